Background: an optimization exercise with open tools, aiming at small area and a short achievable clock period. Do not read the settings as production practice.
Where RTL was checked, it was by simulation tests only, not by an equivalence proof against the original.
Order is by start time. A run may have started before the one above it ended, and the first run may already hold edits.
Not every run is shown, and edits may drop behaviour that the tests do not exercise.
For runs 2 to 7, 10, 12 to 14, 16 to 24, 30 to 32, 35, 39, 40, 42 and 47, only the layout was checked, not whether the RTL still works.
Power and IR drop assume default switching activity.

--- design/flow/run.sh ---
#!/bin/bash
# synth_recipe.tcl (not shown) runs the flow's synth.tcl, then flattens the netlist and writes it again
# the make line also repeats each setting of config.mk as NAME=value (left out here)
make -C /OpenROAD-flow-scripts/flow DESIGN_CONFIG=/design/flow/config.mk WORK_HOME=/design/flow/orfs CLKGATE_MAP_FILE= SYNTH_SCRIPT=/design/flow/synth_recipe.tcl finish
--- design/flow/constraint.sdc ---
create_clock -name core_clock -period 11.0 [get_ports {Clock}]
set_input_delay 2.2000 -clock core_clock [delete_from_list [all_inputs] [get_ports {Clock}]]
set_output_delay 2.2000 -clock core_clock [all_outputs]
set_load 0.01 [all_outputs]
--- design/flow/config.mk ---
export PLATFORM = sky130hd
export DESIGN_NAME = NEURON
export DESIGN_NICKNAME = NEURON
export VERILOG_FILES = /design/flow/design.v
export SDC_FILE = /design/flow/constraint.sdc
export NUM_CORES = 4
export LEC_CHECK = 0
export CAP_MARGIN = 20
export CORE_MARGIN = 2
export CORE_UTILIZATION = 40
export SLEW_MARGIN = 20
--- design/flow/design.v ---
`timescale 1ns / 1ps
module HA (I1, I2, sum, carry);
input I1, I2;
output sum, carry;
xor (sum, I1, I2);
and (carry, I1, I2);
endmodule
module FA (I1, I2, I3, sum, carry);
input I1, I2, I3;
output sum, carry;
xor (xout, I1, I2);
xor (sum, xout, I3);
and (o1, I1, I2);
and (o2, xout, I3);
or (carry, o1, o2);
endmodule
module MYLTIPLY6BIT (SignA, SignB, ExponentA, ExponentB, MantissaA, MantissaB, SignOut, ExponentOut, ExponentC, MantissaOut);
input SignA;
input SignB;
input [4:0] ExponentA;
input [4:0] ExponentB;
input	[5 :0] MantissaA;
input	[5 :0] MantissaB;
output SignOut;
output [5:0] ExponentOut;
output ExponentC;
output [11 :0] MantissaOut;
assign SignOut = SignA ~^ SignB;
FA	inst1	(ExponentA[0], ExponentB[0], 1'b0, ExponentOut[0], rca1);
FA	inst2	(ExponentA[1], ExponentB[1], rca1, ExponentOut[1], rca2);
FA	inst3 (ExponentA[2], ExponentB[2], rca2, ExponentOut[2], rca3);
FA	inst4	(ExponentA[3], ExponentB[3], rca3, ExponentOut[3], rca4);
FA	inst5	(ExponentA[4], ExponentB[4], rca4, ExponentOut[4], ExponentC);
assign ExponentOut[5]=ExponentC;
wire	[35 :1]	pp;
wire	[4 :0]	r1c;
wire	[4 :1]	r1s;
wire	[4 :0]	r2c;
wire	[4 :1]	r2s;
wire	[4 :0]	r3c;
wire	[4 :1]	r3s;
wire	[4 :0]	r4c;
wire	[4 :1]	r4s;
wire	[4 :0]	r5c;
wire	[4 :1]	r5s;
wire	[3 :0]	r6c;
and	(MantissaOut[0], MantissaA[0], MantissaB[0]);
and	(pp[1], MantissaA[0], MantissaB[1]);
and	(pp[2], MantissaA[0], MantissaB[2]);
and	(pp[3], MantissaA[0], MantissaB[3]);
and	(pp[4], MantissaA[0], MantissaB[4]);
and	(pp[5], MantissaA[0], MantissaB[5]);
and	(pp[6], MantissaA[1], MantissaB[0]);
and	(pp[7], MantissaA[1], MantissaB[1]);
and	(pp[8], MantissaA[1], MantissaB[2]);
and	(pp[9], MantissaA[1], MantissaB[3]);
and	(pp[10], MantissaA[1], MantissaB[4]);
and	(pp[11], MantissaA[1], MantissaB[5]);
and	(pp[12], MantissaA[2], MantissaB[0]);
and	(pp[13], MantissaA[2], MantissaB[1]);
and	(pp[14], MantissaA[2], MantissaB[2]);
and	(pp[15], MantissaA[2], MantissaB[3]);
and	(pp[16], MantissaA[2], MantissaB[4]);
and	(pp[17], MantissaA[2], MantissaB[5]);
and	(pp[18], MantissaA[3], MantissaB[0]);
and	(pp[19], MantissaA[3], MantissaB[1]);
and	(pp[20], MantissaA[3], MantissaB[2]);
and	(pp[21], MantissaA[3], MantissaB[3]);
and	(pp[22], MantissaA[3], MantissaB[4]);
and	(pp[23], MantissaA[3], MantissaB[5]);
and	(pp[24], MantissaA[4], MantissaB[0]);
and	(pp[25], MantissaA[4], MantissaB[1]);
and	(pp[26], MantissaA[4], MantissaB[2]);
and	(pp[27], MantissaA[4], MantissaB[3]);
and	(pp[28], MantissaA[4], MantissaB[4]);
and	(pp[29], MantissaA[4], MantissaB[5]);
and	(pp[30], MantissaA[5], MantissaB[0]);
and	(pp[31], MantissaA[5], MantissaB[1]);
and	(pp[32], MantissaA[5], MantissaB[2]);
and	(pp[33], MantissaA[5], MantissaB[3]);
and	(pp[34], MantissaA[5], MantissaB[4]);
and	(pp[35], MantissaA[5], MantissaB[5]);
HA	inst37	(pp[6], pp[1], MantissaOut[1], r1c[0]);
FA	inst38	(pp[7], pp[2], r1c[0], r1s[1], r1c[1]);
FA	inst39	(pp[8], pp[3], r1c[1], r1s[2], r1c[2]);
FA	inst40	(pp[9], pp[4], r1c[2], r1s[3], r1c[3]);
FA	inst41	(pp[10], pp[5], r1c[3], r1s[4], r1c[4]);
HA	inst42	(r1s[1], pp[12], MantissaOut[2], r2c[0]);
FA	inst43	(r1s[2], pp[13], r2c[0], r2s[1], r2c[1]);
FA	inst44	(r1s[3], pp[14], r2c[1], r2s[2], r2c[2]);
FA	inst45	(r1s[4], pp[15], r2c[2], r2s[3], r2c[3]);
FA	inst46	(r1c[4], pp[11], r2c[3], r2s[4], r2c[4]);
HA	inst47	(r2s[1], pp[18], MantissaOut[3], r3c[0]);
FA	inst48	(r2s[2], pp[19], r3c[0], r3s[1], r3c[1]);
FA	inst49	(r2s[3], pp[20], r3c[1], r3s[2], r3c[2]);
FA	inst50	(r2s[4], pp[16], r3c[2], r3s[3], r3c[3]);
FA	inst51	(r2c[4], pp[17], r3c[3], r3s[4], r3c[4]);
HA	inst52	(r3s[1], pp[24], MantissaOut[4], r4c[0]);
FA	inst53	(r3s[2], pp[25], r4c[0], r4s[1], r4c[1]);
FA	inst54	(r3s[3], pp[21], r4c[1], r4s[2], r4c[2]);
FA	inst55	(r3s[4], pp[22], r4c[2], r4s[3], r4c[3]);
FA	inst56	(r3c[4], pp[23], r4c[3], r4s[4], r4c[4]);
HA	inst57	(r4s[1], pp[30], MantissaOut[5], r5c[0]);
FA	inst58	(r4s[2], pp[26], r5c[0], r5s[1], r5c[1]);
FA	inst59	(r4s[3], pp[27], r5c[1], r5s[2], r5c[2]);
FA	inst60	(r4s[4], pp[28], r5c[2], r5s[3], r5c[3]);
FA	inst61	(r4c[4], pp[29], r5c[3], r5s[4], r5c[4]);
HA	inst62	(r5s[1], pp[31], MantissaOut[6], r6c[0]);
FA	inst63	(r5s[2], pp[32], r6c[0], MantissaOut[7], r6c[1]);
FA	inst64	(r5s[3], pp[33], r6c[1], MantissaOut[8], r6c[2]);
FA	inst65	(r5s[4], pp[34], r6c[2], MantissaOut[9], r6c[3]);
FA	inst66	(r5c[4], pp[35], r6c[3], MantissaOut[10], MantissaOut[11]);
endmodule
`timescale 1ns / 1ps
module ADDER (Clock, SignA, SignB, ExponentA, ExponentB, MantissaA, MantissaB, SignOut, ExponentOut, MantissaOut, Cout);
	input Clock;
	input SignA;
	input SignB;
	input [5 :0] ExponentA;
	input [5 :0] ExponentB;
	input	[11 :0] MantissaA;
	input	[11 :0] MantissaB;
	output reg SignOut;
	output reg[5:0] ExponentOut;
	output [11 :0] MantissaOut;
	output Cout;
	reg mode;  
	reg [5 :0] diff;
	reg [11 :0] ma;
	reg [11 :0] mb;
	reg [11 :0] aa;
	reg [11 :0] bb;
	always @ (posedge Clock)
	begin
		if(ExponentA==ExponentB)
		begin
			diff <= ExponentA - ExponentB;
			ma <= MantissaA;
			mb <= MantissaB;
			ExponentOut <= ExponentA;
		end
		else if (ExponentA > ExponentB) 
		begin 
			diff <= ExponentA - ExponentB;
			mb <= MantissaB >> diff;
			ma <= MantissaA;
			ExponentOut <= ExponentA;
		end
		else if (ExponentB > ExponentA) 
		begin
			diff <= ExponentB - ExponentA;
			ma <= MantissaA >> diff;
			mb <= MantissaB;
			ExponentOut <= ExponentB;
		end
		if ((SignA == 1) && (SignB == 1))
		begin 
			SignOut <= 1;
			aa <= ma;
			bb <= mb;
			mode <= 1'b0;
		end
		else if ((SignA == 0) && (SignB == 0))
		begin
			SignOut <= 0;
			aa <= ma;
			bb <= mb;
			mode <= 1'b0;
		end
		else if ((SignA == 0) && (SignB == 1))
		begin 
			if (ma>mb)
			begin
				SignOut <= 0;
				aa <= ma;
				bb <= ~mb;
				mode <= 1'b1;
			end
			else
			begin
				SignOut <= 1;
				aa <= mb;
				bb <= ~ma;
				mode <= 1'b1;
			end
		end
		else if ((SignA == 1) && (SignB == 0))
		begin 
			if (ma>mb)
			begin 
				SignOut <= 1;
				aa <= ma;
				bb <= ~mb;
				mode <= 1'b1;
			end
			else
			begin
				SignOut <= 0;
				aa <= mb;
				bb <= ~ma;
				mode <= 1'b1;
			end
		end
	end
	FA	inst100	(aa[0], bb[0], mode, MantissaOut[0], rca1);
	FA	inst101	(aa[1], bb[1], rca1, MantissaOut[1], rca2);
	FA	inst102	(aa[2], bb[2], rca2, MantissaOut[2], rca3);
	FA	inst103	(aa[3], bb[3], rca3, MantissaOut[3], rca4);
	FA	inst104	(aa[4], bb[4], rca4, MantissaOut[4], rca5);
	FA	inst105	(aa[5], bb[5], rca5, MantissaOut[5], rca6);
	FA	inst106	(aa[6], bb[6], rca6, MantissaOut[6], rca7);
	FA	inst107	(aa[7], bb[7], rca7, MantissaOut[7], rca8);
	FA	inst108	(aa[8], bb[8], rca8, MantissaOut[8], rca9);
	FA	inst109	(aa[9], bb[9], rca9, MantissaOut[9], rca10);
	FA	inst110	(aa[10], bb[10], rca10, MantissaOut[10], rca11);
	FA	inst111	(aa[11], bb[11], rca11, MantissaOut[11], Cout);
endmodule
`timescale 1ns / 1ps
module TANH(Clock, Sign, Exponent, Mantissa, SignOut, ExponentOut, MantissaOut);
	input Clock;
	input Sign;
	input [5:0] Exponent;
	input [11:0] Mantissa;
	output reg SignOut;
	output reg[4:0] ExponentOut;
	output reg[5:0] MantissaOut;
	always @(posedge Clock)
	begin
		if (Sign == 0 && Exponent == 6'b000000 && Mantissa == 12'b000000000000)
		begin
			SignOut <= 0;
			ExponentOut <= 5'b00000;
			MantissaOut <= 6'b000000;
		end
		else if(Sign == 1)
		begin 
			if (((Exponent == 6'b100000) && (Mantissa[11] == 1)) || (Exponent >= 6'b100000))
			begin
				SignOut <= Sign;
				ExponentOut <= 5'b01111;
				MantissaOut <= 6'b000000;
			end 
			else if ((Exponent == 6'b011111) && (Mantissa[11] == 1))
			begin
				SignOut <= Sign;
				ExponentOut <= 5'b01110;
				MantissaOut <= 6'b111000;
			end
			else if (((Exponent == 6'b011111) && (Mantissa[11:6] == 6'b000111)) || (Exponent == 6'b011111))
			begin
				SignOut <= Sign;
				ExponentOut <= 5'b01110;
				MantissaOut <= 6'b101100;
			end
			else if (((Exponent == 6'b011111) && (Mantissa[11:6] == 6'b000000)) || (Exponent == 6'b011110))
			begin
				SignOut <= Sign;
				ExponentOut <= 5'b01110;
				MantissaOut <= 6'b100000;
			end
			else if ((Exponent == 6'b011110) && (Mantissa[11:10] == 2'b01))
			begin
				SignOut <= Sign;
				ExponentOut <= 5'b01110;
				MantissaOut <= 6'b010100;
			end
			else if (Exponent == 6'b011110) 
			begin
				SignOut <= Sign;
				ExponentOut <= 5'b01110;
				MantissaOut <= 6'b000100;
			end
			else if (Exponent == 6'b011101)
			begin
				SignOut <= Sign;
				ExponentOut <= 5'b01101;
				MantissaOut <= 6'b011000;
			end
			else if (Exponent == 6'b011100)
			begin
				SignOut <= Sign;
				ExponentOut <= 5'b01100;
				MantissaOut <= 6'b011110;
			end
			else
			begin
				SignOut <= Sign;
				ExponentOut <= 5'b01011;
				MantissaOut <= 6'b001000;
			end
		end
		else
		begin
			if ( ((Exponent == 6'b100000) && (Mantissa[11] == 1)) || (Exponent >= 6'b100000))
			begin
				SignOut <= Sign;
				ExponentOut <= 5'b01111;
				MantissaOut <= 6'b000000;
			end 
			else if ((Exponent == 6'b011111) && (Mantissa[11] == 1))
			begin
				SignOut <= Sign;
				ExponentOut <= 5'b01110;
				MantissaOut <= 6'b111000;
			end
			else if (((Exponent == 6'b011111) && (Mantissa[11:6] == 6'b000111)) || (Exponent == 6'b011111))
			begin
				SignOut <= Sign;
				ExponentOut <= 5'b01110;
				MantissaOut <= 6'b101100;
			end
			else if (((Exponent == 6'b011111) && (Mantissa[11:6] == 6'b000000)) || (Exponent == 6'b011110))
			begin
				SignOut <= Sign;
				ExponentOut <= 5'b01110;
				MantissaOut <= 6'b100001;
			end
			else if ((Exponent == 6'b011110) && (Mantissa[11:10] == 2'b01))
			begin
				SignOut <= Sign;
				ExponentOut <= 5'b01110;
				MantissaOut <= 6'b010100;
			end
			else if (Exponent == 6'b011110) 
			begin
				SignOut <= Sign;
				ExponentOut <= 5'b01110;
				MantissaOut <= 6'b000100;
			end
			else if (Exponent == 6'b011101)
			begin
				SignOut <= Sign;
				ExponentOut <= 5'b01101;
				MantissaOut <= 6'b011000;
			end
			else if (Exponent == 6'b011100)
			begin
				SignOut <= Sign;
				ExponentOut <= 5'b01100;
				MantissaOut <= 6'b011110;
			end
			else
			begin
				SignOut <= Sign;
				ExponentOut <= 5'b01011;
				MantissaOut <= 6'b001000;
			end
		end
	end
endmodule
`timescale 1ns / 1ps
module SIGMOID(Clock, Sign, Exponent, Mantissa, SignOut, ExponentOut, MantissaOut);
	input Clock;
	input Sign;
	input [5:0] Exponent;
	input [11:0] Mantissa;
	output reg SignOut;
	output reg[4:0] ExponentOut;
	output reg[5:0] MantissaOut;
	always @(posedge Clock )
	begin
		if (Sign == 0 && Exponent == 6'b000000 && Mantissa == 12'b000000000000)
		begin
			SignOut <= 1;
			ExponentOut <= 5'b01110;
			MantissaOut <= 6'b000000;
		end
		else if (Sign == 0)
		begin
			if (Exponent >= 6'b100001)
			begin
				SignOut <= 1;
				ExponentOut <= 5'b00000;
				MantissaOut <= 6'b000000;
			end
			else if (Exponent == 6'b100000)
			begin
				SignOut <= 1;
				ExponentOut <= 5'b01011;
				MantissaOut <= 6'b000000;
			end
			else if ((Exponent == 6'b011111 && ((Mantissa[11:8] == 4'b1111) || Mantissa[11:8] == 4'b0111)))
			begin
				SignOut <= 1;
				ExponentOut <= 5'b01100;
				MantissaOut <= 6'b010000;
			end
			else if ((Exponent == 6'b011110 && Mantissa [11:10] == 2'b11) || (Exponent == 6'b011111))
			begin
				SignOut <= 1;
				ExponentOut <= 5'b01101;
				MantissaOut <= 6'b000001;
			end
			else if (Exponent == 6'b011110)
			begin
				SignOut <= 1;
				ExponentOut <= 5'b01101;
				MantissaOut <= 6'b011000;
			end
			else
			begin
				SignOut <= 1;
				ExponentOut <= 5'b01101;
				MantissaOut <= 6'b110100;
			end
		end
		else
		begin
			if (Exponent >= 6'b100001)
			begin
				SignOut <= 1;
				ExponentOut <= 5'b01111;
				MantissaOut <= 6'b000000;
			end
			else if (Exponent == 6'b100000)
			begin
				SignOut <= 1;
				ExponentOut <= 5'b01110;
				MantissaOut <= 6'b111010;
			end
			else if ((Exponent == 6'b011111 && ((Mantissa[11:8] == 4'b1111) || Mantissa[11:8] == 4'b0111)))
			begin
				SignOut <= 1;
				ExponentOut <= 5'b01110;
				MantissaOut <= 6'b110000;
			end
			else if ((Exponent == 6'b011110 && Mantissa [11:10] == 2'b11) || (Exponent == 6'b011111))
			begin
				SignOut <= 1;
				ExponentOut <= 5'b01110;
				MantissaOut <= 6'b100000;
			end
			else if (Exponent == 6'b011110)
			begin
				SignOut <= 1;
				ExponentOut <= 5'b01110;
				MantissaOut <= 6'b010100;
			end
			else
			begin
				SignOut <= 1;
				ExponentOut <= 5'b01110;
				MantissaOut <= 6'b000110;
			end
		end
	end
endmodule
`timescale 1ns / 1ps
module RELU(Clock, Sign, Exponent, Mantissa, SignOut, ExponentOut, MantissaOut);
	input Clock;
	input Sign;
	input [5:0] Exponent;
	input [11:0] Mantissa;
	output reg SignOut;
	output reg[4:0] ExponentOut;
	output reg[5:0] MantissaOut;
	always @(posedge Clock)
	begin
		if (Sign == 0 && Exponent == 6'b000000 && Mantissa == 12'b000000000000)
		begin 
			SignOut <= 0;
			ExponentOut <= 5'b00000;
			MantissaOut <= 6'b000000;
		end
		else if (Sign == 1)
		begin
			SignOut <= Sign;
			ExponentOut <= Exponent[4:0];
			MantissaOut <= Mantissa[11:6];
		end
		else
		begin
			SignOut <= 0;
			ExponentOut <= 5'b00000;
			MantissaOut <= 6'b000000;
		end
	end
endmodule
`timescale 1ns / 1ps
module NEURON(Clock, SignA, SignB, SignC, SignD, ExponentA, ExponentB, ExponentC, ExponentD, MantissaA, MantissaB, MantissaC, MantissaD, SignOut, ExponentOut, MantissaOut, SignOut1, ExponentOut1, MantissaOut1, SignOut2, ExponentOut2, MantissaOut2);
input Clock;
input SignA;
input SignB;
input SignC;
input SignD;
input [4:0] ExponentA;
input [4:0] ExponentB;
input [4:0] ExponentC;
input [4:0] ExponentD;
input [5:0] MantissaA;
input [5:0] MantissaB;
input [5:0] MantissaC;
input [5:0] MantissaD;
output SignOut, SignOut1, SignOut2;
output [4:0] ExponentOut, ExponentOut1, ExponentOut2;
output [5:0] MantissaOut, MantissaOut1, MantissaOut2;
wire Sign1, Sign2, SignADD, ExponentC3, ExponentC1, ExponentC2;
wire [5:0] Exponent1, Exponent2, ExponentADD;
wire [11:0] Mantissa1, Mantissa2, MantissaADD;
MYLTIPLY6BIT inst1 (SignA, SignB, ExponentA, ExponentB, MantissaA, MantissaB, Sign1, Exponent1, ExponentC1, Mantissa1);
MYLTIPLY6BIT inst2 (SignC, SignD, ExponentC, ExponentD, MantissaC, MantissaD, Sign2, Exponent2, ExponentC2, Mantissa2);
ADDER inst3 (Clock, Sign1, Sign2, Exponent1, Exponent2, Mantissa1, Mantissa2, SignADD, ExponentADD, MantissaADD, ExponentC3);
TANH inst4 (Clock, SignADD, ExponentADD, MantissaADD, SignOut, ExponentOut, MantissaOut);
SIGMOID inst5 (Clock, SignADD, ExponentADD, MantissaADD, SignOut1, ExponentOut1, MantissaOut1);
RELU inst6 (Clock, SignADD, ExponentADD, MantissaADD, SignOut2, ExponentOut2, MantissaOut2);
endmodule
==> impl_metrics.py, run 1 <==
metrics = {
    "status": {
        "status": "complete, no violations",
    },
    "layout": {
        "layout_cells_sized_above_1": 0.0497,
        "final_cell_area_um2": 9230,
        "layout-area-overhead-vs-synth_pct": 15.7,
        "insertedDiodeCount": 0,
        "multi_input_comb_area_um2": 5040,
        "final-seq-area_um2": 2240,
        "final_net_count": 1081,
        "filler_cell_count": 1961,
    },
    "setup_path": {
        "cp_data_arrival_time_ns": 10.27,
        "setup.worst_path.end_class": "flip-flop",
        "worst_ep_required_time_ns": 11.08,
        "timing.setup.critical_path_class": "input pin to flip-flop",
        "path_max_fanout": 7,
        "setup.worst_path.start_class": "input pin",
    },
    "yosys": {
        "flip_flop_and_latch_count_after_synthesis": 94,
        "synth_enable_flop_cells": 36,
        "synth_warnings": 22,
        "synth_top_family_by_area": "adder cells",
        "synth_simple_gate_area_frac": 0.180,
        "synth-async-reset-ratio": 0,
        "synth.avg_cell_area_um2": 9.10,
        "synth_cells": 877,
        "synth_xor_area_frac": 0.00878,
        "cell_area_after_synthesis_um2": 7980,
        "synth-compound-area-share": 0.166,
        "post_synth_num_cell_types": 67,
        "synth_adder_area_share": 0.239,
        "synth_seq_area_share": 0.281,
        "yosys_most_used_dff": "sky130_fd_sc_hd__dfxtp_1",
        "post_synth_mux_area_share": 0.0362,
    },
    "drt": {
        "final_antenna_net_count": 0,
        "drc_errors": 0,
        "post_drt_wl_per_cell_um": 14.3,
        "routed-via-count": 6275,
        "drt-pass1-iter-count": 5,
        "detail_route.iter0.violations": 587,
        "vias_per_cell": 5.27,
        "detailed_route_wl_um": 17100,
    },
    "timing": {
        "grt_setup_unrepaired": "no",
        "final-max-slew-violation-count": 0,
        "max_freq_mhz": 98.1,
        "relative_slew_margins": 0.351,
        "number_of_setup_violations_in_the_final_report": 0,
        "max_slew.worst_pin.slew_ns": 0.973,
        "clock-skew-final_ns": 0.00828,
        "final_min_period_over_clock_period": 0.927,
        "period_minus_slack_ns": 10.19,
        "setup-tns-final_ns": 0,
        "final-hold-violation-count": 0,
    },
    "pwr": {
        "vdd_drop_max_uv": 124,
        "power.density_nw_per_um2": 277,
        "internal-power_mw": 1.39,
        "comb_power_share": 0.601,
        "leakage_nw": 3.90,
        "pwr-share-clk": 0.119,
        "power_frac_seq": 0.280,
        "p_switching_mw": 1.17,
        "power_switching_share": 0.456,
    },
    "clock_network": {
        "tritoncts_buffer_count": 9,
        "clk_pin_slew_ns": 0.07,
        "postCtsSetupBuffers": 0,
        "tritoncts_num_sinks": 94,
        "tritoncts": "done",
        "cts_max_path_buffers": 2,
        "cts_root_buffer": "sky130_fd_sc_hd__clkbuf_16",
        "htreeDepth": 3,
        "worst_skew_pair.late_latency_ns": 0.35,
        "post_cts_resize_count": 0,
        "cts-hold-fix-buffers": 0,
    },
    "die": {
        "die_height_um": 145,
        "row_count": 51,
        "chipWidth_um": 145,
        "initial_core_util": 0.408,
        "ios": 85,
        "core_area_um2": 19500,
        "die_area_um2": 21100,
    },
    "grt": {
        "grt_pass1_vias": 6235,
        "grt_pass1_wl_um": 30000,
        "gr_usage_total": 0.169,
        "globalRouteOverflowTotal": 0,
        "antenna_found_initial": 0,
        "maximum_number_of_pins_on_one_net_before_global_route_repair": 40,
    },
    "min_path": {
        "hold_path.class": "flip-flop to flip-flop",
    },
    "job": {
        "max_cap_violations": 0,
    },
    "place": {
        "placed_cell_area_um2": 8930,
        "buffer_ports.inserted": 81,
        "place_hpwl_um": 13200,
        "finalWeightedCongestion": 0.869,
    },
}
-- per-layer routing --
layer	up-vias	global-route usage	wire (µm)
met2	170	0.281	8050
li1	3093	-	-
met4	0	0.0456	330
met3	20	0.0280	784
met5	-	0	0
met1	2992	0.228	7910
-- per-stage QoR --
stage,instances,worst slack (ns),hold WS [ns],utilization,total power [mW]
final,1191,0.807,0.541,0.473,2.56
after global placement,1175,0.536,0.519,0.457,2.25
after CTS,1191,0.790,0.540,0.473,2.57
after detailed placement,1175,0.420,0.523,0.457,2.26
after global routing,1191,0.405,0.590,0.473,2.81
after floorplan,878,1.36,0.475,-,1.82
-- state kept, by name, indices dropped and copies added (netlist names) --
register	flops
inst3.ma	12
inst4.MantissaOut	6
inst3.mb	12
inst3.mode	1
inst4.ExponentOut	4
inst5.ExponentOut	4
inst6.MantissaOut	6
inst3.ExponentOut	6
inst5.MantissaOut	6
inst3.SignOut	1
inst6.ExponentOut	5
inst4.SignOut	1
inst3.bb	12
inst3.diff	6
inst3.aa	12
-- cell usage after synthesis (4+ instances only) --
library cell                count  area share
sky130_fd_sc_hd__a211oi_1      10      0.0094
sky130_fd_sc_hd__a21o_1         9      0.0085
sky130_fd_sc_hd__a21oi_1       34       0.021
sky130_fd_sc_hd__a221oi_1      14       0.015
sky130_fd_sc_hd__a22o_1         5      0.0055
sky130_fd_sc_hd__a31oi_1        4      0.0031
sky130_fd_sc_hd__and2_1        68       0.053
sky130_fd_sc_hd__buf_1          4      0.0019
sky130_fd_sc_hd__buf_2          7      0.0044
sky130_fd_sc_hd__buf_4          4      0.0038
sky130_fd_sc_hd__clkbuf_1      39       0.018
sky130_fd_sc_hd__dfxtp_1       58        0.15
sky130_fd_sc_hd__edfxtp_1      36        0.14
sky130_fd_sc_hd__fa_1          69        0.17
sky130_fd_sc_hd__ha_1          42       0.066
sky130_fd_sc_hd__inv_1        118       0.056
sky130_fd_sc_hd__mux2i_1       21       0.026
sky130_fd_sc_hd__nand2_1       97       0.046
sky130_fd_sc_hd__nand2b_1       6      0.0047
sky130_fd_sc_hd__nand3_1        6      0.0038
sky130_fd_sc_hd__nand3b_1       5      0.0047
sky130_fd_sc_hd__nand4_1        6      0.0047
sky130_fd_sc_hd__nor2_1        51       0.024
sky130_fd_sc_hd__nor2b_1        4      0.0031
sky130_fd_sc_hd__nor3_1        17       0.011
sky130_fd_sc_hd__nor4_1         6      0.0047
sky130_fd_sc_hd__o2111ai_1     11       0.012
sky130_fd_sc_hd__o21ai_0       18       0.011
sky130_fd_sc_hd__o221ai_1       4      0.0044
sky130_fd_sc_hd__o22ai_1        4      0.0031
sky130_fd_sc_hd__o311ai_0      19       0.021
sky130_fd_sc_hd__o311ai_1       6      0.0066
sky130_fd_sc_hd__o31ai_1        9      0.0085
sky130_fd_sc_hd__or2_2          8      0.0063
sky130_fd_sc_hd__xnor2_1        6      0.0066
-- power by group through the flow --
stage	sequential [mW]	combinational [mW]	clock (mW)
4_1_cts	0.720	1.54	0.314
3_5_place_dp	0.727	1.54	0
2_1_floorplan	0.667	1.16	0
6_report	0.718	1.54	0.305
5_1_grt	0.744	1.74	0.326
3_3_place_gp	0.725	1.52	0
-- path summary, 6_finish.rpt --
check	startpoint	end	slack, ns	cells past startpoint
worst min-delay path	inst3.mb[11]	inst3.bb[11]	0.54	2
worst max register to register	inst3.aa[0]	inst5.MantissaOut[0]	4.85	18
worst min register to register	inst3.mb[11]	inst3.bb[11]	0.54	2
worst max-delay path	MantissaB[0]	inst3.ma[0]	0.81	26
-- cells in the final DEF (no fill, tap or decap), drive strengths merged, types with 25 or more instances in the layout --
| master | instances |
|---|---|
| inv | 123 |
| and2 | 68 |
| ha | 42 |
| clkdlybuf4s50 | 81 |
| edfxtp | 36 |
| dfxtp | 58 |
| o311ai | 25 |
| nand2 | 97 |
| fa | 69 |
| a21oi | 34 |
| nor2 | 51 |
-- cells by family (layout without fill, tap and decap cells) --
kind of cell | after synthesis | in the layout
and+or+nand+nor | 283 | 283
AOI/OAI and AO/OA | 177 | 177
buffers and inverters | 176 | 224
adders and majority gates | 111 | 111
DFF | 94 | 94
muxes | 26 | 26
xor gates and xnor gates | 8 | 8
other | 2 | 3
-- cell type report --
type	instances	share of cell area
Inverter	119	0.0484
Tap cell	265	0.0359
Clock inverter	7	0.00786
Multi-Input combinational cell	608	0.546
Clock buffer	9	0.0244
Timing Repair Buffer	89	0.0944
Sequential cell	94	0.243
-- critical path: stages --
cell	delay [ns]
sky130_fd_sc_hd__clkdlybuf4s50_1	0.50
sky130_fd_sc_hd__and2_1	0.21
sky130_fd_sc_hd__ha_1	0.18
sky130_fd_sc_hd__inv_1	0.06
sky130_fd_sc_hd__fa_1	0.16
sky130_fd_sc_hd__inv_1	0.05
sky130_fd_sc_hd__fa_1	0.37
sky130_fd_sc_hd__fa_1	0.47
sky130_fd_sc_hd__fa_1	0.45
sky130_fd_sc_hd__fa_1	0.49
sky130_fd_sc_hd__fa_1	0.55
sky130_fd_sc_hd__inv_1	0.05
sky130_fd_sc_hd__fa_1	0.40
sky130_fd_sc_hd__inv_1	0.07
sky130_fd_sc_hd__fa_1	0.43
sky130_fd_sc_hd__fa_1	0.45
sky130_fd_sc_hd__fa_1	0.40
sky130_fd_sc_hd__fa_1	0.49
sky130_fd_sc_hd__inv_1	0.05
sky130_fd_sc_hd__fa_1	0.43
sky130_fd_sc_hd__fa_1	0.36
sky130_fd_sc_hd__inv_1	0.07
sky130_fd_sc_hd__fa_1	0.50
sky130_fd_sc_hd__mux4_2	0.54
sky130_fd_sc_hd__a21oi_1	0.22
sky130_fd_sc_hd__o41ai_2	0.09
==> inputs of run 2 (changes only) <==
==> design/flow/design.v (replaced) <==
`timescale 1ns / 1ps
module MUL6_FA (input a, input b, input c, output s, output co);
  assign s = a ^ b ^ c;
  assign co = (a & b) | (a & c) | (b & c);
endmodule
module MUL6_HA (input a, input b, output s, output co);
  assign s = a ^ b;
  assign co = a & b;
endmodule
module MUL6 (input [5:0] a, input [5:0] b, output [11:0] p);
  wire [5:0] pp [0:5];
  genvar i, j;
  generate
    for (i = 0; i < 6; i = i + 1) begin : gi
      for (j = 0; j < 6; j = j + 1) begin : gj
        assign pp[i][j] = a[i] & b[j];
      end
    end
  endgenerate
  wire s1_4, c1_4, s1_5a, c1_5a, s1_5b, c1_5b, s1_6a, c1_6a, s1_6b, c1_6b, s1_7, c1_7;
  MUL6_HA h14 (pp[0][4], pp[1][3], s1_4, c1_4);
  MUL6_FA f15 (pp[0][5], pp[1][4], pp[2][3], s1_5a, c1_5a);
  MUL6_HA h15 (pp[3][2], pp[4][1], s1_5b, c1_5b);
  MUL6_FA f16 (pp[1][5], pp[2][4], pp[3][3], s1_6a, c1_6a);
  MUL6_HA h16 (pp[4][2], pp[5][1], s1_6b, c1_6b);
  MUL6_FA f17 (pp[2][5], pp[3][4], pp[4][3], s1_7, c1_7);
  wire s2_3, c2_3, s2_4, c2_4, s2_5, c2_5, s2_6, c2_6, s2_7, c2_7, s2_8, c2_8;
  MUL6_HA h23 (pp[0][3], pp[1][2], s2_3, c2_3);
  MUL6_FA f24 (pp[2][2], pp[3][1], pp[4][0], s2_4, c2_4);
  MUL6_FA f25 (pp[5][0], c1_4, s1_5a, s2_5, c2_5);
  MUL6_FA f26 (c1_5a, c1_5b, s1_6a, s2_6, c2_6);
  MUL6_FA f27 (pp[5][2], c1_6a, c1_6b, s2_7, c2_7);
  MUL6_FA f28 (pp[3][5], pp[4][4], pp[5][3], s2_8, c2_8);
  wire s3_2, c3_2, s3_3, c3_3, s3_4, c3_4, s3_5, c3_5, s3_6, c3_6, s3_7, c3_7, s3_8, c3_8, s3_9, c3_9;
  MUL6_HA h32 (pp[0][2], pp[1][1], s3_2, c3_2);
  MUL6_FA f33 (pp[2][1], pp[3][0], s2_3, s3_3, c3_3);
  MUL6_FA f34 (s1_4, c2_3, s2_4, s3_4, c3_4);
  MUL6_FA f35 (s1_5b, c2_4, s2_5, s3_5, c3_5);
  MUL6_FA f36 (s1_6b, c2_5, s2_6, s3_6, c3_6);
  MUL6_FA f37 (s1_7, c2_6, s2_7, s3_7, c3_7);
  MUL6_FA f38 (c1_7, c2_7, s2_8, s3_8, c3_8);
  MUL6_FA f39 (pp[4][5], pp[5][4], c2_8, s3_9, c3_9);
  wire [11:0] r0 = {1'b0, pp[5][5], s3_9, s3_8, s3_7, s3_6, s3_5, s3_4, s3_3, s3_2, pp[0][1], pp[0][0]};
  wire [11:0] r1 = {1'b0, c3_9, c3_8, c3_7, c3_6, c3_5, c3_4, c3_3, c3_2, pp[2][0], pp[1][0], 1'b0};
  assign p = r0 + r1;
endmodule
`timescale 1ns / 1ps
module NEURON(Clock, SignA, SignB, SignC, SignD, ExponentA, ExponentB, ExponentC, ExponentD, MantissaA, MantissaB, MantissaC, MantissaD, SignOut, ExponentOut, MantissaOut, SignOut1, ExponentOut1, MantissaOut1, SignOut2, ExponentOut2, MantissaOut2);
input Clock;
input SignA;
input SignB;
input SignC;
input SignD;
input [4:0] ExponentA;
input [4:0] ExponentB;
input [4:0] ExponentC;
input [4:0] ExponentD;
input [5:0] MantissaA;
input [5:0] MantissaB;
input [5:0] MantissaC;
input [5:0] MantissaD;
output reg SignOut, SignOut1, SignOut2;
output reg [4:0] ExponentOut, ExponentOut1, ExponentOut2;
output reg [5:0] MantissaOut, MantissaOut1, MantissaOut2;
reg [5:0] r_ma, r_mb, r_mc, r_md;
reg [5:0] r_e1, r_e2;    
reg r_t1, r_t2;          
always @(posedge Clock) begin
  r_ma <= MantissaA; r_mb <= MantissaB; r_mc <= MantissaC; r_md <= MantissaD;
  r_e1 <= ExponentA + ExponentB;
  r_e2 <= ExponentC + ExponentD;
  r_t1 <= SignA ~^ SignB;
  r_t2 <= SignC ~^ SignD;
end
wire e1_gt = r_e1 > r_e2;
wire e2_gt = r_e2 > r_e1;
wire [5:0] ediff = e1_gt ? r_e1 - r_e2 : r_e2 - r_e1;
wire [3:0] dsat = ediff[3:0] | {4{ediff[5] | ediff[4]}};
wire [11:0] p1, p2;
MUL6 mul1 (r_ma, r_mb, p1);
MUL6 mul2 (r_mc, r_md, p2);
reg [3:0] r_d;           
reg [11:0] r_p1, r_p2;   
reg [3:0] r_sh1, r_sh2;  
always @(posedge Clock) begin
  r_d <= dsat;
  r_p1 <= p1;
  r_p2 <= p2;
  r_sh1 <= e2_gt ? r_d : 4'd0;
  r_sh2 <= e1_gt ? r_d : 4'd0;
end
wire [11:0] ma = r_p1 >> r_sh1;
wire [11:0] mb = r_p2 >> r_sh2;
wire same = r_t1 ~^ r_t2;
wire [11:0] b = same ? mb : ~mb;
wire [12:0] s0 = {1'b0, ma} + {1'b0, b};
wire [11:0] s1 = ma + b + 12'd1;
wire c = s0[12];         
wire [5:0] m = same ? s0[11:6] : (c ? s1[11:6] : ~s0[11:6]);
wire z = same ? (s0[11:0] == 12'd0) : (s0[11:0] == 12'hfff);
wire s = (same | c) ? r_t1 : r_t2;
wire [5:0] E = e1_gt ? r_e1 : r_e2;
wire zero = ~s & (E == 6'd0) & z;
wire ge32 = E[5];
wire ge33 = E[5] & (E[4:0] != 5'd0);
wire eq32 = E == 6'd32;
wire eq31 = E == 6'd31;
wire eq30 = E == 6'd30;
wire eq29 = E == 6'd29;
wire eq28 = E == 6'd28;
reg [4:0] te; reg [5:0] tm;
always @* begin
  if (zero) begin te = 5'b00000; tm = 6'b000000; end
  else if (ge32) begin te = 5'b01111; tm = 6'b000000; end
  else if (eq31 & m[5]) begin te = 5'b01110; tm = 6'b111000; end
  else if (eq31) begin te = 5'b01110; tm = 6'b101100; end
  else if (eq30) begin te = 5'b01110; tm = {5'b10000, ~s}; end
  else if (eq29) begin te = 5'b01101; tm = 6'b011000; end
  else if (eq28) begin te = 5'b01100; tm = 6'b011110; end
  else begin te = 5'b01011; tm = 6'b001000; end
end
reg [4:0] se; reg [5:0] sm;
always @* begin
  if (zero) begin se = 5'b01110; sm = 6'b000000; end
  else if (~s) begin
    if (ge33) begin se = 5'b00000; sm = 6'b000000; end
    else if (eq32) begin se = 5'b01011; sm = 6'b000000; end
    else if (eq31 & (m[4:2] == 3'b111)) begin se = 5'b01100; sm = 6'b010000; end
    else if ((eq30 & (m[5:4] == 2'b11)) | eq31) begin se = 5'b01101; sm = 6'b000001; end
    else if (eq30) begin se = 5'b01101; sm = 6'b011000; end
    else begin se = 5'b01101; sm = 6'b110100; end
  end else begin
    if (ge33) begin se = 5'b01111; sm = 6'b000000; end
    else if (eq32) begin se = 5'b01110; sm = 6'b111010; end
    else if (eq31 & (m[4:2] == 3'b111)) begin se = 5'b01110; sm = 6'b110000; end
    else if ((eq30 & (m[5:4] == 2'b11)) | eq31) begin se = 5'b01110; sm = 6'b100000; end
    else if (eq30) begin se = 5'b01110; sm = 6'b010100; end
    else begin se = 5'b01110; sm = 6'b000110; end
  end
end
always @(posedge Clock) begin
  SignOut <= s;
  ExponentOut <= te;
  MantissaOut <= tm;
  SignOut1 <= 1'b1;
  ExponentOut1 <= se;
  MantissaOut1 <= sm;
  SignOut2 <= s;
  ExponentOut2 <= s ? E[4:0] : 5'd0;
  MantissaOut2 <= s ? m : 6'd0;
end
endmodule
==> run 2 against run 1 <==
  * Cell count fell by 3.9%
  * Register-to-register slack improved by 1.4 ns
  * Synthesized cell count fell by 4.0%
  * Routed wire length fell by 13%
  * Clock power rose by 2%
  * First-iteration DRC count fell by 47%
  * Sequential power fell by 19%
  * Critical path depth fell by 9
  * Flip-flop and latch count rose by 12
  * Die area fell by 5.7%
  * Design area fell by 4.9%
  * Largest power group unchanged
==> impl_metrics.py, run 2 <==
metrics = {
    "yosys": {
        "cell_area_after_synthesis_um2": 7510,
        "synth_enable_flop_cells": 0,
        "synth.largest_area_cell": "sky130_fd_sc_hd__dfxtp_1",
        "synth-async-reset-ratio": 0,
        "synthDominantCellAreaShare": 0.283,
        "yosys_most_used_dff": "sky130_fd_sc_hd__dfxtp_1",
        "yosys.cell_count.top_type": "sky130_fd_sc_hd__dfxtp_1",
        "synth.avg_cell_area_um2": 8.92,
        "netlist_top_cells_area": "sky130_fd_sc_hd__dfxtp_1, sky130_fd_sc_hd__ha_1, sky130_fd_sc_hd__fa_1, sky130_fd_sc_hd__and2_1, sky130_fd_sc_hd__xnor2_1",
        "flip_flop_and_latch_count_after_synthesis": 106,
        "synth_seq_area_share": 0.283,
        "synth_cells": 842,
        "post_synth_num_cell_types": 68,
        "synth.top_cells.by_count": "sky130_fd_sc_hd__dfxtp_1, sky130_fd_sc_hd__inv_1, sky130_fd_sc_hd__ha_1",
        "synth_warnings": 2,
    },
    "setup_path": {
        "timing.setup.critical_path_class": "flip-flop to flip-flop",
        "path_max_fanout": 12,
        "worst_ep_required_time_ns": 11.24,
        "cp_data_arrival_time_ns": 4.99,
        "worst_path_max_delay_cell": "sky130_fd_sc_hd__dfxtp_1",
        "setup.worst_path.start_class": "flip-flop",
        "critical_path.cell_chain": "mux2_2 -> nor2_1 -> a211oi_1 -> a21oi_1 -> o22ai_1 -> xnor2_1 -> ha_1 -> fa_1 -> a21o_1 -> a221oi_4 -> nor4_2 -> nor2_1 -> or4b_2 -> nand4_1 -> or2_1 -> a21o_1 -> a31o_1",
        "max_stage_delay_ns": 0.66,
        "setup.worst_path.end_class": "flip-flop",
        "worst-r2r-cell-count": 17,
    },
    "layout": {
        "insertedDiodeCount": 0,
        "final_core_utilization": 0.472,
        "final_net_count": 1056,
        "most_frequent_standard_cell_in_the_layout_excluding_fill_and_tap_cells": "sky130_fd_sc_hd__dfxtp_1",
        "largestRegisters": "r_p1 (12), r_p2 (12)",
        "final_cell_mix": "sky130_fd_sc_hd__dfxtp_1, sky130_fd_sc_hd__clkdlybuf4s50_1, sky130_fd_sc_hd__inv_1, sky130_fd_sc_hd__ha_1",
        "layout-area-overhead-vs-synth_pct": 16.8,
        "layout_cells_sized_above_1": 0.0505,
    },
    "place": {
        "finalWeightedCongestion": 0.825,
        "dpl_worst_slack_ns": 6.31,
        "place_hpwl_um": 12000,
        "buffer_ports.inserted": 81,
    },
    "grt": {
        "grt_pass1_wl_um": 25900,
        "grt_pass1_vias": 5633,
        "maximum_number_of_pins_on_one_net_before_global_route_repair": 19,
        "gr_usage_total": 0.156,
        "globalRouteOverflowTotal": 0,
        "antenna_found_initial": 0,
    },
    "job": {
        "max_cap_violations": 0,
    },
    "clock_network": {
        "cts_root_buffer": "sky130_fd_sc_hd__clkbuf_16",
        "tritoncts_buffer_count": 9,
        "post_cts_resize_count": 0,
        "tritoncts_num_sinks": 106,
        "tritoncts": "done",
        "cts_max_path_buffers": 2,
        "htreeDepth": 3,
        "cts-hold-fix-buffers": 0,
        "worst_skew_pair.late_latency_ns": 0.35,
        "clk_pin_slew_ns": 0.07,
        "postCtsSetupBuffers": 0,
    },
    "die": {
        "row_count": 50,
        "core_area_um2": 18600,
        "ios": 85,
        "initial_core_util": 0.404,
        "die_height_um": 141,
        "chipWidth_um": 141,
        "die_area_um2": 19900,
    },
    "drt": {
        "drc_errors": 0,
        "drt-pass1-iter-count": 5,
        "vias_per_cell": 5.12,
        "detailed_route_wl_um": 14800,
        "post_drt_wl_per_cell_um": 13.0,
        "final_antenna_net_count": 0,
        "routed-via-count": 5861,
        "detail_route.iter0.violations": 309,
    },
    "timing": {
        "final-max-slew-violation-count": 0,
        "clock-skew-final_ns": 0.00830,
        "relative_slew_margins": 0.541,
        "max_freq_mhz": 211,
        "final-hold-violation-count": 0,
        "final_critical_path_setup_slack_ns": 6.25,
        "setup-tns-final_ns": 0,
        "max_slew.worst_pin.slew_ns": 0.689,
        "final_min_period_over_clock_period": 0.432,
        "period_minus_slack_ns": 4.75,
        "finalHoldWorstSlack_ns": 0.446,
        "grt_setup_unrepaired": "no",
        "number_of_setup_violations_in_the_final_report": 0,
    },
    "pwr": {
        "power.density_nw_per_um2": 295,
        "vdd_drop_max_uv": 199,
        "leakage_nw": 3.90,
        "power.total_mw": 2.59,
    },
    "min_path": {
        "hold_path.class": "flip-flop to flip-flop",
        "whs_path_depth": 1,
    },
    "status": {
        "status": "complete, no violations",
    },
}
[run 2: worst max-delay path, delay by kind of cell, from the launching register on]
family | cells | cell delay, ns
mux | 1 | 0.41
simple gates | 6 | 1.44
flops | 1 | 0.66
compound gates | 7 | 1.29
fa+ha+maj | 2 | 0.66
xor+xnor | 1 | 0.18
[run 2: metal layers]
metal / share of wire / vias up / track usage / routed length (µm)
met5: 0 / - / 0 / 0
met4: 0.015 / 0 / 0.0447 / 225
met3: 0.030 / 13 / 0.0258 / 438
met2: 0.46 / 85 / 0.254 / 6860
met1: 0.49 / 2775 / 0.216 / 7300
li1: - / 2988 / - / -
[run 2: power by group]
group | switching (mW) | internal, mW
Clock | 0.146 | 0.167
Combinational | 0.959 | 0.732
Sequential | 0.0964 | 0.488
Total | 1.20 | 1.39
[run 2: final timing paths]
check / start / endpoint / slack [ns]
worst max-delay path: r_sh2[0] / MantissaOut1[2] / 6.25
worst min-delay path: r_d[2] / r_sh1[2] / 0.45
worst max register to register: r_sh2[0] / MantissaOut1[2] / 6.25
worst min register to register: r_d[2] / r_sh1[2] / 0.45
[run 2: layout make-up]
| type | instances | area, µm² |
|---|---|---|
| Fill cell | 1800 | 9810 |
| Multi-Input combinational cell | 628 | 4940 |
| Sequential cell | 106 | 2120 |
| Timing Repair Buffer | 85 | 841 |
| Tap cell | 234 | 293 |
| Inverter | 75 | 282 |
| Clock buffer | 11 | 253 |
| Clock inverter | 5 | 38.8 |
[run 2: cells by family after synthesis]
logic type	count (synthesis)	synth area share
and+or+nand+nor	265	0.183
AOI/OAI and AO/OA	166	0.144
buffers and inverters	109	0.0593
DFF	106	0.283
adders and majority gates	102	0.207
xor gates and xnor gates	53	0.0618
muxes	39	0.0607
other	2	0.00100
[run 2: stage by stage]
stage,area [µm²],std cells
2_1_floorplan,7510,843
3_3_place_gp,8480,1128
3_5_place_dp,8480,1128
4_1_cts,8770,1144
5_1_grt,8770,1144
6_report,8770,1144
==> inputs of run 3 (changes only) <==
==> design/flow/flow/run.sh (new file) <==
#!/bin/bash
set -euo pipefail
export SETUP_SLACK_MARGIN=7.5
bash standard.sh > standard_flow.log 2>&1
==> design/flow/standard.sh (new file) <==
#!/bin/bash
# synth_recipe.tcl (not shown) runs the flow's synth.tcl, then flattens the netlist and writes it again
# the make line also repeats each setting of config.mk as NAME=value (left out here)
make -C /OpenROAD-flow-scripts/flow DESIGN_CONFIG=/design/flow/config.mk WORK_HOME=/design/flow/orfs CLKGATE_MAP_FILE= SYNTH_SCRIPT=/design/flow/synth_recipe.tcl "${@:-finish}"
removed: design/flow/run.sh
==> run 3 against run 2 <==
  * Still clean on timing, DRC and antenna
  * Worst hold slack better by 0.017 ns
  * Power rose by 24%
  * Flip-flop and latch count stayed put
  * Count of clock-buffer cells in the layout increased by 1
  * Synthesized cell count did not move
  * Combinational power up 37%
==> impl_metrics.py, run 3 <==
metrics = {
    "setup_path": {
        "cp_data_arrival_time_ns": 4.49,
        "setup.worst_path.start_class": "flip-flop",
        "timing.setup.critical_path_class": "flip-flop to flip-flop",
        "worst_ep_required_time_ns": 11.28,
        "setup.worst_path.end_class": "flip-flop",
        "path_max_fanout": 6,
    },
    "clock_network": {
        "tritoncts": "done",
        "worst_skew_pair.late_latency_ns": 0.36,
        "htreeDepth": 3,
        "tritoncts_num_sinks": 106,
        "clk_pin_slew_ns": 0.07,
        "cts_max_path_buffers": 2,
        "tritoncts_buffer_count": 9,
        "cts_root_buffer": "sky130_fd_sc_hd__clkbuf_16",
    },
    "timing": {
        "period_minus_slack_ns": 4.21,
        "relative_slew_margins": 0.579,
        "max_freq_mhz": 237,
        "finalHoldWorstSlack_ns": 0.463,
        "grt_setup_unrepaired": "yes",
        "number_of_setup_violations_in_the_final_report": 0,
        "clock-skew-final_ns": 0.0124,
        "final-hold-violation-count": 0,
        "final_min_period_over_clock_period": 0.383,
        "final-max-slew-violation-count": 0,
        "max_slew.worst_pin.slew_ns": 0.632,
        "final_critical_path_setup_slack_ns": 6.79,
        "setup-tns-final_ns": 0,
    },
    "layout": {
        "final_cell_area_um2": 9500,
        "most_frequent_standard_cell_in_the_layout_excluding_fill_and_tap_cells": "sky130_fd_sc_hd__dfxtp_1",
        "insertedDiodeCount": 0,
        "final_net_count": 1084,
        "largestRegisters": "r_p1 (12), r_p2 (12)",
        "final_core_utilization": 0.511,
        "final_cell_mix": "sky130_fd_sc_hd__dfxtp_1, sky130_fd_sc_hd__clkdlybuf4s50_1, sky130_fd_sc_hd__inv_1, sky130_fd_sc_hd__and2_1, sky130_fd_sc_hd__nor2_1",
        "layout-area-overhead-vs-synth_pct": 26.6,
        "instances_no_fill": 1171,
        "filler_cell_count": 1744,
        "layout_cells_sized_above_1": 0.160,
    },
    "place": {
        "placed_cell_area_um2": 8520,
        "finalWeightedCongestion": 0.874,
        "dpl.cell_count": 1127,
        "buffer_ports.inserted": 81,
        "place_hpwl_um": 12000,
        "dpl_worst_slack_ns": 5.84,
    },
    "yosys": {
        "synthDominantCellAreaShare": 0.283,
        "synth_enable_flop_cells": 0,
        "synth_cells": 842,
        "synth_seq_area_share": 0.283,
        "post_synth_num_cell_types": 68,
        "synth_warnings": 2,
        "netlist_top_cells_area": "sky130_fd_sc_hd__dfxtp_1, sky130_fd_sc_hd__ha_1, sky130_fd_sc_hd__fa_1, sky130_fd_sc_hd__and2_1, sky130_fd_sc_hd__xnor2_1",
        "yosys_most_used_dff": "sky130_fd_sc_hd__dfxtp_1",
        "synth-async-reset-ratio": 0,
        "synth.top_cells.by_count": "sky130_fd_sc_hd__dfxtp_1, sky130_fd_sc_hd__inv_1, sky130_fd_sc_hd__ha_1",
        "synth.largest_area_cell": "sky130_fd_sc_hd__dfxtp_1",
        "yosys.cell_count.top_type": "sky130_fd_sc_hd__dfxtp_1",
        "synth.avg_cell_area_um2": 8.92,
        "flip_flop_and_latch_count_after_synthesis": 106,
        "cell_area_after_synthesis_um2": 7510,
    },
    "status": {
        "status": "complete, no violations",
    },
    "pwr": {
        "power.total_mw": 3.22,
        "vdd_drop_max_uv": 201,
        "power.density_nw_per_um2": 339,
        "leakage_nw": 4.13,
    },
    "drt": {
        "vias_per_cell": 5.16,
        "drt-pass1-iter-count": 5,
        "post_drt_wl_per_cell_um": 13.9,
        "detailed_route_wl_um": 16300,
        "final_antenna_net_count": 0,
        "detail_route.iter0.violations": 345,
        "routed-via-count": 6047,
        "drc_errors": 0,
    },
    "die": {
        "core_area_um2": 18600,
        "ios": 85,
        "initial_core_util": 0.404,
        "row_count": 50,
        "chipWidth_um": 141,
        "die_height_um": 141,
        "die_area_um2": 19900,
    },
    "grt": {
        "antenna_found_initial": 0,
        "grt_pass1_wl_um": 27400,
        "grt_pass1_vias": 5727,
        "maximum_number_of_pins_on_one_net_before_global_route_repair": 20,
        "gr_usage_total": 0.167,
        "globalRouteOverflowTotal": 0,
    },
    "min_path": {
        "hold_path.class": "flip-flop to flip-flop",
    },
    "job": {
        "max_cap_violations": 0,
    },
}
run 3: cell counts after synthesis:
Identical to the previous run, type by type.
run 3: path summary, 6_finish.rpt:
check	startpoint	end	slack (ns)	cells past startpoint
max reg2reg	r_sh2[0]	MantissaOut1[4]	6.79	21
max	r_sh2[0]	MantissaOut1[4]	6.79	21
min reg2reg	r_d[3]	r_sh1[3]	0.46	1
min	r_d[3]	r_sh1[3]	0.46	1
run 3: critical path, cell delays in order (launching register included):
cell and delay, ns:
sky130_fd_sc_hd__dfxtp_4 0.40, sky130_fd_sc_hd__buf_8 0.14, sky130_fd_sc_hd__buf_6 0.10, sky130_fd_sc_hd__mux2i_1 0.20, sky130_fd_sc_hd__a211oi_2 0.09, sky130_fd_sc_hd__a21oi_1 0.16, sky130_fd_sc_hd__o22ai_2 0.11, sky130_fd_sc_hd__xnor2_2 0.18
sky130_fd_sc_hd__ha_2 0.21, sky130_fd_sc_hd__fa_2 0.35, sky130_fd_sc_hd__a21o_1 0.20, sky130_fd_sc_hd__a221oi_4 0.28, sky130_fd_sc_hd__buf_6 0.16, sky130_fd_sc_hd__buf_6 0.10, sky130_fd_sc_hd__o21ai_4 0.07, sky130_fd_sc_hd__and3_4 0.20
sky130_fd_sc_hd__a311oi_2 0.24, sky130_fd_sc_hd__nand4_1 0.18, sky130_fd_sc_hd__buf_4 0.18, sky130_fd_sc_hd__nor4_4 0.31, sky130_fd_sc_hd__a221oi_2 0.10, sky130_fd_sc_hd__o22ai_1 0.17
run 3: power breakdown:
group	internal, mW	switching [mW]	total (mW)
combinational	1.09	1.22	2.31
clock	0.166	0.147	0.313
sequential	0.490	0.103	0.593
total	1.75	1.47	3.22
run 3: cell families after synthesis:
group | share of synthesized area
buf+inv | 0.0593
compound gates | 0.144
simple gates | 0.183
xor+xnor | 0.0618
other cells | 0.00100
fa+ha+maj | 0.207
flops | 0.283
mux | 0.0607
run 3: area by class of cell:
class	instances	area, µm²	share of cell area
clock buffers	12	256	0.0270
clock inverters	3	23.8	0.00250
inverters	75	287	0.0302
multi-input cells	628	5430	0.571
flip-flops and latches	106	2130	0.224
well taps	234	293	0.0308
repair buffers	113	1080	0.114
run 3: per-layer routing:
metal / vias up / global-route usage / routed length, µm
li1: 3044 / - / -
met1: 2864 / 0.236 / 7830
met2: 111 / 0.263 / 7670
met3: 28 / 0.0296 / 507
met4: 0 / 0.0489 / 317
met5: - / 0 / 0
run 3: timing repair:
item	in CTS	in global routing
setup endpoints to repair	33	40
setup buffers	19	10
resized for setup	47	62
hold buffers	0	0
pin swaps	24	18
==> inputs of run 4 (changes only) <==
==> design/flow/design.v (replaced) <==
`timescale 1ns / 1ps
module MUL6_FA (input a, input b, input c, output s, output co);
  assign s = a ^ b ^ c;
  assign co = (a & b) | (a & c) | (b & c);
endmodule
module MUL6_HA (input a, input b, output s, output co);
  assign s = a ^ b;
  assign co = a & b;
endmodule
module MUL6 (input [5:0] a, input [5:0] b, output [11:0] p);
  wire [5:0] pp [0:5];
  genvar i, j;
  generate
    for (i = 0; i < 6; i = i + 1) begin : gi
      for (j = 0; j < 6; j = j + 1) begin : gj
        assign pp[i][j] = a[i] & b[j];
      end
    end
  endgenerate
  wire s1_4, c1_4, s1_5a, c1_5a, s1_5b, c1_5b, s1_6a, c1_6a, s1_6b, c1_6b, s1_7, c1_7;
  MUL6_HA h14 (pp[0][4], pp[1][3], s1_4, c1_4);
  MUL6_FA f15 (pp[0][5], pp[1][4], pp[2][3], s1_5a, c1_5a);
  MUL6_HA h15 (pp[3][2], pp[4][1], s1_5b, c1_5b);
  MUL6_FA f16 (pp[1][5], pp[2][4], pp[3][3], s1_6a, c1_6a);
  MUL6_HA h16 (pp[4][2], pp[5][1], s1_6b, c1_6b);
  MUL6_FA f17 (pp[2][5], pp[3][4], pp[4][3], s1_7, c1_7);
  wire s2_3, c2_3, s2_4, c2_4, s2_5, c2_5, s2_6, c2_6, s2_7, c2_7, s2_8, c2_8;
  MUL6_HA h23 (pp[0][3], pp[1][2], s2_3, c2_3);
  MUL6_FA f24 (pp[2][2], pp[3][1], pp[4][0], s2_4, c2_4);
  MUL6_FA f25 (pp[5][0], c1_4, s1_5a, s2_5, c2_5);
  MUL6_FA f26 (c1_5a, c1_5b, s1_6a, s2_6, c2_6);
  MUL6_FA f27 (pp[5][2], c1_6a, c1_6b, s2_7, c2_7);
  MUL6_FA f28 (pp[3][5], pp[4][4], pp[5][3], s2_8, c2_8);
  wire s3_2, c3_2, s3_3, c3_3, s3_4, c3_4, s3_5, c3_5, s3_6, c3_6, s3_7, c3_7, s3_8, c3_8, s3_9, c3_9;
  MUL6_HA h32 (pp[0][2], pp[1][1], s3_2, c3_2);
  MUL6_FA f33 (pp[2][1], pp[3][0], s2_3, s3_3, c3_3);
  MUL6_FA f34 (s1_4, c2_3, s2_4, s3_4, c3_4);
  MUL6_FA f35 (s1_5b, c2_4, s2_5, s3_5, c3_5);
  MUL6_FA f36 (s1_6b, c2_5, s2_6, s3_6, c3_6);
  MUL6_FA f37 (s1_7, c2_6, s2_7, s3_7, c3_7);
  MUL6_FA f38 (c1_7, c2_7, s2_8, s3_8, c3_8);
  MUL6_FA f39 (pp[4][5], pp[5][4], c2_8, s3_9, c3_9);
  wire [11:0] r0 = {1'b0, pp[5][5], s3_9, s3_8, s3_7, s3_6, s3_5, s3_4, s3_3, s3_2, pp[0][1], pp[0][0]};
  wire [11:0] r1 = {1'b0, c3_9, c3_8, c3_7, c3_6, c3_5, c3_4, c3_3, c3_2, pp[2][0], pp[1][0], 1'b0};
  assign p[0] = r0[0];
  assign p[11:1] = r0[11:1] + r1[11:1];
endmodule
`timescale 1ns / 1ps
module NEURON(Clock, SignA, SignB, SignC, SignD, ExponentA, ExponentB, ExponentC, ExponentD, MantissaA, MantissaB, MantissaC, MantissaD, SignOut, ExponentOut, MantissaOut, SignOut1, ExponentOut1, MantissaOut1, SignOut2, ExponentOut2, MantissaOut2);
input Clock;
input SignA;
input SignB;
input SignC;
input SignD;
input [4:0] ExponentA;
input [4:0] ExponentB;
input [4:0] ExponentC;
input [4:0] ExponentD;
input [5:0] MantissaA;
input [5:0] MantissaB;
input [5:0] MantissaC;
input [5:0] MantissaD;
output SignOut, SignOut1, SignOut2;
output [4:0] ExponentOut, ExponentOut1, ExponentOut2;
output [5:0] MantissaOut, MantissaOut1, MantissaOut2;
reg [5:0] r_ma, r_mb, r_mc, r_md;
reg [5:0] r_e1, r_e2;    
reg r_t1, r_t2;          
always @(posedge Clock) begin
  r_ma <= MantissaA; r_mb <= MantissaB; r_mc <= MantissaC; r_md <= MantissaD;
  r_e1 <= ExponentA + ExponentB;
  r_e2 <= ExponentC + ExponentD;
  r_t1 <= SignA ~^ SignB;
  r_t2 <= SignC ~^ SignD;
end
wire [6:0] xd = {1'b0, r_e1} + {1'b0, ~r_e2};
wire [6:0] yd = {1'b0, r_e2} + {1'b0, ~r_e1};
wire e1_gt = xd[6];
wire e2_gt = yd[6];
wire [5:0] ediff = e1_gt ? ~yd[5:0] : ~xd[5:0];
wire [3:0] dsat = ediff[3:0] | {4{ediff[5] | ediff[4]}};
wire [11:0] p1, p2;
MUL6 mul1 (r_ma, r_mb, p1);
MUL6 mul2 (r_mc, r_md, p2);
reg [3:0] r_d;           
reg [11:0] r_p1, r_p2;   
reg [3:0] r_sh1, r_sh2;  
always @(posedge Clock) begin
  r_d <= dsat;
  r_p1 <= p1;
  r_p2 <= p2;
  r_sh1 <= r_d & {4{e2_gt}};
  r_sh2 <= r_d & {4{e1_gt}};
end
wire [11:0] ma = r_p1 >> r_sh1;
wire [11:0] mb = r_p2 >> r_sh2;
wire same = r_t1 ~^ r_t2;
wire inv = ~same;
wire [11:0] bb = mb ^ {12{inv}};
wire [6:0] lo = {1'b0, ma[5:0]} + {1'b0, bb[5:0]};
wire gl = lo[6];                           
wire pl = &(ma[5:0] ^ bb[5:0]);            
wire [6:0] u0 = {1'b0, ma[11:6]} + {1'b0, bb[11:6]};
wire [5:0] u1 = ma[11:6] + bb[11:6] + 6'd1;
wire gu = u0[6];
wire pu = &(ma[11:6] ^ bb[11:6]);
wire c_g1 = gu | pu;                       
wire c_g0 = gu;                            
wire [5:0] m_g1 = same ? u1 : (c_g1 ? u1 : ~u1);
wire [5:0] m_g0 = same ? u0[5:0] : (c_g0 ? (pl ? u1 : u0[5:0]) : ~u0[5:0]);
wire [5:0] m = gl ? m_g1 : m_g0;
wire c = gl ? c_g1 : c_g0;                 
wire [11:0] pr = ma ^ bb;
wire [11:0] kk = ma | bb;
wire z = (pr[0] == inv) & (pr[11:1] == kk[10:0]);
wire s = (same | c) ? r_t1 : r_t2;
wire [5:0] E = e1_gt ? r_e1 : r_e2;
wire ge33 = (r_e1[5] & |r_e1[4:0]) | (r_e2[5] & |r_e2[4:0]);
wire ge32 = r_e1[5] | r_e2[5];
wire ge31 = ge32 | (&r_e1[4:0]) | (&r_e2[4:0]);
wire ge30 = ge32 | (&r_e1[4:1]) | (&r_e2[4:1]);
wire ge29 = ge32 | (&r_e1[4:2] & (r_e1[1] | r_e1[0])) | (&r_e2[4:2] & (r_e2[1] | r_e2[0]));
wire ge28 = ge32 | (&r_e1[4:2]) | (&r_e2[4:2]);
wire e0 = ~|{r_e1, r_e2};
reg q_s, q_zero, q_ge33, q_ge32, q_eq31, q_eq30, q_eq29, q_eq28;
reg [5:0] q_m;
reg [4:0] q_e;
always @(posedge Clock) begin
  q_s <= s;
  q_m <= m;
  q_e <= E[4:0];
  q_zero <= ~s & e0 & z;
  q_ge33 <= ge33;
  q_ge32 <= ge32;
  q_eq31 <= ge31 & ~ge32;
  q_eq30 <= ge30 & ~ge31;
  q_eq29 <= ge29 & ~ge30;
  q_eq28 <= ge28 & ~ge29;
end
wire ss = q_s;
wire zero = q_zero;
wire eq32 = q_ge32 & ~q_ge33;
reg [4:0] te; reg [5:0] tm;
always @* begin
  if (zero) begin te = 5'b00000; tm = 6'b000000; end
  else if (q_ge32) begin te = 5'b01111; tm = 6'b000000; end
  else if (q_eq31 & q_m[5]) begin te = 5'b01110; tm = 6'b111000; end
  else if (q_eq31) begin te = 5'b01110; tm = 6'b101100; end
  else if (q_eq30) begin te = 5'b01110; tm = {5'b10000, ~ss}; end
  else if (q_eq29) begin te = 5'b01101; tm = 6'b011000; end
  else if (q_eq28) begin te = 5'b01100; tm = 6'b011110; end
  else begin te = 5'b01011; tm = 6'b001000; end
end
reg [4:0] se; reg [5:0] sm;
always @* begin
  if (zero) begin se = 5'b01110; sm = 6'b000000; end
  else if (~ss) begin
    if (q_ge33) begin se = 5'b00000; sm = 6'b000000; end
    else if (eq32) begin se = 5'b01011; sm = 6'b000000; end
    else if (q_eq31 & (q_m[4:2] == 3'b111)) begin se = 5'b01100; sm = 6'b010000; end
    else if ((q_eq30 & (q_m[5:4] == 2'b11)) | q_eq31) begin se = 5'b01101; sm = 6'b000001; end
    else if (q_eq30) begin se = 5'b01101; sm = 6'b011000; end
    else begin se = 5'b01101; sm = 6'b110100; end
  end else begin
    if (q_ge33) begin se = 5'b01111; sm = 6'b000000; end
    else if (eq32) begin se = 5'b01110; sm = 6'b111010; end
    else if (q_eq31 & (q_m[4:2] == 3'b111)) begin se = 5'b01110; sm = 6'b110000; end
    else if ((q_eq30 & (q_m[5:4] == 2'b11)) | q_eq31) begin se = 5'b01110; sm = 6'b100000; end
    else if (q_eq30) begin se = 5'b01110; sm = 6'b010100; end
    else begin se = 5'b01110; sm = 6'b000110; end
  end
end
assign SignOut = ss;
assign ExponentOut = te;
assign MantissaOut = tm;
assign SignOut1 = 1'b1;
assign ExponentOut1 = se;
assign MantissaOut1 = sm;
assign SignOut2 = ss;
assign ExponentOut2 = ss ? q_e : 5'd0;
assign MantissaOut2 = ss ? q_m : 6'd0;
endmodule
==> design/flow/run.sh (new file) <==
#!/bin/bash
# synth_recipe.tcl (not shown) runs the flow's synth.tcl, then flattens the netlist and writes it again
# the make line also repeats each setting of config.mk as NAME=value (left out here)
make -C /OpenROAD-flow-scripts/flow DESIGN_CONFIG=/design/flow/config.mk WORK_HOME=/design/flow/orfs CLKGATE_MAP_FILE= SYNTH_SCRIPT=/design/flow/synth_recipe.tcl finish
removed: design/flow/flow/run.sh
removed: design/flow/standard.sh
==> run 4 against run 3 <==
  * Critical endpoint is now MantissaOut1[5]
  * Clock skew fell by 0.0044 ns
  * Critical path type is now flip-flop to output port
  * Area after synthesis rose by 0.73%
  * Count of clock-buffer cells in the layout fell by 3
  * Worst hold slack got worse by 0.014 ns
  * Clock power fell by 3%
==> impl_metrics.py, run 4 <==
metrics = {
    "setup_path": {
        "cp_data_arrival_time_ns": 2.12,
        "timing.setup.critical_path_class": "flip-flop to output port",
        "setup.reg_to_reg.worst_slack_ns": 7.04,
        "worst_ep_required_time_ns": 8.80,
        "setup.worst_path.end_class": "output port",
        "regToRegEndpoint": "q_m[5]",
        "path_max_fanout": 27,
        "worst_r2r_startpoint": "r_sh2[1]",
        "worst-r2r-cell-count": 13,
        "critPathCapture": "MantissaOut1[5]",
        "setup.worst_path.start_class": "flip-flop",
        "critical_path.startpoint": "q_s",
    },
    "place": {
        "finalWeightedCongestion": 0.900,
        "dpl_worst_slack_ns": 7.06,
        "dpl.cell_count": 1147,
        "buffer_ports.inserted": 81,
        "place_hpwl_um": 12100,
    },
    "timing": {
        "grt_setup_unrepaired": "no",
        "max_slew.worst_pin.slew_ns": 0.982,
        "period_minus_slack_ns": 4.32,
        "setup-tns-final_ns": 0,
        "number_of_setup_violations_in_the_final_report": 0,
        "clock-skew-final_ns": 0.00799,
        "final-hold-violation-count": 0,
        "final_min_period_over_clock_period": 0.393,
        "max_freq_mhz": 232,
        "final-max-slew-violation-count": 0,
        "relative_slew_margins": 0.345,
        "final_critical_path_setup_slack_ns": 6.68,
    },
    "yosys": {
        "synth_xor_area_frac": 0.0793,
        "synth_enable_flop_cells": 0,
        "synth_seq_area_share": 0.246,
        "yosys_most_used_dff": "sky130_fd_sc_hd__dfxtp_1",
        "yosys.cell_count.top_type": "sky130_fd_sc_hd__dfxtp_1",
        "synth.largest_area_cell": "sky130_fd_sc_hd__dfxtp_1",
        "synth.top_cells.by_count": "sky130_fd_sc_hd__dfxtp_1, sky130_fd_sc_hd__inv_1, sky130_fd_sc_hd__and2_1",
        "synth.avg_cell_area_um2": 8.81,
        "cell_area_after_synthesis_um2": 7560,
        "netlist_top_cells_area": "sky130_fd_sc_hd__dfxtp_1, sky130_fd_sc_hd__ha_1, sky130_fd_sc_hd__fa_1, sky130_fd_sc_hd__and2_1, sky130_fd_sc_hd__xnor2_1",
        "synth_simple_gate_area_frac": 0.189,
        "post_synth_mux_area_share": 0.0668,
        "synth_top_family_by_area": "adder cells",
        "post_synth_num_cell_types": 66,
        "flip_flop_and_latch_count_after_synthesis": 93,
        "synth_cells": 858,
        "synth_warnings": 2,
        "synth_adder_area_share": 0.226,
        "synth-async-reset-ratio": 0,
        "synth-compound-area-share": 0.132,
        "synthDominantCellAreaShare": 0.246,
    },
    "grt": {
        "grt_pass1_wl_um": 26100,
        "maximum_number_of_pins_on_one_net_before_global_route_repair": 28,
        "gr_usage_total": 0.157,
        "antenna_found_initial": 0,
        "grt_pass1_vias": 5546,
        "globalRouteOverflowTotal": 0,
    },
    "clock_network": {
        "clk_pin_slew_ns": 0.07,
        "tritoncts": "done",
        "htreeDepth": 3,
        "post_cts_resize_count": 0,
        "tritoncts_buffer_count": 9,
        "tritoncts_num_sinks": 93,
        "cts_root_buffer": "sky130_fd_sc_hd__clkbuf_16",
        "worst_skew_pair.late_latency_ns": 0.35,
        "cts-hold-fix-buffers": 0,
        "cts_max_path_buffers": 2,
        "postCtsSetupBuffers": 0,
    },
    "die": {
        "die_height_um": 141,
        "row_count": 50,
        "core_area_um2": 18600,
        "die_area_um2": 20000,
        "initial_core_util": 0.406,
        "ios": 85,
        "chipWidth_um": 141,
    },
    "status": {
        "status": "complete, no violations",
    },
    "drt": {
        "detail_route.iter0.violations": 267,
        "routed-via-count": 5770,
        "drt-pass1-iter-count": 5,
        "final_antenna_net_count": 0,
        "drc_errors": 0,
        "post_drt_wl_per_cell_um": 12.8,
        "vias_per_cell": 4.96,
        "detailed_route_wl_um": 14900,
    },
    "layout": {
        "layout-area-overhead-vs-synth_pct": 16.9,
        "final_cell_mix": "sky130_fd_sc_hd__dfxtp_1, sky130_fd_sc_hd__inv_1, sky130_fd_sc_hd__clkdlybuf4s50_1, sky130_fd_sc_hd__and2_1, sky130_fd_sc_hd__ha_1",
        "most_frequent_standard_cell_in_the_layout_excluding_fill_and_tap_cells": "sky130_fd_sc_hd__dfxtp_1",
        "filler_cell_count": 1816,
        "layout_cells_sized_above_1": 0.0527,
        "largestRegisters": "r_p1 (12), r_p2 (12)",
        "instances_no_fill": 1163,
        "final_net_count": 1087,
        "insertedDiodeCount": 0,
    },
    "min_path": {
        "hold_path.class": "flip-flop to flip-flop",
        "whs_path_depth": 1,
    },
    "pwr": {
        "vdd_drop_max_uv": 122,
        "power.density_nw_per_um2": 270,
        "leakage_nw": 3.91,
    },
    "job": {
        "max_cap_violations": 0,
    },
}
run 4: changes by cell type after synthesis, sizes merged, moves of 6 or more:
cell / change
o21ai: +8
inv: +10
dfxtp: -13
nor2: -14
a21oi: -10
nand4: -6
o21bai: -8
xnor2: +9
nor2b: +10
and2: +15
ha: +11
clkbuf: -6
run 4: cell families after synthesis:
kind of cell / after synthesis
compound gates: 155
buf+inv: 112
xor+xnor: 66
mux: 44
other cells: 2
simple gates: 272
fa+ha+maj: 114
flops: 93
run 4: power by group:
part	total [mW]	internal, mW	switching (mW)	leakage, nW
clock network	0.303	0.159	0.144	0.145
logic	1.54	0.742	0.802	2.99
registers	0.541	0.432	0.109	0.781
run 4: critical path, cell delays in order, from the launching register on:
cell	delay [ns]
sky130_fd_sc_hd__dfxtp_1	0.81
sky130_fd_sc_hd__o21ai_0	0.20
sky130_fd_sc_hd__a31oi_1	0.19
sky130_fd_sc_hd__clkdlybuf4s50_1	0.57
run 4: layer usage:
| layer | vias up | share of wire | GRT usage |
|---|---|---|---|
| li1 | 3020 | - | - |
| met1 | 2660 | 0.51 | 0.222 |
| met2 | 75 | 0.45 | 0.250 |
| met3 | 15 | 0.025 | 0.0243 |
| met4 | 0 | 0.011 | 0.0426 |
| met5 | - | 0 | 0 |
run 4: cell type report:
| cell class | instances | area, µm² | area share |
|---|---|---|---|
| clock buffer | 9 | 225 | 0.0255 |
| clock inverter | 7 | 67.6 | 0.00764 |
| inverter | 84 | 315 | 0.0357 |
| multi-input combinational | 654 | 5260 | 0.595 |
| sequential | 93 | 1860 | 0.211 |
| tap | 234 | 293 | 0.0331 |
| timing repair buffer | 82 | 818 | 0.0926 |
run 4: worst min-delay path by stage:
stage,start,to,slack [ns]
4_1_cts,r_d[2],r_sh2[2],0.45
3_3_place_gp,r_d[2],r_sh2[2],0.43
2_1_floorplan,r_d[0],r_sh2[0],0.42
3_5_place_dp,r_d[2],r_sh2[2],0.43
5_1_grt,r_d[3],r_sh2[3],0.46
6_report,r_d[3],r_sh2[3],0.45
run 4: stage by stage:
stage	util	hold WS [ns]	total power, mW	instance area, µm²
after floorplan	-	0.421	1.74	7570
after global placement	0.458	0.430	2.09	8550
after detailed placement	0.458	0.435	2.09	8550
after CTS	0.474	0.452	2.41	8840
after global routing	0.474	0.464	2.61	8840
final	0.474	0.448	2.39	8840
==> inputs of run 5 (changes only) <==
--- a/design/flow/design.v
+++ b/design/flow/design.v
@@ -97,22 +97,39 @@
 wire same = r_t1 ~^ r_t2;
 wire inv = ~same;
 wire [11:0] bb = mb ^ {12{inv}};
-wire [6:0] lo = {1'b0, ma[5:0]} + {1'b0, bb[5:0]};
-wire gl = lo[6];                           
-wire pl = &(ma[5:0] ^ bb[5:0]);            
-wire [6:0] u0 = {1'b0, ma[11:6]} + {1'b0, bb[11:6]};
-wire [5:0] u1 = ma[11:6] + bb[11:6] + 6'd1;
-wire gu = u0[6];
-wire pu = &(ma[11:6] ^ bb[11:6]);
-wire c_g1 = gu | pu;                       
-wire c_g0 = gu;                            
-wire [5:0] m_g1 = same ? u1 : (c_g1 ? u1 : ~u1);
-wire [5:0] m_g0 = same ? u0[5:0] : (c_g0 ? (pl ? u1 : u0[5:0]) : ~u0[5:0]);
-wire [5:0] m = gl ? m_g1 : m_g0;
-wire c = gl ? c_g1 : c_g0;                 
-wire [11:0] pr = ma ^ bb;
-wire [11:0] kk = ma | bb;
-wire z = (pr[0] == inv) & (pr[11:1] == kk[10:0]);
+wire [11:0] p = ma ^ bb;
+wire [11:0] g = ma & bb;
+wire g10 = g[1] | p[1] & g[0],    p10 = p[1] & p[0];
+wire g32 = g[3] | p[3] & g[2],    p32 = p[3] & p[2];
+wire g54 = g[5] | p[5] & g[4],    p54 = p[5] & p[4];
+wire g76 = g[7] | p[7] & g[6],    p76 = p[7] & p[6];
+wire g98 = g[9] | p[9] & g[8],    p98 = p[9] & p[8];
+wire gba = g[11] | p[11] & g[10], pba = p[11] & p[10];
+wire g30 = g32 | p32 & g10,       p30 = p32 & p10;
+wire g74 = g76 | p76 & g54,       p74 = p76 & p54;
+wire gb8 = gba | pba & g98,       pb8 = pba & p98;
+wire g50 = g54 | p54 & g30,       p50 = p54 & p30;
+wire g70 = g74 | p74 & g30,       p70 = p74 & p30;
+wire gb0 = gb8 | pb8 & g70;        
+wire g60 = g[6] | p[6] & g50,     p60 = p[6] & p50;
+wire g80 = g[8] | p[8] & g70,     p80 = p[8] & p70;
+wire g90 = g98 | p98 & g70,       p90 = p98 & p70;
+wire ga0 = g[10] | p[10] & g90,   pa0 = p[10] & p90;
+wire ci = inv & gb0;
+wire [11:6] cc;
+assign cc[6]  = g50 | p50 & ci;
+assign cc[7]  = g60 | p60 & ci;
+assign cc[8]  = g70 | p70 & ci;
+assign cc[9]  = g80 | p80 & ci;
+assign cc[10] = g90 | p90 & ci;
+assign cc[11] = ga0 | pa0 & ci;
+wire flip = inv & ~gb0;
+wire [5:0] su = p[11:6] ^ cc[11:6];
+wire [5:0] m = su ^ {6{flip}};
+wire c = gb0;
+wire [5:0] kl = ma[5:0] | mb[5:0];
+wire lowz = ~p[0] & (p[5:1] == kl[4:0]);
+wire z = inv ? (p50 & p[6] & p[7] & pb8) : (lowz & ~|su);
 wire s = (same | c) ? r_t1 : r_t2;
 wire [5:0] E = e1_gt ? r_e1 : r_e2;
 wire ge33 = (r_e1[5] & |r_e1[4:0]) | (r_e2[5] & |r_e2[4:0]);
==> run 5 against run 4 <==
  * First-iteration DRC count fell by 48%
  * Sequential power rose by 2%
  * Worst hold slack improved by 0.015 ns
  * Critical path type unchanged
  * Non-clock buffer count did not move
  * Die area fell by 8.7%
  * Highest routed layer unchanged
  * Still clean
  * Routed wire length fell by 2.6%
  * Combinational power fell by 26%
  * Area after synthesis fell by 9.0%
==> impl_metrics.py, run 5 <==
metrics = {
    "place": {
        "place_hpwl_um": 11800,
        "placed_cell_area_um2": 7820,
        "buffer_ports.inserted": 81,
        "finalWeightedCongestion": 0.860,
    },
    "yosys": {
        "netlist_top_cells_area": "sky130_fd_sc_hd__dfxtp_1, sky130_fd_sc_hd__ha_1, sky130_fd_sc_hd__fa_1, sky130_fd_sc_hd__and2_1, sky130_fd_sc_hd__xnor2_1",
        "synth_xor_area_frac": 0.0725,
        "post_synth_num_cell_types": 62,
        "yosys_most_used_dff": "sky130_fd_sc_hd__dfxtp_1",
        "synth_seq_area_share": 0.270,
        "synth-async-reset-ratio": 0,
        "synth_top_family_by_area": "adder cells",
        "synth_warnings": 2,
        "synth_simple_gate_area_frac": 0.176,
        "synth.top_cells.by_count": "sky130_fd_sc_hd__dfxtp_1, sky130_fd_sc_hd__and2_1, sky130_fd_sc_hd__inv_1",
        "synth-compound-area-share": 0.119,
        "cell_area_after_synthesis_um2": 6880,
        "synth_enable_flop_cells": 0,
        "synth_adder_area_share": 0.223,
        "synthDominantCellAreaShare": 0.270,
        "flip_flop_and_latch_count_after_synthesis": 93,
        "yosys.cell_count.top_type": "sky130_fd_sc_hd__dfxtp_1",
        "synth.avg_cell_area_um2": 9.24,
        "synth_cells": 745,
        "synth.largest_area_cell": "sky130_fd_sc_hd__dfxtp_1",
        "post_synth_mux_area_share": 0.0771,
    },
    "clock_network": {
        "post_cts_resize_count": 0,
        "htreeDepth": 3,
        "tritoncts_buffer_count": 9,
        "tritoncts_num_sinks": 93,
        "clk_pin_slew_ns": 0.07,
        "cts_max_path_buffers": 2,
        "cts-hold-fix-buffers": 0,
        "worst_skew_pair.late_latency_ns": 0.35,
        "tritoncts": "done",
        "postCtsSetupBuffers": 0,
        "cts_root_buffer": "sky130_fd_sc_hd__clkbuf_16",
    },
    "grt": {
        "grt_pass1_vias": 5300,
        "maximum_number_of_pins_on_one_net_before_global_route_repair": 26,
        "globalRouteOverflowTotal": 0,
        "gr_usage_total": 0.168,
        "antenna_found_initial": 0,
        "grt_pass1_wl_um": 24500,
    },
    "pwr": {
        "power_frac_seq": 0.270,
        "p_switching_uw": 840,
        "pwr-share-clk": 0.171,
        "internal-power_mw": 1.20,
        "vdd_drop_max_uv": 115,
        "power.density_nw_per_um2": 251,
        "leakage_nw": 3.57,
        "comb_power_share": 0.559,
        "power_switching_share": 0.411,
    },
    "setup_path": {
        "worst_ep_required_time_ns": 8.80,
        "setup.worst_path.start_class": "flip-flop",
        "setup.worst_path.end_class": "output port",
        "worst_path_max_delay_cell": "sky130_fd_sc_hd__dfxtp_1",
        "worst-path-buf-inv": 1,
        "max_stage_delay_ns": 0.77,
        "crit_family": "flip-flops",
        "cp_data_arrival_time_ns": 2.30,
        "critical_path.cell_chain": "nand2_1 -> a2111oi_0 -> clkdlybuf4s50_1",
        "worst_r2r_startpoint": "r_sh2[0]",
        "timing.setup.critical_path_class": "flip-flop to output port",
        "path_max_fanout": 25,
        "critical_path.startpoint": "q_s",
    },
    "layout": {
        "layout_cells_sized_above_1": 0.0502,
        "largestRegisters": "r_p1 (12), r_p2 (12)",
        "final_cell_mix": "sky130_fd_sc_hd__dfxtp_1, sky130_fd_sc_hd__clkdlybuf4s50_1, sky130_fd_sc_hd__and2_1, sky130_fd_sc_hd__inv_1, sky130_fd_sc_hd__ha_1",
        "multi_input_comb_area_um2": 4600,
        "final-seq-area_um2": 1860,
        "most_frequent_standard_cell_in_the_layout_excluding_fill_and_tap_cells": "sky130_fd_sc_hd__dfxtp_1",
        "final_net_count": 961,
        "filler_cell_count": 1593,
        "layout-area-overhead-vs-synth_pct": 18.6,
        "final_cell_area_um2": 8160,
        "insertedDiodeCount": 0,
    },
    "die": {
        "die_height_um": 135,
        "chipWidth_um": 135,
        "core_area_um2": 16700,
        "ios": 85,
        "row_count": 47,
        "die_area_um2": 18300,
        "initial_core_util": 0.412,
    },
    "timing": {
        "period_minus_slack_ns": 4.50,
        "max_freq_mhz": 222,
        "number_of_setup_violations_in_the_final_report": 0,
        "clock-skew-final_ns": 0.00918,
        "grt_setup_unrepaired": "no",
        "setup-tns-final_ns": 0,
        "final-hold-violation-count": 0,
        "max_slew.worst_pin.slew_ns": 0.697,
        "final_min_period_over_clock_period": 0.409,
        "final-max-slew-violation-count": 0,
        "relative_slew_margins": 0.534,
    },
    "drt": {
        "routed-via-count": 5200,
        "drt-pass1-iter-count": 4,
        "detail_route.iter0.violations": 139,
        "met3WireLength_um": 452,
        "wl_met1_um": 6160,
        "post_drt_wl_per_cell_um": 14.0,
        "detailed_route_wl_um": 14500,
        "drc_errors": 0,
        "final_antenna_net_count": 0,
        "vias_per_cell": 5.02,
        "highest_layer": "met4",
        "met2_length_um": 7560,
    },
    "status": {
        "status": "complete, no violations",
    },
    "min_path": {
        "worstHoldStart": "r_d[0]",
        "hold_path.class": "flip-flop to flip-flop",
    },
    "job": {
        "max_cap_violations": 0,
    },
}
[run 5: metrics by stage]
step,setup slack (ns),power (mW),hold WS (ns),util,cells
6_report,6.50,2.04,0.463,0.489,1036
5_1_grt,6.31,2.21,0.483,0.489,1036
4_1_cts,6.47,2.06,0.468,0.489,1036
3_5_place_dp,6.69,1.70,0.458,0.468,1020
3_3_place_gp,6.85,1.67,0.461,0.468,1020
2_1_floorplan,7.22,1.42,0.430,-,746
[run 5: cell type report]
type                       count  area share
inverter                      70      0.0322
clock inverter                 6      0.0123
sequential                    93       0.228
tap                          220      0.0337
clock buffer                  10      0.0293
multi-input combinational    555       0.564
timing repair buffer          82       0.100
[run 5: worst register-to-register path: stages (launching register included)]
cell and delay [ns]:
sky130_fd_sc_hd__dfxtp_1 0.74, sky130_fd_sc_hd__mux4_2 0.58, sky130_fd_sc_hd__mux2i_1 0.15, sky130_fd_sc_hd__o22ai_1 0.14
sky130_fd_sc_hd__xnor2_1 0.16, sky130_fd_sc_hd__ha_1 0.32, sky130_fd_sc_hd__a21oi_1 0.18, sky130_fd_sc_hd__o22ai_1 0.13
sky130_fd_sc_hd__a311oi_1 0.36, sky130_fd_sc_hd__o21bai_1 0.15, sky130_fd_sc_hd__a21o_1 0.21, sky130_fd_sc_hd__xor2_1 0.17
sky130_fd_sc_hd__or4_1 0.55, sky130_fd_sc_hd__nor4_1 0.27, sky130_fd_sc_hd__o21a_1 0.15
[run 5: power groups by stage]
| stage | Combinational, mW | Sequential [mW] | Clock, mW |
|---|---|---|---|
| 3_3_place_gp | 1.11 | 0.554 | 0 |
| 5_1_grt | 1.27 | 0.569 | 0.372 |
| 2_1_floorplan | 0.942 | 0.478 | 0 |
| 6_report | 1.14 | 0.552 | 0.350 |
| 4_1_cts | 1.15 | 0.552 | 0.360 |
| 3_5_place_dp | 1.14 | 0.560 | 0 |
[run 5: final timing paths]
path | to | cells past startpoint | slack (ns)
worst max-delay path | MantissaOut1[2] | 3 | 6.50
worst max register to register | q_zero | 14 | 6.69
worst min register to register | r_sh2[0] | 1 | 0.46
worst min-delay path | r_sh2[0] | 1 | 0.46
[run 5: per-layer routing]
metal,up-vias,GRT usage
met3,20,0.0307
met5,-,0
met1,2459,0.196
met2,81,0.303
met4,0,0.0660
li1,2640,-
==> inputs of run 6 (changes only) <==
--- a/design/flow/design.v
+++ b/design/flow/design.v
@@ -139,13 +139,18 @@
 wire ge29 = ge32 | (&r_e1[4:2] & (r_e1[1] | r_e1[0])) | (&r_e2[4:2] & (r_e2[1] | r_e2[0]));
 wire ge28 = ge32 | (&r_e1[4:2]) | (&r_e2[4:2]);
 wire e0 = ~|{r_e1, r_e2};
-reg q_s, q_zero, q_ge33, q_ge32, q_eq31, q_eq30, q_eq29, q_eq28;
-reg [5:0] q_m;
-reg [4:0] q_e;
+reg q_s, q_sn, q_zero, q_ge33, q_ge32, q_eq31, q_eq30, q_eq29, q_eq28;
+reg q_m5, q_m432, q_m54;
+reg [5:0] q_rm;
+reg [4:0] q_re;
 always @(posedge Clock) begin
   q_s <= s;
-  q_m <= m;
-  q_e <= E[4:0];
+  q_sn <= ~s;
+  q_rm <= s ? m : 6'd0;
+  q_re <= s ? E[4:0] : 5'd0;
+  q_m5 <= m[5];
+  q_m432 <= &m[4:2];
+  q_m54 <= &m[5:4];
   q_zero <= ~s & e0 & z;
   q_ge33 <= ge33;
   q_ge32 <= ge32;
@@ -154,16 +159,15 @@
   q_eq29 <= ge29 & ~ge30;
   q_eq28 <= ge28 & ~ge29;
 end
-wire ss = q_s;
 wire zero = q_zero;
 wire eq32 = q_ge32 & ~q_ge33;
 reg [4:0] te; reg [5:0] tm;
 always @* begin
   if (zero) begin te = 5'b00000; tm = 6'b000000; end
   else if (q_ge32) begin te = 5'b01111; tm = 6'b000000; end
-  else if (q_eq31 & q_m[5]) begin te = 5'b01110; tm = 6'b111000; end
+  else if (q_eq31 & q_m5) begin te = 5'b01110; tm = 6'b111000; end
   else if (q_eq31) begin te = 5'b01110; tm = 6'b101100; end
-  else if (q_eq30) begin te = 5'b01110; tm = {5'b10000, ~ss}; end
+  else if (q_eq30) begin te = 5'b01110; tm = {5'b10000, ~q_s}; end
   else if (q_eq29) begin te = 5'b01101; tm = 6'b011000; end
   else if (q_eq28) begin te = 5'b01100; tm = 6'b011110; end
   else begin te = 5'b01011; tm = 6'b001000; end
@@ -171,29 +175,29 @@
 reg [4:0] se; reg [5:0] sm;
 always @* begin
   if (zero) begin se = 5'b01110; sm = 6'b000000; end
-  else if (~ss) begin
+  else if (q_sn) begin
     if (q_ge33) begin se = 5'b00000; sm = 6'b000000; end
     else if (eq32) begin se = 5'b01011; sm = 6'b000000; end
-    else if (q_eq31 & (q_m[4:2] == 3'b111)) begin se = 5'b01100; sm = 6'b010000; end
-    else if ((q_eq30 & (q_m[5:4] == 2'b11)) | q_eq31) begin se = 5'b01101; sm = 6'b000001; end
+    else if (q_eq31 & q_m432) begin se = 5'b01100; sm = 6'b010000; end
+    else if ((q_eq30 & q_m54) | q_eq31) begin se = 5'b01101; sm = 6'b000001; end
     else if (q_eq30) begin se = 5'b01101; sm = 6'b011000; end
     else begin se = 5'b01101; sm = 6'b110100; end
   end else begin
     if (q_ge33) begin se = 5'b01111; sm = 6'b000000; end
     else if (eq32) begin se = 5'b01110; sm = 6'b111010; end
-    else if (q_eq31 & (q_m[4:2] == 3'b111)) begin se = 5'b01110; sm = 6'b110000; end
-    else if ((q_eq30 & (q_m[5:4] == 2'b11)) | q_eq31) begin se = 5'b01110; sm = 6'b100000; end
+    else if (q_eq31 & q_m432) begin se = 5'b01110; sm = 6'b110000; end
+    else if ((q_eq30 & q_m54) | q_eq31) begin se = 5'b01110; sm = 6'b100000; end
     else if (q_eq30) begin se = 5'b01110; sm = 6'b010100; end
     else begin se = 5'b01110; sm = 6'b000110; end
   end
 end
-assign SignOut = ss;
+assign SignOut = q_s;
 assign ExponentOut = te;
 assign MantissaOut = tm;
 assign SignOut1 = 1'b1;
 assign ExponentOut1 = se;
 assign MantissaOut1 = sm;
-assign SignOut2 = ss;
-assign ExponentOut2 = ss ? q_e : 5'd0;
-assign MantissaOut2 = ss ? q_m : 6'd0;
-endmodule
+assign SignOut2 = q_s;
+assign ExponentOut2 = q_re;
+assign MantissaOut2 = q_rm;
+endmodule
==> run 6 against run 5 <==
  * Routed wire length fell by 0.98%
  * Non-clock buffer count is the same
  * Die area is 3.5% higher
  * Setup slack worse by 0.23 ns
  * Flip-flop and latch count up 4
  * Register-to-register slack lost 0.42 ns
  * Critical endpoint is now q_zero
  * Still clean
  * Critical path type is now flip-flop to flip-flop
  * Via count up 6.0%
==> impl_metrics.py, run 6 <==
metrics = {
    "status": {
        "status": "complete, no violations",
    },
    "yosys": {
        "synth.largest_area_cell": "sky130_fd_sc_hd__dfxtp_1",
        "flip_flop_and_latch_count_after_synthesis": 97,
        "yosys.cell_count.top_type": "sky130_fd_sc_hd__dfxtp_1",
        "synth_seq_area_share": 0.272,
        "synth_simple_gate_area_frac": 0.197,
        "synth-async-reset-ratio": 0,
        "synth.top_cells.by_count": "sky130_fd_sc_hd__dfxtp_1, sky130_fd_sc_hd__and2_1, sky130_fd_sc_hd__inv_1",
        "cell_area_after_synthesis_um2": 7130,
        "synthDominantCellAreaShare": 0.272,
        "synth_top_family_by_area": "adder cells",
        "synth.avg_cell_area_um2": 9.06,
        "synth_xor_area_frac": 0.0663,
        "synth_warnings": 2,
        "netlist_top_cells_area": "sky130_fd_sc_hd__dfxtp_1, sky130_fd_sc_hd__ha_1, sky130_fd_sc_hd__fa_1, sky130_fd_sc_hd__and2_1, sky130_fd_sc_hd__xnor2_1",
        "post_synth_num_cell_types": 61,
        "synth_adder_area_share": 0.215,
        "synth_enable_flop_cells": 0,
        "yosys_most_used_dff": "sky130_fd_sc_hd__dfxtp_1",
        "synth_cells": 787,
        "synth-compound-area-share": 0.118,
        "post_synth_mux_area_share": 0.0779,
    },
    "clock_network": {
        "tritoncts_buffer_count": 9,
        "cts-hold-fix-buffers": 0,
        "postCtsSetupBuffers": 0,
        "tritoncts": "done",
        "worst_skew_pair.late_latency_ns": 0.35,
        "cts_max_path_buffers": 2,
        "post_cts_resize_count": 0,
        "clk_pin_slew_ns": 0.07,
        "htreeDepth": 3,
        "tritoncts_num_sinks": 97,
        "cts_root_buffer": "sky130_fd_sc_hd__clkbuf_16",
    },
    "die": {
        "chipWidth_um": 138,
        "die_area_um2": 18900,
        "initial_core_util": 0.411,
        "core_area_um2": 17400,
        "die_height_um": 138,
        "ios": 85,
        "row_count": 48,
    },
    "timing": {
        "relative_slew_margins": 0.322,
        "final_critical_path_setup_slack_ns": 6.27,
        "final-hold-violation-count": 0,
        "max_slew.worst_pin.slew_ns": 1.01,
        "final-max-slew-violation-count": 0,
        "max_freq_mhz": 212,
        "final_min_period_over_clock_period": 0.430,
        "period_minus_slack_ns": 4.73,
        "clock-skew-final_ns": 0.00785,
        "number_of_setup_violations_in_the_final_report": 0,
        "grt_setup_unrepaired": "no",
        "setup-tns-final_ns": 0,
    },
    "layout": {
        "layout_cells_sized_above_1": 0.0547,
        "final_core_utilization": 0.485,
        "final_cell_area_um2": 8420,
        "largestRegisters": "r_p1 (12), r_p2 (12)",
        "final_net_count": 1005,
        "final_cell_mix": "sky130_fd_sc_hd__dfxtp_1, sky130_fd_sc_hd__clkdlybuf4s50_1, sky130_fd_sc_hd__inv_1, sky130_fd_sc_hd__and2_1, sky130_fd_sc_hd__ha_1",
        "insertedDiodeCount": 0,
    },
    "grt": {
        "globalRouteOverflowTotal": 0,
        "grt_pass1_vias": 5311,
        "grt_pass1_wl_um": 24700,
        "gr_usage_total": 0.162,
        "maximum_number_of_pins_on_one_net_before_global_route_repair": 21,
        "antenna_found_initial": 0,
    },
    "pwr": {
        "pwr-share-clk": 0.144,
        "internal-power_mw": 1.26,
        "vdd_drop_max_uv": 134,
        "power.density_nw_per_um2": 263,
        "leakage_nw": 3.68,
        "power_switching_share": 0.431,
        "power_frac_seq": 0.252,
        "comb_power_share": 0.604,
        "p_switching_uw": 955,
        "power.total_mw": 2.21,
    },
    "setup_path": {
        "setup.worst_path.end_class": "flip-flop",
        "critical_path.cell_chain": "mux4_2 -> and2_1 -> a211o_1 -> xnor2_1 -> ha_1 -> nand4_1 -> nor4_1 -> nand2_1 -> nor4b_1 -> nor3_1 -> xor2_1 -> or4_1 -> a2111oi_2",
        "cp_data_arrival_time_ns": 4.98,
        "timing.setup.critical_path_class": "flip-flop to flip-flop",
        "crit_family": "simple AND/OR/NAND/NOR gates",
        "setup.reg_to_reg.worst_slack_ns": 6.27,
        "path_max_fanout": 13,
        "worst_ep_required_time_ns": 11.25,
        "setup.worst_path.start_class": "flip-flop",
        "worst_path_max_delay_cell": "sky130_fd_sc_hd__dfxtp_1",
        "worst-path-buf-inv": 0,
        "max_stage_delay_ns": 0.73,
    },
    "drt": {
        "vias_per_cell": 5.08,
        "post_drt_wl_per_cell_um": 13.2,
        "final_antenna_net_count": 0,
        "detailed_route_wl_um": 14300,
        "detail_route.iter0.violations": 331,
        "drc_errors": 0,
        "drt-pass1-iter-count": 4,
        "routed-via-count": 5510,
    },
    "place": {
        "finalWeightedCongestion": 0.847,
        "place_hpwl_um": 11700,
        "placed_cell_area_um2": 8120,
        "dpl_worst_slack_ns": 6.26,
        "buffer_ports.inserted": 81,
    },
    "job": {
        "max_cap_violations": 0,
    },
    "min_path": {
        "hold_path.class": "flip-flop to flip-flop",
    },
}
run 6: changes by cell type in the layout (fill, tap and decap cells not counted), sizes merged, moves of 5 or more:
cell | before | now
o21bai | 12 | 7
nand2 | 51 | 57
and2 | 73 | 68
a21o | 8 | 13
o211ai | 0 | 5
nor2 | 35 | 63
o21ai | 34 | 19
a21oi | 41 | 51
run 6: layout make-up:
type                            count  area (µm²)
Tap cell                          225         282
Sequential cell                    97        1940
Inverter                           67         251
Clock inverter                      5        63.8
Clock buffer                       10         239
Timing Repair Buffer               82         818
Fill cell                        1666        8940
Multi-Input combinational cell    598        4820
run 6: final timing paths:
kind / cells after the start / endpoint / startpoint
max: 13 / q_zero / r_sh2[0]
min: 1 / r_sh2[3] / r_d[3]
max reg2reg: 13 / q_zero / r_sh2[0]
min reg2reg: 1 / r_sh2[3] / r_d[3]
run 6: per-stage QoR:
stage | std cells | hold slack (ns)
detailed placement | 1069 | 0.434
finish | 1084 | 0.446
CTS | 1084 | 0.449
global route | 1084 | 0.481
floorplan | 788 | 0.421
global placement | 1069 | 0.428
run 6: logic make-up (layout without fill, tap and decap cells):
family	count (synthesis)	after routing
compound gates	131	131
xor+xnor	54	54
fa+ha+maj	101	101
buf+inv	93	164
flops	97	97
mux	37	37
other cells	2	3
simple gates	272	272
run 6: worst register-to-register path, cell delays in order, from the launching register on:
cell                        delay [ns]
sky130_fd_sc_hd__dfxtp_1          0.73
sky130_fd_sc_hd__mux4_2           0.59
sky130_fd_sc_hd__and2_1           0.17
sky130_fd_sc_hd__a211o_1          0.30
sky130_fd_sc_hd__xnor2_1          0.14
sky130_fd_sc_hd__ha_1             0.36
sky130_fd_sc_hd__nand4_1          0.21
sky130_fd_sc_hd__nor4_1           0.52
sky130_fd_sc_hd__nand2_1          0.20
sky130_fd_sc_hd__nor4b_1          0.18
sky130_fd_sc_hd__nor3_1           0.23
sky130_fd_sc_hd__xor2_1           0.17
sky130_fd_sc_hd__or4_1            0.55
sky130_fd_sc_hd__a2111oi_2        0.29
run 6: power by group through the flow:
stage	logic [mW]	registers, mW	clock network, mW
3_5_place_dp	1.33	0.568	0
6_report	1.34	0.558	0.318
4_1_cts	1.34	0.559	0.329
5_1_grt	1.49	0.577	0.344
2_1_floorplan	1.09	0.507	0
3_3_place_gp	1.33	0.568	0
run 6: per-layer routing:
| layer | global-route usage | vias up | wire, µm |
|---|---|---|---|
| li1 | - | 2805 | - |
| met1 | 0.219 | 2620 | 6790 |
| met2 | 0.267 | 72 | 6900 |
| met3 | 0.0309 | 13 | 459 |
| met4 | 0.0435 | 0 | 189 |
| met5 | 0 | - | 0 |
==> inputs of run 7 (changes only) <==
==> design/flow/flow/run.sh (new file) <==
#!/bin/bash
# The standard layout; the port buffers are plain buf_2 cells instead of
# the resizer's default pick.
set -euo pipefail
export BUFFER_PORTS_ARGS="-buffer_cell sky130_fd_sc_hd__buf_2"
bash standard.sh > standard_flow.log 2>&1
==> design/flow/standard.sh (new file) <==
#!/bin/bash
# synth_recipe.tcl (not shown) runs the flow's synth.tcl, then flattens the netlist and writes it again
# the make line also repeats each setting of config.mk as NAME=value (left out here)
make -C /OpenROAD-flow-scripts/flow DESIGN_CONFIG=/design/flow/config.mk WORK_HOME=/design/flow/orfs CLKGATE_MAP_FILE= SYNTH_SCRIPT=/design/flow/synth_recipe.tcl "${@:-finish}"
removed: design/flow/run.sh
==> run 7 against run 6 <==
  * Still clean on timing, DRC and antenna
  * Combinational power is 3% lower
  * Maximum frequency increased by 0.78%
  * Die area unchanged
  * Critical path type unchanged
  * Critical endpoint unchanged
  * Largest cell class unchanged
  * Highest routed layer unchanged
==> impl_metrics.py, run 7 <==
metrics = {
    "yosys": {
        "flip_flop_and_latch_count_after_synthesis": 97,
        "yosys_most_used_dff": "sky130_fd_sc_hd__dfxtp_1",
        "synth_cells": 787,
        "netlist_top_cells_area": "sky130_fd_sc_hd__dfxtp_1, sky130_fd_sc_hd__ha_1, sky130_fd_sc_hd__fa_1, sky130_fd_sc_hd__and2_1, sky130_fd_sc_hd__xnor2_1",
        "synth.top_cells.by_count": "sky130_fd_sc_hd__dfxtp_1, sky130_fd_sc_hd__and2_1, sky130_fd_sc_hd__inv_1",
        "cell_area_after_synthesis_um2": 7130,
        "post_synth_num_cell_types": 61,
        "synth.avg_cell_area_um2": 9.06,
        "synth_enable_flop_cells": 0,
        "yosys.cell_count.top_type": "sky130_fd_sc_hd__dfxtp_1",
        "synth-async-reset-ratio": 0,
        "synthDominantCellAreaShare": 0.272,
        "synth_seq_area_share": 0.272,
        "synth.largest_area_cell": "sky130_fd_sc_hd__dfxtp_1",
        "synth_warnings": 2,
    },
    "layout": {
        "most_frequent_standard_cell_in_the_layout_excluding_fill_and_tap_cells": "sky130_fd_sc_hd__dfxtp_1",
        "final-seq-area_um2": 1940,
        "final_net_count": 1005,
        "multi_input_comb_area_um2": 4820,
        "largestRegisters": "r_p1 (12), r_p2 (12)",
        "final_cell_mix": "sky130_fd_sc_hd__dfxtp_1, sky130_fd_sc_hd__buf_2, sky130_fd_sc_hd__inv_1, sky130_fd_sc_hd__and2_1, sky130_fd_sc_hd__ha_1",
        "layout-area-overhead-vs-synth_pct": 12.2,
        "final_core_utilization": 0.461,
        "insertedDiodeCount": 0,
        "layout_cells_sized_above_1": 0.150,
        "filler_cell_count": 1708,
    },
    "setup_path": {
        "worst-r2r-cell-count": 12,
        "setup.worst_path.end_class": "flip-flop",
        "cp_data_arrival_time_ns": 4.94,
        "critical_path.cell_chain": "mux4_2 -> and2_1 -> a211o_1 -> xnor2_1 -> ha_1 -> nand4_1 -> nor3_1 -> nor4_1 -> nor2_1 -> mux2i_1 -> inv_1 -> a2111oi_2",
        "path_max_fanout": 13,
        "worst_path_max_delay_cell": "sky130_fd_sc_hd__mux2i_1",
        "timing.setup.critical_path_class": "flip-flop to flip-flop",
        "setup.reg_to_reg.worst_slack_ns": 6.31,
        "worst_ep_required_time_ns": 11.25,
        "setup.worst_path.start_class": "flip-flop",
        "regToRegEndpoint": "q_zero",
        "worst_r2r_startpoint": "r_sh2[0]",
        "max_stage_delay_ns": 0.76,
    },
    "grt": {
        "grt_pass1_vias": 5121,
        "globalRouteOverflowTotal": 0,
        "antenna_found_initial": 0,
        "gr_usage_total": 0.160,
        "maximum_number_of_pins_on_one_net_before_global_route_repair": 21,
        "grt_pass1_wl_um": 24000,
    },
    "place": {
        "buffer_ports.inserted": 81,
        "place_hpwl_um": 11500,
        "finalWeightedCongestion": 0.847,
    },
    "pwr": {
        "power.density_nw_per_um2": 270,
        "power.total_mw": 2.16,
        "power_frac_seq": 0.259,
        "vdd_drop_max_uv": 119,
        "pwr-share-clk": 0.139,
        "power_switching_share": 0.446,
        "p_switching_uw": 963,
        "comb_power_share": 0.602,
        "leakage_nw": 3.70,
        "internal-power_mw": 1.20,
    },
    "min_path": {
        "whs_path_depth": 1,
        "worst_min_delay_path_endpoint": "r_sh2[1]",
        "hold_path.class": "flip-flop to flip-flop",
        "worstHoldStart": "r_d[1]",
    },
    "job": {
        "max_cap_violations": 0,
    },
    "die": {
        "initial_core_util": 0.411,
        "die_height_um": 138,
        "core_area_um2": 17400,
        "chipWidth_um": 138,
        "die_area_um2": 18900,
        "row_count": 48,
        "ios": 85,
    },
    "drt": {
        "detail_route.iter0.violations": 243,
        "final_antenna_net_count": 0,
        "drt-pass1-iter-count": 5,
        "detailed_route_wl_um": 14300,
        "routed-via-count": 5477,
        "drc_errors": 0,
        "vias_per_cell": 5.05,
        "post_drt_wl_per_cell_um": 13.1,
    },
    "clock_network": {
        "tritoncts_buffer_count": 9,
        "cts_max_path_buffers": 2,
        "htreeDepth": 3,
        "postCtsSetupBuffers": 0,
        "cts-hold-fix-buffers": 0,
        "tritoncts": "done",
        "worst_skew_pair.late_latency_ns": 0.36,
        "post_cts_resize_count": 0,
        "tritoncts_num_sinks": 97,
        "cts_root_buffer": "sky130_fd_sc_hd__clkbuf_16",
        "clk_pin_slew_ns": 0.07,
    },
    "status": {
        "status": "complete, no violations",
    },
    "timing": {
        "max_freq_mhz": 213,
        "grt_setup_unrepaired": "no",
        "setup-tns-final_ns": 0,
        "number_of_setup_violations_in_the_final_report": 0,
        "max_slew.worst_pin.slew_ns": 1.07,
        "clock-skew-final_ns": 0.00692,
        "final_min_period_over_clock_period": 0.426,
        "final-hold-violation-count": 0,
        "final-max-slew-violation-count": 0,
        "relative_slew_margins": 0.285,
        "period_minus_slack_ns": 4.69,
    },
}
run 7: worst max-delay path by stage:
stage | startpoint | cells past startpoint | endpoint
2_1_floorplan | r_sh2[0] | 13 | q_zero
3_3_place_gp | r_sh2[0] | 13 | q_zero
3_5_place_dp | r_sh2[0] | 13 | q_zero
4_1_cts | r_sh2[0] | 13 | q_zero
5_1_grt | r_sh2[0] | 12 | q_zero
6_report | r_sh2[0] | 12 | q_zero
run 7: power groups by stage:
stage,registers [mW],logic [mW],clock network [mW]
finish,0.559,1.30,0.300
CTS,0.560,1.30,0.312
floorplan,0.507,1.09,0
detailed placement,0.568,1.30,0
global route,0.577,1.47,0.326
global placement,0.567,1.29,0
run 7: stage by stage:
stage	std cells	area (µm²)	hold slack, ns	setup WS, ns
2_1_floorplan	788	7130	0.421	6.90
3_3_place_gp	1069	7710	0.426	6.42
3_5_place_dp	1069	7710	0.437	6.36
4_1_cts	1085	8000	0.454	6.34
5_1_grt	1085	8000	0.480	5.84
6_report	1085	8000	0.448	6.31
run 7: critical path, delay by kind of cell, from the launching register on:
kind | cells | cell delay, ns
AOI/OAI and AO/OA | 2 | 0.66
xor gates and xnor gates | 1 | 0.14
adders and majority gates | 1 | 0.35
buffers and inverters | 1 | 0.19
DFF | 1 | 0.73
muxes | 2 | 1.33
and+or+nand+nor | 5 | 1.20
run 7: cell families after synthesis:
kind of cell / Yosys count / synth area share
AO/OA/AOI/OAI: 131 / 0.118
XOR/XNOR: 54 / 0.0663
adder cells (fa/ha/maj): 101 / 0.215
buffers and inverters: 93 / 0.0525
flip-flops: 97 / 0.272
multiplexers: 37 / 0.0779
other: 2 / 0.00105
AND/OR/NAND/NOR: 272 / 0.197
run 7: final cells by class:
type,count,area share
Inverter,67,0.0314
Multi-Input combinational cell,598,0.603
Clock buffer,9,0.0282
Timing Repair Buffer,82,0.0516
Sequential cell,97,0.243
Tap cell,225,0.0352
Clock inverter,7,0.00751
run 7: metal layers:
metal	vias up	GRT usage	routed length, µm
li1	2815	-	-
met1	2558	0.211	6740
met2	81	0.260	6840
met3	23	0.0287	402
met4	0	0.0624	280
met5	-	0	0
==> inputs of run 8 (changes only) <==
--- a/design/flow/design.v
+++ b/design/flow/design.v
@@ -127,9 +127,8 @@
 wire [5:0] su = p[11:6] ^ cc[11:6];
 wire [5:0] m = su ^ {6{flip}};
 wire c = gb0;
-wire [5:0] kl = ma[5:0] | mb[5:0];
-wire lowz = ~p[0] & (p[5:1] == kl[4:0]);
-wire z = inv ? (p50 & p[6] & p[7] & pb8) : (lowz & ~|su);
+wire [11:0] kl = ma | mb;
+wire z = inv ? (p50 & p[6] & p[7] & pb8) : (~p[0] & (p[11:1] == kl[10:0]));
 wire s = (same | c) ? r_t1 : r_t2;
 wire [5:0] E = e1_gt ? r_e1 : r_e2;
 wire ge33 = (r_e1[5] & |r_e1[4:0]) | (r_e2[5] & |r_e2[4:0]);
==> design/flow/flow/run.sh (replaced) <==
#!/bin/bash
# The standard layout, with plain buf_2 cells as port buffers and timing
# repair aiming below the clock period (paths with less than SETUP_SLACK_MARGIN
# ns of slack are repaired).
set -euo pipefail
export BUFFER_PORTS_ARGS="-buffer_cell sky130_fd_sc_hd__buf_2"
export SETUP_SLACK_MARGIN=7.5
bash standard.sh > standard_flow.log 2>&1
==> run 8 against run 7 <==
  * Via count rose by 6.4%
  * Non-clock buffer count rose by 42
  * First-iteration DRC count rose by 51%
  * Sequential power barely moved
  * Critical path depth fell by 7
  * Die area rose by 1.3%
  * Register-to-register slack improved by 1.2 ns
  * Synthesized cell count rose by 2.3%
  * Largest power group unchanged
  * Clock power rose by 17%
  * Routed wire length rose by 9.6%
  * Largest cell class unchanged
  * Maximum frequency rose by 29%
  * Clock skew fell by 0.0024 ns
==> impl_metrics.py, run 8 <==
metrics = {
    "grt": {
        "maximum_number_of_pins_on_one_net_before_global_route_repair": 18,
        "grt_pass1_wl_um": 26100,
        "grt_pass1_vias": 5495,
        "globalRouteOverflowTotal": 0,
        "gr_usage_total": 0.163,
        "antenna_found_initial": 0,
    },
    "yosys": {
        "synth_warnings": 2,
        "synth_cells": 805,
        "synth.largest_area_cell": "sky130_fd_sc_hd__dfxtp_1",
        "synthDominantCellAreaShare": 0.269,
        "flip_flop_and_latch_count_after_synthesis": 97,
        "synth.avg_cell_area_um2": 8.97,
        "yosys_most_used_dff": "sky130_fd_sc_hd__dfxtp_1",
        "yosys.cell_count.top_type": "sky130_fd_sc_hd__dfxtp_1",
        "synth.top_cells.by_count": "sky130_fd_sc_hd__dfxtp_1, sky130_fd_sc_hd__inv_1, sky130_fd_sc_hd__nand2_1",
        "netlist_top_cells_area": "sky130_fd_sc_hd__dfxtp_1, sky130_fd_sc_hd__ha_1, sky130_fd_sc_hd__fa_1, sky130_fd_sc_hd__xnor2_1, sky130_fd_sc_hd__and2_1",
        "synth_enable_flop_cells": 0,
        "cell_area_after_synthesis_um2": 7220,
        "synth-async-reset-ratio": 0,
        "synth_seq_area_share": 0.269,
        "post_synth_num_cell_types": 64,
    },
    "timing": {
        "grt_setup_unrepaired": "yes",
        "max_freq_mhz": 275,
        "relative_slew_margins": 0.523,
        "final_min_period_over_clock_period": 0.331,
        "period_minus_slack_ns": 3.64,
        "clock-skew-final_ns": 0.00453,
        "final-hold-violation-count": 0,
        "number_of_setup_violations_in_the_final_report": 0,
        "max_slew.worst_pin.slew_ns": 0.713,
        "setup-tns-final_ns": 0,
        "finalHoldWorstSlack_ns": 0.453,
        "final-max-slew-violation-count": 0,
    },
    "die": {
        "core_area_um2": 17800,
        "row_count": 49,
        "ios": 85,
        "die_height_um": 138,
        "initial_core_util": 0.405,
        "die_area_um2": 19100,
        "chipWidth_um": 138,
    },
    "setup_path": {
        "path_max_fanout": 9,
        "worst_ep_required_time_ns": 8.80,
        "setup.worst_path.end_class": "output port",
        "cp_data_arrival_time_ns": 1.44,
        "timing.setup.critical_path_class": "flip-flop to output port",
        "setup.worst_path.start_class": "flip-flop",
    },
    "drt": {
        "drt-pass1-iter-count": 5,
        "detail_route.iter0.violations": 366,
        "routed-via-count": 5830,
        "detailed_route_wl_um": 15600,
        "vias_per_cell": 5.08,
        "drc_errors": 0,
        "post_drt_wl_per_cell_um": 13.6,
        "final_antenna_net_count": 0,
    },
    "pwr": {
        "vdd_drop_max_uv": 137,
        "leakage_nw": 4.05,
        "power.density_nw_per_um2": 291,
        "power.total_mw": 2.57,
    },
    "place": {
        "place_hpwl_um": 11500,
        "finalWeightedCongestion": 0.860,
        "buffer_ports.inserted": 81,
    },
    "layout": {
        "insertedDiodeCount": 0,
        "layout-area-overhead-vs-synth_pct": 22.3,
        "most_frequent_standard_cell_in_the_layout_excluding_fill_and_tap_cells": "sky130_fd_sc_hd__buf_2",
        "final_cell_mix": "sky130_fd_sc_hd__buf_2, sky130_fd_sc_hd__dfxtp_1, sky130_fd_sc_hd__inv_1, sky130_fd_sc_hd__nand2_1, sky130_fd_sc_hd__ha_1",
        "final-seq-area_um2": 1990,
        "filler_cell_count": 1665,
        "largestRegisters": "r_p1 (12), r_p2 (12)",
        "multi_input_comb_area_um2": 5130,
        "layout_cells_sized_above_1": 0.242,
        "final_net_count": 1063,
    },
    "clock_network": {
        "cts_max_path_buffers": 2,
        "tritoncts_num_sinks": 97,
        "tritoncts": "done",
        "clk_pin_slew_ns": 0.07,
        "cts_root_buffer": "sky130_fd_sc_hd__clkbuf_16",
        "worst_skew_pair.late_latency_ns": 0.35,
        "cts-hold-fix-buffers": 0,
        "htreeDepth": 3,
        "tritoncts_buffer_count": 9,
    },
    "min_path": {
        "hold_path.class": "flip-flop to flip-flop",
    },
    "status": {
        "status": "complete, no violations",
    },
    "job": {
        "max_cap_violations": 0,
    },
}
==> run 8: logic make-up (layout without fill, tap and decap cells) <==
group	after synthesis	count (layout)	synth area share
mux	41	41	0.0793
other cells	2	3	0.00104
simple gates	253	253	0.175
compound gates	149	149	0.132
flops	97	97	0.269
buf+inv	100	212	0.0558
xor+xnor	62	62	0.0752
fa+ha+maj	101	101	0.212
==> run 8: cell type report <==
cell class	count	area share
timing repair buffer	124	0.0924
tap	229	0.0324
inverter	72	0.0309
clock inverter	6	0.0110
multi-input combinational	609	0.581
clock buffer	10	0.0271
sequential	97	0.225
==> run 8: report_power, final <==
part           switching [mW]  internal (mW)
clock network           0.143          0.209
registers               0.109          0.451
logic                   0.831          0.824
total                    1.08           1.48
==> run 8: final timing paths <==
path / from / to / slack, ns / cells after the start
max: q_eq31 / MantissaOut1[4] / 7.36 / 5
min: r_d[3] / r_sh1[3] / 0.45 / 1
max reg2reg: r_sh2[0] / q_zero / 7.48 / 15
min reg2reg: r_d[3] / r_sh1[3] / 0.45 / 1
==> run 8: what timing repair did <==
action | in CTS | in global routing
endpoints found under the setup margin | 35 | 39
pin swaps | 12 | 29
buffers inserted | 26 | 15
resized for setup | 41 | 58
cloned | 0 | 1
==> run 8: metal layers <==
| metal | vias up | global-route usage | wire [µm] |
|---|---|---|---|
| met5 | - | 0 | 0 |
| met4 | 0 | 0.0532 | 275 |
| met3 | 20 | 0.0326 | 565 |
| met2 | 105 | 0.262 | 7390 |
| met1 | 2750 | 0.221 | 7390 |
| li1 | 2955 | - | - |
==> run 8: worst max-delay path: stages, from the launching register on <==
cell                       delay [ns]
sky130_fd_sc_hd__dfxtp_4         0.39
sky130_fd_sc_hd__nand2b_4        0.17
sky130_fd_sc_hd__o211ai_1        0.16
sky130_fd_sc_hd__a21oi_1         0.09
sky130_fd_sc_hd__nor3_1          0.12
sky130_fd_sc_hd__buf_2           0.15
==> run 8: per-stage QoR <==
stage / instances / setup WS (ns) / area, µm² / util
2_1_floorplan: 806 / 7.51 / 7250 / -
3_3_place_gp: 1089 / 6.51 / 7810 / 0.438
3_5_place_dp: 1089 / 6.48 / 7810 / 0.438
4_1_cts: 1131 / 7.35 / 8490 / 0.476
5_1_grt: 1147 / 7.28 / 8830 / 0.495
6_report: 1147 / 7.36 / 8830 / 0.495
==> inputs of run 9 (changes only) <==
--- a/design/flow/flow/run.sh
+++ b/design/flow/flow/run.sh
@@ -4,5 +4,5 @@
 # ns of slack are repaired).
 set -euo pipefail
 export BUFFER_PORTS_ARGS="-buffer_cell sky130_fd_sc_hd__buf_2"
-export SETUP_SLACK_MARGIN=7.5
+export SETUP_SLACK_MARGIN=7.0
 bash standard.sh > standard_flow.log 2>&1
==> run 9 against run 8 <==
  * Combinational power is 19% lower
  * Clock power shrank 12%
  * Sequential share of layout area grew 1.3 points
  * Critical path depth fell by 1
  * Area after synthesis stayed put
  * Worst hold slack worse by 0.0065 ns
  * Still clean on timing, DRC and antenna
  * Maximum frequency decreased by 4.3%
  * Core utilization down 3.4 points
  * Power shrank 14%
  * Largest power group unchanged
  * Non-clock buffer count decreased by 32
==> impl_metrics.py, run 9 <==
metrics = {
    "layout": {
        "final_net_count": 1031,
        "layout-area-overhead-vs-synth_pct": 13.8,
        "insertedDiodeCount": 0,
        "filler_cell_count": 1731,
        "final-seq-area_um2": 1960,
        "layout_cells_sized_above_1": 0.155,
        "final_cell_area_um2": 8220,
        "most_frequent_standard_cell_in_the_layout_excluding_fill_and_tap_cells": "sky130_fd_sc_hd__dfxtp_1",
        "largestRegisters": "r_p1 (12), r_p2 (12)",
        "final_cell_mix": "sky130_fd_sc_hd__dfxtp_1, sky130_fd_sc_hd__buf_2, sky130_fd_sc_hd__inv_1, sky130_fd_sc_hd__nand2_1, sky130_fd_sc_hd__ha_1",
        "multi_input_comb_area_um2": 4920,
    },
    "yosys": {
        "yosys_most_used_dff": "sky130_fd_sc_hd__dfxtp_1",
        "flip_flop_and_latch_count_after_synthesis": 97,
        "synth_enable_flop_cells": 0,
        "post_synth_num_cell_types": 64,
        "synth.top_cells.by_count": "sky130_fd_sc_hd__dfxtp_1, sky130_fd_sc_hd__inv_1, sky130_fd_sc_hd__nand2_1",
        "synthDominantCellAreaShare": 0.269,
        "yosys.cell_count.top_type": "sky130_fd_sc_hd__dfxtp_1",
        "synth-async-reset-ratio": 0,
        "synth_warnings": 2,
        "synth.avg_cell_area_um2": 8.97,
        "synth_cells": 805,
        "cell_area_after_synthesis_um2": 7220,
        "synth.largest_area_cell": "sky130_fd_sc_hd__dfxtp_1",
        "netlist_top_cells_area": "sky130_fd_sc_hd__dfxtp_1, sky130_fd_sc_hd__ha_1, sky130_fd_sc_hd__fa_1, sky130_fd_sc_hd__xnor2_1, sky130_fd_sc_hd__and2_1",
        "synth_seq_area_share": 0.269,
    },
    "drt": {
        "drc_errors": 0,
        "vias_per_cell": 5.03,
        "routed-via-count": 5605,
        "drt-pass1-iter-count": 4,
        "final_antenna_net_count": 0,
        "detail_route.iter0.violations": 354,
        "post_drt_wl_per_cell_um": 12.8,
        "detailed_route_wl_um": 14200,
    },
    "place": {
        "finalWeightedCongestion": 0.847,
        "place_hpwl_um": 11200,
        "buffer_ports.inserted": 81,
        "placed_cell_area_um2": 7790,
    },
    "die": {
        "ios": 85,
        "initial_core_util": 0.405,
        "die_height_um": 138,
        "chipWidth_um": 138,
        "die_area_um2": 19100,
        "core_area_um2": 17800,
        "row_count": 49,
    },
    "clock_network": {
        "tritoncts_num_sinks": 97,
        "htreeDepth": 3,
        "cts_root_buffer": "sky130_fd_sc_hd__clkbuf_16",
        "tritoncts_buffer_count": 9,
        "cts-hold-fix-buffers": 0,
        "cts_max_path_buffers": 2,
        "clk_pin_slew_ns": 0.07,
        "worst_skew_pair.late_latency_ns": 0.36,
        "tritoncts": "done",
    },
    "setup_path": {
        "worst_ep_required_time_ns": 8.80,
        "timing.setup.critical_path_class": "flip-flop to output port",
        "worst-r2r-cell-count": 13,
        "setup.reg_to_reg.worst_slack_ns": 7.23,
        "setup.worst_path.start_class": "flip-flop",
        "regToRegEndpoint": "q_m5",
        "setup.worst_path.end_class": "output port",
        "critical_path.startpoint": "q_ge32",
        "cp_data_arrival_time_ns": 1.60,
        "path_max_fanout": 12,
        "critPathCapture": "MantissaOut1[5]",
        "worst_r2r_startpoint": "r_sh2[0]",
    },
    "timing": {
        "period_minus_slack_ns": 3.80,
        "final-max-slew-violation-count": 0,
        "max_freq_mhz": 263,
        "final_min_period_over_clock_period": 0.346,
        "setup-tns-final_ns": 0,
        "grt_setup_unrepaired": "no",
        "relative_slew_margins": 0.338,
        "clock-skew-final_ns": 0.0150,
        "final-hold-violation-count": 0,
        "number_of_setup_violations_in_the_final_report": 0,
        "max_slew.worst_pin.slew_ns": 0.989,
    },
    "grt": {
        "gr_usage_total": 0.152,
        "globalRouteOverflowTotal": 0,
        "maximum_number_of_pins_on_one_net_before_global_route_repair": 20,
        "grt_pass1_wl_um": 24500,
        "grt_pass1_vias": 5268,
        "antenna_found_initial": 0,
    },
    "pwr": {
        "vdd_drop_max_uv": 104,
        "power.density_nw_per_um2": 270,
        "leakage_nw": 3.79,
    },
    "job": {
        "max_cap_violations": 0,
    },
    "min_path": {
        "hold_path.class": "flip-flop to flip-flop",
        "worstHoldStart": "r_d[2]",
    },
    "status": {
        "status": "complete, no violations",
    },
}
[run 9: worst min-delay path by stage]
stage	endpoint	slack, ns	cells after the start
3_3_place_gp	r_sh1[3]	0.44	1
4_1_cts	r_sh1[2]	0.46	1
5_1_grt	r_sh2[2]	0.47	1
6_report	r_sh2[2]	0.45	1
3_5_place_dp	r_sh1[3]	0.45	1
2_1_floorplan	r_sh1[0]	0.43	1
[run 9: metal layers]
metal	vias to the layer above	track usage	wire length, µm
li1	2894	-	-
met1	2612	0.218	7260
met2	80	0.234	6370
met3	19	0.0201	348
met4	0	0.0569	254
met5	-	0	0
[run 9: final cells by class]
cell class                      count  share of cell area
Inverter                           72              0.0329
Clock buffer                       10              0.0279
Timing Repair Buffer               92              0.0609
Multi-Input combinational cell    609               0.599
Clock inverter                      5             0.00685
Tap cell                          229              0.0349
Sequential cell                    97               0.238
[run 9: metrics by stage]
step | utilization | cells | power (mW) | setup WS [ns] | hold slack (ns)
2_1_floorplan | - | 806 | 1.59 | 7.26 | 0.430
6_report | 0.461 | 1114 | 2.22 | 7.20 | 0.447
4_1_cts | 0.454 | 1104 | 2.17 | 7.01 | 0.459
3_5_place_dp | 0.437 | 1089 | 1.85 | 6.34 | 0.447
3_3_place_gp | 0.437 | 1089 | 1.85 | 6.40 | 0.442
5_1_grt | 0.461 | 1114 | 2.42 | 7.02 | 0.472
[run 9: logic make-up (layout without fill, tap and decap cells)]
group | count (synthesis) | in the layout | share of synthesized area
AND/OR/NAND/NOR | 253 | 253 | 0.175
AO/OA/AOI/OAI | 149 | 149 | 0.132
adder cells (fa/ha/maj) | 101 | 101 | 0.212
buffers and inverters | 100 | 179 | 0.0558
flip-flops | 97 | 97 | 0.269
XOR/XNOR | 62 | 62 | 0.0752
multiplexers | 41 | 41 | 0.0793
other | 2 | 3 | 0.00104
[run 9: where the power goes]
group / internal [mW] / switching, mW
combinational: 0.636 / 0.709
clock: 0.175 / 0.134
sequential: 0.449 / 0.113
total: 1.26 / 0.956
[run 9: timing repair]
| action | CTS | global route |
|---|---|---|
| gates resized for setup | 6 | 8 |
| setup endpoints to repair | 16 | 16 |
| pin swaps | 0 | 1 |
| buffers inserted | 0 | 10 |
[run 9: worst max-delay path, stage by stage (launching register included)]
cell and delay (ns):
sky130_fd_sc_hd__dfxtp_1 0.42, sky130_fd_sc_hd__nor3_1 0.42, sky130_fd_sc_hd__a21oi_1 0.13, sky130_fd_sc_hd__nor3_1 0.13, sky130_fd_sc_hd__buf_2 0.15
==> inputs of run 10 (changes only) <==
--- a/design/flow/design.v
+++ b/design/flow/design.v
@@ -139,17 +139,13 @@
 wire ge28 = ge32 | (&r_e1[4:2]) | (&r_e2[4:2]);
 wire e0 = ~|{r_e1, r_e2};
 reg q_s, q_sn, q_zero, q_ge33, q_ge32, q_eq31, q_eq30, q_eq29, q_eq28;
-reg q_m5, q_m432, q_m54;
-reg [5:0] q_rm;
-reg [4:0] q_re;
+reg [5:0] q_m;
+reg [4:0] q_e;
 always @(posedge Clock) begin
   q_s <= s;
   q_sn <= ~s;
-  q_rm <= s ? m : 6'd0;
-  q_re <= s ? E[4:0] : 5'd0;
-  q_m5 <= m[5];
-  q_m432 <= &m[4:2];
-  q_m54 <= &m[5:4];
+  q_m <= m;
+  q_e <= E[4:0];
   q_zero <= ~s & e0 & z;
   q_ge33 <= ge33;
   q_ge32 <= ge32;
@@ -158,6 +154,9 @@
   q_eq29 <= ge29 & ~ge30;
   q_eq28 <= ge28 & ~ge29;
 end
+wire q_m5 = q_m[5];
+wire q_m432 = &q_m[4:2];
+wire q_m54 = &q_m[5:4];
 wire zero = q_zero;
 wire eq32 = q_ge32 & ~q_ge33;
 reg [4:0] te; reg [5:0] tm;
@@ -197,6 +196,6 @@
 assign ExponentOut1 = se;
 assign MantissaOut1 = sm;
 assign SignOut2 = q_s;
-assign ExponentOut2 = q_re;
-assign MantissaOut2 = q_rm;
-endmodule
+assign ExponentOut2 = q_s ? q_e : 5'd0;
+assign MantissaOut2 = q_s ? q_m : 6'd0;
+endmodule
==> run 10 against run 9 <==
  * Largest cell class unchanged
  * Design area shrank 4.3%
  * Synthesized cell count down 6.5%
  * Routed wire length decreased by 4.3%
  * Worst hold slack lost 0.0050 ns
  * Register-to-register slack gained 0.17 ns
  * Sequential share of layout area increased by 0.24 points
  * Sequential power down 1%
==> impl_metrics.py, run 10 <==
metrics = {
    "pwr": {
        "vdd_drop_max_uv": 113,
        "power.density_nw_per_um2": 257,
        "leakage_nw": 3.69,
    },
    "layout": {
        "layout-area-overhead-vs-synth_pct": 12.6,
        "filler_cell_count": 1742,
        "largestRegisters": "r_p1 (12), r_p2 (12)",
        "most_frequent_standard_cell_in_the_layout_excluding_fill_and_tap_cells": "sky130_fd_sc_hd__dfxtp_1",
        "final-seq-area_um2": 1890,
        "layout_cells_sized_above_1": 0.169,
        "instances_no_fill": 1051,
        "final_cell_mix": "sky130_fd_sc_hd__dfxtp_1, sky130_fd_sc_hd__buf_2, sky130_fd_sc_hd__inv_1, sky130_fd_sc_hd__and2_1, sky130_fd_sc_hd__ha_1",
        "multi_input_comb_area_um2": 4740,
        "insertedDiodeCount": 0,
        "final_net_count": 972,
    },
    "clock_network": {
        "tritoncts": "done",
        "cts_max_path_buffers": 2,
        "worst_skew_pair.late_latency_ns": 0.35,
        "htreeDepth": 3,
        "clk_pin_slew_ns": 0.06,
        "tritoncts_buffer_count": 9,
        "tritoncts_num_sinks": 94,
        "cts_root_buffer": "sky130_fd_sc_hd__clkbuf_16",
    },
    "timing": {
        "max_freq_mhz": 257,
        "setup-tns-final_ns": 0,
        "number_of_setup_violations_in_the_final_report": 0,
        "final-hold-violation-count": 0,
        "grt_setup_unrepaired": "no",
        "final_min_period_over_clock_period": 0.353,
        "relative_slew_margins": 0.453,
        "max_slew.worst_pin.slew_ns": 0.821,
        "final_critical_path_setup_slack_ns": 7.11,
        "clock-skew-final_ns": 0.00608,
        "period_minus_slack_ns": 3.89,
        "final-max-slew-violation-count": 0,
        "finalHoldWorstSlack_ns": 0.442,
    },
    "yosys": {
        "synth-compound-area-share": 0.116,
        "synth.avg_cell_area_um2": 9.28,
        "yosys_most_used_dff": "sky130_fd_sc_hd__dfxtp_1",
        "synth_top_family_by_area": "adder cells",
        "synth_xor_area_frac": 0.0777,
        "cell_area_after_synthesis_um2": 6980,
        "synth_enable_flop_cells": 0,
        "synth.largest_area_cell": "sky130_fd_sc_hd__dfxtp_1",
        "synth.top_cells.by_count": "sky130_fd_sc_hd__dfxtp_1, sky130_fd_sc_hd__and2_1, sky130_fd_sc_hd__ha_1, sky130_fd_sc_hd__inv_1, sky130_fd_sc_hd__nand2_1",
        "synth_seq_area_share": 0.269,
        "post_synth_mux_area_share": 0.0863,
        "post_synth_num_cell_types": 62,
        "flip_flop_and_latch_count_after_synthesis": 94,
        "synth_adder_area_share": 0.220,
        "synth_warnings": 2,
        "synth_simple_gate_area_frac": 0.175,
        "synth_cells": 753,
        "synthDominantCellAreaShare": 0.269,
        "yosys.cell_count.top_type": "sky130_fd_sc_hd__dfxtp_1",
        "netlist_top_cells_area": "sky130_fd_sc_hd__dfxtp_1, sky130_fd_sc_hd__ha_1, sky130_fd_sc_hd__fa_1, sky130_fd_sc_hd__xnor2_1, sky130_fd_sc_hd__and2_1",
        "synth-async-reset-ratio": 0,
    },
    "drt": {
        "post_drt_wl_per_cell_um": 13.0,
        "drt-pass1-iter-count": 4,
        "routed-via-count": 5231,
        "drc_errors": 0,
        "vias_per_cell": 4.98,
        "detail_route.iter0.violations": 253,
        "final_antenna_net_count": 0,
        "detailed_route_wl_um": 13600,
    },
    "setup_path": {
        "setup.worst_path.end_class": "output port",
        "worst-r2r-cell-count": 13,
        "path_max_fanout": 8,
        "worst_ep_required_time_ns": 8.80,
        "timing.setup.critical_path_class": "flip-flop to output port",
        "setup.worst_path.start_class": "flip-flop",
        "regToRegEndpoint": "q_m[5]",
        "critical_path.cell_chain": "and4_2 -> o21ai_0 -> a2111oi_1 -> buf_2",
        "worst_r2r_startpoint": "r_sh2[0]",
        "critPathCapture": "MantissaOut1[4]",
        "setup.reg_to_reg.worst_slack_ns": 7.40,
        "critical_path.startpoint": "q_eq31",
        "max_stage_delay_ns": 0.41,
        "worst_path_max_delay_cell": "sky130_fd_sc_hd__dfxtp_2",
        "cp_data_arrival_time_ns": 1.69,
    },
    "place": {
        "buffer_ports.inserted": 81,
        "dpl.cell_count": 1036,
        "dpl_worst_slack_ns": 6.81,
        "finalWeightedCongestion": 0.851,
        "place_hpwl_um": 11100,
    },
    "die": {
        "core_area_um2": 17200,
        "chipWidth_um": 136,
        "row_count": 48,
        "die_height_um": 136,
        "die_area_um2": 18500,
        "initial_core_util": 0.407,
        "ios": 85,
    },
    "min_path": {
        "hold_path.class": "flip-flop to flip-flop",
    },
    "grt": {
        "antenna_found_initial": 0,
        "maximum_number_of_pins_on_one_net_before_global_route_repair": 17,
        "grt_pass1_wl_um": 23400,
        "gr_usage_total": 0.156,
        "grt_pass1_vias": 5160,
        "globalRouteOverflowTotal": 0,
    },
    "job": {
        "max_cap_violations": 0,
    },
    "status": {
        "status": "complete, no violations",
    },
}
run 10: worst min-delay path by stage:
| stage | to | start | slack (ns) | cells after the start |
|---|---|---|---|---|
| floorplan | r_sh2[0] | r_d[0] | 0.42 | 1 |
| global placement | r_sh2[1] | r_d[1] | 0.43 | 1 |
| detailed placement | r_sh2[3] | r_d[3] | 0.43 | 1 |
| CTS | r_sh2[3] | r_d[3] | 0.45 | 1 |
| global route | r_sh2[3] | r_d[3] | 0.46 | 1 |
| finish | r_sh2[3] | r_d[3] | 0.44 | 1 |
run 10: stage by stage:
step	total power, mW	util	area [µm²]
5_1_grt	2.22	0.458	7870
4_1_cts	2.04	0.457	7850
2_1_floorplan	1.49	-	6990
3_3_place_gp	1.71	0.439	7540
3_5_place_dp	1.72	0.439	7540
6_report	2.03	0.458	7870
run 10: per-layer routing:
metal  global-route usage  vias up  wire [µm]
met3               0.0291       15        435
met4               0.0451        0        182
met1                0.202     2474       6400
met5                    0        -          0
li1                     -     2670          -
met2                0.265       72       6600
run 10: cells by family after synthesis:
family | Yosys count
AOI/OAI and AO/OA | 126
xor gates and xnor gates | 62
adders and majority gates | 101
buffers and inverters | 91
DFF | 94
muxes | 42
other | 2
and+or+nand+nor | 235
run 10: cell type report:
class	count	share of cell area
Inverter	67	0.0320
Clock inverter	5	0.00732
Tap cell	225	0.0358
Sequential cell	94	0.240
Clock buffer	10	0.0304
Timing Repair Buffer	81	0.0515
Multi-Input combinational cell	569	0.603
run 10: what timing repair did:
| action | 4_1_cts | 5_1_grt |
|---|---|---|
| endpoints found under the setup margin | 7 | 8 |
| hold buffers | 0 | 0 |
| buffers inserted | 0 | 0 |
| resized for setup | 5 | 7 |
| cloned | 0 | 0 |
run 10: where the power goes:
part | switching, mW | total, mW | internal, mW
Combinational | 0.598 | 1.16 | 0.560
Sequential | 0.118 | 0.555 | 0.437
Clock | 0.130 | 0.311 | 0.181
Total | 0.846 | 2.03 | 1.18
run 10: worst max-delay path, delay by kind of cell (launching register included):
family / cells / cell delay [ns]
simple gates: 1 / 0.27
compound gates: 2 / 0.47
buf+inv: 1 / 0.19
flops: 1 / 0.41
==> inputs of run 11 (changes only) <==
--- a/design/flow/design.v
+++ b/design/flow/design.v
@@ -83,17 +83,18 @@
 MUL6 mul1 (r_ma, r_mb, p1);
 MUL6 mul2 (r_mc, r_md, p2);
 reg [3:0] r_d;           
-reg [11:0] r_p1, r_p2;   
-reg [3:0] r_sh1, r_sh2;  
+reg [11:0] r_x, r_y;
+reg [3:0] r_amt;
+reg r_swp;
 always @(posedge Clock) begin
   r_d <= dsat;
-  r_p1 <= p1;
-  r_p2 <= p2;
-  r_sh1 <= r_d & {4{e2_gt}};
-  r_sh2 <= r_d & {4{e1_gt}};
-end
-wire [11:0] ma = r_p1 >> r_sh1;
-wire [11:0] mb = r_p2 >> r_sh2;
+  r_x <= e2_gt ? p1 : p2;
+  r_y <= e2_gt ? p2 : p1;
+  r_amt <= r_d & {4{e1_gt | e2_gt}};
+  r_swp <= e2_gt;
+end
+wire [11:0] ma = r_y;
+wire [11:0] mb = r_x >> r_amt;
 wire same = r_t1 ~^ r_t2;
 wire inv = ~same;
 wire [11:0] bb = mb ^ {12{inv}};
@@ -128,8 +129,11 @@
 wire [5:0] m = su ^ {6{flip}};
 wire c = gb0;
 wire [11:0] kl = ma | mb;
-wire z = inv ? (p50 & p[6] & p[7] & pb8) : (~p[0] & (p[11:1] == kl[10:0]));
-wire s = (same | c) ? r_t1 : r_t2;
+wire zsub = p50 & p[6] & p[7] & pb8;    
+wire z = inv ? zsub : (~p[0] & (p[11:1] == kl[10:0]));
+wire ta = r_swp ? r_t2 : r_t1;   
+wire tb = r_swp ? r_t1 : r_t2;   
+wire s = same ? r_t1 : ((c | (r_swp & zsub)) ? ta : tb);
 wire [5:0] E = e1_gt ? r_e1 : r_e2;
 wire ge33 = (r_e1[5] & |r_e1[4:0]) | (r_e2[5] & |r_e2[4:0]);
 wire ge32 = r_e1[5] | r_e2[5];
==> run 11 against run 10 <==
  * Still clean on timing, DRC and antenna
  * Power is 3.8% lower
  * Area after synthesis is 0.47% higher
  * Die area rose by 0.45%
  * Count of clock-buffer cells in the layout unchanged
  * Routed wire length rose by 4.3%
  * Flip-flop and latch count fell by 3
  * Maximum frequency about the same
  * Non-clock buffer count is 1 higher
  * Cell count increased by 0.95%
  * First-iteration DRC count rose by 22%
  * Sequential power fell by 3%
  * Sequential share of layout area shrank 0.96 points
  * Largest power group unchanged
==> impl_metrics.py, run 11 <==
metrics = {
    "clock_network": {
        "htreeDepth": 3,
        "clk_pin_slew_ns": 0.07,
        "worst_skew_pair.late_latency_ns": 0.35,
        "tritoncts_buffer_count": 9,
        "tritoncts": "done",
        "postCtsSetupBuffers": 0,
        "tritoncts_num_sinks": 91,
        "cts_root_buffer": "sky130_fd_sc_hd__clkbuf_16",
        "cts_max_path_buffers": 2,
    },
    "setup_path": {
        "timing.setup.critical_path_class": "flip-flop to output port",
        "cp_data_arrival_time_ns": 1.69,
        "worst-r2r-cell-count": 13,
        "worst-path-buf-inv": 1,
        "setup.worst_path.end_class": "output port",
        "critical_path.cell_chain": "nor2_2 -> nand2_1 -> a221oi_1 -> buf_2",
        "regToRegEndpoint": "r_y[10]",
        "worst_r2r_startpoint": "r_mc[0]",
        "setup.worst_path.start_class": "flip-flop",
        "crit_family": "flip-flops",
        "worst_path_max_delay_cell": "sky130_fd_sc_hd__dfxtp_1",
        "max_stage_delay_ns": 0.43,
        "setup.reg_to_reg.worst_slack_ns": 7.27,
        "path_max_fanout": 9,
        "worst_ep_required_time_ns": 8.80,
    },
    "min_path": {
        "whs_path_depth": 1,
        "worst_min_delay_path_endpoint": "r_amt[2]",
        "worstHoldStart": "r_d[2]",
        "hold_path.class": "flip-flop to flip-flop",
    },
    "place": {
        "dpl.cell_count": 1045,
        "finalWeightedCongestion": 0.895,
        "buffer_ports.inserted": 81,
        "place_hpwl_um": 11600,
    },
    "yosys": {
        "synthDominantCellAreaShare": 0.260,
        "netlist_top_cells_area": "sky130_fd_sc_hd__dfxtp_1, sky130_fd_sc_hd__ha_1, sky130_fd_sc_hd__fa_1, sky130_fd_sc_hd__and2_1, sky130_fd_sc_hd__xnor2_1",
        "post_synth_num_cell_types": 70,
        "synth_enable_flop_cells": 0,
        "synth.avg_cell_area_um2": 9.23,
        "synth_warnings": 2,
        "yosys_most_used_dff": "sky130_fd_sc_hd__dfxtp_1",
        "synth-async-reset-ratio": 0,
        "flip_flop_and_latch_count_after_synthesis": 91,
        "synth_seq_area_share": 0.260,
        "synth.top_cells.by_count": "sky130_fd_sc_hd__dfxtp_1, sky130_fd_sc_hd__and2_1, sky130_fd_sc_hd__ha_1",
        "synth.largest_area_cell": "sky130_fd_sc_hd__dfxtp_1",
        "yosys.cell_count.top_type": "sky130_fd_sc_hd__dfxtp_1",
        "synth_cells": 760,
        "cell_area_after_synthesis_um2": 7020,
    },
    "timing": {
        "final-max-slew-violation-count": 0,
        "clock-skew-final_ns": 0.0102,
        "max_slew.worst_pin.slew_ns": 0.882,
        "final_min_period_over_clock_period": 0.353,
        "setup-tns-final_ns": 0,
        "number_of_setup_violations_in_the_final_report": 0,
        "max_freq_mhz": 257,
        "final-hold-violation-count": 0,
        "period_minus_slack_ns": 3.89,
        "relative_slew_margins": 0.410,
        "grt_setup_unrepaired": "yes",
    },
    "die": {
        "row_count": 48,
        "ios": 85,
        "die_height_um": 136,
        "initial_core_util": 0.407,
        "chipWidth_um": 136,
        "die_area_um2": 18600,
        "core_area_um2": 17200,
    },
    "drt": {
        "detailed_route_wl_um": 14200,
        "final_antenna_net_count": 0,
        "vias_per_cell": 5.08,
        "drt-pass1-iter-count": 4,
        "drc_errors": 0,
        "detail_route.iter0.violations": 308,
        "routed-via-count": 5393,
        "post_drt_wl_per_cell_um": 13.4,
    },
    "grt": {
        "grt_pass1_wl_um": 24500,
        "globalRouteOverflowTotal": 0,
        "grt_pass1_vias": 5260,
        "antenna_found_initial": 0,
        "gr_usage_total": 0.164,
        "maximum_number_of_pins_on_one_net_before_global_route_repair": 24,
    },
    "layout": {
        "final_cell_mix": "sky130_fd_sc_hd__dfxtp_1, sky130_fd_sc_hd__buf_2, sky130_fd_sc_hd__and2_1, sky130_fd_sc_hd__ha_1, sky130_fd_sc_hd__inv_1",
        "most_frequent_standard_cell_in_the_layout_excluding_fill_and_tap_cells": "sky130_fd_sc_hd__dfxtp_1",
        "layout-area-overhead-vs-synth_pct": 12.6,
        "instances_no_fill": 1061,
        "largestRegisters": "r_x (12), r_y (12)",
        "insertedDiodeCount": 0,
        "layout_cells_sized_above_1": 0.166,
        "final_net_count": 981,
    },
    "pwr": {
        "leakage_nw": 3.67,
        "power.density_nw_per_um2": 247,
        "vdd_drop_max_uv": 100,
    },
    "job": {
        "max_cap_violations": 0,
    },
    "status": {
        "status": "complete, no violations",
    },
}
## run 11: worst max path at each step
stage	from	end	cells after the start
final	q_eq31	MantissaOut1[5]	4
after global routing	q_eq31	MantissaOut1[5]	4
after CTS	q_eq31	MantissaOut1[5]	4
after detailed placement	r_ma[0]	r_y[10]	13
after global placement	r_ma[0]	r_x[10]	11
after floorplan	r_mc[0]	r_x[10]	13
## run 11: layer usage
metal,global-route usage,wire length (µm)
met1,0.233,7300
met2,0.259,6490
met3,0.0268,286
met4,0.0417,124
met5,0,0
## run 11: layout make-up
type | instances | area [µm²]
clock inverter | 6 | 52.6
multi-input combinational | 584 | 4860
sequential | 91 | 1820
timing repair buffer | 82 | 413
clock buffer | 10 | 239
tap | 225 | 282
fill | 1676 | 9340
inverter | 63 | 236
## run 11: kinds of logic (layout without fill, tap and decap cells)
logic type | after synthesis | after routing | share of synthesized area
and+or+nand+nor | 242 | 242 | 0.187
AOI/OAI and AO/OA | 143 | 143 | 0.132
xor gates and xnor gates | 50 | 50 | 0.0635
buffers and inverters | 86 | 161 | 0.0524
DFF | 91 | 91 | 0.260
other | 2 | 3 | 0.00107
adders and majority gates | 101 | 101 | 0.219
muxes | 45 | 45 | 0.0851
## run 11: where the power goes
| group | internal, mW | total, mW | switching (mW) | leakage, nW |
|---|---|---|---|---|
| Combinational | 0.527 | 1.11 | 0.583 | 2.76 |
| Clock | 0.164 | 0.302 | 0.138 | 0.145 |
| Sequential | 0.428 | 0.537 | 0.109 | 0.764 |
| Total | 1.12 | 1.95 | 0.830 | 3.67 |
## run 11: worst reg2reg max path, delay by kind of cell (launching register included)
family,cells,cell delay [ns]
adders and majority gates,4,1.76
AOI/OAI and AO/OA,3,0.72
DFF,1,0.34
muxes,1,0.27
and+or+nand+nor,2,0.26
xor gates and xnor gates,1,0.18
buffers and inverters,2,0.10
## run 11: per-stage QoR
stage	hold WS [ns]	setup WS (ns)	utilization	total power, mW	area, µm²
after detailed placement	0.423	7.25	0.440	1.65	7590
after floorplan	0.406	7.51	-	1.41	7020
after CTS	0.439	7.01	0.457	1.96	7880
final	0.436	7.11	0.458	1.95	7900
after global placement	0.411	7.29	0.440	1.64	7590
after global routing	0.448	7.00	0.458	2.14	7900
## run 11: repair_timing
| action | CTS | global route |
|---|---|---|
| hold buffers | 0 | 0 |
| setup endpoints to repair | 0 | 13 |
| gates resized for setup | 0 | 6 |
==> inputs of run 12 (changes only) <==
--- a/design/flow/design.v
+++ b/design/flow/design.v
@@ -83,18 +83,17 @@
 MUL6 mul1 (r_ma, r_mb, p1);
 MUL6 mul2 (r_mc, r_md, p2);
 reg [3:0] r_d;           
-reg [11:0] r_x, r_y;
-reg [3:0] r_amt;
-reg r_swp;
+reg [11:0] r_p1, r_p2;   
+reg [3:0] r_sh1, r_sh2;  
 always @(posedge Clock) begin
   r_d <= dsat;
-  r_x <= e2_gt ? p1 : p2;
-  r_y <= e2_gt ? p2 : p1;
-  r_amt <= r_d & {4{e1_gt | e2_gt}};
-  r_swp <= e2_gt;
-end
-wire [11:0] ma = r_y;
-wire [11:0] mb = r_x >> r_amt;
+  r_p1 <= p1;
+  r_p2 <= p2;
+  r_sh1 <= r_d & {4{e2_gt}};
+  r_sh2 <= r_d & {4{e1_gt}};
+end
+wire [11:0] ma = r_p1 >> r_sh1;
+wire [11:0] mb = r_p2 >> r_sh2;
 wire same = r_t1 ~^ r_t2;
 wire inv = ~same;
 wire [11:0] bb = mb ^ {12{inv}};
@@ -129,11 +128,8 @@
 wire [5:0] m = su ^ {6{flip}};
 wire c = gb0;
 wire [11:0] kl = ma | mb;
-wire zsub = p50 & p[6] & p[7] & pb8;    
-wire z = inv ? zsub : (~p[0] & (p[11:1] == kl[10:0]));
-wire ta = r_swp ? r_t2 : r_t1;   
-wire tb = r_swp ? r_t1 : r_t2;   
-wire s = same ? r_t1 : ((c | (r_swp & zsub)) ? ta : tb);
+wire z = inv ? (p50 & p[6] & p[7] & pb8) : (~p[0] & (p[11:1] == kl[10:0]));
+wire s = (same | c) ? r_t1 : r_t2;
 wire [5:0] E = e1_gt ? r_e1 : r_e2;
 wire ge33 = (r_e1[5] & |r_e1[4:0]) | (r_e2[5] & |r_e2[4:0]);
 wire ge32 = r_e1[5] | r_e2[5];
@@ -144,11 +140,14 @@
 wire e0 = ~|{r_e1, r_e2};
 reg q_s, q_sn, q_zero, q_ge33, q_ge32, q_eq31, q_eq30, q_eq29, q_eq28;
 reg [5:0] q_m;
+reg q_m432, q_m54;      
 reg [4:0] q_e;
 always @(posedge Clock) begin
   q_s <= s;
   q_sn <= ~s;
   q_m <= m;
+  q_m432 <= &m[4:2];
+  q_m54 <= &m[5:4];
   q_e <= E[4:0];
   q_zero <= ~s & e0 & z;
   q_ge33 <= ge33;
@@ -159,8 +158,6 @@
   q_eq28 <= ge28 & ~ge29;
 end
 wire q_m5 = q_m[5];
-wire q_m432 = &q_m[4:2];
-wire q_m54 = &q_m[5:4];
 wire zero = q_zero;
 wire eq32 = q_ge32 & ~q_ge33;
 reg [4:0] te; reg [5:0] tm;
==> run 12 against run 11 <==
  * Clock power up 3%
  * Worst hold slack better by 0.0065 ns
  * Non-clock buffer count up 4
  * Count of clock-buffer cells in the layout down 1
  * Cell count up 4.1%
  * Critical path depth up 1
  * Design area up 3.3%
  * First-iteration DRC count down 7.8%
  * Routed wire length up 0.66%
  * Critical path type unchanged
  * Largest cell class unchanged
==> impl_metrics.py, run 12 <==
metrics = {
    "status": {
        "status": "complete, no violations",
    },
    "timing": {
        "grt_setup_unrepaired": "no",
        "setup-tns-final_ns": 0,
        "final_critical_path_setup_slack_ns": 7.16,
        "final-hold-violation-count": 0,
        "final-max-slew-violation-count": 0,
        "number_of_setup_violations_in_the_final_report": 0,
        "max_freq_mhz": 260,
        "final_min_period_over_clock_period": 0.349,
        "clock-skew-final_ns": 0.00624,
        "period_minus_slack_ns": 3.84,
        "relative_slew_margins": 0.444,
        "max_slew.worst_pin.slew_ns": 0.831,
    },
    "setup_path": {
        "critical_path.cell_chain": "nand2b_1 -> o211ai_1 -> a21oi_1 -> nor3_1 -> buf_2",
        "path_max_fanout": 10,
        "path_depth": 5,
        "timing.setup.critical_path_class": "flip-flop to output port",
        "worst_path_max_delay_cell": "sky130_fd_sc_hd__dfxtp_1",
        "worst-r2r-cell-count": 11,
        "cp_data_arrival_time_ns": 1.64,
        "setup.worst_path.end_class": "output port",
        "crit_family": "flip-flops",
        "worst_ep_required_time_ns": 8.80,
        "max_stage_delay_ns": 0.56,
        "worst-path-buf-inv": 1,
        "setup.worst_path.start_class": "flip-flop",
    },
    "die": {
        "chipWidth_um": 139,
        "die_height_um": 139,
        "initial_core_util": 0.405,
        "core_area_um2": 17900,
        "row_count": 49,
        "ios": 85,
        "die_area_um2": 19200,
    },
    "drt": {
        "vias_per_cell": 5.02,
        "final_antenna_net_count": 0,
        "post_drt_wl_per_cell_um": 12.9,
        "routed-via-count": 5552,
        "detailed_route_wl_um": 14300,
        "drt-pass1-iter-count": 5,
        "detail_route.iter0.violations": 284,
        "drc_errors": 0,
    },
    "yosys": {
        "yosys.cell_count.top_type": "sky130_fd_sc_hd__dfxtp_1",
        "synth_cells": 801,
        "post_synth_num_cell_types": 61,
        "flip_flop_and_latch_count_after_synthesis": 96,
        "cell_area_after_synthesis_um2": 7260,
        "synth.largest_area_cell": "sky130_fd_sc_hd__dfxtp_1",
        "synthDominantCellAreaShare": 0.265,
        "synth-async-reset-ratio": 0,
        "synth_warnings": 2,
        "netlist_top_cells_area": "sky130_fd_sc_hd__dfxtp_1, sky130_fd_sc_hd__ha_1, sky130_fd_sc_hd__fa_1, sky130_fd_sc_hd__and2_1, sky130_fd_sc_hd__xnor2_1",
        "synth_enable_flop_cells": 0,
        "synth.avg_cell_area_um2": 9.06,
        "synth_seq_area_share": 0.265,
        "synth.top_cells.by_count": "sky130_fd_sc_hd__dfxtp_1, sky130_fd_sc_hd__nand2_1, sky130_fd_sc_hd__inv_1",
        "yosys_most_used_dff": "sky130_fd_sc_hd__dfxtp_1",
    },
    "layout": {
        "insertedDiodeCount": 0,
        "largestRegisters": "r_p1 (12), r_p2 (12)",
        "filler_cell_count": 1757,
        "multi_input_comb_area_um2": 4950,
        "layout_cells_sized_above_1": 0.150,
        "final-seq-area_um2": 1930,
        "final_net_count": 1021,
        "most_frequent_standard_cell_in_the_layout_excluding_fill_and_tap_cells": "sky130_fd_sc_hd__dfxtp_1",
        "final_core_utilization": 0.456,
        "final_cell_mix": "sky130_fd_sc_hd__dfxtp_1, sky130_fd_sc_hd__buf_2, sky130_fd_sc_hd__nand2_1, sky130_fd_sc_hd__inv_1, sky130_fd_sc_hd__ha_1",
        "layout-area-overhead-vs-synth_pct": 12.5,
    },
    "min_path": {
        "hold_path.class": "flip-flop to flip-flop",
        "whs_path_depth": 1,
    },
    "pwr": {
        "leakage_nw": 3.80,
        "pwr-share-clk": 0.142,
        "comb_power_share": 0.599,
        "power_switching_share": 0.430,
        "power.density_nw_per_um2": 267,
        "vdd_drop_max_uv": 132,
        "internal-power_mw": 1.24,
        "power_frac_seq": 0.259,
        "p_switching_uw": 939,
    },
    "grt": {
        "grt_pass1_wl_um": 24500,
        "maximum_number_of_pins_on_one_net_before_global_route_repair": 17,
        "gr_usage_total": 0.151,
        "antenna_found_initial": 0,
        "grt_pass1_vias": 5288,
        "globalRouteOverflowTotal": 0,
    },
    "clock_network": {
        "clk_pin_slew_ns": 0.06,
        "cts-hold-fix-buffers": 0,
        "htreeDepth": 3,
        "tritoncts": "done",
        "tritoncts_num_sinks": 96,
        "worst_skew_pair.late_latency_ns": 0.34,
        "cts_root_buffer": "sky130_fd_sc_hd__clkbuf_16",
        "cts_max_path_buffers": 2,
        "tritoncts_buffer_count": 9,
    },
    "place": {
        "finalWeightedCongestion": 0.859,
        "place_hpwl_um": 11400,
        "dpl_worst_slack_ns": 6.42,
        "buffer_ports.inserted": 81,
    },
    "job": {
        "max_cap_violations": 0,
    },
}
[run 12: cell types whose count changed in the layout (fill, tap and decap cells not counted), moves of 6 or more]
cell | before | now
sky130_fd_sc_hd__o21a_1 | 8 | 2
sky130_fd_sc_hd__nand2_1 | 38 | 72
sky130_fd_sc_hd__mux2i_1 | 15 | 27
sky130_fd_sc_hd__a31oi_1 | 7 | 1
sky130_fd_sc_hd__o21bai_1 | 0 | 6
sky130_fd_sc_hd__and2_1 | 74 | 64
sky130_fd_sc_hd__a21oi_1 | 37 | 45
sky130_fd_sc_hd__inv_1 | 62 | 70
sky130_fd_sc_hd__xnor2_1 | 35 | 42
sky130_fd_sc_hd__mux2_2 | 22 | 3
sky130_fd_sc_hd__mux4_2 | 3 | 15
[run 12: what timing repair did]
item / in CTS / in global routing
setup buffers: 4 / 0
cloned: 0 / 0
resized for setup: 2 / 5
pin swaps: 1 / 0
endpoints found under the setup margin: 7 / 6
[run 12: layout make-up]
class                           count  share of cell area
Clock buffer                        9              0.0276
Clock inverter                      7             0.00858
Inverter                           70              0.0322
Multi-Input combinational cell    608               0.606
Sequential cell                    96               0.236
Tap cell                          229              0.0351
Timing Repair Buffer               86              0.0543
[run 12: power groups by stage]
stage	logic [mW]	clock network (mW)	registers, mW
2_1_floorplan	1.09	0	0.497
3_3_place_gp	1.27	0	0.570
3_5_place_dp	1.27	0	0.572
4_1_cts	1.29	0.321	0.564
5_1_grt	1.46	0.333	0.584
6_report	1.31	0.311	0.565
[run 12: worst paths after layout]
check	from	end	slack [ns]
max	q_eq31	MantissaOut1[4]	7.16
max reg2reg	r_sh2[3]	q_m432	7.33
min	r_d[2]	r_sh2[2]	0.44
min reg2reg	r_d[2]	r_sh2[2]	0.44
[run 12: through the flow]
stage               power (mW)  hold slack (ns)  area, µm²  instances
global route              2.38            0.461       8160       1105
detailed placement        1.84            0.431       7820       1085
floorplan                 1.59            0.421       7260        802
finish                    2.18            0.442       8160       1105
global placement          1.84            0.434       7820       1085
CTS                       2.17            0.444       8150       1105
[run 12: cell families (layout without fill, tap and decap cells)]
group	Yosys count	count (layout)	share of synthesized area
and+or+nand+nor	261	261	0.186
AOI/OAI and AO/OA	140	140	0.123
muxes	45	45	0.0884
adders and majority gates	101	101	0.211
xor gates and xnor gates	58	58	0.0700
buffers and inverters	98	172	0.0553
other	2	3	0.00103
DFF	96	96	0.265
[run 12: routing by layer]
layer	share of wire	global-route usage	wire (µm)
met1	0.50	0.213	7170
met2	0.45	0.240	6470
met3	0.032	0.0252	452
met4	0.014	0.0425	200
met5	0	0	0
==> inputs of run 13 (changes only) <==
==> design/flow/flow/run.sh (replaced) <==
#!/bin/bash
# The standard layout, with plain buf_1 cells as port buffers and timing
# repair aiming below the clock period (paths with less than SETUP_SLACK_MARGIN
# ns of slack are repaired).
set -euo pipefail
export BUFFER_PORTS_ARGS="-buffer_cell sky130_fd_sc_hd__buf_1"
export SETUP_SLACK_MARGIN=7.0
bash standard.sh > standard_flow.log 2>&1
--- a/design/flow/config.mk
+++ b/design/flow/config.mk
@@ -7,5 +7,6 @@
 export LEC_CHECK = 0
 export CAP_MARGIN = 20
 export CORE_MARGIN = 2
-export CORE_UTILIZATION = 40
+export CORE_UTILIZATION = 55
+export CTS_BUF_LIST = sky130_fd_sc_hd__clkbuf_8
 export SLEW_MARGIN = 20
==> run 13 against run 12 <==
  * Register-to-register slack worse by 0.11 ns
  * Count of clock-buffer cells in the layout is 1 higher
  * Sequential power hardly changed
  * Area after synthesis stayed put
  * Critical path type unchanged
==> impl_metrics.py, run 13 <==
metrics = {
    "status": {
        "status": "complete, no violations",
    },
    "die": {
        "ios": 85,
        "chipWidth_um": 119,
        "die_area_um2": 14100,
        "die_height_um": 119,
        "row_count": 41,
        "core_area_um2": 12800,
        "initial_core_util": 0.568,
    },
    "clock_network": {
        "tritoncts": "done",
        "tritoncts_num_sinks": 96,
        "tritoncts_buffer_count": 9,
        "worst_skew_pair.late_latency_ns": 0.37,
        "htreeDepth": 3,
        "cts_max_path_buffers": 2,
        "cts_root_buffer": "sky130_fd_sc_hd__clkbuf_8",
        "clk_pin_slew_ns": 0.08,
        "cts-hold-fix-buffers": 0,
    },
    "layout": {
        "final_core_utilization": 0.615,
        "insertedDiodeCount": 0,
        "instances_no_fill": 1046,
        "final_net_count": 1022,
        "final_cell_area_um2": 7860,
        "largestRegisters": "r_p1 (12), r_p2 (12)",
        "most_frequent_standard_cell_in_the_layout_excluding_fill_and_tap_cells": "sky130_fd_sc_hd__dfxtp_1",
        "layout-area-overhead-vs-synth_pct": 8.33,
        "layout_cells_sized_above_1": 0.0538,
        "final_cell_mix": "sky130_fd_sc_hd__dfxtp_1, sky130_fd_sc_hd__buf_1, sky130_fd_sc_hd__nand2_1, sky130_fd_sc_hd__inv_1, sky130_fd_sc_hd__ha_1",
    },
    "yosys": {
        "yosys.cell_count.top_type": "sky130_fd_sc_hd__dfxtp_1",
        "synth.top_cells.by_count": "sky130_fd_sc_hd__dfxtp_1, sky130_fd_sc_hd__nand2_1, sky130_fd_sc_hd__inv_1",
        "synth.avg_cell_area_um2": 9.06,
        "synthDominantCellAreaShare": 0.265,
        "flip_flop_and_latch_count_after_synthesis": 96,
        "post_synth_num_cell_types": 61,
        "synth_enable_flop_cells": 0,
        "synth_cells": 801,
        "yosys_most_used_dff": "sky130_fd_sc_hd__dfxtp_1",
        "synth.largest_area_cell": "sky130_fd_sc_hd__dfxtp_1",
        "cell_area_after_synthesis_um2": 7260,
        "synth-async-reset-ratio": 0,
        "synth_warnings": 2,
        "netlist_top_cells_area": "sky130_fd_sc_hd__dfxtp_1, sky130_fd_sc_hd__ha_1, sky130_fd_sc_hd__fa_1, sky130_fd_sc_hd__and2_1, sky130_fd_sc_hd__xnor2_1",
        "synth_seq_area_share": 0.265,
    },
    "pwr": {
        "p_switching_uw": 918,
        "power.density_nw_per_um2": 262,
        "power_switching_share": 0.445,
        "vdd_drop_max_uv": 117,
        "internal-power_mw": 1.15,
        "power.total_mw": 2.06,
        "pwr-share-clk": 0.098,
        "comb_power_share": 0.629,
        "leakage_nw": 3.50,
        "power_frac_seq": 0.272,
    },
    "timing": {
        "max_slew.worst_pin.slew_ns": 0.678,
        "setup-tns-final_ns": 0,
        "relative_slew_margins": 0.546,
        "clock-skew-final_ns": 0.00595,
        "number_of_setup_violations_in_the_final_report": 0,
        "max_freq_mhz": 260,
        "final_critical_path_setup_slack_ns": 7.15,
        "period_minus_slack_ns": 3.85,
        "finalHoldWorstSlack_ns": 0.462,
        "final_min_period_over_clock_period": 0.350,
        "final-hold-violation-count": 0,
        "final-max-slew-violation-count": 0,
        "grt_setup_unrepaired": "no",
    },
    "place": {
        "buffer_ports.inserted": 81,
        "dpl.cell_count": 1028,
        "placed_cell_area_um2": 7650,
        "place_hpwl_um": 11800,
        "finalWeightedCongestion": 0.889,
        "dpl_worst_slack_ns": 6.44,
    },
    "setup_path": {
        "cp_data_arrival_time_ns": 1.65,
        "path_max_fanout": 10,
        "critical_path.cell_chain": "nand2b_1 -> nor4_1 -> a21oi_1 -> nor3_1 -> buf_1",
        "timing.setup.critical_path_class": "flip-flop to output port",
        "worst_path_max_delay_cell": "sky130_fd_sc_hd__dfxtp_1",
        "max_stage_delay_ns": 0.42,
        "worst_ep_required_time_ns": 8.80,
        "setup.worst_path.start_class": "flip-flop",
        "setup.worst_path.end_class": "output port",
    },
    "drt": {
        "drc_errors": 0,
        "detailed_route_wl_um": 14600,
        "drt-pass1-iter-count": 5,
        "routed-via-count": 5636,
        "final_antenna_net_count": 0,
        "vias_per_cell": 5.39,
        "post_drt_wl_per_cell_um": 13.9,
        "detail_route.iter0.violations": 304,
    },
    "job": {
        "max_cap_violations": 0,
    },
    "grt": {
        "antenna_found_initial": 0,
        "grt_pass1_wl_um": 24500,
        "maximum_number_of_pins_on_one_net_before_global_route_repair": 17,
        "gr_usage_total": 0.210,
        "grt_pass1_vias": 5467,
        "globalRouteOverflowTotal": 0,
    },
    "min_path": {
        "hold_path.class": "flip-flop to flip-flop",
    },
}
## run 13: cell counts after synthesis
No cell type changed its count.
## run 13: area by class of cell
class | instances | area [µm²]
timing repair buffer | 87 | 349
multi-input combinational | 608 | 4950
tap | 172 | 215
sequential | 96 | 1930
clock buffer | 10 | 138
clock inverter | 3 | 21.3
inverter | 70 | 263
fill | 1142 | 4910
## run 13: final timing paths
check	slack, ns	cells past startpoint	to	from
worst min register to register	0.46	1	r_sh2[2]	r_d[2]
worst min-delay path	0.46	1	r_sh2[2]	r_d[2]
worst max-delay path	7.15	5	MantissaOut1[3]	q_eq31
worst max register to register	7.22	12	q_m432	r_sh2[1]
## run 13: logic make-up after synthesis
family / synth area share
fa+ha+maj: 0.211
flops: 0.265
buf+inv: 0.0553
compound gates: 0.123
simple gates: 0.186
other cells: 0.00103
xor+xnor: 0.0700
mux: 0.0884
## run 13: routing by layer
| metal | routed length, µm | GRT usage | vias up |
|---|---|---|---|
| met3 | 666 | 0.0345 | 23 |
| li1 | - | - | 2852 |
| met1 | 6420 | 0.255 | 2614 |
| met2 | 7200 | 0.372 | 147 |
| met4 | 274 | 0.0766 | 0 |
| met5 | 0 | 0 | - |
## run 13: repair_timing
action,CTS,global route
cloned,0,0
pin swaps,0,1
buffers inserted,0,5
gates resized for setup,3,3
hold endpoints to repair,0,0
setup endpoints to repair,7,6
## run 13: power by group through the flow
stage,Combinational [mW],Sequential (mW),Clock (mW)
after CTS,1.27,0.561,0.209
after global routing,1.45,0.579,0.222
after floorplan,1.09,0.497,0
after detailed placement,1.26,0.568,0
after global placement,1.23,0.565,0
final,1.30,0.562,0.203
## run 13: worst max-delay path: cells and delay by family (launching register included)
kind,cells,cell delay [ns]
compound gates,1,0.06
buf+inv,1,0.18
flops,1,0.42
simple gates,3,0.62
==> inputs of run 14 (changes only) <==
--- a/design/flow/design.v
+++ b/design/flow/design.v
@@ -140,14 +140,11 @@
 wire e0 = ~|{r_e1, r_e2};
 reg q_s, q_sn, q_zero, q_ge33, q_ge32, q_eq31, q_eq30, q_eq29, q_eq28;
 reg [5:0] q_m;
-reg q_m432, q_m54;      
 reg [4:0] q_e;
 always @(posedge Clock) begin
   q_s <= s;
   q_sn <= ~s;
   q_m <= m;
-  q_m432 <= &m[4:2];
-  q_m54 <= &m[5:4];
   q_e <= E[4:0];
   q_zero <= ~s & e0 & z;
   q_ge33 <= ge33;
@@ -158,6 +155,8 @@
   q_eq28 <= ge28 & ~ge29;
 end
 wire q_m5 = q_m[5];
+wire q_m432 = &q_m[4:2];
+wire q_m54 = &q_m[5:4];
 wire zero = q_zero;
 wire eq32 = q_ge32 & ~q_ge33;
 reg [4:0] te; reg [5:0] tm;
==> run 14 against run 13 <==
  * Still clean
  * Register-to-register slack better by 0.05 ns
  * Combinational power is 11% lower
  * Clock power is 26% higher
  * Power is 4.0% lower
  * Maximum frequency is 1.3% lower
  * Clock skew is 0.0076 ns higher
  * Sequential share of layout area is 0.25 points higher
  * Flip-flop and latch count is 2 lower
  * First-iteration DRC count is 13% higher
  * Die area is 3.6% lower
  * Routed wire length is 4.2% lower
  * Core utilization is 0.34 points lower
  * Critical path type unchanged
==> impl_metrics.py, run 14 <==
metrics = {
    "status": {
        "status": "complete, no violations",
    },
    "clock_network": {
        "postCtsSetupBuffers": 0,
        "tritoncts": "done",
        "htreeDepth": 3,
        "cts-hold-fix-buffers": 0,
        "cts_root_buffer": "sky130_fd_sc_hd__clkbuf_8",
        "worst_skew_pair.late_latency_ns": 0.37,
        "cts_max_path_buffers": 2,
    },
    "min_path": {
        "worst_min_delay_path_endpoint": "r_sh2[3]",
        "worstHoldStart": "r_d[3]",
        "whs_path_depth": 1,
        "hold_path.class": "flip-flop to flip-flop",
    },
    "setup_path": {
        "setup.worst_path.end_class": "output port",
        "worst-path-buf-inv": 1,
        "cp_data_arrival_time_ns": 1.70,
        "path_depth": 4,
        "critical_path.startpoint": "q_eq31",
        "max_stage_delay_ns": 0.41,
        "worst-r2r-cell-count": 13,
        "worst_r2r_startpoint": "r_sh2[0]",
        "setup.reg_to_reg.worst_slack_ns": 7.27,
        "worst_path_max_delay_cell": "sky130_fd_sc_hd__dfxtp_4",
        "critical_path.cell_chain": "and4_4 -> o21ai_0 -> a2111oi_1 -> buf_2",
        "worst_ep_required_time_ns": 8.80,
        "regToRegEndpoint": "q_m[5]",
        "timing.setup.critical_path_class": "flip-flop to output port",
    },
    "die": {
        "ios": 85,
        "initial_core_util": 0.558,
        "die_area_um2": 13600,
        "core_area_um2": 12500,
        "row_count": 41,
        "die_height_um": 117,
    },
    "yosys": {
        "post_synth_num_cell_types": 62,
        "synth_enable_flop_cells": 0,
        "synth.avg_cell_area_um2": 9.28,
        "synth_seq_area_share": 0.269,
        "synth_xor_area_frac": 0.0777,
        "synth_top_family_by_area": "adder cells",
        "flip_flop_and_latch_count_after_synthesis": 94,
        "synthDominantCellAreaShare": 0.269,
        "synth-async-reset-ratio": 0,
        "synth.largest_area_cell": "sky130_fd_sc_hd__dfxtp_1",
        "synth-compound-area-share": 0.116,
        "cell_area_after_synthesis_um2": 6980,
        "synth_simple_gate_area_frac": 0.175,
        "netlist_top_cells_area": "sky130_fd_sc_hd__dfxtp_1, sky130_fd_sc_hd__ha_1, sky130_fd_sc_hd__fa_1, sky130_fd_sc_hd__xnor2_1, sky130_fd_sc_hd__and2_1",
        "yosys_most_used_dff": "sky130_fd_sc_hd__dfxtp_1",
        "yosys.cell_count.top_type": "sky130_fd_sc_hd__dfxtp_1",
        "synth_cells": 753,
        "post_synth_mux_area_share": 0.0863,
        "synth.top_cells.by_count": "sky130_fd_sc_hd__dfxtp_1, sky130_fd_sc_hd__and2_1, sky130_fd_sc_hd__ha_1, sky130_fd_sc_hd__inv_1, sky130_fd_sc_hd__nand2_1",
        "synth_adder_area_share": 0.220,
        "synth_warnings": 2,
    },
    "grt": {
        "grt_pass1_vias": 4797,
        "globalRouteOverflowTotal": 0,
        "grt_pass1_wl_um": 23100,
        "antenna_found_initial": 0,
        "gr_usage_total": 0.216,
        "maximum_number_of_pins_on_one_net_before_global_route_repair": 18,
    },
    "timing": {
        "period_minus_slack_ns": 3.90,
        "final-max-slew-violation-count": 0,
        "max_slew.worst_pin.slew_ns": 0.794,
        "clock-skew-final_ns": 0.0135,
        "number_of_setup_violations_in_the_final_report": 0,
        "setup-tns-final_ns": 0,
        "final_min_period_over_clock_period": 0.354,
        "grt_setup_unrepaired": "no",
        "final-hold-violation-count": 0,
        "relative_slew_margins": 0.471,
        "max_freq_mhz": 257,
    },
    "layout": {
        "final-seq-area_um2": 1900,
        "final_net_count": 972,
        "filler_cell_count": 1146,
        "instances_no_fill": 999,
        "largestRegisters": "r_p1 (12), r_p2 (12)",
        "insertedDiodeCount": 0,
        "final_cell_mix": "sky130_fd_sc_hd__dfxtp_1, sky130_fd_sc_hd__buf_1, sky130_fd_sc_hd__inv_1, sky130_fd_sc_hd__and2_1, sky130_fd_sc_hd__ha_1",
        "layout_cells_sized_above_1": 0.0774,
        "most_frequent_standard_cell_in_the_layout_excluding_fill_and_tap_cells": "sky130_fd_sc_hd__dfxtp_1",
        "multi_input_comb_area_um2": 4760,
    },
    "pwr": {
        "power_frac_seq": 0.285,
        "vdd_drop_max_uv": 125,
        "power.total_mw": 1.98,
        "power.density_nw_per_um2": 259,
        "leakage_nw": 3.42,
        "internal-power_mw": 1.12,
        "comb_power_share": 0.586,
        "power_switching_share": 0.434,
    },
    "place": {
        "buffer_ports.inserted": 81,
        "place_hpwl_um": 11500,
        "dpl.cell_count": 983,
        "dpl_worst_slack_ns": 6.72,
        "finalWeightedCongestion": 0.910,
    },
    "drt": {
        "detail_route.iter0.violations": 345,
        "wl_met1_um": 6840,
        "drt-pass1-iter-count": 5,
        "highest_layer": "met4",
        "routed-via-count": 5256,
        "final_antenna_net_count": 0,
        "post_drt_wl_per_cell_um": 14.0,
        "drc_errors": 0,
        "detailed_route_wl_um": 13900,
    },
}
-- run 14: changes by cell type after synthesis, moves of 5 or more --
cell / previous run / this run
sky130_fd_sc_hd__inv_1: 70 / 65
sky130_fd_sc_hd__nand2_1: 72 / 58
sky130_fd_sc_hd__clkbuf_1: 18 / 12
sky130_fd_sc_hd__mux2i_1: 27 / 22
sky130_fd_sc_hd__xnor2_1: 42 / 48
sky130_fd_sc_hd__nor2_1: 40 / 35
sky130_fd_sc_hd__nand3_1: 8 / 14
sky130_fd_sc_hd__o211ai_1: 7 / 2
-- run 14: worst max path at each step --
stage	endpoint	slack [ns]
after global placement	q_m[1]	6.85
after CTS	MantissaOut1[4]	6.99
after global routing	MantissaOut1[4]	7.00
final	MantissaOut1[4]	7.10
after detailed placement	q_m[5]	6.72
after floorplan	MantissaOut1[4]	7.23
-- run 14: power by group through the flow --
stage	clock network [mW]	registers [mW]	logic (mW)
floorplan	0	0.488	1.01
global placement	0	0.559	1.13
detailed placement	0	0.564	1.15
CTS	0.267	0.557	1.16
global route	0.280	0.580	1.30
finish	0.256	0.564	1.16
-- run 14: through the flow --
stage	hold slack, ns	cell area (µm²)	utilization
global placement	0.442	7370	0.589
finish	0.462	7660	0.612
global route	0.476	7660	0.612
floorplan	0.421	6990	-
detailed placement	0.436	7370	0.589
CTS	0.461	7620	0.609
-- run 14: routing by layer --
metal,GRT usage,vias to the layer above
met5,0,-
met4,0.0714,0
met3,0.0441,22
met2,0.325,144
met1,0.312,2417
li1,-,2673
-- run 14: area by class of cell --
type                    count  share of cell area
clock buffers               9              0.0162
repair buffers             81              0.0400
multi-input cells         569               0.621
well taps                 172              0.0281
clock inverters             7              0.0140
flip-flops and latches     94               0.248
inverters                  67              0.0328
-- run 14: what timing repair did --
item | CTS | global route
endpoints found under the hold margin | 0 | 0
resized for setup | 7 | 13
pin swaps | 0 | 1
endpoints found under the setup margin | 8 | 7
-- run 14: worst register-to-register path, delay by kind of cell (launching register included) --
family          cells  cell delay (ns)
compound gates      6             1.33
mux                 1             0.55
xor+xnor            3             0.51
flops               1             0.49
simple gates        2             0.41
fa+ha+maj           1             0.36
==> inputs of run 15 (changes only) <==
--- a/design/flow/design.v
+++ b/design/flow/design.v
@@ -83,17 +83,18 @@
 MUL6 mul1 (r_ma, r_mb, p1);
 MUL6 mul2 (r_mc, r_md, p2);
 reg [3:0] r_d;           
-reg [11:0] r_p1, r_p2;   
-reg [3:0] r_sh1, r_sh2;  
+reg [11:0] r_x, r_y;
+reg [3:0] r_amt;
+reg r_swp;
 always @(posedge Clock) begin
   r_d <= dsat;
-  r_p1 <= p1;
-  r_p2 <= p2;
-  r_sh1 <= r_d & {4{e2_gt}};
-  r_sh2 <= r_d & {4{e1_gt}};
-end
-wire [11:0] ma = r_p1 >> r_sh1;
-wire [11:0] mb = r_p2 >> r_sh2;
+  r_x <= e2_gt ? p1 : p2;
+  r_y <= e2_gt ? p2 : p1;
+  r_amt <= r_d & {4{e1_gt | e2_gt}};
+  r_swp <= e2_gt;
+end
+wire [11:0] ma = r_y;
+wire [11:0] mb = r_x >> r_amt;
 wire same = r_t1 ~^ r_t2;
 wire inv = ~same;
 wire [11:0] bb = mb ^ {12{inv}};
@@ -128,8 +129,11 @@
 wire [5:0] m = su ^ {6{flip}};
 wire c = gb0;
 wire [11:0] kl = ma | mb;
-wire z = inv ? (p50 & p[6] & p[7] & pb8) : (~p[0] & (p[11:1] == kl[10:0]));
-wire s = (same | c) ? r_t1 : r_t2;
+wire zsub = p50 & p[6] & p[7] & pb8;    
+wire z = inv ? zsub : (~p[0] & (p[11:1] == kl[10:0]));
+wire ta = r_swp ? r_t2 : r_t1;   
+wire tb = r_swp ? r_t1 : r_t2;   
+wire s = same ? r_t1 : ((c | (r_swp & zsub)) ? ta : tb);
 wire [5:0] E = e1_gt ? r_e1 : r_e2;
 wire ge33 = (r_e1[5] & |r_e1[4:0]) | (r_e2[5] & |r_e2[4:0]);
 wire ge32 = r_e1[5] | r_e2[5];
==> run 15 against run 14 <==
  * Still clean
  * Cell count grew 0.70%
  * Clock power decreased by 9.4%
  * Die area is 0.45% higher
  * Non-clock buffer count did not move
  * Count of clock-buffer cells in the layout did not move
  * Power shrank 5.1%
  * First-iteration DRC count fell by 19%
==> impl_metrics.py, run 15 <==
metrics = {
    "die": {
        "core_area_um2": 12500,
        "die_height_um": 117,
        "initial_core_util": 0.561,
        "ios": 85,
        "chipWidth_um": 117,
        "row_count": 41,
        "die_area_um2": 13700,
    },
    "drt": {
        "routed-via-count": 5591,
        "final_antenna_net_count": 0,
        "drc_errors": 0,
        "detailed_route_wl_um": 14700,
        "vias_per_cell": 5.56,
        "post_drt_wl_per_cell_um": 14.6,
        "drt-pass1-iter-count": 6,
        "detail_route.iter0.violations": 278,
    },
    "clock_network": {
        "post_cts_resize_count": 0,
        "cts_max_path_buffers": 2,
        "clk_pin_slew_ns": 0.09,
        "htreeDepth": 3,
        "tritoncts_num_sinks": 91,
        "tritoncts_buffer_count": 9,
        "worst_skew_pair.late_latency_ns": 0.37,
        "cts-hold-fix-buffers": 0,
        "tritoncts": "done",
        "cts_root_buffer": "sky130_fd_sc_hd__clkbuf_8",
        "postCtsSetupBuffers": 0,
    },
    "timing": {
        "grt_setup_unrepaired": "no",
        "final_min_period_over_clock_period": 0.351,
        "final-hold-violation-count": 0,
        "setup-tns-final_ns": 0,
        "period_minus_slack_ns": 3.86,
        "max_slew.worst_pin.slew_ns": 1.05,
        "max_freq_mhz": 259,
        "relative_slew_margins": 0.299,
        "number_of_setup_violations_in_the_final_report": 0,
        "final-max-slew-violation-count": 0,
        "clock-skew-final_ns": 0.00748,
    },
    "min_path": {
        "worstHoldStart": "r_d[1]",
        "hold_path.class": "flip-flop to flip-flop",
        "worst_min_delay_path_endpoint": "r_amt[1]",
        "whs_path_depth": 1,
    },
    "grt": {
        "grt_pass1_wl_um": 24800,
        "grt_pass1_vias": 5317,
        "gr_usage_total": 0.230,
        "globalRouteOverflowTotal": 0,
        "antenna_found_initial": 0,
        "maximum_number_of_pins_on_one_net_before_global_route_repair": 24,
    },
    "setup_path": {
        "worst_path_max_delay_cell": "sky130_fd_sc_hd__dfxtp_1",
        "worst_ep_required_time_ns": 8.80,
        "timing.setup.critical_path_class": "flip-flop to output port",
        "regToRegEndpoint": "r_y[10]",
        "setup.reg_to_reg.worst_slack_ns": 7.24,
        "critical_path.startpoint": "q_eq30",
        "worst-r2r-cell-count": 11,
        "path_depth": 5,
        "max_stage_delay_ns": 0.50,
        "setup.worst_path.end_class": "output port",
        "crit_family": "flip-flops",
        "path_max_fanout": 5,
        "critical_path.cell_chain": "nand2b_1 -> a21oi_1 -> nor3_1 -> a211oi_1 -> buf_1",
        "setup.worst_path.start_class": "flip-flop",
        "cp_data_arrival_time_ns": 1.66,
        "worst_r2r_startpoint": "r_ma[0]",
        "worst-path-buf-inv": 1,
    },
    "yosys": {
        "synth_simple_gate_area_frac": 0.187,
        "synth_seq_area_share": 0.260,
        "netlist_top_cells_area": "sky130_fd_sc_hd__dfxtp_1, sky130_fd_sc_hd__ha_1, sky130_fd_sc_hd__fa_1, sky130_fd_sc_hd__and2_1, sky130_fd_sc_hd__xnor2_1",
        "synth-compound-area-share": 0.132,
        "synth_top_family_by_area": "adder cells",
        "synth_warnings": 2,
        "synth.largest_area_cell": "sky130_fd_sc_hd__dfxtp_1",
        "post_synth_mux_area_share": 0.0851,
        "synth_cells": 760,
        "synth.avg_cell_area_um2": 9.23,
        "post_synth_num_cell_types": 70,
        "synth_adder_area_share": 0.219,
        "cell_area_after_synthesis_um2": 7020,
        "synth_xor_area_frac": 0.0635,
        "yosys_most_used_dff": "sky130_fd_sc_hd__dfxtp_1",
        "synthDominantCellAreaShare": 0.260,
        "synth-async-reset-ratio": 0,
        "synth_enable_flop_cells": 0,
        "synth.top_cells.by_count": "sky130_fd_sc_hd__dfxtp_1, sky130_fd_sc_hd__and2_1, sky130_fd_sc_hd__ha_1",
        "yosys.cell_count.top_type": "sky130_fd_sc_hd__dfxtp_1",
        "flip_flop_and_latch_count_after_synthesis": 91,
    },
    "pwr": {
        "vdd_drop_max_uv": 93.4,
        "leakage_nw": 3.39,
        "power.density_nw_per_um2": 246,
        "power.total_mw": 1.88,
    },
    "job": {
        "max_cap_violations": 0,
    },
    "layout": {
        "most_frequent_standard_cell_in_the_layout_excluding_fill_and_tap_cells": "sky130_fd_sc_hd__dfxtp_1",
        "largestRegisters": "r_x (12), r_y (12)",
        "layout_cells_sized_above_1": 0.0695,
        "filler_cell_count": 1124,
        "insertedDiodeCount": 0,
        "final_cell_mix": "sky130_fd_sc_hd__dfxtp_1, sky130_fd_sc_hd__buf_1, sky130_fd_sc_hd__and2_1, sky130_fd_sc_hd__ha_1, sky130_fd_sc_hd__inv_1",
        "final_net_count": 980,
        "layout-area-overhead-vs-synth_pct": 8.88,
    },
    "place": {
        "buffer_ports.inserted": 81,
        "place_hpwl_um": 12000,
        "finalWeightedCongestion": 0.890,
    },
    "status": {
        "status": "complete, no violations",
    },
}
-- run 15: changes by cell type after synthesis, moves of 8 or more --
cell and change:
sky130_fd_sc_hd__xnor2_1 -13, sky130_fd_sc_hd__nand2_1 -20, sky130_fd_sc_hd__mux4_2 -10, sky130_fd_sc_hd__o21ai_0 +9, sky130_fd_sc_hd__mux2_2 +17, sky130_fd_sc_hd__o21bai_1 -8
sky130_fd_sc_hd__and2_1 +9
-- run 15: worst max-delay path by stage --
stage	to	slack, ns
after global routing	MantissaOut[1]	7.00
final	MantissaOut1[4]	7.14
after CTS	MantissaOut1[5]	7.05
after global placement	r_y[10]	7.33
after detailed placement	r_y[10]	7.23
after floorplan	r_x[10]	7.51
-- run 15: layer usage --
metal | GRT usage | share of wire | up-vias
met2 | 0.376 | 0.48 | 124
li1 | - | - | 2769
met5 | 0 | 0 | -
met3 | 0.0412 | 0.038 | 8
met4 | 0.0416 | 0.0056 | 0
met1 | 0.326 | 0.48 | 2690
-- run 15: stage by stage --
step / setup WS [ns] / utilization / hold slack (ns) / std cells / instance area (µm²)
after CTS: 7.05 / 0.608 / 0.443 / 1006 / 7610
final: 7.14 / 0.610 / 0.439 / 1006 / 7640
after global routing: 7.00 / 0.610 / 0.462 / 1006 / 7640
after detailed placement: 7.23 / 0.592 / 0.421 / 991 / 7410
after floorplan: 7.51 / - / 0.406 / 761 / 7020
after global placement: 7.33 / 0.592 / 0.418 / 991 / 7410
-- run 15: cells by family after synthesis --
group,Yosys count
buffers and inverters,86
xor gates and xnor gates,50
muxes,45
DFF,91
and+or+nand+nor,242
AOI/OAI and AO/OA,143
adders and majority gates,101
other,2
-- run 15: power by group --
| part | leakage, nW | switching (mW) | internal (mW) | total [mW] |
|---|---|---|---|---|
| Sequential | 0.765 | 0.108 | 0.428 | 0.536 |
| Combinational | 2.52 | 0.596 | 0.515 | 1.11 |
| Clock | 0.102 | 0.125 | 0.107 | 0.232 |
| Total | 3.39 | 0.829 | 1.05 | 1.88 |
-- run 15: layout make-up --
class | instances | area [µm²] | share of cell area
multi-input combinational | 584 | 4860 | 0.637
sequential | 91 | 1820 | 0.239
timing repair buffer | 81 | 304 | 0.0398
inverter | 63 | 236 | 0.0310
tap | 172 | 215 | 0.0282
clock buffer | 9 | 124 | 0.0162
clock inverter | 6 | 72.6 | 0.00950
==> inputs of run 16 (changes only) <==
--- a/design/flow/design.v
+++ b/design/flow/design.v
@@ -63,13 +63,27 @@
 output SignOut, SignOut1, SignOut2;
 output [4:0] ExponentOut, ExponentOut1, ExponentOut2;
 output [5:0] MantissaOut, MantissaOut1, MantissaOut2;
+wire [5:0] e1, e2;
+wire [4:1] k1, k2;
+MUL6_HA ea0 (ExponentA[0], ExponentB[0], e1[0], k1[1]);
+MUL6_HA ec0 (ExponentC[0], ExponentD[0], e2[0], k2[1]);
+genvar i;
+generate for (i = 1; i < 5; i = i + 1) begin : eadd
+  if (i < 4) begin : mid
+    MUL6_FA ea (ExponentA[i], ExponentB[i], k1[i], e1[i], k1[i+1]);
+    MUL6_FA ec (ExponentC[i], ExponentD[i], k2[i], e2[i], k2[i+1]);
+  end else begin : top
+    MUL6_FA ea (ExponentA[i], ExponentB[i], k1[i], e1[i], e1[5]);
+    MUL6_FA ec (ExponentC[i], ExponentD[i], k2[i], e2[i], e2[5]);
+  end
+end endgenerate
 reg [5:0] r_ma, r_mb, r_mc, r_md;
 reg [5:0] r_e1, r_e2;    
 reg r_t1, r_t2;          
 always @(posedge Clock) begin
   r_ma <= MantissaA; r_mb <= MantissaB; r_mc <= MantissaC; r_md <= MantissaD;
-  r_e1 <= ExponentA + ExponentB;
-  r_e2 <= ExponentC + ExponentD;
+  r_e1 <= e1;
+  r_e2 <= e2;
   r_t1 <= SignA ~^ SignB;
   r_t2 <= SignC ~^ SignD;
 end
==> run 16 against run 15 <==
  * Still clean on timing, DRC and antenna
  * Count of clock-buffer cells in the layout up 1
  * First-iteration DRC count up 9.0%
  * Power down 3.2%
==> impl_metrics.py, run 16 <==
metrics = {
    "grt": {
        "grt_util_met2": 0.388,
        "maximum_number_of_pins_on_one_net_before_global_route_repair": 25,
        "antenna_found_initial": 0,
        "globalRouteMet1Util": 0.317,
        "gr_usage_total": 0.235,
        "grt_pass1_wl_um": 24700,
        "globalRouteOverflowTotal": 0,
        "globalRoute.busiestLayer": "met2",
        "gr-usage-met3": 0.0361,
        "grt_pass1_vias": 5184,
    },
    "timing": {
        "grt_setup_unrepaired": "yes",
        "relative_slew_margins": 0.433,
        "final_min_period_over_clock_period": 0.355,
        "period_minus_slack_ns": 3.90,
        "max_slew.worst_pin.slew_ns": 0.843,
        "clock-skew-final_ns": 0.0101,
        "max_freq_mhz": 256,
        "final-max-slew-violation-count": 0,
        "finalHoldWorstSlack_ns": 0.430,
        "setup-tns-final_ns": 0,
        "final_critical_path_setup_slack_ns": 7.10,
        "final-hold-violation-count": 0,
        "number_of_setup_violations_in_the_final_report": 0,
    },
    "job": {
        "max_cap_violations": 0,
    },
    "yosys": {
        "yosys.cell_count.top_type": "sky130_fd_sc_hd__dfxtp_1",
        "synth.top_cells.by_count": "sky130_fd_sc_hd__dfxtp_1, sky130_fd_sc_hd__and2_1, sky130_fd_sc_hd__inv_1",
        "synth.avg_cell_area_um2": 9.22,
        "synth_enable_flop_cells": 0,
        "yosys_most_used_dff": "sky130_fd_sc_hd__dfxtp_1",
        "synth-async-reset-ratio": 0,
        "synth_seq_area_share": 0.265,
        "cell_area_after_synthesis_um2": 6870,
        "synth_warnings": 2,
        "post_synth_num_cell_types": 66,
        "synth.largest_area_cell": "sky130_fd_sc_hd__dfxtp_1",
        "netlist_top_cells_area": "sky130_fd_sc_hd__dfxtp_1, sky130_fd_sc_hd__fa_1, sky130_fd_sc_hd__ha_1, sky130_fd_sc_hd__and2_1, sky130_fd_sc_hd__xnor2_1",
        "synth_cells": 745,
        "synthDominantCellAreaShare": 0.265,
        "flip_flop_and_latch_count_after_synthesis": 91,
    },
    "pwr": {
        "vdd_drop_max_uv": 98.0,
        "power.density_nw_per_um2": 243,
        "comb_power_share": 0.584,
        "power_switching_share": 0.443,
        "p_switching_uw": 805,
        "internal-power_mw": 1.01,
        "power.total_mw": 1.82,
        "leakage_nw": 3.30,
        "pwr-share-clk": 0.115,
        "power_frac_seq": 0.301,
    },
    "clock_network": {
        "tritoncts_buffer_count": 9,
        "worst_skew_pair.late_latency_ns": 0.37,
        "cts-hold-fix-buffers": 0,
        "htreeDepth": 3,
        "tritoncts": "done",
        "cts_max_path_buffers": 2,
        "clk_pin_slew_ns": 0.09,
        "cts_root_buffer": "sky130_fd_sc_hd__clkbuf_8",
        "tritoncts_num_sinks": 91,
    },
    "die": {
        "core_area_um2": 12100,
        "initial_core_util": 0.567,
        "chipWidth_um": 116,
        "die_area_um2": 13400,
        "die_height_um": 116,
        "ios": 85,
        "row_count": 40,
    },
    "layout": {
        "final_cell_area_um2": 7490,
        "filler_cell_count": 1079,
        "final_cell_mix": "sky130_fd_sc_hd__dfxtp_1, sky130_fd_sc_hd__buf_1, sky130_fd_sc_hd__and2_1, sky130_fd_sc_hd__inv_1, sky130_fd_sc_hd__ha_1",
        "layout_cells_sized_above_1": 0.0719,
        "final_core_utilization": 0.619,
        "instances_no_fill": 989,
        "final_net_count": 964,
        "insertedDiodeCount": 0,
        "layout-area-overhead-vs-synth_pct": 9.05,
        "most_frequent_standard_cell_in_the_layout_excluding_fill_and_tap_cells": "sky130_fd_sc_hd__dfxtp_1",
        "largestRegisters": "r_x (12), r_y (12)",
    },
    "min_path": {
        "hold_path.class": "flip-flop to flip-flop",
        "worstHoldStart": "r_d[2]",
    },
    "drt": {
        "met2_length_um": 7020,
        "drc_errors": 0,
        "final_antenna_net_count": 0,
        "routed-via-count": 5346,
        "detailed_route_wl_um": 14800,
        "highest_layer": "met4",
        "post_drt_wl_per_cell_um": 15.0,
        "met3WireLength_um": 525,
        "vias_per_cell": 5.41,
        "drt-pass1-iter-count": 5,
        "detail_route.iter0.violations": 303,
        "wl_met1_um": 7010,
    },
    "setup_path": {
        "setup.worst_path.start_class": "flip-flop",
        "timing.setup.critical_path_class": "flip-flop to output port",
        "worst_r2r_startpoint": "r_md[5]",
        "cp_data_arrival_time_ns": 1.70,
        "worst_ep_required_time_ns": 8.80,
        "setup.worst_path.end_class": "output port",
        "critical_path.startpoint": "q_m[5]",
        "path_max_fanout": 4,
    },
    "place": {
        "placed_cell_area_um2": 7290,
        "buffer_ports.inserted": 81,
        "finalWeightedCongestion": 0.959,
        "dpl.cell_count": 973,
        "place_hpwl_um": 12100,
        "dpl_worst_slack_ns": 6.92,
    },
    "status": {
        "status": "complete, no violations",
    },
}
## run 16: cell count changes after synthesis, moves of 5 or more
cell	delta
sky130_fd_sc_hd__inv_1	+7
sky130_fd_sc_hd__o21ai_0	-6
sky130_fd_sc_hd__ha_1	-8
sky130_fd_sc_hd__a31oi_1	-5
sky130_fd_sc_hd__mux2i_1	+7
sky130_fd_sc_hd__nand4_1	-5
sky130_fd_sc_hd__a21oi_1	-8
sky130_fd_sc_hd__a21o_1	-5
sky130_fd_sc_hd__fa_1	+6
sky130_fd_sc_hd__mux4_1	-5
sky130_fd_sc_hd__o21a_1	-6
## run 16: path summary, 6_finish.rpt
check | to | slack [ns] | cells after the start
worst max-delay path | MantissaOut1[0] | 7.10 | 5
worst min-delay path | r_amt[2] | 0.43 | 1
worst max register to register | r_y[10] | 7.22 | 13
worst min register to register | r_amt[2] | 0.43 | 1
## run 16: worst max-delay path, cell delays in order, from the launching register on
cell and delay, ns:
sky130_fd_sc_hd__dfxtp_2 0.37, sky130_fd_sc_hd__and2_1 0.19, sky130_fd_sc_hd__a21oi_2 0.09, sky130_fd_sc_hd__a41o_1 0.24
sky130_fd_sc_hd__nor4_1 0.26, sky130_fd_sc_hd__clkbuf_2 0.19
## run 16: power by group through the flow
| stage | Sequential [mW] | Combinational, mW | Clock (mW) |
|---|---|---|---|
| detailed placement | 0.551 | 1.05 | 0 |
| CTS | 0.544 | 1.06 | 0.216 |
| global route | 0.561 | 1.19 | 0.230 |
| global placement | 0.551 | 1.03 | 0 |
| floorplan | 0.476 | 0.894 | 0 |
| finish | 0.546 | 1.06 | 0.209 |
## run 16: layout make-up
cell class	count	area, µm²	area share
clock buffers	10	138	0.0184
clock inverters	6	41.3	0.00551
inverters	70	263	0.0351
multi-input cells	561	4700	0.627
flip-flops and latches	91	1830	0.244
well taps	168	210	0.0281
repair buffers	83	320	0.0427
## run 16: cells by family (layout without fill, tap and decap cells)
group / count (synthesis) / in the layout / share of synthesized area
simple gates: 243 / 243 / 0.188
compound gates: 118 / 118 / 0.115
fa+ha+maj: 99 / 99 / 0.226
buf+inv: 94 / 169 / 0.0550
flops: 91 / 91 / 0.265
xor+xnor: 50 / 50 / 0.0637
mux: 48 / 48 / 0.0861
other cells: 2 / 3 / 0.00109
## run 16: repair_timing
| item | CTS | global route |
|---|---|---|
| pin swaps | 0 | 1 |
| buffers inserted | 0 | 0 |
| endpoints found under the setup margin | 4 | 15 |
| resized for setup | 3 | 7 |
==> inputs of run 17 (changes only) <==
--- a/design/flow/flow/run.sh
+++ b/design/flow/flow/run.sh
@@ -4,5 +4,5 @@
 # ns of slack are repaired).
 set -euo pipefail
 export BUFFER_PORTS_ARGS="-buffer_cell sky130_fd_sc_hd__buf_1"
-export SETUP_SLACK_MARGIN=7.0
+export SETUP_SLACK_MARGIN=7.25
 bash standard.sh > standard_flow.log 2>&1
==> run 17 against run 16 <==
  * Core utilization increased by 1.9 points
  * Critical path depth unchanged
  * Setup slack improved by 0.20 ns
  * Via count increased by 1.9%
  * Flip-flop and latch count unchanged
  * Global-route usage about the same
  * Critical path type unchanged
  * Critical endpoint is now MantissaOut1[5]
==> impl_metrics.py, run 17 <==
metrics = {
    "drt": {
        "vias_per_cell": 5.47,
        "detailed_route_wl_um": 15200,
        "drt-pass1-iter-count": 5,
        "post_drt_wl_per_cell_um": 15.2,
        "detail_route.iter0.violations": 324,
        "final_antenna_net_count": 0,
        "drc_errors": 0,
        "routed-via-count": 5446,
    },
    "yosys": {
        "yosys_most_used_dff": "sky130_fd_sc_hd__dfxtp_1",
        "synth.avg_cell_area_um2": 9.22,
        "flip_flop_and_latch_count_after_synthesis": 91,
        "synth-async-reset-ratio": 0,
        "synth-compound-area-share": 0.115,
        "synth_top_family_by_area": "adder cells",
        "synth_warnings": 2,
        "synth_cells": 745,
        "post_synth_num_cell_types": 66,
        "synth_enable_flop_cells": 0,
        "synthDominantCellAreaShare": 0.265,
        "cell_area_after_synthesis_um2": 6870,
        "yosys.cell_count.top_type": "sky130_fd_sc_hd__dfxtp_1",
        "synth_adder_area_share": 0.226,
        "synth_xor_area_frac": 0.0637,
        "netlist_top_cells_area": "sky130_fd_sc_hd__dfxtp_1, sky130_fd_sc_hd__fa_1, sky130_fd_sc_hd__ha_1, sky130_fd_sc_hd__and2_1, sky130_fd_sc_hd__xnor2_1",
        "post_synth_mux_area_share": 0.0861,
        "synth.top_cells.by_count": "sky130_fd_sc_hd__dfxtp_1, sky130_fd_sc_hd__and2_1, sky130_fd_sc_hd__inv_1",
        "synth.largest_area_cell": "sky130_fd_sc_hd__dfxtp_1",
        "synth_simple_gate_area_frac": 0.188,
        "synth_seq_area_share": 0.265,
    },
    "clock_network": {
        "clk_pin_slew_ns": 0.09,
        "cts_root_buffer": "sky130_fd_sc_hd__clkbuf_8",
        "tritoncts": "done",
        "htreeDepth": 3,
        "tritoncts_buffer_count": 9,
        "worst_skew_pair.late_latency_ns": 0.37,
        "cts_max_path_buffers": 2,
        "tritoncts_num_sinks": 91,
        "cts-hold-fix-buffers": 0,
    },
    "pwr": {
        "power.density_nw_per_um2": 245,
        "leakage_nw": 3.39,
        "power.total_mw": 1.89,
        "vdd_drop_max_uv": 108,
    },
    "timing": {
        "relative_slew_margins": 0.431,
        "setup-tns-final_ns": 0,
        "period_minus_slack_ns": 3.71,
        "max_freq_mhz": 270,
        "final-max-slew-violation-count": 0,
        "max_slew.worst_pin.slew_ns": 0.845,
        "number_of_setup_violations_in_the_final_report": 0,
        "clock-skew-final_ns": 0.0141,
        "final-hold-violation-count": 0,
        "final_min_period_over_clock_period": 0.337,
        "finalHoldWorstSlack_ns": 0.432,
        "grt_setup_unrepaired": "yes",
    },
    "place": {
        "finalWeightedCongestion": 0.947,
        "placed_cell_area_um2": 7300,
        "place_hpwl_um": 12100,
        "buffer_ports.inserted": 81,
        "dpl.cell_count": 973,
    },
    "setup_path": {
        "worst_ep_required_time_ns": 8.80,
        "path_max_fanout": 3,
        "setup.worst_path.start_class": "flip-flop",
        "cp_data_arrival_time_ns": 1.51,
        "setup.worst_path.end_class": "output port",
        "timing.setup.critical_path_class": "flip-flop to output port",
    },
    "die": {
        "chipWidth_um": 116,
        "initial_core_util": 0.567,
        "die_height_um": 116,
        "core_area_um2": 12100,
        "ios": 85,
        "row_count": 40,
        "die_area_um2": 13400,
    },
    "status": {
        "status": "complete, no violations",
    },
    "layout": {
        "most_frequent_standard_cell_in_the_layout_excluding_fill_and_tap_cells": "sky130_fd_sc_hd__dfxtp_1",
        "instances_no_fill": 996,
        "layout_cells_sized_above_1": 0.123,
        "filler_cell_count": 1097,
        "final_cell_area_um2": 7730,
        "insertedDiodeCount": 0,
        "final_cell_mix": "sky130_fd_sc_hd__dfxtp_1, sky130_fd_sc_hd__and2_1, sky130_fd_sc_hd__buf_1, sky130_fd_sc_hd__inv_1, sky130_fd_sc_hd__ha_1",
        "largestRegisters": "r_x (12), r_y (12)",
        "final_net_count": 971,
        "layout-area-overhead-vs-synth_pct": 12.5,
    },
    "grt": {
        "grt_pass1_vias": 5185,
        "gr_usage_total": 0.235,
        "grt_pass1_wl_um": 24900,
        "globalRouteOverflowTotal": 0,
        "maximum_number_of_pins_on_one_net_before_global_route_repair": 25,
        "antenna_found_initial": 0,
    },
    "min_path": {
        "hold_path.class": "flip-flop to flip-flop",
    },
    "job": {
        "max_cap_violations": 0,
    },
}
## run 17: cell counts after synthesis
Identical to the previous run, type by type.
## run 17: kinds of logic after synthesis
logic type / count (synthesis)
AND/OR/NAND/NOR: 243
AO/OA/AOI/OAI: 118
adder cells (fa/ha/maj): 99
buffers and inverters: 94
flip-flops: 91
XOR/XNOR: 50
multiplexers: 48
other: 2
## run 17: where the power goes
part	internal [mW]	switching (mW)	total [mW]
Clock	0.105	0.121	0.225
Combinational	0.524	0.588	1.11
Sequential	0.430	0.123	0.553
## run 17: area by class of cell
type	count	area [µm²]	share of cell area
clock inverter	7	68.8	0.00891
sequential	91	1850	0.239
multi-input combinational	561	4830	0.625
timing repair buffer	90	379	0.0491
clock buffer	9	124	0.0160
tap	168	210	0.0272
inverter	70	269	0.0348
## run 17: path summary, 6_finish.rpt
path,to,slack (ns),depth (start not counted),from
max,MantissaOut1[5],7.29,5,q_m[5]
min,r_amt[2],0.43,1,r_d[2]
max reg2reg,r_y[10],7.37,13,r_ma[2]
min reg2reg,r_amt[2],0.43,1,r_d[2]
## run 17: per-stage QoR
stage / setup slack [ns] / utilization
after floorplan: 7.17 / -
after global placement: 7.06 / 0.603
after detailed placement: 6.95 / 0.603
after CTS: 7.25 / 0.623
after global routing: 7.21 / 0.638
final: 7.29 / 0.638
## run 17: worst max-delay path: stages, from the launching register on
cell,delay (ns)
sky130_fd_sc_hd__dfxtp_2,0.34
sky130_fd_sc_hd__and2_4,0.17
sky130_fd_sc_hd__a21oi_4,0.06
sky130_fd_sc_hd__buf_4,0.14
sky130_fd_sc_hd__a221oi_1,0.26
sky130_fd_sc_hd__buf_2,0.18
## run 17: layer usage
layer  up-vias  track usage  share of wire
li1       2695            -              -
met1      2577        0.320           0.47
met2       154        0.383           0.47
met3        20       0.0492          0.049
met4         0       0.0643          0.012
met5         -            0              0
## run 17: repair_timing
| item | 4_1_cts | 5_1_grt |
|---|---|---|
| endpoints found under the setup margin | 20 | 23 |
| setup buffers | 1 | 6 |
| hold endpoints to repair | 0 | 0 |
| cloned | 0 | 0 |
| pin swaps | 5 | 9 |
| gates resized for setup | 20 | 35 |
==> inputs of run 18 (changes only) <==
--- a/design/flow/flow/run.sh
+++ b/design/flow/flow/run.sh
@@ -4,5 +4,5 @@
 # ns of slack are repaired).
 set -euo pipefail
 export BUFFER_PORTS_ARGS="-buffer_cell sky130_fd_sc_hd__buf_1"
-export SETUP_SLACK_MARGIN=7.25
+export SETUP_SLACK_MARGIN=7.0
 bash standard.sh > standard_flow.log 2>&1
--- a/design/flow/config.mk
+++ b/design/flow/config.mk
@@ -5,6 +5,7 @@
 export SDC_FILE = /design/flow/constraint.sdc
 export NUM_CORES = 4
 export LEC_CHECK = 0
+export ABC_AREA = 1
 export CAP_MARGIN = 20
 export CORE_MARGIN = 2
 export CORE_UTILIZATION = 55
==> run 18 against run 17 <==
  * Still clean
  * Maximum frequency is 2.6% lower
  * Via count is 11% higher
  * Largest power group unchanged
  * Highest routed layer unchanged
  * First-iteration DRC count down 7.1%
==> impl_metrics.py, run 18 <==
metrics = {
    "yosys": {
        "synth_warnings": 2,
        "cell_area_after_synthesis_um2": 7120,
        "synth_seq_area_share": 0.256,
        "yosys_most_used_dff": "sky130_fd_sc_hd__dfxtp_1",
        "flip_flop_and_latch_count_after_synthesis": 91,
        "post_synth_num_cell_types": 44,
        "synth.largest_area_cell": "sky130_fd_sc_hd__dfxtp_1",
        "synth_cells": 1020,
        "synth-async-reset-ratio": 0,
        "netlist_top_cells_area": "sky130_fd_sc_hd__dfxtp_1, sky130_fd_sc_hd__nand2_1, sky130_fd_sc_hd__fa_1, sky130_fd_sc_hd__inv_1, sky130_fd_sc_hd__ha_1",
        "synth.avg_cell_area_um2": 6.98,
        "synth.top_cells.by_count": "sky130_fd_sc_hd__nand2_1, sky130_fd_sc_hd__inv_1, sky130_fd_sc_hd__dfxtp_1",
        "yosys.cell_count.top_type": "sky130_fd_sc_hd__nand2_1",
        "synthDominantCellAreaShare": 0.256,
        "synth_enable_flop_cells": 0,
    },
    "setup_path": {
        "critical_path.startpoint": "q_eq30",
        "cp_data_arrival_time_ns": 1.60,
        "worst_ep_required_time_ns": 8.80,
        "path_max_fanout": 7,
        "setup.reg_to_reg.worst_slack_ns": 7.35,
        "regToRegEndpoint": "r_x[8]",
        "timing.setup.critical_path_class": "flip-flop to output port",
        "setup.worst_path.end_class": "output port",
        "setup.worst_path.start_class": "flip-flop",
        "worst_r2r_startpoint": "r_ma[2]",
        "worst-r2r-cell-count": 16,
    },
    "timing": {
        "setup-tns-final_ns": 0,
        "max_freq_mhz": 263,
        "final-hold-violation-count": 0,
        "final_critical_path_setup_slack_ns": 7.20,
        "period_minus_slack_ns": 3.80,
        "number_of_setup_violations_in_the_final_report": 0,
        "clock-skew-final_ns": 0.0158,
        "final-max-slew-violation-count": 0,
        "final_min_period_over_clock_period": 0.346,
        "grt_setup_unrepaired": "no",
    },
    "min_path": {
        "worst_min_delay_path_endpoint": "r_amt[1]",
        "whs_path_depth": 2,
        "hold_path.class": "flip-flop to flip-flop",
        "worstHoldStart": "r_d[1]",
    },
    "status": {
        "status": "complete, no violations",
    },
    "layout": {
        "insertedDiodeCount": 0,
        "final_core_utilization": 0.618,
        "final_net_count": 1245,
        "most_frequent_standard_cell_in_the_layout_excluding_fill_and_tap_cells": "sky130_fd_sc_hd__nand2_1",
        "layout-area-overhead-vs-synth_pct": 9.63,
        "instances_no_fill": 1274,
        "layout_cells_sized_above_1": 0.0408,
        "largestRegisters": "r_x (12), r_y (12)",
        "final_cell_mix": "sky130_fd_sc_hd__nand2_1, sky130_fd_sc_hd__inv_1, sky130_fd_sc_hd__dfxtp_1, sky130_fd_sc_hd__buf_1, sky130_fd_sc_hd__nand3_1",
    },
    "clock_network": {
        "cts_max_path_buffers": 2,
        "tritoncts_num_sinks": 91,
        "htreeDepth": 3,
        "clk_pin_slew_ns": 0.09,
        "postCtsSetupBuffers": 0,
        "cts-hold-fix-buffers": 0,
        "post_cts_resize_count": 0,
        "tritoncts": "done",
        "worst_skew_pair.late_latency_ns": 0.37,
        "tritoncts_buffer_count": 9,
        "cts_root_buffer": "sky130_fd_sc_hd__clkbuf_8",
    },
    "grt": {
        "grt_pass1_vias": 5672,
        "antenna_found_initial": 0,
        "globalRouteOverflowTotal": 0,
        "gr_usage_total": 0.220,
        "maximum_number_of_pins_on_one_net_before_global_route_repair": 28,
        "grt_pass1_wl_um": 25400,
    },
    "job": {
        "max_cap_violations": 0,
    },
    "pwr": {
        "comb_power_share": 0.581,
        "power.density_nw_per_um2": 243,
        "power_frac_seq": 0.271,
        "power_switching_share": 0.477,
        "pwr-share-clk": 0.148,
        "p_switching_uw": 906,
        "internal-power_uw": 994,
        "vdd_drop_max_uv": 87.9,
        "leakage_nw": 4.44,
    },
    "place": {
        "dpl.cell_count": 1258,
        "place_hpwl_um": 11800,
        "dpl_worst_slack_ns": 6.92,
        "finalWeightedCongestion": 0.873,
        "buffer_ports.inserted": 81,
    },
    "die": {
        "chipWidth_um": 118,
        "core_area_um2": 12600,
        "initial_core_util": 0.564,
        "ios": 85,
        "die_height_um": 118,
        "die_area_um2": 13900,
        "row_count": 41,
    },
    "drt": {
        "post_drt_wl_per_cell_um": 11.3,
        "vias_per_cell": 4.76,
        "final_antenna_net_count": 0,
        "drt-pass1-iter-count": 4,
        "drc_errors": 0,
        "detail_route.iter0.violations": 301,
        "routed-via-count": 6066,
        "detailed_route_wl_um": 14300,
    },
}
[run 18: kinds of logic after synthesis]
| family | count (synthesis) | synth area share |
|---|---|---|
| and+or+nand+nor | 467 | 0.277 |
| buffers and inverters | 226 | 0.125 |
| adders and majority gates | 99 | 0.218 |
| AOI/OAI and AO/OA | 97 | 0.0760 |
| DFF | 91 | 0.256 |
| xor gates and xnor gates | 35 | 0.0431 |
| muxes | 3 | 0.00422 |
| other | 2 | 0.00106 |
[run 18: power groups by stage]
stage	combinational, mW	sequential, mW	clock [mW]
after global routing	1.29	0.528	0.301
after detailed placement	1.10	0.522	0
after global placement	1.10	0.521	0
after CTS	1.11	0.514	0.289
after floorplan	0.913	0.479	0
final	1.10	0.514	0.282
[run 18: worst max path at each step]
stage | to | slack, ns
6_report | MantissaOut1[2] | 7.20
5_1_grt | MantissaOut1[2] | 7.03
4_1_cts | MantissaOut1[2] | 7.16
3_5_place_dp | r_e1[4] | 6.92
3_3_place_gp | r_e1[4] | 6.96
2_1_floorplan | r_e1[4] | 7.10
[run 18: per-layer routing]
layer	GRT usage	up-vias	wire length (µm)
met2	0.361	108	6470
met5	0	-	0
li1	-	3300	-
met1	0.305	2648	7260
met4	0.0444	0	116
met3	0.0397	10	499
[run 18: worst max-delay path, cell delays in order, from the launching register on]
cell	delay [ns]
sky130_fd_sc_hd__dfxtp_1	0.35
sky130_fd_sc_hd__nor2_1	0.35
sky130_fd_sc_hd__nand2_1	0.09
sky130_fd_sc_hd__a21oi_1	0.18
sky130_fd_sc_hd__o21a_1	0.14
sky130_fd_sc_hd__buf_1	0.14
[run 18: through the flow]
stage | cell area [µm²] | power [mW] | hold slack, ns
2_1_floorplan | 7120 | 1.39 | 0.394
3_3_place_gp | 7550 | 1.62 | 0.406
3_5_place_dp | 7550 | 1.63 | 0.405
4_1_cts | 7800 | 1.91 | 0.419
5_1_grt | 7800 | 2.12 | 0.445
6_report | 7800 | 1.90 | 0.418
[run 18: layout make-up]
type | instances | area, µm²
multi-input combinational | 704 | 4410
fill | 1265 | 4820
sequential | 91 | 1820
clock inverter | 6 | 116
timing repair buffer | 83 | 319
inverter | 208 | 781
clock buffer | 10 | 138
tap | 172 | 215
==> inputs of run 19 (changes only) <==
--- a/design/flow/design.v
+++ b/design/flow/design.v
@@ -88,10 +88,11 @@
   r_t2 <= SignC ~^ SignD;
 end
 wire [6:0] xd = {1'b0, r_e1} + {1'b0, ~r_e2};
-wire [6:0] yd = {1'b0, r_e2} + {1'b0, ~r_e1};
 wire e1_gt = xd[6];
-wire e2_gt = yd[6];
-wire [5:0] ediff = e1_gt ? ~yd[5:0] : ~xd[5:0];
+wire e_eq = &xd[5:0];
+wire e2_gt = ~e1_gt & ~e_eq;
+wire [5:0] xd1 = xd[5:0] + 6'd1;
+wire [5:0] ediff = e1_gt ? xd1 : ~xd[5:0];
 wire [3:0] dsat = ediff[3:0] | {4{ediff[5] | ediff[4]}};
 wire [11:0] p1, p2;
 MUL6 mul1 (r_ma, r_mb, p1);
@@ -149,12 +150,12 @@
 wire tb = r_swp ? r_t1 : r_t2;   
 wire s = same ? r_t1 : ((c | (r_swp & zsub)) ? ta : tb);
 wire [5:0] E = e1_gt ? r_e1 : r_e2;
-wire ge33 = (r_e1[5] & |r_e1[4:0]) | (r_e2[5] & |r_e2[4:0]);
-wire ge32 = r_e1[5] | r_e2[5];
-wire ge31 = ge32 | (&r_e1[4:0]) | (&r_e2[4:0]);
-wire ge30 = ge32 | (&r_e1[4:1]) | (&r_e2[4:1]);
-wire ge29 = ge32 | (&r_e1[4:2] & (r_e1[1] | r_e1[0])) | (&r_e2[4:2] & (r_e2[1] | r_e2[0]));
-wire ge28 = ge32 | (&r_e1[4:2]) | (&r_e2[4:2]);
+wire ge33 = E[5] & |E[4:0];
+wire ge32 = E[5];
+wire ge31 = E[5] | &E[4:0];
+wire ge30 = E[5] | &E[4:1];
+wire ge29 = E[5] | (&E[4:2] & (E[1] | E[0]));
+wire ge28 = E[5] | &E[4:2];
 wire e0 = ~|{r_e1, r_e2};
 reg q_s, q_sn, q_zero, q_ge33, q_ge32, q_eq31, q_eq30, q_eq29, q_eq28;
 reg [5:0] q_m;
--- a/design/flow/flow/run.sh
+++ b/design/flow/flow/run.sh
@@ -4,5 +4,5 @@
 # ns of slack are repaired).
 set -euo pipefail
 export BUFFER_PORTS_ARGS="-buffer_cell sky130_fd_sc_hd__buf_1"
-export SETUP_SLACK_MARGIN=7.0
+export SETUP_SLACK_MARGIN=7.25
 bash standard.sh > standard_flow.log 2>&1
--- a/design/flow/config.mk
+++ b/design/flow/config.mk
@@ -5,7 +5,6 @@
 export SDC_FILE = /design/flow/constraint.sdc
 export NUM_CORES = 4
 export LEC_CHECK = 0
-export ABC_AREA = 1
 export CAP_MARGIN = 20
 export CORE_MARGIN = 2
 export CORE_UTILIZATION = 55
==> run 19 against run 18 <==
  * First-iteration DRC count down 32%
  * Largest power group unchanged
  * Clock skew about the same
  * Worst hold slack better by 0.016 ns
  * Flip-flop and latch count unchanged
  * Area after synthesis down 6.1%
  * Still clean on timing, DRC and antenna
  * Sequential share of layout area up 1.1 points
  * Global-route usage down 0.51 points
  * Power down 8.1%
  * Critical path type unchanged
  * Routed wire length down 5.2%
==> impl_metrics.py, run 19 <==
metrics = {
    "status": {
        "status": "complete, no violations",
    },
    "drt": {
        "drc_errors": 0,
        "final_antenna_net_count": 0,
        "drt-pass1-iter-count": 5,
        "detailed_route_wl_um": 13600,
        "post_drt_wl_per_cell_um": 14.5,
        "vias_per_cell": 5.34,
        "routed-via-count": 5022,
        "detail_route.iter0.violations": 204,
    },
    "setup_path": {
        "worst_ep_required_time_ns": 8.80,
        "setup.worst_path.start_class": "flip-flop",
        "critical_path.cell_chain": "nand4_1 -> nand2b_4 -> a21oi_2 -> nor3_2 -> buf_2",
        "max_stage_delay_ns": 0.42,
        "path_max_fanout": 7,
        "worst_r2r_startpoint": "r_amt[1]",
        "timing.setup.critical_path_class": "flip-flop to output port",
        "setup.worst_path.end_class": "output port",
        "worst_path_max_delay_cell": "sky130_fd_sc_hd__dfxtp_4",
        "worst-r2r-cell-count": 13,
        "cp_data_arrival_time_ns": 1.57,
        "critical_path.startpoint": "q_eq31",
    },
    "layout": {
        "layout-area-overhead-vs-synth_pct": 13.4,
        "insertedDiodeCount": 0,
        "most_frequent_standard_cell_in_the_layout_excluding_fill_and_tap_cells": "sky130_fd_sc_hd__dfxtp_1",
        "final_net_count": 929,
        "largestRegisters": "r_x (12), r_y (12)",
        "final_cell_mix": "sky130_fd_sc_hd__dfxtp_1, sky130_fd_sc_hd__and2_1, sky130_fd_sc_hd__buf_1, sky130_fd_sc_hd__inv_1, sky130_fd_sc_hd__ha_1",
        "layout_cells_sized_above_1": 0.140,
        "final_core_utilization": 0.636,
    },
    "clock_network": {
        "worst_skew_pair.late_latency_ns": 0.38,
        "cts_root_buffer": "sky130_fd_sc_hd__clkbuf_8",
        "cts_max_path_buffers": 2,
        "htreeDepth": 3,
        "clk_pin_slew_ns": 0.08,
        "tritoncts": "done",
        "tritoncts_num_sinks": 91,
        "tritoncts_buffer_count": 9,
    },
    "timing": {
        "max_freq_mhz": 265,
        "setup-tns-final_ns": 0,
        "relative_slew_margins": 0.604,
        "final_min_period_over_clock_period": 0.343,
        "period_minus_slack_ns": 3.77,
        "number_of_setup_violations_in_the_final_report": 0,
        "final-hold-violation-count": 0,
        "final-max-slew-violation-count": 0,
        "max_slew.worst_pin.slew_ns": 0.592,
        "clock-skew-final_ns": 0.0158,
        "grt_setup_unrepaired": "yes",
    },
    "die": {
        "ios": 85,
        "core_area_um2": 11900,
        "die_height_um": 114,
        "initial_core_util": 0.561,
        "row_count": 40,
        "chipWidth_um": 114,
        "die_area_um2": 13000,
    },
    "yosys": {
        "yosys.cell_count.top_type": "sky130_fd_sc_hd__dfxtp_1",
        "flip_flop_and_latch_count_after_synthesis": 91,
        "yosys_most_used_dff": "sky130_fd_sc_hd__dfxtp_1",
        "synth.largest_area_cell": "sky130_fd_sc_hd__dfxtp_1",
        "synth_seq_area_share": 0.273,
        "cell_area_after_synthesis_um2": 6680,
        "synth_enable_flop_cells": 0,
        "synth_cells": 706,
        "synthDominantCellAreaShare": 0.273,
        "synth_warnings": 2,
        "synth.top_cells.by_count": "sky130_fd_sc_hd__dfxtp_1, sky130_fd_sc_hd__and2_1, sky130_fd_sc_hd__inv_1",
        "post_synth_num_cell_types": 60,
        "netlist_top_cells_area": "sky130_fd_sc_hd__dfxtp_1, sky130_fd_sc_hd__fa_1, sky130_fd_sc_hd__ha_1, sky130_fd_sc_hd__and2_1, sky130_fd_sc_hd__xnor2_1",
        "synth.avg_cell_area_um2": 9.46,
        "synth-async-reset-ratio": 0,
    },
    "place": {
        "buffer_ports.inserted": 81,
        "finalWeightedCongestion": 0.893,
        "place_hpwl_um": 10800,
    },
    "grt": {
        "gr_usage_total": 0.215,
        "globalRouteOverflowTotal": 0,
        "grt_pass1_wl_um": 22200,
        "grt_pass1_vias": 4692,
        "maximum_number_of_pins_on_one_net_before_global_route_repair": 28,
        "antenna_found_initial": 0,
    },
    "pwr": {
        "power.density_nw_per_um2": 230,
        "leakage_nw": 3.46,
        "vdd_drop_max_uv": 89.4,
        "power.total_mw": 1.75,
    },
    "min_path": {
        "whs_path_depth": 1,
        "hold_path.class": "flip-flop to flip-flop",
        "worstHoldStart": "r_d[2]",
    },
    "job": {
        "max_cap_violations": 0,
    },
}
==> run 19: area by class of cell <==
cell class	count	area, µm²
Clock buffer	11	151
Clock inverter	5	60.1
Fill cell	1030	4330
Inverter	70	265
Multi-Input combinational cell	525	4680
Sequential cell	91	1850
Tap cell	147	184
Timing Repair Buffer	91	384
==> run 19: where the power goes <==
group	leakage, nW	total, mW	internal [mW]	switching (mW)
Sequential	0.765	0.531	0.430	0.101
Clock	0.106	0.237	0.118	0.119
Combinational	2.59	0.979	0.472	0.507
Total	3.46	1.75	1.02	0.727
==> run 19: repair_timing <==
| item | in CTS | in global routing |
|---|---|---|
| pin swaps | 3 | 7 |
| endpoints found under the setup margin | 20 | 22 |
| hold buffers | 0 | 0 |
| setup buffers | 1 | 7 |
| resized for setup | 22 | 44 |
==> run 19: through the flow <==
step	std cells	cell area [µm²]	hold slack, ns	setup slack, ns
finish	940	7580	0.433	7.23
global route	940	7580	0.464	7.16
CTS	933	7360	0.437	7.24
detailed placement	916	7070	0.414	6.72
global placement	916	7070	0.412	6.90
floorplan	707	6700	0.406	7.17
==> run 19: kinds of logic (layout without fill, tap and decap cells) <==
group,after synthesis,after routing,synth area share
XOR/XNOR,53,53,0.0695
other,2,3,0.00112
flip-flops,91,91,0.273
AND/OR/NAND/NOR,220,220,0.174
multiplexers,53,53,0.102
AO/OA/AOI/OAI,104,104,0.105
adder cells (fa/ha/maj),92,92,0.218
buffers and inverters,91,177,0.0581
==> run 19: per-layer routing <==
| metal | part of all wire | routed length, µm | track usage |
|---|---|---|---|
| met1 | 0.46 | 6190 | 0.271 |
| met2 | 0.50 | 6740 | 0.377 |
| met3 | 0.033 | 453 | 0.0365 |
| met4 | 0.016 | 222 | 0.0667 |
| met5 | 0 | 0 | 0 |
==> run 19: final timing paths <==
kind,to,slack [ns]
worst min register to register,r_amt[2],0.43
worst min-delay path,r_amt[2],0.43
worst max register to register,q_zero,7.28
worst max-delay path,MantissaOut1[4],7.23
==> run 19: worst max-delay path, delay by kind of cell, from the launching register on <==
family,cells,cell delay (ns)
buffers and inverters,1,0.16
AO/OA/AOI/OAI,1,0.06
flip-flops,1,0.42
AND/OR/NAND/NOR,3,0.57
==> inputs of run 20 (changes only) <==
--- a/design/flow/flow/run.sh
+++ b/design/flow/flow/run.sh
@@ -4,5 +4,5 @@
 # ns of slack are repaired).
 set -euo pipefail
 export BUFFER_PORTS_ARGS="-buffer_cell sky130_fd_sc_hd__buf_1"
-export SETUP_SLACK_MARGIN=7.25
+export SETUP_SLACK_MARGIN=7.5
 bash standard.sh > standard_flow.log 2>&1
==> run 20 against run 19 <==
  * Worst hold slack better by 0.0067 ns
  * Non-clock buffer count rose by 33
  * Synthesized cell count is the same
  * Die area unchanged
  * Register-to-register slack improved by 0.20 ns
  * Sequential share of layout area shrank 1.0 points
  * Sequential power is 1% lower
  * Setup slack lost 0.012 ns
  * Cell count rose by 3.5%
  * Still clean
  * Combinational power up 13%
==> impl_metrics.py, run 20 <==
metrics = {
    "yosys": {
        "synth_simple_gate_area_frac": 0.174,
        "flip_flop_and_latch_count_after_synthesis": 91,
        "synth_adder_area_share": 0.218,
        "synth_enable_flop_cells": 0,
        "post_synth_mux_area_share": 0.102,
        "post_synth_num_cell_types": 60,
        "synthDominantCellAreaShare": 0.273,
        "synth-async-reset-ratio": 0,
        "yosys_most_used_dff": "sky130_fd_sc_hd__dfxtp_1",
        "cell_area_after_synthesis_um2": 6680,
        "synth-compound-area-share": 0.105,
        "synth_cells": 706,
        "synth_top_family_by_area": "adder cells",
        "synth.top_cells.by_count": "sky130_fd_sc_hd__dfxtp_1, sky130_fd_sc_hd__and2_1, sky130_fd_sc_hd__inv_1",
        "synth_warnings": 2,
        "synth.avg_cell_area_um2": 9.46,
        "synth.largest_area_cell": "sky130_fd_sc_hd__dfxtp_1",
        "synth_xor_area_frac": 0.0695,
        "synth_seq_area_share": 0.273,
        "netlist_top_cells_area": "sky130_fd_sc_hd__dfxtp_1, sky130_fd_sc_hd__fa_1, sky130_fd_sc_hd__ha_1, sky130_fd_sc_hd__and2_1, sky130_fd_sc_hd__xnor2_1",
        "yosys.cell_count.top_type": "sky130_fd_sc_hd__dfxtp_1",
    },
    "timing": {
        "max_slew.worst_pin.slew_ns": 0.591,
        "relative_slew_margins": 0.605,
        "period_minus_slack_ns": 3.79,
        "final-max-slew-violation-count": 0,
        "final-hold-violation-count": 0,
        "number_of_setup_violations_in_the_final_report": 0,
        "max_freq_mhz": 264,
        "final_min_period_over_clock_period": 0.344,
        "clock-skew-final_ns": 0.00929,
        "grt_setup_unrepaired": "yes",
        "setup-tns-final_ns": 0,
    },
    "die": {
        "die_height_um": 114,
        "die_area_um2": 13000,
        "chipWidth_um": 114,
        "row_count": 40,
        "core_area_um2": 11900,
        "ios": 85,
        "initial_core_util": 0.561,
    },
    "drt": {
        "detail_route.iter0.violations": 171,
        "vias_per_cell": 5.31,
        "detailed_route_wl_um": 14300,
        "drc_errors": 0,
        "post_drt_wl_per_cell_um": 14.7,
        "final_antenna_net_count": 0,
        "routed-via-count": 5162,
        "drt-pass1-iter-count": 4,
    },
    "clock_network": {
        "worst_skew_pair.late_latency_ns": 0.37,
        "clk_pin_slew_ns": 0.09,
        "cts-hold-fix-buffers": 0,
        "cts_max_path_buffers": 2,
        "htreeDepth": 3,
        "tritoncts_num_sinks": 91,
        "cts_root_buffer": "sky130_fd_sc_hd__clkbuf_8",
        "tritoncts_buffer_count": 9,
        "tritoncts": "done",
    },
    "setup_path": {
        "worst_ep_required_time_ns": 8.80,
        "setup.worst_path.end_class": "output port",
        "timing.setup.critical_path_class": "flip-flop to output port",
        "cp_data_arrival_time_ns": 1.59,
        "max_stage_delay_ns": 0.38,
        "worst-r2r-cell-count": 12,
        "regToRegEndpoint": "r_y[11]",
        "worst_path_max_delay_cell": "sky130_fd_sc_hd__dfxtp_4",
        "critical_path.cell_chain": "buf_4 -> a21oi_4 -> nand2b_4 -> a21oi_2 -> nor3_1 -> buf_2",
        "setup.worst_path.start_class": "flip-flop",
        "setup.reg_to_reg.worst_slack_ns": 7.48,
        "path_max_fanout": 6,
        "worst_r2r_startpoint": "r_mc[0]",
    },
    "status": {
        "status": "complete, no violations",
    },
    "pwr": {
        "power.density_nw_per_um2": 228,
        "leakage_nw": 3.69,
        "vdd_drop_max_uv": 111,
    },
    "layout": {
        "layout-area-overhead-vs-synth_pct": 20.9,
        "final_core_utilization": 0.678,
        "insertedDiodeCount": 0,
        "layout_cells_sized_above_1": 0.255,
        "most_frequent_standard_cell_in_the_layout_excluding_fill_and_tap_cells": "sky130_fd_sc_hd__and2_1",
        "final_net_count": 962,
        "final_cell_mix": "sky130_fd_sc_hd__and2_1, sky130_fd_sc_hd__buf_1, sky130_fd_sc_hd__dfxtp_1, sky130_fd_sc_hd__inv_1, sky130_fd_sc_hd__ha_1",
        "largestRegisters": "r_x (12), r_y (12)",
    },
    "grt": {
        "maximum_number_of_pins_on_one_net_before_global_route_repair": 28,
        "gr_usage_total": 0.219,
        "antenna_found_initial": 0,
        "grt_pass1_wl_um": 22800,
        "grt_pass1_vias": 4865,
        "globalRouteOverflowTotal": 0,
    },
    "place": {
        "finalWeightedCongestion": 0.915,
        "buffer_ports.inserted": 81,
        "place_hpwl_um": 10900,
    },
    "min_path": {
        "worst_min_delay_path_endpoint": "r_amt[1]",
        "worstHoldStart": "r_d[1]",
        "whs_path_depth": 1,
        "hold_path.class": "flip-flop to flip-flop",
    },
    "job": {
        "max_cap_violations": 0,
    },
}
-- run 20: per-stage QoR --
stage / cells / power [mW] / hold WS, ns / instance area (µm²) / setup WS, ns
final: 973 / 1.84 / 0.440 / 8080 / 7.21
after CTS: 945 / 1.73 / 0.447 / 7630 / 7.23
after global routing: 973 / 1.99 / 0.452 / 8080 / 7.11
after global placement: 916 / 1.42 / 0.411 / 7140 / 7.02
after floorplan: 707 / 1.25 / 0.406 / 6760 / 7.19
after detailed placement: 916 / 1.44 / 0.423 / 7140 / 6.88
-- run 20: worst max-delay path: cells and delay by family, from the launching register on --
family / cells / cell delay, ns
DFF: 1 / 0.38
and+or+nand+nor: 2 / 0.33
buffers and inverters: 2 / 0.30
AOI/OAI and AO/OA: 2 / 0.19
-- run 20: logic make-up after synthesis --
group / Yosys count
AOI/OAI and AO/OA: 104
xor gates and xnor gates: 53
adders and majority gates: 92
other: 2
buffers and inverters: 91
and+or+nand+nor: 220
DFF: 91
muxes: 53
-- run 20: area by class of cell --
class | count | area, µm²
Inverter | 70 | 269
Sequential cell | 91 | 1890
Tap cell | 147 | 184
Timing Repair Buffer | 124 | 658
Clock buffer | 9 | 124
Fill cell | 972 | 3830
Multi-Input combinational cell | 525 | 4890
Clock inverter | 7 | 60.1
-- run 20: power by group --
group          switching [mW]  internal (mW)
Sequential             0.0927          0.431
Combinational           0.554          0.553
Clock                   0.126         0.0858
Total                   0.772           1.07
-- run 20: worst max path at each step --
stage	end	cells past startpoint	slack, ns	start
4_1_cts	MantissaOut1[4]	6	7.23	q_m[5]
3_5_place_dp	q_zero	12	6.88	r_amt[1]
6_report	MantissaOut1[4]	6	7.21	q_eq31
3_3_place_gp	q_zero	12	7.02	r_amt[1]
2_1_floorplan	r_e1[4]	9	7.19	ExponentA[0]
5_1_grt	ExponentOut1[0]	6	7.11	q_eq31
-- run 20: routing by layer --
layer | share of wire | global-route usage | up-vias | wire (µm)
met3 | 0.030 | 0.0418 | 9 | 436
li1 | - | - | 2629 | -
met4 | 0.010 | 0.0569 | 0 | 143
met5 | 0 | 0 | - | 0
met2 | 0.51 | 0.382 | 100 | 7240
met1 | 0.45 | 0.280 | 2424 | 6480
-- run 20: timing repair --
| action | 4_1_cts | 5_1_grt |
|---|---|---|
| endpoints found under the hold margin | 0 | 0 |
| buffers inserted | 13 | 28 |
| cloned | 0 | 0 |
| endpoints found under the setup margin | 47 | 36 |
| resized for setup | 71 | 68 |
| pin swaps | 18 | 24 |
==> inputs of run 21 (changes only) <==
--- a/design/flow/design.v
+++ b/design/flow/design.v
@@ -143,9 +143,9 @@
 wire [5:0] su = p[11:6] ^ cc[11:6];
 wire [5:0] m = su ^ {6{flip}};
 wire c = gb0;
-wire [11:0] kl = ma | mb;
+wire [5:0] kl = ma[5:0] | mb[5:0];
 wire zsub = p50 & p[6] & p[7] & pb8;    
-wire z = inv ? zsub : (~p[0] & (p[11:1] == kl[10:0]));
+wire z = inv ? zsub : (~p[0] & (p[5:1] == kl[4:0]) & ~|su);
 wire ta = r_swp ? r_t2 : r_t1;   
 wire tb = r_swp ? r_t1 : r_t2;   
 wire s = same ? r_t1 : ((c | (r_swp & zsub)) ? ta : tb);
@@ -156,7 +156,7 @@
 wire ge30 = E[5] | &E[4:1];
 wire ge29 = E[5] | (&E[4:2] & (E[1] | E[0]));
 wire ge28 = E[5] | &E[4:2];
-wire e0 = ~|{r_e1, r_e2};
+wire e0 = ~|E;
 reg q_s, q_sn, q_zero, q_ge33, q_ge32, q_eq31, q_eq30, q_eq29, q_eq28;
 reg [5:0] q_m;
 reg [4:0] q_e;
--- a/design/flow/flow/run.sh
+++ b/design/flow/flow/run.sh
@@ -4,5 +4,5 @@
 # ns of slack are repaired).
 set -euo pipefail
 export BUFFER_PORTS_ARGS="-buffer_cell sky130_fd_sc_hd__buf_1"
-export SETUP_SLACK_MARGIN=7.5
+export SETUP_SLACK_MARGIN=7.25
 bash standard.sh > standard_flow.log 2>&1
==> run 21 against run 20 <==
  * Critical path depth is 1 lower
  * Flip-flop and latch count stayed put
  * Sequential power hardly changed
  * Via count is 1.6% higher
  * Largest cell class unchanged
==> impl_metrics.py, run 21 <==
metrics = {
    "yosys": {
        "post_synth_num_cell_types": 59,
        "netlist_top_cells_area": "sky130_fd_sc_hd__dfxtp_1, sky130_fd_sc_hd__fa_1, sky130_fd_sc_hd__ha_1, sky130_fd_sc_hd__and2_1, sky130_fd_sc_hd__inv_1",
        "synth_seq_area_share": 0.277,
        "synth-async-reset-ratio": 0,
        "synth.top_cells.by_count": "sky130_fd_sc_hd__dfxtp_1, sky130_fd_sc_hd__inv_1, sky130_fd_sc_hd__and2_1",
        "synth.avg_cell_area_um2": 9.30,
        "synth_enable_flop_cells": 0,
        "yosys_most_used_dff": "sky130_fd_sc_hd__dfxtp_1",
        "synth.largest_area_cell": "sky130_fd_sc_hd__dfxtp_1",
        "yosys.cell_count.top_type": "sky130_fd_sc_hd__dfxtp_1",
        "cell_area_after_synthesis_um2": 6580,
        "synth_warnings": 2,
        "flip_flop_and_latch_count_after_synthesis": 91,
        "synth_cells": 708,
        "synthDominantCellAreaShare": 0.277,
    },
    "job": {
        "max_cap_violations": 0,
    },
    "place": {
        "dpl_worst_slack_ns": 6.84,
        "dpl.cell_count": 913,
        "place_hpwl_um": 10700,
        "buffer_ports.inserted": 81,
        "finalWeightedCongestion": 0.908,
    },
    "layout": {
        "insertedDiodeCount": 0,
        "layout-area-overhead-vs-synth_pct": 17.9,
        "final_net_count": 956,
        "instances_no_fill": 963,
        "final_cell_mix": "sky130_fd_sc_hd__inv_1, sky130_fd_sc_hd__dfxtp_1, sky130_fd_sc_hd__buf_1, sky130_fd_sc_hd__and2_1, sky130_fd_sc_hd__ha_1",
        "final_core_utilization": 0.671,
        "layout_cells_sized_above_1": 0.183,
        "largestRegisters": "r_x (12), r_y (12)",
    },
    "die": {
        "die_area_um2": 12900,
        "initial_core_util": 0.569,
        "ios": 85,
        "row_count": 39,
        "die_height_um": 113,
        "core_area_um2": 11600,
        "chipWidth_um": 113,
    },
    "timing": {
        "final-hold-violation-count": 0,
        "final_critical_path_setup_slack_ns": 7.18,
        "period_minus_slack_ns": 3.82,
        "clock-skew-final_ns": 0.0107,
        "setup-tns-final_ns": 0,
        "grt_setup_unrepaired": "yes",
        "relative_slew_margins": 0.610,
        "number_of_setup_violations_in_the_final_report": 0,
        "max_slew.worst_pin.slew_ns": 0.585,
        "final-max-slew-violation-count": 0,
        "max_freq_mhz": 262,
        "final_min_period_over_clock_period": 0.347,
    },
    "setup_path": {
        "setup.worst_path.start_class": "flip-flop",
        "critical_path.cell_chain": "nand2b_1 -> o21ai_1 -> nor3_2 -> nor3_2 -> buf_2",
        "path_max_fanout": 6,
        "setup.worst_path.end_class": "output port",
        "worst_r2r_startpoint": "r_mc[0]",
        "cpMostUsedCell": "sky130_fd_sc_hd__nor3_2",
        "worst_path_max_delay_cell": "sky130_fd_sc_hd__dfxtp_4",
        "max_stage_delay_ns": 0.39,
        "cp_data_arrival_time_ns": 1.62,
        "worst_ep_required_time_ns": 8.80,
        "critical_path.startpoint": "q_eq31",
        "timing.setup.critical_path_class": "flip-flop to output port",
    },
    "pwr": {
        "comb_power_share": 0.581,
        "pwr-share-clk": 0.137,
        "p_switching_uw": 768,
        "power.total_mw": 1.85,
        "power_switching_share": 0.416,
        "power_frac_seq": 0.282,
        "vdd_drop_max_uv": 117,
        "leakage_nw": 3.52,
        "internal-power_mw": 1.08,
        "power.density_nw_per_um2": 238,
    },
    "grt": {
        "globalRouteOverflowTotal": 0,
        "grt_pass1_vias": 4998,
        "grt_pass1_wl_um": 23300,
        "gr_usage_total": 0.226,
        "maximum_number_of_pins_on_one_net_before_global_route_repair": 26,
        "antenna_found_initial": 0,
    },
    "clock_network": {
        "cts_root_buffer": "sky130_fd_sc_hd__clkbuf_8",
        "tritoncts_num_sinks": 91,
        "tritoncts": "done",
        "clk_pin_slew_ns": 0.08,
        "htreeDepth": 3,
        "tritoncts_buffer_count": 9,
        "worst_skew_pair.late_latency_ns": 0.38,
        "cts_max_path_buffers": 2,
        "cts-hold-fix-buffers": 0,
    },
    "min_path": {
        "worstHoldStart": "r_d[3]",
        "hold_path.class": "flip-flop to flip-flop",
    },
    "drt": {
        "final_antenna_net_count": 0,
        "detailed_route_wl_um": 14100,
        "post_drt_wl_per_cell_um": 14.7,
        "routed-via-count": 5245,
        "detail_route.iter0.violations": 283,
        "drc_errors": 0,
        "vias_per_cell": 5.45,
        "drt-pass1-iter-count": 5,
    },
    "status": {
        "status": "complete, no violations",
    },
}
[run 21: changes by cell type after synthesis, moves of 6 or more]
cell	change
sky130_fd_sc_hd__o21ai_0	-7
sky130_fd_sc_hd__xnor2_1	-6
sky130_fd_sc_hd__a21oi_1	+14
sky130_fd_sc_hd__inv_1	+7
[run 21: routing by layer]
metal / track usage / part of all wire / vias up
li1: - / - / 2593
met1: 0.267 / 0.41 / 2459
met2: 0.414 / 0.52 / 169
met3: 0.0367 / 0.045 / 24
met4: 0.0829 / 0.020 / 0
met5: 0 / 0 / -
[run 21: path summary, 6_finish.rpt]
path,end,slack (ns),cells past startpoint
setup / recovery,MantissaOut1[4],7.18,5
hold / removal,r_amt[3],0.43,1
setup reg to reg,r_y[10],7.28,12
hold reg to reg,r_amt[3],0.43,1
[run 21: cell type report]
class,count,area [µm²]
multi-input cells,520,4620
fillers,968,3800
flip-flops and latches,91,1860
repair buffers,116,577
inverters,77,294
well taps,143,179
clock buffers,10,138
clock inverters,6,87.6
[run 21: kinds of logic (layout without fill, tap and decap cells)]
family                   count (synthesis)  after routing  share of synthesized area
AND/OR/NAND/NOR                        221            221                      0.177
XOR/XNOR                                52             52                     0.0692
multiplexers                            46             46                     0.0893
adder cells (fa/ha/maj)                 92             92                      0.222
buffers and inverters                   98            209                     0.0603
other                                    2              3                    0.00114
AO/OA/AOI/OAI                          106            106                      0.105
flip-flops                              91             91                      0.277
[run 21: metrics by stage]
stage	hold WS [ns]	cell area (µm²)
floorplan	0.406	6600
global placement	0.413	6980
detailed placement	0.418	6980
CTS	0.432	7320
global route	0.448	7760
finish	0.430	7760
[run 21: timing repair]
| action | in CTS | in global routing |
|---|---|---|
| setup buffers | 4 | 30 |
| resized for setup | 31 | 54 |
| hold endpoints to repair | 0 | 0 |
| endpoints found under the setup margin | 20 | 19 |
| pin swaps | 8 | 21 |
[run 21: critical path: cells and delay by family, from the launching register on]
kind | cells | cell delay, ns
simple gates | 3 | 0.47
buf+inv | 1 | 0.16
compound gates | 1 | 0.24
flops | 1 | 0.39
[run 21: power by group through the flow]
stage | clock, mW | sequential (mW) | combinational, mW
floorplan | 0 | 0.470 | 0.750
global placement | 0 | 0.530 | 0.870
detailed placement | 0 | 0.531 | 0.890
CTS | 0.263 | 0.527 | 0.914
global route | 0.275 | 0.534 | 1.18
finish | 0.254 | 0.521 | 1.07
==> inputs of run 22 (changes only) <==
--- a/design/flow/flow/run.sh
+++ b/design/flow/flow/run.sh
@@ -4,5 +4,5 @@
 # ns of slack are repaired).
 set -euo pipefail
 export BUFFER_PORTS_ARGS="-buffer_cell sky130_fd_sc_hd__buf_1"
-export SETUP_SLACK_MARGIN=7.25
+export SETUP_SLACK_MARGIN=7.1
 bash standard.sh > standard_flow.log 2>&1
==> run 22 against run 21 <==
  * Core utilization is 3.2 points lower
  * Critical path depth is 1 higher
  * First-iteration DRC count is 19% lower
  * Clock skew is 0.0077 ns higher
  * Highest routed layer unchanged
  * Combinational power is 11% lower
  * Sequential power hardly changed
  * Cell count is 2.9% lower
  * Sequential share of layout area is 0.97 points higher
  * Synthesized cell count stayed put
==> impl_metrics.py, run 22 <==
metrics = {
    "status": {
        "status": "complete, no violations",
    },
    "die": {
        "die_area_um2": 12900,
        "chipWidth_um": 113,
        "initial_core_util": 0.569,
        "row_count": 39,
        "core_area_um2": 11600,
        "ios": 85,
        "die_height_um": 113,
    },
    "setup_path": {
        "critical_path.startpoint": "q_m[5]",
        "timing.setup.critical_path_class": "flip-flop to output port",
        "setup.reg_to_reg.worst_slack_ns": 7.19,
        "worst_ep_required_time_ns": 8.80,
        "setup.worst_path.start_class": "flip-flop",
        "path_max_fanout": 4,
        "critical_path.cell_chain": "and2_4 -> a21oi_4 -> nand2b_4 -> a21oi_1 -> nor3_2 -> buf_2",
        "max_stage_delay_ns": 0.35,
        "regToRegEndpoint": "q_zero",
        "cp_data_arrival_time_ns": 1.69,
        "setup.worst_path.end_class": "output port",
        "worst_r2r_startpoint": "r_amt[2]",
        "worst_path_max_delay_cell": "sky130_fd_sc_hd__dfxtp_2",
        "worst-r2r-cell-count": 13,
    },
    "drt": {
        "drc_errors": 0,
        "post_drt_wl_per_cell_um": 14.2,
        "final_antenna_net_count": 0,
        "detail_route.iter0.violations": 228,
        "drt-pass1-iter-count": 5,
        "vias_per_cell": 5.51,
        "detailed_route_wl_um": 13300,
        "routed-via-count": 5152,
    },
    "yosys": {
        "synthDominantCellAreaShare": 0.277,
        "synth.top_cells.by_count": "sky130_fd_sc_hd__dfxtp_1, sky130_fd_sc_hd__inv_1, sky130_fd_sc_hd__and2_1",
        "synth-async-reset-ratio": 0,
        "post_synth_num_cell_types": 59,
        "synth.avg_cell_area_um2": 9.30,
        "synth_enable_flop_cells": 0,
        "synth_warnings": 2,
        "synth_seq_area_share": 0.277,
        "yosys.cell_count.top_type": "sky130_fd_sc_hd__dfxtp_1",
        "netlist_top_cells_area": "sky130_fd_sc_hd__dfxtp_1, sky130_fd_sc_hd__fa_1, sky130_fd_sc_hd__ha_1, sky130_fd_sc_hd__and2_1, sky130_fd_sc_hd__inv_1",
        "synth.largest_area_cell": "sky130_fd_sc_hd__dfxtp_1",
        "yosys_most_used_dff": "sky130_fd_sc_hd__dfxtp_1",
        "synth_cells": 708,
        "flip_flop_and_latch_count_after_synthesis": 91,
        "cell_area_after_synthesis_um2": 6580,
    },
    "layout": {
        "layout_cells_sized_above_1": 0.117,
        "final_cell_mix": "sky130_fd_sc_hd__dfxtp_1, sky130_fd_sc_hd__buf_1, sky130_fd_sc_hd__inv_1, sky130_fd_sc_hd__and2_1, sky130_fd_sc_hd__ha_1",
        "final_cell_area_um2": 7390,
        "largestRegisters": "r_x (12), r_y (12)",
        "instances_no_fill": 935,
        "most_frequent_standard_cell_in_the_layout_excluding_fill_and_tap_cells": "sky130_fd_sc_hd__dfxtp_1",
        "layout-area-overhead-vs-synth_pct": 12.2,
        "final-seq-area_um2": 1840,
        "final_net_count": 929,
        "filler_cell_count": 1012,
        "insertedDiodeCount": 0,
        "multi_input_comb_area_um2": 4500,
    },
    "clock_network": {
        "tritoncts_num_sinks": 91,
        "worst_skew_pair.late_latency_ns": 0.38,
        "cts_max_path_buffers": 2,
        "clk_pin_slew_ns": 0.08,
        "htreeDepth": 3,
        "cts_root_buffer": "sky130_fd_sc_hd__clkbuf_8",
        "tritoncts": "done",
        "tritoncts_buffer_count": 9,
    },
    "pwr": {
        "vdd_drop_max_uv": 123,
        "power.total_mw": 1.71,
        "leakage_nw": 3.34,
        "power.density_nw_per_um2": 232,
    },
    "timing": {
        "setup-tns-final_ns": 0,
        "number_of_setup_violations_in_the_final_report": 0,
        "clock-skew-final_ns": 0.0184,
        "max_freq_mhz": 257,
        "period_minus_slack_ns": 3.89,
        "final_critical_path_setup_slack_ns": 7.11,
        "max_slew.worst_pin.slew_ns": 0.586,
        "relative_slew_margins": 0.608,
        "final_min_period_over_clock_period": 0.354,
        "final-hold-violation-count": 0,
        "grt_setup_unrepaired": "yes",
        "final-max-slew-violation-count": 0,
    },
    "grt": {
        "grt_pass1_wl_um": 22000,
        "maximum_number_of_pins_on_one_net_before_global_route_repair": 26,
        "grt_pass1_vias": 4926,
        "gr_usage_total": 0.213,
        "antenna_found_initial": 0,
        "globalRouteOverflowTotal": 0,
    },
    "place": {
        "buffer_ports.inserted": 81,
        "dpl.cell_count": 913,
        "place_hpwl_um": 10700,
        "placed_cell_area_um2": 6970,
        "dpl_worst_slack_ns": 6.83,
        "finalWeightedCongestion": 0.895,
    },
    "min_path": {
        "worstHoldStart": "r_d[3]",
        "hold_path.class": "flip-flop to flip-flop",
        "worst_min_delay_path_endpoint": "r_amt[3]",
        "whs_path_depth": 1,
    },
    "job": {
        "max_cap_violations": 0,
    },
}
-- run 22: layout make-up --
class                   count  share of cell area
clock buffers              12              0.0224
inverters                  77              0.0391
multi-input cells         520               0.609
repair buffers             89              0.0495
clock inverters             3             0.00627
flip-flops and latches     91               0.250
well taps                 143              0.0242
-- run 22: logic make-up after synthesis --
family / synth area share
flops: 0.277
fa+ha+maj: 0.222
simple gates: 0.177
buf+inv: 0.0603
xor+xnor: 0.0692
other cells: 0.00114
compound gates: 0.105
mux: 0.0893
-- run 22: timing repair --
item                                    in CTS  in global routing
resized for setup                            7                 33
pin swaps                                    0                  5
endpoints found under the setup margin       6                 12
buffers inserted                             0                  7
hold buffers                                 0                  0
-- run 22: worst max-delay path: cells and delay by family, from the launching register on --
kind	cells	cell delay [ns]
AO/OA/AOI/OAI	2	0.26
AND/OR/NAND/NOR	3	0.55
flip-flops	1	0.35
buffers and inverters	1	0.16
-- run 22: per-layer routing --
layer  track usage  vias up  wire length [µm]
met5             0        -                 0
met4        0.0528        0               218
met3        0.0414       19               587
met2         0.410      145              7030
met1         0.240     2453              5430
li1              -     2535                 -
-- run 22: worst max path at each step --
stage          slack, ns  cells after the start         endpoint
2_1_floorplan       7.14                      9          r_e1[4]
3_3_place_gp        6.93                     13           q_zero
3_5_place_dp        6.83                     13           q_zero
4_1_cts             7.06                     12           q_zero
5_1_grt             7.03                     13           q_zero
6_report            7.11                      6  MantissaOut1[4]
-- run 22: report_power, final --
part | internal, mW | switching, mW | leakage (nW)
logic | 0.447 | 0.505 | 2.47
clock network | 0.123 | 0.114 | 0.105
registers | 0.427 | 0.0971 | 0.765
total | 0.997 | 0.716 | 3.34
-- run 22: stage by stage --
step,hold slack [ns],util
finish,0.435,0.639
global route,0.462,0.639
global placement,0.415,0.603
floorplan,0.406,-
CTS,0.435,0.623
detailed placement,0.411,0.603
==> inputs of run 23 (changes only) <==
--- a/design/flow/flow/run.sh
+++ b/design/flow/flow/run.sh
@@ -4,5 +4,5 @@
 # ns of slack are repaired).
 set -euo pipefail
 export BUFFER_PORTS_ARGS="-buffer_cell sky130_fd_sc_hd__buf_1"
-export SETUP_SLACK_MARGIN=7.1
+export SETUP_SLACK_MARGIN=7.4
 bash standard.sh > standard_flow.log 2>&1
--- a/design/flow/config.mk
+++ b/design/flow/config.mk
@@ -10,3 +10,4 @@
 export CORE_UTILIZATION = 55
 export CTS_BUF_LIST = sky130_fd_sc_hd__clkbuf_8
 export SLEW_MARGIN = 20
+export TNS_END_PERCENT = 5
==> run 23 against run 22 <==
  * Critical endpoint is now ExponentOut1[0]
  * Global-route usage up 1.2 points
  * Die area is the same
  * First-iteration DRC count up 21%
  * Critical path depth stayed put
  * Count of clock-buffer cells in the layout decreased by 2
  * Area after synthesis unchanged
  * Maximum frequency is 1.8% higher
  * Clock power grew 8%
  * Clock skew decreased by 0.0064 ns
  * Combinational power grew 11%
  * Still clean
  * Setup slack improved by 0.068 ns
  * Cell count grew 2.2%
==> impl_metrics.py, run 23 <==
metrics = {
    "yosys": {
        "flip_flop_and_latch_count_after_synthesis": 91,
        "synth_seq_area_share": 0.277,
        "synth.largest_area_cell": "sky130_fd_sc_hd__dfxtp_1",
        "synth_warnings": 2,
        "netlist_top_cells_area": "sky130_fd_sc_hd__dfxtp_1, sky130_fd_sc_hd__fa_1, sky130_fd_sc_hd__ha_1, sky130_fd_sc_hd__and2_1, sky130_fd_sc_hd__inv_1",
        "yosys.cell_count.top_type": "sky130_fd_sc_hd__dfxtp_1",
        "synth.avg_cell_area_um2": 9.30,
        "synth_cells": 708,
        "synth.top_cells.by_count": "sky130_fd_sc_hd__dfxtp_1, sky130_fd_sc_hd__inv_1, sky130_fd_sc_hd__and2_1",
        "synth_enable_flop_cells": 0,
        "post_synth_num_cell_types": 59,
        "cell_area_after_synthesis_um2": 6580,
        "yosys_most_used_dff": "sky130_fd_sc_hd__dfxtp_1",
        "synth-async-reset-ratio": 0,
        "synthDominantCellAreaShare": 0.277,
    },
    "clock_network": {
        "cts_root_buffer": "sky130_fd_sc_hd__clkbuf_8",
        "tritoncts_buffer_count": 9,
        "tritoncts_num_sinks": 91,
        "htreeDepth": 3,
        "cts_max_path_buffers": 2,
        "clk_pin_slew_ns": 0.08,
        "cts-hold-fix-buffers": 0,
        "worst_skew_pair.late_latency_ns": 0.38,
        "tritoncts": "done",
    },
    "place": {
        "finalWeightedCongestion": 0.908,
        "buffer_ports.inserted": 81,
        "place_hpwl_um": 10700,
    },
    "layout": {
        "insertedDiodeCount": 0,
        "layout_cells_sized_above_1": 0.166,
        "layout-area-overhead-vs-synth_pct": 16.7,
        "most_frequent_standard_cell_in_the_layout_excluding_fill_and_tap_cells": "sky130_fd_sc_hd__dfxtp_1",
        "largestRegisters": "r_x (12), r_y (12)",
        "final_cell_mix": "sky130_fd_sc_hd__dfxtp_1, sky130_fd_sc_hd__inv_1, sky130_fd_sc_hd__buf_1, sky130_fd_sc_hd__and2_1, sky130_fd_sc_hd__ha_1",
        "final_net_count": 949,
    },
    "pwr": {
        "power.density_nw_per_um2": 239,
        "vdd_drop_max_uv": 117,
        "power.total_mw": 1.84,
        "leakage_nw": 3.49,
    },
    "timing": {
        "final-max-slew-violation-count": 0,
        "max_slew.worst_pin.slew_ns": 0.601,
        "clock-skew-final_ns": 0.0119,
        "final_min_period_over_clock_period": 0.347,
        "relative_slew_margins": 0.598,
        "max_freq_mhz": 262,
        "final-hold-violation-count": 0,
        "number_of_setup_violations_in_the_final_report": 0,
        "setup-tns-final_ns": 0,
        "grt_setup_unrepaired": "yes",
        "period_minus_slack_ns": 3.82,
    },
    "die": {
        "die_height_um": 113,
        "initial_core_util": 0.569,
        "chipWidth_um": 113,
        "die_area_um2": 12900,
        "row_count": 39,
        "core_area_um2": 11600,
        "ios": 85,
    },
    "drt": {
        "met3WireLength_um": 535,
        "highest_layer": "met4",
        "final_antenna_net_count": 0,
        "drc_errors": 0,
        "routed-via-count": 5242,
        "wl_met1_um": 5940,
        "met2_length_um": 7200,
        "post_drt_wl_per_cell_um": 14.7,
        "vias_per_cell": 5.48,
        "detailed_route_wl_um": 14000,
        "detail_route.iter0.violations": 275,
        "drt-pass1-iter-count": 7,
    },
    "status": {
        "status": "complete, no violations",
    },
    "setup_path": {
        "cp_data_arrival_time_ns": 1.62,
        "path_max_fanout": 6,
        "worst_ep_required_time_ns": 8.80,
        "timing.setup.critical_path_class": "flip-flop to output port",
        "setup.worst_path.start_class": "flip-flop",
        "setup.worst_path.end_class": "output port",
    },
    "grt": {
        "antenna_found_initial": 0,
        "maximum_number_of_pins_on_one_net_before_global_route_repair": 26,
        "globalRouteOverflowTotal": 0,
        "grt_pass1_wl_um": 23200,
        "gr_usage_total": 0.225,
        "grt_pass1_vias": 5017,
    },
    "min_path": {
        "hold_path.class": "flip-flop to flip-flop",
    },
    "job": {
        "max_cap_violations": 0,
    },
}
[run 23: stage by stage]
step | hold slack (ns) | instance area [µm²] | utilization | worst slack [ns] | cells
final | 0.430 | 7680 | 0.664 | 7.18 | 956
after global routing | 0.448 | 7680 | 0.664 | 7.13 | 956
after CTS | 0.432 | 7360 | 0.636 | 7.22 | 936
after detailed placement | 0.418 | 6980 | 0.603 | 6.84 | 913
after global placement | 0.413 | 6980 | 0.603 | 6.91 | 913
after floorplan | 0.406 | 6600 | - | 7.17 | 709
[run 23: final cells by class]
type / count / area [µm²]
Clock buffer: 10 / 138
Clock inverter: 6 / 87.6
Fill cell: 990 / 3880
Inverter: 77 / 292
Multi-Input combinational cell: 520 / 4610
Sequential cell: 91 / 1850
Tap cell: 143 / 179
Timing Repair Buffer: 109 / 526
[run 23: critical path, stage by stage (launching register included)]
cell and delay [ns]:
sky130_fd_sc_hd__dfxtp_4 0.41, sky130_fd_sc_hd__nand4_1 0.22, sky130_fd_sc_hd__o21ai_1 0.20, sky130_fd_sc_hd__nor2_1 0.05, sky130_fd_sc_hd__a21oi_1 0.15, sky130_fd_sc_hd__nor2_1 0.08, sky130_fd_sc_hd__clkbuf_2 0.13
[run 23: what timing repair did]
item                                    CTS  global route
setup buffers                             7            20
endpoints found under the setup margin   33            29
gates resized for setup                  32            42
pin swaps                                 8            20
[run 23: path summary, 6_finish.rpt]
check | slack [ns] | from | to | depth (start not counted)
worst max register to register | 7.27 | r_mc[0] | r_y[10] | 12
worst max-delay path | 7.18 | q_eq31 | ExponentOut1[0] | 6
worst min register to register | 0.43 | r_d[3] | r_amt[3] | 1
worst min-delay path | 0.43 | r_d[3] | r_amt[3] | 1
[run 23: power by group]
group	switching (mW)	total, mW	internal (mW)
logic	0.551	1.06	0.509
registers	0.0940	0.523	0.429
clock network	0.120	0.254	0.134
total	0.765	1.84	1.07
[run 23: logic make-up after synthesis]
kind of cell,after synthesis,synth area share
simple gates,221,0.177
compound gates,106,0.105
buf+inv,98,0.0603
fa+ha+maj,92,0.222
flops,91,0.277
xor+xnor,52,0.0692
mux,46,0.0893
other cells,2,0.00114
[run 23: per-layer routing]
layer,GRT usage,vias up
li1,-,2578
met5,0,-
met2,0.412,144
met3,0.0372,30
met4,0.0870,0
met1,0.264,2490
==> inputs of run 24 (changes only) <==
--- a/design/flow/flow/run.sh
+++ b/design/flow/flow/run.sh
@@ -4,5 +4,5 @@
 # ns of slack are repaired).
 set -euo pipefail
 export BUFFER_PORTS_ARGS="-buffer_cell sky130_fd_sc_hd__buf_1"
-export SETUP_SLACK_MARGIN=7.4
+export SETUP_SLACK_MARGIN=7.25
 bash standard.sh > standard_flow.log 2>&1
==> run 24 against run 23 <==
  * Still clean
  * Sequential share of layout area is 0.21 points higher
  * Die area unchanged
  * Non-clock buffer count fell by 2
  * Global-route usage decreased by 0.071 points
  * Setup slack gained 0.00052 ns
  * Synthesized cell count unchanged
  * Worst hold slack hardly changed
  * Clock skew increased by 0.0014 ns
  * Via count down 0.84%
  * Clock power hardly changed
  * Largest cell class unchanged
  * Highest routed layer unchanged
==> impl_metrics.py, run 24 <==
metrics = {
    "status": {
        "status": "complete, no violations",
    },
    "place": {
        "buffer_ports.inserted": 81,
        "finalWeightedCongestion": 0.908,
        "placed_cell_area_um2": 6980,
        "place_hpwl_um": 10700,
    },
    "drt": {
        "detailed_route_wl_um": 13900,
        "wl_met1_um": 5850,
        "post_drt_wl_per_cell_um": 14.6,
        "highest_layer": "met4",
        "met2_length_um": 7260,
        "met3WireLength_um": 532,
        "drc_errors": 0,
        "drt-pass1-iter-count": 5,
        "vias_per_cell": 5.45,
        "detail_route.iter0.violations": 293,
        "final_antenna_net_count": 0,
        "routed-via-count": 5198,
    },
    "timing": {
        "final-hold-violation-count": 0,
        "final_min_period_over_clock_period": 0.347,
        "max_freq_mhz": 262,
        "period_minus_slack_ns": 3.82,
        "relative_slew_margins": 0.599,
        "setup-tns-final_ns": 0,
        "final-max-slew-violation-count": 0,
        "clock-skew-final_ns": 0.0133,
        "max_slew.worst_pin.slew_ns": 0.600,
        "grt_setup_unrepaired": "yes",
        "number_of_setup_violations_in_the_final_report": 0,
    },
    "yosys": {
        "synth.top_cells.by_count": "sky130_fd_sc_hd__dfxtp_1, sky130_fd_sc_hd__inv_1, sky130_fd_sc_hd__and2_1",
        "flip_flop_and_latch_count_after_synthesis": 91,
        "synth-async-reset-ratio": 0,
        "cell_area_after_synthesis_um2": 6580,
        "synth_enable_flop_cells": 0,
        "synth_top_family_by_area": "adder cells",
        "synth_seq_area_share": 0.277,
        "synth_cells": 708,
        "post_synth_num_cell_types": 59,
        "yosys.cell_count.top_type": "sky130_fd_sc_hd__dfxtp_1",
        "netlist_top_cells_area": "sky130_fd_sc_hd__dfxtp_1, sky130_fd_sc_hd__fa_1, sky130_fd_sc_hd__ha_1, sky130_fd_sc_hd__and2_1, sky130_fd_sc_hd__inv_1",
        "synth_adder_area_share": 0.222,
        "synth_simple_gate_area_frac": 0.177,
        "synth.avg_cell_area_um2": 9.30,
        "synth.largest_area_cell": "sky130_fd_sc_hd__dfxtp_1",
        "post_synth_mux_area_share": 0.0893,
        "synth_xor_area_frac": 0.0692,
        "synth_warnings": 2,
        "synth-compound-area-share": 0.105,
        "synthDominantCellAreaShare": 0.277,
        "yosys_most_used_dff": "sky130_fd_sc_hd__dfxtp_1",
    },
    "die": {
        "die_area_um2": 12900,
        "chipWidth_um": 113,
        "row_count": 39,
        "ios": 85,
        "die_height_um": 113,
        "initial_core_util": 0.569,
        "core_area_um2": 11600,
    },
    "clock_network": {
        "tritoncts": "done",
        "worst_skew_pair.late_latency_ns": 0.38,
        "cts_root_buffer": "sky130_fd_sc_hd__clkbuf_8",
        "htreeDepth": 3,
        "tritoncts_buffer_count": 9,
        "clk_pin_slew_ns": 0.08,
        "cts_max_path_buffers": 2,
        "tritoncts_num_sinks": 91,
    },
    "grt": {
        "globalRouteMet1Util": 0.270,
        "antenna_found_initial": 0,
        "globalRouteOverflowTotal": 0,
        "gr_usage_total": 0.224,
        "grt_pass1_wl_um": 23100,
        "grt_pass1_vias": 4908,
        "grt_util_met2": 0.408,
        "gr-usage-met3": 0.0409,
        "maximum_number_of_pins_on_one_net_before_global_route_repair": 26,
        "globalRoute.busiestLayer": "met2",
    },
    "setup_path": {
        "timing.setup.critical_path_class": "flip-flop to output port",
        "path_max_fanout": 7,
        "cp_data_arrival_time_ns": 1.62,
        "setup.worst_path.start_class": "flip-flop",
        "worst_ep_required_time_ns": 8.80,
        "setup.worst_path.end_class": "output port",
    },
    "layout": {
        "final_net_count": 947,
        "layout-area-overhead-vs-synth_pct": 15.5,
        "final_cell_mix": "sky130_fd_sc_hd__dfxtp_1, sky130_fd_sc_hd__buf_1, sky130_fd_sc_hd__inv_1, sky130_fd_sc_hd__and2_1, sky130_fd_sc_hd__ha_1",
        "insertedDiodeCount": 0,
        "most_frequent_standard_cell_in_the_layout_excluding_fill_and_tap_cells": "sky130_fd_sc_hd__dfxtp_1",
        "filler_cell_count": 1002,
        "layout_cells_sized_above_1": 0.154,
        "largestRegisters": "r_x (12), r_y (12)",
        "final_cell_area_um2": 7600,
    },
    "pwr": {
        "comb_power_share": 0.571,
        "p_switching_uw": 752,
        "power_frac_seq": 0.288,
        "internal-power_mw": 1.06,
        "pwr-share-clk": 0.141,
        "vdd_drop_max_uv": 120,
        "power_switching_share": 0.416,
        "power.density_nw_per_um2": 238,
        "leakage_nw": 3.46,
    },
    "min_path": {
        "hold_path.class": "flip-flop to flip-flop",
    },
    "job": {
        "max_cap_violations": 0,
    },
}
## run 24: cell counts after synthesis
Identical to the previous run, type by type.
## run 24: metrics by stage
stage	worst slack, ns	hold WS (ns)	utilization	total power, mW	cells
6_report	7.18	0.430	0.658	1.81	954
5_1_grt	7.08	0.448	0.658	1.95	954
4_1_cts	7.14	0.432	0.627	1.69	930
3_5_place_dp	6.84	0.418	0.603	1.42	913
3_3_place_gp	6.91	0.413	0.603	1.40	913
2_1_floorplan	7.17	0.406	-	1.22	709
## run 24: critical path: stages (launching register included)
cell and delay (ns):
sky130_fd_sc_hd__dfxtp_1 0.39, sky130_fd_sc_hd__inv_2 0.12, sky130_fd_sc_hd__nand2_2 0.10, sky130_fd_sc_hd__nor4_2 0.32, sky130_fd_sc_hd__buf_4 0.17, sky130_fd_sc_hd__buf_1 0.14
## run 24: layout make-up
cell class | instances | area (µm²) | area share
Inverter | 77 | 292 | 0.0383
Clock inverter | 6 | 87.6 | 0.0115
Tap cell | 143 | 179 | 0.0235
Multi-Input combinational cell | 520 | 4560 | 0.599
Timing Repair Buffer | 107 | 500 | 0.0658
Clock buffer | 10 | 138 | 0.0181
Sequential cell | 91 | 1850 | 0.243
## run 24: final timing paths
path	start	end	slack (ns)	depth (start not counted)
worst min register to register	r_d[3]	r_amt[3]	0.43	1
worst max-delay path	q_zero	MantissaOut[1]	7.18	5
worst max register to register	r_ma[0]	r_y[10]	7.28	12
worst min-delay path	r_d[3]	r_amt[3]	0.43	1
## run 24: power groups by stage
| stage | logic [mW] | clock network [mW] | registers, mW |
|---|---|---|---|
| 2_1_floorplan | 0.750 | 0 | 0.470 |
| 3_3_place_gp | 0.870 | 0 | 0.530 |
| 3_5_place_dp | 0.890 | 0 | 0.531 |
| 4_1_cts | 0.900 | 0.263 | 0.528 |
| 5_1_grt | 1.14 | 0.276 | 0.535 |
| 6_report | 1.03 | 0.254 | 0.521 |
## run 24: cells by family (layout without fill, tap and decap cells)
| family | Yosys count | after routing |
|---|---|---|
| other cells | 2 | 3 |
| fa+ha+maj | 92 | 92 |
| xor+xnor | 52 | 52 |
| compound gates | 106 | 106 |
| simple gates | 221 | 221 |
| mux | 46 | 46 |
| buf+inv | 98 | 200 |
| flops | 91 | 91 |
## run 24: what timing repair did
| item | 4_1_cts | 5_1_grt |
|---|---|---|
| endpoints found under the setup margin | 20 | 24 |
| resized for setup | 17 | 42 |
| buffers inserted | 1 | 24 |
| cloned | 0 | 0 |
| pin swaps | 3 | 18 |
| hold buffers | 0 | 0 |
==> inputs of run 25 (changes only) <==
--- a/design/flow/design.v
+++ b/design/flow/design.v
@@ -40,10 +40,36 @@
   MUL6_FA f37 (s1_7, c2_6, s2_7, s3_7, c3_7);
   MUL6_FA f38 (c1_7, c2_7, s2_8, s3_8, c3_8);
   MUL6_FA f39 (pp[4][5], pp[5][4], c2_8, s3_9, c3_9);
-  wire [11:0] r0 = {1'b0, pp[5][5], s3_9, s3_8, s3_7, s3_6, s3_5, s3_4, s3_3, s3_2, pp[0][1], pp[0][0]};
-  wire [11:0] r1 = {1'b0, c3_9, c3_8, c3_7, c3_6, c3_5, c3_4, c3_3, c3_2, pp[2][0], pp[1][0], 1'b0};
-  assign p[0] = r0[0];
-  assign p[11:1] = r0[11:1] + r1[11:1];
+  wire c2, c3, c4, c5;
+  assign p[0] = pp[0][0];
+  MUL6_HA a1 (pp[0][1], pp[1][0], p[1], c2);
+  MUL6_FA a2 (s3_2, pp[2][0], c2, p[2], c3);
+  MUL6_FA a3 (s3_3, c3_2, c3, p[3], c4);
+  MUL6_FA a4 (s3_4, c3_3, c4, p[4], c5);
+  MUL6_ADD6 a5 ({pp[5][5], s3_9, s3_8, s3_7, s3_6, s3_5}, {c3_9, c3_8, c3_7, c3_6, c3_5, c3_4}, c5, p[10:5], p[11]);
+endmodule
+module MUL6_ADD6 (input [5:0] a, input [5:0] b, input ci, output [5:0] s, output co);
+  wire [5:0] p = a ^ b;
+  wire [5:0] g = a & b;
+  wire G_0_m1 = g[0] | (p[0] & ci);
+  wire G_2_1 = g[2] | (p[2] & g[1]);
+  wire P_2_1 = p[2] & p[1];
+  wire G_1_m1 = g[1] | (p[1] & G_0_m1);
+  wire G_2_m1 = G_2_1 | (P_2_1 & G_0_m1);
+  wire G_4_3 = g[4] | (p[4] & g[3]);
+  wire P_4_3 = p[4] & p[3];
+  wire G_5_3 = g[5] | (p[5] & G_4_3);
+  wire P_5_3 = p[5] & P_4_3;
+  wire G_3_m1 = g[3] | (p[3] & G_2_m1);
+  wire G_4_m1 = G_4_3 | (P_4_3 & G_2_m1);
+  wire G_5_m1 = G_5_3 | (P_5_3 & G_2_m1);
+  assign s[0] = p[0] ^ ci;
+  assign s[1] = p[1] ^ G_0_m1;
+  assign s[2] = p[2] ^ G_1_m1;
+  assign s[3] = p[3] ^ G_2_m1;
+  assign s[4] = p[4] ^ G_3_m1;
+  assign s[5] = p[5] ^ G_4_m1;
+  assign co = G_5_m1;
 endmodule
 `timescale 1ns / 1ps
 module NEURON(Clock, SignA, SignB, SignC, SignD, ExponentA, ExponentB, ExponentC, ExponentD, MantissaA, MantissaB, MantissaC, MantissaD, SignOut, ExponentOut, MantissaOut, SignOut1, ExponentOut1, MantissaOut1, SignOut2, ExponentOut2, MantissaOut2);
==> run 25 against run 24 <==
  * Maximum frequency down 1.7%
  * Count of clock-buffer cells in the layout unchanged
  * Register-to-register slack worse by 0.17 ns
  * Die area shrank 3.4%
  * Sequential share of layout area increased by 1.1 points
  * Critical path depth grew 9
  * Power down 9.0%
  * Via count shrank 9.6%
  * Clock skew is 0.00095 ns higher
  * Area after synthesis is 3.5% lower
==> impl_metrics.py, run 25 <==
metrics = {
    "pwr": {
        "power.total_mw": 1.64,
        "vdd_drop_max_uv": 153,
        "leakage_nw": 3.26,
        "power.density_nw_per_um2": 228,
    },
    "setup_path": {
        "worst_ep_required_time_ns": 11.31,
        "setup.worst_path.end_class": "flip-flop",
        "setup.worst_path.start_class": "flip-flop",
        "timing.setup.critical_path_class": "flip-flop to flip-flop",
        "cp_data_arrival_time_ns": 4.20,
        "path_max_fanout": 7,
    },
    "timing": {
        "clock-skew-final_ns": 0.0143,
        "max_freq_mhz": 257,
        "final-max-slew-violation-count": 0,
        "setup-tns-final_ns": 0,
        "grt_setup_unrepaired": "yes",
        "final-hold-violation-count": 0,
        "final_min_period_over_clock_period": 0.354,
        "max_slew.worst_pin.slew_ns": 0.844,
        "number_of_setup_violations_in_the_final_report": 0,
        "finalHoldWorstSlack_ns": 0.438,
        "period_minus_slack_ns": 3.89,
        "relative_slew_margins": 0.436,
    },
    "layout": {
        "largestRegisters": "r_x (12), r_y (12)",
        "layout_cells_sized_above_1": 0.125,
        "final_net_count": 884,
        "final-seq-area_um2": 1840,
        "final_cell_mix": "sky130_fd_sc_hd__inv_1, sky130_fd_sc_hd__dfxtp_1, sky130_fd_sc_hd__buf_1, sky130_fd_sc_hd__and2_1, sky130_fd_sc_hd__fa_1",
        "multi_input_comb_area_um2": 4270,
        "instances_no_fill": 889,
        "insertedDiodeCount": 0,
        "layout-area-overhead-vs-synth_pct": 13.6,
        "filler_cell_count": 972,
        "most_frequent_standard_cell_in_the_layout_excluding_fill_and_tap_cells": "sky130_fd_sc_hd__inv_1",
    },
    "drt": {
        "drt-pass1-iter-count": 4,
        "detail_route.iter0.violations": 186,
        "detailed_route_wl_um": 12200,
        "vias_per_cell": 5.28,
        "drc_errors": 0,
        "routed-via-count": 4698,
        "post_drt_wl_per_cell_um": 13.8,
        "final_antenna_net_count": 0,
    },
    "yosys": {
        "synth-async-reset-ratio": 0,
        "synth_enable_flop_cells": 0,
        "cell_area_after_synthesis_um2": 6350,
        "flip_flop_and_latch_count_after_synthesis": 91,
        "synth.top_cells.by_count": "sky130_fd_sc_hd__inv_1, sky130_fd_sc_hd__dfxtp_1, sky130_fd_sc_hd__and2_1",
        "synth_cells": 656,
        "synth_warnings": 2,
        "synth_seq_area_share": 0.287,
        "netlist_top_cells_area": "sky130_fd_sc_hd__dfxtp_1, sky130_fd_sc_hd__fa_1, sky130_fd_sc_hd__ha_1, sky130_fd_sc_hd__and2_1, sky130_fd_sc_hd__inv_1",
        "post_synth_num_cell_types": 56,
        "yosys.cell_count.top_type": "sky130_fd_sc_hd__inv_1",
        "synth.avg_cell_area_um2": 9.69,
        "synth.largest_area_cell": "sky130_fd_sc_hd__dfxtp_1",
        "yosys_most_used_dff": "sky130_fd_sc_hd__dfxtp_1",
        "synthDominantCellAreaShare": 0.287,
    },
    "grt": {
        "grt_pass1_vias": 4707,
        "grt_pass1_wl_um": 21500,
        "gr_usage_total": 0.214,
        "globalRouteOverflowTotal": 0,
        "antenna_found_initial": 0,
        "maximum_number_of_pins_on_one_net_before_global_route_repair": 28,
    },
    "die": {
        "row_count": 39,
        "ios": 85,
        "initial_core_util": 0.559,
        "core_area_um2": 11400,
        "die_area_um2": 12400,
        "chipWidth_um": 111,
        "die_height_um": 111,
    },
    "min_path": {
        "hold_path.class": "flip-flop to flip-flop",
    },
    "clock_network": {
        "worst_skew_pair.late_latency_ns": 0.38,
        "cts-hold-fix-buffers": 0,
        "cts_max_path_buffers": 2,
        "tritoncts_num_sinks": 91,
        "htreeDepth": 3,
        "tritoncts_buffer_count": 9,
        "cts_root_buffer": "sky130_fd_sc_hd__clkbuf_8",
        "tritoncts": "done",
        "clk_pin_slew_ns": 0.09,
    },
    "place": {
        "finalWeightedCongestion": 0.956,
        "buffer_ports.inserted": 81,
        "dpl.cell_count": 863,
        "place_hpwl_um": 9810,
    },
    "status": {
        "status": "complete, no violations",
    },
    "job": {
        "max_cap_violations": 0,
    },
}
run 25: where the power goes:
| group | internal (mW) | switching [mW] |
|---|---|---|
| logic | 0.445 | 0.482 |
| clock network | 0.0901 | 0.120 |
| registers | 0.425 | 0.0827 |
run 25: cells by family after synthesis:
| kind of cell | synth area share |
|---|---|
| adder cells (fa/ha/maj) | 0.245 |
| buffers and inverters | 0.0705 |
| AND/OR/NAND/NOR | 0.169 |
| flip-flops | 0.287 |
| AO/OA/AOI/OAI | 0.0738 |
| multiplexers | 0.101 |
| other | 0.00118 |
| XOR/XNOR | 0.0524 |
run 25: worst max-delay path: stages (launching register included):
cell,delay [ns]
sky130_fd_sc_hd__dfxtp_4,0.41
sky130_fd_sc_hd__buf_6,0.13
sky130_fd_sc_hd__mux4_1,0.53
sky130_fd_sc_hd__mux2i_1,0.15
sky130_fd_sc_hd__mux2i_1,0.12
sky130_fd_sc_hd__xnor2_1,0.16
sky130_fd_sc_hd__ha_1,0.33
sky130_fd_sc_hd__nand4_1,0.19
sky130_fd_sc_hd__buf_4,0.21
sky130_fd_sc_hd__or4_4,0.47
sky130_fd_sc_hd__nand4b_1,0.15
sky130_fd_sc_hd__o311ai_2,0.14
sky130_fd_sc_hd__a211o_1,0.29
sky130_fd_sc_hd__or4_1,0.42
sky130_fd_sc_hd__a21oi_2,0.13
run 25: stage by stage:
step,util,area (µm²),setup slack (ns)
2_1_floorplan,-,6370,7.17
3_3_place_gp,0.595,6770,6.84
3_5_place_dp,0.595,6770,6.65
4_1_cts,0.630,7160,7.18
5_1_grt,0.635,7220,6.97
6_report,0.635,7220,7.11
run 25: final cells by class:
| class | count | area share |
|---|---|---|
| flip-flops and latches | 91 | 0.255 |
| clock buffers | 10 | 0.0191 |
| multi-input cells | 453 | 0.592 |
| repair buffers | 92 | 0.0544 |
| inverters | 94 | 0.0489 |
| well taps | 143 | 0.0248 |
| clock inverters | 6 | 0.00642 |
run 25: path summary, 6_finish.rpt:
check,start,to,slack [ns],cells past startpoint
min reg2reg,r_d[3],r_amt[3],0.44,1
max,r_amt[0],q_zero,7.11,14
max reg2reg,r_amt[0],q_zero,7.11,14
min,r_d[3],r_amt[3],0.44,1
run 25: routing by layer:
metal | GRT usage | vias up | part of all wire
met2 | 0.391 | 113 | 0.52
met4 | 0.0790 | 0 | 0.018
met1 | 0.247 | 2242 | 0.42
li1 | - | 2328 | -
met5 | 0 | - | 0
met3 | 0.0441 | 15 | 0.042
run 25: what timing repair did:
item / in CTS / in global routing
resized for setup: 43 / 11
setup buffers: 8 / 2
pin swaps: 13 / 8
setup endpoints to repair: 29 / 23
==> inputs of run 26 (changes only) <==
--- a/design/flow/flow/run.sh
+++ b/design/flow/flow/run.sh
@@ -4,5 +4,5 @@
 # ns of slack are repaired).
 set -euo pipefail
 export BUFFER_PORTS_ARGS="-buffer_cell sky130_fd_sc_hd__buf_1"
-export SETUP_SLACK_MARGIN=7.25
+export SETUP_SLACK_MARGIN=7.1
 bash standard.sh > standard_flow.log 2>&1
==> run 26 against run 25 <==
  * Still clean on timing, DRC and antenna
  * Combinational power is 4.2% higher
  * Synthesized cell count unchanged
  * Worst hold slack got worse by 0.0073 ns
  * Flip-flop and latch count did not move
  * Design area grew 1.1%
  * Critical path depth fell by 3
  * Clock skew is 0.0044 ns lower
  * Largest power group unchanged
==> impl_metrics.py, run 26 <==
metrics = {
    "yosys": {
        "yosys_most_used_dff": "sky130_fd_sc_hd__dfxtp_1",
        "synthDominantCellAreaShare": 0.287,
        "synth_enable_flop_cells": 0,
        "post_synth_num_cell_types": 56,
        "netlist_top_cells_area": "sky130_fd_sc_hd__dfxtp_1, sky130_fd_sc_hd__fa_1, sky130_fd_sc_hd__ha_1, sky130_fd_sc_hd__and2_1, sky130_fd_sc_hd__inv_1",
        "synth_warnings": 2,
        "synth.largest_area_cell": "sky130_fd_sc_hd__dfxtp_1",
        "synth-async-reset-ratio": 0,
        "yosys.cell_count.top_type": "sky130_fd_sc_hd__inv_1",
        "synth_seq_area_share": 0.287,
        "cell_area_after_synthesis_um2": 6350,
        "flip_flop_and_latch_count_after_synthesis": 91,
        "synth_cells": 656,
        "synth.avg_cell_area_um2": 9.69,
        "synth.top_cells.by_count": "sky130_fd_sc_hd__inv_1, sky130_fd_sc_hd__dfxtp_1, sky130_fd_sc_hd__and2_1",
    },
    "setup_path": {
        "cpMostUsedCell": "sky130_fd_sc_hd__fa_1",
        "setup.worst_path.end_class": "flip-flop",
        "timing.setup.critical_path_class": "flip-flop to flip-flop",
        "path_max_fanout": 7,
        "worst-r2r-cell-count": 11,
        "setup.reg_to_reg.worst_slack_ns": 7.15,
        "setup.worst_path.start_class": "flip-flop",
        "worst_path_max_delay_cell": "sky130_fd_sc_hd__fa_1",
        "regToRegEndpoint": "r_y[8]",
        "worst_ep_required_time_ns": 11.26,
        "critical_path.cell_chain": "and2_1 -> fa_1 -> inv_1 -> fa_1 -> fa_1 -> inv_1 -> fa_1 -> a21o_1 -> a21o_1 -> fa_1 -> mux2_2",
        "worst_r2r_startpoint": "r_ma[0]",
        "cp_data_arrival_time_ns": 4.12,
        "max_stage_delay_ns": 0.53,
    },
    "pwr": {
        "power_frac_seq": 0.300,
        "power.density_nw_per_um2": 233,
        "power.total_mw": 1.70,
        "p_switching_uw": 689,
        "vdd_drop_max_uv": 181,
        "leakage_nw": 3.29,
        "internal-power_mw": 1.01,
        "power_switching_share": 0.406,
        "comb_power_share": 0.569,
        "pwr-share-clk": 0.131,
    },
    "die": {
        "die_area_um2": 12400,
        "die_height_um": 111,
        "ios": 85,
        "row_count": 39,
        "core_area_um2": 11400,
        "chipWidth_um": 111,
        "initial_core_util": 0.559,
    },
    "drt": {
        "routed-via-count": 4606,
        "final_antenna_net_count": 0,
        "detail_route.iter0.violations": 226,
        "detailed_route_wl_um": 12400,
        "post_drt_wl_per_cell_um": 13.8,
        "vias_per_cell": 5.13,
        "drt-pass1-iter-count": 4,
        "drc_errors": 0,
    },
    "layout": {
        "layout-area-overhead-vs-synth_pct": 14.8,
        "final_net_count": 892,
        "final_cell_mix": "sky130_fd_sc_hd__inv_1, sky130_fd_sc_hd__dfxtp_1, sky130_fd_sc_hd__buf_1, sky130_fd_sc_hd__and2_1, sky130_fd_sc_hd__fa_1",
        "most_frequent_standard_cell_in_the_layout_excluding_fill_and_tap_cells": "sky130_fd_sc_hd__inv_1",
        "layout_cells_sized_above_1": 0.135,
        "largestRegisters": "r_x (12), r_y (12)",
        "insertedDiodeCount": 0,
    },
    "min_path": {
        "worst_min_delay_path_endpoint": "r_amt[2]",
        "hold_path.class": "flip-flop to flip-flop",
        "whs_path_depth": 1,
        "worstHoldStart": "r_d[2]",
    },
    "grt": {
        "globalRouteOverflowTotal": 0,
        "grt_pass1_wl_um": 21400,
        "grt_pass1_vias": 4698,
        "maximum_number_of_pins_on_one_net_before_global_route_repair": 28,
        "gr_usage_total": 0.213,
        "antenna_found_initial": 0,
    },
    "timing": {
        "relative_slew_margins": 0.466,
        "final-max-slew-violation-count": 0,
        "final-hold-violation-count": 0,
        "max_freq_mhz": 259,
        "number_of_setup_violations_in_the_final_report": 0,
        "max_slew.worst_pin.slew_ns": 0.799,
        "period_minus_slack_ns": 3.85,
        "setup-tns-final_ns": 0,
        "clock-skew-final_ns": 0.00986,
        "final_min_period_over_clock_period": 0.350,
        "grt_setup_unrepaired": "yes",
    },
    "place": {
        "finalWeightedCongestion": 0.955,
        "place_hpwl_um": 9800,
        "buffer_ports.inserted": 81,
    },
    "clock_network": {
        "clk_pin_slew_ns": 0.08,
        "htreeDepth": 3,
        "worst_skew_pair.late_latency_ns": 0.37,
        "tritoncts": "done",
        "tritoncts_num_sinks": 91,
        "tritoncts_buffer_count": 9,
        "post_cts_resize_count": 12,
        "cts_max_path_buffers": 2,
        "cts-hold-fix-buffers": 0,
        "cts_root_buffer": "sky130_fd_sc_hd__clkbuf_8",
        "postCtsSetupBuffers": 2,
    },
    "job": {
        "max_cap_violations": 0,
    },
    "status": {
        "status": "complete, no violations",
    },
}
[run 26: metal layers]
layer | routed length [µm] | part of all wire | global-route usage | vias to the layer above
met5 | 0 | 0 | 0 | -
li1 | - | - | - | 2333
met2 | 6260 | 0.51 | 0.378 | 104
met3 | 509 | 0.041 | 0.0577 | 13
met4 | 247 | 0.020 | 0.0675 | 0
met1 | 5370 | 0.43 | 0.252 | 2156
[run 26: layout make-up]
type | instances | area, µm²
timing repair buffer | 100 | 455
clock inverter | 6 | 57.6
clock buffer | 10 | 138
tap | 143 | 179
fill | 983 | 4070
inverter | 94 | 353
sequential | 91 | 1840
multi-input combinational | 453 | 4280
[run 26: stage by stage]
stage | hold slack, ns | setup slack (ns) | utilization | area [µm²] | cells
2_1_floorplan | 0.406 | 7.10 | - | 6360 | 657
3_3_place_gp | 0.416 | 6.79 | 0.594 | 6750 | 863
3_5_place_dp | 0.416 | 6.62 | 0.594 | 6750 | 863
4_1_cts | 0.434 | 6.99 | 0.617 | 7010 | 881
5_1_grt | 0.452 | 6.96 | 0.642 | 7300 | 897
6_report | 0.430 | 7.15 | 0.642 | 7300 | 897
[run 26: worst max-delay path, delay by kind of cell (launching register included)]
| family | cells | cell delay (ns) |
|---|---|---|
| multiplexers | 1 | 0.28 |
| buffers and inverters | 2 | 0.10 |
| adder cells (fa/ha/maj) | 5 | 2.38 |
| flip-flops | 1 | 0.38 |
| AO/OA/AOI/OAI | 2 | 0.40 |
| AND/OR/NAND/NOR | 1 | 0.20 |
[run 26: power by group through the flow]
stage | logic, mW | clock network, mW | registers [mW]
final | 0.966 | 0.222 | 0.509
after global routing | 1.07 | 0.244 | 0.524
after CTS | 0.822 | 0.232 | 0.508
after detailed placement | 0.798 | 0 | 0.514
after global placement | 0.777 | 0 | 0.512
after floorplan | 0.667 | 0 | 0.466
[run 26: how the worst max path moves through the flow]
stage | startpoint | end | slack (ns) | cells past startpoint
after detailed placement | r_amt[0] | q_zero | 6.62 | 12
final | r_ma[0] | r_y[8] | 7.15 | 11
after global placement | r_amt[0] | q_zero | 6.79 | 13
after floorplan | ExponentA[0] | r_e1[4] | 7.10 | 9
after CTS | r_amt[0] | q_zero | 6.99 | 12
after global routing | r_amt[0] | q_zero | 6.96 | 16
[run 26: logic make-up (layout without fill, tap and decap cells)]
kind of cell               count (synthesis)  in the layout  share of synthesized area
xor gates and xnor gates                  38             38                     0.0524
DFF                                       91             91                      0.287
muxes                                     49             49                      0.101
other                                      2              3                    0.00118
AOI/OAI and AO/OA                         74             74                     0.0738
adders and majority gates                 94             94                      0.245
buffers and inverters                    113            210                     0.0705
and+or+nand+nor                          195            195                      0.169
==> inputs of run 27 (changes only) <==
--- a/design/flow/config.mk
+++ b/design/flow/config.mk
@@ -7,7 +7,8 @@
 export LEC_CHECK = 0
 export CAP_MARGIN = 20
 export CORE_MARGIN = 2
-export CORE_UTILIZATION = 55
+export CORE_UTILIZATION = 70
 export CTS_BUF_LIST = sky130_fd_sc_hd__clkbuf_8
+export PLACE_DENSITY = 0.75
 export SLEW_MARGIN = 20
 export TNS_END_PERCENT = 5
==> run 27 against run 26 <==
  * Cell count fell by 4.1%
  * Routed wire length rose by 6.4%
  * Non-clock buffer count fell by 2
  * Synthesized cell count did not move
  * Register-to-register slack got worse by 0.14 ns
  * Critical path type unchanged
  * Highest routed layer unchanged
==> impl_metrics.py, run 27 <==
metrics = {
    "status": {
        "status": "complete, no violations",
    },
    "die": {
        "die_area_um2": 9850,
        "initial_core_util": 0.725,
        "die_height_um": 99.3,
        "row_count": 34,
        "ios": 85,
        "chipWidth_um": 99.3,
        "core_area_um2": 8760,
    },
    "pwr": {
        "leakage_nw": 3.28,
        "vdd_drop_max_uv": 104,
        "power.density_nw_per_um2": 235,
    },
    "job": {
        "max_cap_violations": 0,
    },
    "yosys": {
        "synth.top_cells.by_count": "sky130_fd_sc_hd__inv_1, sky130_fd_sc_hd__dfxtp_1, sky130_fd_sc_hd__and2_1",
        "synth.largest_area_cell": "sky130_fd_sc_hd__dfxtp_1",
        "synth-async-reset-ratio": 0,
        "synth.avg_cell_area_um2": 9.69,
        "synth_seq_area_share": 0.287,
        "synth_cells": 656,
        "netlist_top_cells_area": "sky130_fd_sc_hd__dfxtp_1, sky130_fd_sc_hd__fa_1, sky130_fd_sc_hd__ha_1, sky130_fd_sc_hd__and2_1, sky130_fd_sc_hd__inv_1",
        "yosys_most_used_dff": "sky130_fd_sc_hd__dfxtp_1",
        "post_synth_num_cell_types": 56,
        "yosys.cell_count.top_type": "sky130_fd_sc_hd__inv_1",
        "flip_flop_and_latch_count_after_synthesis": 91,
        "synth_enable_flop_cells": 0,
        "synthDominantCellAreaShare": 0.287,
        "synth_warnings": 2,
        "cell_area_after_synthesis_um2": 6350,
    },
    "clock_network": {
        "tritoncts": "done",
        "htreeDepth": 3,
        "worst_skew_pair.late_latency_ns": 0.35,
        "cts_root_buffer": "sky130_fd_sc_hd__clkbuf_8",
        "tritoncts_num_sinks": 91,
        "clk_pin_slew_ns": 0.09,
        "cts_max_path_buffers": 2,
        "tritoncts_buffer_count": 9,
    },
    "setup_path": {
        "timing.setup.critical_path_class": "flip-flop to flip-flop",
        "path_max_fanout": 7,
        "critical_path.cell_chain": "buf_4 -> mux2i_1 -> o21a_1 -> nor3_2 -> xnor2_1 -> ha_2 -> a21o_1 -> a31oi_1 -> or4_4 -> a31oi_4 -> xnor2_2 -> nand4b_1 -> or4_1 -> a21oi_1",
        "crit_family": "simple AND/OR/NAND/NOR gates",
        "cp_data_arrival_time_ns": 4.27,
        "worst_ep_required_time_ns": 11.28,
        "max_stage_delay_ns": 0.65,
        "setup.worst_path.start_class": "flip-flop",
        "worst_path_max_delay_cell": "sky130_fd_sc_hd__or4_4",
        "setup.worst_path.end_class": "flip-flop",
        "worst-path-buf-inv": 1,
    },
    "drt": {
        "detail_route.iter0.violations": 177,
        "drt-pass1-iter-count": 4,
        "post_drt_wl_per_cell_um": 15.3,
        "vias_per_cell": 5.66,
        "routed-via-count": 4868,
        "drc_errors": 0,
        "final_antenna_net_count": 0,
        "detailed_route_wl_um": 13200,
    },
    "grt": {
        "globalRouteOverflowTotal": 0,
        "antenna_found_initial": 0,
        "grt_pass1_vias": 4780,
        "grt_pass1_wl_um": 21700,
        "maximum_number_of_pins_on_one_net_before_global_route_repair": 28,
        "gr_usage_total": 0.270,
    },
    "min_path": {
        "hold_path.class": "flip-flop to flip-flop",
    },
    "timing": {
        "period_minus_slack_ns": 3.99,
        "max_freq_mhz": 251,
        "relative_slew_margins": 0.475,
        "number_of_setup_violations_in_the_final_report": 0,
        "clock-skew-final_ns": 0.0129,
        "final_critical_path_setup_slack_ns": 7.01,
        "setup-tns-final_ns": 0,
        "grt_setup_unrepaired": "yes",
        "final-max-slew-violation-count": 0,
        "final_min_period_over_clock_period": 0.363,
        "final-hold-violation-count": 0,
        "max_slew.worst_pin.slew_ns": 0.786,
    },
    "layout": {
        "filler_cell_count": 540,
        "final_cell_area_um2": 7180,
        "layout-area-overhead-vs-synth_pct": 13.0,
        "largestRegisters": "r_x (12), r_y (12)",
        "insertedDiodeCount": 0,
        "final_cell_mix": "sky130_fd_sc_hd__inv_1, sky130_fd_sc_hd__dfxtp_1, sky130_fd_sc_hd__buf_1, sky130_fd_sc_hd__and2_1, sky130_fd_sc_hd__fa_1",
        "most_frequent_standard_cell_in_the_layout_excluding_fill_and_tap_cells": "sky130_fd_sc_hd__inv_1",
        "layout_cells_sized_above_1": 0.110,
        "final_net_count": 890,
    },
    "place": {
        "finalWeightedCongestion": 0.891,
        "dpl_worst_slack_ns": 6.51,
        "buffer_ports.inserted": 81,
        "placed_cell_area_um2": 6710,
        "place_hpwl_um": 9980,
    },
}
run 27: changes by cell type in the layout (fill, tap and decap cells not counted), moves of 2 or more:
cell and delta:
sky130_fd_sc_hd__buf_4 -2, sky130_fd_sc_hd__dfxtp_1 +2, sky130_fd_sc_hd__dfxtp_2 -2, sky130_fd_sc_hd__mux4_1 +4, sky130_fd_sc_hd__mux4_2 -4, sky130_fd_sc_hd__o21ai_2 -2
run 27: worst paths after layout:
path | start | endpoint | slack [ns] | cells after the start
setup / recovery | r_amt[0] | q_zero | 7.01 | 14
hold / removal | r_d[2] | r_amt[2] | 0.43 | 1
setup reg to reg | r_amt[0] | q_zero | 7.01 | 14
hold reg to reg | r_d[2] | r_amt[2] | 0.43 | 1
run 27: per-layer routing:
metal | global-route usage | vias to the layer above | share of wire
met5 | 0 | - | 0
met2 | 0.475 | 174 | 0.51
met4 | 0.0674 | 0 | 0.026
met1 | 0.355 | 2326 | 0.42
li1 | - | 2341 | -
met3 | 0.0387 | 27 | 0.049
run 27: final cells by class:
| class | count | area [µm²] | share of cell area |
|---|---|---|---|
| clock inverters | 7 | 62.6 | 0.00871 |
| flip-flops and latches | 91 | 1830 | 0.255 |
| inverters | 94 | 353 | 0.0491 |
| multi-input cells | 453 | 4230 | 0.590 |
| well taps | 108 | 135 | 0.0188 |
| repair buffers | 98 | 439 | 0.0612 |
| clock buffers | 9 | 124 | 0.0173 |
run 27: through the flow:
stage | hold slack [ns] | utilization | total power [mW] | instances
floorplan | 0.406 | - | 1.13 | 657
detailed placement | 0.414 | 0.766 | 1.32 | 828
global placement | 0.411 | 0.766 | 1.28 | 828
CTS | 0.433 | 0.796 | 1.57 | 845
global route | 0.444 | 0.819 | 1.81 | 860
finish | 0.426 | 0.819 | 1.69 | 860
run 27: cell families (layout without fill, tap and decap cells):
logic type / count (synthesis) / after routing / share of synthesized area
and+or+nand+nor: 195 / 195 / 0.169
buffers and inverters: 113 / 208 / 0.0705
adders and majority gates: 94 / 94 / 0.245
DFF: 91 / 91 / 0.287
AOI/OAI and AO/OA: 74 / 74 / 0.0738
muxes: 49 / 49 / 0.101
xor gates and xnor gates: 38 / 38 / 0.0524
other: 2 / 3 / 0.00118
run 27: repair_timing:
item,in CTS,in global routing
buffers inserted,1,15
pin swaps,1,11
hold buffers,0,0
endpoints found under the setup margin,17,16
resized for setup,15,29
cloned,0,0
run 27: report_power, final:
group	switching, mW	total (mW)	internal (mW)	leakage [nW]
Combinational	0.498	0.964	0.465	2.41
Clock	0.112	0.214	0.103	0.103
Sequential	0.0857	0.510	0.424	0.764
==> inputs of run 28 (changes only) <==
--- a/design/flow/flow/run.sh
+++ b/design/flow/flow/run.sh
@@ -4,5 +4,5 @@
 # ns of slack are repaired).
 set -euo pipefail
 export BUFFER_PORTS_ARGS="-buffer_cell sky130_fd_sc_hd__buf_1"
-export SETUP_SLACK_MARGIN=7.1
+export SETUP_SLACK_MARGIN=7.3
 bash standard.sh > standard_flow.log 2>&1
--- a/design/flow/config.mk
+++ b/design/flow/config.mk
@@ -7,8 +7,7 @@
 export LEC_CHECK = 0
 export CAP_MARGIN = 20
 export CORE_MARGIN = 2
-export CORE_UTILIZATION = 70
+export CORE_UTILIZATION = 55
 export CTS_BUF_LIST = sky130_fd_sc_hd__clkbuf_8
-export PLACE_DENSITY = 0.75
 export SLEW_MARGIN = 20
 export TNS_END_PERCENT = 5
==> run 28 against run 27 <==
  * Sequential power down 0.8%
  * Still clean on timing, DRC and antenna
  * Maximum frequency up 3.2%
  * Worst hold slack better by 0.018 ns
  * Register-to-register slack better by 0.12 ns
  * Cell count up 4.5%
  * First-iteration DRC count up 14%
  * Critical path depth unchanged
  * Largest power group unchanged
  * Synthesized cell count unchanged
  * Count of clock-buffer cells in the layout up 1
  * Global-route usage down 5.5 points
  * Die area up 26%
==> impl_metrics.py, run 28 <==
metrics = {
    "setup_path": {
        "setup.worst_path.end_class": "flip-flop",
        "cp_data_arrival_time_ns": 4.18,
        "setup.worst_path.start_class": "flip-flop",
        "critical_path.cell_chain": "buf_6 -> mux4_1 -> mux2i_1 -> mux2i_1 -> xnor2_1 -> ha_1 -> nand4_1 -> buf_4 -> or4_4 -> a21oi_2 -> o21ai_0 -> a211o_1 -> or4_4 -> a21oi_2",
        "path_max_fanout": 7,
        "worst_ep_required_time_ns": 11.31,
        "timing.setup.critical_path_class": "flip-flop to flip-flop",
        "worst_path_max_delay_cell": "sky130_fd_sc_hd__mux4_1",
        "max_stage_delay_ns": 0.53,
        "worst-r2r-cell-count": 14,
    },
    "clock_network": {
        "htreeDepth": 3,
        "tritoncts_buffer_count": 9,
        "tritoncts_num_sinks": 91,
        "cts_max_path_buffers": 2,
        "worst_skew_pair.late_latency_ns": 0.38,
        "tritoncts": "done",
        "cts_root_buffer": "sky130_fd_sc_hd__clkbuf_8",
        "clk_pin_slew_ns": 0.09,
    },
    "timing": {
        "max_slew.worst_pin.slew_ns": 0.845,
        "max_freq_mhz": 259,
        "final-hold-violation-count": 0,
        "setup-tns-final_ns": 0,
        "clock-skew-final_ns": 0.0163,
        "final-max-slew-violation-count": 0,
        "number_of_setup_violations_in_the_final_report": 0,
        "grt_setup_unrepaired": "yes",
        "period_minus_slack_ns": 3.87,
        "relative_slew_margins": 0.436,
        "final_critical_path_setup_slack_ns": 7.13,
        "final_min_period_over_clock_period": 0.352,
    },
    "grt": {
        "gr_usage_total": 0.216,
        "grt_pass1_wl_um": 21600,
        "maximum_number_of_pins_on_one_net_before_global_route_repair": 28,
        "grt_pass1_vias": 4770,
        "antenna_found_initial": 0,
        "globalRouteOverflowTotal": 0,
    },
    "yosys": {
        "flip_flop_and_latch_count_after_synthesis": 91,
        "synth.largest_area_cell": "sky130_fd_sc_hd__dfxtp_1",
        "synth.top_cells.by_count": "sky130_fd_sc_hd__inv_1, sky130_fd_sc_hd__dfxtp_1, sky130_fd_sc_hd__and2_1",
        "synth_seq_area_share": 0.287,
        "synth-async-reset-ratio": 0,
        "synthDominantCellAreaShare": 0.287,
        "synth.avg_cell_area_um2": 9.69,
        "yosys_most_used_dff": "sky130_fd_sc_hd__dfxtp_1",
        "synth_enable_flop_cells": 0,
        "cell_area_after_synthesis_um2": 6350,
        "post_synth_num_cell_types": 56,
        "synth_cells": 656,
        "netlist_top_cells_area": "sky130_fd_sc_hd__dfxtp_1, sky130_fd_sc_hd__fa_1, sky130_fd_sc_hd__ha_1, sky130_fd_sc_hd__and2_1, sky130_fd_sc_hd__inv_1",
        "yosys.cell_count.top_type": "sky130_fd_sc_hd__inv_1",
        "synth_warnings": 2,
    },
    "place": {
        "finalWeightedCongestion": 0.956,
        "dpl.cell_count": 863,
        "dpl_worst_slack_ns": 6.65,
        "buffer_ports.inserted": 81,
        "place_hpwl_um": 9810,
    },
    "layout": {
        "final-seq-area_um2": 1850,
        "filler_cell_count": 966,
        "most_frequent_standard_cell_in_the_layout_excluding_fill_and_tap_cells": "sky130_fd_sc_hd__inv_1",
        "insertedDiodeCount": 0,
        "final_core_utilization": 0.644,
        "final_cell_mix": "sky130_fd_sc_hd__inv_1, sky130_fd_sc_hd__buf_1, sky130_fd_sc_hd__dfxtp_1, sky130_fd_sc_hd__and2_1, sky130_fd_sc_hd__fa_1",
        "multi_input_comb_area_um2": 4290,
        "instances_no_fill": 899,
        "largestRegisters": "r_x (12), r_y (12)",
        "layout_cells_sized_above_1": 0.144,
        "final_net_count": 894,
        "layout-area-overhead-vs-synth_pct": 15.2,
    },
    "pwr": {
        "leakage_nw": 3.32,
        "power.density_nw_per_um2": 228,
        "vdd_drop_max_uv": 163,
        "power.total_mw": 1.67,
    },
    "die": {
        "initial_core_util": 0.559,
        "ios": 85,
        "core_area_um2": 11400,
        "die_area_um2": 12400,
        "die_height_um": 111,
        "chipWidth_um": 111,
        "row_count": 39,
    },
    "min_path": {
        "whs_path_depth": 1,
        "hold_path.class": "flip-flop to flip-flop",
    },
    "drt": {
        "detail_route.iter0.violations": 202,
        "post_drt_wl_per_cell_um": 13.8,
        "routed-via-count": 4744,
        "final_antenna_net_count": 0,
        "detailed_route_wl_um": 12400,
        "drc_errors": 0,
        "drt-pass1-iter-count": 5,
        "vias_per_cell": 5.28,
    },
    "status": {
        "status": "complete, no violations",
    },
    "job": {
        "max_cap_violations": 0,
    },
}
## run 28: final timing paths
kind,startpoint,to,slack (ns)
min,r_d[3],r_amt[3],0.44
max,r_amt[0],q_zero,7.13
max reg2reg,r_amt[0],q_zero,7.13
min reg2reg,r_d[3],r_amt[3],0.44
## run 28: metal layers
metal  track usage  routed length (µm)
met2         0.392                6350
met5             0                   0
met4        0.0955                 400
met1         0.245                5060
met3        0.0441                 579
## run 28: kinds of logic (layout without fill, tap and decap cells)
family	Yosys count	in the layout	share of synthesized area
XOR/XNOR	38	38	0.0524
adder cells (fa/ha/maj)	94	94	0.245
flip-flops	91	91	0.287
AO/OA/AOI/OAI	74	74	0.0738
buffers and inverters	113	212	0.0705
multiplexers	49	49	0.101
other	2	3	0.00118
AND/OR/NAND/NOR	195	195	0.169
## run 28: final cells by class
class | instances | share of cell area
flip-flops and latches | 91 | 0.252
clock buffers | 10 | 0.0188
repair buffers | 102 | 0.0639
multi-input cells | 453 | 0.586
inverters | 94 | 0.0482
clock inverters | 6 | 0.00632
well taps | 143 | 0.0244
## run 28: stage by stage
stage | area (µm²) | hold WS [ns]
4_1_cts | 7260 | 0.444
3_5_place_dp | 6770 | 0.422
5_1_grt | 7320 | 0.449
3_3_place_gp | 6770 | 0.418
6_report | 7320 | 0.444
2_1_floorplan | 6370 | 0.406
## run 28: where the power goes
group	leakage, nW	internal, mW	switching [mW]
logic	2.46	0.462	0.488
registers	0.765	0.425	0.0812
clock network	0.0897	0.0901	0.120
## run 28: worst max-delay path, delay by kind of cell, from the launching register on
family                   cells  cell delay (ns)
XOR/XNOR                     1             0.17
adder cells (fa/ha/maj)      1             0.33
flip-flops                   1             0.41
multiplexers                 3             0.80
AO/OA/AOI/OAI                4             0.68
AND/OR/NAND/NOR              3             1.07
buffers and inverters        2             0.35
## run 28: what timing repair did
action / 4_1_cts / 5_1_grt
endpoints found under the setup margin: 29 / 25
resized for setup: 55 / 9
hold endpoints to repair: 0 / 0
hold buffers: 0 / 0
pin swaps: 24 / 9
buffers inserted: 16 / 4
==> inputs of run 29 (changes only) <==
--- a/design/flow/flow/run.sh
+++ b/design/flow/flow/run.sh
@@ -4,5 +4,5 @@
 # ns of slack are repaired).
 set -euo pipefail
 export BUFFER_PORTS_ARGS="-buffer_cell sky130_fd_sc_hd__buf_1"
-export SETUP_SLACK_MARGIN=7.3
+export SETUP_SLACK_MARGIN=7.2
 bash standard.sh > standard_flow.log 2>&1
--- a/design/flow/config.mk
+++ b/design/flow/config.mk
@@ -10,4 +10,3 @@
 export CORE_UTILIZATION = 55
 export CTS_BUF_LIST = sky130_fd_sc_hd__clkbuf_8
 export SLEW_MARGIN = 20
-export TNS_END_PERCENT = 5
==> run 29 against run 28 <==
  * Global-route usage increased by 0.17 points
  * Sequential share of layout area decreased by 0.19 points
  * First-iteration DRC count decreased by 21%
  * Core utilization increased by 1.0 points
  * Routed wire length increased by 2.0%
  * Power decreased by 1.6%
  * Clock skew decreased by 0.0058 ns
  * Cell count increased by 0.11%
  * Synthesized cell count unchanged
  * Count of clock-buffer cells in the layout unchanged
  * Design area increased by 1.6%
  * Critical path type unchanged
  * Critical endpoint unchanged
  * Largest cell class unchanged
  * Highest routed layer unchanged
==> impl_metrics.py, run 29 <==
metrics = {
    "drt": {
        "drc_errors": 0,
        "drt-pass1-iter-count": 4,
        "final_antenna_net_count": 0,
        "vias_per_cell": 5.23,
        "post_drt_wl_per_cell_um": 14.0,
        "detail_route.iter0.violations": 159,
        "routed-via-count": 4709,
        "detailed_route_wl_um": 12600,
    },
    "pwr": {
        "comb_power_share": 0.554,
        "internal-power_uw": 963,
        "power_frac_seq": 0.310,
        "vdd_drop_max_uv": 150,
        "pwr-share-clk": 0.136,
        "power_switching_share": 0.413,
        "power.total_mw": 1.64,
        "power.density_nw_per_um2": 220,
        "p_switching_uw": 677,
        "leakage_nw": 3.34,
    },
    "yosys": {
        "synth_cells": 656,
        "synthDominantCellAreaShare": 0.287,
        "synth-async-reset-ratio": 0,
        "flip_flop_and_latch_count_after_synthesis": 91,
        "synth_enable_flop_cells": 0,
        "synth.top_cells.by_count": "sky130_fd_sc_hd__inv_1, sky130_fd_sc_hd__dfxtp_1, sky130_fd_sc_hd__and2_1",
        "yosys_most_used_dff": "sky130_fd_sc_hd__dfxtp_1",
        "yosys.cell_count.top_type": "sky130_fd_sc_hd__inv_1",
        "post_synth_num_cell_types": 56,
        "synth_warnings": 2,
        "netlist_top_cells_area": "sky130_fd_sc_hd__dfxtp_1, sky130_fd_sc_hd__fa_1, sky130_fd_sc_hd__ha_1, sky130_fd_sc_hd__and2_1, sky130_fd_sc_hd__inv_1",
        "synth.largest_area_cell": "sky130_fd_sc_hd__dfxtp_1",
        "cell_area_after_synthesis_um2": 6350,
        "synth_seq_area_share": 0.287,
        "synth.avg_cell_area_um2": 9.69,
    },
    "layout": {
        "layout-area-overhead-vs-synth_pct": 17.1,
        "final_cell_area_um2": 7440,
        "final_core_utilization": 0.654,
        "insertedDiodeCount": 0,
        "final_net_count": 895,
        "layout_cells_sized_above_1": 0.181,
        "largestRegisters": "r_x (12), r_y (12)",
        "instances_no_fill": 900,
        "final_cell_mix": "sky130_fd_sc_hd__inv_1, sky130_fd_sc_hd__buf_1, sky130_fd_sc_hd__and2_1, sky130_fd_sc_hd__dfxtp_1, sky130_fd_sc_hd__fa_1",
        "most_frequent_standard_cell_in_the_layout_excluding_fill_and_tap_cells": "sky130_fd_sc_hd__inv_1",
    },
    "grt": {
        "maximum_number_of_pins_on_one_net_before_global_route_repair": 28,
        "antenna_found_initial": 0,
        "gr_usage_total": 0.218,
        "globalRouteOverflowTotal": 0,
        "grt_pass1_vias": 4863,
        "grt_pass1_wl_um": 22100,
    },
    "setup_path": {
        "worst_path_max_delay_cell": "sky130_fd_sc_hd__mux4_2",
        "max_stage_delay_ns": 0.54,
        "cpMostUsedCell": "sky130_fd_sc_hd__a21oi_2",
        "worst-path-buf-inv": 2,
        "path_max_fanout": 7,
        "timing.setup.critical_path_class": "flip-flop to flip-flop",
        "worst_ep_required_time_ns": 11.32,
        "worst_r2r_startpoint": "r_amt[0]",
        "crit_family": "simple AND/OR/NAND/NOR gates",
        "critical_path.startpoint": "r_amt[0]",
        "setup.worst_path.start_class": "flip-flop",
        "cp_data_arrival_time_ns": 4.21,
        "setup.worst_path.end_class": "flip-flop",
        "critical_path.cell_chain": "buf_6 -> mux4_2 -> mux2i_1 -> nor2_1 -> xnor2_1 -> ha_1 -> nand4_1 -> buf_4 -> o221ai_4 -> a31oi_4 -> a21oi_2 -> or3_4 -> a211o_1 -> or4_4 -> a21oi_2",
    },
    "clock_network": {
        "worst_skew_pair.late_latency_ns": 0.38,
        "clk_pin_slew_ns": 0.10,
        "tritoncts_buffer_count": 9,
        "htreeDepth": 3,
        "cts_max_path_buffers": 2,
        "cts_root_buffer": "sky130_fd_sc_hd__clkbuf_8",
        "tritoncts_num_sinks": 91,
        "tritoncts": "done",
    },
    "die": {
        "die_area_um2": 12400,
        "core_area_um2": 11400,
        "initial_core_util": 0.559,
        "ios": 85,
        "die_height_um": 111,
        "row_count": 39,
        "chipWidth_um": 111,
    },
    "place": {
        "finalWeightedCongestion": 0.928,
        "place_hpwl_um": 9890,
        "dpl_worst_slack_ns": 6.69,
        "placed_cell_area_um2": 6780,
        "dpl.cell_count": 863,
        "buffer_ports.inserted": 81,
    },
    "timing": {
        "grt_setup_unrepaired": "yes",
        "number_of_setup_violations_in_the_final_report": 0,
        "clock-skew-final_ns": 0.0105,
        "max_slew.worst_pin.slew_ns": 0.708,
        "setup-tns-final_ns": 0,
        "final-hold-violation-count": 0,
        "period_minus_slack_ns": 3.89,
        "relative_slew_margins": 0.528,
        "max_freq_mhz": 257,
        "finalHoldWorstSlack_ns": 0.439,
        "final_critical_path_setup_slack_ns": 7.11,
        "final-max-slew-violation-count": 0,
        "final_min_period_over_clock_period": 0.353,
    },
    "min_path": {
        "worstHoldStart": "r_d[3]",
        "hold_path.class": "flip-flop to flip-flop",
    },
    "status": {
        "status": "complete, no violations",
    },
    "job": {
        "max_cap_violations": 0,
    },
}
==> run 29: power groups by stage <==
stage,Clock (mW),Combinational [mW],Sequential [mW]
after CTS,0.231,0.858,0.505
final,0.224,0.908,0.508
after global placement,0,0.779,0.512
after global routing,0.244,1.02,0.523
after floorplan,0,0.671,0.466
after detailed placement,0,0.797,0.514
==> run 29: path summary, 6_finish.rpt <==
| check | to | slack (ns) | cells after the start |
|---|---|---|---|
| setup / recovery | q_zero | 7.11 | 15 |
| hold / removal | r_amt[3] | 0.44 | 1 |
| setup reg to reg | q_zero | 7.11 | 15 |
| hold reg to reg | r_amt[3] | 0.44 | 1 |
==> run 29: cell type report <==
cell class / instances / area [µm²]
Sequential cell: 91 / 1860
Tap cell: 143 / 179
Inverter: 94 / 353
Fill cell: 953 / 3930
Clock inverter: 6 / 55.1
Timing Repair Buffer: 103 / 494
Clock buffer: 10 / 138
Multi-Input combinational cell: 453 / 4360
==> run 29: worst register-to-register path, delay by kind of cell, from the launching register on <==
family	cells	cell delay, ns
and+or+nand+nor	4	0.99
AOI/OAI and AO/OA	5	0.92
muxes	2	0.73
DFF	1	0.42
adders and majority gates	1	0.32
buffers and inverters	2	0.30
xor gates and xnor gates	1	0.15
==> run 29: cells by family after synthesis <==
family | Yosys count | synth area share
simple gates | 195 | 0.169
buf+inv | 113 | 0.0705
fa+ha+maj | 94 | 0.245
flops | 91 | 0.287
compound gates | 74 | 0.0738
mux | 49 | 0.101
xor+xnor | 38 | 0.0524
other cells | 2 | 0.00118
==> run 29: what timing repair did <==
action                                  in CTS  in global routing
hold buffers                                 0                  0
endpoints found under the setup margin      26                 20
resized for setup                           42                 48
pin swaps                                   10                 31
buffers inserted                             7                 14
hold endpoints to repair                     0                  0
==> run 29: per-layer routing <==
layer,track usage,wire (µm),vias to the layer above
met5,0,0,-
met4,0.0749,278,0
met3,0.0310,498,28
met2,0.402,6570,137
met1,0.259,5300,2200
li1,-,-,2344
==> inputs of run 30 (changes only) <==
--- a/design/flow/design.v
+++ b/design/flow/design.v
@@ -169,9 +169,9 @@
 wire [5:0] su = p[11:6] ^ cc[11:6];
 wire [5:0] m = su ^ {6{flip}};
 wire c = gb0;
-wire [5:0] kl = ma[5:0] | mb[5:0];
+wire [11:0] kl = ma | mb;
 wire zsub = p50 & p[6] & p[7] & pb8;    
-wire z = inv ? zsub : (~p[0] & (p[5:1] == kl[4:0]) & ~|su);
+wire z = inv ? zsub : (~p[0] & (p[11:1] == kl[10:0]));
 wire ta = r_swp ? r_t2 : r_t1;   
 wire tb = r_swp ? r_t1 : r_t2;   
 wire s = same ? r_t1 : ((c | (r_swp & zsub)) ? ta : tb);
--- a/design/flow/flow/run.sh
+++ b/design/flow/flow/run.sh
@@ -4,5 +4,5 @@
 # ns of slack are repaired).
 set -euo pipefail
 export BUFFER_PORTS_ARGS="-buffer_cell sky130_fd_sc_hd__buf_1"
-export SETUP_SLACK_MARGIN=7.2
+export SETUP_SLACK_MARGIN=7.1
 bash standard.sh > standard_flow.log 2>&1
--- a/design/flow/config.mk
+++ b/design/flow/config.mk
@@ -10,3 +10,4 @@
 export CORE_UTILIZATION = 55
 export CTS_BUF_LIST = sky130_fd_sc_hd__clkbuf_8
 export SLEW_MARGIN = 20
+export TNS_END_PERCENT = 5
==> run 30 against run 29 <==
  * Count of clock-buffer cells in the layout stayed put
  * Global-route usage is 1.2 points higher
  * Highest routed layer unchanged
  * Cell count is 7.4% higher
  * Combinational power is 2% higher
  * Routed wire length is 13% higher
  * Critical path type is now flip-flop to output port
  * Critical endpoint is now MantissaOut[2]
  * Area after synthesis is 7.0% higher
  * Critical path depth is 10 lower
  * Power is 2.6% higher
  * Core utilization is 4.2 points lower
  * Synthesized cell count is 10% higher
  * Register-to-register slack better by 0.11 ns
  * Maximum frequency is 0.82% lower
==> impl_metrics.py, run 30 <==
metrics = {
    "layout": {
        "insertedDiodeCount": 0,
        "instances_no_fill": 967,
        "final_net_count": 937,
        "final_cell_area_um2": 7390,
        "final_core_utilization": 0.612,
    },
    "pwr": {
        "leakage_nw": 3.36,
        "internal-power_uw": 937,
        "pwr-share-clk": 0.127,
        "power.density_nw_per_um2": 228,
        "power_switching_share": 0.443,
        "power_frac_seq": 0.323,
    },
    "place": {
        "dpl.cell_count": 951,
        "finalWeightedCongestion": 0.875,
        "placed_cell_area_um2": 7180,
        "buffer_ports.inserted": 81,
    },
    "yosys": {
        "netlist_top_cells_area": "sky130_fd_sc_hd__dfxtp_1, sky130_fd_sc_hd__fa_1, sky130_fd_sc_hd__ha_1, sky130_fd_sc_hd__and2_1, sky130_fd_sc_hd__inv_1",
        "synth-async-reset-ratio": 0,
        "synthDominantCellAreaShare": 0.268,
        "cell_area_after_synthesis_um2": 6800,
        "synth_warnings": 2,
        "synth_cells": 722,
        "post_synth_num_cell_types": 68,
        "synth_enable_flop_cells": 0,
        "yosys.cell_count.top_type": "sky130_fd_sc_hd__inv_1",
        "synth.top_cells.by_count": "sky130_fd_sc_hd__inv_1, sky130_fd_sc_hd__dfxtp_1, sky130_fd_sc_hd__and2_1",
        "synth_seq_area_share": 0.268,
    },
    "drt": {
        "final_antenna_net_count": 0,
        "detail_route.iter0.violations": 281,
        "routed-via-count": 5108,
        "vias_per_cell": 5.28,
    },
    "timing": {
        "final_min_period_over_clock_period": 0.356,
        "max_freq_mhz": 255,
        "relative_slew_margins": 0.382,
        "clock-skew-final_ns": 0.0138,
        "final-max-slew-violation-count": 0,
        "grt_setup_unrepaired": "yes",
        "setup-tns-final_ns": 0,
    },
    "clock_network": {
        "cts_max_path_buffers": 2,
        "tritoncts_num_sinks": 91,
        "postCtsSetupBuffers": 0,
        "cts_root_buffer": "sky130_fd_sc_hd__clkbuf_8",
        "worst_skew_pair.late_latency_ns": 0.37,
        "clk_pin_slew_ns": 0.09,
    },
    "grt": {
        "grt_util_met2": 0.395,
        "grt_pass1_vias": 5039,
        "maximum_number_of_pins_on_one_net_before_global_route_repair": 28,
        "grt_pass1_wl_um": 23900,
        "globalRoute.busiestLayer": "met2",
        "gr_usage_total": 0.229,
        "antenna_found_initial": 0,
        "globalRouteMet1Util": 0.296,
    },
    "min_path": {
        "worstHoldStart": "r_d[3]",
    },
    "die": {
        "core_area_um2": 12100,
        "row_count": 40,
        "die_area_um2": 13300,
        "die_height_um": 115,
        "chipWidth_um": 115,
        "initial_core_util": 0.564,
    },
    "job": {
        "max_cap_violations": 0,
    },
    "setup_path": {
        "crit_family": "simple AND/OR/NAND/NOR gates",
        "critical_path.startpoint": "q_ge32",
        "setup.worst_path.start_class": "flip-flop",
        "cp_data_arrival_time_ns": 1.72,
        "max_stage_delay_ns": 0.41,
        "critical_path.cell_chain": "inv_2 -> nand2_1 -> nor4_2 -> a41o_1 -> buf_1",
        "timing.setup.critical_path_class": "flip-flop to output port",
        "worst_ep_required_time_ns": 8.80,
        "worst_path_max_delay_cell": "sky130_fd_sc_hd__dfxtp_1",
        "setup.worst_path.end_class": "output port",
        "worst-path-buf-inv": 2,
    },
    "status": {
        "status": "complete, no violations",
    },
}
-- run 30: changes by cell type after synthesis, moves of 7 or more --
cell                       previous run  this run
sky130_fd_sc_hd__o21ai_0             17        10
sky130_fd_sc_hd__nand2b_1             8        15
sky130_fd_sc_hd__xor2_1               7        16
sky130_fd_sc_hd__xnor2_1             31        23
sky130_fd_sc_hd__mux2i_1             27        37
sky130_fd_sc_hd__inv_1               93       103
sky130_fd_sc_hd__nor2_1              23        33
sky130_fd_sc_hd__nand2_1             32        45
-- run 30: worst paths after layout --
path,to,slack [ns],cells past startpoint
worst max register to register,r_y[10],7.22,13
worst min-delay path,r_amt[3],0.43,1
worst max-delay path,MantissaOut[2],7.08,5
worst min register to register,r_amt[3],0.43,1
-- run 30: cells by family (layout without fill, tap and decap cells) --
| group | count (synthesis) | in the layout | synth area share |
|---|---|---|---|
| xor gates and xnor gates | 39 | 39 | 0.0502 |
| muxes | 59 | 59 | 0.101 |
| other | 2 | 3 | 0.00110 |
| AOI/OAI and AO/OA | 83 | 83 | 0.0858 |
| buffers and inverters | 126 | 202 | 0.0795 |
| DFF | 91 | 91 | 0.268 |
| and+or+nand+nor | 228 | 228 | 0.185 |
| adders and majority gates | 94 | 94 | 0.229 |
-- run 30: what timing repair did --
action	in CTS	in global routing
hold buffers	0	0
pin swaps	0	0
cloned	0	0
setup endpoints to repair	13	25
resized for setup	4	8
-- run 30: area by class of cell --
| type | instances | area [µm²] | share of cell area |
|---|---|---|---|
| clock inverters | 6 | 48.8 | 0.00661 |
| well taps | 168 | 210 | 0.0285 |
| multi-input cells | 506 | 4450 | 0.603 |
| flip-flops and latches | 91 | 1830 | 0.248 |
| repair buffers | 82 | 312 | 0.0422 |
| clock buffers | 10 | 138 | 0.0186 |
| inverters | 104 | 390 | 0.0529 |
-- run 30: power groups by stage --
| stage | logic, mW | clock network, mW | registers (mW) |
|---|---|---|---|
| 5_1_grt | 1.03 | 0.234 | 0.556 |
| 3_3_place_gp | 0.900 | 0 | 0.547 |
| 4_1_cts | 0.926 | 0.221 | 0.539 |
| 2_1_floorplan | 0.780 | 0 | 0.473 |
| 3_5_place_dp | 0.921 | 0 | 0.547 |
| 6_report | 0.924 | 0.214 | 0.544 |
-- run 30: per-layer routing --
metal | vias up | share of wire
li1 | 2517 | -
met5 | - | 0
met1 | 2465 | 0.47
met2 | 115 | 0.48
met3 | 11 | 0.037
met4 | 0 | 0.013
-- run 30: metrics by stage --
step	worst slack [ns]	total power [mW]
floorplan	7.10	1.25
global route	6.95	1.82
finish	7.08	1.68
detailed placement	6.86	1.47
CTS	7.05	1.69
global placement	6.99	1.45
==> inputs of run 31 (changes only) <==
--- a/design/flow/flow/run.sh
+++ b/design/flow/flow/run.sh
@@ -4,5 +4,5 @@
 # ns of slack are repaired).
 set -euo pipefail
 export BUFFER_PORTS_ARGS="-buffer_cell sky130_fd_sc_hd__buf_1"
-export SETUP_SLACK_MARGIN=7.1
+export SETUP_SLACK_MARGIN=7.3
 bash standard.sh > standard_flow.log 2>&1
==> run 31 against run 30 <==
  * Cell count increased by 0.72%
  * Critical path depth unchanged
  * Flip-flop and latch count unchanged
  * Die area unchanged
  * Design area increased by 2.8%
  * Non-clock buffer count increased by 7
  * Maximum frequency increased by 4.9%
  * Synthesized cell count unchanged
  * Critical endpoint is now MantissaOut1[5]
  * Largest power group unchanged
==> impl_metrics.py, run 31 <==
metrics = {
    "setup_path": {
        "worst-path-buf-inv": 2,
        "worst_ep_required_time_ns": 8.80,
        "max_stage_delay_ns": 0.35,
        "setup.worst_path.start_class": "flip-flop",
        "worst_path_max_delay_cell": "sky130_fd_sc_hd__dfxtp_2",
        "worst_r2r_startpoint": "r_md[2]",
        "path_max_fanout": 3,
        "critical_path.startpoint": "q_m[4]",
        "cp_data_arrival_time_ns": 1.53,
        "setup.worst_path.end_class": "output port",
        "timing.setup.critical_path_class": "flip-flop to output port",
        "critical_path.cell_chain": "and2_4 -> a21oi_4 -> buf_4 -> a221oi_1 -> buf_2",
        "crit_family": "flip-flops",
    },
    "yosys": {
        "synth_cells": 722,
        "synth_seq_area_share": 0.268,
        "synthDominantCellAreaShare": 0.268,
        "yosys.cell_count.top_type": "sky130_fd_sc_hd__inv_1",
        "synth.avg_cell_area_um2": 9.42,
        "flip_flop_and_latch_count_after_synthesis": 91,
        "yosys_most_used_dff": "sky130_fd_sc_hd__dfxtp_1",
        "synth.largest_area_cell": "sky130_fd_sc_hd__dfxtp_1",
        "synth.top_cells.by_count": "sky130_fd_sc_hd__inv_1, sky130_fd_sc_hd__dfxtp_1, sky130_fd_sc_hd__and2_1",
        "synth_warnings": 2,
        "synth-async-reset-ratio": 0,
        "post_synth_num_cell_types": 68,
        "netlist_top_cells_area": "sky130_fd_sc_hd__dfxtp_1, sky130_fd_sc_hd__fa_1, sky130_fd_sc_hd__ha_1, sky130_fd_sc_hd__and2_1, sky130_fd_sc_hd__inv_1",
        "cell_area_after_synthesis_um2": 6800,
        "synth_enable_flop_cells": 0,
    },
    "clock_network": {
        "tritoncts_num_sinks": 91,
        "tritoncts": "done",
        "cts_root_buffer": "sky130_fd_sc_hd__clkbuf_8",
        "cts_max_path_buffers": 2,
        "cts-hold-fix-buffers": 0,
        "htreeDepth": 3,
        "tritoncts_buffer_count": 9,
        "worst_skew_pair.late_latency_ns": 0.38,
        "clk_pin_slew_ns": 0.09,
    },
    "drt": {
        "final_antenna_net_count": 0,
        "drc_errors": 0,
        "post_drt_wl_per_cell_um": 14.8,
        "routed-via-count": 5080,
        "detailed_route_wl_um": 14400,
        "drt-pass1-iter-count": 4,
        "vias_per_cell": 5.22,
        "detail_route.iter0.violations": 237,
    },
    "pwr": {
        "leakage_nw": 3.45,
        "vdd_drop_max_uv": 112,
        "power.density_nw_per_um2": 229,
    },
    "grt": {
        "grt_pass1_vias": 5137,
        "maximum_number_of_pins_on_one_net_before_global_route_repair": 28,
        "gr_usage_total": 0.235,
        "globalRouteOverflowTotal": 0,
        "grt_pass1_wl_um": 24300,
        "antenna_found_initial": 0,
    },
    "die": {
        "chipWidth_um": 115,
        "die_area_um2": 13300,
        "ios": 85,
        "row_count": 40,
        "core_area_um2": 12100,
        "die_height_um": 115,
        "initial_core_util": 0.564,
    },
    "job": {
        "max_cap_violations": 0,
    },
    "layout": {
        "final_core_utilization": 0.630,
        "most_frequent_standard_cell_in_the_layout_excluding_fill_and_tap_cells": "sky130_fd_sc_hd__inv_1",
        "final_cell_mix": "sky130_fd_sc_hd__inv_1, sky130_fd_sc_hd__buf_1, sky130_fd_sc_hd__and2_1, sky130_fd_sc_hd__dfxtp_1, sky130_fd_sc_hd__fa_1",
        "final_net_count": 944,
        "filler_cell_count": 1069,
        "instances_no_fill": 974,
        "insertedDiodeCount": 0,
        "layout-area-overhead-vs-synth_pct": 11.7,
        "largestRegisters": "r_x (12), r_y (12)",
        "layout_cells_sized_above_1": 0.130,
    },
    "timing": {
        "relative_slew_margins": 0.369,
        "final_min_period_over_clock_period": 0.339,
        "max_slew.worst_pin.slew_ns": 0.946,
        "final_critical_path_setup_slack_ns": 7.27,
        "number_of_setup_violations_in_the_final_report": 0,
        "final-hold-violation-count": 0,
        "max_freq_mhz": 268,
        "setup-tns-final_ns": 0,
        "final-max-slew-violation-count": 0,
        "period_minus_slack_ns": 3.73,
        "grt_setup_unrepaired": "yes",
        "clock-skew-final_ns": 0.0131,
    },
    "place": {
        "finalWeightedCongestion": 0.865,
        "buffer_ports.inserted": 81,
        "place_hpwl_um": 11600,
        "dpl_worst_slack_ns": 6.86,
        "dpl.cell_count": 951,
    },
    "min_path": {
        "worstHoldStart": "r_d[3]",
        "hold_path.class": "flip-flop to flip-flop",
    },
    "status": {
        "status": "complete, no violations",
    },
}
## run 31: cell counts after synthesis
No cell type changed its count.
## run 31: kinds of logic (layout without fill, tap and decap cells)
logic type / Yosys count / in the layout / synth area share
muxes: 59 / 59 / 0.101
adders and majority gates: 94 / 94 / 0.229
AOI/OAI and AO/OA: 83 / 83 / 0.0858
buffers and inverters: 126 / 209 / 0.0795
other: 2 / 3 / 0.00110
xor gates and xnor gates: 39 / 39 / 0.0502
DFF: 91 / 91 / 0.268
and+or+nand+nor: 228 / 228 / 0.185
## run 31: final cells by class
| class | count | area [µm²] | share of cell area |
|---|---|---|---|
| multi-input cells | 506 | 4530 | 0.597 |
| clock buffers | 11 | 151 | 0.0199 |
| well taps | 168 | 210 | 0.0277 |
| inverters | 104 | 393 | 0.0517 |
| repair buffers | 89 | 382 | 0.0502 |
| flip-flops and latches | 91 | 1860 | 0.245 |
| clock inverters | 5 | 60.1 | 0.00791 |
## run 31: path summary, 6_finish.rpt
kind | slack, ns | endpoint | depth (start not counted)
setup / recovery | 7.27 | MantissaOut1[5] | 5
hold / removal | 0.43 | r_amt[3] | 1
setup reg to reg | 7.35 | r_y[10] | 13
hold reg to reg | 0.43 | r_amt[3] | 1
## run 31: per-stage QoR
step / hold slack [ns] / cell area [µm²] / total power, mW
after detailed placement: 0.417 / 7180 / 1.47
after global routing: 0.466 / 7590 / 1.89
after floorplan: 0.406 / 6810 / 1.25
after global placement: 0.416 / 7180 / 1.45
after CTS: 0.438 / 7460 / 1.72
final: 0.430 / 7590 / 1.74
## run 31: repair_timing
action | CTS | global route
endpoints found under the hold margin | 0 | 0
pin swaps | 3 | 8
setup endpoints to repair | 30 | 27
resized for setup | 21 | 36
setup buffers | 2 | 5
## run 31: power breakdown
group	internal (mW)	total, mW	leakage, nW	switching, mW
clock network	0.118	0.239	0.106	0.120
logic	0.438	0.957	2.58	0.519
registers	0.430	0.541	0.765	0.112
## run 31: layer usage
metal	share of wire	vias to the layer above	global-route usage
met4	0.024	0	0.0876
met2	0.49	136	0.405
met3	0.039	26	0.0364
met1	0.45	2390	0.298
li1	-	2528	-
met5	0	-	0
==> inputs of run 32 (changes only) <==
--- a/design/flow/design.v
+++ b/design/flow/design.v
@@ -169,9 +169,9 @@
 wire [5:0] su = p[11:6] ^ cc[11:6];
 wire [5:0] m = su ^ {6{flip}};
 wire c = gb0;
-wire [11:0] kl = ma | mb;
+wire [5:0] kl = ma[5:0] | mb[5:0];
 wire zsub = p50 & p[6] & p[7] & pb8;    
-wire z = inv ? zsub : (~p[0] & (p[11:1] == kl[10:0]));
+wire z = inv ? zsub : (~p[0] & (p[5:1] == kl[4:0]) & ~|su);
 wire ta = r_swp ? r_t2 : r_t1;   
 wire tb = r_swp ? r_t1 : r_t2;   
 wire s = same ? r_t1 : ((c | (r_swp & zsub)) ? ta : tb);
@@ -185,11 +185,14 @@
 wire e0 = ~|E;
 reg q_s, q_sn, q_zero, q_ge33, q_ge32, q_eq31, q_eq30, q_eq29, q_eq28;
 reg [5:0] q_m;
+reg q_m432, q_m54;      
 reg [4:0] q_e;
 always @(posedge Clock) begin
   q_s <= s;
   q_sn <= ~s;
   q_m <= m;
+  q_m432 <= &m[4:2];
+  q_m54 <= &m[5:4];
   q_e <= E[4:0];
   q_zero <= ~s & e0 & z;
   q_ge33 <= ge33;
@@ -200,8 +203,6 @@
   q_eq28 <= ge28 & ~ge29;
 end
 wire q_m5 = q_m[5];
-wire q_m432 = &q_m[4:2];
-wire q_m54 = &q_m[5:4];
 wire zero = q_zero;
 wire eq32 = q_ge32 & ~q_ge33;
 reg [4:0] te; reg [5:0] tm;
--- a/design/flow/flow/run.sh
+++ b/design/flow/flow/run.sh
@@ -4,5 +4,5 @@
 # ns of slack are repaired).
 set -euo pipefail
 export BUFFER_PORTS_ARGS="-buffer_cell sky130_fd_sc_hd__buf_1"
-export SETUP_SLACK_MARGIN=7.3
+export SETUP_SLACK_MARGIN=7.1
 bash standard.sh > standard_flow.log 2>&1
==> run 32 against run 31 <==
  * Still clean on timing, DRC and antenna
  * Clock skew rose by 0.0038 ns
  * Cell count shrank 6.0%
  * Critical path depth down 1
  * Clock power shrank 2%
  * Power shrank 0.45%
  * Count of clock-buffer cells in the layout down 2
  * Sequential power down 2%
  * Register-to-register slack lost 0.22 ns
  * Die area shrank 2.5%
  * Highest routed layer unchanged
==> impl_metrics.py, run 32 <==
metrics = {
    "yosys": {
        "synth.top_cells.by_count": "sky130_fd_sc_hd__dfxtp_1, sky130_fd_sc_hd__inv_1, sky130_fd_sc_hd__and2_1",
        "yosys_most_used_dff": "sky130_fd_sc_hd__dfxtp_1",
        "post_synth_num_cell_types": 63,
        "synth_seq_area_share": 0.281,
        "synth.largest_area_cell": "sky130_fd_sc_hd__dfxtp_1",
        "synth.avg_cell_area_um2": 9.61,
        "synth-async-reset-ratio": 0,
        "netlist_top_cells_area": "sky130_fd_sc_hd__dfxtp_1, sky130_fd_sc_hd__fa_1, sky130_fd_sc_hd__ha_1, sky130_fd_sc_hd__and2_1, sky130_fd_sc_hd__inv_1",
        "synthDominantCellAreaShare": 0.281,
        "flip_flop_and_latch_count_after_synthesis": 93,
        "synth_cells": 689,
        "cell_area_after_synthesis_um2": 6620,
        "synth_warnings": 2,
        "synth_enable_flop_cells": 0,
        "yosys.cell_count.top_type": "sky130_fd_sc_hd__dfxtp_1",
    },
    "die": {
        "chipWidth_um": 114,
        "row_count": 40,
        "core_area_um2": 11900,
        "initial_core_util": 0.558,
        "die_height_um": 114,
        "die_area_um2": 12900,
        "ios": 85,
    },
    "drt": {
        "detail_route.iter0.violations": 252,
        "routed-via-count": 4809,
        "detailed_route_wl_um": 13300,
        "met3WireLength_um": 453,
        "wl_met1_um": 6170,
        "met2_length_um": 6540,
        "highest_layer": "met4",
        "drc_errors": 0,
        "final_antenna_net_count": 0,
        "vias_per_cell": 5.25,
        "drt-pass1-iter-count": 4,
        "post_drt_wl_per_cell_um": 14.5,
    },
    "pwr": {
        "top_power_group": "combinational logic",
        "internal-power_uw": 994,
        "comb_power_share": 0.556,
        "power_clock_uw": 235,
        "power_frac_seq": 0.308,
        "pwr-share-clk": 0.136,
        "power_switching_share": 0.425,
        "vdd_drop_max_uv": 105,
        "leakage_nw": 3.28,
        "p_switching_uw": 735,
        "seq_cell_power_uw": 532,
        "combinational_logic_power_uw": 962,
        "power.density_nw_per_um2": 234,
    },
    "grt": {
        "globalRouteMet1Util": 0.285,
        "grt_util_met2": 0.357,
        "gr-usage-met3": 0.0388,
        "antenna_found_initial": 0,
        "globalRoute.busiestLayer": "met2",
        "gr_usage_total": 0.212,
        "grt_pass1_wl_um": 21700,
        "grt_pass1_vias": 4627,
        "maximum_number_of_pins_on_one_net_before_global_route_repair": 28,
        "globalRouteOverflowTotal": 0,
    },
    "min_path": {
        "worstHoldStart": "r_d[2]",
        "worst_min_delay_path_endpoint": "r_amt[2]",
        "hold_path.class": "flip-flop to flip-flop",
        "whs_path_depth": 1,
    },
    "setup_path": {
        "setup.worst_path.end_class": "output port",
        "worst_ep_required_time_ns": 8.80,
        "cp_data_arrival_time_ns": 1.75,
        "worst_r2r_startpoint": "r_mc[0]",
        "path_max_fanout": 7,
        "setup.worst_path.start_class": "flip-flop",
        "setup.reg_to_reg.worst_slack_ns": 7.13,
        "timing.setup.critical_path_class": "flip-flop to output port",
        "worst-r2r-cell-count": 11,
        "regToRegEndpoint": "r_y[8]",
    },
    "clock_network": {
        "cts-hold-fix-buffers": 0,
        "tritoncts": "done",
        "htreeDepth": 3,
        "clk_pin_slew_ns": 0.10,
        "tritoncts_buffer_count": 9,
        "cts_max_path_buffers": 2,
        "tritoncts_num_sinks": 93,
        "cts_root_buffer": "sky130_fd_sc_hd__clkbuf_8",
        "worst_skew_pair.late_latency_ns": 0.37,
    },
    "timing": {
        "number_of_setup_violations_in_the_final_report": 0,
        "max_freq_mhz": 253,
        "setup-tns-final_ns": 0,
        "max_slew.worst_pin.slew_ns": 0.678,
        "final-max-slew-violation-count": 0,
        "finalHoldWorstSlack_ns": 0.428,
        "grt_setup_unrepaired": "yes",
        "final-hold-violation-count": 0,
        "clock-skew-final_ns": 0.0169,
        "period_minus_slack_ns": 3.95,
        "final_min_period_over_clock_period": 0.359,
        "relative_slew_margins": 0.547,
    },
    "place": {
        "finalWeightedCongestion": 0.884,
        "place_hpwl_um": 10900,
        "buffer_ports.inserted": 81,
    },
    "layout": {
        "final_net_count": 907,
        "insertedDiodeCount": 0,
        "layout_cells_sized_above_1": 0.104,
        "largestRegisters": "r_x (12), r_y (12)",
        "layout-area-overhead-vs-synth_pct": 11.3,
        "most_frequent_standard_cell_in_the_layout_excluding_fill_and_tap_cells": "sky130_fd_sc_hd__inv_1",
        "final_cell_mix": "sky130_fd_sc_hd__inv_1, sky130_fd_sc_hd__dfxtp_1, sky130_fd_sc_hd__buf_1, sky130_fd_sc_hd__and2_1, sky130_fd_sc_hd__fa_1",
    },
    "job": {
        "max_cap_violations": 0,
    },
    "status": {
        "status": "complete, no violations",
    },
}
## run 32: cell count changes in the layout (fill, tap and decap cells not counted), moves of 5 or more
| cell | previous run | this run |
|---|---|---|
| sky130_fd_sc_hd__nand2_1 | 44 | 38 |
| sky130_fd_sc_hd__mux2i_1 | 37 | 24 |
| sky130_fd_sc_hd__dfxtp_1 | 67 | 86 |
| sky130_fd_sc_hd__dfxtp_2 | 19 | 3 |
| sky130_fd_sc_hd__xor2_1 | 15 | 10 |
| sky130_fd_sc_hd__nand2b_1 | 14 | 8 |
| sky130_fd_sc_hd__inv_1 | 102 | 91 |
## run 32: through the flow
stage	util	setup WS (ns)	power, mW	area [µm²]	cells
3_5_place_dp	0.590	6.94	1.46	7000	896
2_1_floorplan	-	7.10	1.25	6630	690
6_report	0.622	7.05	1.73	7370	916
4_1_cts	0.609	7.01	1.70	7220	912
5_1_grt	0.622	6.96	1.87	7370	916
3_3_place_gp	0.590	6.98	1.44	7000	896
## run 32: worst max-delay path by stage
stage                       startpoint               to  slack (ns)  cells after the start
after floorplan           ExponentC[0]          r_e2[4]        7.10                      9
after global placement    ExponentC[0]          r_e2[4]        6.98                     10
after detailed placement      r_amt[1]           q_m432        6.94                     13
after CTS                       q_eq30  MantissaOut1[5]        7.01                      3
after global routing            q_eq31  MantissaOut1[5]        6.96                      4
final                           q_eq31  MantissaOut1[5]        7.05                      4
## run 32: what timing repair did
| item | CTS | global route |
|---|---|---|
| setup buffers | 0 | 3 |
| endpoints found under the setup margin | 13 | 14 |
| gates resized for setup | 6 | 29 |
| pin swaps | 0 | 3 |
## run 32: kinds of logic (layout without fill, tap and decap cells)
logic type,count (synthesis),after routing,synth area share
compound gates,83,83,0.0837
simple gates,208,208,0.170
buf+inv,114,193,0.0699
flops,93,93,0.281
other cells,2,3,0.00113
fa+ha+maj,94,94,0.235
xor+xnor,41,41,0.0554
mux,54,54,0.104
## run 32: cell type report
cell class / count / area [µm²]
inverter: 91 / 342
multi-input combinational: 483 / 4410
clock buffer: 9 / 124
timing repair buffer: 86 / 348
clock inverter: 7 / 81.3
tap: 147 / 184
sequential: 93 / 1880
fill: 1018 / 4490
## run 32: worst max-delay path, cell delays in order (launching register included)
cell and delay [ns]:
sky130_fd_sc_hd__dfxtp_4 0.36, sky130_fd_sc_hd__buf_4 0.16, sky130_fd_sc_hd__a2111oi_1 0.60, sky130_fd_sc_hd__a2111oi_4 0.12
sky130_fd_sc_hd__clkbuf_2 0.16
==> inputs of run 33 (changes only) <==
--- a/design/flow/design.v
+++ b/design/flow/design.v
@@ -185,14 +185,11 @@
 wire e0 = ~|E;
 reg q_s, q_sn, q_zero, q_ge33, q_ge32, q_eq31, q_eq30, q_eq29, q_eq28;
 reg [5:0] q_m;
-reg q_m432, q_m54;      
 reg [4:0] q_e;
 always @(posedge Clock) begin
   q_s <= s;
   q_sn <= ~s;
   q_m <= m;
-  q_m432 <= &m[4:2];
-  q_m54 <= &m[5:4];
   q_e <= E[4:0];
   q_zero <= ~s & e0 & z;
   q_ge33 <= ge33;
@@ -203,6 +200,8 @@
   q_eq28 <= ge28 & ~ge29;
 end
 wire q_m5 = q_m[5];
+wire q_m432 = &q_m[4:2];
+wire q_m54 = &q_m[5:4];
 wire zero = q_zero;
 wire eq32 = q_ge32 & ~q_ge33;
 reg [4:0] te; reg [5:0] tm;
--- a/design/flow/config.mk
+++ b/design/flow/config.mk
@@ -8,6 +8,8 @@
 export CAP_MARGIN = 20
 export CORE_MARGIN = 2
 export CORE_UTILIZATION = 55
-export CTS_BUF_LIST = sky130_fd_sc_hd__clkbuf_8
+export CTS_BUF_LIST = sky130_fd_sc_hd__clkbuf_16
+export CTS_CLUSTER_DIAMETER = 500
+export CTS_CLUSTER_SIZE = 100
 export SLEW_MARGIN = 20
 export TNS_END_PERCENT = 5
==> run 33 against run 32 <==
  * Still clean on timing, DRC and antenna
  * Power shrank 1.3%
  * Cell count shrank 2.9%
  * Global-route usage is essentially flat
  * Worst hold slack lost 0.0028 ns
  * Sequential power shrank 4.9%
  * Sequential share of layout area shrank 0.32 points
  * Clock power grew 25%
  * Flip-flop and latch count shrank 2
  * Critical endpoint is now MantissaOut1[0]
==> impl_metrics.py, run 33 <==
metrics = {
    "status": {
        "status": "complete, no violations",
    },
    "layout": {
        "instances_no_fill": 889,
        "final_net_count": 884,
        "layout_cells_sized_above_1": 0.110,
        "insertedDiodeCount": 0,
        "final_cell_mix": "sky130_fd_sc_hd__inv_1, sky130_fd_sc_hd__dfxtp_1, sky130_fd_sc_hd__buf_1, sky130_fd_sc_hd__and2_1, sky130_fd_sc_hd__fa_1",
        "layout-area-overhead-vs-synth_pct": 14.6,
        "most_frequent_standard_cell_in_the_layout_excluding_fill_and_tap_cells": "sky130_fd_sc_hd__inv_1",
        "largestRegisters": "r_x (12), r_y (12)",
    },
    "yosys": {
        "yosys_most_used_dff": "sky130_fd_sc_hd__dfxtp_1",
        "synth_warnings": 2,
        "post_synth_num_cell_types": 56,
        "synth.largest_area_cell": "sky130_fd_sc_hd__dfxtp_1",
        "synth.top_cells.by_count": "sky130_fd_sc_hd__inv_1, sky130_fd_sc_hd__dfxtp_1, sky130_fd_sc_hd__and2_1",
        "yosys.cell_count.top_type": "sky130_fd_sc_hd__inv_1",
        "synth-async-reset-ratio": 0,
        "synthDominantCellAreaShare": 0.287,
        "synth.avg_cell_area_um2": 9.69,
        "synth_cells": 656,
        "synth_enable_flop_cells": 0,
        "cell_area_after_synthesis_um2": 6350,
        "synth_seq_area_share": 0.287,
        "netlist_top_cells_area": "sky130_fd_sc_hd__dfxtp_1, sky130_fd_sc_hd__fa_1, sky130_fd_sc_hd__ha_1, sky130_fd_sc_hd__and2_1, sky130_fd_sc_hd__inv_1",
        "flip_flop_and_latch_count_after_synthesis": 91,
    },
    "die": {
        "chipWidth_um": 111,
        "core_area_um2": 11400,
        "initial_core_util": 0.559,
        "row_count": 39,
        "die_area_um2": 12400,
        "die_height_um": 111,
        "ios": 85,
    },
    "drt": {
        "detailed_route_wl_um": 12400,
        "drc_errors": 0,
        "drt-pass1-iter-count": 7,
        "detail_route.iter0.violations": 246,
        "post_drt_wl_per_cell_um": 13.9,
        "routed-via-count": 4603,
        "final_antenna_net_count": 0,
        "vias_per_cell": 5.18,
    },
    "setup_path": {
        "setup.worst_path.end_class": "output port",
        "worst_ep_required_time_ns": 8.80,
        "setup.worst_path.start_class": "flip-flop",
        "timing.setup.critical_path_class": "flip-flop to output port",
        "path_max_fanout": 4,
        "cp_data_arrival_time_ns": 1.69,
    },
    "clock_network": {
        "htreeDepth": 3,
        "tritoncts_num_sinks": 91,
        "clk_pin_slew_ns": 0.06,
        "cts_max_path_buffers": 2,
        "tritoncts_buffer_count": 9,
        "worst_skew_pair.late_latency_ns": 0.35,
        "cts_root_buffer": "sky130_fd_sc_hd__clkbuf_16",
        "tritoncts": "done",
        "cts-hold-fix-buffers": 0,
    },
    "place": {
        "finalWeightedCongestion": 0.955,
        "buffer_ports.inserted": 81,
        "dpl.cell_count": 863,
        "place_hpwl_um": 9800,
    },
    "timing": {
        "relative_slew_margins": 0.476,
        "max_freq_mhz": 257,
        "final_min_period_over_clock_period": 0.353,
        "max_slew.worst_pin.slew_ns": 0.785,
        "period_minus_slack_ns": 3.89,
        "number_of_setup_violations_in_the_final_report": 0,
        "grt_setup_unrepaired": "yes",
        "final-hold-violation-count": 0,
        "final-max-slew-violation-count": 0,
        "setup-tns-final_ns": 0,
        "clock-skew-final_ns": 0.00893,
    },
    "grt": {
        "maximum_number_of_pins_on_one_net_before_global_route_repair": 28,
        "gr_usage_total": 0.211,
        "grt_pass1_wl_um": 21400,
        "grt_pass1_vias": 4698,
        "antenna_found_initial": 0,
        "globalRouteOverflowTotal": 0,
    },
    "pwr": {
        "power.density_nw_per_um2": 234,
        "leakage_nw": 3.29,
        "vdd_drop_max_uv": 146,
    },
    "job": {
        "max_cap_violations": 0,
    },
    "min_path": {
        "hold_path.class": "flip-flop to flip-flop",
    },
}
-- run 33: changes by cell type after synthesis, sizes merged, moves of 4 or more --
cell,previous run,this run
nor2,28,23
nor3,20,14
nor2b,11,4
mux2,18,13
nand2,38,32
a211oi,5,1
buf,14,9
-- run 33: layer usage --
layer,global-route usage,vias to the layer above,routed length (µm)
met5,0,-,0
met2,0.380,110,6290
met1,0.251,2150,5350
met3,0.0566,13,539
li1,-,2330,-
met4,0.0543,0,206
-- run 33: worst paths after layout --
path                          end  slack [ns]  cells past startpoint     from
setup / recovery  MantissaOut1[0]        7.11                      5   q_m[5]
hold reg to reg          r_amt[2]        0.43                      1   r_d[2]
hold / removal           r_amt[2]        0.43                      1   r_d[2]
setup reg to reg          r_y[10]        7.15                     13  r_mc[2]
-- run 33: critical path, cell delays in order (launching register included) --
cell and delay, ns:
sky130_fd_sc_hd__dfxtp_1 0.39, sky130_fd_sc_hd__and2_1 0.22, sky130_fd_sc_hd__a21oi_2 0.09, sky130_fd_sc_hd__nand2b_1 0.18, sky130_fd_sc_hd__nor4_1 0.28, sky130_fd_sc_hd__buf_1 0.19
-- run 33: report_power, final --
group | switching (mW) | internal (mW) | total (mW)
logic | 0.470 | 0.437 | 0.908
registers | 0.0815 | 0.425 | 0.506
clock network | 0.121 | 0.173 | 0.294
total | 0.673 | 1.03 | 1.71
-- run 33: what timing repair did --
action / CTS / global route
setup endpoints to repair: 20 / 21
gates resized for setup: 10 / 37
pin swaps: 1 / 11
setup buffers: 1 / 9
hold endpoints to repair: 0 / 0
-- run 33: cell families after synthesis --
logic type      share of synthesized area
fa+ha+maj                           0.245
buf+inv                            0.0705
compound gates                     0.0738
flops                               0.287
xor+xnor                           0.0524
mux                                 0.101
other cells                       0.00118
simple gates                        0.169
-- run 33: layout make-up --
cell class / count / area (µm²)
tap: 143 / 179
timing repair buffer: 92 / 395
sequential: 91 / 1830
clock buffer: 9 / 225
clock inverter: 7 / 61.3
multi-input combinational: 453 / 4240
inverter: 94 / 353
fill: 984 / 4090
-- run 33: metrics by stage --
step | power, mW | instance area, µm² | setup slack (ns) | hold WS, ns | util
finish | 1.71 | 7280 | 7.11 | 0.425 | 0.641
global route | 1.85 | 7280 | 6.98 | 0.447 | 0.641
CTS | 1.63 | 7090 | 7.03 | 0.429 | 0.623
detailed placement | 1.31 | 6750 | 6.62 | 0.416 | 0.594
global placement | 1.29 | 6750 | 6.79 | 0.416 | 0.594
floorplan | 1.13 | 6360 | 7.10 | 0.406 | -
==> inputs of run 34 (changes only) <==
--- a/design/flow/config.mk
+++ b/design/flow/config.mk
@@ -8,8 +8,7 @@
 export CAP_MARGIN = 20
 export CORE_MARGIN = 2
 export CORE_UTILIZATION = 55
-export CTS_BUF_LIST = sky130_fd_sc_hd__clkbuf_16
-export CTS_CLUSTER_DIAMETER = 500
-export CTS_CLUSTER_SIZE = 100
+export CTS_BUF_LIST = sky130_fd_sc_hd__clkbuf_8
+export PLACE_DENSITY = 0.7
 export SLEW_MARGIN = 20
 export TNS_END_PERCENT = 5
==> run 34 against run 33 <==
  * Via count grew 1.6%
  * Setup slack worse by 0.068 ns
  * Maximum frequency fell by 1.7%
  * Non-clock buffer count up 4
  * Design area shrank 0.31%
  * Power is 1.2% lower
  * Routed wire length increased by 2.3%
  * Sequential power hardly changed
  * Critical path depth did not move
  * Count of clock-buffer cells in the layout unchanged
  * Flip-flop and latch count unchanged
  * Clock power decreased by 17%
  * Largest cell class unchanged
  * Highest routed layer unchanged
==> impl_metrics.py, run 34 <==
metrics = {
    "yosys": {
        "netlist_top_cells_area": "sky130_fd_sc_hd__dfxtp_1, sky130_fd_sc_hd__fa_1, sky130_fd_sc_hd__ha_1, sky130_fd_sc_hd__and2_1, sky130_fd_sc_hd__inv_1",
        "synth_seq_area_share": 0.287,
        "synth.avg_cell_area_um2": 9.69,
        "flip_flop_and_latch_count_after_synthesis": 91,
        "synth_warnings": 2,
        "synth.top_cells.by_count": "sky130_fd_sc_hd__inv_1, sky130_fd_sc_hd__dfxtp_1, sky130_fd_sc_hd__and2_1",
        "yosys.cell_count.top_type": "sky130_fd_sc_hd__inv_1",
        "synthDominantCellAreaShare": 0.287,
        "yosys_most_used_dff": "sky130_fd_sc_hd__dfxtp_1",
        "synth.largest_area_cell": "sky130_fd_sc_hd__dfxtp_1",
        "synth_cells": 656,
        "post_synth_num_cell_types": 56,
        "cell_area_after_synthesis_um2": 6350,
        "synth-async-reset-ratio": 0,
        "synth_enable_flop_cells": 0,
    },
    "grt": {
        "gr_usage_total": 0.212,
        "grt_pass1_wl_um": 21500,
        "antenna_found_initial": 0,
        "globalRouteOverflowTotal": 0,
        "maximum_number_of_pins_on_one_net_before_global_route_repair": 28,
        "grt_pass1_vias": 4784,
    },
    "drt": {
        "post_drt_wl_per_cell_um": 14.2,
        "routed-via-count": 4677,
        "vias_per_cell": 5.24,
        "drc_errors": 0,
        "detailed_route_wl_um": 12700,
        "detail_route.iter0.violations": 187,
        "drt-pass1-iter-count": 4,
        "final_antenna_net_count": 0,
    },
    "clock_network": {
        "cts-hold-fix-buffers": 0,
        "cts_max_path_buffers": 2,
        "tritoncts_num_sinks": 91,
        "htreeDepth": 3,
        "worst_skew_pair.late_latency_ns": 0.38,
        "tritoncts_buffer_count": 9,
        "clk_pin_slew_ns": 0.09,
        "cts_root_buffer": "sky130_fd_sc_hd__clkbuf_8",
        "tritoncts": "done",
    },
    "layout": {
        "layout-area-overhead-vs-synth_pct": 14.3,
        "most_frequent_standard_cell_in_the_layout_excluding_fill_and_tap_cells": "sky130_fd_sc_hd__inv_1",
        "final-seq-area_um2": 1840,
        "final_cell_mix": "sky130_fd_sc_hd__inv_1, sky130_fd_sc_hd__dfxtp_1, sky130_fd_sc_hd__buf_1, sky130_fd_sc_hd__and2_1, sky130_fd_sc_hd__fa_1",
        "insertedDiodeCount": 0,
        "final_net_count": 888,
        "multi_input_comb_area_um2": 4250,
        "filler_cell_count": 975,
        "layout_cells_sized_above_1": 0.115,
        "final_core_utilization": 0.639,
        "largestRegisters": "r_x (12), r_y (12)",
    },
    "pwr": {
        "leakage_nw": 3.30,
        "internal-power_mw": 1.00,
        "power_switching_share": 0.406,
        "power.density_nw_per_um2": 232,
        "comb_power_share": 0.555,
        "vdd_drop_max_uv": 145,
        "p_switching_uw": 685,
        "power_frac_seq": 0.301,
        "pwr-share-clk": 0.145,
    },
    "timing": {
        "final_min_period_over_clock_period": 0.359,
        "period_minus_slack_ns": 3.95,
        "number_of_setup_violations_in_the_final_report": 0,
        "setup-tns-final_ns": 0,
        "final-hold-violation-count": 0,
        "final_critical_path_setup_slack_ns": 7.05,
        "relative_slew_margins": 0.453,
        "max_freq_mhz": 253,
        "final-max-slew-violation-count": 0,
        "max_slew.worst_pin.slew_ns": 0.820,
        "clock-skew-final_ns": 0.0133,
        "grt_setup_unrepaired": "yes",
    },
    "setup_path": {
        "setup.reg_to_reg.worst_slack_ns": 7.10,
        "regToRegEndpoint": "q_zero",
        "cp_data_arrival_time_ns": 1.75,
        "setup.worst_path.end_class": "output port",
        "worst_ep_required_time_ns": 8.80,
        "path_max_fanout": 7,
        "timing.setup.critical_path_class": "flip-flop to output port",
        "worst_r2r_startpoint": "r_amt[0]",
        "setup.worst_path.start_class": "flip-flop",
        "worst-r2r-cell-count": 14,
    },
    "place": {
        "finalWeightedCongestion": 0.944,
        "buffer_ports.inserted": 81,
        "place_hpwl_um": 9910,
        "dpl_worst_slack_ns": 6.66,
    },
    "min_path": {
        "worstHoldStart": "r_d[3]",
        "worst_min_delay_path_endpoint": "r_amt[3]",
        "hold_path.class": "flip-flop to flip-flop",
        "whs_path_depth": 1,
    },
    "die": {
        "initial_core_util": 0.559,
        "row_count": 39,
        "die_height_um": 111,
        "core_area_um2": 11400,
        "ios": 85,
        "chipWidth_um": 111,
        "die_area_um2": 12400,
    },
    "status": {
        "status": "complete, no violations",
    },
    "job": {
        "max_cap_violations": 0,
    },
}
[run 34: cell counts after synthesis]
No cell type changed its count.
[run 34: cell families after synthesis]
group,count (synthesis),synth area share
AO/OA/AOI/OAI,74,0.0738
XOR/XNOR,38,0.0524
adder cells (fa/ha/maj),94,0.245
buffers and inverters,113,0.0705
flip-flops,91,0.287
multiplexers,49,0.101
other,2,0.00118
AND/OR/NAND/NOR,195,0.169
[run 34: what timing repair did]
item,in CTS,in global routing
pin swaps,2,11
resized for setup,15,35
endpoints found under the hold margin,0,0
setup buffers,0,14
endpoints found under the setup margin,20,18
[run 34: final cells by class]
class | count | area share
Clock buffer | 9 | 0.0171
Clock inverter | 6 | 0.0112
Sequential cell | 91 | 0.253
Timing Repair Buffer | 96 | 0.0596
Multi-Input combinational cell | 453 | 0.586
Inverter | 94 | 0.0486
Tap cell | 143 | 0.0246
[run 34: how the worst max path moves through the flow]
stage / depth (start not counted) / from / end / slack (ns)
floorplan: 9 / ExponentA[0] / r_e1[4] / 7.10
global placement: 13 / r_amt[0] / q_zero / 6.77
detailed placement: 13 / r_amt[0] / q_zero / 6.66
CTS: 14 / r_ma[0] / r_x[11] / 7.04
global route: 14 / r_amt[0] / q_zero / 6.88
finish: 5 / q_eq31 / MantissaOut1[4] / 7.05
[run 34: power by group through the flow]
stage               Clock [mW]  Sequential, mW  Combinational, mW
finish                   0.244           0.507              0.936
global route             0.264           0.520               1.04
CTS                      0.249           0.509              0.820
detailed placement           0           0.515              0.798
global placement             0           0.512              0.779
floorplan                    0           0.466              0.667
[run 34: worst max-delay path: stages, from the launching register on]
cell and delay [ns]:
sky130_fd_sc_hd__dfxtp_1 0.49, sky130_fd_sc_hd__nand4_1 0.26, sky130_fd_sc_hd__nand2b_1 0.18, sky130_fd_sc_hd__a21oi_1 0.09, sky130_fd_sc_hd__nor3_1 0.19, sky130_fd_sc_hd__buf_1 0.17
[run 34: through the flow]
step	hold slack [ns]	cells	total power, mW	area, µm²
global route	0.477	892	1.83	7260
CTS	0.446	878	1.58	7020
detailed placement	0.414	863	1.31	6750
global placement	0.420	863	1.29	6750
floorplan	0.406	657	1.13	6360
finish	0.441	892	1.69	7260
[run 34: metal layers]
layer,GRT usage,up-vias,part of all wire
li1,-,2328,-
met1,0.242,2209,0.41
met2,0.397,119,0.52
met3,0.0397,21,0.045
met4,0.0757,0,0.020
met5,0,-,0
==> inputs of run 35 (changes only) <==
--- a/design/flow/design.v
+++ b/design/flow/design.v
@@ -169,9 +169,9 @@
 wire [5:0] su = p[11:6] ^ cc[11:6];
 wire [5:0] m = su ^ {6{flip}};
 wire c = gb0;
-wire [5:0] kl = ma[5:0] | mb[5:0];
+wire [11:0] kl = ma | mb;
 wire zsub = p50 & p[6] & p[7] & pb8;    
-wire z = inv ? zsub : (~p[0] & (p[5:1] == kl[4:0]) & ~|su);
+wire z = inv ? zsub : (~p[0] & (p[11:1] == kl[10:0]));
 wire ta = r_swp ? r_t2 : r_t1;   
 wire tb = r_swp ? r_t1 : r_t2;   
 wire s = same ? r_t1 : ((c | (r_swp & zsub)) ? ta : tb);
--- a/design/flow/flow/run.sh
+++ b/design/flow/flow/run.sh
@@ -4,5 +4,5 @@
 # ns of slack are repaired).
 set -euo pipefail
 export BUFFER_PORTS_ARGS="-buffer_cell sky130_fd_sc_hd__buf_1"
-export SETUP_SLACK_MARGIN=7.1
+export SETUP_SLACK_MARGIN=7.35
 bash standard.sh > standard_flow.log 2>&1
--- a/design/flow/config.mk
+++ b/design/flow/config.mk
@@ -9,6 +9,5 @@
 export CORE_MARGIN = 2
 export CORE_UTILIZATION = 55
 export CTS_BUF_LIST = sky130_fd_sc_hd__clkbuf_8
-export PLACE_DENSITY = 0.7
 export SLEW_MARGIN = 20
 export TNS_END_PERCENT = 5
==> run 35 against run 34 <==
  * Register-to-register slack improved by 0.24 ns
  * Critical path depth increased by 1
  * Core utilization decreased by 1.0 points
  * Critical path type unchanged
  * Largest cell class unchanged
==> impl_metrics.py, run 35 <==
metrics = {
    "status": {
        "status": "complete, no violations",
    },
    "setup_path": {
        "worst_r2r_startpoint": "r_md[2]",
        "cp_data_arrival_time_ns": 1.53,
        "worst_path_max_delay_cell": "sky130_fd_sc_hd__dfxtp_2",
        "critPathCapture": "MantissaOut1[3]",
        "worst_ep_required_time_ns": 8.80,
        "setup.worst_path.start_class": "flip-flop",
        "path_max_fanout": 2,
        "worst-r2r-cell-count": 13,
        "critical_path.cell_chain": "and2_4 -> buf_4 -> nor4_1 -> a21oi_1 -> nor2_1 -> buf_1",
        "timing.setup.critical_path_class": "flip-flop to output port",
        "regToRegEndpoint": "r_y[10]",
        "max_stage_delay_ns": 0.33,
        "setup.worst_path.end_class": "output port",
        "critical_path.startpoint": "q_m[5]",
        "setup.reg_to_reg.worst_slack_ns": 7.34,
    },
    "timing": {
        "final-max-slew-violation-count": 0,
        "max_slew.worst_pin.slew_ns": 0.947,
        "number_of_setup_violations_in_the_final_report": 0,
        "final-hold-violation-count": 0,
        "grt_setup_unrepaired": "yes",
        "relative_slew_margins": 0.369,
        "final_min_period_over_clock_period": 0.339,
        "setup-tns-final_ns": 0,
        "finalHoldWorstSlack_ns": 0.431,
        "clock-skew-final_ns": 0.0126,
        "max_freq_mhz": 268,
        "period_minus_slack_ns": 3.73,
    },
    "grt": {
        "grt_pass1_vias": 5143,
        "grt_pass1_wl_um": 24400,
        "antenna_found_initial": 0,
        "gr_usage_total": 0.235,
        "maximum_number_of_pins_on_one_net_before_global_route_repair": 28,
        "globalRouteOverflowTotal": 0,
    },
    "yosys": {
        "netlist_top_cells_area": "sky130_fd_sc_hd__dfxtp_1, sky130_fd_sc_hd__fa_1, sky130_fd_sc_hd__ha_1, sky130_fd_sc_hd__and2_1, sky130_fd_sc_hd__inv_1",
        "synth.avg_cell_area_um2": 9.42,
        "synthDominantCellAreaShare": 0.268,
        "flip_flop_and_latch_count_after_synthesis": 91,
        "cell_area_after_synthesis_um2": 6800,
        "yosys.cell_count.top_type": "sky130_fd_sc_hd__inv_1",
        "yosys_most_used_dff": "sky130_fd_sc_hd__dfxtp_1",
        "synth-async-reset-ratio": 0,
        "synth_enable_flop_cells": 0,
        "synth_seq_area_share": 0.268,
        "post_synth_num_cell_types": 68,
        "synth.largest_area_cell": "sky130_fd_sc_hd__dfxtp_1",
        "synth.top_cells.by_count": "sky130_fd_sc_hd__inv_1, sky130_fd_sc_hd__dfxtp_1, sky130_fd_sc_hd__and2_1",
        "synth_cells": 722,
        "synth_warnings": 2,
    },
    "layout": {
        "final_core_utilization": 0.629,
        "instances_no_fill": 974,
        "layout_cells_sized_above_1": 0.129,
        "filler_cell_count": 1070,
        "final_net_count": 944,
        "final_cell_mix": "sky130_fd_sc_hd__inv_1, sky130_fd_sc_hd__buf_1, sky130_fd_sc_hd__and2_1, sky130_fd_sc_hd__dfxtp_1, sky130_fd_sc_hd__fa_1",
        "insertedDiodeCount": 0,
        "most_frequent_standard_cell_in_the_layout_excluding_fill_and_tap_cells": "sky130_fd_sc_hd__inv_1",
        "layout-area-overhead-vs-synth_pct": 11.5,
        "largestRegisters": "r_x (12), r_y (12)",
    },
    "drt": {
        "detailed_route_wl_um": 14400,
        "met3WireLength_um": 471,
        "wl_met1_um": 6570,
        "met2_length_um": 7030,
        "drc_errors": 0,
        "detail_route.iter0.violations": 262,
        "final_antenna_net_count": 0,
        "vias_per_cell": 5.18,
        "highest_layer": "met4",
        "drt-pass1-iter-count": 4,
        "post_drt_wl_per_cell_um": 14.8,
        "routed-via-count": 5042,
    },
    "place": {
        "finalWeightedCongestion": 0.865,
        "buffer_ports.inserted": 81,
        "dpl.cell_count": 951,
        "place_hpwl_um": 11600,
    },
    "die": {
        "initial_core_util": 0.564,
        "die_height_um": 115,
        "core_area_um2": 12100,
        "die_area_um2": 13300,
        "ios": 85,
        "chipWidth_um": 115,
        "row_count": 40,
    },
    "clock_network": {
        "cts_root_buffer": "sky130_fd_sc_hd__clkbuf_8",
        "htreeDepth": 3,
        "cts_max_path_buffers": 2,
        "tritoncts_buffer_count": 9,
        "clk_pin_slew_ns": 0.09,
        "worst_skew_pair.late_latency_ns": 0.38,
        "tritoncts_num_sinks": 91,
        "cts-hold-fix-buffers": 0,
        "tritoncts": "done",
    },
    "min_path": {
        "worstHoldStart": "r_d[3]",
        "hold_path.class": "flip-flop to flip-flop",
        "whs_path_depth": 1,
    },
    "pwr": {
        "power.density_nw_per_um2": 229,
        "vdd_drop_max_uv": 112,
        "leakage_nw": 3.45,
    },
    "job": {
        "max_cap_violations": 0,
    },
}
run 35: changes by cell type in the layout (fill, tap and decap cells not counted), sizes merged, moves of 7 or more:
cell	before	now
nor2	23	33
mux2i	27	37
inv	97	105
xnor2	31	23
xor2	7	16
buf	96	89
nand2b	8	15
nand2	32	45
run 35: stage by stage:
step                worst slack, ns  power [mW]  cell area [µm²]
finish                         7.27        1.74             7580
global route                   7.20        1.89             7580
CTS                            7.23        1.73             7480
detailed placement             6.86        1.47             7180
global placement               7.04        1.45             7180
floorplan                      7.17        1.25             6810
run 35: kinds of logic (layout without fill, tap and decap cells):
family,count (synthesis),after routing,share of synthesized area
adders and majority gates,94,94,0.229
and+or+nand+nor,228,228,0.185
muxes,59,59,0.101
buffers and inverters,126,209,0.0795
DFF,91,91,0.268
other,2,3,0.00110
xor gates and xnor gates,39,39,0.0502
AOI/OAI and AO/OA,83,83,0.0858
run 35: how the worst min path moves through the flow:
| stage | end | slack (ns) |
|---|---|---|
| after floorplan | r_amt[0] | 0.41 |
| after global placement | r_amt[3] | 0.42 |
| after detailed placement | r_amt[0] | 0.42 |
| after CTS | r_amt[3] | 0.44 |
| after global routing | r_amt[3] | 0.47 |
| final | r_amt[3] | 0.43 |
run 35: metal layers:
layer,GRT usage,vias to the layer above
met4,0.0876,0
met3,0.0364,23
met5,0,-
met1,0.299,2383
met2,0.405,105
li1,-,2531
run 35: cell type report:
class	count	area, µm²	share of cell area
Tap cell	168	210	0.0277
Sequential cell	91	1860	0.246
Inverter	104	393	0.0518
Clock buffer	11	151	0.0200
Multi-Input combinational cell	506	4530	0.598
Clock inverter	5	60.1	0.00792
Timing Repair Buffer	89	368	0.0485
run 35: power breakdown:
part	leakage, nW	switching, mW	internal [mW]	total, mW
Sequential	0.765	0.112	0.430	0.541
Combinational	2.58	0.519	0.439	0.958
Clock	0.106	0.121	0.118	0.239
Total	3.45	0.751	0.987	1.74
run 35: what timing repair did:
| action | 4_1_cts | 5_1_grt |
|---|---|---|
| endpoints found under the setup margin | 31 | 30 |
| setup buffers | 2 | 5 |
| pin swaps | 6 | 7 |
| hold endpoints to repair | 0 | 0 |
| cloned | 0 | 0 |
| gates resized for setup | 28 | 27 |
run 35: critical path, delay by kind of cell (launching register included):
kind                   cells  cell delay, ns
AOI/OAI and AO/OA          1            0.07
buffers and inverters      2            0.29
DFF                        1            0.33
and+or+nand+nor            3            0.47
==> inputs of run 36 (changes only) <==
--- a/design/flow/design.v
+++ b/design/flow/design.v
@@ -6,70 +6,6 @@
 module MUL6_HA (input a, input b, output s, output co);
   assign s = a ^ b;
   assign co = a & b;
-endmodule
-module MUL6 (input [5:0] a, input [5:0] b, output [11:0] p);
-  wire [5:0] pp [0:5];
-  genvar i, j;
-  generate
-    for (i = 0; i < 6; i = i + 1) begin : gi
-      for (j = 0; j < 6; j = j + 1) begin : gj
-        assign pp[i][j] = a[i] & b[j];
-      end
-    end
-  endgenerate
-  wire s1_4, c1_4, s1_5a, c1_5a, s1_5b, c1_5b, s1_6a, c1_6a, s1_6b, c1_6b, s1_7, c1_7;
-  MUL6_HA h14 (pp[0][4], pp[1][3], s1_4, c1_4);
-  MUL6_FA f15 (pp[0][5], pp[1][4], pp[2][3], s1_5a, c1_5a);
-  MUL6_HA h15 (pp[3][2], pp[4][1], s1_5b, c1_5b);
-  MUL6_FA f16 (pp[1][5], pp[2][4], pp[3][3], s1_6a, c1_6a);
-  MUL6_HA h16 (pp[4][2], pp[5][1], s1_6b, c1_6b);
-  MUL6_FA f17 (pp[2][5], pp[3][4], pp[4][3], s1_7, c1_7);
-  wire s2_3, c2_3, s2_4, c2_4, s2_5, c2_5, s2_6, c2_6, s2_7, c2_7, s2_8, c2_8;
-  MUL6_HA h23 (pp[0][3], pp[1][2], s2_3, c2_3);
-  MUL6_FA f24 (pp[2][2], pp[3][1], pp[4][0], s2_4, c2_4);
-  MUL6_FA f25 (pp[5][0], c1_4, s1_5a, s2_5, c2_5);
-  MUL6_FA f26 (c1_5a, c1_5b, s1_6a, s2_6, c2_6);
-  MUL6_FA f27 (pp[5][2], c1_6a, c1_6b, s2_7, c2_7);
-  MUL6_FA f28 (pp[3][5], pp[4][4], pp[5][3], s2_8, c2_8);
-  wire s3_2, c3_2, s3_3, c3_3, s3_4, c3_4, s3_5, c3_5, s3_6, c3_6, s3_7, c3_7, s3_8, c3_8, s3_9, c3_9;
-  MUL6_HA h32 (pp[0][2], pp[1][1], s3_2, c3_2);
-  MUL6_FA f33 (pp[2][1], pp[3][0], s2_3, s3_3, c3_3);
-  MUL6_FA f34 (s1_4, c2_3, s2_4, s3_4, c3_4);
-  MUL6_FA f35 (s1_5b, c2_4, s2_5, s3_5, c3_5);
-  MUL6_FA f36 (s1_6b, c2_5, s2_6, s3_6, c3_6);
-  MUL6_FA f37 (s1_7, c2_6, s2_7, s3_7, c3_7);
-  MUL6_FA f38 (c1_7, c2_7, s2_8, s3_8, c3_8);
-  MUL6_FA f39 (pp[4][5], pp[5][4], c2_8, s3_9, c3_9);
-  wire c2, c3, c4, c5;
-  assign p[0] = pp[0][0];
-  MUL6_HA a1 (pp[0][1], pp[1][0], p[1], c2);
-  MUL6_FA a2 (s3_2, pp[2][0], c2, p[2], c3);
-  MUL6_FA a3 (s3_3, c3_2, c3, p[3], c4);
-  MUL6_FA a4 (s3_4, c3_3, c4, p[4], c5);
-  MUL6_ADD6 a5 ({pp[5][5], s3_9, s3_8, s3_7, s3_6, s3_5}, {c3_9, c3_8, c3_7, c3_6, c3_5, c3_4}, c5, p[10:5], p[11]);
-endmodule
-module MUL6_ADD6 (input [5:0] a, input [5:0] b, input ci, output [5:0] s, output co);
-  wire [5:0] p = a ^ b;
-  wire [5:0] g = a & b;
-  wire G_0_m1 = g[0] | (p[0] & ci);
-  wire G_2_1 = g[2] | (p[2] & g[1]);
-  wire P_2_1 = p[2] & p[1];
-  wire G_1_m1 = g[1] | (p[1] & G_0_m1);
-  wire G_2_m1 = G_2_1 | (P_2_1 & G_0_m1);
-  wire G_4_3 = g[4] | (p[4] & g[3]);
-  wire P_4_3 = p[4] & p[3];
-  wire G_5_3 = g[5] | (p[5] & G_4_3);
-  wire P_5_3 = p[5] & P_4_3;
-  wire G_3_m1 = g[3] | (p[3] & G_2_m1);
-  wire G_4_m1 = G_4_3 | (P_4_3 & G_2_m1);
-  wire G_5_m1 = G_5_3 | (P_5_3 & G_2_m1);
-  assign s[0] = p[0] ^ ci;
-  assign s[1] = p[1] ^ G_0_m1;
-  assign s[2] = p[2] ^ G_1_m1;
-  assign s[3] = p[3] ^ G_2_m1;
-  assign s[4] = p[4] ^ G_3_m1;
-  assign s[5] = p[5] ^ G_4_m1;
-  assign co = G_5_m1;
 endmodule
 `timescale 1ns / 1ps
 module NEURON(Clock, SignA, SignB, SignC, SignD, ExponentA, ExponentB, ExponentC, ExponentD, MantissaA, MantissaB, MantissaC, MantissaD, SignOut, ExponentOut, MantissaOut, SignOut1, ExponentOut1, MantissaOut1, SignOut2, ExponentOut2, MantissaOut2);
@@ -121,8 +57,73 @@
 wire [5:0] ediff = e1_gt ? xd1 : ~xd[5:0];
 wire [3:0] dsat = ediff[3:0] | {4{ediff[5] | ediff[4]}};
 wire [11:0] p1, p2;
-MUL6 mul1 (r_ma, r_mb, p1);
-MUL6 mul2 (r_mc, r_md, p2);
+genvar q, gi, gj;
+generate for (q = 0; q < 2; q = q + 1) begin : mul
+  wire [5:0] a = q ? r_mc : r_ma;
+  wire [5:0] b = q ? r_md : r_mb;
+  wire [11:0] p;
+  wire [5:0] pp [0:5];
+    for (gi = 0; gi < 6; gi = gi + 1) begin : pi
+      for (gj = 0; gj < 6; gj = gj + 1) begin : pj
+        assign pp[gi][gj] = a[gi] & b[gj];
+      end
+    end
+  wire s1_4, c1_4, s1_5a, c1_5a, s1_5b, c1_5b, s1_6a, c1_6a, s1_6b, c1_6b, s1_7, c1_7;
+  MUL6_HA h14 (pp[0][4], pp[1][3], s1_4, c1_4);
+  MUL6_FA f15 (pp[0][5], pp[1][4], pp[2][3], s1_5a, c1_5a);
+  MUL6_HA h15 (pp[3][2], pp[4][1], s1_5b, c1_5b);
+  MUL6_FA f16 (pp[1][5], pp[2][4], pp[3][3], s1_6a, c1_6a);
+  MUL6_HA h16 (pp[4][2], pp[5][1], s1_6b, c1_6b);
+  MUL6_FA f17 (pp[2][5], pp[3][4], pp[4][3], s1_7, c1_7);
+  wire s2_3, c2_3, s2_4, c2_4, s2_5, c2_5, s2_6, c2_6, s2_7, c2_7, s2_8, c2_8;
+  MUL6_HA h23 (pp[0][3], pp[1][2], s2_3, c2_3);
+  MUL6_FA f24 (pp[2][2], pp[3][1], pp[4][0], s2_4, c2_4);
+  MUL6_FA f25 (pp[5][0], c1_4, s1_5a, s2_5, c2_5);
+  MUL6_FA f26 (c1_5a, c1_5b, s1_6a, s2_6, c2_6);
+  MUL6_FA f27 (pp[5][2], c1_6a, c1_6b, s2_7, c2_7);
+  MUL6_FA f28 (pp[3][5], pp[4][4], pp[5][3], s2_8, c2_8);
+  wire s3_2, c3_2, s3_3, c3_3, s3_4, c3_4, s3_5, c3_5, s3_6, c3_6, s3_7, c3_7, s3_8, c3_8, s3_9, c3_9;
+  MUL6_HA h32 (pp[0][2], pp[1][1], s3_2, c3_2);
+  MUL6_FA f33 (pp[2][1], pp[3][0], s2_3, s3_3, c3_3);
+  MUL6_FA f34 (s1_4, c2_3, s2_4, s3_4, c3_4);
+  MUL6_FA f35 (s1_5b, c2_4, s2_5, s3_5, c3_5);
+  MUL6_FA f36 (s1_6b, c2_5, s2_6, s3_6, c3_6);
+  MUL6_FA f37 (s1_7, c2_6, s2_7, s3_7, c3_7);
+  MUL6_FA f38 (c1_7, c2_7, s2_8, s3_8, c3_8);
+  MUL6_FA f39 (pp[4][5], pp[5][4], c2_8, s3_9, c3_9);
+  wire c2, c3, c4, c5;
+  assign p[0] = pp[0][0];
+  MUL6_HA a1 (pp[0][1], pp[1][0], p[1], c2);
+  MUL6_FA a2 (s3_2, pp[2][0], c2, p[2], c3);
+  MUL6_FA a3 (s3_3, c3_2, c3, p[3], c4);
+  MUL6_FA a4 (s3_4, c3_3, c4, p[4], c5);
+  wire [5:0] xa = {pp[5][5], s3_9, s3_8, s3_7, s3_6, s3_5};
+  wire [5:0] xb = {c3_9, c3_8, c3_7, c3_6, c3_5, c3_4};
+  wire xci = c5;
+  wire [5:0] xp = xa ^ xb;
+  wire [5:0] xg = xa & xb;
+  wire xG_0_m1 = xg[0] | (xp[0] & xci);
+  wire xG_2_1 = xg[2] | (xp[2] & xg[1]);
+  wire xP_2_1 = xp[2] & xp[1];
+  wire xG_1_m1 = xg[1] | (xp[1] & xG_0_m1);
+  wire xG_2_m1 = xG_2_1 | (xP_2_1 & xG_0_m1);
+  wire xG_4_3 = xg[4] | (xp[4] & xg[3]);
+  wire xP_4_3 = xp[4] & xp[3];
+  wire xG_5_3 = xg[5] | (xp[5] & xG_4_3);
+  wire xP_5_3 = xp[5] & xP_4_3;
+  wire xG_3_m1 = xg[3] | (xp[3] & xG_2_m1);
+  wire xG_4_m1 = xG_4_3 | (xP_4_3 & xG_2_m1);
+  wire xG_5_m1 = xG_5_3 | (xP_5_3 & xG_2_m1);
+  assign p[0+5] = xp[0] ^ xci;
+  assign p[1+5] = xp[1] ^ xG_0_m1;
+  assign p[2+5] = xp[2] ^ xG_1_m1;
+  assign p[3+5] = xp[3] ^ xG_2_m1;
+  assign p[4+5] = xp[4] ^ xG_3_m1;
+  assign p[5+5] = xp[5] ^ xG_4_m1;
+  assign p[11] = xG_5_m1;
+end endgenerate
+assign p1 = mul[0].p;
+assign p2 = mul[1].p;
 reg [3:0] r_d;           
 reg [11:0] r_x, r_y;
 reg [3:0] r_amt;
--- a/design/flow/flow/run.sh
+++ b/design/flow/flow/run.sh
@@ -4,5 +4,5 @@
 # ns of slack are repaired).
 set -euo pipefail
 export BUFFER_PORTS_ARGS="-buffer_cell sky130_fd_sc_hd__buf_1"
-export SETUP_SLACK_MARGIN=7.35
+export SETUP_SLACK_MARGIN=7.3
 bash standard.sh > standard_flow.log 2>&1
==> run 36 against run 35 <==
  * Critical path depth is the same
  * Combinational power grew 1%
  * First-iteration DRC count shrank 2.3%
  * Core utilization grew 2.0 points
==> impl_metrics.py, run 36 <==
metrics = {
    "status": {
        "status": "complete, no violations",
    },
    "yosys": {
        "flip_flop_and_latch_count_after_synthesis": 91,
        "synthDominantCellAreaShare": 0.280,
        "post_synth_num_cell_types": 59,
        "synth_warnings": 1,
        "yosys.cell_count.top_type": "sky130_fd_sc_hd__inv_1",
        "synth_seq_area_share": 0.280,
        "netlist_top_cells_area": "sky130_fd_sc_hd__dfxtp_1, sky130_fd_sc_hd__fa_1, sky130_fd_sc_hd__ha_1, sky130_fd_sc_hd__and2_1, sky130_fd_sc_hd__inv_1",
        "synth-async-reset-ratio": 0,
        "synth_cells": 691,
        "synth_enable_flop_cells": 0,
        "synth.largest_area_cell": "sky130_fd_sc_hd__dfxtp_1",
        "cell_area_after_synthesis_um2": 6510,
        "yosys_most_used_dff": "sky130_fd_sc_hd__dfxtp_1",
        "synth.top_cells.by_count": "sky130_fd_sc_hd__inv_1, sky130_fd_sc_hd__dfxtp_1, sky130_fd_sc_hd__and2_1",
        "synth.avg_cell_area_um2": 9.42,
    },
    "grt": {
        "gr_usage_total": 0.226,
        "grt_pass1_wl_um": 23200,
        "maximum_number_of_pins_on_one_net_before_global_route_repair": 28,
        "globalRouteOverflowTotal": 0,
        "antenna_found_initial": 0,
        "grt_pass1_vias": 4966,
    },
    "clock_network": {
        "tritoncts_buffer_count": 9,
        "tritoncts": "done",
        "htreeDepth": 3,
        "cts_root_buffer": "sky130_fd_sc_hd__clkbuf_8",
        "cts-hold-fix-buffers": 0,
        "worst_skew_pair.late_latency_ns": 0.36,
        "clk_pin_slew_ns": 0.09,
        "tritoncts_num_sinks": 91,
        "cts_max_path_buffers": 2,
    },
    "timing": {
        "final-hold-violation-count": 0,
        "setup-tns-final_ns": 0,
        "period_minus_slack_ns": 3.76,
        "max_slew.worst_pin.slew_ns": 0.770,
        "number_of_setup_violations_in_the_final_report": 0,
        "final_min_period_over_clock_period": 0.342,
        "relative_slew_margins": 0.480,
        "max_freq_mhz": 266,
        "final-max-slew-violation-count": 0,
        "final_critical_path_setup_slack_ns": 7.24,
        "grt_setup_unrepaired": "yes",
        "clock-skew-final_ns": 0.00838,
        "finalHoldWorstSlack_ns": 0.449,
    },
    "drt": {
        "detailed_route_wl_um": 13600,
        "post_drt_wl_per_cell_um": 14.7,
        "final_antenna_net_count": 0,
        "detail_route.iter0.violations": 256,
        "routed-via-count": 4976,
        "drc_errors": 0,
        "drt-pass1-iter-count": 4,
        "vias_per_cell": 5.37,
    },
    "die": {
        "ios": 85,
        "die_area_um2": 12700,
        "die_height_um": 113,
        "row_count": 39,
        "chipWidth_um": 113,
        "initial_core_util": 0.567,
        "core_area_um2": 11500,
    },
    "setup_path": {
        "worst_r2r_startpoint": "r_ma[2]",
        "setup.worst_path.end_class": "output port",
        "worst_path_max_delay_cell": "sky130_fd_sc_hd__dfxtp_2",
        "cp_data_arrival_time_ns": 1.56,
        "max_stage_delay_ns": 0.34,
        "worst_ep_required_time_ns": 8.80,
        "crit_family": "simple AND/OR/NAND/NOR gates",
        "setup.reg_to_reg.worst_slack_ns": 7.33,
        "setup.worst_path.start_class": "flip-flop",
        "path_max_fanout": 4,
        "timing.setup.critical_path_class": "flip-flop to output port",
        "critical_path.cell_chain": "and2_4 -> a21oi_4 -> nand2b_4 -> a21oi_1 -> nor3_1 -> buf_2",
        "regToRegEndpoint": "r_x[10]",
        "worst-r2r-cell-count": 12,
        "worst-path-buf-inv": 1,
    },
    "pwr": {
        "leakage_nw": 3.37,
        "vdd_drop_max_uv": 154,
        "power.density_nw_per_um2": 228,
    },
    "layout": {
        "filler_cell_count": 989,
        "insertedDiodeCount": 0,
        "most_frequent_standard_cell_in_the_layout_excluding_fill_and_tap_cells": "sky130_fd_sc_hd__inv_1",
        "final_net_count": 922,
        "largestRegisters": "r_x (12), r_y (12)",
        "final-seq-area_um2": 1860,
        "layout-area-overhead-vs-synth_pct": 14.3,
        "multi_input_comb_area_um2": 4420,
        "final_cell_mix": "sky130_fd_sc_hd__inv_1, sky130_fd_sc_hd__buf_1, sky130_fd_sc_hd__dfxtp_1, sky130_fd_sc_hd__and2_1, sky130_fd_sc_hd__fa_1",
        "layout_cells_sized_above_1": 0.143,
    },
    "place": {
        "buffer_ports.inserted": 81,
        "finalWeightedCongestion": 0.879,
        "dpl_worst_slack_ns": 6.72,
        "place_hpwl_um": 11000,
    },
    "min_path": {
        "whs_path_depth": 1,
        "hold_path.class": "flip-flop to flip-flop",
        "worst_min_delay_path_endpoint": "r_amt[3]",
        "worstHoldStart": "r_d[3]",
    },
    "job": {
        "max_cap_violations": 0,
    },
}
==> run 36: cell types whose count changed in the layout (fill, tap and decap cells not counted), sizes merged, moves of 4 or more <==
cell    before  now
mux2i       37   28
nand2       45   41
nand2b      15    5
nor2        33   28
nor3        17   11
xnor2       23   31
xor2        16   10
==> run 36: final cells by class <==
class                      count  share of cell area
clock buffer                  10              0.0185
clock inverter                 6             0.00454
inverter                     105              0.0532
multi-input combinational    478               0.595
sequential                    91               0.251
tap                          143              0.0241
timing repair buffer          94              0.0544
==> run 36: worst max path at each step <==
stage                      start         endpoint  slack [ns]  cells past startpoint
floorplan           ExponentA[0]          r_e1[4]        7.17                      9
global placement        r_amt[1]           q_zero        6.81                     10
detailed placement      r_amt[0]           q_zero        6.72                     11
CTS                       q_m[5]  MantissaOut1[4]        7.22                      6
global route              q_eq31  ExponentOut1[0]        7.17                      6
finish                    q_m[5]  MantissaOut1[4]        7.24                      6
==> run 36: cell families (layout without fill, tap and decap cells) <==
| family | after synthesis | count (layout) | synth area share |
|---|---|---|---|
| other cells | 2 | 3 | 0.00115 |
| fa+ha+maj | 94 | 94 | 0.240 |
| mux | 50 | 50 | 0.0944 |
| compound gates | 86 | 86 | 0.0858 |
| buf+inv | 123 | 215 | 0.0740 |
| flops | 91 | 91 | 0.280 |
| simple gates | 204 | 204 | 0.170 |
| xor+xnor | 41 | 41 | 0.0552 |
==> run 36: routing by layer <==
metal  part of all wire  GRT usage  routed length, µm
met5                  0          0                  0
met4              0.011     0.0602                154
met3              0.043     0.0434                585
met2               0.51      0.402               6920
met1               0.44      0.282               5920
==> run 36: stage by stage <==
stage | power [mW] | instances | instance area (µm²) | util
6_report | 1.69 | 927 | 7430 | 0.648
5_1_grt | 1.83 | 927 | 7430 | 0.648
4_1_cts | 1.65 | 925 | 7270 | 0.634
3_5_place_dp | 1.40 | 899 | 6930 | 0.604
3_3_place_gp | 1.37 | 899 | 6930 | 0.604
2_1_floorplan | 1.18 | 692 | 6520 | -
==> run 36: power breakdown <==
part	switching (mW)	internal [mW]	total, mW
Clock	0.109	0.0862	0.195
Combinational	0.521	0.450	0.971
Sequential	0.0976	0.429	0.527
Total	0.727	0.966	1.69
==> run 36: timing repair <==
action	4_1_cts	5_1_grt
buffers inserted	10	2
endpoints found under the setup margin	28	27
gates resized for setup	33	39
pin swaps	6	10
==> inputs of run 37 (changes only) <==
--- a/design/flow/config.mk
+++ b/design/flow/config.mk
@@ -10,4 +10,5 @@
 export CORE_UTILIZATION = 55
 export CTS_BUF_LIST = sky130_fd_sc_hd__clkbuf_8
 export SLEW_MARGIN = 20
+export SYNTH_HIERARCHICAL = 1
 export TNS_END_PERCENT = 5
==> run 37 against run 36 <==
  * Design area fell by 3.2%
  * Count of clock-buffer cells in the layout is the same
  * Combinational power fell by 7.4%
  * Non-clock buffer count is 3 lower
  * Critical endpoint unchanged
==> impl_metrics.py, run 37 <==
metrics = {
    "min_path": {
        "hold_path.class": "flip-flop to flip-flop",
        "whs_path_depth": 1,
        "worst_min_delay_path_endpoint": "r_amt[1]",
        "worstHoldStart": "r_d[1]",
    },
    "place": {
        "placed_cell_area_um2": 6810,
        "place_hpwl_um": 10400,
        "finalWeightedCongestion": 0.876,
        "buffer_ports.inserted": 81,
        "dpl_worst_slack_ns": 6.70,
    },
    "drt": {
        "post_drt_wl_per_cell_um": 15.2,
        "detail_route.iter0.violations": 223,
        "wl_met1_um": 5640,
        "drt-pass1-iter-count": 4,
        "vias_per_cell": 5.47,
        "routed-via-count": 4703,
        "met3WireLength_um": 509,
        "drc_errors": 0,
        "detailed_route_wl_um": 13000,
        "met2_length_um": 6560,
        "highest_layer": "met4",
        "final_antenna_net_count": 0,
    },
    "layout": {
        "final_cell_area_um2": 7190,
        "final_net_count": 855,
        "most_frequent_standard_cell_in_the_layout_excluding_fill_and_tap_cells": "sky130_fd_sc_hd__and2_1",
        "layout-area-overhead-vs-synth_pct": 12.4,
        "insertedDiodeCount": 0,
        "final_core_utilization": 0.633,
        "final_cell_mix": "sky130_fd_sc_hd__and2_1, sky130_fd_sc_hd__dfxtp_1, sky130_fd_sc_hd__buf_1, sky130_fd_sc_hd__fa_1, sky130_fd_sc_hd__ha_1",
        "largestRegisters": "r_x (12), r_y (12)",
        "layout_cells_sized_above_1": 0.121,
    },
    "setup_path": {
        "regToRegEndpoint": "r_y[10]",
        "worst-r2r-cell-count": 14,
        "max_stage_delay_ns": 0.40,
        "path_max_fanout": 4,
        "cp_data_arrival_time_ns": 1.63,
        "worst_r2r_startpoint": "r_mc[1]",
        "crit_family": "flip-flops",
        "setup.worst_path.end_class": "output port",
        "critical_path.cell_chain": "and4_4 -> o21ai_2 -> a2111oi_2 -> buf_2",
        "setup.reg_to_reg.worst_slack_ns": 7.27,
        "worst_path_max_delay_cell": "sky130_fd_sc_hd__dfxtp_4",
        "setup.worst_path.start_class": "flip-flop",
        "timing.setup.critical_path_class": "flip-flop to output port",
        "worst-path-buf-inv": 1,
        "worst_ep_required_time_ns": 8.80,
    },
    "pwr": {
        "leakage_nw": 3.10,
        "vdd_drop_max_uv": 143,
        "power.density_nw_per_um2": 231,
    },
    "grt": {
        "globalRouteOverflowTotal": 0,
        "grt_pass1_wl_um": 22700,
        "maximum_number_of_pins_on_one_net_before_global_route_repair": 26,
        "gr_usage_total": 0.225,
        "grt_pass1_vias": 4887,
        "antenna_found_initial": 0,
    },
    "clock_network": {
        "htreeDepth": 3,
        "clk_pin_slew_ns": 0.09,
        "tritoncts": "done",
        "worst_skew_pair.late_latency_ns": 0.37,
        "cts-hold-fix-buffers": 0,
        "tritoncts_buffer_count": 9,
        "cts_root_buffer": "sky130_fd_sc_hd__clkbuf_8",
        "cts_max_path_buffers": 2,
        "tritoncts_num_sinks": 91,
    },
    "yosys": {
        "yosys_most_used_dff": "sky130_fd_sc_hd__dfxtp_1",
        "yosys.cell_count.top_type": "sky130_fd_sc_hd__dfxtp_1",
        "synth.top_cells.by_count": "sky130_fd_sc_hd__dfxtp_1, sky130_fd_sc_hd__and2_1, sky130_fd_sc_hd__fa_1",
        "synthDominantCellAreaShare": 0.285,
        "synth_cells": 629,
        "post_synth_num_cell_types": 63,
        "synth.avg_cell_area_um2": 10.2,
        "netlist_top_cells_area": "sky130_fd_sc_hd__dfxtp_1, sky130_fd_sc_hd__fa_1, sky130_fd_sc_hd__ha_1, sky130_fd_sc_hd__and2_1, sky130_fd_sc_hd__mux2i_1",
        "synth_warnings": 7,
        "synth_enable_flop_cells": 0,
        "synth-async-reset-ratio": 0,
        "cell_area_after_synthesis_um2": 6400,
        "flip_flop_and_latch_count_after_synthesis": 91,
        "synth_seq_area_share": 0.285,
        "synth.largest_area_cell": "sky130_fd_sc_hd__dfxtp_1",
    },
    "timing": {
        "max_freq_mhz": 261,
        "grt_setup_unrepaired": "yes",
        "final_min_period_over_clock_period": 0.348,
        "final_critical_path_setup_slack_ns": 7.17,
        "period_minus_slack_ns": 3.83,
        "max_slew.worst_pin.slew_ns": 0.783,
        "final-max-slew-violation-count": 0,
        "final-hold-violation-count": 0,
        "setup-tns-final_ns": 0,
        "relative_slew_margins": 0.476,
        "number_of_setup_violations_in_the_final_report": 0,
        "clock-skew-final_ns": 0.0155,
    },
    "die": {
        "initial_core_util": 0.563,
        "die_height_um": 112,
        "ios": 85,
        "core_area_um2": 11400,
        "chipWidth_um": 112,
        "row_count": 39,
        "die_area_um2": 12500,
    },
    "job": {
        "max_cap_violations": 0,
    },
    "status": {
        "status": "complete, no violations",
    },
}
[run 37: routing by layer]
metal  track usage  up-vias
li1              -     2347
met1         0.271     2216
met2         0.403      112
met3        0.0392       28
met4        0.0798        0
met5             0        -
[run 37: cell families (layout without fill, tap and decap cells)]
kind of cell | Yosys count | after routing | share of synthesized area
and+or+nand+nor | 195 | 195 | 0.173
AOI/OAI and AO/OA | 100 | 100 | 0.105
adders and majority gates | 94 | 94 | 0.244
DFF | 91 | 91 | 0.285
buffers and inverters | 53 | 140 | 0.0362
muxes | 52 | 52 | 0.0984
xor gates and xnor gates | 42 | 42 | 0.0575
other | 2 | 3 | 0.00117
[run 37: how the worst max path moves through the flow]
stage | endpoint | cells past startpoint | startpoint
global placement | q_zero | 12 | r_amt[0]
detailed placement | q_zero | 12 | r_amt[0]
floorplan | r_e1[4] | 5 | ExponentA[0]
finish | MantissaOut1[4] | 4 | q_m[4]
global route | q_m[2] | 12 | r_amt[0]
CTS | MantissaOut1[4] | 4 | q_eq31
[run 37: final cells by class]
type	count	area [µm²]
inverter	33	124
fill	976	4180
timing repair buffer	91	382
clock buffer	10	138
sequential	91	1840
multi-input combinational	486	4460
clock inverter	6	65.1
tap	143	179
[run 37: per-stage QoR]
| stage | total power, mW | cells | hold WS (ns) |
|---|---|---|---|
| 2_1_floorplan | 1.19 | 630 | 0.414 |
| 3_3_place_gp | 1.37 | 836 | 0.429 |
| 3_5_place_dp | 1.39 | 836 | 0.437 |
| 4_1_cts | 1.65 | 854 | 0.450 |
| 5_1_grt | 1.81 | 860 | 0.458 |
| 6_report | 1.66 | 860 | 0.447 |
[run 37: what timing repair did]
item                                    4_1_cts  5_1_grt
endpoints found under the setup margin       24       33
pin swaps                                     2        3
buffers inserted                              2        6
resized for setup                            26       14
[run 37: power by group]
part           internal, mW  leakage, nW  switching, mW  total, mW
combinational         0.435         2.23          0.463      0.899
clock                 0.112        0.108          0.120      0.232
sequential            0.427        0.765          0.108      0.534
total                 0.974         3.10          0.691       1.66
[run 37: modules after synthesis, one instance, submodules excluded]
module	copies in the design	flops+latches	cells	area (µm²)
NEURON	1	91	571	5340
MUL6_FA	44	0	1	20.0
MUL6_HA	14	0	1	12.5
==> inputs of run 38 (changes only) <==
--- a/design/flow/flow/run.sh
+++ b/design/flow/flow/run.sh
@@ -4,5 +4,5 @@
 # ns of slack are repaired).
 set -euo pipefail
 export BUFFER_PORTS_ARGS="-buffer_cell sky130_fd_sc_hd__buf_1"
-export SETUP_SLACK_MARGIN=7.3
+export SETUP_SLACK_MARGIN=7.45
 bash standard.sh > standard_flow.log 2>&1
==> run 38 against run 37 <==
  * Largest power group unchanged
  * Cell count did not move
  * Combinational power rose by 0.8%
  * Worst hold slack improved by 0.0016 ns
  * Area after synthesis did not move
  * Routed wire length fell by 0.27%
  * Via count rose by 0.74%
  * Die area did not move
  * Design area rose by 0.23%
  * Largest cell class unchanged
  * Count of clock-buffer cells in the layout did not move
  * Critical endpoint unchanged
  * Sequential power barely moved
==> impl_metrics.py, run 38 <==
metrics = {
    "layout": {
        "largestRegisters": "r_x (12), r_y (12)",
        "layout-area-overhead-vs-synth_pct": 12.7,
        "instances_no_fill": 860,
        "insertedDiodeCount": 0,
        "layout_cells_sized_above_1": 0.127,
        "final_net_count": 855,
        "final_cell_mix": "sky130_fd_sc_hd__and2_1, sky130_fd_sc_hd__dfxtp_1, sky130_fd_sc_hd__buf_1, sky130_fd_sc_hd__fa_1, sky130_fd_sc_hd__ha_1",
        "most_frequent_standard_cell_in_the_layout_excluding_fill_and_tap_cells": "sky130_fd_sc_hd__and2_1",
    },
    "timing": {
        "final_min_period_over_clock_period": 0.349,
        "final-hold-violation-count": 0,
        "period_minus_slack_ns": 3.83,
        "clock-skew-final_ns": 0.0150,
        "final_critical_path_setup_slack_ns": 7.17,
        "max_slew.worst_pin.slew_ns": 0.856,
        "max_freq_mhz": 261,
        "final-max-slew-violation-count": 0,
        "number_of_setup_violations_in_the_final_report": 0,
        "setup-tns-final_ns": 0,
        "relative_slew_margins": 0.428,
        "finalHoldWorstSlack_ns": 0.449,
        "grt_setup_unrepaired": "yes",
    },
    "die": {
        "chipWidth_um": 112,
        "initial_core_util": 0.563,
        "die_height_um": 112,
        "row_count": 39,
        "die_area_um2": 12500,
        "ios": 85,
        "core_area_um2": 11400,
    },
    "setup_path": {
        "worst_path_max_delay_cell": "sky130_fd_sc_hd__dfxtp_4",
        "worst_r2r_startpoint": "r_mc[1]",
        "critical_path.startpoint": "q_m[4]",
        "timing.setup.critical_path_class": "flip-flop to output port",
        "cp_data_arrival_time_ns": 1.63,
        "worst-path-buf-inv": 1,
        "max_stage_delay_ns": 0.39,
        "worst_ep_required_time_ns": 8.80,
        "setup.worst_path.end_class": "output port",
        "path_max_fanout": 4,
        "setup.worst_path.start_class": "flip-flop",
        "critical_path.cell_chain": "and4_4 -> o21ai_2 -> a2111oi_2 -> buf_2",
        "crit_family": "compound AO/OA/AOI/OAI gates",
    },
    "status": {
        "status": "complete, no violations",
    },
    "grt": {
        "grt_pass1_wl_um": 22800,
        "antenna_found_initial": 0,
        "maximum_number_of_pins_on_one_net_before_global_route_repair": 26,
        "globalRouteOverflowTotal": 0,
        "gr_usage_total": 0.225,
        "grt_pass1_vias": 4899,
    },
    "yosys": {
        "post_synth_mux_area_share": 0.0984,
        "synth_seq_area_share": 0.285,
        "synth_cells": 629,
        "synthDominantCellAreaShare": 0.285,
        "cell_area_after_synthesis_um2": 6400,
        "synth_xor_area_frac": 0.0575,
        "netlist_top_cells_area": "sky130_fd_sc_hd__dfxtp_1, sky130_fd_sc_hd__fa_1, sky130_fd_sc_hd__ha_1, sky130_fd_sc_hd__and2_1, sky130_fd_sc_hd__mux2i_1",
        "synth_simple_gate_area_frac": 0.173,
        "post_synth_num_cell_types": 63,
        "synth_top_family_by_area": "adder cells",
        "yosys.cell_count.top_type": "sky130_fd_sc_hd__dfxtp_1",
        "synth.top_cells.by_count": "sky130_fd_sc_hd__dfxtp_1, sky130_fd_sc_hd__and2_1, sky130_fd_sc_hd__fa_1",
        "synth-compound-area-share": 0.105,
        "yosys_most_used_dff": "sky130_fd_sc_hd__dfxtp_1",
        "synth-async-reset-ratio": 0,
        "synth_enable_flop_cells": 0,
        "synth_warnings": 7,
        "synth.avg_cell_area_um2": 10.2,
        "synth_adder_area_share": 0.244,
        "synth.largest_area_cell": "sky130_fd_sc_hd__dfxtp_1",
        "flip_flop_and_latch_count_after_synthesis": 91,
    },
    "clock_network": {
        "clk_pin_slew_ns": 0.09,
        "cts-hold-fix-buffers": 0,
        "tritoncts_buffer_count": 9,
        "tritoncts": "done",
        "htreeDepth": 3,
        "worst_skew_pair.late_latency_ns": 0.37,
        "cts_max_path_buffers": 2,
        "cts_root_buffer": "sky130_fd_sc_hd__clkbuf_8",
        "tritoncts_num_sinks": 91,
    },
    "pwr": {
        "power.total_mw": 1.67,
        "power.density_nw_per_um2": 232,
        "vdd_drop_max_uv": 152,
        "leakage_nw": 3.11,
    },
    "place": {
        "dpl_worst_slack_ns": 6.70,
        "dpl.cell_count": 836,
        "buffer_ports.inserted": 81,
        "place_hpwl_um": 10400,
        "finalWeightedCongestion": 0.876,
    },
    "drt": {
        "post_drt_wl_per_cell_um": 15.1,
        "drt-pass1-iter-count": 4,
        "drc_errors": 0,
        "vias_per_cell": 5.51,
        "routed-via-count": 4738,
        "detailed_route_wl_um": 13000,
        "detail_route.iter0.violations": 241,
        "final_antenna_net_count": 0,
    },
    "min_path": {
        "hold_path.class": "flip-flop to flip-flop",
        "worstHoldStart": "r_d[1]",
    },
    "job": {
        "max_cap_violations": 0,
    },
}
==> run 38: cell counts after synthesis <==
No cell type changed its count.
==> run 38: modules after synthesis, one instance, submodules excluded <==
| module | cells inside | area [µm²] |
|---|---|---|
| MUL6_FA | 1 | 20.0 |
| MUL6_HA | 1 | 12.5 |
| NEURON | 571 | 5340 |
==> run 38: metal layers <==
metal  global-route usage  vias to the layer above  part of all wire  routed length, µm
met5                    0                        -                 0                  0
met4               0.0798                        0             0.024                315
met3               0.0392                       26             0.040                523
met2                0.405                      127              0.51               6580
met1                0.271                     2240              0.43               5590
li1                     -                     2345                 -                  -
==> run 38: report_power, final <==
part	switching, mW	leakage, nW	internal [mW]
Clock	0.120	0.108	0.112
Combinational	0.466	2.24	0.439
Sequential	0.107	0.765	0.427
==> run 38: through the flow <==
step / utilization / instance area [µm²]
global route: 0.634 / 7210
floorplan: - / 6420
global placement: 0.599 / 6810
CTS: 0.630 / 7160
finish: 0.634 / 7210
detailed placement: 0.599 / 6810
==> run 38: repair_timing <==
action / in CTS / in global routing
cloned: 0 / 0
setup buffers: 6 / 2
resized for setup: 30 / 13
pin swaps: 2 / 4
setup endpoints to repair: 40 / 48
==> run 38: kinds of logic after synthesis <==
| kind of cell | after synthesis |
|---|---|
| AND/OR/NAND/NOR | 195 |
| AO/OA/AOI/OAI | 100 |
| adder cells (fa/ha/maj) | 94 |
| flip-flops | 91 |
| buffers and inverters | 53 |
| multiplexers | 52 |
| XOR/XNOR | 42 |
| other | 2 |
==> run 38: path summary, 6_finish.rpt <==
| kind | end | slack [ns] | cells past startpoint |
|---|---|---|---|
| max reg2reg | r_y[10] | 7.27 | 14 |
| min | r_amt[1] | 0.45 | 1 |
| min reg2reg | r_amt[1] | 0.45 | 1 |
| max | MantissaOut1[4] | 7.17 | 4 |
==> run 38: final cells by class <==
| type | count | area, µm² |
|---|---|---|
| fillers | 974 | 4160 |
| multi-input cells | 486 | 4480 |
| inverters | 33 | 124 |
| well taps | 143 | 179 |
| clock inverters | 6 | 65.1 |
| flip-flops and latches | 91 | 1840 |
| clock buffers | 10 | 138 |
| repair buffers | 91 | 382 |
==> inputs of run 39 (changes only) <==
--- a/design/flow/design.v
+++ b/design/flow/design.v
@@ -184,63 +184,51 @@
 wire ge29 = E[5] | (&E[4:2] & (E[1] | E[0]));
 wire ge28 = E[5] | &E[4:2];
 wire e0 = ~|E;
-reg q_s, q_sn, q_zero, q_ge33, q_ge32, q_eq31, q_eq30, q_eq29, q_eq28;
+wire zero = ~s & e0 & z;
+wire eq32 = ge32 & ~ge33;
+wire eq31 = ge31 & ~ge32;
+wire eq30 = ge30 & ~ge31;
+wire eq29 = ge29 & ~ge30;
+wire eq28 = ge28 & ~ge29;
+wire m432 = &m[4:2];
+wire m54 = &m[5:4];
+reg q_s, q_sn;
 reg [5:0] q_m;
 reg [4:0] q_e;
+reg t_z, t_32, t_a, t_b, t_30, t_29, t_28, t_el;    
+reg s_33, s_32, s_c, s_d, s_30, s_el;               
 always @(posedge Clock) begin
   q_s <= s;
   q_sn <= ~s;
   q_m <= m;
   q_e <= E[4:0];
-  q_zero <= ~s & e0 & z;
-  q_ge33 <= ge33;
-  q_ge32 <= ge32;
-  q_eq31 <= ge31 & ~ge32;
-  q_eq30 <= ge30 & ~ge31;
-  q_eq29 <= ge29 & ~ge30;
-  q_eq28 <= ge28 & ~ge29;
-end
-wire q_m5 = q_m[5];
-wire q_m432 = &q_m[4:2];
-wire q_m54 = &q_m[5:4];
-wire zero = q_zero;
-wire eq32 = q_ge32 & ~q_ge33;
-reg [4:0] te; reg [5:0] tm;
-always @* begin
-  if (zero) begin te = 5'b00000; tm = 6'b000000; end
-  else if (q_ge32) begin te = 5'b01111; tm = 6'b000000; end
-  else if (q_eq31 & q_m5) begin te = 5'b01110; tm = 6'b111000; end
-  else if (q_eq31) begin te = 5'b01110; tm = 6'b101100; end
-  else if (q_eq30) begin te = 5'b01110; tm = {5'b10000, ~q_s}; end
-  else if (q_eq29) begin te = 5'b01101; tm = 6'b011000; end
-  else if (q_eq28) begin te = 5'b01100; tm = 6'b011110; end
-  else begin te = 5'b01011; tm = 6'b001000; end
-end
-reg [4:0] se; reg [5:0] sm;
-always @* begin
-  if (zero) begin se = 5'b01110; sm = 6'b000000; end
-  else if (q_sn) begin
-    if (q_ge33) begin se = 5'b00000; sm = 6'b000000; end
-    else if (eq32) begin se = 5'b01011; sm = 6'b000000; end
-    else if (q_eq31 & q_m432) begin se = 5'b01100; sm = 6'b010000; end
-    else if ((q_eq30 & q_m54) | q_eq31) begin se = 5'b01101; sm = 6'b000001; end
-    else if (q_eq30) begin se = 5'b01101; sm = 6'b011000; end
-    else begin se = 5'b01101; sm = 6'b110100; end
-  end else begin
-    if (q_ge33) begin se = 5'b01111; sm = 6'b000000; end
-    else if (eq32) begin se = 5'b01110; sm = 6'b111010; end
-    else if (q_eq31 & q_m432) begin se = 5'b01110; sm = 6'b110000; end
-    else if ((q_eq30 & q_m54) | q_eq31) begin se = 5'b01110; sm = 6'b100000; end
-    else if (q_eq30) begin se = 5'b01110; sm = 6'b010100; end
-    else begin se = 5'b01110; sm = 6'b000110; end
-  end
+  t_z <= zero;
+  t_32 <= ge32;
+  t_a <= eq31 & m[5];
+  t_b <= eq31 & ~m[5];
+  t_30 <= eq30;
+  t_29 <= eq29;
+  t_28 <= eq28;
+  t_el <= ~ge28 & ~zero;
+  s_33 <= ge33;
+  s_32 <= eq32;
+  s_c <= eq31 & m432;
+  s_d <= (eq31 & ~m432) | (eq30 & m54);
+  s_30 <= eq30 & ~m54;
+  s_el <= ~ge30 & ~zero;
 end
 assign SignOut = q_s;
-assign ExponentOut = te;
-assign MantissaOut = tm;
+assign ExponentOut = {1'b0, ~t_z, t_32 | t_a | t_b | t_30 | t_29 | t_28, t_32 | t_a | t_b | t_30 | t_el, t_32 | t_29 | t_el};
+assign MantissaOut = {t_a | t_b | t_30, t_a | t_29 | t_28, t_a | t_b | t_29 | t_28 | t_el, t_b | t_28, t_28, t_30 & q_sn};
 assign SignOut1 = 1'b1;
-assign ExponentOut1 = se;
-assign MantissaOut1 = sm;
+assign ExponentOut1 = {1'b0, ~(q_sn & s_33), ~(q_sn & (s_33 | s_32)), t_z | q_s | s_32,
+                       (q_sn & (s_32 | s_d | s_30 | s_el)) | (q_s & s_33)};
+assign MantissaOut1 = {(q_sn & s_el) | (q_s & (s_32 | s_c | s_d)),
+                       s_c | s_30 | (q_sn & s_el) | (q_s & s_32),
+                       (q_sn & s_30) | (q_s & s_32),
+                       s_el | (q_s & s_30),
+                       q_s & (s_32 | s_el),
+                       q_sn & s_d};
 assign SignOut2 = q_s;
 assign ExponentOut2 = q_s ? q_e : 5'd0;
 assign MantissaOut2 = q_s ? q_m : 6'd0;
--- a/design/flow/flow/run.sh
+++ b/design/flow/flow/run.sh
@@ -4,5 +4,5 @@
 # ns of slack are repaired).
 set -euo pipefail
 export BUFFER_PORTS_ARGS="-buffer_cell sky130_fd_sc_hd__buf_1"
-export SETUP_SLACK_MARGIN=7.45
+export SETUP_SLACK_MARGIN=7.3
 bash standard.sh > standard_flow.log 2>&1
==> run 39 against run 38 <==
  * Flip-flop and latch count increased by 7
  * Core utilization decreased by 0.42 points
  * Setup slack improved by 0.034 ns
  * Via count decreased by 0.61%
  * Synthesized cell count increased by 1.1%
  * Highest routed layer unchanged
==> impl_metrics.py, run 39 <==
metrics = {
    "status": {
        "status": "complete, no violations",
    },
    "setup_path": {
        "setup.reg_to_reg.worst_slack_ns": 7.26,
        "cp_data_arrival_time_ns": 1.60,
        "worst_path_max_delay_cell": "sky130_fd_sc_hd__or4_1",
        "worst-path-buf-inv": 1,
        "critPathCapture": "ExponentOut[2]",
        "timing.setup.critical_path_class": "flip-flop to output port",
        "worst-r2r-cell-count": 11,
        "setup.worst_path.end_class": "output port",
        "worst_r2r_startpoint": "r_mc[0]",
        "worst_ep_required_time_ns": 8.80,
        "path_depth": 3,
        "setup.worst_path.start_class": "flip-flop",
        "critical_path.startpoint": "t_30",
        "max_stage_delay_ns": 0.39,
        "critical_path.cell_chain": "or3_4 -> or4_1 -> clkbuf_2",
        "crit_family": "simple AND/OR/NAND/NOR gates",
        "regToRegEndpoint": "r_x[8]",
        "path_max_fanout": 3,
    },
    "timing": {
        "relative_slew_margins": 0.532,
        "final-max-slew-violation-count": 0,
        "period_minus_slack_ns": 3.80,
        "setup-tns-final_ns": 0,
        "max_freq_mhz": 263,
        "number_of_setup_violations_in_the_final_report": 0,
        "final-hold-violation-count": 0,
        "clock-skew-final_ns": 0.0118,
        "final_min_period_over_clock_period": 0.345,
        "grt_setup_unrepaired": "yes",
        "max_slew.worst_pin.slew_ns": 0.701,
    },
    "yosys": {
        "synth-async-reset-ratio": 0,
        "synthDominantCellAreaShare": 0.296,
        "synth_warnings": 7,
        "yosys.cell_count.top_type": "sky130_fd_sc_hd__dfxtp_1",
        "synth.avg_cell_area_um2": 10.4,
        "post_synth_num_cell_types": 73,
        "synth_cells": 636,
        "flip_flop_and_latch_count_after_synthesis": 98,
        "synth.largest_area_cell": "sky130_fd_sc_hd__dfxtp_1",
        "cell_area_after_synthesis_um2": 6640,
        "synth_enable_flop_cells": 0,
        "yosys_most_used_dff": "sky130_fd_sc_hd__dfxtp_1",
        "synth.top_cells.by_count": "sky130_fd_sc_hd__dfxtp_1, sky130_fd_sc_hd__and2_1, sky130_fd_sc_hd__fa_1",
        "synth_seq_area_share": 0.296,
        "netlist_top_cells_area": "sky130_fd_sc_hd__dfxtp_1, sky130_fd_sc_hd__fa_1, sky130_fd_sc_hd__and2_1, sky130_fd_sc_hd__ha_1, sky130_fd_sc_hd__xnor2_1",
    },
    "die": {
        "row_count": 40,
        "initial_core_util": 0.557,
        "core_area_um2": 11900,
        "chipWidth_um": 114,
        "ios": 85,
        "die_area_um2": 13000,
        "die_height_um": 114,
    },
    "grt": {
        "grt_pass1_vias": 4712,
        "maximum_number_of_pins_on_one_net_before_global_route_repair": 26,
        "globalRouteMet1Util": 0.264,
        "globalRoute.busiestLayer": "met2",
        "antenna_found_initial": 0,
        "gr_usage_total": 0.215,
        "grt_pass1_wl_um": 22000,
        "gr-usage-met3": 0.0526,
        "grt_util_met2": 0.377,
        "globalRouteOverflowTotal": 0,
    },
    "layout": {
        "layout-area-overhead-vs-synth_pct": 13.0,
        "final_core_utilization": 0.630,
        "insertedDiodeCount": 0,
        "layout_cells_sized_above_1": 0.132,
        "final_cell_mix": "sky130_fd_sc_hd__dfxtp_1, sky130_fd_sc_hd__and2_1, sky130_fd_sc_hd__buf_1, sky130_fd_sc_hd__fa_1, sky130_fd_sc_hd__ha_1",
        "most_frequent_standard_cell_in_the_layout_excluding_fill_and_tap_cells": "sky130_fd_sc_hd__dfxtp_1",
        "final_net_count": 865,
        "largestRegisters": "r_x (12), r_y (12)",
    },
    "clock_network": {
        "worst_skew_pair.late_latency_ns": 0.38,
        "htreeDepth": 3,
        "cts-hold-fix-buffers": 0,
        "clk_pin_slew_ns": 0.09,
        "cts_root_buffer": "sky130_fd_sc_hd__clkbuf_8",
        "tritoncts_buffer_count": 9,
        "tritoncts_num_sinks": 98,
        "cts_max_path_buffers": 2,
        "tritoncts": "done",
    },
    "job": {
        "max_cap_violations": 0,
    },
    "pwr": {
        "power.density_nw_per_um2": 242,
        "vdd_drop_max_uv": 80.2,
        "leakage_nw": 3.29,
    },
    "min_path": {
        "hold_path.class": "flip-flop to flip-flop",
        "worstHoldStart": "r_d[3]",
    },
    "drt": {
        "wl_met1_um": 5970,
        "routed-via-count": 4709,
        "final_antenna_net_count": 0,
        "vias_per_cell": 5.39,
        "detail_route.iter0.violations": 183,
        "met2_length_um": 6650,
        "drc_errors": 0,
        "detailed_route_wl_um": 13400,
        "drt-pass1-iter-count": 4,
        "met3WireLength_um": 569,
        "post_drt_wl_per_cell_um": 15.3,
        "highest_layer": "met4",
    },
    "place": {
        "finalWeightedCongestion": 0.882,
        "buffer_ports.inserted": 81,
        "place_hpwl_um": 10700,
    },
}
## run 39: cell types whose count changed after synthesis, moves of 4 or more
| cell | change |
|---|---|
| sky130_fd_sc_hd__nand2_1 | +13 |
| sky130_fd_sc_hd__mux2_1 | +10 |
| sky130_fd_sc_hd__a211oi_1 | +4 |
| sky130_fd_sc_hd__nor3_1 | -4 |
| sky130_fd_sc_hd__and2_1 | +6 |
| sky130_fd_sc_hd__a21oi_1 | -9 |
| sky130_fd_sc_hd__o21ai_0 | -4 |
| sky130_fd_sc_hd__dfxtp_1 | +7 |
| sky130_fd_sc_hd__o211ai_1 | -4 |
| sky130_fd_sc_hd__mux2_2 | -6 |
## run 39: kinds of logic (layout without fill, tap and decap cells)
family,Yosys count,count (layout),synth area share
AO/OA/AOI/OAI,90,90,0.0963
XOR/XNOR,43,43,0.0618
adder cells (fa/ha/maj),94,94,0.235
buffers and inverters,54,144,0.0392
flip-flops,98,98,0.296
multiplexers,55,55,0.103
other,2,3,0.00113
AND/OR/NAND/NOR,200,200,0.168
## run 39: final cells by class
| type | count | area, µm² |
|---|---|---|
| Clock buffer | 9 | 124 |
| Clock inverter | 7 | 105 |
| Fill cell | 1013 | 4410 |
| Inverter | 34 | 128 |
| Multi-Input combinational cell | 485 | 4580 |
| Sequential cell | 98 | 1970 |
| Tap cell | 147 | 184 |
| Timing Repair Buffer | 94 | 410 |
## run 39: worst min path at each step
stage / to / slack [ns] / depth (start not counted)
after CTS: r_amt[3] / 0.44 / 1
after global placement: r_amt[3] / 0.41 / 1
after floorplan: r_amt[0] / 0.41 / 1
final: r_amt[3] / 0.43 / 1
after global routing: r_amt[2] / 0.45 / 1
after detailed placement: r_amt[3] / 0.41 / 1
## run 39: report_power, final
group	switching, mW	internal, mW	total (mW)
combinational	0.519	0.481	1.00
clock	0.132	0.132	0.264
sequential	0.0983	0.454	0.552
## run 39: per-module statistics from Yosys, one instance, submodules excluded
module   cells  flip-flops and latches  cell area [µm²]  times used
MUL6_HA      1                       0             12.5          14
NEURON     578                      98             5580           1
MUL6_FA      1                       0             20.0          44
## run 39: repair_timing
item	CTS	global route
resized for setup	9	29
setup buffers	4	8
setup endpoints to repair	28	44
pin swaps	1	10
## run 39: stage by stage
step	power, mW	hold WS (ns)	worst slack, ns	instances	instance area [µm²]
after floorplan	1.26	0.406	7.06	637	6660
after global placement	1.43	0.410	6.64	846	7020
after detailed placement	1.46	0.412	6.49	846	7020
after CTS	1.74	0.436	7.17	866	7310
after global routing	1.96	0.445	7.11	874	7500
final	1.82	0.432	7.20	874	7500
==> inputs of run 40 (changes only) <==
--- a/design/flow/design.v
+++ b/design/flow/design.v
@@ -184,51 +184,64 @@
 wire ge29 = E[5] | (&E[4:2] & (E[1] | E[0]));
 wire ge28 = E[5] | &E[4:2];
 wire e0 = ~|E;
-wire zero = ~s & e0 & z;
-wire eq32 = ge32 & ~ge33;
-wire eq31 = ge31 & ~ge32;
-wire eq30 = ge30 & ~ge31;
-wire eq29 = ge29 & ~ge30;
-wire eq28 = ge28 & ~ge29;
-wire m432 = &m[4:2];
-wire m54 = &m[5:4];
-reg q_s, q_sn;
+reg q_s, q_sn, q_zero, q_ge33, q_ge32, q_eq31, q_eq30, q_eq29, q_eq28;
 reg [5:0] q_m;
+reg q_m432, q_m54;      
 reg [4:0] q_e;
-reg t_z, t_32, t_a, t_b, t_30, t_29, t_28, t_el;    
-reg s_33, s_32, s_c, s_d, s_30, s_el;               
 always @(posedge Clock) begin
   q_s <= s;
   q_sn <= ~s;
   q_m <= m;
+  q_m432 <= &m[4:2];
+  q_m54 <= &m[5:4];
   q_e <= E[4:0];
-  t_z <= zero;
-  t_32 <= ge32;
-  t_a <= eq31 & m[5];
-  t_b <= eq31 & ~m[5];
-  t_30 <= eq30;
-  t_29 <= eq29;
-  t_28 <= eq28;
-  t_el <= ~ge28 & ~zero;
-  s_33 <= ge33;
-  s_32 <= eq32;
-  s_c <= eq31 & m432;
-  s_d <= (eq31 & ~m432) | (eq30 & m54);
-  s_30 <= eq30 & ~m54;
-  s_el <= ~ge30 & ~zero;
+  q_zero <= ~s & e0 & z;
+  q_ge33 <= ge33;
+  q_ge32 <= ge32;
+  q_eq31 <= ge31 & ~ge32;
+  q_eq30 <= ge30 & ~ge31;
+  q_eq29 <= ge29 & ~ge30;
+  q_eq28 <= ge28 & ~ge29;
+end
+wire q_m5 = q_m[5];
+wire zero = q_zero;
+wire eq32 = q_ge32 & ~q_ge33;
+reg [4:0] te; reg [5:0] tm;
+always @* begin
+  if (zero) begin te = 5'b00000; tm = 6'b000000; end
+  else if (q_ge32) begin te = 5'b01111; tm = 6'b000000; end
+  else if (q_eq31 & q_m5) begin te = 5'b01110; tm = 6'b111000; end
+  else if (q_eq31) begin te = 5'b01110; tm = 6'b101100; end
+  else if (q_eq30) begin te = 5'b01110; tm = {5'b10000, ~q_s}; end
+  else if (q_eq29) begin te = 5'b01101; tm = 6'b011000; end
+  else if (q_eq28) begin te = 5'b01100; tm = 6'b011110; end
+  else begin te = 5'b01011; tm = 6'b001000; end
+end
+reg [4:0] se; reg [5:0] sm;
+always @* begin
+  if (zero) begin se = 5'b01110; sm = 6'b000000; end
+  else if (q_sn) begin
+    if (q_ge33) begin se = 5'b00000; sm = 6'b000000; end
+    else if (eq32) begin se = 5'b01011; sm = 6'b000000; end
+    else if (q_eq31 & q_m432) begin se = 5'b01100; sm = 6'b010000; end
+    else if ((q_eq30 & q_m54) | q_eq31) begin se = 5'b01101; sm = 6'b000001; end
+    else if (q_eq30) begin se = 5'b01101; sm = 6'b011000; end
+    else begin se = 5'b01101; sm = 6'b110100; end
+  end else begin
+    if (q_ge33) begin se = 5'b01111; sm = 6'b000000; end
+    else if (eq32) begin se = 5'b01110; sm = 6'b111010; end
+    else if (q_eq31 & q_m432) begin se = 5'b01110; sm = 6'b110000; end
+    else if ((q_eq30 & q_m54) | q_eq31) begin se = 5'b01110; sm = 6'b100000; end
+    else if (q_eq30) begin se = 5'b01110; sm = 6'b010100; end
+    else begin se = 5'b01110; sm = 6'b000110; end
+  end
 end
 assign SignOut = q_s;
-assign ExponentOut = {1'b0, ~t_z, t_32 | t_a | t_b | t_30 | t_29 | t_28, t_32 | t_a | t_b | t_30 | t_el, t_32 | t_29 | t_el};
-assign MantissaOut = {t_a | t_b | t_30, t_a | t_29 | t_28, t_a | t_b | t_29 | t_28 | t_el, t_b | t_28, t_28, t_30 & q_sn};
+assign ExponentOut = te;
+assign MantissaOut = tm;
 assign SignOut1 = 1'b1;
-assign ExponentOut1 = {1'b0, ~(q_sn & s_33), ~(q_sn & (s_33 | s_32)), t_z | q_s | s_32,
-                       (q_sn & (s_32 | s_d | s_30 | s_el)) | (q_s & s_33)};
-assign MantissaOut1 = {(q_sn & s_el) | (q_s & (s_32 | s_c | s_d)),
-                       s_c | s_30 | (q_sn & s_el) | (q_s & s_32),
-                       (q_sn & s_30) | (q_s & s_32),
-                       s_el | (q_s & s_30),
-                       q_s & (s_32 | s_el),
-                       q_sn & s_d};
+assign ExponentOut1 = se;
+assign MantissaOut1 = sm;
 assign SignOut2 = q_s;
 assign ExponentOut2 = q_s ? q_e : 5'd0;
 assign MantissaOut2 = q_s ? q_m : 6'd0;
==> run 40 against run 39 <==
  * Clock power shrank 12%
  * Die area up 0.69%
  * Setup slack improved by 0.11 ns
  * Cell count grew 3.5%
  * Clock skew shrank 0.00052 ns
  * Maximum frequency up 2.9%
  * Critical path depth increased by 2
  * Power grew 2.6%
  * Design area up 2.3%
  * Global-route usage rose by 0.75 points
  * Non-clock buffer count rose by 6
  * Still clean on timing, DRC and antenna
==> impl_metrics.py, run 40 <==
metrics = {
    "status": {
        "status": "complete, no violations",
    },
    "setup_path": {
        "setup.reg_to_reg.worst_slack_ns": 7.35,
        "setup.worst_path.start_class": "flip-flop",
        "worst_r2r_startpoint": "r_mc[2]",
        "critical_path.cell_chain": "nand2b_4 -> o211ai_1 -> nor2_1 -> nor4b_2 -> buf_2",
        "regToRegEndpoint": "r_y[10]",
        "worst-r2r-cell-count": 11,
        "path_max_fanout": 4,
        "cp_data_arrival_time_ns": 1.49,
        "worst_ep_required_time_ns": 8.80,
        "setup.worst_path.end_class": "output port",
        "timing.setup.critical_path_class": "flip-flop to output port",
        "worst_path_max_delay_cell": "sky130_fd_sc_hd__dfxtp_4",
        "max_stage_delay_ns": 0.38,
    },
    "timing": {
        "final_min_period_over_clock_period": 0.336,
        "max_slew.worst_pin.slew_ns": 0.713,
        "grt_setup_unrepaired": "yes",
        "period_minus_slack_ns": 3.69,
        "setup-tns-final_ns": 0,
        "number_of_setup_violations_in_the_final_report": 0,
        "relative_slew_margins": 0.524,
        "max_freq_mhz": 271,
        "finalHoldWorstSlack_ns": 0.444,
        "final-hold-violation-count": 0,
        "clock-skew-final_ns": 0.0113,
        "final-max-slew-violation-count": 0,
    },
    "layout": {
        "final_cell_area_um2": 7670,
        "most_frequent_standard_cell_in_the_layout_excluding_fill_and_tap_cells": "sky130_fd_sc_hd__and2_1",
        "insertedDiodeCount": 0,
        "layout_cells_sized_above_1": 0.197,
        "largestRegisters": "r_x (12), r_y (12)",
        "final_core_utilization": 0.641,
        "layout-area-overhead-vs-synth_pct": 14.7,
        "instances_no_fill": 905,
        "final_cell_mix": "sky130_fd_sc_hd__and2_1, sky130_fd_sc_hd__buf_1, sky130_fd_sc_hd__dfxtp_1, sky130_fd_sc_hd__fa_1, sky130_fd_sc_hd__ha_1",
        "final_net_count": 897,
    },
    "pwr": {
        "power_switching_share": 0.421,
        "p_switching_uw": 784,
        "power_frac_seq": 0.290,
        "vdd_drop_max_uv": 141,
        "internal-power_mw": 1.08,
        "leakage_nw": 3.27,
        "pwr-share-clk": 0.124,
        "power.density_nw_per_um2": 243,
        "comb_power_share": 0.585,
    },
    "drt": {
        "vias_per_cell": 5.48,
        "final_antenna_net_count": 0,
        "drc_errors": 0,
        "routed-via-count": 4961,
        "drt-pass1-iter-count": 5,
        "post_drt_wl_per_cell_um": 15.2,
        "detail_route.iter0.violations": 220,
        "detailed_route_wl_um": 13800,
    },
    "yosys": {
        "synth_simple_gate_area_frac": 0.189,
        "post_synth_mux_area_share": 0.109,
        "netlist_top_cells_area": "sky130_fd_sc_hd__dfxtp_1, sky130_fd_sc_hd__fa_1, sky130_fd_sc_hd__ha_1, sky130_fd_sc_hd__and2_1, sky130_fd_sc_hd__mux2_2",
        "synth_warnings": 7,
        "synth-async-reset-ratio": 0,
        "synth.avg_cell_area_um2": 9.96,
        "synth.top_cells.by_count": "sky130_fd_sc_hd__dfxtp_1, sky130_fd_sc_hd__and2_1, sky130_fd_sc_hd__fa_1",
        "synth_adder_area_share": 0.233,
        "post_synth_num_cell_types": 61,
        "yosys_most_used_dff": "sky130_fd_sc_hd__dfxtp_1",
        "flip_flop_and_latch_count_after_synthesis": 93,
        "yosys.cell_count.top_type": "sky130_fd_sc_hd__dfxtp_1",
        "synth_top_family_by_area": "adder cells",
        "synth.largest_area_cell": "sky130_fd_sc_hd__dfxtp_1",
        "synth-compound-area-share": 0.0923,
        "synth_seq_area_share": 0.278,
        "synth_enable_flop_cells": 0,
        "synthDominantCellAreaShare": 0.278,
        "synth_xor_area_frac": 0.0576,
        "synth_cells": 671,
        "cell_area_after_synthesis_um2": 6690,
    },
    "die": {
        "initial_core_util": 0.559,
        "ios": 85,
        "chipWidth_um": 114,
        "core_area_um2": 12000,
        "die_area_um2": 13100,
        "die_height_um": 114,
        "row_count": 40,
    },
    "min_path": {
        "worst_min_delay_path_endpoint": "r_amt[3]",
        "worstHoldStart": "r_d[3]",
        "whs_path_depth": 1,
        "hold_path.class": "flip-flop to flip-flop",
    },
    "grt": {
        "maximum_number_of_pins_on_one_net_before_global_route_repair": 28,
        "antenna_found_initial": 1,
        "gr_usage_total": 0.222,
        "grt_pass1_vias": 4822,
        "globalRouteOverflowTotal": 0,
        "grt_pass1_wl_um": 23000,
    },
    "clock_network": {
        "tritoncts": "done",
        "worst_skew_pair.late_latency_ns": 0.37,
        "htreeDepth": 3,
        "tritoncts_buffer_count": 9,
        "tritoncts_num_sinks": 93,
        "cts-hold-fix-buffers": 0,
        "cts_max_path_buffers": 2,
        "clk_pin_slew_ns": 0.09,
        "cts_root_buffer": "sky130_fd_sc_hd__clkbuf_8",
    },
    "place": {
        "place_hpwl_um": 10700,
        "placed_cell_area_um2": 7060,
        "buffer_ports.inserted": 81,
        "dpl.cell_count": 873,
        "finalWeightedCongestion": 0.852,
    },
    "job": {
        "max_cap_violations": 0,
    },
}
[run 40: cell type report]
cell class	count	area, µm²
Multi-Input combinational cell	520	4790
Fill cell	1025	4290
Sequential cell	93	1920
Timing Repair Buffer	100	472
Tap cell	147	184
Clock buffer	9	124
Inverter	30	113
Clock inverter	6	71.3
[run 40: repair_timing]
action / CTS / global route
endpoints found under the hold margin: 0 / 0
pin swaps: 3 / 31
resized for setup: 18 / 83
buffers inserted: 10 / 7
setup endpoints to repair: 27 / 33
[run 40: kinds of logic after synthesis]
family,count (synthesis)
simple gates,229
fa+ha+maj,94
flops,93
compound gates,92
buf+inv,59
mux,58
xor+xnor,44
other cells,2
[run 40: power groups by stage]
stage / Clock, mW / Combinational (mW) / Sequential (mW)
after global placement: 0 / 0.947 / 0.545
after CTS: 0.239 / 1.00 / 0.535
final: 0.232 / 1.09 / 0.541
after detailed placement: 0 / 0.963 / 0.546
after global routing: 0.255 / 1.21 / 0.555
after floorplan: 0 / 0.820 / 0.480
[run 40: worst max-delay path by stage]
stage / from / to / slack [ns] / cells past startpoint
after floorplan: ExponentA[0] / r_e1[4] / 7.06 / 5
after global placement: r_amt[0] / q_zero / 6.70 / 13
after detailed placement: r_amt[0] / q_zero / 6.60 / 13
after CTS: q_eq31 / MantissaOut1[4] / 7.19 / 5
after global routing: r_amt[0] / q_m54 / 7.18 / 15
final: q_eq31 / MantissaOut1[4] / 7.31 / 5
[run 40: metrics by stage]
| step | power, mW | worst slack (ns) |
|---|---|---|
| after floorplan | 1.30 | 7.06 |
| after global placement | 1.49 | 6.70 |
| after detailed placement | 1.51 | 6.60 |
| after CTS | 1.78 | 7.19 |
| after global routing | 2.02 | 7.18 |
| final | 1.86 | 7.31 |
[run 40: per-module statistics from Yosys, one instance, submodules excluded]
module   area [µm²]  copies in the design
MUL6_HA        12.5                    14
MUL6_FA        20.0                    44
NEURON         5630                     1
[run 40: routing by layer]
layer	share of wire	wire length (µm)	up-vias	track usage
met2	0.48	6600	108	0.366
met4	0.012	168	2	0.0569
met3	0.035	479	19	0.0455
met1	0.47	6500	2372	0.300
li1	-	-	2460	-
met5	0.00094	13	-	0
[run 40: critical path: cells and delay by family, from the launching register on]
| kind | cells | cell delay [ns] |
|---|---|---|
| compound gates | 1 | 0.16 |
| buf+inv | 1 | 0.16 |
| flops | 1 | 0.38 |
| simple gates | 3 | 0.43 |
==> inputs of run 41 (changes only) <==
--- a/design/flow/design.v
+++ b/design/flow/design.v
@@ -186,14 +186,11 @@
 wire e0 = ~|E;
 reg q_s, q_sn, q_zero, q_ge33, q_ge32, q_eq31, q_eq30, q_eq29, q_eq28;
 reg [5:0] q_m;
-reg q_m432, q_m54;      
 reg [4:0] q_e;
 always @(posedge Clock) begin
   q_s <= s;
   q_sn <= ~s;
   q_m <= m;
-  q_m432 <= &m[4:2];
-  q_m54 <= &m[5:4];
   q_e <= E[4:0];
   q_zero <= ~s & e0 & z;
   q_ge33 <= ge33;
@@ -204,6 +201,8 @@
   q_eq28 <= ge28 & ~ge29;
 end
 wire q_m5 = q_m[5];
+wire q_m432 = &q_m[4:2];
+wire q_m54 = &q_m[5:4];
 wire zero = q_zero;
 wire eq32 = q_ge32 & ~q_ge33;
 reg [4:0] te; reg [5:0] tm;
--- a/design/flow/flow/run.sh
+++ b/design/flow/flow/run.sh
@@ -4,5 +4,5 @@
 # ns of slack are repaired).
 set -euo pipefail
 export BUFFER_PORTS_ARGS="-buffer_cell sky130_fd_sc_hd__buf_1"
-export SETUP_SLACK_MARGIN=7.3
+export SETUP_SLACK_MARGIN=7.2
 bash standard.sh > standard_flow.log 2>&1
==> run 41 against run 40 <==
  * Flip-flop and latch count decreased by 2
  * Still clean on timing, DRC and antenna
  * Clock power about the same
  * Count of clock-buffer cells in the layout rose by 1
  * Area after synthesis is 4.3% lower
  * Combinational power shrank 17%
  * Register-to-register slack lost 0.08 ns
  * Critical endpoint is now MantissaOut1[3]
  * Highest routed layer is now met4
  * Routed wire length is 5.3% lower
  * Sequential share of layout area rose by 0.59 points
  * Die area decreased by 4.2%
  * Sequential power down 1%
==> impl_metrics.py, run 41 <==
metrics = {
    "die": {
        "die_height_um": 112,
        "core_area_um2": 11400,
        "chipWidth_um": 112,
        "die_area_um2": 12500,
        "initial_core_util": 0.563,
        "ios": 85,
        "row_count": 39,
    },
    "timing": {
        "final-max-slew-violation-count": 0,
        "clock-skew-final_ns": 0.0155,
        "grt_setup_unrepaired": "yes",
        "final_min_period_over_clock_period": 0.347,
        "max_slew.worst_pin.slew_ns": 0.810,
        "final-hold-violation-count": 0,
        "max_freq_mhz": 262,
        "relative_slew_margins": 0.458,
        "setup-tns-final_ns": 0,
        "period_minus_slack_ns": 3.82,
        "number_of_setup_violations_in_the_final_report": 0,
    },
    "place": {
        "finalWeightedCongestion": 0.876,
        "place_hpwl_um": 10400,
        "buffer_ports.inserted": 81,
        "placed_cell_area_um2": 6810,
    },
    "pwr": {
        "power.density_nw_per_um2": 231,
        "vdd_drop_max_uv": 142,
        "leakage_nw": 3.10,
    },
    "grt": {
        "gr_usage_total": 0.224,
        "antenna_found_initial": 0,
        "grt_pass1_wl_um": 22600,
        "grt_pass1_vias": 4842,
        "maximum_number_of_pins_on_one_net_before_global_route_repair": 26,
        "globalRouteOverflowTotal": 0,
    },
    "status": {
        "status": "complete, no violations",
    },
    "yosys": {
        "yosys_most_used_dff": "sky130_fd_sc_hd__dfxtp_1",
        "synth_xor_area_frac": 0.0575,
        "synth_top_family_by_area": "adder cells",
        "synth_adder_area_share": 0.244,
        "synth.top_cells.by_count": "sky130_fd_sc_hd__dfxtp_1, sky130_fd_sc_hd__and2_1, sky130_fd_sc_hd__fa_1",
        "synth-async-reset-ratio": 0,
        "synth_seq_area_share": 0.285,
        "synth_enable_flop_cells": 0,
        "post_synth_num_cell_types": 63,
        "synth-compound-area-share": 0.105,
        "flip_flop_and_latch_count_after_synthesis": 91,
        "synth_cells": 629,
        "synth_warnings": 7,
        "cell_area_after_synthesis_um2": 6400,
        "yosys.cell_count.top_type": "sky130_fd_sc_hd__dfxtp_1",
        "synth_simple_gate_area_frac": 0.173,
        "synth.largest_area_cell": "sky130_fd_sc_hd__dfxtp_1",
        "netlist_top_cells_area": "sky130_fd_sc_hd__dfxtp_1, sky130_fd_sc_hd__fa_1, sky130_fd_sc_hd__ha_1, sky130_fd_sc_hd__and2_1, sky130_fd_sc_hd__mux2i_1",
        "synth.avg_cell_area_um2": 10.2,
        "synthDominantCellAreaShare": 0.285,
        "post_synth_mux_area_share": 0.0984,
    },
    "layout": {
        "final_cell_mix": "sky130_fd_sc_hd__and2_1, sky130_fd_sc_hd__dfxtp_1, sky130_fd_sc_hd__buf_1, sky130_fd_sc_hd__fa_1, sky130_fd_sc_hd__ha_1",
        "largestRegisters": "r_x (12), r_y (12)",
        "final_net_count": 855,
        "most_frequent_standard_cell_in_the_layout_excluding_fill_and_tap_cells": "sky130_fd_sc_hd__and2_1",
        "final_cell_area_um2": 7210,
        "insertedDiodeCount": 0,
        "final-seq-area_um2": 1840,
        "multi_input_comb_area_um2": 4470,
        "layout-area-overhead-vs-synth_pct": 12.6,
        "filler_cell_count": 975,
        "layout_cells_sized_above_1": 0.126,
    },
    "setup_path": {
        "timing.setup.critical_path_class": "flip-flop to output port",
        "critical_path.startpoint": "q_eq31",
        "setup.reg_to_reg.worst_slack_ns": 7.27,
        "cp_data_arrival_time_ns": 1.62,
        "regToRegEndpoint": "r_y[10]",
        "worst-r2r-cell-count": 14,
        "critical_path.cell_chain": "nand2b_4 -> a21oi_4 -> nand2_1 -> mux2_2 -> nor3_2 -> buf_2",
        "worst_r2r_startpoint": "r_mc[1]",
        "setup.worst_path.end_class": "output port",
        "max_stage_delay_ns": 0.37,
        "critPathCapture": "MantissaOut1[3]",
        "setup.worst_path.start_class": "flip-flop",
        "worst_path_max_delay_cell": "sky130_fd_sc_hd__dfxtp_4",
        "worst_ep_required_time_ns": 8.80,
        "path_max_fanout": 4,
    },
    "clock_network": {
        "tritoncts": "done",
        "htreeDepth": 3,
        "cts_root_buffer": "sky130_fd_sc_hd__clkbuf_8",
        "tritoncts_num_sinks": 91,
        "clk_pin_slew_ns": 0.09,
        "worst_skew_pair.late_latency_ns": 0.37,
        "cts_max_path_buffers": 2,
        "tritoncts_buffer_count": 9,
    },
    "min_path": {
        "hold_path.class": "flip-flop to flip-flop",
    },
    "drt": {
        "post_drt_wl_per_cell_um": 15.2,
        "final_antenna_net_count": 0,
        "drt-pass1-iter-count": 4,
        "routed-via-count": 4731,
        "detail_route.iter0.violations": 225,
        "drc_errors": 0,
        "detailed_route_wl_um": 13000,
        "vias_per_cell": 5.50,
    },
    "job": {
        "max_cap_violations": 0,
    },
}
==> run 41: critical path, delay by kind of cell, from the launching register on <==
family	cells	cell delay (ns)
AND/OR/NAND/NOR	3	0.32
flip-flops	1	0.37
multiplexers	1	0.28
buffers and inverters	1	0.15
AO/OA/AOI/OAI	1	0.13
==> run 41: cell families after synthesis <==
| family | count (synthesis) |
|---|---|
| AOI/OAI and AO/OA | 100 |
| xor gates and xnor gates | 42 |
| adders and majority gates | 94 |
| buffers and inverters | 53 |
| DFF | 91 |
| muxes | 52 |
| other | 2 |
| and+or+nand+nor | 195 |
==> run 41: per-module statistics from Yosys, one instance, submodules excluded <==
module / cells inside / flip-flops and latches / cell area (µm²) / copies in the design
MUL6_FA: 1 / 0 / 20.0 / 44
MUL6_HA: 1 / 0 / 12.5 / 14
NEURON: 571 / 91 / 5340 / 1
==> run 41: metal layers <==
layer	part of all wire	wire length (µm)	global-route usage
met4	0.029	380	0.0798
met2	0.50	6530	0.401
met3	0.042	543	0.0392
met5	0	0	0
met1	0.43	5580	0.270
==> run 41: timing repair <==
item,CTS,global route
setup buffers,2,6
hold buffers,0,0
hold endpoints to repair,0,0
endpoints found under the setup margin,17,26
gates resized for setup,22,20
pin swaps,2,1
==> run 41: layout make-up <==
class	count	share of cell area
Multi-Input combinational cell	486	0.621
Sequential cell	91	0.256
Clock inverter	6	0.00903
Clock buffer	10	0.0191
Tap cell	143	0.0248
Timing Repair Buffer	91	0.0530
Inverter	33	0.0172
==> run 41: worst min-delay path by stage <==
stage	startpoint	endpoint	slack (ns)	depth (start not counted)
after global placement	r_d[2]	r_amt[2]	0.43	1
after floorplan	r_d[0]	r_amt[0]	0.41	1
final	r_d[1]	r_amt[1]	0.45	1
after detailed placement	r_d[1]	r_amt[1]	0.44	1
after CTS	r_d[1]	r_amt[1]	0.45	1
after global routing	r_d[1]	r_amt[1]	0.46	1
==> run 41: metrics by stage <==
step | util | std cells | power, mW | hold slack [ns] | setup WS (ns)
final | 0.634 | 860 | 1.67 | 0.448 | 7.18
after global routing | 0.634 | 860 | 1.81 | 0.458 | 7.10
after CTS | 0.624 | 854 | 1.64 | 0.450 | 7.12
after detailed placement | 0.599 | 836 | 1.39 | 0.437 | 6.70
after global placement | 0.599 | 836 | 1.37 | 0.429 | 6.88
after floorplan | - | 630 | 1.19 | 0.414 | 7.06
==> run 41: report_power, final <==
group | total (mW) | leakage, nW | switching (mW) | internal [mW]
clock | 0.231 | 0.108 | 0.120 | 0.112
combinational | 0.902 | 2.23 | 0.466 | 0.437
sequential | 0.534 | 0.765 | 0.107 | 0.427
total | 1.67 | 3.10 | 0.692 | 0.975
==> inputs of run 42 (changes only) <==
--- a/design/flow/design.v
+++ b/design/flow/design.v
@@ -184,12 +184,11 @@
 wire ge29 = E[5] | (&E[4:2] & (E[1] | E[0]));
 wire ge28 = E[5] | &E[4:2];
 wire e0 = ~|E;
-reg q_s, q_sn, q_zero, q_ge33, q_ge32, q_eq31, q_eq30, q_eq29, q_eq28;
+reg q_s, q_zero, q_ge33, q_ge32, q_eq31, q_eq30, q_eq29, q_eq28;
 reg [5:0] q_m;
 reg [4:0] q_e;
 always @(posedge Clock) begin
   q_s <= s;
-  q_sn <= ~s;
   q_m <= m;
   q_e <= E[4:0];
   q_zero <= ~s & e0 & z;
@@ -219,7 +218,7 @@
 reg [4:0] se; reg [5:0] sm;
 always @* begin
   if (zero) begin se = 5'b01110; sm = 6'b000000; end
-  else if (q_sn) begin
+  else if (~q_s) begin
     if (q_ge33) begin se = 5'b00000; sm = 6'b000000; end
     else if (eq32) begin se = 5'b01011; sm = 6'b000000; end
     else if (q_eq31 & q_m432) begin se = 5'b01100; sm = 6'b010000; end
--- a/design/flow/flow/run.sh
+++ b/design/flow/flow/run.sh
@@ -4,5 +4,5 @@
 # ns of slack are repaired).
 set -euo pipefail
 export BUFFER_PORTS_ARGS="-buffer_cell sky130_fd_sc_hd__buf_1"
-export SETUP_SLACK_MARGIN=7.2
+export SETUP_SLACK_MARGIN=7.3
 bash standard.sh > standard_flow.log 2>&1
==> run 42 against run 41 <==
  * Register-to-register slack barely moved
  * Combinational power increased by 3.4%
  * Non-clock buffer count increased by 1
==> impl_metrics.py, run 42 <==
metrics = {
    "yosys": {
        "yosys_most_used_dff": "sky130_fd_sc_hd__dfxtp_1",
        "synth_enable_flop_cells": 0,
        "synth_seq_area_share": 0.274,
        "synthDominantCellAreaShare": 0.274,
        "yosys.cell_count.top_type": "sky130_fd_sc_hd__dfxtp_1",
        "synth.avg_cell_area_um2": 10.2,
        "synth.top_cells.by_count": "sky130_fd_sc_hd__dfxtp_1, sky130_fd_sc_hd__and2_1, sky130_fd_sc_hd__fa_1",
        "synth.largest_area_cell": "sky130_fd_sc_hd__dfxtp_1",
        "synth_warnings": 7,
        "cell_area_after_synthesis_um2": 6570,
        "synth-async-reset-ratio": 0,
        "post_synth_num_cell_types": 75,
        "flip_flop_and_latch_count_after_synthesis": 90,
        "netlist_top_cells_area": "sky130_fd_sc_hd__dfxtp_1, sky130_fd_sc_hd__fa_1, sky130_fd_sc_hd__ha_1, sky130_fd_sc_hd__and2_1, sky130_fd_sc_hd__xnor2_1",
        "synth_cells": 644,
    },
    "pwr": {
        "leakage_nw": 3.10,
        "power.total_mw": 1.67,
        "power.density_nw_per_um2": 230,
        "vdd_drop_max_uv": 83.5,
    },
    "die": {
        "row_count": 39,
        "die_area_um2": 12800,
        "chipWidth_um": 113,
        "initial_core_util": 0.571,
        "ios": 85,
        "die_height_um": 113,
        "core_area_um2": 11500,
    },
    "layout": {
        "final_net_count": 867,
        "most_frequent_standard_cell_in_the_layout_excluding_fill_and_tap_cells": "sky130_fd_sc_hd__dfxtp_1",
        "insertedDiodeCount": 0,
        "filler_cell_count": 989,
        "layout_cells_sized_above_1": 0.132,
        "largestRegisters": "r_x (12), r_y (12)",
        "layout-area-overhead-vs-synth_pct": 10.4,
        "final_cell_mix": "sky130_fd_sc_hd__dfxtp_1, sky130_fd_sc_hd__and2_1, sky130_fd_sc_hd__buf_1, sky130_fd_sc_hd__fa_1, sky130_fd_sc_hd__ha_1",
    },
    "min_path": {
        "whs_path_depth": 1,
        "hold_path.class": "flip-flop to flip-flop",
    },
    "place": {
        "buffer_ports.inserted": 81,
        "place_hpwl_um": 10600,
        "finalWeightedCongestion": 0.909,
        "dpl_worst_slack_ns": 6.78,
    },
    "timing": {
        "clock-skew-final_ns": 0.00743,
        "max_slew.worst_pin.slew_ns": 1.07,
        "final-hold-violation-count": 0,
        "relative_slew_margins": 0.284,
        "number_of_setup_violations_in_the_final_report": 0,
        "max_freq_mhz": 262,
        "final_min_period_over_clock_period": 0.347,
        "setup-tns-final_ns": 0,
        "final-max-slew-violation-count": 0,
        "grt_setup_unrepaired": "yes",
        "period_minus_slack_ns": 3.82,
        "final_critical_path_setup_slack_ns": 7.18,
    },
    "setup_path": {
        "crit_family": "compound AO/OA/AOI/OAI gates",
        "max_stage_delay_ns": 0.37,
        "worst-path-buf-inv": 2,
        "path_max_fanout": 5,
        "cpMostUsedCell": "sky130_fd_sc_hd__a31oi_1",
        "worst_ep_required_time_ns": 8.80,
        "setup.reg_to_reg.worst_slack_ns": 7.26,
        "worst_path_max_delay_cell": "sky130_fd_sc_hd__dfxtp_4",
        "worst-r2r-cell-count": 12,
        "setup.worst_path.start_class": "flip-flop",
        "cp_data_arrival_time_ns": 1.62,
        "setup.worst_path.end_class": "output port",
        "path_depth": 5,
        "critical_path.cell_chain": "buf_4 -> a31oi_1 -> o21ai_0 -> a31oi_1 -> buf_1",
        "timing.setup.critical_path_class": "flip-flop to output port",
    },
    "grt": {
        "grt_pass1_wl_um": 22800,
        "antenna_found_initial": 0,
        "gr_usage_total": 0.223,
        "grt_pass1_vias": 4790,
        "globalRouteOverflowTotal": 0,
        "maximum_number_of_pins_on_one_net_before_global_route_repair": 26,
    },
    "drt": {
        "detailed_route_wl_um": 13500,
        "post_drt_wl_per_cell_um": 15.5,
        "final_antenna_net_count": 0,
        "vias_per_cell": 5.62,
        "drc_errors": 0,
        "drt-pass1-iter-count": 4,
        "routed-via-count": 4899,
        "detail_route.iter0.violations": 138,
    },
    "clock_network": {
        "tritoncts": "done",
        "htreeDepth": 3,
        "worst_skew_pair.late_latency_ns": 0.38,
        "tritoncts_buffer_count": 9,
        "tritoncts_num_sinks": 90,
        "cts_root_buffer": "sky130_fd_sc_hd__clkbuf_8",
        "cts_max_path_buffers": 2,
        "cts-hold-fix-buffers": 0,
        "clk_pin_slew_ns": 0.09,
    },
    "job": {
        "max_cap_violations": 0,
    },
    "status": {
        "status": "complete, no violations",
    },
}
-- run 42: path summary, 6_finish.rpt --
| path | startpoint | end |
|---|---|---|
| setup / recovery | q_eq30 | MantissaOut1[4] |
| hold / removal | r_d[3] | r_amt[3] |
| setup reg to reg | r_amt[0] | q_zero |
| hold reg to reg | r_d[3] | r_amt[3] |
-- run 42: per-module statistics from Yosys, one instance, submodules excluded --
module / cells / area [µm²] / copies in the design
MUL6_HA: 1 / 12.5 / 14
MUL6_FA: 1 / 20.0 / 44
NEURON: 586 / 5510 / 1
-- run 42: cell type report --
cell class / instances / area, µm² / share of cell area
multi-input cells: 498 / 4560 / 0.628
repair buffers: 92 / 389 / 0.0536
inverters: 33 / 124 / 0.0171
clock buffers: 10 / 138 / 0.0190
well taps: 143 / 179 / 0.0247
clock inverters: 6 / 47.5 / 0.00655
flip-flops and latches: 90 / 1820 / 0.251
-- run 42: metrics by stage --
stage / cells / instance area, µm² / util / hold slack [ns]
2_1_floorplan: 645 / 6590 / - / 0.414
3_3_place_gp: 846 / 6910 / 0.600 / 0.429
3_5_place_dp: 846 / 6910 / 0.600 / 0.440
4_1_cts: 864 / 7170 / 0.623 / 0.452
5_1_grt: 872 / 7260 / 0.630 / 0.481
6_report: 872 / 7260 / 0.630 / 0.447
-- run 42: repair_timing --
item                                   4_1_cts  5_1_grt
resized for setup                           22        9
setup buffers                                2        8
endpoints found under the hold margin        0        0
pin swaps                                    0        4
setup endpoints to repair                   31       28
cloned                                       0        0
-- run 42: cells by family after synthesis --
group | Yosys count | synth area share
AOI/OAI and AO/OA | 106 | 0.110
DFF | 90 | 0.274
buffers and inverters | 57 | 0.0453
xor gates and xnor gates | 39 | 0.0531
and+or+nand+nor | 200 | 0.171
adders and majority gates | 94 | 0.237
muxes | 56 | 0.108
other | 2 | 0.00114
-- run 42: where the power goes --
part / switching, mW / leakage, nW / internal [mW]
sequential: 0.0926 / 0.756 / 0.419
combinational: 0.475 / 2.25 / 0.458
clock: 0.130 / 0.0995 / 0.0913
total: 0.697 / 3.10 / 0.969
-- run 42: per-layer routing --
metal  track usage  routed length, µm
met1         0.291               5960
met2         0.375               6700
met3        0.0332                570
met4        0.0846                276
met5             0                  0
==> inputs of run 43 (changes only) <==
--- a/design/flow/design.v
+++ b/design/flow/design.v
@@ -184,11 +184,12 @@
 wire ge29 = E[5] | (&E[4:2] & (E[1] | E[0]));
 wire ge28 = E[5] | &E[4:2];
 wire e0 = ~|E;
-reg q_s, q_zero, q_ge33, q_ge32, q_eq31, q_eq30, q_eq29, q_eq28;
+reg q_s, q_sn, q_zero, q_ge33, q_ge32, q_eq31, q_eq30, q_eq29, q_eq28;
 reg [5:0] q_m;
 reg [4:0] q_e;
 always @(posedge Clock) begin
   q_s <= s;
+  q_sn <= ~s;
   q_m <= m;
   q_e <= E[4:0];
   q_zero <= ~s & e0 & z;
@@ -218,7 +219,7 @@
 reg [4:0] se; reg [5:0] sm;
 always @* begin
   if (zero) begin se = 5'b01110; sm = 6'b000000; end
-  else if (~q_s) begin
+  else if (q_sn) begin
     if (q_ge33) begin se = 5'b00000; sm = 6'b000000; end
     else if (eq32) begin se = 5'b01011; sm = 6'b000000; end
     else if (q_eq31 & q_m432) begin se = 5'b01100; sm = 6'b010000; end
--- a/design/flow/config.mk
+++ b/design/flow/config.mk
@@ -7,7 +7,7 @@
 export LEC_CHECK = 0
 export CAP_MARGIN = 20
 export CORE_MARGIN = 2
-export CORE_UTILIZATION = 55
+export CORE_UTILIZATION = 65
 export CTS_BUF_LIST = sky130_fd_sc_hd__clkbuf_8
 export SLEW_MARGIN = 20
 export SYNTH_HIERARCHICAL = 1
==> run 43 against run 42 <==
  * Die area decreased by 17%
  * Still clean
  * Cell count decreased by 1.9%
  * Clock skew increased by 0.0036 ns
  * Via count decreased by 0.92%
  * Critical endpoint is now MantissaOut1[3]
  * Critical path type unchanged
==> impl_metrics.py, run 43 <==
metrics = {
    "status": {
        "status": "complete, no violations",
    },
    "drt": {
        "met2_length_um": 6400,
        "post_drt_wl_per_cell_um": 15.6,
        "vias_per_cell": 5.68,
        "routed-via-count": 4854,
        "highest_layer": "met4",
        "drt-pass1-iter-count": 5,
        "final_antenna_net_count": 0,
        "drc_errors": 0,
        "detail_route.iter0.violations": 213,
        "detailed_route_wl_um": 13300,
        "met3WireLength_um": 702,
        "wl_met1_um": 5890,
    },
    "yosys": {
        "synth_top_family_by_area": "adder cells",
        "synth-compound-area-share": 0.105,
        "flip_flop_and_latch_count_after_synthesis": 91,
        "synth_adder_area_share": 0.244,
        "synth-async-reset-ratio": 0,
        "synth_xor_area_frac": 0.0575,
        "synth_enable_flop_cells": 0,
        "yosys_most_used_dff": "sky130_fd_sc_hd__dfxtp_1",
        "synth_simple_gate_area_frac": 0.173,
        "synth.top_cells.by_count": "sky130_fd_sc_hd__dfxtp_1, sky130_fd_sc_hd__and2_1, sky130_fd_sc_hd__fa_1",
        "synth_seq_area_share": 0.285,
        "synth_warnings": 7,
        "post_synth_num_cell_types": 63,
        "yosys.cell_count.top_type": "sky130_fd_sc_hd__dfxtp_1",
        "synthDominantCellAreaShare": 0.285,
        "synth.avg_cell_area_um2": 10.2,
        "synth_cells": 629,
        "synth.largest_area_cell": "sky130_fd_sc_hd__dfxtp_1",
        "cell_area_after_synthesis_um2": 6400,
        "netlist_top_cells_area": "sky130_fd_sc_hd__dfxtp_1, sky130_fd_sc_hd__fa_1, sky130_fd_sc_hd__ha_1, sky130_fd_sc_hd__and2_1, sky130_fd_sc_hd__mux2i_1",
    },
    "pwr": {
        "comb_power_share": 0.550,
        "power_switching_share": 0.425,
        "power_frac_seq": 0.324,
        "power.density_nw_per_um2": 231,
        "p_switching_uw": 707,
        "pwr-share-clk": 0.126,
        "vdd_drop_max_uv": 139,
        "leakage_nw": 3.11,
    },
    "setup_path": {
        "path_max_fanout": 5,
        "worst-r2r-cell-count": 14,
        "cp_data_arrival_time_ns": 1.61,
        "setup.reg_to_reg.worst_slack_ns": 7.26,
        "regToRegEndpoint": "r_y[10]",
        "path_depth": 6,
        "worst-path-buf-inv": 1,
        "critPathCapture": "MantissaOut1[3]",
        "max_stage_delay_ns": 0.46,
        "worst_ep_required_time_ns": 8.80,
        "setup.worst_path.end_class": "output port",
        "worst_r2r_startpoint": "r_ma[1]",
        "setup.worst_path.start_class": "flip-flop",
    },
    "layout": {
        "insertedDiodeCount": 0,
        "layout_cells_sized_above_1": 0.144,
        "final_net_count": 860,
        "final_cell_mix": "sky130_fd_sc_hd__and2_1, sky130_fd_sc_hd__buf_1, sky130_fd_sc_hd__dfxtp_1, sky130_fd_sc_hd__fa_1, sky130_fd_sc_hd__ha_1",
        "filler_cell_count": 733,
        "instances_no_fill": 855,
        "layout-area-overhead-vs-synth_pct": 12.7,
        "largestRegisters": "r_x (12), r_y (12)",
    },
    "place": {
        "buffer_ports.inserted": 81,
        "place_hpwl_um": 10400,
        "dpl.cell_count": 826,
    },
    "clock_network": {
        "tritoncts_num_sinks": 91,
        "cts-hold-fix-buffers": 0,
        "htreeDepth": 3,
        "clk_pin_slew_ns": 0.10,
        "cts_max_path_buffers": 2,
        "tritoncts": "done",
        "cts_root_buffer": "sky130_fd_sc_hd__clkbuf_8",
        "tritoncts_buffer_count": 9,
    },
    "timing": {
        "grt_setup_unrepaired": "yes",
        "period_minus_slack_ns": 3.81,
        "max_freq_mhz": 263,
        "setup-tns-final_ns": 0,
        "final-max-slew-violation-count": 0,
        "final_min_period_over_clock_period": 0.346,
        "max_slew.worst_pin.slew_ns": 0.788,
        "number_of_setup_violations_in_the_final_report": 0,
        "relative_slew_margins": 0.473,
        "clock-skew-final_ns": 0.0111,
        "final-hold-violation-count": 0,
    },
    "grt": {
        "globalRouteOverflowTotal": 0,
        "grt_pass1_wl_um": 21300,
        "gr_usage_total": 0.259,
        "maximum_number_of_pins_on_one_net_before_global_route_repair": 26,
        "antenna_found_initial": 0,
        "grt_pass1_vias": 4675,
    },
    "die": {
        "die_area_um2": 10700,
        "core_area_um2": 9680,
        "ios": 85,
        "chipWidth_um": 103,
        "row_count": 36,
        "die_height_um": 103,
        "initial_core_util": 0.661,
    },
    "min_path": {
        "hold_path.class": "flip-flop to flip-flop",
        "whs_path_depth": 1,
        "worstHoldStart": "r_d[1]",
        "worst_min_delay_path_endpoint": "r_amt[1]",
    },
    "job": {
        "max_cap_violations": 0,
    },
}
run 43: layer usage:
metal	track usage	up-vias
li1	-	2367
met1	0.348	2279
met2	0.424	176
met3	0.0464	32
met4	0.0921	0
met5	0	-
run 43: per-module statistics from Yosys, one instance, submodules excluded:
| module | cells inside | flip-flops and latches | area (µm²) |
|---|---|---|---|
| NEURON | 571 | 91 | 5340 |
| MUL6_HA | 1 | 0 | 12.5 |
| MUL6_FA | 1 | 0 | 20.0 |
run 43: through the flow:
step           hold slack, ns  area (µm²)  utilization  worst slack [ns]  power (mW)
3_3_place_gp            0.424        6800        0.702              6.88        1.36
3_5_place_dp            0.433        6800        0.702              6.71        1.39
2_1_floorplan           0.414        6420            -              7.06        1.19
4_1_cts                 0.448        7060        0.729              7.18        1.61
6_report                0.445        7210        0.745              7.19        1.66
5_1_grt                 0.455        7210        0.745              7.12        1.79
run 43: worst register-to-register path, cell delays in order, from the launching register on:
cell                      delay, ns
sky130_fd_sc_hd__dfxtp_4       0.38
sky130_fd_sc_hd__and2_1        0.16
sky130_fd_sc_hd__ha_1          0.32
sky130_fd_sc_hd__fa_1          0.51
sky130_fd_sc_hd__fa_2          0.40
sky130_fd_sc_hd__fa_1          0.36
sky130_fd_sc_hd__inv_1         0.08
sky130_fd_sc_hd__fa_1          0.18
sky130_fd_sc_hd__inv_1         0.07
sky130_fd_sc_hd__a21o_1        0.15
sky130_fd_sc_hd__a21o_1        0.19
sky130_fd_sc_hd__a21o_1        0.18
sky130_fd_sc_hd__a21o_1        0.21
sky130_fd_sc_hd__xor2_1        0.17
sky130_fd_sc_hd__mux2_4        0.29
run 43: what timing repair did:
item | CTS | global route
gates cloned | 0 | 0
gates resized for setup | 20 | 31
setup endpoints to repair | 22 | 34
pin swaps | 4 | 6
buffers inserted | 3 | 10
run 43: layout make-up:
cell class / count / area [µm²] / share of cell area
sequential: 91 / 1860 / 0.258
tap: 133 / 166 / 0.0231
multi-input combinational: 486 / 4460 / 0.619
timing repair buffer: 96 / 419 / 0.0581
clock inverter: 7 / 58.8 / 0.00816
clock buffer: 9 / 124 / 0.0172
inverter: 33 / 124 / 0.0172
run 43: power groups by stage:
| stage | Combinational, mW | Sequential, mW | Clock, mW |
|---|---|---|---|
| 2_1_floorplan | 0.722 | 0.471 | 0 |
| 3_3_place_gp | 0.827 | 0.536 | 0 |
| 3_5_place_dp | 0.848 | 0.539 | 0 |
| 4_1_cts | 0.861 | 0.537 | 0.213 |
| 5_1_grt | 1.01 | 0.550 | 0.227 |
| 6_report | 0.915 | 0.539 | 0.209 |
==> inputs of run 44 (changes only) <==
--- a/design/flow/config.mk
+++ b/design/flow/config.mk
@@ -7,7 +7,7 @@
 export LEC_CHECK = 0
 export CAP_MARGIN = 20
 export CORE_MARGIN = 2
-export CORE_UTILIZATION = 65
+export CORE_UTILIZATION = 60
 export CTS_BUF_LIST = sky130_fd_sc_hd__clkbuf_8
 export SLEW_MARGIN = 20
 export SYNTH_HIERARCHICAL = 1
==> run 44 against run 43 <==
  * Design area decreased by 0.76%
  * Maximum frequency barely moved
  * Sequential power shrank 0.9%
==> impl_metrics.py, run 44 <==
metrics = {
    "drt": {
        "routed-via-count": 4832,
        "vias_per_cell": 5.68,
        "final_antenna_net_count": 0,
        "drt-pass1-iter-count": 5,
        "detailed_route_wl_um": 13300,
        "detail_route.iter0.violations": 306,
        "post_drt_wl_per_cell_um": 15.7,
        "drc_errors": 0,
    },
    "yosys": {
        "synth_warnings": 7,
        "yosys_most_used_dff": "sky130_fd_sc_hd__dfxtp_1",
        "netlist_top_cells_area": "sky130_fd_sc_hd__dfxtp_1, sky130_fd_sc_hd__fa_1, sky130_fd_sc_hd__ha_1, sky130_fd_sc_hd__and2_1, sky130_fd_sc_hd__mux2i_1",
        "synth-async-reset-ratio": 0,
        "post_synth_mux_area_share": 0.0984,
        "cell_area_after_synthesis_um2": 6400,
        "synth_enable_flop_cells": 0,
        "yosys.cell_count.top_type": "sky130_fd_sc_hd__dfxtp_1",
        "synthDominantCellAreaShare": 0.285,
        "synth_adder_area_share": 0.244,
        "synth_top_family_by_area": "adder cells",
        "synth.avg_cell_area_um2": 10.2,
        "post_synth_num_cell_types": 63,
        "synth_seq_area_share": 0.285,
        "synth.largest_area_cell": "sky130_fd_sc_hd__dfxtp_1",
        "synth_simple_gate_area_frac": 0.173,
        "synth-compound-area-share": 0.105,
        "flip_flop_and_latch_count_after_synthesis": 91,
        "synth.top_cells.by_count": "sky130_fd_sc_hd__dfxtp_1, sky130_fd_sc_hd__and2_1, sky130_fd_sc_hd__fa_1",
        "synth_cells": 629,
        "synth_xor_area_frac": 0.0575,
    },
    "pwr": {
        "power.density_nw_per_um2": 232,
        "pwr-share-clk": 0.132,
        "comb_power_share": 0.545,
        "p_switching_uw": 712,
        "vdd_drop_max_uv": 117,
        "power_switching_share": 0.429,
        "power.total_mw": 1.66,
        "internal-power_uw": 946,
        "leakage_nw": 3.10,
        "power_frac_seq": 0.323,
    },
    "die": {
        "chipWidth_um": 107,
        "die_area_um2": 11500,
        "ios": 85,
        "initial_core_util": 0.620,
        "row_count": 37,
        "core_area_um2": 10300,
        "die_height_um": 107,
    },
    "layout": {
        "insertedDiodeCount": 0,
        "final_cell_mix": "sky130_fd_sc_hd__and2_1, sky130_fd_sc_hd__dfxtp_1, sky130_fd_sc_hd__buf_1, sky130_fd_sc_hd__fa_1, sky130_fd_sc_hd__ha_1",
        "filler_cell_count": 811,
        "largestRegisters": "r_x (12), r_y (12)",
        "most_frequent_standard_cell_in_the_layout_excluding_fill_and_tap_cells": "sky130_fd_sc_hd__and2_1",
        "final_core_utilization": 0.693,
        "layout-area-overhead-vs-synth_pct": 11.8,
        "final_cell_area_um2": 7160,
        "layout_cells_sized_above_1": 0.122,
        "final_net_count": 853,
    },
    "grt": {
        "grt_pass1_vias": 4699,
        "maximum_number_of_pins_on_one_net_before_global_route_repair": 26,
        "globalRouteOverflowTotal": 0,
        "grt_pass1_wl_um": 22100,
        "gr_usage_total": 0.244,
        "antenna_found_initial": 0,
    },
    "clock_network": {
        "cts-hold-fix-buffers": 0,
        "htreeDepth": 3,
        "cts_root_buffer": "sky130_fd_sc_hd__clkbuf_8",
        "tritoncts_buffer_count": 9,
        "tritoncts": "done",
        "tritoncts_num_sinks": 91,
        "cts_max_path_buffers": 2,
        "clk_pin_slew_ns": 0.10,
        "worst_skew_pair.late_latency_ns": 0.37,
    },
    "setup_path": {
        "setup.worst_path.start_class": "flip-flop",
        "setup.worst_path.end_class": "output port",
        "worst_ep_required_time_ns": 8.80,
        "cp_data_arrival_time_ns": 1.61,
        "timing.setup.critical_path_class": "flip-flop to output port",
        "critPathCapture": "MantissaOut1[3]",
        "worst-r2r-cell-count": 14,
        "setup.reg_to_reg.worst_slack_ns": 7.27,
        "regToRegEndpoint": "r_y[10]",
        "critical_path.startpoint": "q_m[4]",
        "path_max_fanout": 4,
        "worst_r2r_startpoint": "r_mc[1]",
    },
    "job": {
        "max_cap_violations": 0,
    },
    "timing": {
        "final_critical_path_setup_slack_ns": 7.19,
        "final_min_period_over_clock_period": 0.346,
        "period_minus_slack_ns": 3.81,
        "final-max-slew-violation-count": 0,
        "number_of_setup_violations_in_the_final_report": 0,
        "max_freq_mhz": 263,
        "grt_setup_unrepaired": "yes",
        "relative_slew_margins": 0.499,
        "final-hold-violation-count": 0,
        "max_slew.worst_pin.slew_ns": 0.749,
        "clock-skew-final_ns": 0.00928,
        "setup-tns-final_ns": 0,
    },
    "place": {
        "finalWeightedCongestion": 0.910,
        "placed_cell_area_um2": 6800,
        "place_hpwl_um": 10800,
        "dpl_worst_slack_ns": 6.70,
        "buffer_ports.inserted": 81,
    },
    "status": {
        "status": "complete, no violations",
    },
    "min_path": {
        "hold_path.class": "flip-flop to flip-flop",
    },
}
-- run 44: logic make-up after synthesis --
logic type	after synthesis
AOI/OAI and AO/OA	100
xor gates and xnor gates	42
adders and majority gates	94
buffers and inverters	53
DFF	91
muxes	52
other	2
and+or+nand+nor	195
-- run 44: area by class of cell --
class	instances	area, µm²	area share
multi-input cells	486	4450	0.621
flip-flops and latches	91	1840	0.258
repair buffers	89	378	0.0528
well taps	136	170	0.0238
clock buffers	9	124	0.0173
inverters	33	124	0.0173
clock inverters	7	71.3	0.00997
-- run 44: power by group through the flow --
stage | Combinational (mW) | Clock (mW) | Sequential, mW
floorplan | 0.722 | 0 | 0.471
global placement | 0.838 | 0 | 0.535
detailed placement | 0.859 | 0 | 0.537
CTS | 0.876 | 0.224 | 0.535
global route | 0.996 | 0.240 | 0.547
finish | 0.903 | 0.219 | 0.534
-- run 44: per-layer routing --
| layer | track usage | share of wire |
|---|---|---|
| met1 | 0.327 | 0.46 |
| met2 | 0.407 | 0.48 |
| met3 | 0.0448 | 0.053 |
| met4 | 0.0686 | 0.013 |
| met5 | 0 | 0 |
-- run 44: stage by stage --
| step | hold slack [ns] | cells |
|---|---|---|
| CTS | 0.452 | 848 |
| global route | 0.461 | 851 |
| detailed placement | 0.434 | 829 |
| floorplan | 0.414 | 630 |
| global placement | 0.430 | 829 |
| finish | 0.446 | 851 |
-- run 44: how the worst min path moves through the flow --
| stage | start | to | slack [ns] | depth (start not counted) |
|---|---|---|---|---|
| CTS | r_d[1] | r_amt[1] | 0.45 | 1 |
| global route | r_d[1] | r_amt[1] | 0.46 | 1 |
| floorplan | r_d[0] | r_amt[0] | 0.41 | 1 |
| global placement | r_d[1] | r_amt[1] | 0.43 | 1 |
| detailed placement | r_d[1] | r_amt[1] | 0.43 | 1 |
| finish | r_d[1] | r_amt[1] | 0.45 | 1 |
-- run 44: worst max-delay path: stages, from the launching register on --
cell	delay [ns]
sky130_fd_sc_hd__dfxtp_4	0.37
sky130_fd_sc_hd__buf_4	0.14
sky130_fd_sc_hd__a21oi_2	0.14
sky130_fd_sc_hd__nand2_1	0.07
sky130_fd_sc_hd__mux2_4	0.27
sky130_fd_sc_hd__nor3_2	0.10
sky130_fd_sc_hd__buf_2	0.15
-- run 44: what timing repair did --
item / 4_1_cts / 5_1_grt
pin swaps: 2 / 2
setup buffers: 3 / 3
endpoints found under the setup margin: 26 / 37
resized for setup: 21 / 15
-- run 44: per-module statistics from Yosys (local to each module, per instance) --
module | flops+latches | area (µm²)
MUL6_FA | 0 | 20.0
MUL6_HA | 0 | 12.5
NEURON | 91 | 5340
==> inputs of run 45 (changes only) <==
==> design/flow/config.mk (replaced) <==
export PLATFORM = sky130hd
export DESIGN_NAME = NEURON
export DESIGN_NICKNAME = NEURON
export VERILOG_FILES = /design/flow/design.v
export SDC_FILE = /design/flow/constraint.sdc
export NUM_CORES = 4
export LEC_CHECK = 0
export CAP_MARGIN = 10
export CORE_MARGIN = 2
export CORE_UTILIZATION = 60
export CTS_BUF_LIST = sky130_fd_sc_hd__clkbuf_8
export SLEW_MARGIN = 10
export SYNTH_HIERARCHICAL = 1
export TNS_END_PERCENT = 5
==> run 45 against run 44 <==
  * Clock skew did not move
  * Die area did not move
  * Setup slack did not move
  * Critical path type unchanged
  * Largest cell class unchanged
==> impl_metrics.py, run 45 <==
metrics = {
    "layout": {
        "layout_cells_sized_above_1": 0.122,
        "largestRegisters": "r_x (12), r_y (12)",
        "instances_no_fill": 851,
        "final_cell_area_um2": 7160,
        "most_frequent_standard_cell_in_the_layout_excluding_fill_and_tap_cells": "sky130_fd_sc_hd__and2_1",
        "insertedDiodeCount": 0,
        "layout-area-overhead-vs-synth_pct": 11.8,
        "final_net_count": 853,
        "final_cell_mix": "sky130_fd_sc_hd__and2_1, sky130_fd_sc_hd__dfxtp_1, sky130_fd_sc_hd__buf_1, sky130_fd_sc_hd__fa_1, sky130_fd_sc_hd__ha_1",
    },
    "die": {
        "core_area_um2": 10300,
        "die_area_um2": 11500,
        "ios": 85,
        "die_height_um": 107,
        "chipWidth_um": 107,
        "initial_core_util": 0.620,
        "row_count": 37,
    },
    "pwr": {
        "p_switching_uw": 712,
        "power_frac_seq": 0.323,
        "internal-power_uw": 946,
        "power_switching_share": 0.429,
        "vdd_drop_max_uv": 117,
        "pwr-share-clk": 0.132,
        "leakage_nw": 3.10,
        "power.density_nw_per_um2": 232,
        "comb_power_share": 0.545,
    },
    "drt": {
        "drt-pass1-iter-count": 5,
        "detail_route.iter0.violations": 306,
        "vias_per_cell": 5.68,
        "detailed_route_wl_um": 13300,
        "drc_errors": 0,
        "post_drt_wl_per_cell_um": 15.7,
        "routed-via-count": 4832,
        "final_antenna_net_count": 0,
    },
    "setup_path": {
        "timing.setup.critical_path_class": "flip-flop to output port",
        "cp_data_arrival_time_ns": 1.61,
        "worst_path_max_delay_cell": "sky130_fd_sc_hd__dfxtp_4",
        "setup.reg_to_reg.worst_slack_ns": 7.27,
        "worst-path-buf-inv": 2,
        "path_depth": 6,
        "crit_family": "flip-flops",
        "setup.worst_path.start_class": "flip-flop",
        "path_max_fanout": 4,
        "max_stage_delay_ns": 0.37,
        "setup.worst_path.end_class": "output port",
        "critical_path.cell_chain": "buf_4 -> a21oi_2 -> nand2_1 -> mux2_4 -> nor3_2 -> buf_2",
        "worst-r2r-cell-count": 14,
        "worst_ep_required_time_ns": 8.80,
    },
    "timing": {
        "relative_slew_margins": 0.499,
        "final-max-slew-violation-count": 0,
        "final_min_period_over_clock_period": 0.346,
        "number_of_setup_violations_in_the_final_report": 0,
        "grt_setup_unrepaired": "yes",
        "clock-skew-final_ns": 0.00928,
        "max_freq_mhz": 263,
        "final_critical_path_setup_slack_ns": 7.19,
        "max_slew.worst_pin.slew_ns": 0.749,
        "period_minus_slack_ns": 3.81,
        "final-hold-violation-count": 0,
        "setup-tns-final_ns": 0,
    },
    "min_path": {
        "hold_path.class": "flip-flop to flip-flop",
        "whs_path_depth": 1,
    },
    "yosys": {
        "yosys_most_used_dff": "sky130_fd_sc_hd__dfxtp_1",
        "post_synth_num_cell_types": 63,
        "synth_top_family_by_area": "adder cells",
        "synth.largest_area_cell": "sky130_fd_sc_hd__dfxtp_1",
        "synth_adder_area_share": 0.244,
        "post_synth_mux_area_share": 0.0984,
        "netlist_top_cells_area": "sky130_fd_sc_hd__dfxtp_1, sky130_fd_sc_hd__fa_1, sky130_fd_sc_hd__ha_1, sky130_fd_sc_hd__and2_1, sky130_fd_sc_hd__mux2i_1",
        "synth_seq_area_share": 0.285,
        "synth-async-reset-ratio": 0,
        "flip_flop_and_latch_count_after_synthesis": 91,
        "synth_cells": 629,
        "synth-compound-area-share": 0.105,
        "synth.top_cells.by_count": "sky130_fd_sc_hd__dfxtp_1, sky130_fd_sc_hd__and2_1, sky130_fd_sc_hd__fa_1",
        "synth_warnings": 7,
        "synth_simple_gate_area_frac": 0.173,
        "yosys.cell_count.top_type": "sky130_fd_sc_hd__dfxtp_1",
        "synth_xor_area_frac": 0.0575,
        "synth.avg_cell_area_um2": 10.2,
        "synth_enable_flop_cells": 0,
        "cell_area_after_synthesis_um2": 6400,
        "synthDominantCellAreaShare": 0.285,
    },
    "clock_network": {
        "tritoncts_num_sinks": 91,
        "cts_root_buffer": "sky130_fd_sc_hd__clkbuf_8",
        "worst_skew_pair.late_latency_ns": 0.37,
        "tritoncts": "done",
        "clk_pin_slew_ns": 0.10,
        "tritoncts_buffer_count": 9,
        "cts_max_path_buffers": 2,
        "htreeDepth": 3,
    },
    "place": {
        "buffer_ports.inserted": 81,
        "dpl_worst_slack_ns": 6.70,
        "placed_cell_area_um2": 6800,
        "dpl.cell_count": 829,
        "finalWeightedCongestion": 0.910,
        "place_hpwl_um": 10800,
    },
    "grt": {
        "grt_pass1_wl_um": 22100,
        "grt_pass1_vias": 4699,
        "antenna_found_initial": 0,
        "maximum_number_of_pins_on_one_net_before_global_route_repair": 26,
        "globalRouteOverflowTotal": 0,
        "gr_usage_total": 0.244,
    },
    "status": {
        "status": "complete, no violations",
    },
    "job": {
        "max_cap_violations": 0,
    },
}
run 45: power groups by stage:
| stage | combinational (mW) | sequential, mW | clock [mW] |
|---|---|---|---|
| after CTS | 0.876 | 0.535 | 0.224 |
| final | 0.903 | 0.534 | 0.219 |
| after floorplan | 0.722 | 0.471 | 0 |
| after global placement | 0.838 | 0.535 | 0 |
| after detailed placement | 0.859 | 0.537 | 0 |
| after global routing | 0.996 | 0.547 | 0.240 |
run 45: path summary, 6_finish.rpt:
kind,startpoint,to
hold reg to reg,r_d[1],r_amt[1]
hold / removal,r_d[1],r_amt[1]
setup reg to reg,r_mc[1],r_y[10]
setup / recovery,q_m[4],MantissaOut1[3]
run 45: cells by family after synthesis:
group	after synthesis
simple gates	195
mux	52
other cells	2
fa+ha+maj	94
xor+xnor	42
flops	91
compound gates	100
buf+inv	53
run 45: layout make-up:
type / instances / area (µm²)
Sequential cell: 91 / 1840
Inverter: 33 / 124
Timing Repair Buffer: 89 / 378
Clock inverter: 7 / 71.3
Multi-Input combinational cell: 486 / 4450
Clock buffer: 9 / 124
Fill cell: 811 / 3170
Tap cell: 136 / 170
run 45: per-module statistics from Yosys, one instance, submodules excluded:
module	cells inside	cell area, µm²	flops+latches
MUL6_HA	1	12.5	0
MUL6_FA	1	20.0	0
NEURON	571	5340	91
run 45: what timing repair did:
| action | in CTS | in global routing |
|---|---|---|
| endpoints found under the setup margin | 26 | 37 |
| buffers inserted | 3 | 3 |
| pin swaps | 2 | 2 |
| resized for setup | 21 | 15 |
| cloned | 0 | 0 |
| hold buffers | 0 | 0 |
run 45: metrics by stage:
step | hold WS (ns) | total power [mW] | util
6_report | 0.446 | 1.66 | 0.693
5_1_grt | 0.461 | 1.78 | 0.693
4_1_cts | 0.452 | 1.64 | 0.686
3_5_place_dp | 0.434 | 1.40 | 0.659
3_3_place_gp | 0.430 | 1.37 | 0.659
2_1_floorplan | 0.414 | 1.19 | -
run 45: per-layer routing:
metal / part of all wire / track usage / wire length [µm]
met5: 0 / 0 / 0
met3: 0.053 / 0.0448 / 711
met1: 0.46 / 0.327 / 6100
met4: 0.013 / 0.0686 / 167
met2: 0.48 / 0.407 / 6350
==> inputs of run 46 (changes only) <==
--- a/design/flow/design.v
+++ b/design/flow/design.v
@@ -49,11 +49,32 @@
   r_t1 <= SignA ~^ SignB;
   r_t2 <= SignC ~^ SignD;
 end
-wire [6:0] xd = {1'b0, r_e1} + {1'b0, ~r_e2};
+genvar x;
+wire [6:0] xd;
+wire [5:0] ne2 = ~r_e2;
+wire [5:1] xc;
+MUL6_HA xh0 (r_e1[0], ne2[0], xd[0], xc[1]);
+generate for (x = 1; x < 6; x = x + 1) begin : xdr
+  if (x < 5) begin : m
+    MUL6_FA xf (r_e1[x], ne2[x], xc[x], xd[x], xc[x+1]);
+  end else begin : t
+    MUL6_FA xf (r_e1[x], ne2[x], xc[x], xd[x], xd[6]);
+  end
+end endgenerate
 wire e1_gt = xd[6];
 wire e_eq = &xd[5:0];
 wire e2_gt = ~e1_gt & ~e_eq;
-wire [5:0] xd1 = xd[5:0] + 6'd1;
+wire [5:0] xd1;              
+wire [5:1] ic;
+assign xd1[0] = ~xd[0];
+assign ic[1] = xd[0];
+generate for (x = 1; x < 6; x = x + 1) begin : inc
+  if (x < 5) begin : m
+    MUL6_HA ih (xd[x], ic[x], xd1[x], ic[x+1]);
+  end else begin : t
+    assign xd1[x] = xd[x] ^ ic[x];
+  end
+end endgenerate
 wire [5:0] ediff = e1_gt ? xd1 : ~xd[5:0];
 wire [3:0] dsat = ediff[3:0] | {4{ediff[5] | ediff[4]}};
 wire [11:0] p1, p2;
==> design/flow/config.mk (replaced) <==
export PLATFORM = sky130hd
export DESIGN_NAME = NEURON
export DESIGN_NICKNAME = NEURON
export VERILOG_FILES = /design/flow/design.v
export SDC_FILE = /design/flow/constraint.sdc
export NUM_CORES = 4
export LEC_CHECK = 0
export CAP_MARGIN = 20
export CORE_MARGIN = 2
export CORE_UTILIZATION = 60
export CTS_BUF_LIST = sky130_fd_sc_hd__clkbuf_8
export SLEW_MARGIN = 20
export SYNTH_HIERARCHICAL = 1
export TNS_END_PERCENT = 5
==> run 46 against run 45 <==
  * Setup slack worse by 0.015 ns
  * Flip-flop and latch count unchanged
  * Via count down 4.1%
  * Largest power group unchanged
  * Sequential share of layout area is 0.30 points higher
  * Highest routed layer unchanged
  * Power grew 0.70%
  * Worst hold slack lost 0.0026 ns
  * Non-clock buffer count unchanged
  * Synthesized cell count shrank 1.9%
==> impl_metrics.py, run 46 <==
metrics = {
    "clock_network": {
        "clk_pin_slew_ns": 0.10,
        "cts_max_path_buffers": 2,
        "worst_skew_pair.late_latency_ns": 0.38,
        "htreeDepth": 3,
        "cts_root_buffer": "sky130_fd_sc_hd__clkbuf_8",
        "tritoncts": "done",
        "tritoncts_num_sinks": 91,
        "cts-hold-fix-buffers": 0,
        "tritoncts_buffer_count": 9,
    },
    "job": {
        "max_cap_violations": 0,
    },
    "timing": {
        "final_min_period_over_clock_period": 0.347,
        "final-hold-violation-count": 0,
        "max_freq_mhz": 262,
        "period_minus_slack_ns": 3.82,
        "relative_slew_margins": 0.564,
        "final-max-slew-violation-count": 0,
        "max_slew.worst_pin.slew_ns": 0.648,
        "grt_setup_unrepaired": "yes",
        "setup-tns-final_ns": 0,
        "number_of_setup_violations_in_the_final_report": 0,
        "clock-skew-final_ns": 0.00940,
    },
    "yosys": {
        "post_synth_num_cell_types": 62,
        "synth_warnings": 7,
        "yosys_most_used_dff": "sky130_fd_sc_hd__dfxtp_1",
        "synth_seq_area_share": 0.288,
        "flip_flop_and_latch_count_after_synthesis": 91,
        "synth_cells": 617,
        "synth.largest_area_cell": "sky130_fd_sc_hd__dfxtp_1",
        "cell_area_after_synthesis_um2": 6320,
        "synth.top_cells.by_count": "sky130_fd_sc_hd__dfxtp_1, sky130_fd_sc_hd__and2_1, sky130_fd_sc_hd__fa_1",
        "synth-async-reset-ratio": 0,
        "synth_enable_flop_cells": 0,
        "synthDominantCellAreaShare": 0.288,
        "netlist_top_cells_area": "sky130_fd_sc_hd__dfxtp_1, sky130_fd_sc_hd__fa_1, sky130_fd_sc_hd__and2_1, sky130_fd_sc_hd__ha_1, sky130_fd_sc_hd__mux2_2",
        "yosys.cell_count.top_type": "sky130_fd_sc_hd__dfxtp_1",
        "synth.avg_cell_area_um2": 10.2,
    },
    "grt": {
        "grt_pass1_vias": 4552,
        "maximum_number_of_pins_on_one_net_before_global_route_repair": 25,
        "gr_usage_total": 0.240,
        "antenna_found_initial": 0,
        "grt_pass1_wl_um": 21500,
        "globalRouteOverflowTotal": 0,
    },
    "setup_path": {
        "worst-r2r-cell-count": 13,
        "crit_family": "compound AO/OA/AOI/OAI gates",
        "worst_path_max_delay_cell": "sky130_fd_sc_hd__dfxtp_4",
        "worst_ep_required_time_ns": 8.80,
        "regToRegEndpoint": "q_zero",
        "timing.setup.critical_path_class": "flip-flop to output port",
        "path_max_fanout": 2,
        "path_depth": 5,
        "worst-path-buf-inv": 1,
        "setup.worst_path.start_class": "flip-flop",
        "cp_data_arrival_time_ns": 1.62,
        "setup.reg_to_reg.worst_slack_ns": 7.27,
        "critical_path.startpoint": "q_m[5]",
        "critical_path.cell_chain": "a31oi_4 -> a41oi_1 -> o21a_1 -> a2111oi_2 -> buf_2",
        "worst_r2r_startpoint": "r_amt[0]",
        "setup.worst_path.end_class": "output port",
        "critPathCapture": "MantissaOut1[4]",
        "max_stage_delay_ns": 0.37,
    },
    "die": {
        "die_height_um": 107,
        "ios": 85,
        "row_count": 37,
        "die_area_um2": 11400,
        "core_area_um2": 10300,
        "initial_core_util": 0.615,
        "chipWidth_um": 107,
    },
    "status": {
        "status": "complete, no violations",
    },
    "layout": {
        "final_core_utilization": 0.692,
        "layout_cells_sized_above_1": 0.141,
        "final_net_count": 841,
        "instances_no_fill": 837,
        "layout-area-overhead-vs-synth_pct": 12.6,
        "final_cell_mix": "sky130_fd_sc_hd__and2_1, sky130_fd_sc_hd__buf_1, sky130_fd_sc_hd__dfxtp_1, sky130_fd_sc_hd__fa_1, sky130_fd_sc_hd__ha_1",
        "final_cell_area_um2": 7120,
        "most_frequent_standard_cell_in_the_layout_excluding_fill_and_tap_cells": "sky130_fd_sc_hd__and2_1",
        "largestRegisters": "r_x (12), r_y (12)",
        "insertedDiodeCount": 0,
    },
    "drt": {
        "detail_route.iter0.violations": 191,
        "final_antenna_net_count": 0,
        "routed-via-count": 4635,
        "drc_errors": 0,
        "drt-pass1-iter-count": 5,
        "post_drt_wl_per_cell_um": 15.5,
        "detailed_route_wl_um": 13000,
        "vias_per_cell": 5.54,
    },
    "place": {
        "place_hpwl_um": 10300,
        "dpl.cell_count": 813,
        "buffer_ports.inserted": 81,
        "placed_cell_area_um2": 6710,
        "finalWeightedCongestion": 0.921,
    },
    "pwr": {
        "power.total_mw": 1.67,
        "leakage_nw": 3.06,
        "power.density_nw_per_um2": 235,
        "vdd_drop_max_uv": 106,
    },
    "min_path": {
        "hold_path.class": "flip-flop to flip-flop",
    },
}
run 46: cell types whose count changed after synthesis, moves of 5 or more:
| cell | previous run | this run |
|---|---|---|
| sky130_fd_sc_hd__clkbuf_1 | 8 | 14 |
| sky130_fd_sc_hd__inv_1 | 32 | 25 |
| sky130_fd_sc_hd__mux2i_1 | 28 | 20 |
| sky130_fd_sc_hd__nand2_1 | 26 | 32 |
| sky130_fd_sc_hd__nand2b_1 | 5 | 10 |
| sky130_fd_sc_hd__nor2_1 | 20 | 30 |
| sky130_fd_sc_hd__nor2b_1 | 6 | 16 |
| sky130_fd_sc_hd__xnor2_1 | 29 | 18 |
run 46: what timing repair did:
item,4_1_cts,5_1_grt
endpoints found under the setup margin,44,57
cloned,1,0
buffers inserted,2,5
gates resized for setup,26,25
pin swaps,5,2
run 46: final cells by class:
cell class | instances | area, µm²
multi-input combinational | 480 | 4430
fill | 808 | 3160
sequential | 91 | 1850
timing repair buffer | 89 | 365
tap | 136 | 170
clock buffer | 10 | 138
inverter | 25 | 93.8
clock inverter | 6 | 67.6
run 46: how the worst min path moves through the flow:
| stage | start | endpoint | slack [ns] | depth (start not counted) |
|---|---|---|---|---|
| after floorplan | r_d[0] | r_amt[0] | 0.41 | 1 |
| after global routing | r_d[1] | r_amt[1] | 0.46 | 1 |
| after global placement | r_d[1] | r_amt[1] | 0.42 | 1 |
| after detailed placement | r_d[3] | r_amt[3] | 0.42 | 1 |
| final | r_d[1] | r_amt[1] | 0.44 | 1 |
| after CTS | r_d[3] | r_amt[3] | 0.45 | 1 |
run 46: cells by family (layout without fill, tap and decap cells):
logic type	after synthesis	in the layout	synth area share
DFF	91	91	0.288
xor gates and xnor gates	34	34	0.0471
other	2	3	0.00119
adders and majority gates	96	96	0.255
and+or+nand+nor	213	214	0.186
AOI/OAI and AO/OA	85	85	0.0927
buffers and inverters	48	130	0.0325
muxes	48	48	0.0965
run 46: stage by stage:
stage | setup WS, ns | hold WS [ns]
final | 7.18 | 0.444
after global routing | 7.09 | 0.457
after CTS | 7.11 | 0.449
after detailed placement | 6.66 | 0.424
after global placement | 6.77 | 0.422
after floorplan | 7.06 | 0.414
run 46: per-layer routing:
layer	track usage	vias to the layer above	part of all wire
met5	0	-	0
met4	0.0798	0	0.018
met1	0.297	2212	0.42
li1	-	2271	-
met2	0.428	127	0.51
met3	0.0383	25	0.046
run 46: power breakdown:
| group | switching, mW | leakage (nW) | internal [mW] |
|---|---|---|---|
| registers | 0.109 | 0.765 | 0.427 |
| clock network | 0.135 | 0.106 | 0.0961 |
| logic | 0.461 | 2.19 | 0.440 |
| total | 0.706 | 3.06 | 0.963 |
==> inputs of run 47 (changes only) <==
--- a/design/flow/design.v
+++ b/design/flow/design.v
@@ -207,11 +207,14 @@
 wire e0 = ~|E;
 reg q_s, q_sn, q_zero, q_ge33, q_ge32, q_eq31, q_eq30, q_eq29, q_eq28;
 reg [5:0] q_m;
+reg q_m432, q_m54;      
 reg [4:0] q_e;
 always @(posedge Clock) begin
   q_s <= s;
   q_sn <= ~s;
   q_m <= m;
+  q_m432 <= &m[4:2];
+  q_m54 <= &m[5:4];
   q_e <= E[4:0];
   q_zero <= ~s & e0 & z;
   q_ge33 <= ge33;
@@ -222,8 +225,6 @@
   q_eq28 <= ge28 & ~ge29;
 end
 wire q_m5 = q_m[5];
-wire q_m432 = &q_m[4:2];
-wire q_m54 = &q_m[5:4];
 wire zero = q_zero;
 wire eq32 = q_ge32 & ~q_ge33;
 reg [4:0] te; reg [5:0] tm;
==> run 47 against run 46 <==
  * Still clean on timing, DRC and antenna
  * Critical path type unchanged
  * Routed wire length up 8.4%
  * Sequential power up 1%
  * Flip-flop and latch count up 2
  * Clock power down 7%
==> impl_metrics.py, run 47 <==
metrics = {
    "status": {
        "status": "complete, no violations",
    },
    "yosys": {
        "yosys.cell_count.top_type": "sky130_fd_sc_hd__dfxtp_1",
        "synth-async-reset-ratio": 0,
        "flip_flop_and_latch_count_after_synthesis": 93,
        "synth_enable_flop_cells": 0,
        "synthDominantCellAreaShare": 0.281,
        "synth_seq_area_share": 0.281,
        "synth.top_cells.by_count": "sky130_fd_sc_hd__dfxtp_1, sky130_fd_sc_hd__and2_1, sky130_fd_sc_hd__fa_1",
        "post_synth_num_cell_types": 64,
        "netlist_top_cells_area": "sky130_fd_sc_hd__dfxtp_1, sky130_fd_sc_hd__fa_1, sky130_fd_sc_hd__and2_1, sky130_fd_sc_hd__ha_1, sky130_fd_sc_hd__mux2i_1",
        "yosys_most_used_dff": "sky130_fd_sc_hd__dfxtp_1",
        "synth.largest_area_cell": "sky130_fd_sc_hd__dfxtp_1",
        "synth_cells": 674,
        "synth_warnings": 7,
        "cell_area_after_synthesis_um2": 6620,
        "synth.avg_cell_area_um2": 9.82,
    },
    "setup_path": {
        "cp_data_arrival_time_ns": 1.51,
        "path_max_fanout": 11,
        "worst_ep_required_time_ns": 8.80,
        "setup.worst_path.end_class": "output port",
        "worst-r2r-cell-count": 11,
        "timing.setup.critical_path_class": "flip-flop to output port",
        "setup.worst_path.start_class": "flip-flop",
    },
    "die": {
        "core_area_um2": 10800,
        "row_count": 38,
        "ios": 85,
        "chipWidth_um": 109,
        "die_height_um": 109,
        "die_area_um2": 11900,
        "initial_core_util": 0.613,
    },
    "layout": {
        "insertedDiodeCount": 0,
        "final_cell_area_um2": 7440,
        "layout-area-overhead-vs-synth_pct": 12.4,
        "final_core_utilization": 0.689,
        "final_net_count": 896,
        "largestRegisters": "r_x (12), r_y (12)",
        "final_cell_mix": "sky130_fd_sc_hd__and2_1, sky130_fd_sc_hd__buf_1, sky130_fd_sc_hd__dfxtp_1, sky130_fd_sc_hd__fa_1, sky130_fd_sc_hd__nand2_1",
        "most_frequent_standard_cell_in_the_layout_excluding_fill_and_tap_cells": "sky130_fd_sc_hd__and2_1",
        "layout_cells_sized_above_1": 0.147,
    },
    "drt": {
        "post_drt_wl_per_cell_um": 15.7,
        "routed-via-count": 4960,
        "detailed_route_wl_um": 14000,
        "drt-pass1-iter-count": 6,
        "vias_per_cell": 5.54,
        "final_antenna_net_count": 0,
        "drc_errors": 0,
        "detail_route.iter0.violations": 327,
    },
    "clock_network": {
        "worst_skew_pair.late_latency_ns": 0.38,
        "tritoncts_num_sinks": 93,
        "htreeDepth": 3,
        "cts_max_path_buffers": 2,
        "tritoncts_buffer_count": 9,
        "cts-hold-fix-buffers": 0,
        "clk_pin_slew_ns": 0.10,
        "cts_root_buffer": "sky130_fd_sc_hd__clkbuf_8",
        "tritoncts": "done",
    },
    "min_path": {
        "whs_path_depth": 1,
        "hold_path.class": "flip-flop to flip-flop",
    },
    "pwr": {
        "power.density_nw_per_um2": 241,
        "vdd_drop_max_uv": 128,
        "leakage_nw": 3.24,
    },
    "timing": {
        "final-max-slew-violation-count": 0,
        "final_min_period_over_clock_period": 0.338,
        "max_freq_mhz": 269,
        "setup-tns-final_ns": 0,
        "finalHoldWorstSlack_ns": 0.445,
        "period_minus_slack_ns": 3.71,
        "number_of_setup_violations_in_the_final_report": 0,
        "clock-skew-final_ns": 0.0128,
        "max_slew.worst_pin.slew_ns": 0.692,
        "relative_slew_margins": 0.527,
        "grt_setup_unrepaired": "yes",
        "final_critical_path_setup_slack_ns": 7.29,
        "final-hold-violation-count": 0,
    },
    "place": {
        "dpl_worst_slack_ns": 6.30,
        "place_hpwl_um": 11000,
        "buffer_ports.inserted": 81,
        "finalWeightedCongestion": 0.958,
        "placed_cell_area_um2": 6980,
    },
    "grt": {
        "grt_pass1_wl_um": 22900,
        "maximum_number_of_pins_on_one_net_before_global_route_repair": 23,
        "antenna_found_initial": 0,
        "grt_pass1_vias": 4820,
        "gr_usage_total": 0.249,
        "globalRouteOverflowTotal": 0,
    },
    "job": {
        "max_cap_violations": 0,
    },
}
[run 47: cell count changes after synthesis, moves of 4 or more]
cell,change
sky130_fd_sc_hd__xnor2_1,+7
sky130_fd_sc_hd__nand2_1,+11
sky130_fd_sc_hd__mux2i_1,+6
sky130_fd_sc_hd__o211ai_1,+5
sky130_fd_sc_hd__inv_1,+9
sky130_fd_sc_hd__mux2_2,-4
sky130_fd_sc_hd__o22ai_1,+6
[run 47: timing repair]
action                     in CTS  in global routing
pin swaps                       2                 19
setup endpoints to repair      49                 52
setup buffers                   2                  9
gates cloned                    1                  0
gates resized for setup        20                 45
[run 47: final timing paths]
check          start              to  slack, ns
min           r_d[1]        r_amt[1]       0.45
max           q_zero  MantissaOut[2]       7.29
min reg2reg   r_d[1]        r_amt[1]       0.45
max reg2reg  r_e2[0]          r_y[1]       7.30
[run 47: critical path, stage by stage, from the launching register on]
cell	delay, ns
sky130_fd_sc_hd__dfxtp_4	0.39
sky130_fd_sc_hd__or2_2	0.36
sky130_fd_sc_hd__nor2b_2	0.14
sky130_fd_sc_hd__and2_1	0.12
sky130_fd_sc_hd__buf_2	0.12
[run 47: per-stage QoR]
step	std cells	power (mW)
finish	895	1.79
global placement	868	1.47
global route	895	1.94
detailed placement	868	1.50
CTS	886	1.74
floorplan	675	1.28
[run 47: power by group]
part           total, mW  internal (mW)  switching [mW]
registers          0.543          0.435           0.108
logic               1.04          0.483           0.554
clock network      0.215         0.0901           0.125
total               1.79           1.01           0.786
[run 47: kinds of logic (layout without fill, tap and decap cells)]
kind of cell / count (synthesis) / after routing / share of synthesized area
flops: 93 / 93 / 0.281
mux: 46 / 46 / 0.0807
xor+xnor: 42 / 42 / 0.0556
simple gates: 228 / 229 / 0.189
other cells: 2 / 3 / 0.00114
fa+ha+maj: 96 / 96 / 0.244
compound gates: 104 / 104 / 0.107
buf+inv: 63 / 142 / 0.0418
[run 47: per-layer routing]
metal  up-vias  wire, µm  global-route usage
met5         -         0                   0
met1      2357      6190               0.323
met3        15       665              0.0550
li1       2450         -                   -
met2       138      7020               0.425
met4         0       170              0.0604
[run 47: final cells by class]
type                            instances  area, µm²
Inverter                               34        128
Multi-Input combinational cell        520       4660
Clock inverter                          5       43.8
Sequential cell                        93       1900
Fill cell                             858       3360
Timing Repair Buffer                   93        393
Tap cell                              140        175
Clock buffer                           10        138
[run 47: modules after synthesis, one instance, submodules excluded]
module   cells  area (µm²)
MUL6_FA      1        20.0
MUL6_HA      1        12.5
NEURON     606        5400
==> inputs of run 48 (changes only) <==
--- a/design/flow/design.v
+++ b/design/flow/design.v
@@ -207,14 +207,11 @@
 wire e0 = ~|E;
 reg q_s, q_sn, q_zero, q_ge33, q_ge32, q_eq31, q_eq30, q_eq29, q_eq28;
 reg [5:0] q_m;
-reg q_m432, q_m54;      
 reg [4:0] q_e;
 always @(posedge Clock) begin
   q_s <= s;
   q_sn <= ~s;
   q_m <= m;
-  q_m432 <= &m[4:2];
-  q_m54 <= &m[5:4];
   q_e <= E[4:0];
   q_zero <= ~s & e0 & z;
   q_ge33 <= ge33;
@@ -225,6 +222,8 @@
   q_eq28 <= ge28 & ~ge29;
 end
 wire q_m5 = q_m[5];
+wire q_m432 = &q_m[4:2];
+wire q_m54 = &q_m[5:4];
 wire zero = q_zero;
 wire eq32 = q_ge32 & ~q_ge33;
 reg [4:0] te; reg [5:0] tm;
--- a/design/flow/flow/run.sh
+++ b/design/flow/flow/run.sh
@@ -4,5 +4,5 @@
 # ns of slack are repaired).
 set -euo pipefail
 export BUFFER_PORTS_ARGS="-buffer_cell sky130_fd_sc_hd__buf_1"
-export SETUP_SLACK_MARGIN=7.3
+export SETUP_SLACK_MARGIN=7.1
 bash standard.sh > standard_flow.log 2>&1
==> run 48 against run 47 <==
  * Still clean on timing, DRC and antenna
  * Maximum frequency fell by 5.7%
  * Area after synthesis fell by 4.5%
  * Synthesized cell count fell by 8.5%
  * Combinational power fell by 14%
  * Critical path type unchanged
  * Highest routed layer unchanged
==> impl_metrics.py, run 48 <==
metrics = {
    "yosys": {
        "synth_warnings": 7,
        "synthDominantCellAreaShare": 0.288,
        "post_synth_num_cell_types": 62,
        "cell_area_after_synthesis_um2": 6320,
        "yosys_most_used_dff": "sky130_fd_sc_hd__dfxtp_1",
        "synth_enable_flop_cells": 0,
        "synth_seq_area_share": 0.288,
        "synth.top_cells.by_count": "sky130_fd_sc_hd__dfxtp_1, sky130_fd_sc_hd__and2_1, sky130_fd_sc_hd__fa_1",
        "netlist_top_cells_area": "sky130_fd_sc_hd__dfxtp_1, sky130_fd_sc_hd__fa_1, sky130_fd_sc_hd__and2_1, sky130_fd_sc_hd__ha_1, sky130_fd_sc_hd__mux2_2",
        "synth_cells": 617,
        "yosys.cell_count.top_type": "sky130_fd_sc_hd__dfxtp_1",
        "synth.largest_area_cell": "sky130_fd_sc_hd__dfxtp_1",
        "flip_flop_and_latch_count_after_synthesis": 91,
        "synth-async-reset-ratio": 0,
        "synth.avg_cell_area_um2": 10.2,
    },
    "setup_path": {
        "max_stage_delay_ns": 0.36,
        "setup.worst_path.start_class": "flip-flop",
        "setup.reg_to_reg.worst_slack_ns": 7.17,
        "setup.worst_path.end_class": "output port",
        "path_max_fanout": 5,
        "timing.setup.critical_path_class": "flip-flop to output port",
        "worst_path_max_delay_cell": "sky130_fd_sc_hd__dfxtp_2",
        "cp_data_arrival_time_ns": 1.74,
        "worst-path-buf-inv": 1,
        "crit_family": "compound AO/OA/AOI/OAI gates",
        "critical_path.cell_chain": "a31oi_4 -> a41oi_1 -> o21a_1 -> a2111oi_2 -> buf_2",
        "worst_ep_required_time_ns": 8.80,
    },
    "clock_network": {
        "cts_max_path_buffers": 2,
        "cts_root_buffer": "sky130_fd_sc_hd__clkbuf_8",
        "tritoncts_buffer_count": 9,
        "tritoncts": "done",
        "cts-hold-fix-buffers": 0,
        "clk_pin_slew_ns": 0.10,
        "tritoncts_num_sinks": 91,
        "htreeDepth": 3,
        "worst_skew_pair.late_latency_ns": 0.38,
    },
    "drt": {
        "detail_route.iter0.violations": 230,
        "drt-pass1-iter-count": 4,
        "final_antenna_net_count": 0,
        "vias_per_cell": 5.51,
        "post_drt_wl_per_cell_um": 15.5,
        "drc_errors": 0,
        "routed-via-count": 4604,
        "detailed_route_wl_um": 12900,
    },
    "layout": {
        "final_cell_mix": "sky130_fd_sc_hd__and2_1, sky130_fd_sc_hd__dfxtp_1, sky130_fd_sc_hd__buf_1, sky130_fd_sc_hd__fa_1, sky130_fd_sc_hd__ha_1",
        "insertedDiodeCount": 0,
        "layout-area-overhead-vs-synth_pct": 11.8,
        "final_cell_area_um2": 7060,
        "largestRegisters": "r_x (12), r_y (12)",
        "most_frequent_standard_cell_in_the_layout_excluding_fill_and_tap_cells": "sky130_fd_sc_hd__and2_1",
        "layout_cells_sized_above_1": 0.117,
        "final_net_count": 839,
        "filler_cell_count": 827,
    },
    "pwr": {
        "power.density_nw_per_um2": 235,
        "vdd_drop_max_uv": 106,
        "leakage_nw": 3.04,
        "power.total_mw": 1.66,
    },
    "die": {
        "chipWidth_um": 107,
        "core_area_um2": 10300,
        "die_height_um": 107,
        "row_count": 37,
        "initial_core_util": 0.615,
        "die_area_um2": 11400,
        "ios": 85,
    },
    "grt": {
        "grt_pass1_wl_um": 21500,
        "gr_usage_total": 0.239,
        "grt_pass1_vias": 4534,
        "globalRouteOverflowTotal": 0,
        "maximum_number_of_pins_on_one_net_before_global_route_repair": 25,
        "antenna_found_initial": 0,
    },
    "timing": {
        "final-hold-violation-count": 0,
        "max_slew.worst_pin.slew_ns": 0.677,
        "clock-skew-final_ns": 0.0115,
        "final_critical_path_setup_slack_ns": 7.06,
        "relative_slew_margins": 0.544,
        "period_minus_slack_ns": 3.94,
        "max_freq_mhz": 254,
        "final_min_period_over_clock_period": 0.358,
        "final-max-slew-violation-count": 0,
        "setup-tns-final_ns": 0,
        "number_of_setup_violations_in_the_final_report": 0,
        "grt_setup_unrepaired": "yes",
    },
    "place": {
        "finalWeightedCongestion": 0.921,
        "placed_cell_area_um2": 6710,
        "place_hpwl_um": 10300,
        "dpl_worst_slack_ns": 6.66,
        "buffer_ports.inserted": 81,
    },
    "min_path": {
        "hold_path.class": "flip-flop to flip-flop",
    },
    "job": {
        "max_cap_violations": 0,
    },
    "status": {
        "status": "complete, no violations",
    },
}
run 48: cell types whose count changed after synthesis, sizes merged, moves of 3 or more:
cell    delta
mux2       +5
nor2b      +3
mux2i      -6
o21ai      -4
inv        -9
o22ai      -6
nand2     -11
xnor2      -7
nand3      -3
mux4       +3
buf        -3
clkbuf     -3
o211ai     -5
run 48: repair_timing:
| item | CTS | global route |
|---|---|---|
| gates resized for setup | 9 | 21 |
| gates cloned | 1 | 0 |
| setup buffers | 1 | 4 |
| pin swaps | 2 | 0 |
| endpoints found under the setup margin | 34 | 42 |
run 48: cell type report:
class                      count  area [µm²]  share of cell area
multi-input combinational    480        4410               0.624
tap                          136         170              0.0241
clock buffer                  10         138              0.0195
inverter                      25        93.8              0.0133
clock inverter                 6        67.6             0.00957
timing repair buffer          87         350              0.0496
sequential                    91        1840               0.260
run 48: kinds of logic (layout without fill, tap and decap cells):
group,Yosys count,in the layout,share of synthesized area
AND/OR/NAND/NOR,213,214,0.186
adder cells (fa/ha/maj),96,96,0.255
flip-flops,91,91,0.288
AO/OA/AOI/OAI,85,85,0.0927
multiplexers,48,48,0.0965
buffers and inverters,48,128,0.0325
XOR/XNOR,34,34,0.0471
other,2,3,0.00119
run 48: per-layer routing:
layer  vias up  GRT usage  wire (µm)
met3        20     0.0383        490
met4         0     0.0761        197
li1       2267          -          -
met5         -          0          0
met1      2205      0.297       5630
met2       112      0.426       6610
run 48: per-module statistics from Yosys, one instance, submodules excluded:
module	copies in the design	cells inside	flip-flops and latches	area [µm²]
NEURON	1	549	91	5100
MUL6_HA	19	1	0	12.5
MUL6_FA	49	1	0	20.0
run 48: worst paths after layout:
kind	startpoint	end	cells after the start
max reg2reg	r_mc[0]	r_x[9]	14
min reg2reg	r_d[1]	r_amt[1]	1
min	r_d[1]	r_amt[1]	1
max	q_m[5]	MantissaOut1[4]	5
run 48: through the flow:
| stage | hold WS (ns) | utilization | cells |
|---|---|---|---|
| finish | 0.444 | 0.687 | 835 |
| global placement | 0.422 | 0.653 | 813 |
| floorplan | 0.414 | - | 618 |
| CTS | 0.449 | 0.677 | 831 |
| detailed placement | 0.424 | 0.653 | 813 |
| global route | 0.457 | 0.687 | 835 |
run 48: report_power, final:
group	switching (mW)	internal (mW)	total [mW]
Combinational	0.459	0.436	0.895
Clock	0.135	0.0961	0.232
Sequential	0.109	0.425	0.534
==> inputs of run 49 (changes only) <==
--- a/design/flow/flow/run.sh
+++ b/design/flow/flow/run.sh
@@ -4,5 +4,5 @@
 # ns of slack are repaired).
 set -euo pipefail
 export BUFFER_PORTS_ARGS="-buffer_cell sky130_fd_sc_hd__buf_1"
-export SETUP_SLACK_MARGIN=7.1
+export SETUP_SLACK_MARGIN=7.3
 bash standard.sh > standard_flow.log 2>&1
--- a/design/flow/config.mk
+++ b/design/flow/config.mk
@@ -7,7 +7,7 @@
 export LEC_CHECK = 0
 export CAP_MARGIN = 20
 export CORE_MARGIN = 2
-export CORE_UTILIZATION = 60
+export CORE_UTILIZATION = 65
 export CTS_BUF_LIST = sky130_fd_sc_hd__clkbuf_8
 export SLEW_MARGIN = 20
 export SYNTH_HIERARCHICAL = 1
==> run 49 against run 48 <==
  * Worst hold slack better by 0.0028 ns
  * Still clean
  * Flip-flop and latch count stayed put
  * Count of clock-buffer cells in the layout shrank 1
  * Clock skew down 0.00099 ns
  * Critical path depth stayed put
==> impl_metrics.py, run 49 <==
metrics = {
    "die": {
        "chipWidth_um": 103,
        "die_area_um2": 10500,
        "row_count": 35,
        "initial_core_util": 0.677,
        "ios": 85,
        "core_area_um2": 9330,
        "die_height_um": 103,
    },
    "yosys": {
        "cell_area_after_synthesis_um2": 6320,
        "synth.largest_area_cell": "sky130_fd_sc_hd__dfxtp_1",
        "yosys_most_used_dff": "sky130_fd_sc_hd__dfxtp_1",
        "yosys.cell_count.top_type": "sky130_fd_sc_hd__dfxtp_1",
        "synthDominantCellAreaShare": 0.288,
        "synth.top_cells.by_count": "sky130_fd_sc_hd__dfxtp_1, sky130_fd_sc_hd__and2_1, sky130_fd_sc_hd__fa_1",
        "synth_warnings": 7,
        "synth_cells": 617,
        "synth_seq_area_share": 0.288,
        "post_synth_num_cell_types": 62,
        "synth-async-reset-ratio": 0,
        "netlist_top_cells_area": "sky130_fd_sc_hd__dfxtp_1, sky130_fd_sc_hd__fa_1, sky130_fd_sc_hd__and2_1, sky130_fd_sc_hd__ha_1, sky130_fd_sc_hd__mux2_2",
        "synth.avg_cell_area_um2": 10.2,
        "flip_flop_and_latch_count_after_synthesis": 91,
        "synth_enable_flop_cells": 0,
    },
    "layout": {
        "layout_cells_sized_above_1": 0.178,
        "most_frequent_standard_cell_in_the_layout_excluding_fill_and_tap_cells": "sky130_fd_sc_hd__and2_1",
        "final_net_count": 854,
        "layout-area-overhead-vs-synth_pct": 15.9,
        "largestRegisters": "r_x (12), r_y (12)",
        "final-seq-area_um2": 1850,
        "insertedDiodeCount": 0,
        "final_cell_area_um2": 7320,
        "multi_input_comb_area_um2": 4560,
        "filler_cell_count": 652,
        "final_core_utilization": 0.785,
        "final_cell_mix": "sky130_fd_sc_hd__and2_1, sky130_fd_sc_hd__buf_1, sky130_fd_sc_hd__dfxtp_1, sky130_fd_sc_hd__fa_1, sky130_fd_sc_hd__ha_1",
    },
    "clock_network": {
        "worst_skew_pair.late_latency_ns": 0.37,
        "tritoncts_buffer_count": 9,
        "cts_root_buffer": "sky130_fd_sc_hd__clkbuf_8",
        "htreeDepth": 3,
        "tritoncts": "done",
        "cts_max_path_buffers": 2,
        "tritoncts_num_sinks": 91,
        "clk_pin_slew_ns": 0.10,
    },
    "pwr": {
        "leakage_nw": 3.14,
        "power.total_mw": 1.76,
        "power.density_nw_per_um2": 240,
        "vdd_drop_max_uv": 109,
    },
    "timing": {
        "clock-skew-final_ns": 0.0105,
        "setup-tns-final_ns": 0,
        "max_slew.worst_pin.slew_ns": 0.518,
        "final_min_period_over_clock_period": 0.347,
        "final-hold-violation-count": 0,
        "number_of_setup_violations_in_the_final_report": 0,
        "period_minus_slack_ns": 3.82,
        "grt_setup_unrepaired": "yes",
        "finalHoldWorstSlack_ns": 0.446,
        "final-max-slew-violation-count": 0,
        "relative_slew_margins": 0.655,
        "max_freq_mhz": 262,
    },
    "setup_path": {
        "max_stage_delay_ns": 0.39,
        "critical_path.cell_chain": "a31oi_4 -> a41oi_2 -> o21a_1 -> a2111oi_4 -> buf_2",
        "path_max_fanout": 5,
        "setup.worst_path.end_class": "output port",
        "timing.setup.critical_path_class": "flip-flop to output port",
        "setup.reg_to_reg.worst_slack_ns": 7.24,
        "worst_path_max_delay_cell": "sky130_fd_sc_hd__dfxtp_4",
        "setup.worst_path.start_class": "flip-flop",
        "regToRegEndpoint": "r_x[9]",
        "worst_ep_required_time_ns": 8.80,
        "cp_data_arrival_time_ns": 1.62,
        "worst-r2r-cell-count": 13,
        "worst_r2r_startpoint": "r_ma[0]",
    },
    "drt": {
        "final_antenna_net_count": 0,
        "post_drt_wl_per_cell_um": 16.8,
        "detailed_route_wl_um": 14200,
        "drc_errors": 0,
        "routed-via-count": 4848,
        "vias_per_cell": 5.75,
        "drt-pass1-iter-count": 5,
        "detail_route.iter0.violations": 166,
    },
    "min_path": {
        "worstHoldStart": "r_d[1]",
        "hold_path.class": "flip-flop to flip-flop",
        "whs_path_depth": 1,
        "worst_min_delay_path_endpoint": "r_amt[1]",
    },
    "grt": {
        "grt_pass1_vias": 4799,
        "gr_usage_total": 0.271,
        "globalRouteOverflowTotal": 0,
        "antenna_found_initial": 0,
        "maximum_number_of_pins_on_one_net_before_global_route_repair": 25,
        "grt_pass1_wl_um": 22000,
    },
    "job": {
        "max_cap_violations": 0,
    },
    "place": {
        "buffer_ports.inserted": 81,
        "place_hpwl_um": 10600,
        "finalWeightedCongestion": 0.942,
        "placed_cell_area_um2": 6700,
    },
    "status": {
        "status": "complete, no violations",
    },
}
[run 49: worst max path at each step]
| stage | cells past startpoint | end | startpoint | slack, ns |
|---|---|---|---|---|
| 2_1_floorplan | 5 | r_e1[4] | ExponentA[0] | 7.06 |
| 5_1_grt | 5 | MantissaOut1[4] | q_eq31 | 7.10 |
| 3_5_place_dp | 9 | r_x[2] | r_e2[0] | 6.63 |
| 4_1_cts | 5 | MantissaOut1[4] | q_m[4] | 7.23 |
| 6_report | 5 | MantissaOut1[4] | q_eq31 | 7.18 |
| 3_3_place_gp | 9 | r_y[2] | r_e2[0] | 6.78 |
[run 49: cell families (layout without fill, tap and decap cells)]
group / after synthesis / in the layout / synth area share
xor gates and xnor gates: 34 / 34 / 0.0471
buffers and inverters: 48 / 143 / 0.0325
adders and majority gates: 96 / 96 / 0.255
muxes: 48 / 48 / 0.0965
DFF: 91 / 91 / 0.288
AOI/OAI and AO/OA: 85 / 85 / 0.0927
and+or+nand+nor: 213 / 214 / 0.186
other: 2 / 3 / 0.00119
[run 49: cell type report]
type / instances / share of cell area
flip-flops and latches: 91 / 0.252
clock buffers: 9 / 0.0169
repair buffers: 102 / 0.0658
clock inverters: 7 / 0.00786
multi-input cells: 480 / 0.622
inverters: 25 / 0.0128
well taps: 129 / 0.0220
[run 49: layer usage]
metal / up-vias / routed length, µm / track usage
li1: 2298 / - / -
met1: 2371 / 5670 / 0.321
met2: 160 / 7670 / 0.510
met3: 19 / 652 / 0.0298
met4: 0 / 179 / 0.0903
met5: - / 0 / 0
[run 49: through the flow]
step | setup slack (ns) | std cells
floorplan | 7.06 | 618
finish | 7.18 | 843
CTS | 7.23 | 834
detailed placement | 6.63 | 806
global placement | 6.78 | 806
global route | 7.10 | 843
[run 49: critical path, delay by kind of cell (launching register included)]
family,cells,cell delay (ns)
flops,1,0.39
compound gates,4,0.67
buf+inv,1,0.20
[run 49: report_power, final]
group | internal [mW] | switching (mW) | total (mW)
Combinational | 0.488 | 0.509 | 0.997
Clock | 0.0862 | 0.133 | 0.219
Sequential | 0.426 | 0.115 | 0.541
Total | 1.00 | 0.756 | 1.76
[run 49: modules after synthesis (local to each module, per instance)]
module,cell area [µm²],flops+latches,copies in the design
NEURON,5100,91,1
MUL6_FA,20.0,0,49
MUL6_HA,12.5,0,19
[run 49: repair_timing]
| action | in CTS | in global routing |
|---|---|---|
| endpoints found under the setup margin | 43 | 55 |
| cloned | 1 | 0 |
| buffers inserted | 11 | 9 |
| pin swaps | 6 | 11 |
| resized for setup | 34 | 42 |
| hold buffers | 0 | 0 |

==> re-timing with driven ports <==
How much do the figures lean on ideal ports? The routed layouts below were timed once more, with nothing changed but the port constraints.
Step 1 assumes that a clkbuf_16 drives the clock port and a buf_2 every other input.
Step 2 adds t to the input delays and takes it off the output delays; t is the mean of the earliest and latest rising clock arrival at the registers after step 1. Input paths then give back, and output paths get back, about the clock's delay inside the block.
a / b / c = ideal / step 1 / step 2; a / b = the first two.
run	t (ns)	setup slack, ns	clock arrival spread, ns	worst register clock-pin slew, ns	pins driven straight from the clock port
run 1	0.381	0.807 / 0.821 / 0.440	0.008 / 0.008	0.07 / 0.07	1
run 2	0.391	6.253 / 6.253 / 6.253	0.008 / 0.009	0.07 / 0.07	1
run 3	0.396	6.788 / 6.788 / 6.788	0.013 / 0.013	0.08 / 0.08	1
run 4	0.387	6.680 / 6.641 / 7.028	0.009 / 0.010	0.07 / 0.07	1
run 5	0.392	6.500 / 6.455 / 6.690	0.014 / 0.014	0.07 / 0.07	1
run 6	0.382	6.274 / 6.274 / 6.274	0.008 / 0.008	0.07 / 0.07	1
run 7	0.396	6.311 / 6.311 / 6.311	0.008 / 0.008	0.07 / 0.07	1
run 8	0.388	7.363 / 7.322 / 7.475	0.005 / 0.004	0.07 / 0.07	1
run 9	0.388	7.198 / 7.159 / 7.235	0.015 / 0.015	0.07 / 0.07	1
run 10	0.380	7.112 / 7.077 / 7.396	0.006 / 0.007	0.06 / 0.06	1
run 11	0.381	7.113 / 7.075 / 7.271	0.010 / 0.011	0.07 / 0.07	1
run 12	0.382	7.161 / 7.121 / 7.331	0.008 / 0.008	0.07 / 0.07	1
run 13	0.405	7.154 / 7.119 / 7.218	0.009 / 0.009	0.09 / 0.09	1
run 14	0.403	7.102 / 7.066 / 7.269	0.014 / 0.014	0.10 / 0.10	1
run 15	0.399	7.136 / 7.101 / 7.244	0.008 / 0.008	0.09 / 0.09	1
run 16	0.403	7.097 / 7.062 / 6.878	0.013 / 0.012	0.09 / 0.09	1
run 17	0.401	7.293 / 7.258 / 6.986	0.014 / 0.015	0.09 / 0.09	1
run 18	0.402	7.195 / 7.157 / 6.937	0.018 / 0.018	0.10 / 0.10	1
run 19	0.410	7.226 / 7.191 / 7.023	0.017 / 0.016	0.10 / 0.10	1
run 20	0.401	7.214 / 7.179 / 7.005	0.010 / 0.010	0.09 / 0.09	1
run 21	0.415	7.185 / 7.146 / 7.021	0.012 / 0.011	0.09 / 0.09	1
run 22	0.405	7.110 / 7.073 / 6.966	0.019 / 0.018	0.09 / 0.09	1
run 23	0.417	7.178 / 7.139 / 7.020	0.013 / 0.013	0.09 / 0.09	1
run 24	0.413	7.178 / 7.139 / 7.020	0.014 / 0.014	0.10 / 0.10	1
run 25	0.410	7.111 / 7.111 / 7.016	0.015 / 0.015	0.10 / 0.10	1
run 26	0.403	7.145 / 7.139 / 6.907	0.011 / 0.011	0.09 / 0.09	1
run 27	0.379	7.009 / 7.009 / 6.930	0.013 / 0.013	0.09 / 0.09	1
run 28	0.412	7.132 / 7.132 / 7.017	0.017 / 0.016	0.10 / 0.10	1
run 29	0.412	7.115 / 7.115 / 7.008	0.012 / 0.012	0.10 / 0.10	1
run 30	0.400	7.083 / 7.047 / 6.928	0.014 / 0.014	0.10 / 0.10	1
run 31	0.406	7.267 / 7.234 / 7.008	0.013 / 0.013	0.09 / 0.09	1
run 32	0.399	7.048 / 7.015 / 6.951	0.017 / 0.017	0.10 / 0.10	1
run 33	0.381	7.115 / 7.075 / 6.906	0.009 / 0.010	0.06 / 0.06	1
run 34	0.409	7.046 / 7.012 / 6.900	0.014 / 0.013	0.09 / 0.09	1
run 35	0.406	7.266 / 7.233 / 7.007	0.014 / 0.013	0.09 / 0.09	1
run 36	0.389	7.239 / 7.205 / 7.028	0.009 / 0.009	0.09 / 0.09	1
run 37	0.401	7.171 / 7.135 / 6.924	0.016 / 0.016	0.09 / 0.09	1
run 38	0.400	7.166 / 7.131 / 6.924	0.015 / 0.015	0.09 / 0.09	1
run 39	0.407	7.200 / 7.165 / 6.886	0.014 / 0.014	0.10 / 0.10	1
run 40	0.400	7.306 / 7.272 / 6.924	0.013 / 0.013	0.09 / 0.09	1
run 41	0.399	7.181 / 7.145 / 6.923	0.015 / 0.015	0.09 / 0.09	1
run 42	0.408	7.182 / 7.148 / 6.939	0.008 / 0.008	0.10 / 0.10	1
run 43	0.398	7.191 / 7.157 / 6.913	0.011 / 0.011	0.10 / 0.10	1
run 44	0.398	7.194 / 7.159 / 6.923	0.010 / 0.010	0.10 / 0.10	1
run 45	0.398	7.194 / 7.159 / 6.923	0.010 / 0.010	0.10 / 0.10	1
run 46	0.412	7.179 / 7.146 / 6.932	0.011 / 0.010	0.10 / 0.10	1
run 47	0.412	7.287 / 7.251 / 6.904	0.012 / 0.013	0.10 / 0.10	1
run 48	0.410	7.062 / 7.029 / 6.928	0.013 / 0.014	0.10 / 0.10	1
run 49	0.401	7.179 / 7.143 / 6.910	0.011 / 0.010	0.10 / 0.10	1
After both steps setup and hold are still met in every run listed. For run 47, which loses most, drivers alone change the setup slack by -0.036 ns; drivers and shift together by -0.383 ns.
